From an optimization exercise on the open Yosys and OpenROAD flow, aimed at small area and a short achievable clock period; shortcuts taken in it are not production practice. Where RTL was checked, it was by simulation tests only, not by an equivalence proof against the original. Order is by start time. A run may have started before the one above it ended, and the first run may already hold edits. Some runs may be left out. An edit can pass the tests and still lose a function that they never use. No functional check of the RTL was part of runs 6 to 8, 14 to 22, 26, 27, 43 and 44. No activity file was given, so power comes from the tool's default toggle rates.

**flow/run.sh**
```bash
#!/bin/bash
# synth_recipe.tcl (not shown) runs the flow's synth.tcl, then flattens the netlist and writes it again
# the make line also repeats each setting of config.mk as NAME=value (left out here)
make -C /OpenROAD-flow-scripts/flow DESIGN_CONFIG=/design/flow/config.mk WORK_HOME=/design/flow/orfs CLKGATE_MAP_FILE= SYNTH_SCRIPT=/design/flow/synth_recipe.tcl finish
```
**flow/design.v**
```verilog
module extractor (
    input [15:0] operand_a,   
    input [15:0] operand_b,   
    output reg [4:0] exp_a,    
    output reg [4:0] exp_b,    
    output reg [10:0] mant_a,   
    output reg [10:0] mant_b,   
    output reg sign_a,         
    output reg sign_b,         
    output reg zero_flag,      
    output reg infinity_flag,  
    output reg NaN_flag        
);
    always @(*) begin
        zero_flag = 1'b0;
        infinity_flag = 1'b0;
        NaN_flag = 1'b0;
        sign_a = operand_a[15];  
        sign_b = operand_b[15];  
        exp_a = operand_a[14:10];  
        exp_b = operand_b[14:10];  
        if (operand_a == 16'b0) begin
            zero_flag = 1'b1;
            mant_a = 11'b0;  
        end else begin
            if (|operand_a[9:0] == 1'b1) begin
                mant_a = {1'b1, operand_a[9:0]};  
            end else begin
                mant_a = {1'b0, operand_a[9:0]};  
            end
        end
        if (operand_b == 16'b0) begin
            zero_flag = 1'b1;
            mant_b = 11'b0;  
        end else begin
            if (|operand_b[9:0] == 1'b1) begin
                mant_b = {1'b1, operand_b[9:0]};  
            end else begin
                mant_b = {1'b0, operand_b[9:0]};  
            end
        end
	zero_flag = ~mant_a[10] & ~mant_b[10];
        if (exp_a == 5'b11111 && operand_a[9:0] == 10'b0) begin
            infinity_flag = 1'b1;  
        end else if (exp_a == 5'b11111 && operand_a[9:0] != 10'b0) begin
            NaN_flag = 1'b1;  
        end
        if (exp_b == 5'b11111 && operand_b[9:0] == 10'b0) begin
            infinity_flag = 1'b1;  
        end else if (exp_b == 5'b11111 && operand_b[9:0] != 10'b0) begin
            NaN_flag = 1'b1;  
        end
    end
endmodule
module alignment_block (
    input sign_m,
    input sign_n,
    input [4:0] exp_m,               
    input [4:0] exp_n,               
    input [10:0] mant_m,             
    input [10:0] mant_n,             
    output reg [13:0] aligned_mantissa,  
    output reg [4:0] big_exponent,   
    output reg [10:0] big_mantissa,   
    output reg final_sign,
    output reg operation_int
);
    wire [5:0] exp_diff;              
    wire [10:0] man_diff;
    wire bigSel;
    assign exp_diff = {1'b0, exp_m[4:0]} + {1'b1, ~exp_n[4:0]} + 1;
    assign man_diff = {1'b0, mant_m[9:0]} + {1'b1, ~mant_n[9:0]} + 1;
    wire expDiffIsZero;
    assign expDiffIsZero = ~|exp_diff;
    wire manDiffIsZero;
    assign manDiffIsZero = ~|man_diff;
    assign bigSel = expDiffIsZero ? man_diff[10] : exp_diff[5];
    wire [3:0] shiftRtAmt = (exp_diff > 11) ? 4'b1011 : exp_diff[3:0];
    wire operation = sign_m ^ sign_n;
    wire signOut = bigSel ? sign_n : sign_m;
    wire [10:0] bigMan = bigSel ? mant_n : mant_m;
    wire [10:0] lilMan = bigSel ? mant_m : mant_n;
    wire [10:0] shiftedMan = lilMan >> shiftRtAmt;
    wire guard = ((shiftRtAmt == 0) || (exp_diff > 11)) ? 1'b0 : lilMan[shiftRtAmt - 1];
    wire round = ((shiftRtAmt <= 1) || (exp_diff > 11)) ? 1'b0 : lilMan[shiftRtAmt - 2];
    reg [10:0] mask;
    always @(*) begin
        casez ({shiftRtAmt, (exp_diff > 11)})
            5'b00000: mask = 11'b00000000000;
            5'b00010: mask = 11'b00000000000;
            5'b00100: mask = 11'b00000000001;
            5'b00110: mask = 11'b00000000011;
            5'b01000: mask = 11'b00000000111;
            5'b01010: mask = 11'b00000001111;
            5'b01100: mask = 11'b00000011111;
            5'b01110: mask = 11'b00000111111;
            5'b10000: mask = 11'b00001111111;
            5'b10010: mask = 11'b00011111111;
            5'b10100: mask = 11'b00111111111;
            5'b10110: mask = 11'b01111111111;
            5'b????1: mask = 11'b11111111111;
            default: mask = 11'b00000000000;
        endcase
    end
    wire sticky = |(lilMan & mask);
    wire [13:0] alignedMan = {shiftedMan, guard, round, sticky};
    assign aligned_mantissa = alignedMan;
    assign big_exponent = exp_m >= exp_n ? exp_m : exp_n;
    assign big_mantissa = bigMan;
    assign final_sign = signOut;
    assign operation_int = operation;
endmodule
module addition_block (
    input [13:0] aligned_mantissa,       
    input [10:0] big_mantissa,            
    input operation_int,
    input final_operation,                 
    output reg [14:0] resultant_mantissa  
);
    reg [14:0] SDm_fa;  
    reg temp_sign;      
    reg operation;
    always @(*) begin
        resultant_mantissa = 0;
        SDm_fa = 0;
	operation = final_operation ^ operation_int;	
        if (operation == 1'b0) begin  
            SDm_fa = {1'b0, aligned_mantissa} + {1'b0, big_mantissa, 3'b0};
        end else begin  
            SDm_fa = {1'b0, big_mantissa, 3'b0} + {1'b0, ~aligned_mantissa} + 1;
	    SDm_fa[14] = 0;
        end
        resultant_mantissa = SDm_fa[14:0];  
    end
endmodule
module normalization_block (
    input [14:0] resultant_mantissa,       
    input [4:0] big_exponent,               
    input final_operation,
    input zero_flag,
    output reg [12:0] normalized_mantissa,  
    output reg [4:0] normalized_exponent     
);
    wire [3:0] leading_zero_count = 0;          
    reg [14:0] shifted_mantissa;            
    reg AS;
    reg SS;
    wire [3:0] normAmt;
    wire [3:0] rawNormAmt;
    wire valid;
    lzd14 lzd(resultant_mantissa[13:0], rawNormAmt, valid);
    assign normAmt = valid ? rawNormAmt : 4'b0;
    always @(*) begin
        normalized_mantissa = resultant_mantissa[12:0];
        normalized_exponent = big_exponent;
	shifted_mantissa = 0;
	if (resultant_mantissa[14] == 1 && final_operation == 0) begin
	    if (zero_flag == 1) begin
            	AS = 1; SS = 0;
            end else begin
                AS = 1; SS = 1;
            end
    	end else begin
            AS = 0; SS = 0;
    	end
        shifted_mantissa = SS ? resultant_mantissa >> 1 : resultant_mantissa;
        normalized_exponent = AS ? big_exponent + 1 : big_exponent;
    if (shifted_mantissa[13] == 1) begin
        normalized_mantissa = shifted_mantissa[12:0];
    end
    else if (shifted_mantissa[13] == 0 && AS == 0 && SS == 0) begin
        if (normAmt < 13 && |resultant_mantissa == 1) begin
            shifted_mantissa = resultant_mantissa << normAmt;
            normalized_mantissa = shifted_mantissa[12:0];
            normalized_exponent = big_exponent + ~normAmt + 1;
        end 
        else if(normAmt == 13) begin
            normalized_exponent = big_exponent + ~normAmt + 1;
            normalized_mantissa = 0;
        end
    end    
    end
endmodule
module lzd14( 
    input [13:0] a,
    output [3:0] position,
    output valid 
);
    wire [2:0] pUpper, pLower;
    wire vUpper, vLower;
    lzd8 lzd8_1( a[13:6], pUpper[2:0], vUpper ); 
    lzd8 lzd8_2( {a[5:0], 2'b0}, pLower[2:0], vLower );  
    assign valid = vUpper | vLower;
    assign position[3] = ~vUpper;
    assign position[2] = vUpper ? pUpper[2] : pLower[2];
    assign position[1] = vUpper ? pUpper[1] : pLower[1];
    assign position[0] = vUpper ? pUpper[0] : pLower[0];
endmodule
 module lzd8( input [7:0] a,
    output [2:0] position,
    output valid );
    wire [1:0] pUpper, pLower;
    wire vUpper, vLower;
    lzd4 lzd4_1( a[7:4], pUpper[1:0], vUpper );
    lzd4 lzd4_2( a[3:0], pLower[1:0], vLower );
    assign valid = vUpper | vLower;
    assign position[2] = ~vUpper;
    assign position[1] = vUpper ? pUpper[1] : pLower[1];
    assign position[0] = vUpper ? pUpper[0] : pLower[0];
 endmodule
 module lzd4( input [3:0] a,
    output [1:0] position,
    output valid );
    wire pUpper, pLower, vUpper, vLower;
    lzd2 lzd2_1( a[3:2], pUpper, vUpper );
    lzd2 lzd2_2( a[1:0], pLower, vLower );
    assign valid = vUpper | vLower;
    assign position[1] = ~vUpper;
    assign position[0] = vUpper ? pUpper : pLower;
 endmodule
 module lzd2( input [1:0] a,
    output position,
    output valid );
    assign valid = a[1] | a[0];
    assign position = ~a[1];
 endmodule
module rounding_block (
    input [12:0] normalized_mantissa,   
    input [4:0] normalized_exponent,    
    input sign,                         
    input infinity_flag,                
    input NaN_flag,                     
    output reg [15:0] result,           
    output reg overflow_flag,           
    output reg underflow_flag           
);
    reg [4:0] final_exponent;           
    reg [9:0] final_mantissa;           
    reg round_bit, guard_bit, sticky_bit;  
    always @(*) begin
        overflow_flag = 1'b0;
        underflow_flag = 1'b0;
        final_exponent = normalized_exponent;
        final_mantissa = normalized_mantissa[12:3];  
        guard_bit = normalized_mantissa[2];
        round_bit = normalized_mantissa[1];
        sticky_bit = normalized_mantissa[0];
        if (guard_bit && (round_bit || sticky_bit || final_mantissa[0])) begin
            final_mantissa = final_mantissa + 1'b1;
        end
        if (final_mantissa == 10'b1000000000) begin
            final_mantissa = 10'b0000000001;   
            final_exponent = final_exponent + 1'b1;  
        end
        if (final_exponent == 5'b11111) begin
            overflow_flag = 1'b1;
            final_mantissa = 10'b0000000000;  
        end
        if (final_exponent == 5'b00000 && final_mantissa == 10'b0000000000) begin
            underflow_flag = 1'b1;
        end
        if (NaN_flag) begin
            final_exponent = 5'b11111;    
            final_mantissa = 10'b1111111111;  
        end
        if (infinity_flag) begin
            final_exponent = 5'b11111;    
            final_mantissa = 10'b0000000000;  
        end
        result = {sign, final_exponent, final_mantissa};
    end
endmodule
module fp_adder_16_bit (
    input clock,
    input reset,
    input in_valid,
    input [15:0] operand_a,
    input [15:0] operand_b,
    input final_operation,
    output reg out_valid,
    output reg [15:0] result,
    output reg overflow_flag,
    output reg underflow_flag,
    output reg zero_flag,
    output reg infinity_flag,
    output reg NaN_flag
);
    wire [4:0] exp_a, exp_b;
    wire [10:0] mant_a, mant_b;
    wire sign_a, sign_b;
    wire [4:0] big_exponent;
    wire [10:0] big_mantissa_int;
    wire [13:0] aligned_mantissa_int;
    wire [14:0] resultant_mantissa_int;
    wire final_sign;
    wire [12:0] normalized_mantissa;
    wire [4:0] normalized_exponent;
    wire op_int;
    wire zero_flag_int;
    wire infinity_flag_int;
    wire NaN_flag_int;
    wire overflow_flag_int;
    wire underflow_flag_int;
    wire [15:0] result_int;
    reg [15:0] reg_operand_a, reg_operand_b;
    reg [4:0] reg_exp_a, reg_exp_b;
    reg [10:0] reg_mant_a, reg_mant_b;
    reg reg_sign_a, reg_sign_b;
    reg [4:0] reg_big_exponent;
    reg [10:0] reg_big_mantissa;
    reg [13:0] reg_aligned_mantissa;
    reg reg_op_int, reg_final_sign;
    reg [14:0] reg_resultant_mantissa;
    reg [12:0] reg_normalized_mantissa;
    reg [4:0] reg_normalized_exponent;
    reg [4:0] valid_pipe;
    reg reg_final_operation, reg_final_operation_1, reg_final_operation_2, reg_final_operation_3;
    reg reg_zero_1, reg_zero_2, reg_zero_3, reg_zero_4;
    reg reg_inf_1, reg_inf_2, reg_inf_3, reg_inf_4;
    reg reg_nan_1, reg_nan_2, reg_nan_3, reg_nan_4;
    reg [4:0] reg_big_exponent_3;
    reg reg_final_sign_3, reg_final_sign_4;
    always @(posedge clock or posedge reset) begin
        if (reset) begin
            reg_operand_a <= 0;
            reg_operand_b <= 0;
            reg_final_operation <= 0;
            valid_pipe[0] <= 0;
        end else begin
            reg_operand_a <= operand_a;
            reg_operand_b <= operand_b;
            reg_final_operation <= final_operation;
            valid_pipe[0] <= in_valid;
        end
    end
    extractor extract (
        .operand_a(reg_operand_a),
        .operand_b(reg_operand_b),
        .exp_a(exp_a),
        .exp_b(exp_b),
        .mant_a(mant_a),
        .mant_b(mant_b),
        .sign_a(sign_a),
        .sign_b(sign_b),
        .zero_flag(zero_flag_int),
        .infinity_flag(infinity_flag_int),
        .NaN_flag(NaN_flag_int)
    );
    always @(posedge clock or posedge reset) begin
        if (reset) begin
            reg_exp_a <= 0;
            reg_exp_b <= 0;
            reg_mant_a <= 0;
            reg_mant_b <= 0;
            reg_sign_a <= 0;
            reg_sign_b <= 0;
            reg_final_operation_1 <= 0;
            reg_zero_1 <= 0;
            reg_inf_1 <= 0;
            reg_nan_1 <= 0;
            valid_pipe[1] <= 0;
        end else begin
            reg_exp_a <= exp_a;
            reg_exp_b <= exp_b;
            reg_mant_a <= mant_a;
            reg_mant_b <= mant_b;
            reg_sign_a <= sign_a;
            reg_sign_b <= sign_b;
            reg_final_operation_1 <= reg_final_operation;
            reg_zero_1 <= zero_flag_int;
            reg_inf_1 <= infinity_flag_int;
            reg_nan_1 <= NaN_flag_int;
            valid_pipe[1] <= valid_pipe[0];
        end
    end
    alignment_block align (
        .sign_m(reg_sign_a),
        .sign_n(reg_sign_b),
        .exp_m(reg_exp_a),
        .exp_n(reg_exp_b),
        .mant_m(reg_mant_a),
        .mant_n(reg_mant_b),
        .aligned_mantissa(aligned_mantissa_int),
        .big_exponent(big_exponent),
        .big_mantissa(big_mantissa_int),
        .final_sign(final_sign),
        .operation_int(op_int)
    );
    always @(posedge clock or posedge reset) begin
        if (reset) begin
            reg_big_exponent <= 0;
            reg_big_mantissa <= 0;
            reg_aligned_mantissa <= 0;
            reg_op_int <= 0;
            reg_final_sign <= 0;
            reg_final_operation_2 <= 0;
            reg_zero_2 <= 0;
            reg_inf_2 <= 0;
            reg_nan_2 <= 0;
            valid_pipe[2] <= 0;
        end else begin
            reg_big_exponent <= big_exponent;
            reg_big_mantissa <= big_mantissa_int;
            reg_aligned_mantissa <= aligned_mantissa_int;
            reg_op_int <= op_int;
            reg_final_sign <= final_sign;
            reg_final_operation_2 <= reg_final_operation_1;
            reg_zero_2 <= reg_zero_1;
            reg_inf_2 <= reg_inf_1;
            reg_nan_2 <= reg_nan_1;
            valid_pipe[2] <= valid_pipe[1];
        end
    end
    addition_block add_sub (
        .aligned_mantissa(reg_aligned_mantissa),
        .big_mantissa(reg_big_mantissa),
        .operation_int(reg_op_int),
        .final_operation(reg_final_operation_2),
        .resultant_mantissa(resultant_mantissa_int)
    );
    always @(posedge clock or posedge reset) begin
        if (reset) begin
            reg_resultant_mantissa <= 0;
            reg_big_exponent_3 <= 0;
            reg_final_sign_3 <= 0;
            reg_final_operation_3 <= 0;
            reg_zero_3 <= 0;
            reg_inf_3 <= 0;
            reg_nan_3 <= 0;
            valid_pipe[3] <= 0;
        end else begin
            reg_resultant_mantissa <= resultant_mantissa_int;
            reg_big_exponent_3 <= reg_big_exponent;
            reg_final_sign_3 <= reg_final_sign;
            reg_final_operation_3 <= reg_final_operation_2;
            reg_zero_3 <= reg_zero_2;
            reg_inf_3 <= reg_inf_2;
            reg_nan_3 <= reg_nan_2;
            valid_pipe[3] <= valid_pipe[2];
        end
    end
    normalization_block normalize (
        .resultant_mantissa(reg_resultant_mantissa),
        .big_exponent(reg_big_exponent_3),
        .final_operation(reg_final_operation_3),
        .zero_flag(reg_zero_3),
        .normalized_mantissa(normalized_mantissa),
        .normalized_exponent(normalized_exponent)
    );
    always @(posedge clock or posedge reset) begin
        if (reset) begin
            reg_normalized_mantissa <= 0;
            reg_normalized_exponent <= 0;
            reg_final_sign_4 <= 0;
            reg_zero_4 <= 0;
            reg_inf_4 <= 0;
            reg_nan_4 <= 0;
            valid_pipe[4] <= 0;
        end else begin
            reg_normalized_mantissa <= normalized_mantissa;
            reg_normalized_exponent <= normalized_exponent;
            reg_final_sign_4 <= reg_final_sign_3;
            reg_zero_4 <= reg_zero_3;
            reg_inf_4 <= reg_inf_3;
            reg_nan_4 <= reg_nan_3;
            valid_pipe[4] <= valid_pipe[3];
        end
    end
    rounding_block round (
        .normalized_mantissa(reg_normalized_mantissa),
        .normalized_exponent(reg_normalized_exponent),
        .sign(reg_final_sign_4),
        .infinity_flag(reg_inf_4),
        .NaN_flag(reg_nan_4),
        .result(result_int),
        .overflow_flag(overflow_flag_int),
        .underflow_flag(underflow_flag_int)
    );
    always @(posedge clock or posedge reset) begin
        if (reset) begin
            result <= 0;
            overflow_flag <= 0;
            underflow_flag <= 0;
            zero_flag <= 0;
            infinity_flag <= 0;
            NaN_flag <= 0;
            out_valid <= 0;
        end else begin
            result <= result_int;
            overflow_flag <= overflow_flag_int;
            underflow_flag <= underflow_flag_int;
            zero_flag <= reg_zero_4;
            infinity_flag <= reg_inf_4;
            NaN_flag <= reg_nan_4;
            out_valid <= valid_pipe[4];
        end
    end
endmodule
```
**flow/constraint.sdc**
```tcl
create_clock -name core_clock -period 3.5 [get_ports {clock}]
set_input_delay 0.7000 -clock core_clock [delete_from_list [all_inputs] [get_ports {clock}]]
set_output_delay 0.7000 -clock core_clock [all_outputs]
set_load 0.01 [all_outputs]
```
**flow/config.mk**
```make
export PLATFORM = sky130hd
export DESIGN_NAME = fp_adder_16_bit
export DESIGN_NICKNAME = fp_adder_16_bit
export VERILOG_FILES = /design/flow/design.v
export SDC_FILE = /design/flow/constraint.sdc
export NUM_CORES = 4
export LEC_CHECK = 0
export CAP_MARGIN = 20
export CORE_MARGIN = 2
export CORE_UTILIZATION = 40
export SLEW_MARGIN = 20
```
==> results of run 1 <==
## final cells by class
type	count	area [µm²]	area share (%)
repair buffers	116	1080	9.76
clock buffers	17	425	3.83
multi-input cells	585	4290	38.6
clock inverters	15	180	1.62
inverters	63	245	2.21
flip-flops and latches	181	4530	40.8
well taps	285	357	3.21
## per-stage QoR
stage | instances | util (%) | total power [mW] | hold WS (ps)
after floorplan | 875 | - | 4.42 | 331
after global placement | 1228 | 46.1 | 5.25 | 332
after detailed placement | 1228 | 46.1 | 5.25 | 335
after CTS | 1260 | 48.8 | 7.23 | 347
after global routing | 1262 | 49.4 | 7.68 | 360
final | 1262 | 49.4 | 7.22 | 346
## worst register-to-register path: stages, from the launching register on
cell,delay (ps)
dfrtp_1,370
inv_2,70
ha_4,120
inv_1,40
fa_2,340
and3_4,160
or3_4,330
a22o_1,300
inv_6,80
a21o_1,150
buf_12,160
mux2i_2,260
mux2i_1,130
mux4_2,470
mux2_2,280
## routing by layer
metal  global-route usage (%)  routed length (µm)  vias up  share of wire, %
met3                     2.56                 624       49               3.1
met4                     8.29                 688        0               3.4
li1                         -                   -     3279                 -
met2                     29.4                9790      164                48
met1                     24.0                9200     3250                45
met5                        0                   0        -                 0
## final timing paths
| path | slack (ps) | startpoint | to | cells past startpoint |
|---|---|---|---|---|
| min reg2reg | 350 | reg_zero_4 | zero_flag | 0 |
| max reg2reg | 130 | reg_exp_a[0] | reg_aligned_mantissa[3] | 14 |
| min in group asynchronous | 710 | reset | valid_pipe[4] | 2 |
| max in group asynchronous | 2070 | reset | reg_operand_b[13] | 3 |
| max | 130 | reg_exp_a[0] | reg_aligned_mantissa[3] | 14 |
| min | 350 | reg_zero_4 | zero_flag | 0 |
## power breakdown
part / switching (mW) / total, mW / leakage [nW] / internal (mW)
registers: 0.401 / 2.85 / 2.18 / 2.45
clock network: 0.920 / 1.95 / 0.297 / 1.03
logic: 1.27 / 2.43 / 2.48 / 1.16
## layout by cell type (no fill, tap or decap), drive strengths merged, types with 12 or more instances in the layout
cell	n
inv	71
a211oi	24
xor2	13
buf	59
mux2i	39
nor2	73
nor3	16
ha	52
and3	12
nand3	13
a21o	12
clkdlybuf4s50	57
clkbuf	17
xnor2	20
o21ai	42
dfrtp	181
nand2	61
nor4	12
a21oi	51
## sequential cells by signal, summed over array words and instances (netlist names), 5 cells and up
signal and cells:
reg_aligned_mantissa 14, reg_big_exponent 5, reg_big_exponent_3 5, reg_big_mantissa 11, reg_exp_a 5, reg_exp_b 5, reg_mant_a 11, reg_mant_b 11
reg_normalized_exponent 5, reg_normalized_mantissa 13, reg_operand_a 16, reg_operand_b 16, reg_resultant_mantissa 15, result 16, valid_pipe 5
## cells by family (layout without fill, tap and decap cells)
group | Yosys count | in the layout | share of synthesized area [%]
fa+ha+maj | 55 | 55 | 7.79
buf+inv | 109 | 211 | 4.89
xor+xnor | 33 | 33 | 3.25
flops | 181 | 181 | 49.6
mux | 49 | 49 | 5.84
compound gates | 215 | 215 | 16.1
simple gates | 233 | 233 | 12.5
## timing repair
item	in CTS	in global routing
resized for setup	0	23
buffers inserted	0	2
setup endpoints to repair	0	8
==> qor.txt, run 1 <==
Worst path top cell family by delay: multiplexers
H-tree Lvls: 4
CP max-delay cell: mux4_2
DR iter-0 viols: 440
Slew headroom: 33.4%
syn nets: 966
Clock transition at path regs: 80 ps
initial antenna violation count: 0
CP arrival: 3690 ps
power per cell area: 650 nW/µm²
pre-CTS setup slack: 24.8 ps
crit end category: flip-flop
Worst Path Buf+Inv: 4
Fin Setup TNS: 0 ps
Nets: 1055
leading area contributor after synthesis: dfrtp_1
Main synth FF type: dfrtp_1
Yosys reg bits: 181
clk buf depth: 2
Post-Syn Instances: 875
Initial Util: 40.6%
Hold Buf Count CTS: 0
Total GRT Usage: 18.0%
Peak VDD IR: 0.336 mV
Data required, critical path: 3830 ps
Clock Skew: 21.2 ps
share of cells above drive strength 1: 14.7%
Via Count: 6742
sequential-to-total area share from yosys stat: 49.6%
Max FO, Critical Path: 12
CTS sink cnt: 181
Max Slew Vio Count: 0
WL/cell: 16.1 µm
aggregate routed wire length: 20300 µm
status: timing/DRC/antenna clean
RSZ-0062 raised after global routing: no
number of synthesized flops with an enable pin: 0
Die Ht: 155 µm
max frequency: 297 MHz
min Tclk post-route: 3370 ps
clock latency on the worst-skew pair: 440 ps
Final HPWL DP: 15300 µm
final setup margin: 135 ps
critical path class: reg -> reg
worst-path cell chain: inv_2 > ha_4 > inv_1 > fa_2 > and3_4 > or3_4 > a22o_1 > inv_6 > a21o_1 > buf_12 > mux2i_2 > mux2i_1 > mux4_2 > mux2_2
TritonCTS clock tree: yes
count of final setup violators: 0
GR Overflow Total: 0
FILL cells: 2032
library cells used by synthesis: 82
placed inst area: 10400 µm²
P_leak: 4.96 nW
pin count of the biggest net entering global routing: 62
diode count: 0
Worst-Margin Slew: 995 ps
Post-synth ARST share: 100%
die area: 24000 µm²
ANT nets after route: 0
Core ar.: 22500 µm²
Site Rows: 55
DRC viols: 0
area delta synth->final: 21.7%
top cells by count, synth: dfrtp_1, nor2_1, nand2_1
min-delay worst type: reg -> reg
Max stage delay on crit path: 470 ps
IO Count: 58
first-pass GRT wire length: 34300 µm
Period Utilization, post-route: 96.2%
CTS root buf: clkbuf_16
Die W: 155 µm
# Max-Cap Violations: 0
DR pass1 iterations: 5
vias in the first global route: 6809
Synth area leaders: dfrtp_1, ha_1, mux2i_1
Mapped Area: 9130 µm²
I/O Buffers: 57
GPL Wtd Cong: 0.946
mean post-synth cell area: 10.4 µm²
Startpoint Class: flip-flop
most numerous cell in the Yosys netlist: dfrtp_1
Yosys Warn Count: 11
fin area: 11100 µm²
via/cell ratio: 5.34
Yosys top cell area share: 49.6%
Num CTS Buffers: 17
final hold vios: 0
==> run 2: changes to the inputs <==
==> flow/design.v (replaced) <==
module fp_adder_16_bit (
    input clock,
    input reset,
    input in_valid,
    input [15:0] operand_a,
    input [15:0] operand_b,
    input final_operation,
    output reg out_valid,
    output reg [15:0] result,
    output reg overflow_flag,
    output reg underflow_flag,
    output reg zero_flag,
    output reg infinity_flag,
    output reg NaN_flag
);
    wire        sa = operand_a[15], sb = operand_b[15];
    wire [4:0]  ea = operand_a[14:10], eb = operand_b[14:10];
    wire [9:0]  fa = operand_a[9:0],  fb = operand_b[9:0];
    wire        ha = |fa, hb = |fb;
    wire [10:0] ma = {ha, fa}, mb = {hb, fb};
    wire ea_max = &ea, eb_max = &eb;
    wire zero_c = ~ha & ~hb;
    wire inf_c  = (ea_max & ~ha) | (eb_max & ~hb);
    wire nan_c  = (ea_max & ha) | (eb_max & hb);
    wire [5:0]  ediff = {1'b0, ea} - {1'b0, eb};      
    wire        e_eq  = (ea == eb);
    wire        f_lt  = (fa < fb);
    wire        bsel  = e_eq ? f_lt : ediff[5];
    wire        sign  = bsel ? sb : sa;
    wire [4:0]  bexp  = ediff[5] ? eb : ea;
    wire [10:0] big   = bsel ? mb : ma;
    wire [10:0] lil   = bsel ? ma : mb;
    wire        flush = ediff[5] | (ediff[4:0] > 5'd11);
    wire [3:0]  sh    = ediff[3:0];
    wire [13:0] lx    = {lil, 3'b000};
    wire [13:0] shx   = lx >> sh;
    wire [13:0] smask = ~(14'h3fff << (sh + 4'd2));    
    wire        stk   = |(lx & smask);
    wire [13:0] al    = flush ? {13'd0, |lil} : {shx[13:1], stk};
    wire        op  = final_operation ^ sa ^ sb;
    wire [14:0] sum = {1'b0, big, 3'b000} + {1'b0, al};
    wire [13:0] dif = {big, 3'b000} - al;
    wire [14:0] R   = op ? {1'b0, dif} : sum;
    wire        as_ = R[14] & ~final_operation;
    reg  [3:0]  lz;
    integer i;
    always @(*) begin
        lz = 4'd0;
        for (i = 0; i <= 13; i = i + 1)
            if (R[i]) lz = 4'd13 - i;
    end
    wire [12:0] nm = as_ ? R[13:1] : (R[12:0] << lz);
    wire [4:0]  ne = as_ ? bexp + 5'd1 : bexp - {1'b0, lz};
    wire        inc = nm[2] & (nm[1] | nm[0] | nm[3]);
    wire [9:0]  mr  = nm[12:3] + {9'd0, inc};
    wire        wr  = (mr == 10'h200);
    wire [4:0]  ex  = wr ? ne + 5'd1 : ne;
    wire [9:0]  mw  = wr ? 10'd1 : mr;
    wire        ovf = &ex;
    wire [9:0]  mo  = ovf ? 10'd0 : mw;
    wire        unf = (ex == 5'd0) & (mo == 10'd0);
    wire [4:0]  xo  = (inf_c | nan_c) ? 5'h1f : ex;
    wire [9:0]  fo  = inf_c ? 10'd0 : nan_c ? 10'h3ff : mo;
    always @(posedge clock) begin
        result         <= {sign, xo, fo};
        overflow_flag  <= ovf;
        underflow_flag <= unf;
        zero_flag      <= zero_c;
        infinity_flag  <= inf_c;
        NaN_flag       <= nan_c;
    end
    always @(posedge clock or posedge reset)
        if (reset) out_valid <= 1'b0;
        else       out_valid <= in_valid;
endmodule
==> qor.txt, run 2 <==
Largest Register: result
ANT nets after route: 0 (unchanged)
share of cells above drive strength 1: 52.8% (+38 points)
area occupied by multi-input gates: 6110 µm² (+43%)
Post-Syn Instances: 800 (-8.6%)
Max Slew Vio Count: 0 (unchanged)
GPL Wtd Cong: 0.983 (+3.8%)
Die W: 125 µm (-19%)
final setup margin: -4790 ps (-4930 ps)
leading area contributor after synthesis: ha_1
via/cell ratio: 5.90 (+10%)
Max FO, Critical Path: 6 (-6)
WL/cell: 19.1 µm (+19%)
critical path class: in -> reg
H-tree Lvls: 1 (-3)
library cells used by synthesis: 110 (+34%)
vias in the first global route: 8296 (+22%)
most common cell after layout, fill and taps aside: buf_4
Core ar.: 14500 µm² (-36%)
first-pass GRT wire length: 42500 µm (+24%)
initial antenna violation count: 0 (unchanged)
Hold Buf Count CTS: 0 (unchanged)
pin count of the biggest net entering global routing: 23 (-63%)
number of synthesized flops with an enable pin: 0 (unchanged)
Inst Count DP: 1336 (+8.8%)
area delta synth->final: 81.4%
Synth area leaders: ha_1, dfxtp_1, nand2_1
Worst-Margin Slew: 733 ps (-262 ps)
TritonCTS clock tree: yes
RSZ-0062 raised after global routing: yes
most numerous cell in the Yosys netlist: nand2_1
Via Count: 8266 (+23%)
IO Count: 58 (unchanged)
Worst Path Buf+Inv: 16 (+12)
DR pass1 iterations: 5 (unchanged)
CTS root buf: clkbuf_16
DR iter-0 viols: 780 (+77%)
min Tclk post-route: 8290 ps (+4930 ps)
Max stage delay on crit path: 450 ps (-20 ps)
mean post-synth cell area: 7.37 µm² (-29%)
I/O Buffers: 57 (unchanged)
final hold vios: 0 (unchanged)
min-delay worst type: in -> async
Startpoint Class: input pin
clk buf depth: 2 (unchanged)
commonest cells after routing, fill and taps aside: buf_4, nand2_1, nor2_1, inv_1, nand3_1
Initial Util: 40.7% (+0.15 points)
Die Ht: 125 µm (-19%)
Worst path depth: 43 (+29)
placed inst area: 9190 µm² (-11%)
CTS sink cnt: 22 (-88%)
Final HPWL DP: 20200 µm (+32%)
SO Viols: negative setup slack
CP arrival: 8420 ps (+4730 ps)
Period Utilization, post-route: 237% (+140 points)
CP max-delay cell: o41ai_2
top cells by count, synth: nand2_1, nor2_1, inv_1
FILL cells: 1078 (-47%)
Mapped Area: 5890 µm² (-35%)
Nets: 1304 (+24%)
aggregate routed wire length: 26800 µm (+32%)
Peak VDD IR: 0.290 mV (-14%)
Largest register FFs: 16
Most common cell on crit path: buf_4
Post-synth ARST share: 4.55% (-95 points)
Fin Setup TNS: -79460 ps (-79460 ps)
Site Rows: 44 (-20%)
pre-CTS setup slack: -5820 ps (-5840 ps)
sequential-to-total area share from yosys stat: 7.56% (-42 points)
Yosys reg bits: 22 (-88%)
P_leak: 4.86 nW (-1.9%)
GR Overflow Total: 0 (unchanged)
diode count: 0 (unchanged)
# Max-Cap Violations: 0 (unchanged)
count of final setup violators: 17 (+17)
fin area: 10700 µm² (-3.7%)
Yosys top cell area share: 9.98% (-40 points)
status: finished with violations
Data required, critical path: 3630 ps (-200 ps)
crit end category: flip-flop
max frequency: 121 MHz (-59%)
Main synth FF type: dfxtp_1
Yosys Warn Count: 1 (-10)
Worst path top cell family by delay: compound AO/OA/AOI/OAI gates
syn nets: 886 (-8.3%)
Seq. cell area: 445 µm² (-90%)
overall power: 5.55 mW (-23%)
power per cell area: 519 nW/µm² (-20%)
DRC viols: 0 (unchanged)
Layout Cells excl Fill: 1401 (+11%)
die area: 15700 µm² (-35%)
Total GRT Usage: 32.3% (+14 points)
Slew headroom: 50.6% (+17 points)
Num CTS Buffers: 3 (-14)
Clock transition at path regs: 60 ps (-20 ps)
## run 2: changes by cell type after synthesis, sizes merged, moves of 12 or more
| cell | delta |
|---|---|
| dfrtp | -180 |
| dfxtp | +21 |
| clkbuf | -15 |
| mux2i | -12 |
| nand2 | +15 |
| nand3 | +25 |
| mux2 | +13 |
## run 2: what timing repair did
action	4_1_cts	5_1_grt
pin swaps	79	21
endpoints found under the setup margin	17	17
resized for setup	242	62
buffers inserted	40	23
gates cloned	2	0
## run 2: metal layers
metal  global-route usage [%]  share of wire, %  vias up
met1                     42.7                43     3934
li1                         -                 -     3868
met5                        0                 0        -
met3                     3.29               6.6       70
met2                     56.4                48      394
met4                     7.91               2.8        0
## run 2: cells by family (layout without fill, tap and decap cells)
family | Yosys count | after routing | synth area share [%]
mux | 55 | 55 | 11.3
buf+inv | 92 | 508 | 6.41
simple gates | 295 | 296 | 25.1
compound gates | 259 | 259 | 34.6
flops | 22 | 22 | 7.56
fa+ha+maj | 50 | 50 | 11.0
xor+xnor | 27 | 27 | 4.01
## run 2: cell type report
| type | instances | share of cell area (%) |
|---|---|---|
| clock buffer | 3 | 0.702 |
| multi-input combinational | 687 | 57.2 |
| tap | 184 | 2.15 |
| clock inverter | 1 | 0.281 |
| inverter | 53 | 2.02 |
| timing repair buffer | 451 | 33.5 |
| sequential | 22 | 4.17 |
## run 2: power by group
part	internal [mW]	switching (mW)	leakage [nW]
logic	2.50	2.35	4.62
clock network	0.227	0.0910	0.0511
registers	0.351	0.0261	0.187
total	3.08	2.46	4.86
## run 2: through the flow
| stage | hold WS (ps) | util [%] |
|---|---|---|
| 2_1_floorplan | 429 | - |
| 3_3_place_gp | 846 | 63.4 |
| 3_5_place_dp | 854 | 63.4 |
| 4_1_cts | 584 | 71.0 |
| 5_1_grt | 591 | 73.8 |
| 6_report | 580 | 73.8 |
## run 2: final timing paths
check	start	to	slack (ps)
hold / removal	reset	out_valid	580
setup / recovery	operand_b[6]	result[11]	-4790
max in group asynchronous	reset	out_valid	2830
min in group core_clock	in_valid	out_valid	880
==> run 3: changes to the inputs <==
==> flow/design.v (replaced) <==
module pipe_stage #(parameter W = 1, parameter EN = 1) (
    input clock,
    input [W-1:0] d,
    output [W-1:0] q
);
    generate if (EN) begin : g_reg
        reg [W-1:0] r;
        always @(posedge clock) r <= d;
        assign q = r;
    end else begin : g_wire
        assign q = d;
    end endgenerate
endmodule
module valid_stage #(parameter EN = 1) (
    input clock,
    input reset,
    input d,
    output q
);
    generate if (EN) begin : g_reg
        reg r;
        always @(posedge clock or posedge reset)
            if (reset) r <= 1'b0;
            else       r <= d;
        assign q = r;
    end else begin : g_wire
        assign q = d;
    end endgenerate
endmodule
module fp_adder_16_bit (
    input clock,
    input reset,
    input in_valid,
    input [15:0] operand_a,
    input [15:0] operand_b,
    input final_operation,
    output reg out_valid,
    output reg [15:0] result,
    output reg overflow_flag,
    output reg underflow_flag,
    output reg zero_flag,
    output reg infinity_flag,
    output reg NaN_flag
);
    localparam S1 = 1;    
    localparam S2 = 1;    
    localparam S3 = 1;    
    localparam S4 = 1;    
    wire        sa = operand_a[15], sb = operand_b[15];
    wire [4:0]  ea = operand_a[14:10], eb = operand_b[14:10];
    wire [9:0]  fa = operand_a[9:0],  fb = operand_b[9:0];
    wire        ha = |fa, hb = |fb;
    wire [10:0] ma = {ha, fa}, mb = {hb, fb};
    wire ea_max = &ea, eb_max = &eb;
    wire zero_c = ~ha & ~hb;
    wire inf_c  = (ea_max & ~ha) | (eb_max & ~hb);
    wire nan_c  = (ea_max & ha) | (eb_max & hb);
    wire [5:0]  ediff = {1'b0, ea} - {1'b0, eb};      
    wire        e_eq  = (ea == eb);
    wire        f_lt  = (fa < fb);
    wire        bsel  = e_eq ? f_lt : ediff[5];
    wire        sign  = bsel ? sb : sa;
    wire [4:0]  bexp  = ediff[5] ? eb : ea;
    wire [10:0] big   = bsel ? mb : ma;
    wire [10:0] lil   = bsel ? ma : mb;
    wire        flush = ediff[5] | (ediff[4:0] > 5'd11);
    wire [3:0]  sh    = ediff[3:0];
    wire        op    = final_operation ^ sa ^ sb;
    wire [10:0] big_1, lil_1;
    wire [4:0]  bexp_1;
    wire [3:0]  sh_1;
    wire        flush_1, sign_1, op_1, fop_1, zero_1, inf_1, nan_1, v_1;
    pipe_stage #(.W(38), .EN(S1)) r1 (clock,
        {big, lil, bexp, sh, flush, sign, op, final_operation, zero_c, inf_c, nan_c},
        {big_1, lil_1, bexp_1, sh_1, flush_1, sign_1, op_1, fop_1, zero_1, inf_1, nan_1});
    valid_stage #(.EN(S1)) rv1 (clock, reset, in_valid, v_1);
    wire [13:0] lx    = {lil_1, 3'b000};
    wire [13:0] shx   = lx >> sh_1;
    wire [13:0] smask = ~(14'h3fff << (sh_1 + 4'd2));    
    wire        stk   = |(lx & smask);
    wire [13:0] al    = flush_1 ? {13'd0, |lil_1} : {shx[13:1], stk};
    wire [10:0] big_2;
    wire [13:0] al_2;
    wire [4:0]  bexp_2;
    wire        sign_2, op_2, fop_2, zero_2, inf_2, nan_2, v_2;
    pipe_stage #(.W(36), .EN(S2)) r2 (clock,
        {big_1, al, bexp_1, sign_1, op_1, fop_1, zero_1, inf_1, nan_1},
        {big_2, al_2, bexp_2, sign_2, op_2, fop_2, zero_2, inf_2, nan_2});
    valid_stage #(.EN(S2)) rv2 (clock, reset, v_1, v_2);
    wire [14:0] s3  = {1'b0, big_2, 3'b000} + {1'b0, al_2 ^ {14{op_2}}} + {14'd0, op_2};
    wire        as_ = s3[14] & ~op_2 & ~fop_2;    
    wire [13:0] R   = s3[13:0];
    wire [13:0] R_3;
    wire [4:0]  bexp_3;
    wire        as_3, sign_3, zero_3, inf_3, nan_3, v_3;
    pipe_stage #(.W(24), .EN(S3)) r3 (clock,
        {R, as_, bexp_2, sign_2, zero_2, inf_2, nan_2},
        {R_3, as_3, bexp_3, sign_3, zero_3, inf_3, nan_3});
    valid_stage #(.EN(S3)) rv3 (clock, reset, v_2, v_3);
    reg  [3:0]  lz;
    integer i;
    always @(*) begin
        lz = 4'd0;
        for (i = 0; i <= 13; i = i + 1)
            if (R_3[i]) lz = 4'd13 - i;
    end
    wire [12:0] nm = as_3 ? R_3[13:1] : (R_3[12:0] << lz);
    wire [4:0]  ne = as_3 ? bexp_3 + 5'd1 : bexp_3 - {1'b0, lz};
    wire [12:0] nm_4;
    wire [4:0]  ne_4;
    wire        sign_4, zero_4, inf_4, nan_4, v_4;
    pipe_stage #(.W(22), .EN(S4)) r4 (clock,
        {nm, ne, sign_3, zero_3, inf_3, nan_3},
        {nm_4, ne_4, sign_4, zero_4, inf_4, nan_4});
    valid_stage #(.EN(S4)) rv4 (clock, reset, v_3, v_4);
    wire        inc = nm_4[2] & (nm_4[1] | nm_4[0] | nm_4[3]);
    wire [9:0]  mr  = nm_4[12:3] + {9'd0, inc};
    wire        wr  = (mr == 10'h200);
    wire [4:0]  ex  = wr ? ne_4 + 5'd1 : ne_4;
    wire [9:0]  mw  = wr ? 10'd1 : mr;
    wire        ovf = &ex;
    wire [9:0]  mo  = ovf ? 10'd0 : mw;
    wire        unf = (ex == 5'd0) & (mo == 10'd0);
    wire [4:0]  xo  = (inf_4 | nan_4) ? 5'h1f : ex;
    wire [9:0]  fo  = inf_4 ? 10'd0 : nan_4 ? 10'h3ff : mo;
    always @(posedge clock) begin
        result         <= {sign_4, xo, fo};
        overflow_flag  <= ovf;
        underflow_flag <= unf;
        zero_flag      <= zero_4;
        infinity_flag  <= inf_4;
        NaN_flag       <= nan_4;
    end
    always @(posedge clock or posedge reset)
        if (reset) out_valid <= 1'b0;
        else       out_valid <= v_4;
endmodule
==> qor.txt, run 3 <==
Mapped Area: 6670 µm² (+13%)
placed inst area: 7420 µm² (-19%)
Num CTS Buffers: 17 (+14)
overall power: 6.85 mW (+24%)
M3 GR Usage: 4.87% (+1.6 points)
Clock transition at path regs: 60 ps (about the same)
Initial Util: 40.5% (-0.20 points)
clock latency on the worst-skew pair: 410 ps
sequential-to-total area share from yosys stat: 44.2% (+37 points)
Worst R2R Start: r3.g_reg.r[20]
hold slack: 325 ps (-255 ps)
# Max-Cap Violations: 0 (unchanged)
Largest register FFs: 38 (+22)
CP arrival: 3350 ps (-5070 ps)
area delta synth->final: 20.4%
Site Rows: 47 (+6.8%)
number of synthesized flops with an enable pin: 0 (unchanged)
Post-Syn Instances: 683 (-15%)
Post-synth ARST share: 3.42% (-1.1 points)
CTS root buf: clkbuf_16
Worst-Margin Slew: 927 ps (+194 ps)
count of final setup violators: 0 (-17)
RSZ-0062 raised after global routing: no
Slew headroom: 38.1% (-12 points)
Yosys top cell area share: 42.3% (+32 points)
met1 Use GR: 20.6% (-22 points)
P_leak: 3.40 nW (-30%)
vias in the first global route: 4920 (-41%)
DR iter-0 viols: 341 (-56%)
leading area contributor after synthesis: dfxtp_1
Critical path origin: r3.g_reg.r[20]
initial antenna violation count: 0 (unchanged)
most common cell after layout, fill and taps aside: dfxtp_1
Regs by FF count: r1.g_reg.r x38, r2.g_reg.r x36, r3.g_reg.r x24
DR pass1 iterations: 5 (unchanged)
Startpoint Class: flip-flop
Fin Setup TNS: 0 ps (+79460 ps)
Die Ht: 133 µm (+6.2%)
DRC viols: 0 (unchanged)
share of cells above drive strength 1: 10.6% (-42 points)
fin area: 8030 µm² (-25%)
Final HPWL DP: 10600 µm (-48%)
grt met2 use: 27.8% (-29 points)
commonest cells after routing, fill and taps aside: dfxtp_1, nor2_1, clkdlybuf4s50_1, a21oi_1, nand2_1
via/cell ratio: 5.18 (-12%)
Period Utilization, post-route: 87.1% (-150 points)
TritonCTS clock tree: yes
grt peak-use layer: met2
Yosys reg bits: 146 (+560%)
post_cts resized: 0 (-100%)
H-tree Lvls: 4 (+3)
Die W: 133 µm (+6.2%)
top cells by count, synth: dfxtp_1, nor2_1, a21oi_1
I/O Buffers: 57 (unchanged)
IO Count: 58 (unchanged)
Peak VDD IR: 0.439 mV (+51%)
CTS sink cnt: 146 (+560%)
Hold Crit Start: r1.g_reg.r[34]
ANT nets after route: 0 (unchanged)
min Tclk post-route: 3050 ps (-5240 ps)
mean post-synth cell area: 9.77 µm² (+33%)
power per cell area: 853 nW/µm² (+64%)
Main synth FF type: dfxtp_1
Largest Register: r1.g_reg.r
Max FO, Critical Path: 10 (+4)
Nets: 810 (-38%)
R2R depth: 10
min-delay worst type: reg -> reg
Total GRT Usage: 16.6% (-16 points)
Max Slew Vio Count: 0 (unchanged)
max frequency: 328 MHz (+170%)
GR Overflow Total: 0 (unchanged)
critical path class: reg -> reg
hold-critical path depth: 0
die area: 17700 µm² (+13%)
Setup Buffers After CTS: 0 (-100%)
library cells used by synthesis: 72 (-35%)
FILL cells: 1554 (+44%)
Yosys Warn Count: 6 (+5)
status: timing/DRC/antenna clean
Clock Skew: 5.19 ps
first-pass GRT wire length: 23900 µm (-44%)
GPL Wtd Cong: 0.871 (-11%)
WL/cell: 14.6 µm (-24%)
pin count of the biggest net entering global routing: 28 (+22%)
diode count: 0 (unchanged)
Hold Buf Count CTS: 0 (unchanged)
final hold vios: 0 (unchanged)
clk buf depth: 2 (unchanged)
crit end category: flip-flop
aggregate routed wire length: 14100 µm (-47%)
Core ar.: 16500 µm² (+14%)
Via Count: 5013 (-39%)
Data required, critical path: 3800 ps (+170 ps)
most numerous cell in the Yosys netlist: dfxtp_1
Synth area leaders: dfxtp_1, ha_1, mux2_2
Post-Route Utilization: 48.8% (-25 points)
syn nets: 758 (-14%)
[run 3: worst max-delay path, cell delays in order, from the launching register on]
cell and delay, ps:
dfxtp_1 560, nor2_1 90, a221oi_1 480, o311ai_2 220
ha_1 300, nor2b_1 160, fa_1 470, a21o_1 190
a21oi_1 170, xor2_1 190, xnor2_1 90
[run 3: final timing paths]
path                             endpoint  slack [ps]
max                         r4.g_reg.r[8]         450
min                        r2.g_reg.r[32]         330
max reg2reg                 r4.g_reg.r[8]         450
min reg2reg                r2.g_reg.r[32]         330
max in group asynchronous       out_valid        2850
min in group asynchronous     rv2.g_reg.r         490
[run 3: final cells by class]
cell class	instances	area [µm²]	share of cell area, %
Clock buffer	18	429	5.35
Clock inverter	14	178	2.21
Inverter	34	128	1.59
Multi-Input combinational cell	473	3440	42.9
Sequential cell	146	2950	36.7
Tap cell	220	275	3.43
Timing Repair Buffer	63	628	7.82
[run 3: kinds of logic (layout without fill, tap and decap cells)]
group / count (synthesis) / in the layout / synth area share [%]
compound gates: 142 / 142 / 14.0
xor+xnor: 51 / 51 / 6.70
fa+ha+maj: 39 / 39 / 7.54
buf+inv: 64 / 129 / 4.24
flops: 146 / 146 / 44.2
mux: 56 / 56 / 9.17
simple gates: 185 / 185 / 14.1
[run 3: power by group]
part / leakage, nW / switching, mW / total [mW] / internal, mW
logic: 1.87 / 1.28 / 2.50 / 1.22
registers: 1.24 / 0.438 / 2.51 / 2.08
clock network: 0.290 / 0.701 / 1.83 / 1.13
[run 3: stage by stage]
step                      worst slack, ps  cells
final                                 452    968
after global routing                  265    968
after CTS                             471    968
after detailed placement              293    936
after global placement                343    936
after floorplan                       397    683
[run 3: routing by layer]
layer	wire length (µm)	vias up	part of all wire, %
li1	-	2519	-
met1	6590	2345	47
met2	6620	131	47
met3	651	18	4.6
met4	257	0	1.8
met5	0	-	0
==> run 4: changes to the inputs <==
--- a/flow/config.mk
+++ b/flow/config.mk
@@ -9,3 +9,4 @@
 export CORE_MARGIN = 2
 export CORE_UTILIZATION = 40
+export SETUP_SLACK_MARGIN = 2.0
 export SLEW_MARGIN = 20
==> qor.txt, run 4 <==
TritonCTS clock tree: yes
area delta synth->final: 47.9%
Post-synth ARST share: 3.42% (unchanged)
library cells used by synthesis: 72 (unchanged)
clock latency on the worst-skew pair: 430 ps (+20 ps)
Mapped Area: 6670 µm² (unchanged)
met2 wire len: 8250 µm (+25%)
Slew headroom: 64.4% (+26 points)
min-delay worst type: reg -> reg
critical path class: reg -> reg
leading area contributor after synthesis: dfxtp_1
via/cell ratio: 5.16 (-0.28%)
H-tree Lvls: 4 (unchanged)
power per cell area: 828 nW/µm² (-2.9%)
Clock Skew: 9.06 ps (+3.87 ps)
Largest Register: r1.g_reg.r
initial antenna violation count: 0 (unchanged)
WL met3: 636 µm (-2.3%)
DRT met1 WL: 6790 µm (+3.0%)
Max Slew Vio Count: 0 (unchanged)
Yosys Warn Count: 6 (unchanged)
GPL Wtd Cong: 0.878 (+0.86%)
Total GRT Usage: 17.8% (+1.1 points)
hold slack: 326 ps (+1.01 ps)
Layout Cells excl Fill: 1048 (+8.3%)
Max FO, Critical Path: 8 (-2)
Site Rows: 47 (unchanged)
IO Count: 58 (unchanged)
top cells by count, synth: dfxtp_1, nor2_1, a21oi_1
vias in the first global route: 5216 (+6.0%)
commonest cells after routing, fill and taps aside: dfxtp_1, buf_4, nor2_1, nand2_1, buf_6
Largest register FFs: 38 (unchanged)
Period Utilization, post-route: 70.0% (-17 points)
first-pass GRT wire length: 25200 µm (+5.5%)
Data required, critical path: 3850 ps (+50 ps)
CTS sink cnt: 146 (unchanged)
Die Ht: 133 µm (unchanged)
min Tclk post-route: 2450 ps (-597 ps)
Synth area leaders: dfxtp_1, ha_1, mux2_2
number of synthesized flops with an enable pin: 0 (unchanged)
RSZ-0062 raised after global routing: yes
count of final setup violators: 0 (unchanged)
Startpoint Class: flip-flop
WL/cell: 15.6 µm (+6.9%)
sequential-to-total area share from yosys stat: 44.2% (unchanged)
Hold Buf Count CTS: 0 (unchanged)
Main synth FF type: dfxtp_1
DR iter-0 viols: 348 (+2.1%)
Initial Util: 40.5% (unchanged)
mean post-synth cell area: 9.77 µm² (unchanged)
Peak VDD IR: 0.444 mV (+1.0%)
pin count of the biggest net entering global routing: 28 (unchanged)
Via Count: 5412 (+8.0%)
# Max-Cap Violations: 0 (unchanged)
Die W: 133 µm (unchanged)
most common cell after layout, fill and taps aside: dfxtp_1
Worst-Margin Slew: 528 ps (-399 ps)
Regs by FF count: r1.g_reg.r x38, r2.g_reg.r x36, r3.g_reg.r x24
final hold vios: 0 (unchanged)
ANT nets after route: 0 (unchanged)
DR pass1 iterations: 5 (unchanged)
I/O Buffers: 57 (unchanged)
status: timing/DRC/antenna clean
GR Overflow Total: 0 (unchanged)
most numerous cell in the Yosys netlist: dfxtp_1
Inst Count DP: 935 (-0.11%)
CP arrival: 2800 ps (-550 ps)
clk buf depth: 2 (unchanged)
Fin Setup TNS: 0 ps (unchanged)
Post-Syn Instances: 683 (unchanged)
Yosys top cell area share: 42.3% (unchanged)
Clock transition at path regs: 60 ps (about the same)
share of cells above drive strength 1: 44.3% (+34 points)
Yosys reg bits: 146 (unchanged)
crit end category: flip-flop
aggregate routed wire length: 16300 µm (+16%)
max frequency: 408 MHz (+24%)
DR top layer: met4
Nets: 890 (+9.9%)
Final HPWL DP: 10600 µm (+0.35%)
diode count: 0 (unchanged)
die area: 17700 µm² (unchanged)
Core ar.: 16500 µm² (unchanged)
Num CTS Buffers: 17 (unchanged)
P_leak: 4.19 nW (+23%)
DRC viols: 0 (unchanged)
syn nets: 758 (unchanged)
CTS root buf: clkbuf_16
-- run 4: cell types whose count changed in the layout (fill, tap and decap cells not counted), moves of 23 or more --
cell,change
dfxtp_1,-27
a21oi_1,-23
mux2_4,+24
buf_4,+47
buf_6,+33
clkdlybuf4s50_1,-52
mux2_2,-24
-- run 4: per-layer routing --
layer  vias up  global-route usage (%)
li1       2687                       -
met1      2533                    21.6
met2       145                    30.1
met3        47                    3.27
met4         0                    9.52
met5         -                       0
-- run 4: path summary, 6_finish.rpt --
check / start / to / slack (ps) / depth (start not counted)
hold / removal: r1.g_reg.r[15] / r2.g_reg.r[10] / 330 / 0
setup / recovery: r3.g_reg.r[10] / r4.g_reg.r[8] / 1050 / 10
setup reg to reg: r3.g_reg.r[10] / r4.g_reg.r[8] / 1050 / 10
min in group asynchronous: reset / rv3.g_reg.r / 480 / 2
max in group asynchronous: reset / out_valid / 2860 / 2
hold reg to reg: r1.g_reg.r[15] / r2.g_reg.r[10] / 330 / 0
-- run 4: cells by family after synthesis --
group                      synth area share, %
buffers and inverters                     4.24
AOI/OAI and AO/OA                         14.0
and+or+nand+nor                           14.1
muxes                                     9.17
adders and majority gates                 7.54
DFF                                       44.2
xor gates and xnor gates                  6.70
-- run 4: layout make-up --
cell class	instances	area, µm²
Tap cell	220	275
Fill cell	1366	6600
Multi-Input combinational cell	473	4430
Sequential cell	146	3010
Inverter	34	171
Timing Repair Buffer	143	1370
Clock inverter	15	176
Clock buffer	17	425
-- run 4: worst max-delay path, stage by stage (launching register included) --
cell and delay [ps]:
dfxtp_2 450, nand2b_4 80, a221oi_4 300, o311ai_4 190, ha_4 280, nor2b_4 130, fa_2 350, a21o_1 180
a21oi_2 120, xor2_1 180, xnor2_1 130
-- run 4: where the power goes --
| part | switching [mW] | total [mW] | internal [mW] |
|---|---|---|---|
| combinational | 1.79 | 3.81 | 2.02 |
| clock | 0.804 | 1.77 | 0.967 |
| sequential | 0.464 | 2.59 | 2.12 |
-- run 4: stage by stage --
| stage | area [µm²] | util [%] | worst slack, ps | power, mW |
|---|---|---|---|---|
| 6_report | 9860 | 59.9 | 1050 | 8.17 |
| 5_1_grt | 9860 | 59.9 | 935 | 8.66 |
| 4_1_cts | 9220 | 56.0 | 1040 | 7.55 |
| 3_5_place_dp | 7820 | 47.5 | 217 | 5.31 |
| 3_3_place_gp | 7820 | 47.5 | 237 | 5.27 |
| 2_1_floorplan | 7170 | - | 922 | 4.69 |
-- run 4: timing repair --
action / 4_1_cts / 5_1_grt
gates cloned: 3 / 1
pin swaps: 50 / 52
setup buffers: 57 / 20
gates resized for setup: 265 / 113
setup endpoints to repair: 115 / 107
==> run 5: changes to the inputs <==
--- a/flow/config.mk
+++ b/flow/config.mk
@@ -9,4 +9,4 @@
 export CORE_MARGIN = 2
 export CORE_UTILIZATION = 40
-export SETUP_SLACK_MARGIN = 2.0
+export SETUP_SLACK_MARGIN = 1.0
 export SLEW_MARGIN = 20
==> qor.txt, run 5 <==
Data required, critical path: 3850 ps (about the same)
min Tclk post-route: 2500 ps (+46.3 ps)
Yosys top cell area share: 42.3% (unchanged)
clock latency on the worst-skew pair: 420 ps (about the same)
Die Ht: 133 µm (unchanged)
IO Count: 58 (unchanged)
syn nets: 758 (unchanged)
Die W: 133 µm (unchanged)
Slew headroom: 33.3% (-31 points)
Nets: 841 (-5.5%)
Max Slew Vio Count: 0 (unchanged)
RSZ-0062 raised after global routing: yes
number of synthesized flops with an enable pin: 0 (unchanged)
Fin Setup TNS: 0 ps (unchanged)
Site Rows: 47 (unchanged)
leading area contributor after synthesis: dfxtp_1
min-delay worst type: reg -> reg
Initial Util: 40.5% (unchanged)
fin area: 8710 µm² (-12%)
Synth area leaders: dfxtp_1, ha_1, mux2_2
Peak VDD IR: 0.443 mV (about the same)
Final HPWL DP: 10900 µm (+3.0%)
Clock transition at path regs: 70 ps (about the same)
Num CTS Buffers: 17 (unchanged)
commonest cells after routing, fill and taps aside: dfxtp_1, nor2_1, a21oi_1, nand2_1, clkdlybuf4s50_1
Total GRT Usage: 17.4% (-0.36 points)
Largest register FFs: 38 (unchanged)
aggregate routed wire length: 15000 µm (-8.4%)
most numerous cell in the Yosys netlist: dfxtp_1
vias in the first global route: 5025 (-3.7%)
DRC viols: 0 (unchanged)
first-pass GRT wire length: 24800 µm (-1.7%)
I/O Buffers: 57 (unchanged)
crit end category: flip-flop
Post-synth ARST share: 3.42% (unchanged)
placed inst area: 7520 µm² (-3.8%)
max frequency: 400 MHz (-1.9%)
Yosys Warn Count: 6 (unchanged)
DR iter-0 viols: 285 (-18%)
critical path class: reg -> reg
Startpoint Class: flip-flop
GPL Wtd Cong: 0.903 (+2.8%)
CTS sink cnt: 146 (unchanged)
Core ar.: 16500 µm² (unchanged)
Period Utilization, post-route: 71.4% (+1.3 points)
GR Overflow Total: 0 (unchanged)
area delta synth->final: 30.7%
Largest Register: r1.g_reg.r
H-tree Lvls: 4 (unchanged)
# Max-Cap Violations: 0 (unchanged)
library cells used by synthesis: 72 (unchanged)
Mapped Area: 6670 µm² (unchanged)
top cells by count, synth: dfxtp_1, nor2_1, a21oi_1
diode count: 0 (unchanged)
initial antenna violation count: 0 (unchanged)
Hold Buf Count CTS: 0 (unchanged)
CTS root buf: clkbuf_16
final hold vios: 0 (unchanged)
Main synth FF type: dfxtp_1
WL/cell: 15.0 µm (-3.9%)
P_leak: 3.73 nW (-11%)
via/cell ratio: 5.14 (-0.52%)
clk buf depth: 2 (unchanged)
die area: 17700 µm² (unchanged)
status: timing/DRC/antenna clean
Yosys reg bits: 146 (unchanged)
Regs by FF count: r1.g_reg.r x38, r2.g_reg.r x36, r3.g_reg.r x24
power per cell area: 845 nW/µm² (+2.1%)
Clock Skew: 7.62 ps (-1.43 ps)
ANT nets after route: 0 (unchanged)
count of final setup violators: 0 (unchanged)
Worst-Margin Slew: 1000 ps (+472 ps)
DR pass1 iterations: 5 (unchanged)
mean post-synth cell area: 9.77 µm² (unchanged)
TritonCTS clock tree: yes
most common cell after layout, fill and taps aside: dfxtp_1
share of cells above drive strength 1: 23.7% (-21 points)
pin count of the biggest net entering global routing: 28 (unchanged)
CP arrival: 2850 ps (+50 ps)
Max FO, Critical Path: 13 (+5)
sequential-to-total area share from yosys stat: 44.2% (unchanged)
Post-Syn Instances: 683 (unchanged)
Via Count: 5132 (-5.2%)
run 5: cell counts after synthesis:
Identical to the previous run, type by type.
run 5: per-layer routing:
metal  GRT usage [%]  routed length (µm)
met1            21.9                6800
met2            29.0                7290
met3            3.54                 468
met4            7.80                 403
met5               0                   0
run 5: worst max-delay path: stages, from the launching register on:
cell,delay [ps]
dfxtp_4,370
nor4_4,320
o31ai_2,120
and2_4,200
clkinv_8,80
ha_4,200
nor2b_4,130
fa_2,380
a21o_1,180
a21oi_2,130
xor2_1,190
xnor2_1,130
run 5: worst paths after layout:
path	startpoint	slack (ps)	to	cells after the start
max in group asynchronous	reset	2880	rv4.g_reg.r	2
min in group asynchronous	reset	460	out_valid	2
hold / removal	r2.g_reg.r[9]	330	r3.g_reg.r[7]	0
hold reg to reg	r2.g_reg.r[9]	330	r3.g_reg.r[7]	0
setup reg to reg	r3.g_reg.r[16]	1000	r4.g_reg.r[8]	11
setup / recovery	r3.g_reg.r[16]	1000	r4.g_reg.r[8]	11
run 5: final cells by class:
class	count	area, µm²
multi-input cells	473	3800
repair buffers	94	901
clock inverters	15	174
clock buffers	17	425
flip-flops and latches	146	3000
inverters	34	143
fillers	1466	7750
well taps	220	275
run 5: stage by stage:
step | power [mW] | setup WS, ps | cells | utilization [%] | hold slack, ps
CTS | 7.19 | 909 | 984 | 51.3 | 328
global placement | 5.13 | 370 | 934 | 45.7 | 310
floorplan | 4.53 | 922 | 683 | - | 310
finish | 7.36 | 1000 | 999 | 52.9 | 328
detailed placement | 5.19 | 312 | 934 | 45.7 | 312
global route | 7.85 | 887 | 999 | 52.9 | 335
run 5: cell families after synthesis:
family	Yosys count	share of synthesized area, %
AO/OA/AOI/OAI	142	14.0
XOR/XNOR	51	6.70
adder cells (fa/ha/maj)	39	7.54
buffers and inverters	64	4.24
flip-flops	146	44.2
multiplexers	56	9.17
AND/OR/NAND/NOR	185	14.1
run 5: repair_timing:
item                       in CTS  in global routing
cloned                          2                  0
pin swaps                      20                 22
gates resized for setup        74                 50
setup endpoints to repair      41                 35
setup buffers                  16                 15
run 5: power by group:
group          switching [mW]  total, mW  internal (mW)
registers               0.481       2.60           2.12
clock network           0.805       1.77          0.968
logic                    1.44       2.99           1.55
total                    2.73       7.36           4.64
==> run 6: changes to the inputs <==
--- a/flow/design.v
+++ b/flow/design.v
@@ -102,24 +102,40 @@
     always @(*) begin
         lz = 4'd0;
-        for (i = 0; i <= 13; i = i + 1)
+        for (i = 0; i < 14; i = i + 1)
             if (R_3[i]) lz = 4'd13 - i;
     end
     wire [12:0] nm = as_3 ? R_3[13:1] : (R_3[12:0] << lz);
-    wire [4:0]  ne = as_3 ? bexp_3 + 5'd1 : bexp_3 - {1'b0, lz};
     wire [12:0] nm_4;
-    wire [4:0]  ne_4;
-    wire        sign_4, zero_4, inf_4, nan_4, v_4;
-    pipe_stage #(.W(22), .EN(S4)) r4 (clock,
-        {nm, ne, sign_3, zero_3, inf_3, nan_3},
-        {nm_4, ne_4, sign_4, zero_4, inf_4, nan_4});
+    wire [3:0]  lz_4;
+    wire [4:0]  bexp_4;
+    wire        as_4, sign_4, zero_4, inf_4, nan_4, v_4;
+    pipe_stage #(.W(27), .EN(S4)) r4 (clock,
+        {nm, lz, bexp_3, as_3, sign_3, zero_3, inf_3, nan_3},
+        {nm_4, lz_4, bexp_4, as_4, sign_4, zero_4, inf_4, nan_4});
     valid_stage #(.EN(S4)) rv4 (clock, reset, v_3, v_4);
+    wire [4:0]  ne0 = as_4 ? bexp_4 + 5'd1 : bexp_4 - {1'b0, lz_4};
+    wire [4:0]  ne1 = ne0 + 5'd1;
+    wire [9:0]  M   = nm_4[12:3];
     wire        inc = nm_4[2] & (nm_4[1] | nm_4[0] | nm_4[3]);
-    wire [9:0]  mr  = nm_4[12:3] + {9'd0, inc};
-    wire        wr  = (mr == 10'h200);
-    wire [4:0]  ex  = wr ? ne_4 + 5'd1 : ne_4;
-    wire [9:0]  mw  = wr ? 10'd1 : mr;
-    wire        ovf = &ex;
-    wire [9:0]  mo  = ovf ? 10'd0 : mw;
-    wire        unf = (ex == 5'd0) & (mo == 10'd0);
+    wire [9:0]  pre;
+    genvar k;
+    generate for (k = 0; k < 10; k = k + 1) begin : g_pre
+        if (k == 0) begin : g0
+            assign pre[k] = 1'b1;
+        end else begin : gk
+            assign pre[k] = &M[k-1:0];
+        end
+    end endgenerate
+    wire [9:0]  mr  = M ^ (pre & {10{inc}});
+    wire        m_all1 = &M;
+    wire        m_zero = ~|M;
+    wire        m_1ff  = (M == 10'h1ff);
+    wire        m_200  = (M == 10'h200);
+    wire        wr  = inc ? m_1ff : m_200;           
+    wire        mrz = inc ? m_all1 : m_zero;         
+    wire        ovf = wr ? (ne0 == 5'd30) : (ne0 == 5'd31);
+    wire        unf = (ne0 == 5'd0) & mrz;
+    wire [4:0]  ex  = wr ? ne1 : ne0;
+    wire [9:0]  mo  = ovf ? 10'd0 : wr ? 10'd1 : mr;
     wire [4:0]  xo  = (inf_4 | nan_4) ? 5'h1f : ex;
     wire [9:0]  fo  = inf_4 ? 10'd0 : nan_4 ? 10'h3ff : mo;
==> qor.txt, run 6 <==
status: timing/DRC/antenna clean
area occupied by multi-input gates: 3750 µm² (-1.3%)
initial antenna violation count: 0 (unchanged)
DRC viols: 0 (unchanged)
worst-path cell chain: clkdlybuf4s50_1 > ha_4 > a21o_1 > a221oi_4 > and2_4 > nor3_4 > buf_12 > buf_16 > mux2_4
Num CTS Buffers: 17 (unchanged)
Mapped Area: 6860 µm² (+2.9%)
CP arrival: 2840 ps (about the same)
Peak VDD IR: 0.350 mV (-21%)
Max Slew Vio Count: 0 (unchanged)
via/cell ratio: 5.31 (+3.3%)
diode count: 0 (unchanged)
clock latency on the worst-skew pair: 420 ps (about the same)
top cells by count, synth: dfxtp_1, nor2_1, inv_1
Period Utilization, post-route: 72.2% (+0.88 points)
Worst-Margin Slew: 661 ps (-339 ps)
Die W: 135 µm (+1.4%)
Initial Util: 41.1% (+0.58 points)
CTS sink cnt: 151 (+3.4%)
Clock transition at path regs: 70 ps (about the same)
RSZ-0062 raised after global routing: yes
Yosys top cell area share: 42.6% (+0.28 points)
syn nets: 763 (+0.66%)
Largest Register: r1.g_reg.r
number of synthesized flops with an enable pin: 0 (unchanged)
clk buf depth: 2 (unchanged)
min Tclk post-route: 2530 ps (+31.0 ps)
crit end category: flip-flop
leading area contributor after synthesis: dfxtp_1
Startpoint Class: input pin
TritonCTS clock tree: yes
count of final setup violators: 0 (unchanged)
aggregate routed wire length: 15600 µm (+4.3%)
# Max-Cap Violations: 0 (unchanged)
CP max-delay cell: clkdlybuf4s50_1
Slew headroom: 55.9% (+23 points)
die area: 18200 µm² (+2.8%)
I/O Buffers: 57 (unchanged)
Nets: 835 (-0.71%)
placed inst area: 7680 µm² (+2.1%)
IO Count: 58 (unchanged)
GPL Wtd Cong: 0.897 (-0.62%)
Max FO, Critical Path: 8 (-5)
Yosys Warn Count: 6 (unchanged)
vias in the first global route: 5239 (+4.3%)
Setup crit end: r1.g_reg.r[21]
final hold vios: 0 (unchanged)
DR iter-0 viols: 361 (+27%)
Via Count: 5264 (+2.6%)
Worst R2R Start: r4.g_reg.r[10]
most common cell after layout, fill and taps aside: dfxtp_1
critical path class: in -> reg
Fin Setup TNS: 0 ps (unchanged)
max frequency: 396 MHz (-1.2%)
Critical path origin: operand_a[12]
area delta synth->final: 25.4%
Data required, critical path: 3810 ps (-40 ps)
Max stage delay on crit path: 570 ps (+190 ps)
Core ar.: 16700 µm² (+1.4%)
H-tree Lvls: 4 (unchanged)
WL/cell: 15.7 µm (+5.0%)
mean post-synth cell area: 9.99 µm² (+2.3%)
Main synth FF type: dfxtp_1
Synth area leaders: dfxtp_1, ha_1, mux2_4
ANT nets after route: 0 (unchanged)
min-delay worst type: reg -> reg
share of cells above drive strength 1: 19.7% (-4.1 points)
DR pass1 iterations: 5 (unchanged)
Die Ht: 135 µm (+1.4%)
Yosys reg bits: 151 (+3.4%)
GR Overflow Total: 0 (unchanged)
library cells used by synthesis: 77 (+6.9%)
commonest cells after routing, fill and taps aside: dfxtp_1, nor2_1, inv_1, nand2_1, clkdlybuf4s50_1
Final HPWL DP: 11400 µm (+4.4%)
power per cell area: 852 nW/µm² (+0.83%)
Post-synth ARST share: 3.31% (-0.11 points)
CTS root buf: clkbuf_16
Site Rows: 47 (unchanged)
Worst R2R Setup Slack: 1070 ps (+70 ps)
Regs by FF count: r1.g_reg.r x38, r2.g_reg.r x36, r4.g_reg.r x27
R2R depth: 8 (-3)
Largest register FFs: 38 (unchanged)
Seq. cell area: 3060 µm² (+2.1%)
Total GRT Usage: 17.9% (+0.44 points)
worst flop-to-flop path endpoint: underflow_flag
first-pass GRT wire length: 25800 µm (+4.2%)
most numerous cell in the Yosys netlist: dfxtp_1
fin area: 8600 µm² (-1.3%)
Post-Syn Instances: 687 (+0.59%)
pin count of the biggest net entering global routing: 19 (-32%)
sequential-to-total area share from yosys stat: 44.4% (+0.23 points)
P_leak: 3.61 nW (-3.0%)
Clock Skew: 10.3 ps (+2.66 ps)
FILL cells: 1511 (+3.1%)
-- run 6: changes by cell type after synthesis, moves of 10 or more --
cell | before | now
mux2_4 | 0 | 18
mux2_2 | 28 | 12
mux2i_1 | 26 | 11
o21ai_0 | 19 | 34
xnor2_1 | 31 | 18
a21oi_1 | 43 | 31
inv_1 | 32 | 44
nand3_1 | 13 | 24
nor2_1 | 58 | 48
-- run 6: worst min-delay path by stage --
stage	start	end	slack, ps	cells past startpoint
after global routing	r2.g_reg.r[7]	r3.g_reg.r[5]	330	0
after CTS	r1.g_reg.r[11]	r2.g_reg.r[6]	330	0
after detailed placement	r2.g_reg.r[6]	r3.g_reg.r[4]	310	0
final	r1.g_reg.r[11]	r2.g_reg.r[6]	320	0
after global placement	r2.g_reg.r[6]	r3.g_reg.r[4]	310	0
after floorplan	r1.g_reg.r[0]	r2.g_reg.r[0]	310	0
-- run 6: cells by family after synthesis --
| family | share of synthesized area, % |
|---|---|
| AOI/OAI and AO/OA | 16.4 |
| xor gates and xnor gates | 6.07 |
| adders and majority gates | 7.51 |
| buffers and inverters | 4.38 |
| DFF | 44.4 |
| muxes | 7.84 |
| and+or+nand+nor | 13.4 |
-- run 6: final cells by class --
cell class | count | share of cell area, %
timing repair buffer | 76 | 8.55
multi-input combinational | 467 | 43.6
sequential | 151 | 35.5
clock inverter | 14 | 1.82
inverter | 46 | 2.04
clock buffer | 18 | 5.24
tap | 220 | 3.20
-- run 6: critical path, delay by kind of cell --
family,cells,cell delay [ps]
adders and majority gates,1,250
buffers and inverters,3,860
AOI/OAI and AO/OA,2,490
and+or+nand+nor,2,240
muxes,1,290
-- run 6: where the power goes --
group          internal (mW)  switching, mW  total, mW  leakage (nW)
Sequential              2.13          0.478       2.61          1.28
Clock                  0.993          0.790       1.78         0.286
Combinational           1.40           1.53       2.94          2.05
-- run 6: per-layer routing --
layer / vias to the layer above / GRT usage [%] / wire length (µm)
met5: - / 0 / 0
li1: 2606 / - / -
met3: 21 / 4.54 / 675
met1: 2476 / 21.1 / 6750
met4: 0 / 6.77 / 260
met2: 161 / 31.2 / 7910
-- run 6: repair_timing --
item / 4_1_cts / 5_1_grt
setup buffers: 7 / 4
hold buffers: 0 / 0
gates resized for setup: 64 / 50
setup endpoints to repair: 37 / 41
cloned: 1 / 1
pin swaps: 13 / 15
-- run 6: per-stage QoR --
stage	hold WS, ps	instances	power, mW	utilization, %	worst slack (ps)
after floorplan	310	687	4.39	-	922
after global placement	311	947	5.19	46.0	221
after detailed placement	312	947	5.20	46.0	143
after CTS	326	987	7.11	50.6	1000
after global routing	329	992	7.80	51.5	898
final	324	992	7.33	51.5	972
==> run 7: changes to the inputs <==
--- a/flow/config.mk
+++ b/flow/config.mk
@@ -9,4 +9,4 @@
 export CORE_MARGIN = 2
 export CORE_UTILIZATION = 40
-export SETUP_SLACK_MARGIN = 1.0
+export SETUP_SLACK_MARGIN = 1.5
 export SLEW_MARGIN = 20
==> qor.txt, run 7 <==
status: timing/DRC/antenna clean
Core ar.: 16700 µm² (unchanged)
min-delay worst type: reg -> reg
FILL cells: 1425 (-5.7%)
Num CTS Buffers: 17 (unchanged)
Total GRT Usage: 18.4% (+0.54 points)
Yosys reg bits: 151 (unchanged)
final hold vios: 0 (unchanged)
area delta synth->final: 39.6%
Nets: 897 (+7.4%)
Initial Util: 41.1% (unchanged)
Largest register FFs: 38 (unchanged)
initial antenna violation count: 0 (unchanged)
CP arrival: 2820 ps (-20 ps)
critical path class: reg -> reg
DRT met1 WL: 7170 µm (+6.1%)
clock latency on the worst-skew pair: 420 ps (about the same)
aggregate routed wire length: 16900 µm (+8.1%)
vias in the first global route: 5419 (+3.4%)
number of synthesized flops with an enable pin: 0 (unchanged)
count of final setup violators: 0 (unchanged)
Hold Buf Count CTS: 0 (unchanged)
Final HPWL DP: 11400 µm (about the same)
final setup margin: 1050 ps (+74.2 ps)
RSZ-0062 raised after global routing: yes
power per cell area: 849 nW/µm² (-0.36%)
area occupied by multi-input gates: 4100 µm² (+9.2%)
Worst R2R Start: r4.g_reg.r[10]
Slew headroom: 50.8% (-5.1 points)
Die Ht: 135 µm (unchanged)
Clock Skew: 11.3 ps (+1.02 ps)
Seq. cell area: 3110 µm² (+1.6%)
Synth area leaders: dfxtp_1, ha_1, mux2_4
diode count: 0 (unchanged)
share of cells above drive strength 1: 34.5% (+15 points)
Worst R2R Setup Slack: 1050 ps (-20 ps)
Post-Syn Instances: 687 (unchanged)
commonest cells after routing, fill and taps aside: dfxtp_1, buf_4, nor2_1, nand2_1, inv_1
Yosys top cell area share: 42.6% (unchanged)
DRC viols: 0 (unchanged)
TritonCTS clock tree: yes
Regs by FF count: r1.g_reg.r x38, r2.g_reg.r x36, r4.g_reg.r x27
first-pass GRT wire length: 26600 µm (+3.3%)
mean post-synth cell area: 9.99 µm² (unchanged)
CTS root buf: clkbuf_16
DR pass1 iterations: 5 (unchanged)
most numerous cell in the Yosys netlist: dfxtp_1
Data required, critical path: 3860 ps (+50 ps)
CTS sink cnt: 151 (unchanged)
Worst-Margin Slew: 737 ps (+76.4 ps)
Max FO, Critical Path: 3 (-5)
clk buf depth: 2 (unchanged)
Die W: 135 µm (unchanged)
library cells used by synthesis: 77 (unchanged)
I/O Buffers: 57 (unchanged)
DR top layer: met4
GPL Wtd Cong: 0.904 (+0.76%)
via/cell ratio: 5.25 (-1.0%)
Clock transition at path regs: 60 ps (about the same)
WL/cell: 16.0 µm (+1.8%)
die area: 18200 µm² (unchanged)
Hold Crit Start: r1.g_reg.r[4]
crit end category: flip-flop
min Tclk post-route: 2450 ps (-74.2 ps)
leading area contributor after synthesis: dfxtp_1
Post-synth ARST share: 3.31% (unchanged)
ANT nets after route: 0 (unchanged)
hold slack: 325 ps (+1.40 ps)
GR Overflow Total: 0 (unchanged)
Site Rows: 47 (unchanged)
top cells by count, synth: dfxtp_1, nor2_1, inv_1
Critical path origin: r4.g_reg.r[10]
sequential-to-total area share from yosys stat: 44.4% (unchanged)
Startpoint Class: flip-flop
Main synth FF type: dfxtp_1
Peak VDD IR: 0.442 mV (+26%)
H-tree Lvls: 4 (unchanged)
most common cell after layout, fill and taps aside: dfxtp_1
Largest Register: r1.g_reg.r
Fin Setup TNS: 0 ps (unchanged)
P_leak: 4.11 nW (+14%)
Mapped Area: 6860 µm² (unchanged)
IO Count: 58 (unchanged)
Period Utilization, post-route: 70.1% (-2.1 points)
pre-CTS setup slack: 168 ps (+25.6 ps)
Yosys Warn Count: 6 (unchanged)
syn nets: 763 (unchanged)
Max Slew Vio Count: 0 (unchanged)
WL met3: 617 µm (-8.6%)
Via Count: 5535 (+5.1%)
max frequency: 407 MHz (+3.0%)
DR iter-0 viols: 361 (unchanged)
# Max-Cap Violations: 0 (unchanged)
pin count of the biggest net entering global routing: 19 (unchanged)
met2 wire len: 8710 µm (+10%)
run 7: changes by cell type in the layout (fill, tap and decap cells not counted), moves of 5 or more:
| cell | before | now |
|---|---|---|
| dlymetal6s2s_1 | 2 | 12 |
| dfxtp_4 | 1 | 13 |
| o21ai_0 | 24 | 14 |
| mux2_4 | 18 | 23 |
| buf_6 | 3 | 14 |
| buf_4 | 13 | 65 |
| inv_1 | 37 | 29 |
| clkdlybuf4s50_1 | 32 | 19 |
| mux2_2 | 12 | 7 |
| nor2_1 | 48 | 40 |
| o21ai_2 | 4 | 11 |
| dfxtp_1 | 140 | 125 |
| nor2_2 | 0 | 5 |
run 7: cells by family after synthesis:
group / after synthesis / synth area share (%)
compound gates: 157 / 16.4
xor+xnor: 46 / 6.07
fa+ha+maj: 40 / 7.51
buf+inv: 70 / 4.38
flops: 151 / 44.4
mux: 42 / 7.84
simple gates: 181 / 13.4
run 7: per-layer routing:
metal  vias up  GRT usage, %
met5         -             0
met4         0          7.93
met2       150          31.9
li1       2743             -
met1      2609          22.0
met3        33          3.94
run 7: cell type report:
cell class                      count  share of cell area, %
Timing Repair Buffer              138                   13.8
Multi-Input combinational cell    467                   42.8
Sequential cell                   151                   32.4
Clock inverter                     14                   1.46
Clock buffer                       18                   4.48
Inverter                           46                   2.14
Tap cell                          220                   2.87
run 7: timing repair:
item | in CTS | in global routing
buffers inserted | 40 | 34
endpoints found under the setup margin | 66 | 77
resized for setup | 153 | 101
gates cloned | 3 | 1
pin swaps | 36 | 36
run 7: path summary, 6_finish.rpt:
path                                   to  depth (start not counted)
setup / recovery           underflow_flag                          9
hold / removal              r2.g_reg.r[4]                          0
setup reg to reg           underflow_flag                          9
hold reg to reg             r2.g_reg.r[4]                          0
max in group asynchronous     rv3.g_reg.r                          2
min in group asynchronous     rv4.g_reg.r                          2
run 7: stage by stage:
| step | power, mW | utilization (%) | std cells | instance area [µm²] |
|---|---|---|---|---|
| CTS | 7.54 | 53.8 | 1019 | 8980 |
| global route | 8.62 | 57.4 | 1054 | 9580 |
| global placement | 5.31 | 46.5 | 944 | 7760 |
| floorplan | 4.52 | - | 687 | 7010 |
| detailed placement | 5.33 | 46.5 | 944 | 7760 |
| finish | 8.13 | 57.4 | 1054 | 9580 |
run 7: power breakdown:
part	internal (mW)	switching, mW
registers	2.18	0.442
logic	1.93	1.89
clock network	0.939	0.759
total	5.05	3.09
run 7: critical path: stages (launching register included):
cell and delay [ps]:
dfxtp_2 330, buf_6 110, or2_4 250, ha_4 160, fa_2 360, a21o_1 180, a21oi_2 140, xnor3_1 270
or4b_4 500, nor2_2 90
==> run 8: changes to the inputs <==
==> flow/flow/run.sh (new file) <==
#!/bin/bash
# Standard ORFS layout, with synthesis mapping the logic through Yosys's own
# ABC script and without full/half-adder extraction. Registers, their names
# and cell types are the same as the standard synthesis gives.
set -euo pipefail
bash standard.sh SYNTH_SCRIPT="$PWD/flow/my_synth.tcl" ADDER_MAP_FILE= finish > "$PWD/flow_make.log" 2>&1
==> flow/flow/my_synth.tcl (new file) <==
proc synth {args} { yosys synth -nofsm -noshare {*}$args }
# technology mapping: Yosys's own ABC script, timing-driven, in place of ORFS's
proc abc {args} {
  set i [lsearch -exact $args -script]
  if {$i >= 0} { set args [lreplace $args $i [expr {$i + 1}]] }
  if {[info exists ::env(MY_ABC_D)]} { lappend args -D $::env(MY_ABC_D) }
  puts "abc override: $args"
  yosys abc {*}$args
}
source $::env(SCRIPTS_DIR)/synth.tcl
# left out here: clear keep_hierarchy, flatten, clean up, hide names made inside functions, write 1_2_yosys.v
==> flow/standard.sh (new file) <==
#!/bin/bash
# synth_recipe.tcl (not shown) runs the flow's synth.tcl, then flattens the netlist and writes it again
# the make line also repeats each setting of config.mk as NAME=value (left out here)
make -C /OpenROAD-flow-scripts/flow DESIGN_CONFIG=/design/flow/config.mk WORK_HOME=/design/flow/orfs CLKGATE_MAP_FILE= SYNTH_SCRIPT=/design/flow/synth_recipe.tcl "${@:-finish}"
--- a/flow/config.mk
+++ b/flow/config.mk
@@ -9,4 +9,4 @@
 export CORE_MARGIN = 2
 export CORE_UTILIZATION = 40
-export SETUP_SLACK_MARGIN = 1.5
+export SETUP_SLACK_MARGIN = 1.0
 export SLEW_MARGIN = 20
removed: flow/run.sh
==> qor.txt, run 8 <==
worst-path cell chain: xor2_2 > maj3_2 > maj3_4 > maj3_4 > maj3_4 > maj3_4 > nand2_4 > a311o_2 > a211o_1 > a31oi_1 > xnor2_1
vias in the first global route: 4603 (-15%)
pre-CTS setup slack: -202 ps (-370 ps)
CP max-delay cell: dfxtp_4
clk buf depth: 2 (unchanged)
Total GRT Usage: 16.5% (-1.9 points)
power per cell area: 893 nW/µm² (+5.2%)
sequential-to-total area share from yosys stat: 50.0% (+5.6 points)
I/O Buffers: 57 (unchanged)
CTS root buf: clkbuf_16
Comb power frac: 41.6% (-5.3 points)
P_leak: 3.42 nW (-17%)
RSZ-0062 raised after global routing: yes
Clock transition at path regs: 60 ps (about the same)
Yosys Warn Count: 6 (unchanged)
commonest cells after routing, fill and taps aside: dfxtp_1, nor2_1, nand2_1, clkdlybuf4s50_1, buf_4
Int Pwr: 4.83 mW (-4.3%)
Core ar.: 15000 µm² (-10%)
number of synthesized flops with an enable pin: 0 (unchanged)
Max FO, Critical Path: 4 (+1)
crit end category: flip-flop
Sequential Power Share: 34.7% (+2.5 points)
Main synth FF type: dfxtp_1
Die W: 127 µm (-5.6%)
IO Count: 58 (unchanged)
area delta synth->final: 36.7%
top cells by count, synth: dfxtp_1, nor2_1, nand2_1
mean post-synth cell area: 9.37 µm² (-6.2%)
Largest Register: r1.g_reg.r
DRC viols: 0 (unchanged)
Regs by FF count: r1.g_reg.r x38, r2.g_reg.r x36, r4.g_reg.r x27
# Max-Cap Violations: 0 (unchanged)
die area: 16200 µm² (-11%)
Net Sw Power: 2.61 mW (-16%)
min-delay worst type: reg -> reg
final setup margin: 485 ps (-561 ps)
ANT nets after route: 0 (unchanged)
Worst-Margin Slew: 776 ps (+39.1 ps)
diode count: 0 (unchanged)
Mapped Area: 6090 µm² (-11%)
max frequency: 332 MHz (-19%)
Period Utilization, post-route: 86.1% (+16 points)
WL/cell: 14.1 µm (-12%)
via/cell ratio: 5.15 (-2.0%)
most common cell after layout, fill and taps aside: dfxtp_1
Post-Syn Instances: 650 (-5.4%)
placed inst area: 7010 µm² (-9.6%)
Post-synth ARST share: 3.31% (unchanged)
share of cells above drive strength 1: 25.9% (-8.6 points)
GR Overflow Total: 0 (unchanged)
TritonCTS clock tree: yes
Worst path top cell family by delay: adder cells
Most common cell on crit path: maj3_4
Worst Path Buf+Inv: 0 (-1)
Site Rows: 45 (-4.3%)
Initial Util: 40.5% (-0.56 points)
Yosys reg bits: 151 (unchanged)
Peak VDD IR: 0.454 mV (+2.9%)
Synth area leaders: dfxtp_1, xnor2_1, mux2i_1
count of final setup violators: 0 (unchanged)
CP arrival: 3320 ps (+500 ps)
most numerous cell in the Yosys netlist: dfxtp_1
aggregate routed wire length: 13500 µm (-20%)
leading area contributor after synthesis: dfxtp_1
CTS sink cnt: 151 (unchanged)
syn nets: 686 (-10%)
min Tclk post-route: 3010 ps (+561 ps)
initial antenna violation count: 0 (unchanged)
Num CTS Buffers: 17 (unchanged)
clock network fraction of design power: 23.7% (+2.8 points)
fin area: 8330 µm² (-13%)
Final HPWL DP: 9310 µm (-18%)
DR iter-0 viols: 309 (-14%)
critical path class: reg -> reg
DR pass1 iterations: 4 (-1)
Via Count: 4937 (-11%)
Slew headroom: 48.2% (-2.6 points)
library cells used by synthesis: 58 (-25%)
first-pass GRT wire length: 21400 µm (-20%)
Die Ht: 127 µm (-5.6%)
Startpoint Class: flip-flop
Clock Skew: 12.0 ps (+0.708 ps)
pin count of the biggest net entering global routing: 19 (unchanged)
Yosys top cell area share: 48.0% (+5.4 points)
clock latency on the worst-skew pair: 420 ps (about the same)
Data required, critical path: 3800 ps (-60 ps)
GPL Wtd Cong: 0.924 (+2.2%)
status: timing/DRC/antenna clean
Sw Share: 35.1% (-2.9 points)
Nets: 794 (-11%)
Max stage delay on crit path: 360 ps (-140 ps)
H-tree Lvls: 4 (unchanged)
hold slack: 326 ps (+1.35 ps)
Max Slew Vio Count: 0 (unchanged)
Largest register FFs: 38 (unchanged)
final hold vios: 0 (unchanged)
## run 8: changes by cell type after synthesis, sizes merged, moves of 16 or more
cell / before / now
inv: 46 / 28
nor2: 48 / 68
ha: 38 / 0
xnor2: 18 / 36
nand2: 34 / 57
mux2i: 11 / 27
mux2: 30 / 12
## run 8: cells by family after synthesis
logic type | after synthesis | synth area share, %
DFF | 151 | 50.0
and+or+nand+nor | 206 | 16.1
xor gates and xnor gates | 57 | 8.19
buffers and inverters | 51 | 3.27
muxes | 39 | 6.65
AOI/OAI and AO/OA | 138 | 14.2
adders and majority gates | 8 | 1.58
## run 8: cell type report
type,count,area [µm²]
clock buffers,18,429
clock inverters,14,153
fillers,1347,6710
inverters,29,109
multi-input cells,448,3280
flip-flops and latches,151,3080
well taps,188,235
repair buffers,111,1040
## run 8: per-layer routing
| metal | wire [µm] | global-route usage [%] |
|---|---|---|
| met4 | 377 | 8.47 |
| met5 | 0 | 0 |
| met3 | 481 | 4.27 |
| met2 | 6840 | 27.7 |
| met1 | 5820 | 19.5 |
## run 8: worst register-to-register path, stage by stage, from the launching register on
cell and delay, ps:
dfxtp_4 360, xor2_2 150, maj3_2 320, maj3_4 350
maj3_4 340, maj3_4 350, maj3_4 360, nand2_4 90
a311o_2 210, a211o_1 150, a31oi_1 90, xnor2_1 130
## run 8: final timing paths
| check | end | depth (start not counted) | from | slack [ps] |
|---|---|---|---|---|
| min in group asynchronous | rv2.g_reg.r | 2 | reset | 470 |
| max | r3.g_reg.r[23] | 11 | r2.g_reg.r[4] | 490 |
| max in group asynchronous | out_valid | 2 | reset | 2860 |
| max reg2reg | r3.g_reg.r[23] | 11 | r2.g_reg.r[4] | 490 |
| min reg2reg | r2.g_reg.r[3] | 0 | r1.g_reg.r[3] | 330 |
| min | r2.g_reg.r[3] | 0 | r1.g_reg.r[3] | 330 |
## run 8: power by group through the flow
stage,registers (mW),logic (mW),clock network [mW]
global route,2.64,3.35,1.90
floorplan,2.46,1.69,0
CTS,2.53,2.49,1.81
finish,2.58,3.09,1.76
global placement,2.55,2.27,0
detailed placement,2.55,2.26,0
## run 8: per-stage QoR
stage	util, %	power (mW)	setup TNS, ps	std cells
6_report	55.4	7.44	0	959
5_1_grt	55.4	7.89	0	959
4_1_cts	52.3	6.83	0	940
3_5_place_dp	46.7	4.81	-3990	888
3_3_place_gp	46.7	4.82	-2420	888
2_1_floorplan	-	4.15	0	650
## run 8: timing repair
action	in CTS	in global routing
resized for setup	54	77
setup buffers	20	19
hold buffers	0	0
setup endpoints to repair	46	56
pin swaps	24	36
==> run 9: changes to the inputs <==
--- a/flow/design.v
+++ b/flow/design.v
@@ -51,5 +51,4 @@
     wire [9:0]  fa = operand_a[9:0],  fb = operand_b[9:0];
     wire        ha = |fa, hb = |fb;
-    wire [10:0] ma = {ha, fa}, mb = {hb, fb};
     wire ea_max = &ea, eb_max = &eb;
     wire zero_c = ~ha & ~hb;
@@ -57,27 +56,31 @@
     wire nan_c  = (ea_max & ha) | (eb_max & hb);
     wire [5:0]  ediff = {1'b0, ea} - {1'b0, eb};      
+    wire        e_lt  = ediff[5];
     wire        e_eq  = (ea == eb);
     wire        f_lt  = (fa < fb);
-    wire        bsel  = e_eq ? f_lt : ediff[5];
-    wire        sign  = bsel ? sb : sa;
-    wire [4:0]  bexp  = ediff[5] ? eb : ea;
-    wire [10:0] big   = bsel ? mb : ma;
-    wire [10:0] lil   = bsel ? ma : mb;
-    wire        flush = ediff[5] | (ediff[4:0] > 5'd11);
+    wire [4:0]  bexp  = e_lt ? eb : ea;
+    wire        flush = e_lt | (ediff[4:0] > 5'd11);
     wire [3:0]  sh    = ediff[3:0];
     wire        op    = final_operation ^ sa ^ sb;
-    wire [10:0] big_1, lil_1;
+    wire [9:0]  fa_1, fb_1;
+    wire        ha_1, hb_1, sa_1, sb_1, e_lt_1, e_eq_1, f_lt_1;
     wire [4:0]  bexp_1;
     wire [3:0]  sh_1;
-    wire        flush_1, sign_1, op_1, fop_1, zero_1, inf_1, nan_1, v_1;
-    pipe_stage #(.W(38), .EN(S1)) r1 (clock,
-        {big, lil, bexp, sh, flush, sign, op, final_operation, zero_c, inf_c, nan_c},
-        {big_1, lil_1, bexp_1, sh_1, flush_1, sign_1, op_1, fop_1, zero_1, inf_1, nan_1});
+    wire        flush_1, op_1, fop_1, zero_1, inf_1, nan_1, v_1;
+    pipe_stage #(.W(42), .EN(S1)) r1 (clock,
+        {fa, fb, ha, hb, sa, sb, e_lt, e_eq, f_lt, bexp, sh, flush, op, final_operation, zero_c, inf_c, nan_c},
+        {fa_1, fb_1, ha_1, hb_1, sa_1, sb_1, e_lt_1, e_eq_1, f_lt_1, bexp_1, sh_1, flush_1, op_1, fop_1, zero_1, inf_1, nan_1});
     valid_stage #(.EN(S1)) rv1 (clock, reset, in_valid, v_1);
-    wire [13:0] lx    = {lil_1, 3'b000};
+    wire [10:0] ma_1  = {ha_1, fa_1}, mb_1 = {hb_1, fb_1};
+    wire        bsel  = e_eq_1 ? f_lt_1 : e_lt_1;
+    wire        sign_1 = bsel ? sb_1 : sa_1;
+    wire [10:0] big_1 = bsel ? mb_1 : ma_1;
+    wire [13:0] lx    = {mb_1, 3'b000};
     wire [13:0] shx   = lx >> sh_1;
     wire [13:0] smask = ~(14'h3fff << (sh_1 + 4'd2));    
     wire        stk   = |(lx & smask);
-    wire [13:0] al    = flush_1 ? {13'd0, |lil_1} : {shx[13:1], stk};
+    wire        fstk  = e_lt_1 ? ha_1 : hb_1;
+    wire [13:0] al    = flush_1 ? {13'd0, fstk} :
+                        (e_eq_1 & f_lt_1) ? {ma_1, 3'b000} : {shx[13:1], stk};
     wire [10:0] big_2;
     wire [13:0] al_2;
==> flow/run.sh (new file) <==
#!/bin/bash
# synth_recipe.tcl (not shown) runs the flow's synth.tcl, then flattens the netlist and writes it again
# the make line also repeats each setting of config.mk as NAME=value (left out here)
make -C /OpenROAD-flow-scripts/flow DESIGN_CONFIG=/design/flow/config.mk WORK_HOME=/design/flow/orfs CLKGATE_MAP_FILE= SYNTH_SCRIPT=/design/flow/synth_recipe.tcl finish
--- a/flow/config.mk
+++ b/flow/config.mk
@@ -9,4 +9,4 @@
 export CORE_MARGIN = 2
 export CORE_UTILIZATION = 40
-export SETUP_SLACK_MARGIN = 1.0
+export SETUP_SLACK_MARGIN = 1.3
 export SLEW_MARGIN = 20
removed: flow/flow/run.sh
removed: flow/flow/my_synth.tcl
removed: flow/standard.sh
==> qor.txt, run 9 <==
Post-Syn Instances: 706 (+8.6%)
min-delay worst type: reg -> reg
share of cells above drive strength 1: 22.3% (-3.6 points)
Total GRT Usage: 18.4% (+1.9 points)
placed inst area: 7730 µm² (+10%)
most numerous cell in the Yosys netlist: dfxtp_1
area delta synth->final: 29.9%
min Tclk post-route: 2380 ps (-630 ps)
Largest register FFs: 42 (+11%)
crit end category: flip-flop
hold-critical path depth: 0 (unchanged)
Largest Register: r1.g_reg.r
Core ar.: 17100 µm² (+14%)
leading area contributor after synthesis: dfxtp_1
syn nets: 782 (+14%)
DR pass1 iterations: 4 (unchanged)
Clock Skew: 7.02 ps (-4.99 ps)
top cells by count, synth: dfxtp_1, nand2_1, nor2_1
Clock transition at path regs: 60 ps (about the same)
vias in the first global route: 5523 (+20%)
first-pass GRT wire length: 26800 µm (+25%)
count of final setup violators: 0 (unchanged)
aggregate routed wire length: 16500 µm (+22%)
Die Ht: 136 µm (+6.4%)
Site Rows: 48 (+6.7%)
Mapped Area: 6930 µm² (+14%)
Slew headroom: 50.7% (+2.5 points)
pin count of the biggest net entering global routing: 19 (unchanged)
Inst Count DP: 972 (+9.5%)
P_leak: 3.71 nW (+8.5%)
Yosys top cell area share: 43.4% (-4.6 points)
WHS Endpoint: r2.g_reg.r[4]
Num CTS Buffers: 17 (unchanged)
Max FO, Critical Path: 3 (-1)
mean post-synth cell area: 9.81 µm² (+4.7%)
RSZ-0062 raised after global routing: yes
pre-CTS setup slack: 615 ps (+816 ps)
Initial Util: 40.5% (-0.057 points)
Post-synth ARST share: 3.23% (-0.085 points)
Startpoint Class: flip-flop
Regs by FF count: r1.g_reg.r x42, r2.g_reg.r x36, r4.g_reg.r x27
I/O Buffers: 57 (unchanged)
CTS root buf: clkbuf_16
Worst R2R Setup Slack: 1120 ps (+630 ps)
Peak VDD IR: 0.361 mV (-21%)
# Max-Cap Violations: 0 (unchanged)
worst flop-to-flop path endpoint: underflow_flag
Data required, critical path: 3860 ps (+60 ps)
Fin Setup TNS: 0 ps (unchanged)
die area: 18400 µm² (+13%)
Nets: 878 (+11%)
critical path class: reg -> reg
Die W: 136 µm (+6.4%)
final setup margin: 1120 ps (+630 ps)
max frequency: 419 MHz (+26%)
via/cell ratio: 5.25 (+2.0%)
Max Slew Vio Count: 0 (unchanged)
status: timing/DRC/antenna clean
GPL Wtd Cong: 0.932 (+0.93%)
Main synth FF type: dfxtp_1
Layout Cells excl Fill: 1040 (+8.4%)
diode count: 0 (unchanged)
CP arrival: 2740 ps (-580 ps)
GR Overflow Total: 0 (unchanged)
IO Count: 58 (unchanged)
Synth area leaders: dfxtp_1, ha_1, mux2_2
Period Utilization, post-route: 68.1% (-18 points)
Via Count: 5459 (+11%)
H-tree Lvls: 4 (unchanged)
WL/cell: 15.9 µm (+12%)
power per cell area: 895 nW/µm² (+0.25%)
library cells used by synthesis: 75 (+29%)
Hold Buf Count CTS: 0 (unchanged)
DRC viols: 0 (unchanged)
R2R depth: 10 (-1)
Worst R2R Start: r4.g_reg.r[10]
overall power: 8.06 mW (+8.4%)
most common cell after layout, fill and taps aside: dfxtp_1
Hold Crit Start: r1.g_reg.r[4]
ANT nets after route: 0 (unchanged)
fin area: 9000 µm² (+8.1%)
final hold vios: 0 (unchanged)
Worst-Margin Slew: 738 ps (-37.6 ps)
number of synthesized flops with an enable pin: 0 (unchanged)
commonest cells after routing, fill and taps aside: dfxtp_1, clkdlybuf4s50_1, nand2_1, nor2_1, inv_1
Final HPWL DP: 11700 µm (+26%)
CTS sink cnt: 155 (+2.6%)
clk buf depth: 2 (unchanged)
initial antenna violation count: 0 (unchanged)
Yosys reg bits: 155 (+2.6%)
sequential-to-total area share from yosys stat: 45.2% (-4.9 points)
clock latency on the worst-skew pair: 420 ps (about the same)
Yosys Warn Count: 6 (unchanged)
DR iter-0 viols: 291 (-5.8%)
TritonCTS clock tree: yes
FILL cells: 1527 (+13%)
==> run 9: through the flow <==
step / hold WS (ps) / utilization [%]
floorplan: 310 / -
global placement: 310 / 45.2
detailed placement: 312 / 45.2
CTS: 325 / 50.6
global route: 331 / 52.6
finish: 327 / 52.6
==> run 9: worst max path at each step <==
stage	startpoint	endpoint	cells past startpoint
detailed placement	operand_b[11]	r1.g_reg.r[11]	9
global placement	operand_b[11]	r1.g_reg.r[13]	9
CTS	r4.g_reg.r[10]	underflow_flag	10
finish	r4.g_reg.r[10]	underflow_flag	10
floorplan	r4.g_reg.r[4]	result[1]	9
global route	r4.g_reg.r[10]	result[5]	12
==> run 9: kinds of logic (layout without fill, tap and decap cells) <==
family | count (synthesis) | count (layout) | synth area share [%]
muxes | 48 | 48 | 7.53
AOI/OAI and AO/OA | 151 | 152 | 15.4
and+or+nand+nor | 200 | 200 | 14.1
DFF | 155 | 155 | 45.2
xor gates and xnor gates | 45 | 45 | 5.89
buffers and inverters | 67 | 175 | 4.48
adders and majority gates | 40 | 40 | 7.44
==> run 9: power breakdown <==
part / total [mW] / switching [mW] / internal [mW]
sequential: 2.63 / 0.444 / 2.19
combinational: 3.63 / 1.80 / 1.83
clock: 1.80 / 0.785 / 1.02
==> run 9: cell type report <==
type	instances	area, µm²	area share [%]
well taps	225	282	3.13
clock inverters	15	171	1.90
clock buffers	17	425	4.73
flip-flops and latches	155	3160	35.1
inverters	47	184	2.04
multi-input cells	485	3880	43.1
repair buffers	96	897	9.97
==> run 9: critical path: stages, from the launching register on <==
cell and delay (ps):
dfxtp_2 360, inv_2 50, ha_4 150, xor2_1 150, nor2_1 60, ha_1 320
a21o_1 200, a21oi_2 130, xnor3_2 290, or4b_4 510, nor2_2 110
==> run 9: what timing repair did <==
| action | 4_1_cts | 5_1_grt |
|---|---|---|
| endpoints found under the setup margin | 37 | 36 |
| cloned | 1 | 0 |
| pin swaps | 15 | 13 |
| setup buffers | 19 | 16 |
| gates resized for setup | 49 | 51 |
==> run 9: metal layers <==
| metal | global-route usage, % | routed length (µm) | vias to the layer above | share of wire [%] |
|---|---|---|---|---|
| met5 | 0 | 0 | - | 0 |
| met4 | 8.51 | 373 | 0 | 2.3 |
| met3 | 3.74 | 620 | 34 | 3.8 |
| met2 | 31.3 | 8270 | 135 | 50 |
| met1 | 22.2 | 7220 | 2569 | 44 |
| li1 | - | - | 2721 | - |
==> run 10: changes to the inputs <==
==> flow/flow/run.sh (new file) <==
#!/bin/bash
# Standard ORFS layout, with synthesis run without full/half-adder cell
# extraction (ADDER_MAP_FILE empty), so ABC maps the arithmetic as plain
# logic. Registers, their names and cell types are the standard synthesis's.
set -euo pipefail
bash standard.sh ADDER_MAP_FILE= finish > "$PWD/flow_make.log" 2>&1
==> flow/standard.sh (new file) <==
#!/bin/bash
# synth_recipe.tcl (not shown) runs the flow's synth.tcl, then flattens the netlist and writes it again
# the make line also repeats each setting of config.mk as NAME=value (left out here)
make -C /OpenROAD-flow-scripts/flow DESIGN_CONFIG=/design/flow/config.mk WORK_HOME=/design/flow/orfs CLKGATE_MAP_FILE= SYNTH_SCRIPT=/design/flow/synth_recipe.tcl "${@:-finish}"
--- a/flow/config.mk
+++ b/flow/config.mk
@@ -9,4 +9,4 @@
 export CORE_MARGIN = 2
 export CORE_UTILIZATION = 40
-export SETUP_SLACK_MARGIN = 1.3
+export SETUP_SLACK_MARGIN = 1.0
 export SLEW_MARGIN = 20
removed: flow/run.sh
==> qor.txt, run 10 <==
DR iter-0 viols: 302 (+3.8%)
Max FO, Critical Path: 2 (-1)
Slew headroom: 47.1% (-3.6 points)
Period Utilization, post-route: 79.7% (+12 points)
Worst-Margin Slew: 792 ps (+53.8 ps)
min Tclk post-route: 2790 ps (+406 ps)
Seq. cell area: 3170 µm² (+0.20%)
Total GRT Usage: 17.9% (-0.47 points)
Hold Crit Start: r2.g_reg.r[9]
most numerous cell in the Yosys netlist: dfxtp_1
TritonCTS clock tree: yes
power per cell area: 805 nW/µm² (-10%)
Mapped Area: 6780 µm² (-2.1%)
initial antenna violation count: 0 (unchanged)
diode count: 0 (unchanged)
syn nets: 767 (-1.9%)
crit end category: flip-flop
CTS sink cnt: 155 (unchanged)
DRC viols: 0 (unchanged)
Inst Count DP: 988 (+1.6%)
Clock transition at path regs: 60 ps (about the same)
H-tree Lvls: 4 (unchanged)
Post-Route Utilization: 52.1% (-0.47 points)
aggregate routed wire length: 15800 µm (-4.2%)
most common cell after layout, fill and taps aside: dfxtp_1
via/cell ratio: 5.39 (+2.7%)
Final HPWL DP: 11200 µm (-4.0%)
Data required, critical path: 3810 ps (-50 ps)
Via Count: 5593 (+2.5%)
die area: 18000 µm² (-2.1%)
Worst R2R Setup Slack: 1060 ps (-60 ps)
Post-Syn Instances: 731 (+3.5%)
Num CTS Buffers: 17 (unchanged)
Largest register FFs: 42 (unchanged)
WL/cell: 15.2 µm (-4.0%)
first-pass GRT wire length: 25900 µm (-3.3%)
mean post-synth cell area: 9.27 µm² (-5.5%)
Site Rows: 47 (-2.1%)
Regs by FF count: r1.g_reg.r x42, r2.g_reg.r x36, r4.g_reg.r x27
Startpoint Class: input pin
GR Overflow Total: 0 (unchanged)
pre-CTS setup slack: -126 ps (-740 ps)
GPL Wtd Cong: 0.846 (-9.2%)
DR pass1 iterations: 5 (+1)
P_leak: 3.36 nW (-9.5%)
FILL cells: 1535 (+0.52%)
final setup margin: 709 ps (-406 ps)
WHS Endpoint: r3.g_reg.r[7]
top cells by count, synth: dfxtp_1, nor2_1, nand2_1
library cells used by synthesis: 57 (-24%)
I/O Buffers: 57 (unchanged)
critical path class: in -> reg
status: timing/DRC/antenna clean
Initial Util: 40.9% (+0.40 points)
Yosys reg bits: 155 (unchanged)
number of synthesized flops with an enable pin: 0 (unchanged)
fin area: 8640 µm² (-4.0%)
Hold Buf Count CTS: 0 (unchanged)
area occupied by multi-input gates: 3670 µm² (-5.3%)
Yosys top cell area share: 44.3% (+0.95 points)
ANT nets after route: 0 (unchanged)
clk buf depth: 2 (unchanged)
Peak VDD IR: 0.412 mV (+14%)
commonest cells after routing, fill and taps aside: dfxtp_1, nand2_1, nor2_1, clkdlybuf4s50_1
area delta synth->final: 27.5%
IO Count: 58 (unchanged)
Largest Register: r1.g_reg.r
hold-critical path depth: 0 (unchanged)
leading area contributor after synthesis: dfxtp_1
pin count of the biggest net entering global routing: 24 (+5)
Die Ht: 134 µm (-1.0%)
RSZ-0062 raised after global routing: yes
Post-synth ARST share: 3.23% (unchanged)
# Max-Cap Violations: 0 (unchanged)
Max Slew Vio Count: 0 (unchanged)
clock latency on the worst-skew pair: 420 ps (about the same)
min-delay worst type: reg -> reg
Layout Cells excl Fill: 1038 (-0.19%)
sequential-to-total area share from yosys stat: 46.2% (+0.99 points)
CTS root buf: clkbuf_16
Main synth FF type: dfxtp_1
share of cells above drive strength 1: 20.8% (-1.5 points)
worst flop-to-flop path endpoint: r3.g_reg.r[23]
count of final setup violators: 0 (unchanged)
Worst R2R Start: r2.g_reg.r[4]
Yosys Warn Count: 6 (unchanged)
Nets: 841 (-4.2%)
Clock Skew: 8.32 ps (+1.30 ps)
max frequency: 358 MHz (-15%)
placed inst area: 7600 µm² (-1.7%)
Die W: 134 µm (-1.0%)
Synth area leaders: dfxtp_1, xnor2_1, mux2i_1
R2R depth: 10 (unchanged)
vias in the first global route: 5408 (-2.1%)
final hold vios: 0 (unchanged)
CP arrival: 3100 ps (+360 ps)
Core ar.: 16600 µm² (-3.1%)
[run 10: cell types whose count changed in the layout (fill, tap and decap cells not counted), sizes merged, moves of 6 or more]
cell / previous run / this run
a211oi: 7 / 13
a21oi: 30 / 47
buf: 39 / 33
ha: 38 / 0
inv: 54 / 41
maj3: 0 / 14
nand3: 23 / 15
o21ai: 29 / 38
o31ai: 3 / 15
xnor2: 18 / 44
xor2: 26 / 17
[run 10: worst max-delay path, stage by stage]
cell     delay (ps)
buf_6            90
nor2b_4         110
maj3_2          280
maj3_2          300
maj3_2          300
maj3_2          290
maj3_2          290
maj3_2          290
maj3_2          290
o22a_1          160
[run 10: how the worst max path moves through the flow]
| stage | start | end | slack [ps] | cells after the start |
|---|---|---|---|---|
| final | operand_b[0] | r1.g_reg.r[15] | 710 | 10 |
| after global routing | operand_b[0] | r1.g_reg.r[15] | 630 | 10 |
| after CTS | operand_b[0] | r1.g_reg.r[15] | 590 | 10 |
| after detailed placement | operand_a[0] | r1.g_reg.r[15] | -130 | 10 |
| after global placement | operand_a[0] | r1.g_reg.r[15] | -90 | 10 |
| after floorplan | operand_b[0] | r1.g_reg.r[15] | 430 | 9 |
[run 10: cells by family (layout without fill, tap and decap cells)]
logic type	count (synthesis)	after routing	share of synthesized area, %
compound gates	183	183	17.6
xor+xnor	61	61	7.88
fa+ha+maj	14	14	2.20
buf+inv	69	156	3.88
flops	155	155	46.2
mux	52	52	8.12
simple gates	197	197	14.2
[run 10: where the power goes]
part	switching, mW	total [mW]	internal [mW]
Combinational	1.26	2.60	1.34
Clock	0.737	1.73	0.997
Sequential	0.449	2.62	2.17
[run 10: metrics by stage]
step                      total power [mW]  setup TNS [ps]  hold WS [ps]
after global placement                4.75           -86.1           310
after CTS                             6.61               0           327
after global routing                  7.42               0           332
final                                 6.96               0           323
after detailed placement              4.78            -126           312
after floorplan                       4.07               0           310
[run 10: cell type report]
cell class / instances / share of cell area [%]
multi-input cells: 507 / 42.5
inverters: 37 / 1.62
clock inverters: 13 / 1.53
well taps: 220 / 3.18
clock buffers: 19 / 5.01
flip-flops and latches: 155 / 36.7
repair buffers: 87 / 9.47
[run 10: layer usage]
layer	part of all wire (%)	track usage [%]	up-vias
met5	0	0	-
met2	51	31.5	150
met3	4.1	4.20	32
met4	1.8	6.78	0
met1	43	21.1	2644
li1	-	-	2767
[run 10: repair_timing]
item | 4_1_cts | 5_1_grt
hold endpoints to repair | 0 | 0
gates resized for setup | 51 | 62
setup endpoints to repair | 23 | 27
pin swaps | 14 | 25
gates cloned | 0 | 1
buffers inserted | 4 | 13
==> run 11: changes to the inputs <==
==> flow/run.sh (new file) <==
#!/bin/bash
# synth_recipe.tcl (not shown) runs the flow's synth.tcl, then flattens the netlist and writes it again
# the make line also repeats each setting of config.mk as NAME=value (left out here)
make -C /OpenROAD-flow-scripts/flow DESIGN_CONFIG=/design/flow/config.mk WORK_HOME=/design/flow/orfs CLKGATE_MAP_FILE= SYNTH_SCRIPT=/design/flow/synth_recipe.tcl finish
removed: flow/flow/run.sh
removed: flow/standard.sh
==> qor.txt, run 11 <==
status: timing/DRC/antenna clean
Max Slew Vio Count: 0 (unchanged)
R2R depth: 11 (+1)
H-tree Lvls: 4 (unchanged)
Nets: 853 (+1.4%)
Net Sw Power: 2.78 mW (+13%)
DR iter-0 viols: 355 (+18%)
Post-Syn Instances: 706 (-3.4%)
IO Count: 58 (unchanged)
DR pass1 iterations: 5 (unchanged)
placed inst area: 7670 µm² (+0.86%)
Inst Count DP: 971 (-1.7%)
Peak VDD IR: 0.588 mV (+43%)
mean post-synth cell area: 9.81 µm² (+5.8%)
via/cell ratio: 5.32 (-1.2%)
Largest register FFs: 42 (unchanged)
CTS sink cnt: 155 (unchanged)
Comb power frac: 40.4% (+3.0 points)
clk buf depth: 2 (unchanged)
Post-synth ARST share: 3.23% (unchanged)
GPL Wtd Cong: 0.929 (+9.8%)
most common cell after layout, fill and taps aside: dfxtp_1
sequential-to-total area share from yosys stat: 45.2% (-0.99 points)
clock network fraction of design power: 24.5% (-0.4 points)
number of synthesized flops with an enable pin: 0 (unchanged)
most numerous cell in the Yosys netlist: dfxtp_1
Main synth FF type: dfxtp_1
RSZ-0062 raised after global routing: yes
Worst R2R Setup Slack: 1060 ps (about the same)
worst-path cell chain: inv_1 > ha_2 > nor2b_4 > fa_2 > a21o_1 > a21oi_2 > xnor3_1 > nand4_1 > buf_6 > o221ai_4 > o21ai_0
Final HPWL DP: 11800 µm (+4.7%)
WHS Endpoint: r2.g_reg.r[0]
area delta synth->final: 22.7%
Startpoint Class: flip-flop
Max stage delay on crit path: 370 ps (+70 ps)
Period Utilization, post-route: 69.8% (-9.9 points)
Slew headroom: 50.0% (+2.8 points)
Worst path top cell family by delay: compound AO/OA/AOI/OAI gates
count of final setup violators: 0 (unchanged)
Clock transition at path regs: 60 ps (about the same)
Site Rows: 48 (+2.1%)
final setup margin: 1060 ps (+348 ps)
Clock Skew: 10.0 ps (+1.69 ps)
die area: 18400 µm² (+2.1%)
Die W: 136 µm (+1.1%)
top cells by count, synth: dfxtp_1, nand2_1, nor2_1
Yosys top cell area share: 43.4% (-0.95 points)
aggregate routed wire length: 16100 µm (+1.8%)
ANT nets after route: 0 (unchanged)
pin count of the biggest net entering global routing: 19 (-21%)
pre-CTS setup slack: 492 ps (+618 ps)
Layout Cells excl Fill: 1015 (-2.2%)
initial antenna violation count: 0 (unchanged)
hold slack: 323 ps (-0.364 ps)
overall power: 7.48 mW (+7.6%)
GR Overflow Total: 0 (unchanged)
final hold vios: 0 (unchanged)
Synth area leaders: dfxtp_1, ha_1, mux2_2
worst flop-to-flop path endpoint: result[7]
Die Ht: 136 µm (+1.1%)
first-pass GRT wire length: 26000 µm (+0.21%)
Worst-Margin Slew: 750 ps (-42.6 ps)
DRC viols: 0 (unchanged)
WL/cell: 15.8 µm (+4.1%)
CTS root buf: clkbuf_16
Yosys Warn Count: 6 (unchanged)
# Max-Cap Violations: 0 (unchanged)
Total GRT Usage: 17.9% (+0.051 points)
Post-Route Utilization: 49.6% (-2.5 points)
min-delay worst type: reg -> reg
syn nets: 782 (+2.0%)
power per cell area: 881 nW/µm² (+9.4%)
CP max-delay cell: fa_2
CP arrival: 2730 ps (-370 ps)
Num CTS Buffers: 17 (unchanged)
critical path class: reg -> reg
I/O Buffers: 57 (unchanged)
clock latency on the worst-skew pair: 420 ps (about the same)
TritonCTS clock tree: yes
Max FO, Critical Path: 4 (+2)
Int Pwr: 4.71 mW (+4.5%)
share of cells above drive strength 1: 12.7% (-8.1 points)
Data required, critical path: 3790 ps (-20 ps)
P_leak: 3.54 nW (+5.6%)
Hold Crit Start: r1.g_reg.r[0]
Mapped Area: 6930 µm² (+2.2%)
Regs by FF count: r1.g_reg.r x42, r2.g_reg.r x36, r4.g_reg.r x27
Via Count: 5404 (-3.4%)
diode count: 0 (unchanged)
Worst R2R Start: r4.g_reg.r[10]
max frequency: 409 MHz (+14%)
leading area contributor after synthesis: dfxtp_1
fin area: 8500 µm² (-1.7%)
Yosys reg bits: 155 (unchanged)
Worst Path Buf+Inv: 2 (+1)
crit end category: flip-flop
Core ar.: 17100 µm² (+3.2%)
min Tclk post-route: 2440 ps (-348 ps)
library cells used by synthesis: 75 (+32%)
Initial Util: 40.5% (-0.40 points)
Fin Setup TNS: 0 ps (unchanged)
hold-critical path depth: 0 (unchanged)
Largest Register: r1.g_reg.r
vias in the first global route: 5282 (-2.3%)
Sw Share: 37.1% (+1.9 points)
commonest cells after routing, fill and taps aside: dfxtp_1, clkdlybuf4s50_1, nand2_1, nor2_1, inv_1
Sequential Power Share: 35.0% (-2.6 points)
[run 11: worst max path at each step]
stage / from / end / slack [ps] / depth (start not counted)
2_1_floorplan: r4.g_reg.r[10] / underflow_flag / 1040 / 9
3_5_place_dp: operand_b[11] / r1.g_reg.r[10] / 490 / 9
4_1_cts: r4.g_reg.r[10] / result[6] / 990 / 12
6_report: r4.g_reg.r[10] / result[7] / 1060 / 11
3_3_place_gp: operand_b[11] / r1.g_reg.r[11] / 700 / 9
5_1_grt: r4.g_reg.r[10] / result[7] / 930 / 11
[run 11: worst reg2reg max path: stages, from the launching register on]
cell,delay [ps]
dfxtp_2,350
inv_1,50
ha_2,270
nor2b_4,140
fa_2,370
a21o_1,200
a21oi_2,120
xnor3_1,200
nand4_1,130
buf_6,160
o221ai_4,230
o21ai_0,120
[run 11: area by class of cell]
cell class | count | area, µm²
timing repair buffer | 71 | 679
sequential | 155 | 3140
clock inverter | 15 | 180
inverter | 47 | 180
clock buffer | 17 | 425
tap | 225 | 282
fill | 1583 | 8620
multi-input combinational | 485 | 3610
[run 11: kinds of logic (layout without fill, tap and decap cells)]
group                      Yosys count  after routing  synth area share, %
muxes                               48             48                 7.53
and+or+nand+nor                    200            200                 14.1
AOI/OAI and AO/OA                  151            152                 15.4
adders and majority gates           40             40                 7.44
buffers and inverters               67            150                 4.48
DFF                                155            155                 45.2
xor gates and xnor gates            45             45                 5.89
[run 11: power groups by stage]
stage | sequential [mW] | combinational (mW) | clock [mW]
6_report | 2.62 | 3.03 | 1.84
5_1_grt | 2.68 | 3.31 | 1.95
4_1_cts | 2.61 | 2.83 | 1.88
3_5_place_dp | 2.64 | 2.64 | 0
3_3_place_gp | 2.64 | 2.61 | 0
2_1_floorplan | 2.45 | 2.08 | 0
[run 11: what timing repair did]
| action | 4_1_cts | 5_1_grt |
|---|---|---|
| endpoints found under the setup margin | 21 | 26 |
| pin swaps | 5 | 19 |
| cloned | 1 | 0 |
| setup buffers | 7 | 4 |
| hold buffers | 0 | 0 |
| resized for setup | 11 | 28 |
[run 11: metal layers]
metal / vias up / share of wire [%] / global-route usage, %
met2: 168 / 50 / 31.5
li1: 2669 / - / -
met4: 0 / 2.5 / 8.10
met3: 37 / 4.5 / 4.49
met1: 2530 / 43 / 20.5
met5: - / 0 / 0
==> run 12: changes to the inputs <==
--- a/flow/config.mk
+++ b/flow/config.mk
@@ -8,5 +8,5 @@
 export CAP_MARGIN = 20
 export CORE_MARGIN = 2
-export CORE_UTILIZATION = 40
+export CORE_UTILIZATION = 60
 export SETUP_SLACK_MARGIN = 1.0
 export SLEW_MARGIN = 20
==> qor.txt, run 12 <==
library cells used by synthesis: 75 (unchanged)
Core ar.: 11300 µm² (-34%)
WHS Endpoint: r2.g_reg.r[9]
I/O Buffers: 57 (unchanged)
Total GRT Usage: 26.4% (+8.5 points)
Layout Cells excl Fill: 939 (-7.5%)
CP max-delay cell: fa_2
Critical path origin: r4.g_reg.r[10]
Worst path top cell family by delay: compound AO/OA/AOI/OAI gates
share of cells above drive strength 1: 13.8% (+1.2 points)
main combinational cell family by area after synthesis: compound AO/OA/AOI/OAI gates
leading area contributor after synthesis: dfxtp_1
final setup margin: 1010 ps (-47.0 ps)
Die Ht: 111 µm (-18%)
number of synthesized flops with an enable pin: 0 (unchanged)
power per cell area: 897 nW/µm² (+1.8%)
vias in the first global route: 5515 (+4.4%)
min-delay worst type: reg -> reg
GPL Wtd Cong: 0.965 (+3.9%)
via/cell ratio: 5.88 (+10%)
sequential-to-total area share from yosys stat: 45.2% (unchanged)
Max Slew Vio Count: 0 (unchanged)
worst-path cell chain: or2_4 > ha_4 > fa_2 > a21o_1 > a21oi_2 > xnor3_1 > nand4_1 > buf_6 > o221ai_4 > o21ai_1
Clock transition at path regs: 60 ps (about the same)
post-synthesis xor/xnor area fraction: 5.89% (unchanged)
Mapped Area: 6930 µm² (unchanged)
Inst Count DP: 889 (-8.4%)
WL/cell: 17.4 µm (+10%)
compound-gate portion of the synthesized area: 15.4% (unchanged)
hold-critical path depth: 0 (unchanged)
syn nets: 782 (unchanged)
Via Count: 5519 (+2.1%)
IO Count: 58 (unchanged)
Hold Crit Start: r1.g_reg.r[13]
Clock Skew: 8.83 ps (-1.18 ps)
post-synthesis adder-cell area fraction: 7.44% (unchanged)
post-synthesis simple-gate area fraction: 14.1% (unchanged)
DR pass1 iterations: 5 (unchanged)
Startpoint Class: flip-flop
die area: 12400 µm² (-32%)
Num CTS Buffers: 17 (unchanged)
mean post-synth cell area: 9.81 µm² (unchanged)
first-pass GRT wire length: 26100 µm (+0.61%)
Post-Syn Instances: 706 (unchanged)
critical path class: reg -> reg
DRC viols: 0 (unchanged)
pre-CTS setup slack: 576 ps (+84.1 ps)
fin area: 8420 µm² (-0.91%)
R2R depth: 10 (-1)
Slew headroom: 47.8% (-2.1 points)
Worst Path Buf+Inv: 1 (-1)
Max stage delay on crit path: 390 ps (+20 ps)
count of final setup violators: 0 (unchanged)
Worst path depth: 10 (-1)
RSZ-0062 raised after global routing: yes
most common cell after layout, fill and taps aside: dfxtp_1
max frequency: 402 MHz (-1.9%)
Main synth FF type: dfxtp_1
Period Utilization, post-route: 71.1% (+1.3 points)
Regs by FF count: r1.g_reg.r x42, r2.g_reg.r x36, r4.g_reg.r x27
FILL cells: 779 (-51%)
CTS sink cnt: 155 (unchanged)
commonest cells after routing, fill and taps aside: dfxtp_1, clkdlybuf4s50_1, nand2_1, nor2_1, inv_1
diode count: 0 (unchanged)
initial antenna violation count: 0 (unchanged)
Post-synth ARST share: 3.23% (unchanged)
overall power: 7.55 mW (+0.86%)
top cells by count, synth: dfxtp_1, nand2_1, nor2_1
Synth area leaders: dfxtp_1, ha_1, mux2_2
CTS root buf: clkbuf_16
CP arrival: 2790 ps (+60 ps)
Yosys reg bits: 155 (unchanged)
Final HPWL DP: 11600 µm (-1.3%)
crit end category: flip-flop
ANT nets after route: 0 (unchanged)
P_leak: 3.55 nW (+0.14%)
Data required, critical path: 3800 ps (about the same)
most numerous cell in the Yosys netlist: dfxtp_1
Fin Setup TNS: 0 ps (unchanged)
DR iter-0 viols: 391 (+10%)
Yosys top cell area share: 43.4% (unchanged)
clock latency on the worst-skew pair: 430 ps (about the same)
area delta synth->final: 21.6%
Worst R2R Start: r4.g_reg.r[10]
# Max-Cap Violations: 0 (unchanged)
placed inst area: 7570 µm² (-1.3%)
Largest Register: r1.g_reg.r
Peak VDD IR: 0.668 mV (+14%)
Max FO, Critical Path: 5 (+1)
mux contribution to synthesized area: 7.53% (unchanged)
Worst-Margin Slew: 776 ps (+26.8 ps)
clk buf depth: 2 (unchanged)
status: timing/DRC/antenna clean
Site Rows: 39 (-19%)
Worst R2R Setup Slack: 1010 ps (-50 ps)
Yosys Warn Count: 6 (unchanged)
Hold Buf Count CTS: 0 (unchanged)
worst flop-to-flop path endpoint: result[2]
final hold vios: 0 (unchanged)
min Tclk post-route: 2490 ps (+47.0 ps)
H-tree Lvls: 4 (unchanged)
Nets: 859 (+0.70%)
aggregate routed wire length: 16400 µm (+1.8%)
GR Overflow Total: 0 (unchanged)
TritonCTS clock tree: yes
Die W: 111 µm (-18%)
pin count of the biggest net entering global routing: 19 (unchanged)
Largest register FFs: 42 (unchanged)
Initial Util: 61.2% (+21 points)
-- run 12: metrics by stage --
stage	util [%]	hold slack (ps)
3_5_place_dp	66.8	312
6_report	74.4	324
2_1_floorplan	-	310
3_3_place_gp	66.8	310
4_1_cts	72.6	325
5_1_grt	74.4	329
-- run 12: worst max-delay path by stage --
stage	end
3_5_place_dp	r1.g_reg.r[11]
3_3_place_gp	r1.g_reg.r[13]
6_report	result[2]
4_1_cts	result[7]
2_1_floorplan	underflow_flag
5_1_grt	result[2]
-- run 12: cell type report --
type / instances / area (µm²) / share of cell area, %
multi-input cells: 485 / 3640 / 43.2
flip-flops and latches: 155 / 3140 / 37.3
repair buffers: 77 / 724 / 8.60
clock buffers: 18 / 429 / 5.10
inverters: 47 / 180 / 2.14
well taps: 143 / 179 / 2.12
clock inverters: 14 / 130 / 1.55
-- run 12: logic make-up after synthesis --
kind of cell	Yosys count
fa+ha+maj	40
compound gates	151
simple gates	200
buf+inv	67
flops	155
xor+xnor	45
mux	48
-- run 12: routing by layer --
layer / global-route usage, % / wire, µm / up-vias
met3: 5.72 / 659 / 59
met2: 47.2 / 8440 / 183
met5: 0 / 0 / -
li1: - / - / 2694
met4: 13.7 / 704 / 0
met1: 29.6 / 6570 / 2583
-- run 12: report_power, final --
part	internal, mW	switching [mW]
clock network	0.934	0.767
logic	1.57	1.67
registers	2.16	0.448
-- run 12: worst register-to-register path, stage by stage (launching register included) --
cell and delay [ps]:
dfxtp_2 330, or2_4 260, ha_4 170, fa_2 390
a21o_1 190, a21oi_2 130, xnor3_1 200, nand4_1 180
buf_6 190, o221ai_4 230, o21ai_1 100
-- run 12: timing repair --
| item | CTS | global route |
|---|---|---|
| cloned | 1 | 0 |
| setup endpoints to repair | 18 | 27 |
| resized for setup | 15 | 29 |
| buffers inserted | 4 | 13 |
| pin swaps | 4 | 18 |
==> run 13: changes to the inputs <==
--- a/flow/config.mk
+++ b/flow/config.mk
@@ -8,5 +8,7 @@
 export CAP_MARGIN = 20
 export CORE_MARGIN = 2
-export CORE_UTILIZATION = 60
+export CORE_UTILIZATION = 40
+export CTS_BUF_LIST = sky130_fd_sc_hd__clkbuf_8
+export CTS_CLUSTER_SIZE = 40
 export SETUP_SLACK_MARGIN = 1.0
 export SLEW_MARGIN = 20
==> qor.txt, run 13 <==
status: timing/DRC/antenna clean
FILL cells: 1599 (+110%)
DRC viols: 0 (unchanged)
aggregate routed wire length: 16100 µm (-1.7%)
Sw Share: 38.7% (+0.50 points)
Startpoint Class: flip-flop
die area: 18400 µm² (+48%)
WHS Endpoint: r2.g_reg.r[0]
IO Count: 58 (unchanged)
clock network fraction of design power: 19.2% (-3.3 points)
Die Ht: 136 µm (+22%)
Worst-Margin Slew: 746 ps (-29.9 ps)
Via Count: 5380 (-2.5%)
Net Sw Power: 2.73 mW (-5.5%)
RSZ-0062 raised after global routing: yes
Fin Setup TNS: 0 ps (unchanged)
Clock Skew: 12.2 ps (+3.39 ps)
initial antenna violation count: 0 (unchanged)
critical path class: reg -> reg
Num CTS Buffers: 17 (unchanged)
most common cell after layout, fill and taps aside: dfxtp_1
worst-path cell chain: nor2_1 > o311ai_0 > nand2_1 > clkinvlp_4 > or4_1 > nand3_1 > o221ai_1
Sequential Power Share: 37.3% (+2.7 points)
share of cells above drive strength 1: 13.0% (-0.81 points)
Yosys Warn Count: 6 (unchanged)
power per cell area: 846 nW/µm² (-5.7%)
Die W: 136 µm (+22%)
pin count of the biggest net entering global routing: 19 (unchanged)
Regs by FF count: r1.g_reg.r x42, r2.g_reg.r x36, r4.g_reg.r x27
clock latency on the worst-skew pair: 450 ps (+20 ps)
crit end category: flip-flop
library cells used by synthesis: 75 (unchanged)
first-pass GRT wire length: 25900 µm (-0.82%)
CP max-delay cell: or4_1
number of synthesized flops with an enable pin: 0 (unchanged)
Largest Register: r1.g_reg.r
Data required, critical path: 3810 ps (about the same)
clk buf depth: 2 (unchanged)
Max stage delay on crit path: 600 ps (+210 ps)
Slew headroom: 50.2% (+2.3 points)
Clock transition at path regs: 90 ps (+30 ps)
Worst R2R Start: r3.g_reg.r[21]
Final HPWL DP: 11800 µm (+1.3%)
Synth area leaders: dfxtp_1, ha_1, mux2_2
Yosys top cell area share: 43.4% (unchanged)
commonest cells after routing, fill and taps aside: dfxtp_1, clkdlybuf4s50_1, nand2_1, nor2_1, inv_1
leading area contributor after synthesis: dfxtp_1
DR pass1 iterations: 5 (unchanged)
ANT nets after route: 0 (unchanged)
mean post-synth cell area: 9.81 µm² (unchanged)
Hold Crit Start: r1.g_reg.r[0]
Post-synth ARST share: 3.23% (unchanged)
Max FO, Critical Path: 13 (+8)
CTS root buf: clkbuf_8
hold-critical path depth: 0 (unchanged)
syn nets: 782 (unchanged)
Core ar.: 17100 µm² (+51%)
sequential-to-total area share from yosys stat: 45.2% (unchanged)
H-tree Lvls: 4 (unchanged)
min-delay worst type: reg -> reg
max frequency: 410 MHz (+2.1%)
Worst path depth: 7 (-3)
area delta synth->final: 20.3%
WL/cell: 15.8 µm (-9.3%)
GPL Wtd Cong: 0.929 (-3.7%)
min Tclk post-route: 2440 ps (-50.0 ps)
TritonCTS clock tree: yes
Worst Path Buf+Inv: 1 (unchanged)
I/O Buffers: 57 (unchanged)
Mapped Area: 6930 µm² (unchanged)
Post-Syn Instances: 706 (unchanged)
Comb power frac: 43.5% (+0.6 points)
CP arrival: 2750 ps (-40 ps)
diode count: 0 (unchanged)
count of final setup violators: 0 (unchanged)
top cells by count, synth: dfxtp_1, nand2_1, nor2_1
Initial Util: 40.5% (-21 points)
Max Slew Vio Count: 0 (unchanged)
Largest register FFs: 42 (unchanged)
pre-CTS setup slack: 492 ps (-84.1 ps)
via/cell ratio: 5.29 (-10%)
CTS sink cnt: 155 (unchanged)
GR Overflow Total: 0 (unchanged)
Inst Count DP: 971 (+9.2%)
Period Utilization, post-route: 69.7% (-1.4 points)
worst flop-to-flop path endpoint: r4.g_reg.r[20]
Yosys reg bits: 155 (unchanged)
vias in the first global route: 5274 (-4.4%)
R2R depth: 7 (-3)
Site Rows: 48 (+23%)
# Max-Cap Violations: 0 (unchanged)
Total GRT Usage: 17.9% (-8.5 points)
Worst path top cell family by delay: simple AND/OR/NAND/NOR gates
Layout Cells excl Fill: 1017 (+8.3%)
Peak VDD IR: 0.391 mV (-42%)
Nets: 855 (-0.47%)
final hold vios: 0 (unchanged)
P_leak: 3.46 nW (-2.4%)
Main synth FF type: dfxtp_1
Int Pwr: 4.32 mW (-7.4%)
final setup margin: 1060 ps (+50.0 ps)
most numerous cell in the Yosys netlist: dfxtp_1
Worst R2R Setup Slack: 1060 ps (+50 ps)
DR iter-0 viols: 300 (-23%)
[run 13: cell counts after synthesis]
Identical to the previous run, type by type.
[run 13: area by class of cell]
class                      count  area [µm²]  share of cell area [%]
timing repair buffer          73         694                    8.34
inverter                      47         180                    2.16
clock buffer                  17         234                    2.81
tap                          225         282                    3.38
sequential                   155        3140                    37.7
multi-input combinational    485        3620                    43.5
clock inverter                15         180                    2.16
[run 13: power groups by stage]
stage               logic (mW)  clock network, mW  registers (mW)
floorplan                 2.08                  0            2.45
global placement          2.61                  0            2.64
detailed placement        2.64                  0            2.64
CTS                       2.83               1.40            2.61
global route              3.36               1.47            2.68
finish                    3.06               1.36            2.63
[run 13: worst reg2reg max path: stages, from the launching register on]
cell and delay, ps:
dfxtp_1 480, nor2_1 210, o311ai_0 250, nand2_1 210, clkinvlp_4 270, or4_1 600
nand3_1 140, o221ai_1 160
[run 13: timing repair]
| action | in CTS | in global routing |
|---|---|---|
| setup endpoints to repair | 21 | 27 |
| gates resized for setup | 13 | 22 |
| pin swaps | 5 | 11 |
| endpoints found under the hold margin | 0 | 0 |
| gates cloned | 0 | 1 |
| buffers inserted | 7 | 6 |
| hold buffers | 0 | 0 |
[run 13: how the worst max path moves through the flow]
stage                         startpoint              to
after floorplan           r4.g_reg.r[10]  underflow_flag
after global placement     operand_b[11]  r1.g_reg.r[11]
after detailed placement   operand_b[11]  r1.g_reg.r[10]
after CTS                 r4.g_reg.r[10]       result[8]
after global routing      r4.g_reg.r[10]       result[9]
final                     r3.g_reg.r[21]  r4.g_reg.r[20]
[run 13: per-layer routing]
| layer | GRT usage, % | share of wire, % | up-vias |
|---|---|---|---|
| met5 | 0 | 0 | - |
| met4 | 7.00 | 2.2 | 0 |
| met3 | 4.75 | 4.1 | 34 |
| met2 | 31.8 | 51 | 162 |
| met1 | 20.4 | 43 | 2503 |
| li1 | - | - | 2681 |
[run 13: cells by family (layout without fill, tap and decap cells)]
kind of cell	after synthesis	after routing	synth area share, %
buf+inv	67	152	4.48
xor+xnor	45	45	5.89
fa+ha+maj	40	40	7.44
simple gates	200	200	14.1
mux	48	48	7.53
compound gates	151	152	15.4
flops	155	155	45.2
[run 13: through the flow]
stage               hold slack, ps  area (µm²)  power, mW  util (%)
floorplan                      310        6930       4.53         -
global placement               310        7670       5.25      44.8
detailed placement             312        7670       5.28      44.8
CTS                            330        8190       6.84      47.8
global route                   336        8330       7.51      48.7
finish                         327        8330       7.05      48.7
==> run 14: changes to the inputs <==
--- a/flow/design.v
+++ b/flow/design.v
@@ -52,5 +52,4 @@
     wire        ha = |fa, hb = |fb;
     wire ea_max = &ea, eb_max = &eb;
-    wire zero_c = ~ha & ~hb;
     wire inf_c  = (ea_max & ~ha) | (eb_max & ~hb);
     wire nan_c  = (ea_max & ha) | (eb_max & hb);
@@ -62,15 +61,16 @@
     wire        flush = e_lt | (ediff[4:0] > 5'd11);
     wire [3:0]  sh    = ediff[3:0];
-    wire        op    = final_operation ^ sa ^ sb;
     wire [9:0]  fa_1, fb_1;
     wire        ha_1, hb_1, sa_1, sb_1, e_lt_1, e_eq_1, f_lt_1;
     wire [4:0]  bexp_1;
     wire [3:0]  sh_1;
-    wire        flush_1, op_1, fop_1, zero_1, inf_1, nan_1, v_1;
-    pipe_stage #(.W(42), .EN(S1)) r1 (clock,
-        {fa, fb, ha, hb, sa, sb, e_lt, e_eq, f_lt, bexp, sh, flush, op, final_operation, zero_c, inf_c, nan_c},
-        {fa_1, fb_1, ha_1, hb_1, sa_1, sb_1, e_lt_1, e_eq_1, f_lt_1, bexp_1, sh_1, flush_1, op_1, fop_1, zero_1, inf_1, nan_1});
+    wire        flush_1, fop_1, inf_1, nan_1, v_1;
+    pipe_stage #(.W(40), .EN(S1)) r1 (clock,
+        {fa, fb, ha, hb, sa, sb, e_lt, e_eq, f_lt, bexp, sh, flush, final_operation, inf_c, nan_c},
+        {fa_1, fb_1, ha_1, hb_1, sa_1, sb_1, e_lt_1, e_eq_1, f_lt_1, bexp_1, sh_1, flush_1, fop_1, inf_1, nan_1});
     valid_stage #(.EN(S1)) rv1 (clock, reset, in_valid, v_1);
     wire [10:0] ma_1  = {ha_1, fa_1}, mb_1 = {hb_1, fb_1};
+    wire        op_1   = fop_1 ^ sa_1 ^ sb_1;
+    wire        zero_1 = ~ha_1 & ~hb_1;
     wire        bsel  = e_eq_1 ? f_lt_1 : e_lt_1;
     wire        sign_1 = bsel ? sb_1 : sa_1;
@@ -109,13 +109,12 @@
     end
     wire [12:0] nm = as_3 ? R_3[13:1] : (R_3[12:0] << lz);
+    wire [4:0]  ne  = as_3 ? bexp_3 + 5'd1 : bexp_3 - {1'b0, lz};
     wire [12:0] nm_4;
-    wire [3:0]  lz_4;
-    wire [4:0]  bexp_4;
-    wire        as_4, sign_4, zero_4, inf_4, nan_4, v_4;
-    pipe_stage #(.W(27), .EN(S4)) r4 (clock,
-        {nm, lz, bexp_3, as_3, sign_3, zero_3, inf_3, nan_3},
-        {nm_4, lz_4, bexp_4, as_4, sign_4, zero_4, inf_4, nan_4});
+    wire [4:0]  ne0;
+    wire        sign_4, zero_4, inf_4, nan_4, v_4;
+    pipe_stage #(.W(22), .EN(S4)) r4 (clock,
+        {nm, ne, sign_3, zero_3, inf_3, nan_3},
+        {nm_4, ne0, sign_4, zero_4, inf_4, nan_4});
     valid_stage #(.EN(S4)) rv4 (clock, reset, v_3, v_4);
-    wire [4:0]  ne0 = as_4 ? bexp_4 + 5'd1 : bexp_4 - {1'b0, lz_4};
     wire [4:0]  ne1 = ne0 + 5'd1;
     wire [9:0]  M   = nm_4[12:3];
==> qor.txt, run 14 <==
status: timing/DRC/antenna clean
power per cell area: 841 nW/µm² (-0.57%)
grt met2 use: 28.5% (-3.3 points)
worst flop-to-flop path endpoint: r4.g_reg.r[8]
Core ar.: 15900 µm² (-6.9%)
DRC viols: 0 (unchanged)
most numerous cell in the Yosys netlist: dfxtp_1
Via Count: 4991 (-7.2%)
Worst R2R Setup Slack: 930 ps (-130 ps)
P_leak: 3.34 nW (-3.5%)
die area: 17400 µm² (-5.3%)
Yosys Warn Count: 6 (unchanged)
sequential-to-total area share from yosys stat: 45.6% (+0.47 points)
Hold Buf Count CTS: 0 (unchanged)
Largest register FFs: 40 (-4.8%)
top cells by count, synth: dfxtp_1, nor2_1, a21oi_1, ha_1, inv_1
clock latency on the worst-skew pair: 450 ps (about the same)
number of synthesized flops with an enable pin: 0 (unchanged)
Clock transition at path regs: 80 ps (about the same)
FILL cells: 1453 (-9.1%)
share of cells above drive strength 1: 15.4% (+2.4 points)
min-delay worst type: reg -> reg
area occupied by multi-input gates: 3390 µm² (-6.3%)
R2R depth: 11 (+4)
compound-gate portion of the synthesized area: 15.4% (-0.029 points)
hold-critical path depth: 0 (unchanged)
M3 GR Usage: 4.08% (-0.68 points)
Synth area leaders: dfxtp_1, ha_1, mux2i_1
GPL Wtd Cong: 0.919 (-1.1%)
final hold vios: 0 (unchanged)
mux contribution to synthesized area: 8.73% (+1.2 points)
syn nets: 734 (-6.1%)
Largest Register: r1.g_reg.r
grt peak-use layer: met2
DR iter-0 viols: 210 (-30%)
ANT nets after route: 0 (unchanged)
Post-synth ARST share: 3.38% (+0.15 points)
critical path class: reg -> reg
library cells used by synthesis: 69 (-8.0%)
Seq. cell area: 3010 µm² (-4.1%)
Num CTS Buffers: 17 (unchanged)
final setup margin: 932 ps (-128 ps)
max frequency: 389 MHz (-5.0%)
Yosys reg bits: 148 (-4.5%)
Max FO, Critical Path: 7 (-6)
Nets: 809 (-5.4%)
pre-CTS setup slack: 688 ps (+195 ps)
placed inst area: 7370 µm² (-3.9%)
I/O Buffers: 57 (unchanged)
fin area: 7980 µm² (-4.2%)
post-synthesis simple-gate area fraction: 12.3% (-1.8 points)
IO Count: 58 (unchanged)
leading area contributor after synthesis: dfxtp_1
most common cell after layout, fill and taps aside: dfxtp_1
Worst R2R Start: r3.g_reg.r[21]
# Max-Cap Violations: 0 (unchanged)
Post-Route Utilization: 50.0% (+1.4 points)
area delta synth->final: 21.8%
initial antenna violation count: 0 (unchanged)
Yosys top cell area share: 43.7% (+0.36 points)
Die Ht: 132 µm (-2.7%)
Fin Setup TNS: 0 ps (unchanged)
aggregate routed wire length: 13900 µm (-13%)
Startpoint Class: flip-flop
clk buf depth: 2 (unchanged)
DR pass1 iterations: 5 (unchanged)
Total GRT Usage: 16.7% (-1.2 points)
first-pass GRT wire length: 23500 µm (-9.2%)
Main synth FF type: dfxtp_1
CTS root buf: clkbuf_8
GR Overflow Total: 0 (unchanged)
Data required, critical path: 3890 ps (+80 ps)
Regs by FF count: r1.g_reg.r x40, r2.g_reg.r x36, r3.g_reg.r x24
Clock Skew: 13.2 ps (+1.01 ps)
CP arrival: 2950 ps (+200 ps)
Peak VDD IR: 0.310 mV (-21%)
H-tree Lvls: 4 (unchanged)
TritonCTS clock tree: yes
count of final setup violators: 0 (unchanged)
Post-Syn Instances: 658 (-6.8%)
diode count: 0 (unchanged)
WHS Endpoint: r4.g_reg.r[1]
Hold Crit Start: r3.g_reg.r[1]
via/cell ratio: 5.19 (-1.9%)
WL/cell: 14.5 µm (-8.4%)
met1 Use GR: 19.2% (-1.2 points)
Initial Util: 41.1% (+0.61 points)
Worst-Margin Slew: 734 ps (-12.7 ps)
CTS sink cnt: 148 (-4.5%)
commonest cells after routing, fill and taps aside: dfxtp_1, clkdlybuf4s50_1, nor2_1, ha_1
min Tclk post-route: 2570 ps (+128 ps)
crit end category: flip-flop
overall power: 6.71 mW (-4.8%)
Slew headroom: 50.9% (+0.73 points)
mean post-synth cell area: 9.95 µm² (+1.4%)
RSZ-0062 raised after global routing: yes
post-synthesis xor/xnor area fraction: 6.42% (+0.53 points)
Die W: 132 µm (-2.7%)
main combinational cell family by area after synthesis: compound AO/OA/AOI/OAI gates
vias in the first global route: 4980 (-5.6%)
post-synthesis adder-cell area fraction: 7.87% (+0.43 points)
Mapped Area: 6550 µm² (-5.5%)
Final HPWL DP: 10500 µm (-11%)
pin count of the biggest net entering global routing: 24 (+5)
Max Slew Vio Count: 0 (unchanged)
Period Utilization, post-route: 73.4% (+3.7 points)
Site Rows: 46 (-4.2%)
run 14: stage by stage:
step | cells | hold WS, ps
final | 962 | 324
after global placement | 918 | 310
after global routing | 962 | 335
after detailed placement | 918 | 312
after CTS | 950 | 328
after floorplan | 658 | 310
run 14: logic make-up after synthesis:
| group | count (synthesis) |
|---|---|
| flops | 148 |
| fa+ha+maj | 40 |
| compound gates | 146 |
| mux | 54 |
| buf+inv | 60 |
| simple gates | 162 |
| xor+xnor | 48 |
run 14: critical path, cell delays in order, from the launching register on:
cell and delay (ps):
dfxtp_2 370, nor2b_1 170, nor3_2 270, a21boi_4 260, inv_1 70, ha_2 250, nor2b_4 130, fa_2 370
a21o_1 200, a21oi_2 160, xnor2_2 130, xnor2_1 130
run 14: power by group:
group,internal (mW),switching [mW],total (mW)
registers,2.11,0.409,2.51
logic,1.43,1.38,2.81
clock network,0.730,0.655,1.38
run 14: layout make-up:
cell class                 count  share of cell area [%]
tap                          216                    3.39
timing repair buffer          77                    9.13
clock inverter                14                    2.18
multi-input combinational    450                    42.5
inverter                      39                    1.90
sequential                   148                    37.8
clock buffer                  18                    3.11
run 14: worst max path at each step:
stage	start	end	slack, ps	cells after the start
after floorplan	r3.g_reg.r[14]	r4.g_reg.r[8]	810	14
after global placement	operand_b[12]	r1.g_reg.r[10]	720	8
after detailed placement	operand_b[12]	r1.g_reg.r[11]	690	8
after CTS	r3.g_reg.r[22]	r4.g_reg.r[8]	790	13
after global routing	r3.g_reg.r[11]	r4.g_reg.r[8]	800	14
final	r3.g_reg.r[21]	r4.g_reg.r[8]	930	11
run 14: routing by layer:
layer / up-vias / part of all wire [%]
met5: - / 0
met4: 0 / 2.8
met3: 33 / 4.2
met2: 157 / 51
met1: 2310 / 42
li1: 2491 / -
run 14: repair_timing:
action,in CTS,in global routing
setup buffers,0,12
endpoints found under the setup margin,5,6
pin swaps,1,14
resized for setup,7,24
==> run 15: changes to the inputs <==
--- a/flow/design.v
+++ b/flow/design.v
@@ -47,4 +47,5 @@
     localparam S3 = 1;    
     localparam S4 = 1;    
+    localparam S5 = 1;    
     wire        sa = operand_a[15], sb = operand_b[15];
     wire [4:0]  ea = operand_a[14:10], eb = operand_b[14:10];
@@ -101,21 +102,24 @@
         {R_3, as_3, bexp_3, sign_3, zero_3, inf_3, nan_3});
     valid_stage #(.EN(S3)) rv3 (clock, reset, v_2, v_3);
-    reg  [3:0]  lz;
+    wire [14:0] T = {as_3, R_3};
+    reg  [3:0]  s;
     integer i;
     always @(*) begin
-        lz = 4'd0;
+        s = 4'd1;
         for (i = 0; i < 14; i = i + 1)
-            if (R_3[i]) lz = 4'd13 - i;
+            if (R_3[i]) s = 4'd14 - i;
+        if (as_3) s = 4'd0;
     end
-    wire [12:0] nm = as_3 ? R_3[13:1] : (R_3[12:0] << lz);
-    wire [4:0]  ne  = as_3 ? bexp_3 + 5'd1 : bexp_3 - {1'b0, lz};
+    wire [14:0] tsh = T << s;
+    wire [12:0] nm  = tsh[13:1];
     wire [12:0] nm_4;
-    wire [4:0]  ne0;
+    wire [3:0]  s_4;
+    wire [4:0]  bexp_4;
     wire        sign_4, zero_4, inf_4, nan_4, v_4;
-    pipe_stage #(.W(22), .EN(S4)) r4 (clock,
-        {nm, ne, sign_3, zero_3, inf_3, nan_3},
-        {nm_4, ne0, sign_4, zero_4, inf_4, nan_4});
+    pipe_stage #(.W(26), .EN(S4)) r4 (clock,
+        {nm, s, bexp_3, sign_3, zero_3, inf_3, nan_3},
+        {nm_4, s_4, bexp_4, sign_4, zero_4, inf_4, nan_4});
     valid_stage #(.EN(S4)) rv4 (clock, reset, v_3, v_4);
-    wire [4:0]  ne1 = ne0 + 5'd1;
+    wire [4:0]  ne  = bexp_4 + 5'd1 - {1'b0, s_4};
     wire [9:0]  M   = nm_4[12:3];
     wire        inc = nm_4[2] & (nm_4[1] | nm_4[0] | nm_4[3]);
@@ -136,20 +140,28 @@
     wire        wr  = inc ? m_1ff : m_200;           
     wire        mrz = inc ? m_all1 : m_zero;         
-    wire        ovf = wr ? (ne0 == 5'd30) : (ne0 == 5'd31);
-    wire        unf = (ne0 == 5'd0) & mrz;
-    wire [4:0]  ex  = wr ? ne1 : ne0;
-    wire [9:0]  mo  = ovf ? 10'd0 : wr ? 10'd1 : mr;
-    wire [4:0]  xo  = (inf_4 | nan_4) ? 5'h1f : ex;
-    wire [9:0]  fo  = inf_4 ? 10'd0 : nan_4 ? 10'h3ff : mo;
+    wire [9:0]  mr_5;
+    wire [4:0]  ne0;
+    wire        wr_5, mrz_5, sign_5, zero_5, inf_5, nan_5, v_5;
+    pipe_stage #(.W(21), .EN(S5)) r5 (clock,
+        {mr, wr, mrz, ne, sign_4, zero_4, inf_4, nan_4},
+        {mr_5, wr_5, mrz_5, ne0, sign_5, zero_5, inf_5, nan_5});
+    valid_stage #(.EN(S5)) rv5 (clock, reset, v_4, v_5);
+    wire [4:0]  ne1 = ne0 + 5'd1;
+    wire        ovf = wr_5 ? (ne0 == 5'd30) : (ne0 == 5'd31);
+    wire        unf = (ne0 == 5'd0) & mrz_5;
+    wire [4:0]  ex  = wr_5 ? ne1 : ne0;
+    wire [9:0]  mo  = ovf ? 10'd0 : wr_5 ? 10'd1 : mr_5;
+    wire [4:0]  xo  = (inf_5 | nan_5) ? 5'h1f : ex;
+    wire [9:0]  fo  = inf_5 ? 10'd0 : nan_5 ? 10'h3ff : mo;
     always @(posedge clock) begin
-        result         <= {sign_4, xo, fo};
+        result         <= {sign_5, xo, fo};
         overflow_flag  <= ovf;
         underflow_flag <= unf;
-        zero_flag      <= zero_4;
-        infinity_flag  <= inf_4;
-        NaN_flag       <= nan_4;
+        zero_flag      <= zero_5;
+        infinity_flag  <= inf_5;
+        NaN_flag       <= nan_5;
     end
     always @(posedge clock or posedge reset)
         if (reset) out_valid <= 1'b0;
-        else       out_valid <= v_4;
+        else       out_valid <= v_5;
 endmodule
--- a/flow/config.mk
+++ b/flow/config.mk
@@ -11,4 +11,4 @@
 export CTS_BUF_LIST = sky130_fd_sc_hd__clkbuf_8
 export CTS_CLUSTER_SIZE = 40
-export SETUP_SLACK_MARGIN = 1.0
+export SETUP_SLACK_MARGIN = 1.3
 export SLEW_MARGIN = 20
==> qor.txt, run 15 <==
GPL Wtd Cong: 0.930 (+1.2%)
Worst Path Buf+Inv: 1 (unchanged)
main combinational cell family by area after synthesis: compound AO/OA/AOI/OAI gates
commonest cells after routing, fill and taps aside: dfxtp_1, clkdlybuf4s50_1, nor2_1, inv_1, nand2_1
# Max-Cap Violations: 0 (unchanged)
CTS root buf: clkbuf_8
final hold vios: 0 (unchanged)
Period Utilization, post-route: 65.5% (-7.9 points)
grt met2 use: 27.6% (-0.86 points)
power per cell area: 793 nW/µm² (-5.6%)
P_leak: 3.61 nW (+8.1%)
vias in the first global route: 5221 (+4.8%)
Worst-Margin Slew: 676 ps (-57.7 ps)
Clock transition at path regs: 80 ps (about the same)
Fin Setup TNS: 0 ps (unchanged)
Data required, critical path: 3890 ps (about the same)
Final HPWL DP: 11200 µm (+6.8%)
sequential-to-total area share from yosys stat: 48.9% (+3.3 points)
Regs by FF count: r1.g_reg.r x40, r2.g_reg.r x36, r4.g_reg.r x26
Yosys reg bits: 174 (+18%)
Core ar.: 17800 µm² (+12%)
first-pass GRT wire length: 24400 µm (+3.6%)
share of cells above drive strength 1: 15.6% (+0.17 points)
FILL cells: 1631 (+12%)
Worst R2R Setup Slack: 1210 ps (+270 ps)
CP arrival: 2680 ps (-270 ps)
count of final setup violators: 0 (unchanged)
DR pass1 iterations: 4 (-1)
IO Count: 58 (unchanged)
met1 Use GR: 17.5% (-1.7 points)
max frequency: 436 MHz (+12%)
pin count of the biggest net entering global routing: 20 (-17%)
ANT nets after route: 0 (unchanged)
Post-Route Utilization: 48.8% (-1.2 points)
Initial Util: 40.4% (-0.65 points)
Critical path origin: r2.g_reg.r[4]
GR Overflow Total: 0 (unchanged)
compound-gate portion of the synthesized area: 14.6% (-0.81 points)
most common cell after layout, fill and taps aside: dfxtp_1
crit end category: flip-flop
via/cell ratio: 5.16 (-0.52%)
Startpoint Class: flip-flop
Post-synth ARST share: 3.45% (+0.070 points)
TritonCTS clock tree: yes
Max stage delay on crit path: 430 ps (+60 ps)
syn nets: 796 (+8.4%)
mean post-synth cell area: 10.0 µm² (+0.43%)
Synth area leaders: dfxtp_1, ha_1, mux2_2
overall power: 6.89 mW (+2.6%)
diode count: 0 (unchanged)
Peak VDD IR: 0.339 mV (+9.5%)
Largest Register: r1.g_reg.r
die area: 19100 µm² (+9.4%)
initial antenna violation count: 0 (unchanged)
Largest register FFs: 40 (unchanged)
post-synthesis simple-gate area fraction: 12.6% (+0.30 points)
status: timing/DRC/antenna clean
R2R depth: 8 (-3)
critical path class: reg -> reg
Via Count: 5321 (+6.6%)
Hold Crit Start: r3.g_reg.r[8]
leading area contributor after synthesis: dfxtp_1
Worst R2R Start: r2.g_reg.r[4]
DRC viols: 0 (unchanged)
clock latency on the worst-skew pair: 460 ps (about the same)
Max FO, Critical Path: 5 (-2)
CTS sink cnt: 174 (+18%)
post-synthesis xor/xnor area fraction: 5.48% (-0.94 points)
Post-Syn Instances: 719 (+9.3%)
Worst path top cell family by delay: simple AND/OR/NAND/NOR gates
Die Ht: 138 µm (+4.6%)
top cells by count, synth: dfxtp_1, nor2_1, inv_1
area delta synth->final: 20.8%
worst flop-to-flop path endpoint: r3.g_reg.r[23]
M3 GR Usage: 3.57% (-0.51 points)
I/O Buffers: 57 (unchanged)
hold-critical path depth: 0 (unchanged)
mux contribution to synthesized area: 6.95% (-1.8 points)
Hold Buf Count CTS: 0 (unchanged)
RSZ-0062 raised after global routing: yes
WHS Endpoint: r4.g_reg.r[8]
Clock Skew: 14.8 ps (+1.53 ps)
hold slack: 331 ps (+6.72 ps)
Nets: 866 (+7.0%)
DR iter-0 viols: 280 (+33%)
Mapped Area: 7190 µm² (+9.7%)
Yosys top cell area share: 46.8% (+3.1 points)
clk buf depth: 2 (unchanged)
Site Rows: 49 (+6.5%)
min-delay worst type: reg -> reg
grt peak-use layer: met2
CP max-delay cell: or4_1
worst-path cell chain: buf_4 > xor2_1 > ha_2 > or3_4 > a211oi_4 > o31ai_4 > or4_1 > nand3_1
most numerous cell in the Yosys netlist: dfxtp_1
Yosys Warn Count: 7 (+1)
aggregate routed wire length: 15200 µm (+9.0%)
Num CTS Buffers: 17 (unchanged)
H-tree Lvls: 4 (unchanged)
Slew headroom: 54.5% (+3.6 points)
post-synthesis adder-cell area fraction: 7.35% (-0.52 points)
min Tclk post-route: 2290 ps (-275 ps)
Total GRT Usage: 15.6% (-1.1 points)
number of synthesized flops with an enable pin: 0 (unchanged)
library cells used by synthesis: 70 (+1.4%)
Main synth FF type: dfxtp_1
Max Slew Vio Count: 0 (unchanged)
Die W: 138 µm (+4.6%)
WL/cell: 14.7 µm (+1.7%)
[run 15: cell count changes in the layout (fill, tap and decap cells not counted), moves of 4 or more]
cell / change
dfxtp_1: +23
inv_1: +17
mux2i_1: -14
a22o_1: -10
a211oi_1: -8
nand2_1: +8
nor2_1: +8
a22oi_1: +6
dfxtp_2: +5
a21oi_1: -4
o2111ai_1: +4
o21ai_1: -4
xor2_1: -4
[run 15: stage by stage]
| step | area [µm²] | std cells | setup WS, ps |
|---|---|---|---|
| final | 8680 | 1031 | 1210 |
| after floorplan | 7200 | 719 | 1250 |
| after detailed placement | 7980 | 985 | 647 |
| after CTS | 8410 | 1019 | 1230 |
| after global placement | 7980 | 985 | 697 |
| after global routing | 8680 | 1031 | 1140 |
[run 15: worst max-delay path by stage]
stage                                 to  slack, ps  cells past startpoint
after global placement    r1.g_reg.r[11]        700                      8
after global routing      r3.g_reg.r[23]       1140                      9
after detailed placement  r1.g_reg.r[12]        650                      8
after floorplan           r3.g_reg.r[23]       1250                      9
final                     r3.g_reg.r[23]       1210                      8
after CTS                 r3.g_reg.r[23]       1230                      8
[run 15: where the power goes]
group	internal (mW)	total (mW)	switching (mW)
combinational	1.33	2.68	1.35
sequential	2.48	2.93	0.451
clock	0.531	1.28	0.748
[run 15: logic make-up after synthesis]
kind of cell    Yosys count
simple gates            186
flops                   174
compound gates          151
buf+inv                  78
xor+xnor                 45
mux                      44
fa+ha+maj                41
[run 15: worst reg2reg max path: stages (launching register included)]
cell and delay [ps]:
dfxtp_4 360, buf_4 160, xor2_1 160, ha_2 180
or3_4 410, a211oi_4 300, o31ai_4 120, or4_1 430
nand3_1 100
[run 15: per-layer routing]
metal	part of all wire (%)	up-vias
li1	-	2683
met1	42	2485
met2	50	113
met3	3.6	40
met4	3.7	0
met5	0	-
[run 15: area by class of cell]
type / count / area, µm² / share of cell area [%]
tap: 229 / 287 / 3.30
inverter: 54 / 203 / 2.34
clock inverter: 14 / 126 / 1.46
sequential: 174 / 3530 / 40.7
clock buffer: 18 / 248 / 2.85
multi-input combinational: 467 / 3550 / 40.9
timing repair buffer: 75 / 734 / 8.46
[run 15: timing repair]
| action | in CTS | in global routing |
|---|---|---|
| setup endpoints to repair | 17 | 20 |
| setup buffers | 2 | 12 |
| cloned | 0 | 0 |
| pin swaps | 0 | 9 |
| resized for setup | 11 | 42 |
==> run 16: changes to the inputs <==
--- a/flow/design.v
+++ b/flow/design.v
@@ -84,15 +84,19 @@
     wire [13:0] al    = flush_1 ? {13'd0, fstk} :
                         (e_eq_1 & f_lt_1) ? {ma_1, 3'b000} : {shx[13:1], stk};
-    wire [10:0] big_2;
-    wire [13:0] al_2;
+    wire [13:0] ax    = al ^ {14{op_1}};
+    wire [2:0]  r_lo  = op_1 ? (3'd0 - al[2:0]) : al[2:0];
+    wire        c3    = op_1 & ~|al[2:0];
+    wire        keep  = ~op_1 & ~fop_1;              
+    wire [10:0] big_2, axh_2;
+    wire [2:0]  r_lo_2;
     wire [4:0]  bexp_2;
-    wire        sign_2, op_2, fop_2, zero_2, inf_2, nan_2, v_2;
+    wire        c3_2, keep_2, sign_2, zero_2, inf_2, nan_2, v_2;
     pipe_stage #(.W(36), .EN(S2)) r2 (clock,
-        {big_1, al, bexp_1, sign_1, op_1, fop_1, zero_1, inf_1, nan_1},
-        {big_2, al_2, bexp_2, sign_2, op_2, fop_2, zero_2, inf_2, nan_2});
+        {big_1, ax[13:3], r_lo, c3, keep, bexp_1, sign_1, zero_1, inf_1, nan_1},
+        {big_2, axh_2, r_lo_2, c3_2, keep_2, bexp_2, sign_2, zero_2, inf_2, nan_2});
     valid_stage #(.EN(S2)) rv2 (clock, reset, v_1, v_2);
-    wire [14:0] s3  = {1'b0, big_2, 3'b000} + {1'b0, al_2 ^ {14{op_2}}} + {14'd0, op_2};
-    wire        as_ = s3[14] & ~op_2 & ~fop_2;    
-    wire [13:0] R   = s3[13:0];
+    wire [11:0] hi  = {1'b0, big_2} + {1'b0, axh_2} + {11'd0, c3_2};
+    wire        as_ = hi[11] & keep_2;
+    wire [13:0] R   = {hi[10:0], r_lo_2};
     wire [13:0] R_3;
     wire [4:0]  bexp_3;
@@ -111,14 +115,15 @@
         if (as_3) s = 4'd0;
     end
-    wire [14:0] tsh = T << s;
-    wire [12:0] nm  = tsh[13:1];
-    wire [12:0] nm_4;
+    wire [14:0] tsh = T << {s[3:2], 2'b00};          
+    wire [13:0] tsh_4;
     wire [3:0]  s_4;
     wire [4:0]  bexp_4;
     wire        sign_4, zero_4, inf_4, nan_4, v_4;
-    pipe_stage #(.W(26), .EN(S4)) r4 (clock,
-        {nm, s, bexp_3, sign_3, zero_3, inf_3, nan_3},
-        {nm_4, s_4, bexp_4, sign_4, zero_4, inf_4, nan_4});
+    pipe_stage #(.W(27), .EN(S4)) r4 (clock,
+        {tsh[13:0], s, bexp_3, sign_3, zero_3, inf_3, nan_3},
+        {tsh_4, s_4, bexp_4, sign_4, zero_4, inf_4, nan_4});
     valid_stage #(.EN(S4)) rv4 (clock, reset, v_3, v_4);
+    wire [13:0] fsh = tsh_4 << s_4[1:0];
+    wire [12:0] nm_4 = fsh[13:1];
     wire [4:0]  ne  = bexp_4 + 5'd1 - {1'b0, s_4};
     wire [9:0]  M   = nm_4[12:3];
==> qor.txt, run 16 <==
IO Count: 58 (unchanged)
max frequency: 451 MHz (+3.3%)
CP arrival: 2510 ps (-170 ps)
DRC viols: 0 (unchanged)
H-tree Lvls: 4 (unchanged)
Fin Setup TNS: 0 ps (unchanged)
I/O Buffers: 57 (unchanged)
Seq. cell area: 3550 µm² (+0.42%)
clk buf depth: 2 (unchanged)
Startpoint Class: flip-flop
GR Overflow Total: 0 (unchanged)
most common cell after layout, fill and taps aside: dfxtp_1
crit end category: flip-flop
Regs by FF count: r1.g_reg.r x40, r2.g_reg.r x36, r4.g_reg.r x27
Final HPWL DP: 10400 µm (-7.4%)
Initial Util: 40.6% (+0.13 points)
DR pass1 iterations: 4 (unchanged)
Period Utilization, post-route: 63.4% (-2.1 points)
top cells by count, synth: dfxtp_1, inv_1, nor2_1
commonest cells after routing, fill and taps aside: dfxtp_1, clkdlybuf4s50_1, inv_1, nor2_1, nand2_1
Yosys Warn Count: 7 (unchanged)
RSZ-0062 raised after global routing: yes
Layout Cells excl Fill: 969 (-6.0%)
syn nets: 740 (-7.0%)
diode count: 0 (unchanged)
FILL cells: 1546 (-5.2%)
Post-synth ARST share: 3.43% (-0.020 points)
pin count of the biggest net entering global routing: 21 (+5.0%)
Mapped Area: 6940 µm² (-3.4%)
Peak VDD IR: 0.329 mV (-3.0%)
Nets: 811 (-6.4%)
CTS sink cnt: 175 (+0.57%)
sequential-to-total area share from yosys stat: 50.9% (+2.0 points)
min-delay worst type: reg -> reg
area occupied by multi-input gates: 3250 µm² (-8.5%)
WL/cell: 14.1 µm (-4.1%)
share of cells above drive strength 1: 15.1% (-0.53 points)
Die W: 136 µm (-1.7%)
library cells used by synthesis: 65 (-7.1%)
Largest register FFs: 40 (unchanged)
Max FO, Critical Path: 13 (+8)
Total GRT Usage: 15.8% (+0.16 points)
ANT nets after route: 0 (unchanged)
Synth area leaders: dfxtp_1, ha_1, xnor2_1
area delta synth->final: 20.7% (about the same)
Yosys top cell area share: 48.7% (+1.9 points)
Worst-Margin Slew: 1150 ps (+474 ps)
critical path class: reg -> reg
most numerous cell in the Yosys netlist: dfxtp_1
Post-Syn Instances: 661 (-8.1%)
via/cell ratio: 4.95 (-4.0%)
Data required, critical path: 3790 ps (-100 ps)
vias in the first global route: 4992 (-4.4%)
TritonCTS clock tree: yes
DR iter-0 viols: 112 (-60%)
Yosys reg bits: 175 (+0.57%)
count of final setup violators: 0 (unchanged)
die area: 18400 µm² (-3.3%)
GPL Wtd Cong: 0.950 (+2.2%)
status: timing/DRC/antenna clean
Num CTS Buffers: 17 (unchanged)
number of synthesized flops with an enable pin: 0 (unchanged)
Core ar.: 17100 µm² (-3.7%)
Max Slew Vio Count: 0 (unchanged)
power per cell area: 771 nW/µm² (-2.8%)
min Tclk post-route: 2220 ps (-73.5 ps)
# Max-Cap Violations: 0 (unchanged)
Via Count: 4801 (-9.8%)
Largest Register: r1.g_reg.r
P_leak: 3.48 nW (-3.7%)
Die Ht: 136 µm (-1.7%)
Slew headroom: 23.1% (-31 points)
Inst Count DP: 930 (-5.6%)
final hold vios: 0 (unchanged)
aggregate routed wire length: 13700 µm (-9.9%)
first-pass GRT wire length: 23000 µm (-5.8%)
Clock transition at path regs: 100 ps (+20 ps)
clock latency on the worst-skew pair: 440 ps (-20 ps)
leading area contributor after synthesis: dfxtp_1
Main synth FF type: dfxtp_1
Site Rows: 48 (-2.0%)
Clock Skew: 13.5 ps (-1.23 ps)
initial antenna violation count: 0 (unchanged)
mean post-synth cell area: 10.5 µm² (+5.1%)
CTS root buf: clkbuf_8
run 16: changes by cell type after synthesis, sizes merged, moves of 5 or more:
cell    before  now
o221ai       5    0
mux2i       18   31
xor2        21    9
nand3       17    9
a21oi       33   40
o22ai        9    4
nor2        55   44
clkbuf      20    8
a21o        11    2
xnor2       24   30
run 16: what timing repair did:
action,4_1_cts,5_1_grt
hold buffers,0,0
gates cloned,0,0
endpoints found under the setup margin,17,20
pin swaps,6,16
gates resized for setup,27,30
buffers inserted,6,2
run 16: stage by stage:
| stage | hold slack (ps) | total power [mW] | setup slack (ps) | util, % | cell area (µm²) |
|---|---|---|---|---|---|
| 4_1_cts | 329 | 6.46 | 1220 | 48.3 | 8260 |
| 3_3_place_gp | 311 | 4.91 | 719 | 45.1 | 7720 |
| 5_1_grt | 332 | 6.91 | 1140 | 48.9 | 8380 |
| 6_report | 325 | 6.46 | 1280 | 48.9 | 8380 |
| 3_5_place_dp | 312 | 4.97 | 543 | 45.1 | 7720 |
| 2_1_floorplan | 310 | 4.36 | 1330 | - | 6940 |
run 16: metal layers:
metal | track usage (%) | wire [µm] | vias up
li1 | - | - | 2426
met1 | 17.9 | 5980 | 2260
met2 | 27.8 | 6990 | 95
met3 | 3.78 | 413 | 20
met4 | 7.75 | 298 | 0
met5 | 0 | 0 | -
run 16: cell type report:
| type | instances | area share [%] |
|---|---|---|
| Sequential cell | 175 | 42.4 |
| Multi-Input combinational cell | 411 | 38.7 |
| Timing Repair Buffer | 68 | 7.90 |
| Tap cell | 225 | 3.36 |
| Clock buffer | 17 | 2.79 |
| Inverter | 59 | 2.67 |
| Clock inverter | 14 | 2.17 |
run 16: cell families after synthesis:
group / after synthesis / share of synthesized area [%]
flip-flops: 175 / 50.9
AND/OR/NAND/NOR: 151 / 10.7
AO/OA/AOI/OAI: 122 / 11.2
buffers and inverters: 75 / 4.58
multiplexers: 56 / 9.53
adder cells (fa/ha/maj): 43 / 8.18
XOR/XNOR: 39 / 4.92
run 16: worst max-delay path, cell delays in order (launching register included):
cell and delay, ps:
dfxtp_4 470, mux4_2 560, mux2i_2 280, nand2_1 90, nand3b_1 130, ha_2 180
ha_1 230, nand2_2 60, o21ai_2 60
run 16: power by group:
part	total [mW]	leakage, nW	internal, mW	switching, mW
clock	1.43	0.211	0.717	0.711
sequential	2.90	1.49	2.50	0.395
combinational	2.13	1.78	1.08	1.06
total	6.46	3.48	4.29	2.16
run 16: path summary, 6_finish.rpt:
path / end / slack, ps / startpoint / cells after the start
max reg2reg: r2.g_reg.r[13] / 1280 / r1.g_reg.r[4] / 8
max in group asynchronous: rv5.g_reg.r / 2860 / reset / 2
min reg2reg: r2.g_reg.r[6] / 320 / r1.g_reg.r[10] / 0
min in group asynchronous: rv2.g_reg.r / 460 / reset / 2
max: r2.g_reg.r[13] / 1280 / r1.g_reg.r[4] / 8
min: r2.g_reg.r[6] / 320 / r1.g_reg.r[10] / 0
==> run 17: changes to the inputs <==
--- a/flow/design.v
+++ b/flow/design.v
@@ -84,19 +84,15 @@
     wire [13:0] al    = flush_1 ? {13'd0, fstk} :
                         (e_eq_1 & f_lt_1) ? {ma_1, 3'b000} : {shx[13:1], stk};
-    wire [13:0] ax    = al ^ {14{op_1}};
-    wire [2:0]  r_lo  = op_1 ? (3'd0 - al[2:0]) : al[2:0];
-    wire        c3    = op_1 & ~|al[2:0];
-    wire        keep  = ~op_1 & ~fop_1;              
-    wire [10:0] big_2, axh_2;
-    wire [2:0]  r_lo_2;
+    wire [10:0] big_2;
+    wire [13:0] al_2;
     wire [4:0]  bexp_2;
-    wire        c3_2, keep_2, sign_2, zero_2, inf_2, nan_2, v_2;
+    wire        sign_2, op_2, fop_2, zero_2, inf_2, nan_2, v_2;
     pipe_stage #(.W(36), .EN(S2)) r2 (clock,
-        {big_1, ax[13:3], r_lo, c3, keep, bexp_1, sign_1, zero_1, inf_1, nan_1},
-        {big_2, axh_2, r_lo_2, c3_2, keep_2, bexp_2, sign_2, zero_2, inf_2, nan_2});
+        {big_1, al, bexp_1, sign_1, op_1, fop_1, zero_1, inf_1, nan_1},
+        {big_2, al_2, bexp_2, sign_2, op_2, fop_2, zero_2, inf_2, nan_2});
     valid_stage #(.EN(S2)) rv2 (clock, reset, v_1, v_2);
-    wire [11:0] hi  = {1'b0, big_2} + {1'b0, axh_2} + {11'd0, c3_2};
-    wire        as_ = hi[11] & keep_2;
-    wire [13:0] R   = {hi[10:0], r_lo_2};
+    wire [14:0] s3  = {1'b0, big_2, 3'b000} + {1'b0, al_2 ^ {14{op_2}}} + {14'd0, op_2};
+    wire        as_ = s3[14] & ~op_2 & ~fop_2;    
+    wire [13:0] R   = s3[13:0];
     wire [13:0] R_3;
     wire [4:0]  bexp_3;
@@ -115,15 +111,14 @@
         if (as_3) s = 4'd0;
     end
-    wire [14:0] tsh = T << {s[3:2], 2'b00};          
-    wire [13:0] tsh_4;
+    wire [14:0] tsh = T << s;
+    wire [12:0] nm  = tsh[13:1];
+    wire [12:0] nm_4;
     wire [3:0]  s_4;
     wire [4:0]  bexp_4;
     wire        sign_4, zero_4, inf_4, nan_4, v_4;
-    pipe_stage #(.W(27), .EN(S4)) r4 (clock,
-        {tsh[13:0], s, bexp_3, sign_3, zero_3, inf_3, nan_3},
-        {tsh_4, s_4, bexp_4, sign_4, zero_4, inf_4, nan_4});
+    pipe_stage #(.W(26), .EN(S4)) r4 (clock,
+        {nm, s, bexp_3, sign_3, zero_3, inf_3, nan_3},
+        {nm_4, s_4, bexp_4, sign_4, zero_4, inf_4, nan_4});
     valid_stage #(.EN(S4)) rv4 (clock, reset, v_3, v_4);
-    wire [13:0] fsh = tsh_4 << s_4[1:0];
-    wire [12:0] nm_4 = fsh[13:1];
     wire [4:0]  ne  = bexp_4 + 5'd1 - {1'b0, s_4};
     wire [9:0]  M   = nm_4[12:3];
--- a/flow/config.mk
+++ b/flow/config.mk
@@ -11,4 +11,4 @@
 export CTS_BUF_LIST = sky130_fd_sc_hd__clkbuf_8
 export CTS_CLUSTER_SIZE = 40
-export SETUP_SLACK_MARGIN = 1.3
+export SETUP_SLACK_MARGIN = 1.5
 export SLEW_MARGIN = 20
==> qor.txt, run 17 <==
H-tree Lvls: 4 (unchanged)
Worst path top cell family by delay: simple AND/OR/NAND/NOR gates
WL/cell: 14.8 µm (+5.0%)
Max FO, Critical Path: 9 (-4)
most common cell after layout, fill and taps aside: dfxtp_1
Main synth FF type: dfxtp_1
Largest Register: r1.g_reg.r
CP arrival: 2510 ps (about the same)
Synth area leaders: dfxtp_1, ha_1, mux2_2
Worst Path Buf+Inv: 0 (unchanged)
final hold vios: 0 (unchanged)
Yosys Warn Count: 7 (unchanged)
via/cell ratio: 5.16 (+4.1%)
share of cells above drive strength 1: 17.0% (+1.9 points)
I/O Buffers: 57 (unchanged)
ANT nets after route: 0 (unchanged)
Fin Setup TNS: 0 ps (unchanged)
Initial Util: 40.4% (-0.13 points)
Comb power frac: 37.9% (+4.9 points)
clock latency on the worst-skew pair: 450 ps (about the same)
top cells by count, synth: dfxtp_1, nor2_1, inv_1
aggregate routed wire length: 15300 µm (+12%)
min Tclk post-route: 2140 ps (-81.2 ps)
most numerous cell in the Yosys netlist: dfxtp_1
DR iter-0 viols: 334 (+200%)
Most common cell on crit path: nand3_1
CTS sink cnt: 174 (-0.57%)
worst-path cell chain: xor2_1 > ha_1 > nand3_1 > nand2_1 > a211oi_2 > o31ai_2 > or4_1 > nand3_1
worst flop-to-flop path endpoint: r3.g_reg.r[23]
WL met3: 481 µm (+16%)
P_leak: 3.71 nW (+6.7%)
Post-synth ARST share: 3.45% (+0.020 points)
Post-Route Utilization: 49.1% (+0.18 points)
Die Ht: 138 µm (+1.7%)
Layout Cells excl Fill: 1030 (+6.3%)
Regs by FF count: r1.g_reg.r x40, r2.g_reg.r x36, r4.g_reg.r x26
Sequential Power Share: 41.8% (-3.0 points)
sequential-to-total area share from yosys stat: 48.9% (-2.0 points)
Yosys reg bits: 174 (-0.57%)
clock network fraction of design power: 20.3% (-1.8 points)
diode count: 0 (unchanged)
Post-Syn Instances: 719 (+8.8%)
Largest register FFs: 40 (unchanged)
Site Rows: 49 (+2.1%)
Mapped Area: 7190 µm² (+3.5%)
number of synthesized flops with an enable pin: 0 (unchanged)
min-delay worst type: reg -> reg
mean post-synth cell area: 10.0 µm² (-4.8%)
Period Utilization, post-route: 61.1% (-2.3 points)
Int Pwr: 4.49 mW (+4.6%)
Sw Share: 36.0% (+2.5 points)
Total GRT Usage: 16.0% (+0.22 points)
R2R depth: 8 (unchanged)
pre-CTS setup slack: 717 ps (+173 ps)
WHS Endpoint: r4.g_reg.r[7]
DRC viols: 0 (unchanged)
TritonCTS clock tree: yes
Worst path depth: 8 (unchanged)
Max stage delay on crit path: 410 ps (-150 ps)
Startpoint Class: flip-flop
leading area contributor after synthesis: dfxtp_1
Slew headroom: 62.7% (+40 points)
DRT met1 WL: 6400 µm (+7.0%)
Core ar.: 17800 µm² (+3.9%)
# Max-Cap Violations: 0 (unchanged)
hold-critical path depth: 0 (unchanged)
vias in the first global route: 5285 (+5.9%)
Clock transition at path regs: 90 ps (about the same)
area delta synth->final: 21.5%
Net Sw Power: 2.52 mW (+17%)
IO Count: 58 (unchanged)
RSZ-0062 raised after global routing: yes
CTS root buf: clkbuf_8
final setup margin: 1360 ps (+81.2 ps)
DR pass1 iterations: 5 (+1)
DR top layer: met4
Worst R2R Setup Slack: 1360 ps (+80 ps)
critical path class: reg -> reg
library cells used by synthesis: 70 (+7.7%)
Hold Crit Start: r3.g_reg.r[7]
overall power: 7.01 mW (+8.6%)
power per cell area: 803 nW/µm² (+4.2%)
initial antenna violation count: 0 (unchanged)
Peak VDD IR: 0.352 mV (+7.1%)
die area: 19100 µm² (+3.4%)
crit end category: flip-flop
Max Slew Vio Count: 0 (unchanged)
pin count of the biggest net entering global routing: 20 (-4.8%)
clk buf depth: 2 (unchanged)
Clock Skew: 14.1 ps (+0.517 ps)
count of final setup violators: 0 (unchanged)
Num CTS Buffers: 17 (unchanged)
GPL Wtd Cong: 0.886 (-6.8%)
Data required, critical path: 3870 ps (+80 ps)
Yosys top cell area share: 46.8% (-1.9 points)
Via Count: 5315 (+11%)
syn nets: 796 (+7.6%)
status: timing/DRC/antenna clean
first-pass GRT wire length: 24800 µm (+8.2%)
Worst R2R Start: r2.g_reg.r[4]
Nets: 866 (+6.8%)
Die W: 138 µm (+1.7%)
met2 wire len: 7900 µm (+13%)
max frequency: 468 MHz (+3.8%)
Worst-Margin Slew: 554 ps (-596 ps)
Inst Count DP: 985 (+5.9%)
GR Overflow Total: 0 (unchanged)
commonest cells after routing, fill and taps aside: dfxtp_1, nor2_1, inv_1, nand2_1, ha_1
CP max-delay cell: or4_1
Final HPWL DP: 11200 µm (+7.6%)
## run 17: cell type report
cell class	count	area [µm²]
Fill cell	1687	9050
Sequential cell	174	3550
Clock inverter	13	164
Timing Repair Buffer	74	694
Clock buffer	18	248
Tap cell	229	287
Inverter	54	206
Multi-Input combinational cell	468	3580
## run 17: how the worst max path moves through the flow
stage,startpoint,to
after floorplan,r2.g_reg.r[4],r3.g_reg.r[23]
after global placement,operand_b[11],r1.g_reg.r[9]
after detailed placement,operand_b[11],r1.g_reg.r[11]
after CTS,r2.g_reg.r[4],r3.g_reg.r[23]
after global routing,r2.g_reg.r[4],r3.g_reg.r[23]
final,r2.g_reg.r[4],r3.g_reg.r[23]
## run 17: kinds of logic (layout without fill, tap and decap cells)
group / count (synthesis) / in the layout / share of synthesized area (%)
AOI/OAI and AO/OA: 151 / 152 / 14.6
xor gates and xnor gates: 45 / 45 / 5.48
adders and majority gates: 41 / 41 / 7.35
buffers and inverters: 78 / 159 / 4.20
DFF: 174 / 174 / 48.9
muxes: 44 / 44 / 6.95
and+or+nand+nor: 186 / 186 / 12.6
## run 17: routing by layer
layer	track usage, %	vias up
met5	0	-
met4	8.59	0
met3	3.91	32
met2	28.8	120
met1	17.4	2488
li1	-	2675
## run 17: what timing repair did
action	4_1_cts	5_1_grt
buffers inserted	11	2
pin swaps	9	6
endpoints found under the setup margin	51	24
cloned	1	0
hold buffers	0	0
resized for setup	71	23
## run 17: metrics by stage
step	hold WS, ps	instance area (µm²)
finish	323	8730
global route	335	8730
CTS	324	8650
detailed placement	312	8010
global placement	310	8010
floorplan	310	7240
## run 17: worst reg2reg max path: cells and delay by family (launching register included)
family                   cells  cell delay [ps]
AND/OR/NAND/NOR              4              740
flip-flops                   1              390
AO/OA/AOI/OAI                2              420
XOR/XNOR                     1              170
adder cells (fa/ha/maj)      1              360
## run 17: power by group through the flow
stage	registers, mW	clock network, mW	logic, mW
after global routing	3.00	1.56	2.89
final	2.93	1.42	2.66
after detailed placement	2.94	0	2.33
after floorplan	2.77	0	1.80
after global placement	2.94	0	2.30
after CTS	2.91	1.47	2.56
==> run 18: changes to the inputs <==
--- a/flow/design.v
+++ b/flow/design.v
@@ -84,15 +84,19 @@
     wire [13:0] al    = flush_1 ? {13'd0, fstk} :
                         (e_eq_1 & f_lt_1) ? {ma_1, 3'b000} : {shx[13:1], stk};
-    wire [10:0] big_2;
-    wire [13:0] al_2;
+    wire [13:0] ax    = al ^ {14{op_1}};
+    wire [2:0]  r_lo  = op_1 ? (3'd0 - al[2:0]) : al[2:0];
+    wire        c3    = op_1 & ~|al[2:0];
+    wire        keep  = ~op_1 & ~fop_1;              
+    wire [10:0] big_2, axh_2;
+    wire [2:0]  r_lo_2;
     wire [4:0]  bexp_2;
-    wire        sign_2, op_2, fop_2, zero_2, inf_2, nan_2, v_2;
+    wire        c3_2, keep_2, sign_2, zero_2, inf_2, nan_2, v_2;
     pipe_stage #(.W(36), .EN(S2)) r2 (clock,
-        {big_1, al, bexp_1, sign_1, op_1, fop_1, zero_1, inf_1, nan_1},
-        {big_2, al_2, bexp_2, sign_2, op_2, fop_2, zero_2, inf_2, nan_2});
+        {big_1, ax[13:3], r_lo, c3, keep, bexp_1, sign_1, zero_1, inf_1, nan_1},
+        {big_2, axh_2, r_lo_2, c3_2, keep_2, bexp_2, sign_2, zero_2, inf_2, nan_2});
     valid_stage #(.EN(S2)) rv2 (clock, reset, v_1, v_2);
-    wire [14:0] s3  = {1'b0, big_2, 3'b000} + {1'b0, al_2 ^ {14{op_2}}} + {14'd0, op_2};
-    wire        as_ = s3[14] & ~op_2 & ~fop_2;    
-    wire [13:0] R   = s3[13:0];
+    wire [11:0] hi  = {1'b0, big_2} + {1'b0, axh_2} + {11'd0, c3_2};
+    wire        as_ = hi[11] & keep_2;
+    wire [13:0] R   = {hi[10:0], r_lo_2};
     wire [13:0] R_3;
     wire [4:0]  bexp_3;
@@ -111,14 +115,15 @@
         if (as_3) s = 4'd0;
     end
-    wire [14:0] tsh = T << s;
-    wire [12:0] nm  = tsh[13:1];
-    wire [12:0] nm_4;
+    wire [14:0] tsh = T << {s[3:2], 2'b00};          
+    wire [13:0] tsh_4;
     wire [3:0]  s_4;
     wire [4:0]  bexp_4;
     wire        sign_4, zero_4, inf_4, nan_4, v_4;
-    pipe_stage #(.W(26), .EN(S4)) r4 (clock,
-        {nm, s, bexp_3, sign_3, zero_3, inf_3, nan_3},
-        {nm_4, s_4, bexp_4, sign_4, zero_4, inf_4, nan_4});
+    pipe_stage #(.W(27), .EN(S4)) r4 (clock,
+        {tsh[13:0], s, bexp_3, sign_3, zero_3, inf_3, nan_3},
+        {tsh_4, s_4, bexp_4, sign_4, zero_4, inf_4, nan_4});
     valid_stage #(.EN(S4)) rv4 (clock, reset, v_3, v_4);
+    wire [13:0] fsh = tsh_4 << s_4[1:0];
+    wire [12:0] nm_4 = fsh[13:1];
     wire [4:0]  ne  = bexp_4 + 5'd1 - {1'b0, s_4};
     wire [9:0]  M   = nm_4[12:3];
==> qor.txt, run 18 <==
Main synth FF type: dfxtp_1
leading area contributor after synthesis: dfxtp_1
DRC viols: 0 (unchanged)
WL/cell: 14.4 µm (-3.1%)
IO Count: 58 (unchanged)
Regs by FF count: r1.g_reg.r x40, r2.g_reg.r x36, r4.g_reg.r x27
crit end category: flip-flop
min Tclk post-route: 2160 ps (+21.0 ps)
I/O Buffers: 57 (unchanged)
clock latency on the worst-skew pair: 460 ps (about the same)
Largest register FFs: 40 (unchanged)
Peak VDD IR: 0.306 mV (-13%)
vias in the first global route: 4816 (-8.9%)
aggregate routed wire length: 14100 µm (-7.9%)
DR iter-0 viols: 177 (-47%)
share of cells above drive strength 1: 18.4% (+1.5 points)
top cells by count, synth: dfxtp_1, inv_1, nor2_1
CP arrival: 2540 ps (+30 ps)
GPL Wtd Cong: 0.984 (+11%)
Max Slew Vio Count: 0 (unchanged)
CTS sink cnt: 175 (+0.57%)
Slew headroom: 48.6% (-14 points)
post-synthesis simple-gate area fraction: 10.7% (-1.9 points)
area occupied by multi-input gates: 3370 µm² (-6.0%)
Die W: 136 µm (-1.7%)
Yosys top cell area share: 48.7% (+1.9 points)
TritonCTS clock tree: yes
die area: 18400 µm² (-3.3%)
mean post-synth cell area: 10.5 µm² (+5.1%)
pin count of the biggest net entering global routing: 21 (+5.0%)
Via Count: 4835 (-9.0%)
most numerous cell in the Yosys netlist: dfxtp_1
Mapped Area: 6940 µm² (-3.4%)
Fin Setup TNS: 0 ps (unchanged)
power per cell area: 771 nW/µm² (-4.0%)
CTS root buf: clkbuf_8
# Max-Cap Violations: 0 (unchanged)
status: timing/DRC/antenna clean
post-synthesis adder-cell area fraction: 8.18% (+0.84 points)
Startpoint Class: flip-flop
P_leak: 3.64 nW (-2.0%)
main combinational cell family by area after synthesis: compound AO/OA/AOI/OAI gates
critical path class: reg -> reg
post-synthesis xor/xnor area fraction: 4.92% (-0.56 points)
initial antenna violation count: 0 (unchanged)
Clock Skew: 17.0 ps (+2.91 ps)
area delta synth->final: 23.8%
Num CTS Buffers: 17 (unchanged)
FILL cells: 1543 (-8.5%)
Data required, critical path: 3880 ps (about the same)
H-tree Lvls: 4 (unchanged)
Clock transition at path regs: 90 ps (about the same)
ANT nets after route: 0 (unchanged)
diode count: 0 (unchanged)
Site Rows: 48 (-2.0%)
mux contribution to synthesized area: 9.53% (+2.6 points)
Yosys Warn Count: 7 (unchanged)
Total GRT Usage: 15.8% (-0.23 points)
Initial Util: 40.6% (+0.13 points)
Period Utilization, post-route: 61.7% (+0.60 points)
count of final setup violators: 0 (unchanged)
clk buf depth: 2 (unchanged)
syn nets: 740 (-7.0%)
most common cell after layout, fill and taps aside: dfxtp_1
number of synthesized flops with an enable pin: 0 (unchanged)
Worst-Margin Slew: 769 ps (+215 ps)
Synth area leaders: dfxtp_1, ha_1, xnor2_1
DR pass1 iterations: 4 (-1)
GR Overflow Total: 0 (unchanged)
Nets: 820 (-5.3%)
Hold Buf Count CTS: 0 (unchanged)
commonest cells after routing, fill and taps aside: dfxtp_1, inv_1, nor2_1, nand2_1, a21oi_1
Core ar.: 17100 µm² (-3.7%)
Max FO, Critical Path: 2 (-7)
Post-Route Utilization: 50.2% (+1.1 points)
Largest Register: r1.g_reg.r
final hold vios: 0 (unchanged)
worst-path cell chain: inv_2 > fa_2 > inv_2 > fa_2 > a21oi_4 > o21ai_4 > a2111oi_4 > o31ai_2 > a21oi_1 > xnor2_1
Yosys reg bits: 175 (+0.57%)
Post-Syn Instances: 661 (-8.1%)
sequential-to-total area share from yosys stat: 50.9% (+2.0 points)
CP max-delay cell: a2111oi_4
max frequency: 463 MHz (-0.97%)
first-pass GRT wire length: 22500 µm (-9.5%)
Seq. cell area: 3560 µm² (+0.14%)
RSZ-0062 raised after global routing: yes
Post-synth ARST share: 3.43% (-0.020 points)
Final HPWL DP: 10300 µm (-8.1%)
library cells used by synthesis: 65 (-7.1%)
Die Ht: 136 µm (-1.7%)
via/cell ratio: 4.94 (-4.3%)
Max stage delay on crit path: 430 ps (+20 ps)
min-delay worst type: reg -> reg
compound-gate portion of the synthesized area: 11.2% (-3.3 points)
[run 18: cell count changes after synthesis, moves of 4 or more]
cell / before / now
xor2_1: 21 / 9
o22ai_1: 9 / 4
a21o_1: 11 / 2
nor4_1: 11 / 7
a211o_1: 4 / 0
o221ai_1: 4 / 0
nor3_1: 14 / 10
a21oi_1: 33 / 38
xnor2_1: 24 / 30
nor2_1: 55 / 43
nand3_1: 17 / 9
clkbuf_1: 20 / 8
mux2i_1: 18 / 26
[run 18: repair_timing]
| action | 4_1_cts | 5_1_grt |
|---|---|---|
| setup endpoints to repair | 54 | 24 |
| hold endpoints to repair | 0 | 0 |
| gates cloned | 0 | 0 |
| gates resized for setup | 66 | 31 |
| setup buffers | 15 | 3 |
| pin swaps | 17 | 20 |
[run 18: final timing paths]
check                                    start  depth (start not counted)             end  slack (ps)
worst max-delay path            r2.g_reg.r[25]                         10  r3.g_reg.r[23]        1340
worst max register to register  r2.g_reg.r[25]                         10  r3.g_reg.r[23]        1340
max in group asynchronous                reset                          2     rv1.g_reg.r        2870
worst min-delay path            r2.g_reg.r[12]                          0  r3.g_reg.r[11]         330
worst min register to register  r2.g_reg.r[12]                          0  r3.g_reg.r[11]         330
min in group asynchronous                reset                          2     rv3.g_reg.r         450
[run 18: per-layer routing]
metal | track usage (%) | routed length (µm) | up-vias
met4 | 8.68 | 417 | 0
li1 | - | - | 2444
met1 | 18.2 | 6160 | 2256
met2 | 26.8 | 7040 | 105
met5 | 0 | 0 | -
met3 | 3.97 | 454 | 30
[run 18: cell type report]
cell class	instances	area share, %
Tap cell	225	3.27
Clock inverter	15	2.53
Inverter	59	2.81
Timing Repair Buffer	77	8.12
Sequential cell	175	41.4
Multi-Input combinational cell	411	39.2
Clock buffer	17	2.72
[run 18: power breakdown]
| group | total (mW) | internal (mW) | switching (mW) |
|---|---|---|---|
| Clock | 1.54 | 0.803 | 0.742 |
| Sequential | 2.89 | 2.50 | 0.388 |
| Combinational | 2.19 | 1.08 | 1.11 |
[run 18: logic make-up (layout without fill, tap and decap cells)]
logic type | Yosys count | count (layout)
compound gates | 122 | 122
buf+inv | 75 | 168
mux | 56 | 56
xor+xnor | 39 | 39
simple gates | 151 | 151
fa+ha+maj | 43 | 43
flops | 175 | 175
[run 18: critical path: cells and delay by family (launching register included)]
kind | cells | cell delay [ps]
DFF | 1 | 330
xor gates and xnor gates | 1 | 130
adders and majority gates | 2 | 550
AOI/OAI and AO/OA | 5 | 1000
buffers and inverters | 2 | 100
[run 18: through the flow]
stage | cells | worst slack, ps | area, µm² | hold slack (ps) | power (mW)
final | 979 | 1340 | 8600 | 326 | 6.63
after global routing | 979 | 1190 | 8600 | 331 | 7.06
after CTS | 976 | 1330 | 8430 | 326 | 6.58
after detailed placement | 929 | 588 | 7780 | 312 | 4.99
after global placement | 929 | 645 | 7780 | 310 | 4.94
after floorplan | 661 | 1480 | 7030 | 310 | 4.40
==> run 19: changes to the inputs <==
--- a/flow/config.mk
+++ b/flow/config.mk
@@ -11,4 +11,4 @@
 export CTS_BUF_LIST = sky130_fd_sc_hd__clkbuf_8
 export CTS_CLUSTER_SIZE = 40
-export SETUP_SLACK_MARGIN = 1.5
+export SETUP_SLACK_MARGIN = 1.7
 export SLEW_MARGIN = 20
==> qor.txt, run 19 <==
Slew headroom: 63.2% (+15 points)
area delta synth->final: 27.2%
aggregate routed wire length: 14300 µm (+1.8%)
status: timing/DRC/antenna clean
mean post-synth cell area: 10.5 µm² (unchanged)
Die Ht: 136 µm (unchanged)
Layout Cells excl Fill: 990 (+1.1%)
Max Slew Vio Count: 0 (unchanged)
Core ar.: 17100 µm² (unchanged)
Yosys reg bits: 175 (unchanged)
Data required, critical path: 3830 ps (-50 ps)
share of cells above drive strength 1: 24.2% (+5.7 points)
Post-Route Utilization: 51.6% (+1.4 points)
leading area contributor after synthesis: dfxtp_1
GR Overflow Total: 0 (unchanged)
Clock Skew: 15.6 ps (-1.36 ps)
Via Count: 4879 (+0.91%)
Largest register FFs: 40 (unchanged)
DR pass1 iterations: 6 (+2)
# Max-Cap Violations: 0 (unchanged)
critical path class: reg -> reg
final hold vios: 0 (unchanged)
Post-synth ARST share: 3.43% (unchanged)
Yosys Warn Count: 7 (unchanged)
I/O Buffers: 57 (unchanged)
Die W: 136 µm (unchanged)
FILL cells: 1526 (-1.1%)
first-pass GRT wire length: 23300 µm (+3.8%)
Mapped Area: 6940 µm² (unchanged)
IO Count: 58 (unchanged)
Period Utilization, post-route: 61.6% (-0.12 points)
Site Rows: 48 (unchanged)
clock latency on the worst-skew pair: 450 ps (about the same)
diode count: 0 (unchanged)
Num CTS Buffers: 17 (unchanged)
WL/cell: 14.5 µm (+0.63%)
Final HPWL DP: 10400 µm (+0.91%)
Clock transition at path regs: 100 ps (about the same)
Peak VDD IR: 0.326 mV (+6.6%)
number of synthesized flops with an enable pin: 0 (unchanged)
pin count of the biggest net entering global routing: 20 (-4.8%)
most common cell after layout, fill and taps aside: dfxtp_1
GPL Wtd Cong: 0.949 (-3.6%)
die area: 18400 µm² (unchanged)
RSZ-0062 raised after global routing: yes
Initial Util: 40.6% (unchanged)
final setup margin: 1340 ps (+4.08 ps)
power per cell area: 767 nW/µm² (-0.45%)
count of final setup violators: 0 (unchanged)
H-tree Lvls: 4 (unchanged)
Hold Buf Count CTS: 0 (unchanged)
initial antenna violation count: 0 (unchanged)
vias in the first global route: 4904 (+1.8%)
TritonCTS clock tree: yes
Max FO, Critical Path: 2 (unchanged)
min Tclk post-route: 2160 ps (-4.08 ps)
syn nets: 740 (unchanged)
ANT nets after route: 0 (unchanged)
Worst-Margin Slew: 549 ps (-220 ps)
CTS sink cnt: 175 (unchanged)
Seq. cell area: 3550 µm² (about the same)
Inst Count DP: 929 (unchanged)
sequential-to-total area share from yosys stat: 50.9% (unchanged)
Yosys top cell area share: 48.7% (unchanged)
Nets: 831 (+1.3%)
CP arrival: 2490 ps (-50 ps)
area occupied by multi-input gates: 3530 µm² (+4.8%)
Total GRT Usage: 16.1% (+0.35 points)
Largest Register: r1.g_reg.r
Post-Syn Instances: 661 (unchanged)
via/cell ratio: 4.93 (-0.21%)
P_leak: 3.67 nW (+0.66%)
Worst R2R Setup Slack: 1340 ps (about the same)
crit end category: flip-flop
Regs by FF count: r1.g_reg.r x40, r2.g_reg.r x36, r4.g_reg.r x27
DR iter-0 viols: 135 (-24%)
CTS root buf: clkbuf_8
min-delay worst type: reg -> reg
most numerous cell in the Yosys netlist: dfxtp_1
Max stage delay on crit path: 370 ps (-60 ps)
Main synth FF type: dfxtp_1
top cells by count, synth: dfxtp_1, inv_1, nor2_1
DRC viols: 0 (unchanged)
CP max-delay cell: fa_2
commonest cells after routing, fill and taps aside: dfxtp_1, inv_1, nor2_1, nand2_1, a21oi_1
library cells used by synthesis: 65 (unchanged)
clk buf depth: 2 (unchanged)
worst-path cell chain: inv_2 > fa_2 > inv_2 > fa_2 > a21oi_4 > o21ai_2 > a2111oi_4 > o31ai_1 > a21oi_1 > xnor2_1
Startpoint Class: flip-flop
pre-CTS setup slack: 584 ps (-3.74 ps)
Fin Setup TNS: 0 ps (unchanged)
Synth area leaders: dfxtp_1, ha_1, xnor2_1
max frequency: 464 MHz (+0.19%)
## run 19: cell counts after synthesis
No cell type changed its count.
## run 19: where the power goes
part           leakage (nW)  switching, mW  internal, mW
clock                 0.211          0.802         0.615
sequential             1.49          0.411          2.51
combinational          1.97           1.20          1.24
## run 19: cell families after synthesis
| group | synth area share [%] |
|---|---|
| and+or+nand+nor | 10.7 |
| buffers and inverters | 4.58 |
| adders and majority gates | 8.18 |
| AOI/OAI and AO/OA | 11.2 |
| xor gates and xnor gates | 4.92 |
| muxes | 9.53 |
| DFF | 50.9 |
## run 19: cell type report
cell class              count  area share [%]
clock buffers              17            2.65
multi-input cells         411            40.0
clock inverters            15            2.20
well taps                 225            3.19
repair buffers             88            8.80
inverters                  59            2.93
flip-flops and latches    175            40.3
## run 19: worst paths after layout
path / from / end / depth (start not counted)
setup / recovery: r2.g_reg.r[25] / r3.g_reg.r[23] / 10
hold / removal: r2.g_reg.r[6] / r3.g_reg.r[6] / 0
setup reg to reg: r2.g_reg.r[25] / r3.g_reg.r[23] / 10
hold reg to reg: r2.g_reg.r[6] / r3.g_reg.r[6] / 0
max in group asynchronous: reset / rv5.g_reg.r / 2
min in group asynchronous: reset / rv4.g_reg.r / 2
## run 19: metal layers
layer | track usage, % | share of wire (%) | vias up
li1 | - | - | 2475
met1 | 18.5 | 43 | 2275
met2 | 28.8 | 52 | 104
met3 | 4.04 | 3.2 | 25
met4 | 6.19 | 2.1 | 0
met5 | 0 | 0 | -
## run 19: critical path, delay by kind of cell (launching register included)
family	cells	cell delay [ps]
AO/OA/AOI/OAI	5	850
adder cells (fa/ha/maj)	2	610
flip-flops	1	330
XOR/XNOR	1	150
buffers and inverters	2	110
## run 19: stage by stage
stage	area, µm²	total power [mW]	hold WS [ps]
final	8830	6.77	327
after detailed placement	7870	5.01	312
after floorplan	7120	4.41	310
after CTS	8500	6.54	329
after global routing	8830	7.23	339
after global placement	7870	4.96	310
## run 19: timing repair
action	CTS	global route
gates resized for setup	81	79
setup buffers	13	16
pin swaps	19	26
cloned	0	0
endpoints found under the setup margin	65	55
==> run 20: changes to the inputs <==
--- a/flow/design.v
+++ b/flow/design.v
@@ -145,28 +145,30 @@
     wire        wr  = inc ? m_1ff : m_200;           
     wire        mrz = inc ? m_all1 : m_zero;         
+    wire [4:0]  ne1 = bexp_4 + 5'd2 - {1'b0, s_4};
+    wire        ovf = wr ? (ne == 5'd30) : (ne == 5'd31);
+    wire        unf = (ne == 5'd0) & mrz;
+    wire [4:0]  ex  = wr ? ne1 : ne;
+    wire        special = inf_4 | nan_4;
+    wire        f_ones  = nan_4 & ~inf_4;               
+    wire        sel_mr  = ~special & ~ovf & ~wr;        
+    wire        f_one   = ~special & ~ovf & wr;         
     wire [9:0]  mr_5;
-    wire [4:0]  ne0;
-    wire        wr_5, mrz_5, sign_5, zero_5, inf_5, nan_5, v_5;
-    pipe_stage #(.W(21), .EN(S5)) r5 (clock,
-        {mr, wr, mrz, ne, sign_4, zero_4, inf_4, nan_4},
-        {mr_5, wr_5, mrz_5, ne0, sign_5, zero_5, inf_5, nan_5});
+    wire [4:0]  ex_5;
+    wire        special_5, f_ones_5, sel_mr_5, f_one_5;
+    wire        ovf_5, unf_5, sign_5, zero_5, inf_5, nan_5, v_5;
+    pipe_stage #(.W(25), .EN(S5)) r5 (clock,
+        {mr, ex, special, f_ones, sel_mr, f_one, ovf, unf, sign_4, zero_4, inf_4, nan_4},
+        {mr_5, ex_5, special_5, f_ones_5, sel_mr_5, f_one_5, ovf_5, unf_5, sign_5, zero_5, inf_5, nan_5});
     valid_stage #(.EN(S5)) rv5 (clock, reset, v_4, v_5);
-    wire [4:0]  ne1 = ne0 + 5'd1;
-    wire        ovf = wr_5 ? (ne0 == 5'd30) : (ne0 == 5'd31);
-    wire        unf = (ne0 == 5'd0) & mrz_5;
-    wire [4:0]  ex  = wr_5 ? ne1 : ne0;
-    wire [9:0]  mo  = ovf ? 10'd0 : wr_5 ? 10'd1 : mr_5;
-    wire [4:0]  xo  = (inf_5 | nan_5) ? 5'h1f : ex;
-    wire [9:0]  fo  = inf_5 ? 10'd0 : nan_5 ? 10'h3ff : mo;
-    always @(posedge clock) begin
-        result         <= {sign_5, xo, fo};
-        overflow_flag  <= ovf;
-        underflow_flag <= unf;
-        zero_flag      <= zero_5;
-        infinity_flag  <= inf_5;
-        NaN_flag       <= nan_5;
+    wire [9:0]  fo = {10{f_ones_5}} | ({10{sel_mr_5}} & mr_5) | {9'd0, f_one_5};
+    wire [4:0]  xo = ex_5 | {5{special_5}};
+    always @(*) begin
+        result         = {sign_5, xo, fo};
+        overflow_flag  = ovf_5;
+        underflow_flag = unf_5;
+        zero_flag      = zero_5;
+        infinity_flag  = inf_5;
+        NaN_flag       = nan_5;
+        out_valid      = v_5;
     end
-    always @(posedge clock or posedge reset)
-        if (reset) out_valid <= 1'b0;
-        else       out_valid <= v_5;
 endmodule
--- a/flow/config.mk
+++ b/flow/config.mk
@@ -11,4 +11,4 @@
 export CTS_BUF_LIST = sky130_fd_sc_hd__clkbuf_8
 export CTS_CLUSTER_SIZE = 40
-export SETUP_SLACK_MARGIN = 1.7
+export SETUP_SLACK_MARGIN = 1.3
 export SLEW_MARGIN = 20
==> qor.txt, run 20 <==
status: timing/DRC/antenna clean
number of synthesized flops with an enable pin: 0 (unchanged)
FILL cells: 1438 (-5.8%)
CTS root buf: clkbuf_8
vias in the first global route: 4769 (-2.8%)
count of final setup violators: 0 (unchanged)
CP max-delay cell: or4_4
Peak VDD IR: 0.297 mV (-8.7%)
area delta synth->final: 26.2%
Largest register FFs: 40 (unchanged)
most common cell after layout, fill and taps aside: dfxtp_1
die area: 17300 µm² (-5.9%)
GR Overflow Total: 0 (unchanged)
Data required, critical path: 3830 ps (about the same)
TritonCTS clock tree: yes
final hold vios: 0 (unchanged)
max frequency: 388 MHz (-16%)
Slew headroom: 46.2% (-17 points)
# Max-Cap Violations: 0 (unchanged)
leading area contributor after synthesis: dfxtp_1
Worst R2R Setup Slack: 920 ps (-420 ps)
first-pass GRT wire length: 22800 µm (-2.3%)
syn nets: 711 (-3.9%)
Worst R2R Start: r4.g_reg.r[9]
Main synth FF type: dfxtp_1
Max stage delay on crit path: 550 ps (+180 ps)
diode count: 0 (unchanged)
DR iter-0 viols: 196 (+45%)
Final HPWL DP: 10100 µm (-3.0%)
mean post-synth cell area: 10.3 µm² (-1.6%)
Die W: 132 µm (-3.0%)
Core ar.: 15900 µm² (-7.2%)
library cells used by synthesis: 54 (-17%)
ANT nets after route: 0 (unchanged)
Die Ht: 132 µm (-3.0%)
via/cell ratio: 4.91 (-0.31%)
power per cell area: 796 nW/µm² (+3.7%)
IO Count: 58 (unchanged)
Worst-Margin Slew: 805 ps (+256 ps)
Yosys top cell area share: 46.7% (-2.1 points)
Max FO, Critical Path: 6 (+4)
WL/cell: 14.3 µm (-0.78%)
worst-path cell chain: mux4_2 > or4_4 > or3_4 > o21ai_4 > a2111oi_2 > a211o_1 > xor2_1
sequential-to-total area share from yosys stat: 48.6% (-2.3 points)
worst flop-to-flop path endpoint: r5.g_reg.r[14]
CTS sink cnt: 157 (-10%)
RSZ-0062 raised after global routing: yes
R2R depth: 7 (-3)
clk buf depth: 2 (unchanged)
clock latency on the worst-skew pair: 440 ps (about the same)
share of cells above drive strength 1: 20.8% (-3.4 points)
Mapped Area: 6520 µm² (-6.1%)
min Tclk post-route: 2580 ps (+425 ps)
pin count of the biggest net entering global routing: 18 (-10%)
GPL Wtd Cong: 0.907 (-4.4%)
crit end category: flip-flop
Post-Route Utilization: 51.8% (+0.22 points)
Initial Util: 41.0% (+0.48 points)
Yosys Warn Count: 7 (unchanged)
initial antenna violation count: 0 (unchanged)
most numerous cell in the Yosys netlist: dfxtp_1
Hold Crit Start: r3.g_reg.r[7]
Nets: 804 (-3.2%)
critical path class: reg -> reg
aggregate routed wire length: 13700 µm (-4.5%)
Post-Syn Instances: 631 (-4.5%)
Synth area leaders: dfxtp_1, ha_1, mux2_2
hold-critical path depth: 0 (unchanged)
top cells by count, synth: dfxtp_1, inv_1, a21oi_1, ha_1
CP arrival: 2910 ps (+420 ps)
I/O Buffers: 57 (unchanged)
min-delay worst type: reg -> reg
Largest Register: r1.g_reg.r
H-tree Lvls: 4 (unchanged)
Yosys reg bits: 157 (-10%)
Hold Buf Count CTS: 0 (unchanged)
DR pass1 iterations: 4 (-2)
Clock transition at path regs: 80 ps (-20 ps)
Site Rows: 46 (-4.2%)
Clock Skew: 10.5 ps (-5.11 ps)
commonest cells after routing, fill and taps aside: dfxtp_1, clkdlybuf4s50_1, inv_1, a21oi_1
DRC viols: 0 (unchanged)
Via Count: 4682 (-4.0%)
Num CTS Buffers: 17 (unchanged)
Startpoint Class: flip-flop
Regs by FF count: r1.g_reg.r x40, r2.g_reg.r x36, r4.g_reg.r x27
WHS Endpoint: r4.g_reg.r[7]
Fin Setup TNS: 0 ps (unchanged)
Total GRT Usage: 16.3% (+0.21 points)
Max Slew Vio Count: 0 (unchanged)
P_leak: 3.53 nW (-3.6%)
Period Utilization, post-route: 73.7% (+12 points)
Post-synth ARST share: 3.18% (-0.24 points)
[run 20: how the worst max path moves through the flow]
| stage | start | to | depth (start not counted) | slack, ps |
|---|---|---|---|---|
| floorplan | r4.g_reg.r[10] | r5.g_reg.r[14] | 8 | 880 |
| global placement | r4.g_reg.r[9] | r5.g_reg.r[14] | 7 | 610 |
| detailed placement | r4.g_reg.r[10] | r5.g_reg.r[14] | 7 | 550 |
| CTS | r4.g_reg.r[9] | r5.g_reg.r[14] | 7 | 910 |
| global route | r4.g_reg.r[9] | r5.g_reg.r[14] | 10 | 830 |
| finish | r4.g_reg.r[9] | r5.g_reg.r[14] | 7 | 920 |
[run 20: final cells by class]
class / count / area [µm²] / area share (%)
clock inverters: 11 / 131 / 1.60
multi-input cells: 401 / 3290 / 40.0
repair buffers: 92 / 845 / 10.3
clock buffers: 21 / 289 / 3.51
inverters: 55 / 206 / 2.51
well taps: 216 / 270 / 3.28
flip-flops and latches: 157 / 3190 / 38.8
[run 20: kinds of logic after synthesis]
family | after synthesis | share of synthesized area, %
flops | 157 | 48.6
buf+inv | 73 | 4.32
xor+xnor | 39 | 5.24
simple gates | 143 | 11.0
mux | 48 | 9.33
fa+ha+maj | 44 | 9.02
compound gates | 127 | 12.5
[run 20: routing by layer]
metal  wire length [µm]  part of all wire, %  track usage [%]
met1               5690                   42             18.1
met2               7220                   53             29.6
met3                457                  3.3             4.63
met4                303                  2.2             6.16
met5                  0                    0                0
[run 20: timing repair]
action / CTS / global route
setup endpoints to repair: 33 / 31
buffers inserted: 22 / 8
resized for setup: 54 / 24
pin swaps: 24 / 17
[run 20: power breakdown]
group          internal [mW]  switching, mW
registers               2.22          0.293
logic                   1.41           1.24
clock network          0.720          0.665
[run 20: critical path, delay by kind of cell (launching register included)]
family	cells	cell delay, ps
AO/OA/AOI/OAI	3	490
AND/OR/NAND/NOR	2	910
flip-flops	1	400
multiplexers	1	530
XOR/XNOR	1	150
[run 20: metrics by stage]
step | hold WS (ps) | power [mW] | std cells | area, µm² | worst slack, ps
after global placement | 312 | 4.71 | 891 | 7360 | 614
after CTS | 332 | 6.37 | 945 | 8070 | 909
after floorplan | 310 | 4.13 | 631 | 6570 | 878
final | 327 | 6.55 | 953 | 8230 | 920
after global routing | 339 | 7.00 | 953 | 8230 | 833
after detailed placement | 312 | 4.78 | 891 | 7360 | 553
==> run 21: changes to the inputs <==
--- a/flow/config.mk
+++ b/flow/config.mk
@@ -11,4 +11,4 @@
 export CTS_BUF_LIST = sky130_fd_sc_hd__clkbuf_8
 export CTS_CLUSTER_SIZE = 40
-export SETUP_SLACK_MARGIN = 1.3
+export SETUP_SLACK_MARGIN = 1.5
 export SLEW_MARGIN = 20
==> qor.txt, run 21 <==
I/O Buffers: 57 (unchanged)
max frequency: 386 MHz (-0.45%)
count of final setup violators: 0 (unchanged)
area occupied by multi-input gates: 3420 µm² (+3.7%)
CP max-delay cell: or4_1
GR Overflow Total: 0 (unchanged)
Slew headroom: 46.2% (about the same)
R2R depth: 6 (-1)
Max stage delay on crit path: 540 ps (about the same)
min-delay worst type: reg -> reg
Largest register FFs: 40 (unchanged)
DR pass1 iterations: 4 (unchanged)
DR iter-0 viols: 184 (-6.1%)
library cells used by synthesis: 54 (unchanged)
Worst R2R Setup Slack: 910 ps (about the same)
FILL cells: 1451 (+0.90%)
via/cell ratio: 4.97 (+1.2%)
Period Utilization, post-route: 74.0% (+0.33 points)
Setup crit end: r5.g_reg.r[11]
Final HPWL DP: 10100 µm (-0.12%)
mean post-synth cell area: 10.3 µm² (unchanged)
most numerous cell in the Yosys netlist: dfxtp_1
initial antenna violation count: 0 (unchanged)
number of synthesized flops with an enable pin: 0 (unchanged)
die area: 17300 µm² (unchanged)
Yosys Warn Count: 7 (unchanged)
Worst path depth: 6 (-1)
Post-synth ARST share: 3.18% (unchanged)
P_leak: 3.68 nW (+4.2%)
Worst path top cell family by delay: simple AND/OR/NAND/NOR gates
most common cell after layout, fill and taps aside: dfxtp_1
CP arrival: 2920 ps (about the same)
Seq. cell area: 3200 µm² (+0.24%)
vias in the first global route: 4880 (+2.3%)
Mapped Area: 6520 µm² (unchanged)
Post-Route Utilization: 52.7% (+0.87 points)
Core ar.: 15900 µm² (unchanged)
Site Rows: 46 (unchanged)
pre-CTS setup slack: 568 ps (+15.0 ps)
ANT nets after route: 0 (unchanged)
Clock Skew: 10.4 ps (-0.0665 ps)
worst flop-to-flop path endpoint: r5.g_reg.r[11]
top cells by count, synth: dfxtp_1, inv_1, a21oi_1, ha_1
final setup margin: 909 ps (-11.6 ps)
clk buf depth: 2 (unchanged)
diode count: 0 (unchanged)
TritonCTS clock tree: yes
H-tree Lvls: 4 (unchanged)
Synth area leaders: dfxtp_1, ha_1, mux2_2
critical path class: reg -> reg
Peak VDD IR: 0.306 mV (+2.9%)
Regs by FF count: r1.g_reg.r x40, r2.g_reg.r x36, r4.g_reg.r x27
clock latency on the worst-skew pair: 440 ps (about the same)
first-pass GRT wire length: 23000 µm (+1.0%)
Largest Register: r1.g_reg.r
status: timing/DRC/antenna clean
Startpoint Class: flip-flop
Worst R2R Start: r4.g_reg.r[9]
Worst Path Buf+Inv: 1 (+1)
crit end category: flip-flop
Max FO, Critical Path: 6 (unchanged)
Data required, critical path: 3830 ps (about the same)
Post-Syn Instances: 631 (unchanged)
IO Count: 58 (unchanged)
Critical path origin: r4.g_reg.r[9]
Worst-Margin Slew: 805 ps (+0.0401 ps)
Num CTS Buffers: 17 (unchanged)
pin count of the biggest net entering global routing: 18 (unchanged)
Yosys top cell area share: 46.7% (unchanged)
min Tclk post-route: 2590 ps (+11.6 ps)
area delta synth->final: 28.3%
GPL Wtd Cong: 0.876 (-3.4%)
leading area contributor after synthesis: dfxtp_1
Max Slew Vio Count: 0 (unchanged)
Fin Setup TNS: 0 ps (unchanged)
CTS sink cnt: 157 (unchanged)
CTS root buf: clkbuf_8
Clock transition at path regs: 80 ps (about the same)
aggregate routed wire length: 14100 µm (+3.0%)
# Max-Cap Violations: 0 (unchanged)
RSZ-0062 raised after global routing: yes
Via Count: 4778 (+2.1%)
Die Ht: 132 µm (unchanged)
Main synth FF type: dfxtp_1
Die W: 132 µm (unchanged)
Initial Util: 41.0% (unchanged)
DRC viols: 0 (unchanged)
final hold vios: 0 (unchanged)
Nets: 812 (+1.0%)
worst-path cell chain: mux4_2 > or4_1 > or3_4 > o21ai_4 > buf_4 > mux2_4
WL/cell: 14.7 µm (+2.1%)
Total GRT Usage: 16.6% (+0.25 points)
sequential-to-total area share from yosys stat: 48.6% (unchanged)
Yosys reg bits: 157 (unchanged)
share of cells above drive strength 1: 25.9% (+5.1 points)
power per cell area: 792 nW/µm² (-0.46%)
syn nets: 711 (unchanged)
commonest cells after routing, fill and taps aside: dfxtp_1, inv_1, buf_4, a21oi_1, nor2_1
## run 21: worst register-to-register path, stage by stage, from the launching register on
cell and delay [ps]:
dfxtp_4 400, mux4_2 530, or4_1 540, or3_4 370
o21ai_4 200, buf_4 160, mux2_4 290
## run 21: what timing repair did
item | 4_1_cts | 5_1_grt
hold buffers | 0 | 0
cloned | 0 | 1
setup buffers | 29 | 10
endpoints found under the setup margin | 54 | 40
pin swaps | 28 | 28
gates resized for setup | 131 | 46
## run 21: area by class of cell
| cell class | instances | area share (%) |
|---|---|---|
| clock buffer | 20 | 3.29 |
| clock inverter | 12 | 1.60 |
| inverter | 55 | 2.56 |
| multi-input combinational | 402 | 40.8 |
| sequential | 157 | 38.2 |
| tap | 216 | 3.23 |
| timing repair buffer | 99 | 10.2 |
## run 21: worst min-delay path by stage
stage                     endpoint  slack [ps]      startpoint  cells after the start
floorplan            r2.g_reg.r[0]         310   r1.g_reg.r[0]                      0
global placement     r5.g_reg.r[3]         310   r4.g_reg.r[3]                      0
detailed placement   r3.g_reg.r[7]         310   r2.g_reg.r[7]                      0
CTS                  r3.g_reg.r[2]         330   r2.g_reg.r[2]                      0
global route         r4.g_reg.r[0]         340   r3.g_reg.r[0]                      0
finish              r3.g_reg.r[10]         330  r2.g_reg.r[11]                      0
## run 21: kinds of logic after synthesis
logic type	count (synthesis)	synth area share, %
AOI/OAI and AO/OA	127	12.5
adders and majority gates	44	9.02
and+or+nand+nor	143	11.0
DFF	157	48.6
muxes	48	9.33
buffers and inverters	73	4.32
xor gates and xnor gates	39	5.24
## run 21: report_power, final
| group | switching [mW] | internal, mW | leakage [nW] | total [mW] |
|---|---|---|---|---|
| clock | 0.657 | 0.698 | 0.212 | 1.36 |
| sequential | 0.293 | 2.22 | 1.33 | 2.51 |
| combinational | 1.35 | 1.41 | 2.14 | 2.76 |
| total | 2.30 | 4.33 | 3.68 | 6.63 |
## run 21: per-stage QoR
| stage | total power, mW | instances | area (µm²) | hold slack (ps) |
|---|---|---|---|---|
| floorplan | 4.15 | 631 | 6600 | 310 |
| global placement | 4.72 | 889 | 7370 | 312 |
| detailed placement | 4.79 | 889 | 7370 | 312 |
| CTS | 6.41 | 950 | 8110 | 329 |
| global route | 7.06 | 961 | 8370 | 337 |
| finish | 6.63 | 961 | 8370 | 330 |
## run 21: metal layers
layer | wire length [µm] | GRT usage, % | vias to the layer above
li1 | - | - | 2384
met1 | 5660 | 17.6 | 2267
met2 | 7460 | 30.3 | 94
met3 | 479 | 4.51 | 33
met4 | 484 | 7.97 | 0
met5 | 0 | 0 | -
==> run 22: changes to the inputs <==
--- a/flow/design.v
+++ b/flow/design.v
@@ -84,19 +84,53 @@
     wire [13:0] al    = flush_1 ? {13'd0, fstk} :
                         (e_eq_1 & f_lt_1) ? {ma_1, 3'b000} : {shx[13:1], stk};
+    wire [13:0] zmask = ~(14'h3fff << (sh_1 + 4'd3));    
+    wire        z3    = flush_1 ? ~fstk : (e_eq_1 & f_lt_1) ? 1'b1 : ~|(lx & zmask);
+    wire        c3    = op_1 & z3;
     wire [13:0] ax    = al ^ {14{op_1}};
-    wire [2:0]  r_lo  = op_1 ? (3'd0 - al[2:0]) : al[2:0];
-    wire        c3    = op_1 & ~|al[2:0];
     wire        keep  = ~op_1 & ~fop_1;              
     wire [10:0] big_2, axh_2;
-    wire [2:0]  r_lo_2;
+    wire [2:0]  al_lo_2;
     wire [4:0]  bexp_2;
-    wire        c3_2, keep_2, sign_2, zero_2, inf_2, nan_2, v_2;
-    pipe_stage #(.W(36), .EN(S2)) r2 (clock,
-        {big_1, ax[13:3], r_lo, c3, keep, bexp_1, sign_1, zero_1, inf_1, nan_1},
-        {big_2, axh_2, r_lo_2, c3_2, keep_2, bexp_2, sign_2, zero_2, inf_2, nan_2});
+    wire        c3_2, op_2, keep_2, sign_2, zero_2, inf_2, nan_2, v_2;
+    pipe_stage #(.W(37), .EN(S2)) r2 (clock,
+        {big_1, ax[13:3], al[2:0], c3, op_1, keep, bexp_1, sign_1, zero_1, inf_1, nan_1},
+        {big_2, axh_2, al_lo_2, c3_2, op_2, keep_2, bexp_2, sign_2, zero_2, inf_2, nan_2});
     valid_stage #(.EN(S2)) rv2 (clock, reset, v_1, v_2);
-    wire [11:0] hi  = {1'b0, big_2} + {1'b0, axh_2} + {11'd0, c3_2};
-    wire        as_ = hi[11] & keep_2;
-    wire [13:0] R   = {hi[10:0], r_lo_2};
+    wire [11:0] g0 = {big_2 & axh_2, c3_2};
+    wire [11:0] p0 = {big_2 ^ axh_2, 1'b0};
+    wire [11:0] g1, p1, g2, p2, g3, p3, g4;
+    genvar j;
+    generate for (j = 0; j < 12; j = j + 1) begin : g_ks
+        if (j >= 1) begin : l1
+            assign g1[j] = g0[j] | (p0[j] & g0[j-1]);
+            assign p1[j] = p0[j] & p0[j-1];
+        end else begin : n1
+            assign g1[j] = g0[j];
+            assign p1[j] = p0[j];
+        end
+        if (j >= 2) begin : l2
+            assign g2[j] = g1[j] | (p1[j] & g1[j-2]);
+            assign p2[j] = p1[j] & p1[j-2];
+        end else begin : n2
+            assign g2[j] = g1[j];
+            assign p2[j] = p1[j];
+        end
+        if (j >= 4) begin : l3
+            assign g3[j] = g2[j] | (p2[j] & g2[j-4]);
+            assign p3[j] = p2[j] & p2[j-4];
+        end else begin : n3
+            assign g3[j] = g2[j];
+            assign p3[j] = p2[j];
+        end
+        if (j >= 8) begin : l4
+            assign g4[j] = g3[j] | (p3[j] & g3[j-8]);
+        end else begin : n4
+            assign g4[j] = g3[j];
+        end
+    end endgenerate
+    wire [11:0] hi   = {g4[11], p0[11:1] ^ g4[10:0]};
+    wire [2:0]  r_lo = op_2 ? (3'd0 - al_lo_2) : al_lo_2;
+    wire        as_  = hi[11] & keep_2;
+    wire [13:0] R    = {hi[10:0], r_lo};
     wire [13:0] R_3;
     wire [4:0]  bexp_3;
@@ -115,5 +149,5 @@
         if (as_3) s = 4'd0;
     end
-    wire [14:0] tsh = T << {s[3:2], 2'b00};          
+    wire [14:0] tsh = T << s;                        
     wire [13:0] tsh_4;
     wire [3:0]  s_4;
@@ -124,6 +158,5 @@
         {tsh_4, s_4, bexp_4, sign_4, zero_4, inf_4, nan_4});
     valid_stage #(.EN(S4)) rv4 (clock, reset, v_3, v_4);
-    wire [13:0] fsh = tsh_4 << s_4[1:0];
-    wire [12:0] nm_4 = fsh[13:1];
+    wire [12:0] nm_4 = tsh_4[13:1];
     wire [4:0]  ne  = bexp_4 + 5'd1 - {1'b0, s_4};
     wire [9:0]  M   = nm_4[12:3];
==> qor.txt, run 22 <==
status: timing/DRC/antenna clean
Clock transition at path regs: 90 ps (about the same)
vias in the first global route: 5564 (+14%)
DR iter-0 viols: 319 (+73%)
Critical path origin: r3.g_reg.r[12]
Sw Share: 36.8% (+2.1 points)
# Max-Cap Violations: 0 (unchanged)
leading area contributor after synthesis: dfxtp_1
P_leak: 3.84 nW (+4.3%)
clock latency on the worst-skew pair: 450 ps (about the same)
commonest cells after routing, fill and taps aside: dfxtp_1, inv_1, nor2_1, buf_4, nand2_1
post-synthesis xor/xnor area fraction: 5.01% (-0.23 points)
post-synthesis adder-cell area fraction: 9.02% (about the same)
count of final setup violators: 0 (unchanged)
Startpoint Class: flip-flop
Mapped Area: 6990 µm² (+7.3%)
Num CTS Buffers: 17 (unchanged)
Site Rows: 48 (+4.3%)
Synth area leaders: dfxtp_1, ha_1, xnor2_1
diode count: 0 (unchanged)
Main synth FF type: dfxtp_1
final setup margin: 1380 ps (+468 ps)
pin count of the biggest net entering global routing: 22 (+4)
Worst R2R Setup Slack: 1380 ps (+470 ps)
TritonCTS clock tree: yes
FILL cells: 1555 (+7.2%)
Via Count: 5532 (+16%)
critical path class: reg -> reg
Post-Syn Instances: 707 (+12%)
worst flop-to-flop path endpoint: r4.g_reg.r[21]
Max stage delay on crit path: 470 ps (-70 ps)
CP arrival: 2470 ps (-450 ps)
main combinational cell family by area after synthesis: compound AO/OA/AOI/OAI gates
Total GRT Usage: 18.2% (+1.6 points)
Regs by FF count: r1.g_reg.r x40, r2.g_reg.r x37, r4.g_reg.r x26
Yosys reg bits: 157 (unchanged)
GR Overflow Total: 0 (unchanged)
crit end category: flip-flop
final hold vios: 0 (unchanged)
worst-path cell chain: nor2_1 > a221oi_4 > buf_4 > o211ai_1 > o21ai_1 > mux4_2 > a31o_1
Comb power frac: 45.0% (+3.4 points)
I/O Buffers: 57 (unchanged)
Slew headroom: 52.4% (+6.3 points)
area occupied by multi-input gates: 3840 µm² (+12%)
Worst R2R Start: r3.g_reg.r[12]
pre-CTS setup slack: 528 ps (-40.0 ps)
IO Count: 58 (unchanged)
CP max-delay cell: mux4_2
die area: 18600 µm² (+7.0%)
Clock Skew: 15.8 ps (+5.33 ps)
Post-synth ARST share: 3.18% (unchanged)
Data required, critical path: 3850 ps (+20 ps)
Initial Util: 40.7% (-0.33 points)
first-pass GRT wire length: 26600 µm (+15%)
Fin Setup TNS: 0 ps (unchanged)
max frequency: 471 MHz (+22%)
R2R depth: 7 (+1)
sequential-to-total area share from yosys stat: 45.3% (-3.3 points)
library cells used by synthesis: 67 (+24%)
Largest register FFs: 40 (unchanged)
Largest Register: r1.g_reg.r
Net Sw Power: 2.67 mW (+16%)
compound-gate portion of the synthesized area: 15.3% (+2.8 points)
mean post-synth cell area: 9.89 µm² (-4.3%)
top cells by count, synth: dfxtp_1, inv_1, ha_1
mux contribution to synthesized area: 8.09% (-1.2 points)
Nets: 895 (+10%)
Yosys Warn Count: 7 (unchanged)
Setup crit end: r4.g_reg.r[21]
hold slack: 328 ps (-1.79 ps)
clock network fraction of design power: 18.5% (-2.0 points)
most common cell after layout, fill and taps aside: dfxtp_1
Hold Buf Count CTS: 0 (unchanged)
clk buf depth: 2 (unchanged)
number of synthesized flops with an enable pin: 0 (unchanged)
Die Ht: 136 µm (+3.5%)
Max FO, Critical Path: 6 (unchanged)
fin area: 8890 µm² (+6.3%)
power per cell area: 817 nW/µm² (+3.1%)
Worst-Margin Slew: 711 ps (-93.8 ps)
Post-Route Utilization: 51.8% (-0.89 points)
ANT nets after route: 0 (unchanged)
Period Utilization, post-route: 60.7% (-13 points)
post-synthesis simple-gate area fraction: 12.3% (+1.3 points)
placed inst area: 7800 µm² (+5.9%)
most numerous cell in the Yosys netlist: dfxtp_1
DR pass1 iterations: 4 (unchanged)
RSZ-0062 raised after global routing: yes
Sequential Power Share: 36.5% (-1.5 points)
min Tclk post-route: 2120 ps (-468 ps)
min-delay worst type: reg -> reg
Yosys top cell area share: 43.5% (-3.2 points)
via/cell ratio: 5.28 (+6.2%)
WL/cell: 15.8 µm (+7.7%)
Max Slew Vio Count: 0 (unchanged)
Int Pwr: 4.59 mW (+6.1%)
GPL Wtd Cong: 0.896 (+2.4%)
initial antenna violation count: 0 (unchanged)
share of cells above drive strength 1: 26.6% (+0.70 points)
Core ar.: 17200 µm² (+8.1%)
CTS root buf: clkbuf_8
DRC viols: 0 (unchanged)
CTS sink cnt: 157 (unchanged)
area delta synth->final: 27.2%
Final HPWL DP: 11600 µm (+15%)
aggregate routed wire length: 16500 µm (+17%)
H-tree Lvls: 4 (unchanged)
syn nets: 791 (+11%)
Die W: 136 µm (+3.5%)
Seq. cell area: 3230 µm² (+1.1%)
Peak VDD IR: 0.286 mV (-6.7%)
[run 22: worst max-delay path, delay by kind of cell (launching register included)]
family                 cells  cell delay [ps]
buffers and inverters      1              170
DFF                        1              380
and+or+nand+nor            1              250
AOI/OAI and AO/OA          4              750
muxes                      1              470
[run 22: cell type report]
type	instances	area share, %
multi-input cells	466	43.2
flip-flops and latches	157	36.4
repair buffers	105	9.84
well taps	225	3.17
inverters	64	2.93
clock buffers	18	2.79
clock inverters	13	1.72
[run 22: metrics by stage]
step | total power [mW] | cells
3_5_place_dp | 5.13 | 970
5_1_grt | 7.70 | 1048
6_report | 7.26 | 1048
3_3_place_gp | 5.07 | 970
2_1_floorplan | 4.46 | 707
4_1_cts | 6.91 | 1039
[run 22: power groups by stage]
stage	sequential (mW)	combinational [mW]	clock, mW
final	2.65	3.27	1.34
after global routing	2.70	3.55	1.45
after CTS	2.59	2.95	1.37
after detailed placement	2.61	2.51	0
after global placement	2.60	2.47	0
after floorplan	2.43	2.02	0
[run 22: layer usage]
layer  share of wire [%]  global-route usage (%)
met4                 3.4                    8.91
met5                   0                       0
met3                 3.5                    3.36
met2                  52                    33.1
met1                  41                    20.3
[run 22: cells by family (layout without fill, tap and decap cells)]
family / after synthesis / count (layout)
muxes: 52 / 52
DFF: 157 / 157
and+or+nand+nor: 174 / 174
xor gates and xnor gates: 40 / 40
buffers and inverters: 84 / 200
adders and majority gates: 48 / 48
AOI/OAI and AO/OA: 152 / 152
[run 22: how the worst min path moves through the flow]
stage                             start             to  slack [ps]  cells after the start
final                     r3.g_reg.r[4]  r4.g_reg.r[4]         330                      0
after global routing      r3.g_reg.r[3]  r4.g_reg.r[3]         330                      0
after CTS                 r2.g_reg.r[3]  r3.g_reg.r[3]         330                      0
after detailed placement  r2.g_reg.r[3]  r3.g_reg.r[3]         310                      0
after global placement    r4.g_reg.r[3]  r5.g_reg.r[3]         310                      0
after floorplan           r1.g_reg.r[0]  r2.g_reg.r[0]         310                      0
[run 22: repair_timing]
item	4_1_cts	5_1_grt
pin swaps	16	13
resized for setup	117	72
setup endpoints to repair	54	34
buffers inserted	38	9
==> run 23: changes to the inputs <==
--- a/flow/design.v
+++ b/flow/design.v
@@ -149,5 +149,5 @@
         if (as_3) s = 4'd0;
     end
-    wire [14:0] tsh = T << s;                        
+    wire [14:0] tsh = T << {s[3:2], 2'b00};          
     wire [13:0] tsh_4;
     wire [3:0]  s_4;
@@ -158,5 +158,6 @@
         {tsh_4, s_4, bexp_4, sign_4, zero_4, inf_4, nan_4});
     valid_stage #(.EN(S4)) rv4 (clock, reset, v_3, v_4);
-    wire [12:0] nm_4 = tsh_4[13:1];
+    wire [13:0] fsh = tsh_4 << s_4[1:0];
+    wire [12:0] nm_4 = fsh[13:1];
     wire [4:0]  ne  = bexp_4 + 5'd1 - {1'b0, s_4};
     wire [9:0]  M   = nm_4[12:3];
@@ -178,30 +179,28 @@
     wire        wr  = inc ? m_1ff : m_200;           
     wire        mrz = inc ? m_all1 : m_zero;         
-    wire [4:0]  ne1 = bexp_4 + 5'd2 - {1'b0, s_4};
-    wire        ovf = wr ? (ne == 5'd30) : (ne == 5'd31);
-    wire        unf = (ne == 5'd0) & mrz;
-    wire [4:0]  ex  = wr ? ne1 : ne;
-    wire        special = inf_4 | nan_4;
-    wire        f_ones  = nan_4 & ~inf_4;               
-    wire        sel_mr  = ~special & ~ovf & ~wr;        
-    wire        f_one   = ~special & ~ovf & wr;         
     wire [9:0]  mr_5;
-    wire [4:0]  ex_5;
-    wire        special_5, f_ones_5, sel_mr_5, f_one_5;
-    wire        ovf_5, unf_5, sign_5, zero_5, inf_5, nan_5, v_5;
-    pipe_stage #(.W(25), .EN(S5)) r5 (clock,
-        {mr, ex, special, f_ones, sel_mr, f_one, ovf, unf, sign_4, zero_4, inf_4, nan_4},
-        {mr_5, ex_5, special_5, f_ones_5, sel_mr_5, f_one_5, ovf_5, unf_5, sign_5, zero_5, inf_5, nan_5});
+    wire [4:0]  ne0;
+    wire        wr_5, mrz_5, sign_5, zero_5, inf_5, nan_5, v_5;
+    pipe_stage #(.W(21), .EN(S5)) r5 (clock,
+        {mr, wr, mrz, ne, sign_4, zero_4, inf_4, nan_4},
+        {mr_5, wr_5, mrz_5, ne0, sign_5, zero_5, inf_5, nan_5});
     valid_stage #(.EN(S5)) rv5 (clock, reset, v_4, v_5);
-    wire [9:0]  fo = {10{f_ones_5}} | ({10{sel_mr_5}} & mr_5) | {9'd0, f_one_5};
-    wire [4:0]  xo = ex_5 | {5{special_5}};
-    always @(*) begin
-        result         = {sign_5, xo, fo};
-        overflow_flag  = ovf_5;
-        underflow_flag = unf_5;
-        zero_flag      = zero_5;
-        infinity_flag  = inf_5;
-        NaN_flag       = nan_5;
-        out_valid      = v_5;
+    wire [4:0]  ne1 = ne0 + 5'd1;
+    wire        ovf = wr_5 ? (ne0 == 5'd30) : (ne0 == 5'd31);
+    wire        unf = (ne0 == 5'd0) & mrz_5;
+    wire [4:0]  ex  = wr_5 ? ne1 : ne0;
+    wire [9:0]  mo  = ovf ? 10'd0 : wr_5 ? 10'd1 : mr_5;
+    wire [4:0]  xo  = (inf_5 | nan_5) ? 5'h1f : ex;
+    wire [9:0]  fo  = inf_5 ? 10'd0 : nan_5 ? 10'h3ff : mo;
+    always @(posedge clock) begin
+        result         <= {sign_5, xo, fo};
+        overflow_flag  <= ovf;
+        underflow_flag <= unf;
+        zero_flag      <= zero_5;
+        infinity_flag  <= inf_5;
+        NaN_flag       <= nan_5;
     end
+    always @(posedge clock or posedge reset)
+        if (reset) out_valid <= 1'b0;
+        else       out_valid <= v_5;
 endmodule
==> qor.txt, run 23 <==
Num CTS Buffers: 17 (unchanged)
area delta synth->final: 21.5%
Hold Buf Count CTS: 0 (unchanged)
I/O Buffers: 57 (unchanged)
Worst path depth: 6 (-1)
Yosys reg bits: 176 (+12%)
IO Count: 58 (unchanged)
count of final setup violators: 0 (unchanged)
library cells used by synthesis: 70 (+4.5%)
Yosys top cell area share: 46.9% (+3.4 points)
Worst path top cell family by delay: multiplexers
worst flop-to-flop path endpoint: r5.g_reg.r[9]
pin count of the biggest net entering global routing: 25 (+14%)
share of cells above drive strength 1: 15.6% (-11 points)
DR iter-0 viols: 178 (-44%)
Worst Path Buf+Inv: 0 (-1)
Critical path origin: r4.g_reg.r[9]
status: timing/DRC/antenna clean
leading area contributor after synthesis: dfxtp_1
Yosys Warn Count: 7 (unchanged)
hold slack: 328 ps (-0.0280 ps)
mean post-synth cell area: 10.5 µm² (+6.7%)
CP max-delay cell: mux4_1
CP arrival: 2290 ps (-180 ps)
Setup crit end: r5.g_reg.r[9]
Via Count: 5109 (-7.6%)
most common cell after layout, fill and taps aside: dfxtp_1
top cells by count, synth: dfxtp_1, nor2_1, inv_1
Clock transition at path regs: 90 ps (about the same)
H-tree Lvls: 4 (unchanged)
fin area: 8820 µm² (-0.86%)
Final HPWL DP: 10800 µm (-6.4%)
sequential-to-total area share from yosys stat: 49.0% (+3.7 points)
Die W: 139 µm (+1.8%)
max frequency: 514 MHz (+9.1%)
worst-path cell chain: mux4_1 > a21boi_2 > and2_1 > nand4_1 > nor2_1 > a22o_1
vias in the first global route: 4864 (-13%)
Startpoint Class: flip-flop
# Max-Cap Violations: 0 (unchanged)
ANT nets after route: 0 (unchanged)
Largest Register: r1.g_reg.r
Slew headroom: 38.1% (-14 points)
Die Ht: 139 µm (+1.8%)
TritonCTS clock tree: yes
CTS sink cnt: 176 (+12%)
P_leak: 3.77 nW (-1.8%)
min Tclk post-route: 1950 ps (-177 ps)
Clock Skew: 17.9 ps (+2.14 ps)
Initial Util: 40.5% (-0.17 points)
initial antenna violation count: 0 (unchanged)
Data required, critical path: 3840 ps (about the same)
overall power: 6.70 mW (-7.7%)
Site Rows: 49 (+2.1%)
Core ar.: 17900 µm² (+4.2%)
Synth area leaders: dfxtp_1, ha_1, mux2_2
GR Overflow Total: 0 (unchanged)
Largest register FFs: 40 (unchanged)
placed inst area: 8100 µm² (+3.8%)
Post-Route Utilization: 49.2% (-2.5 points)
Fin Setup TNS: 0 ps (unchanged)
commonest cells after routing, fill and taps aside: dfxtp_1, nor2_1, inv_1, a21oi_1, ha_1
critical path class: reg -> reg
Nets: 847 (-5.4%)
via/cell ratio: 5.08 (-3.7%)
DRC viols: 0 (unchanged)
Max stage delay on crit path: 570 ps (+100 ps)
crit end category: flip-flop
Total GRT Usage: 14.9% (-3.2 points)
Post-Syn Instances: 688 (-2.7%)
Regs by FF count: r1.g_reg.r x40, r2.g_reg.r x37, r4.g_reg.r x27
GPL Wtd Cong: 0.907 (+1.2%)
Period Utilization, post-route: 55.6% (-5.0 points)
Worst R2R Start: r4.g_reg.r[9]
number of synthesized flops with an enable pin: 0 (unchanged)
Mapped Area: 7260 µm² (+3.8%)
clk buf depth: 2 (unchanged)
Peak VDD IR: 0.329 mV (+15%)
Max FO, Critical Path: 14 (+8)
CTS root buf: clkbuf_8
syn nets: 772 (-2.4%)
Max Slew Vio Count: 0 (unchanged)
Post-synth ARST share: 3.41% (+0.22 points)
die area: 19200 µm² (+3.7%)
aggregate routed wire length: 14700 µm (-11%)
most numerous cell in the Yosys netlist: dfxtp_1
min-delay worst type: reg -> reg
WL/cell: 14.7 µm (-7.1%)
Worst R2R Setup Slack: 1550 ps (+180 ps)
first-pass GRT wire length: 23400 µm (-12%)
power per cell area: 760 nW/µm² (-6.9%)
Worst-Margin Slew: 921 ps (+210 ps)
RSZ-0062 raised after global routing: yes
R2R depth: 6 (-1)
final hold vios: 0 (unchanged)
FILL cells: 1665 (+7.1%)
clock latency on the worst-skew pair: 450 ps (about the same)
Main synth FF type: dfxtp_1
diode count: 0 (unchanged)
DR pass1 iterations: 5 (+1)
[run 23: cell count changes in the layout (fill, tap and decap cells not counted), moves of 10 or more]
cell / change
dfxtp_4: -10
buf_4: -31
nor2_1: +18
dlygate4sd2_1: +21
buf_2: -11
dfxtp_2: -11
dfxtp_1: +39
a21oi_1: +11
[run 23: worst min-delay path by stage]
stage                             start             to  cells past startpoint
after floorplan           r1.g_reg.r[0]  r2.g_reg.r[0]                      0
after global placement    r4.g_reg.r[3]  r5.g_reg.r[3]                      0
after detailed placement  r2.g_reg.r[3]  r3.g_reg.r[3]                      0
after CTS                 r3.g_reg.r[1]  r4.g_reg.r[1]                      0
after global routing      r2.g_reg.r[0]  r3.g_reg.r[0]                      0
final                     r3.g_reg.r[1]  r4.g_reg.r[1]                      0
[run 23: layout make-up]
cell class | count | area, µm² | area share (%)
inverter | 64 | 274 | 3.11
multi-input combinational | 432 | 3550 | 40.3
timing repair buffer | 72 | 696 | 7.89
sequential | 176 | 3570 | 40.5
tap | 229 | 287 | 3.25
clock inverter | 15 | 206 | 2.34
clock buffer | 17 | 234 | 2.65
[run 23: through the flow]
step           std cells  worst slack (ps)
5_1_grt             1005              1450
6_report            1005              1550
3_5_place_dp         962               487
3_3_place_gp         962               595
4_1_cts              999              1500
2_1_floorplan        688              1470
[run 23: cell families after synthesis]
kind of cell	after synthesis	synth area share (%)
DFF	176	49.0
and+or+nand+nor	153	10.1
AOI/OAI and AO/OA	135	12.6
buffers and inverters	80	4.71
muxes	57	10.4
adders and majority gates	48	8.59
xor gates and xnor gates	39	4.71
[run 23: power breakdown]
part,internal (mW),switching [mW]
Sequential,2.51,0.394
Clock,0.791,0.732
Combinational,1.15,1.12
[run 23: timing repair]
item	in CTS	in global routing
pin swaps	5	8
setup buffers	5	5
gates resized for setup	50	26
endpoints found under the setup margin	48	15
gates cloned	0	1
[run 23: layer usage]
metal  global-route usage [%]  part of all wire (%)
met5                        0                     0
met2                     27.4                    52
met1                     17.0                    43
met3                     3.25                   3.1
met4                     5.79                   2.0
==> run 24: changes to the inputs <==
--- a/flow/config.mk
+++ b/flow/config.mk
@@ -11,4 +11,4 @@
 export CTS_BUF_LIST = sky130_fd_sc_hd__clkbuf_8
 export CTS_CLUSTER_SIZE = 40
-export SETUP_SLACK_MARGIN = 1.5
+export SETUP_SLACK_MARGIN = 1.8
 export SLEW_MARGIN = 20
==> qor.txt, run 24 <==
Core ar.: 17900 µm² (unchanged)
power per cell area: 753 nW/µm² (-0.98%)
commonest cells after routing, fill and taps aside: dfxtp_1, buf_4, nor2_1, inv_1, nand2_1
hold-critical path depth: 0 (unchanged)
Final HPWL DP: 11100 µm (+2.2%)
CTS root buf: clkbuf_8
Inst Count DP: 962 (unchanged)
mux contribution to synthesized area: 10.4% (unchanged)
Clock transition at path regs: 90 ps (about the same)
DRC viols: 0 (unchanged)
diode count: 0 (unchanged)
pin count of the biggest net entering global routing: 19 (-24%)
initial antenna violation count: 0 (unchanged)
Regs by FF count: r1.g_reg.r x40, r2.g_reg.r x37, r4.g_reg.r x27
GPL Wtd Cong: 0.908 (+0.12%)
GR Overflow Total: 0 (unchanged)
Post-synth ARST share: 3.41% (unchanged)
IO Count: 58 (unchanged)
WHS Endpoint: r3.g_reg.r[3]
Yosys Warn Count: 7 (unchanged)
ANT nets after route: 0 (unchanged)
R2R depth: 7 (+1)
overall power: 7.31 mW (+9.0%)
CP arrival: 2220 ps (-70 ps)
Worst-Margin Slew: 721 ps (-201 ps)
clk buf depth: 2 (unchanged)
Startpoint Class: flip-flop
min-delay worst type: reg -> reg
post-synthesis xor/xnor area fraction: 4.71% (unchanged)
Die Ht: 139 µm (unchanged)
RSZ-0062 raised after global routing: yes
Worst R2R Setup Slack: 1650 ps (+90 ps)
max frequency: 539 MHz (+5.0%)
Worst path depth: 7 (+1)
Largest register FFs: 40 (unchanged)
Main synth FF type: dfxtp_1
WL/cell: 15.4 µm (+5.1%)
grt met2 use: 29.5% (+2.1 points)
worst-path cell chain: ha_4 > a21o_1 > a221oi_4 > nor2_1 > a31o_2 > o41ai_4 > xnor2_1
CTS sink cnt: 176 (unchanged)
count of final setup violators: 0 (unchanged)
post-synthesis adder-cell area fraction: 8.59% (unchanged)
via/cell ratio: 5.18 (+1.9%)
Max FO, Critical Path: 3 (-11)
Yosys reg bits: 176 (unchanged)
clock latency on the worst-skew pair: 450 ps (about the same)
Clock Skew: 16.8 ps (-1.13 ps)
library cells used by synthesis: 70 (unchanged)
most numerous cell in the Yosys netlist: dfxtp_1
Data required, critical path: 3870 ps (+30 ps)
syn nets: 772 (unchanged)
Nets: 902 (+6.5%)
Site Rows: 49 (unchanged)
Worst R2R Start: r2.g_reg.r[20]
Post-Route Utilization: 54.2% (+5.0 points)
grt peak-use layer: met2
top cells by count, synth: dfxtp_1, nor2_1, inv_1
I/O Buffers: 57 (unchanged)
M3 GR Usage: 3.76% (+0.52 points)
P_leak: 4.07 nW (+8.0%)
first-pass GRT wire length: 25800 µm (+10%)
Largest Register: r1.g_reg.r
mean post-synth cell area: 10.5 µm² (unchanged)
final hold vios: 0 (unchanged)
Peak VDD IR: 0.394 mV (+20%)
Max Slew Vio Count: 0 (unchanged)
sequential-to-total area share from yosys stat: 49.0% (unchanged)
Layout Cells excl Fill: 1060 (+5.5%)
DR pass1 iterations: 7 (+2)
main combinational cell family by area after synthesis: compound AO/OA/AOI/OAI gates
aggregate routed wire length: 16300 µm (+11%)
most common cell after layout, fill and taps aside: dfxtp_1
post-synthesis simple-gate area fraction: 10.1% (unchanged)
die area: 19200 µm² (unchanged)
vias in the first global route: 5405 (+11%)
min Tclk post-route: 1850 ps (-92.9 ps)
met1 Use GR: 18.8% (+1.8 points)
Max stage delay on crit path: 340 ps (-230 ps)
Mapped Area: 7260 µm² (unchanged)
fin area: 9710 µm² (+10%)
Period Utilization, post-route: 53.0% (-2.7 points)
Synth area leaders: dfxtp_1, ha_1, mux2_2
CP max-delay cell: dfxtp_2
Num CTS Buffers: 17 (unchanged)
Post-Syn Instances: 688 (unchanged)
H-tree Lvls: 4 (unchanged)
Worst Path Buf+Inv: 0 (unchanged)
leading area contributor after synthesis: dfxtp_1
Total GRT Usage: 16.4% (+1.4 points)
Die W: 139 µm (unchanged)
Fin Setup TNS: 0 ps (unchanged)
status: timing/DRC/antenna clean
# Max-Cap Violations: 0 (unchanged)
Hold Buf Count CTS: 0 (unchanged)
Yosys top cell area share: 46.9% (unchanged)
Worst path top cell family by delay: compound AO/OA/AOI/OAI gates
Hold Crit Start: r2.g_reg.r[3]
DR iter-0 viols: 176 (-1.1%)
placed inst area: 8250 µm² (+1.9%)
share of cells above drive strength 1: 36.7% (+21 points)
TritonCTS clock tree: yes
crit end category: flip-flop
worst flop-to-flop path endpoint: r3.g_reg.r[23]
Initial Util: 40.5% (unchanged)
compound-gate portion of the synthesized area: 12.6% (unchanged)
critical path class: reg -> reg
Slew headroom: 51.4% (+13 points)
number of synthesized flops with an enable pin: 0 (unchanged)
Via Count: 5490 (+7.5%)
Critical path origin: r2.g_reg.r[20]
area delta synth->final: 33.8%
[run 24: cell counts after synthesis]
No cell type changed its count.
[run 24: layout make-up]
cell class / count / area (µm²)
clock inverter: 14 / 143
fill: 1553 / 8190
timing repair buffer: 127 / 1060
inverter: 64 / 315
multi-input combinational: 432 / 4070
clock buffer: 18 / 248
sequential: 176 / 3590
tap: 229 / 287
[run 24: worst reg2reg max path: stages, from the launching register on]
cell	delay, ps
dfxtp_2	340
ha_4	240
a21o_1	190
a221oi_4	330
nor2_1	70
a31o_2	250
o41ai_4	220
xnor2_1	150
[run 24: metrics by stage]
| stage | hold WS, ps | worst slack [ps] |
|---|---|---|
| floorplan | 310 | 1480 |
| global placement | 310 | 630 |
| detailed placement | 312 | 547 |
| CTS | 322 | 1550 |
| global route | 330 | 1480 |
| finish | 321 | 1650 |
[run 24: repair_timing]
action                     4_1_cts  5_1_grt
gates cloned                     0        1
setup endpoints to repair       73       57
buffers inserted                35       30
pin swaps                       42       55
resized for setup              221       91
[run 24: worst max path at each step]
stage / to / slack (ps)
6_report: r3.g_reg.r[23] / 1650
5_1_grt: r2.g_reg.r[12] / 1480
4_1_cts: r3.g_reg.r[23] / 1550
3_5_place_dp: r1.g_reg.r[8] / 550
3_3_place_gp: r1.g_reg.r[8] / 630
2_1_floorplan: r1.g_reg.r[10] / 1480
[run 24: cells by family after synthesis]
group / Yosys count
flops: 176
simple gates: 153
compound gates: 135
buf+inv: 80
mux: 57
fa+ha+maj: 48
xor+xnor: 39
[run 24: power breakdown]
group          leakage, nW  switching (mW)  internal, mW
registers             1.50           0.414          2.52
logic                 2.38            1.45          1.60
clock network        0.197           0.774         0.547
[run 24: routing by layer]
metal  share of wire [%]  vias up
li1                    -     2664
met1                  41     2656
met2                  53      134
met3                 3.8       36
met4                 2.7        0
met5                   0        -
==> run 25: changes to the inputs <==
--- a/flow/config.mk
+++ b/flow/config.mk
@@ -10,5 +10,6 @@
 export CORE_UTILIZATION = 40
 export CTS_BUF_LIST = sky130_fd_sc_hd__clkbuf_8
+export CTS_CLUSTER_DIAMETER = 150
 export CTS_CLUSTER_SIZE = 40
-export SETUP_SLACK_MARGIN = 1.8
+export SETUP_SLACK_MARGIN = 1.5
 export SLEW_MARGIN = 20
==> qor.txt, run 25 <==
I/O Buffers: 57 (unchanged)
mean post-synth cell area: 10.5 µm² (unchanged)
Post-Route Utilization: 49.2% (-5.0 points)
ANT nets after route: 0 (unchanged)
Max FO, Critical Path: 14 (+11)
share of cells above drive strength 1: 15.6% (-21 points)
count of final setup violators: 0 (unchanged)
FILL cells: 1665 (+7.2%)
top cells by count, synth: dfxtp_1, nor2_1, inv_1
first-pass GRT wire length: 23400 µm (-9.3%)
clock latency on the worst-skew pair: 450 ps (about the same)
Clock Skew: 17.9 ps (+1.13 ps)
Die W: 139 µm (unchanged)
Largest Register: r1.g_reg.r
GR Overflow Total: 0 (unchanged)
P_leak: 3.77 nW (-7.4%)
Nets: 847 (-6.1%)
min-delay worst type: reg -> reg
WL/cell: 14.7 µm (-4.9%)
Yosys top cell area share: 46.9% (unchanged)
final setup margin: 1550 ps (-92.9 ps)
Sequential Power Share: 43.4% (+3.2 points)
hold slack: 328 ps (+7.60 ps)
Main synth FF type: dfxtp_1
Startpoint Class: flip-flop
Fin Setup TNS: 0 ps (unchanged)
pre-CTS setup slack: 487 ps (-59.6 ps)
TritonCTS clock tree: yes
Regs by FF count: r1.g_reg.r x40, r2.g_reg.r x37, r4.g_reg.r x27
crit end category: flip-flop
pin count of the biggest net entering global routing: 25 (+6)
Largest register FFs: 40 (unchanged)
commonest cells after routing, fill and taps aside: dfxtp_1, nor2_1, inv_1, a21oi_1, ha_1
Data required, critical path: 3840 ps (-30 ps)
Worst Path Buf+Inv: 0 (unchanged)
DR iter-0 viols: 178 (+1.1%)
clk buf depth: 2 (unchanged)
Worst R2R Start: r4.g_reg.r[9]
status: timing/DRC/antenna clean
syn nets: 772 (unchanged)
Yosys reg bits: 176 (unchanged)
critical path class: reg -> reg
sequential-to-total area share from yosys stat: 49.0% (unchanged)
DR pass1 iterations: 5 (-2)
R2R depth: 6 (-1)
CTS root buf: clkbuf_8
Worst path top cell family by delay: multiplexers
main combinational cell family by area after synthesis: compound AO/OA/AOI/OAI gates
via/cell ratio: 5.08 (-1.8%)
Num CTS Buffers: 17 (unchanged)
Slew headroom: 38.1% (-13 points)
clock network fraction of design power: 22.7% (+4.6 points)
Hold Buf Count CTS: 0 (unchanged)
initial antenna violation count: 0 (unchanged)
Synth area leaders: dfxtp_1, ha_1, mux2_2
H-tree Lvls: 4 (unchanged)
Via Count: 5109 (-6.9%)
Period Utilization, post-route: 55.6% (+2.7 points)
area delta synth->final: 21.5%
Peak VDD IR: 0.329 mV (-17%)
Clock transition at path regs: 90 ps (about the same)
Initial Util: 40.5% (unchanged)
Core ar.: 17900 µm² (unchanged)
min Tclk post-route: 1950 ps (+92.9 ps)
Post-Syn Instances: 688 (unchanged)
Comb power frac: 33.9% (-7.8 points)
overall power: 6.70 mW (-8.3%)
Sw Share: 33.5% (-2.6 points)
Hold Crit Start: r3.g_reg.r[1]
leading area contributor after synthesis: dfxtp_1
WHS Endpoint: r4.g_reg.r[1]
Max Slew Vio Count: 0 (unchanged)
post-synthesis adder-cell area fraction: 8.59% (unchanged)
# Max-Cap Violations: 0 (unchanged)
Die Ht: 139 µm (unchanged)
Max stage delay on crit path: 570 ps (+230 ps)
worst-path cell chain: mux4_1 > a21boi_2 > and2_1 > nand4_1 > nor2_1 > a22o_1
Net Sw Power: 2.25 mW (-15%)
DRC viols: 0 (unchanged)
Post-synth ARST share: 3.41% (unchanged)
IO Count: 58 (unchanged)
Worst-Margin Slew: 921 ps (+201 ps)
CTS sink cnt: 176 (unchanged)
most common cell after layout, fill and taps aside: dfxtp_1
CP max-delay cell: mux4_1
Worst R2R Setup Slack: 1550 ps (-90 ps)
vias in the first global route: 4864 (-10%)
Yosys Warn Count: 7 (unchanged)
most numerous cell in the Yosys netlist: dfxtp_1
mux contribution to synthesized area: 10.4% (unchanged)
die area: 19200 µm² (unchanged)
power per cell area: 760 nW/µm² (+0.99%)
Final HPWL DP: 10800 µm (-2.2%)
post-synthesis simple-gate area fraction: 10.1% (unchanged)
worst flop-to-flop path endpoint: r5.g_reg.r[9]
max frequency: 514 MHz (-4.8%)
CP arrival: 2290 ps (+70 ps)
post-synthesis xor/xnor area fraction: 4.71% (unchanged)
GPL Wtd Cong: 0.907 (-0.12%)
library cells used by synthesis: 70 (unchanged)
RSZ-0062 raised after global routing: yes
compound-gate portion of the synthesized area: 12.6% (unchanged)
hold-critical path depth: 0 (unchanged)
Int Pwr: 4.46 mW (-4.5%)
Total GRT Usage: 14.9% (-1.4 points)
final hold vios: 0 (unchanged)
diode count: 0 (unchanged)
number of synthesized flops with an enable pin: 0 (unchanged)
aggregate routed wire length: 14700 µm (-9.8%)
Site Rows: 49 (unchanged)
Mapped Area: 7260 µm² (unchanged)
[run 25: cell counts after synthesis]
Identical to the previous run, type by type.
[run 25: logic make-up after synthesis]
kind of cell / count (synthesis)
AO/OA/AOI/OAI: 135
AND/OR/NAND/NOR: 153
adder cells (fa/ha/maj): 48
flip-flops: 176
multiplexers: 57
buffers and inverters: 80
XOR/XNOR: 39
[run 25: worst max-delay path by stage]
stage,start,end,slack [ps],depth (start not counted)
after floorplan,operand_b[11],r1.g_reg.r[12],1470,9
after global placement,operand_b[11],r1.g_reg.r[12],590,9
after detailed placement,operand_b[11],r1.g_reg.r[12],490,9
after CTS,operand_b[13],r1.g_reg.r[12],1500,7
after global routing,r1.g_reg.r[4],r2.g_reg.r[11],1450,8
final,r4.g_reg.r[9],r5.g_reg.r[9],1550,6
[run 25: power by group through the flow]
stage / Combinational (mW) / Sequential, mW / Clock (mW)
after floorplan: 1.69 / 2.84 / 0
after global placement: 2.16 / 2.95 / 0
after detailed placement: 2.19 / 2.96 / 0
after CTS: 2.17 / 2.92 / 1.56
after global routing: 2.52 / 2.98 / 1.64
final: 2.27 / 2.91 / 1.52
[run 25: worst register-to-register path, stage by stage (launching register included)]
cell and delay, ps:
dfxtp_4 480, mux4_1 580, a21boi_2 180, and2_1 170
nand4_1 150, nor2_1 90, a22o_1 200
[run 25: area by class of cell]
cell class | count | area (µm²) | area share (%)
clock buffers | 17 | 234 | 2.65
clock inverters | 15 | 206 | 2.34
inverters | 64 | 274 | 3.11
multi-input cells | 432 | 3550 | 40.3
flip-flops and latches | 176 | 3570 | 40.5
well taps | 229 | 287 | 3.25
repair buffers | 72 | 696 | 7.89
[run 25: through the flow]
stage,instance area (µm²),cells
detailed placement,8100,962
finish,8820,1005
floorplan,7320,688
global placement,8100,962
global route,8820,1005
CTS,8600,999
[run 25: layer usage]
metal  part of all wire (%)  global-route usage (%)  vias up  wire length (µm)
li1                       -                       -     2554                 -
met1                     43                    17.0     2426              6300
met2                     52                    27.4      105              7670
met3                    3.1                    3.25       24               463
met4                    2.0                    5.79        0               301
met5                      0                       0        -                 0
[run 25: timing repair]
item                                    in CTS  in global routing
pin swaps                                    5                  8
endpoints found under the setup margin      48                 15
resized for setup                           50                 26
endpoints found under the hold margin        0                  0
gates cloned                                 0                  1
buffers inserted                             5                  5
==> run 26: changes to the inputs <==
--- a/flow/design.v
+++ b/flow/design.v
@@ -27,4 +27,28 @@
         assign q = d;
     end endgenerate
+endmodule
+module ks_carry #(parameter N = 8) (
+    input  [N-1:0] g,
+    input  [N-1:0] p,
+    output [N-1:0] co
+);
+    localparam L = $clog2(N);
+    wire [N-1:0] gl [0:L];
+    wire [N-1:0] pl [0:L];
+    assign gl[0] = g;
+    assign pl[0] = p;
+    genvar l, i;
+    generate for (l = 0; l < L; l = l + 1) begin : g_lvl
+        for (i = 0; i < N; i = i + 1) begin : g_bit
+            if (i >= (1 << l)) begin : g_op
+                assign gl[l+1][i] = gl[l][i] | (pl[l][i] & gl[l][i-(1<<l)]);
+                assign pl[l+1][i] = pl[l][i] & pl[l][i-(1<<l)];
+            end else begin : g_pass
+                assign gl[l+1][i] = gl[l][i];
+                assign pl[l+1][i] = pl[l][i];
+            end
+        end
+    end endgenerate
+    assign co = gl[L];
 endmodule
 module fp_adder_16_bit (
@@ -55,8 +79,13 @@
     wire inf_c  = (ea_max & ~ha) | (eb_max & ~hb);
     wire nan_c  = (ea_max & ha) | (eb_max & hb);
-    wire [5:0]  ediff = {1'b0, ea} - {1'b0, eb};      
-    wire        e_lt  = ediff[5];
-    wire        e_eq  = (ea == eb);
-    wire        f_lt  = (fa < fb);
+    wire [5:0]  ec;
+    ks_carry #(.N(6)) kse (.g({ea & ~eb, 1'b1}), .p({~(ea ^ eb), 1'b0}), .co(ec));
+    wire [4:0]  ed    = ~(ea ^ eb) ^ ec[4:0];
+    wire        e_lt  = ~ec[5];                       
+    wire        e_eq  = &(~(ea ^ eb));
+    wire [10:0] fc;
+    ks_carry #(.N(11)) ksf (.g({fa & ~fb, 1'b1}), .p({~(fa ^ fb), 1'b0}), .co(fc));
+    wire        f_lt  = ~fc[10];                      
+    wire [5:0]  ediff = {e_lt, ed};
     wire [4:0]  bexp  = e_lt ? eb : ea;
     wire        flush = e_lt | (ediff[4:0] > 5'd11);
@@ -79,10 +108,16 @@
     wire [13:0] lx    = {mb_1, 3'b000};
     wire [13:0] shx   = lx >> sh_1;
-    wire [13:0] smask = ~(14'h3fff << (sh_1 + 4'd2));    
+    reg  [13:0] smask, zmask;
+    integer m;
+    always @(*) begin
+        for (m = 0; m < 14; m = m + 1) begin
+            smask[m] = (m < sh_1 + 2);
+            zmask[m] = (m < sh_1 + 3);
+        end
+    end
     wire        stk   = |(lx & smask);
     wire        fstk  = e_lt_1 ? ha_1 : hb_1;
     wire [13:0] al    = flush_1 ? {13'd0, fstk} :
                         (e_eq_1 & f_lt_1) ? {ma_1, 3'b000} : {shx[13:1], stk};
-    wire [13:0] zmask = ~(14'h3fff << (sh_1 + 4'd3));    
     wire        z3    = flush_1 ? ~fstk : (e_eq_1 & f_lt_1) ? 1'b1 : ~|(lx & zmask);
     wire        c3    = op_1 & z3;
@@ -149,5 +184,5 @@
         if (as_3) s = 4'd0;
     end
-    wire [14:0] tsh = T << {s[3:2], 2'b00};          
+    wire [14:0] tsh = T << {s[3:1], 1'b0};           
     wire [13:0] tsh_4;
     wire [3:0]  s_4;
@@ -158,5 +193,5 @@
         {tsh_4, s_4, bexp_4, sign_4, zero_4, inf_4, nan_4});
     valid_stage #(.EN(S4)) rv4 (clock, reset, v_3, v_4);
-    wire [13:0] fsh = tsh_4 << s_4[1:0];
+    wire [13:0] fsh = tsh_4 << s_4[0];
     wire [12:0] nm_4 = fsh[13:1];
     wire [4:0]  ne  = bexp_4 + 5'd1 - {1'b0, s_4};
--- a/flow/config.mk
+++ b/flow/config.mk
@@ -10,5 +10,4 @@
 export CORE_UTILIZATION = 40
 export CTS_BUF_LIST = sky130_fd_sc_hd__clkbuf_8
-export CTS_CLUSTER_DIAMETER = 150
 export CTS_CLUSTER_SIZE = 40
 export SETUP_SLACK_MARGIN = 1.5
==> qor.txt, run 26 <==
top cells by count, synth: dfxtp_1, inv_1, nor2_1
Largest register FFs: 40 (unchanged)
final hold vios: 0 (unchanged)
P_leak: 3.77 nW (about the same)
sequential-to-total area share from yosys stat: 48.1% (-0.83 points)
Final HPWL DP: 11500 µm (+6.1%)
I/O Buffers: 57 (unchanged)
WL/cell: 15.4 µm (+4.8%)
Startpoint Class: flip-flop
mux contribution to synthesized area: 8.27% (-2.2 points)
first-pass GRT wire length: 26000 µm (+11%)
RSZ-0062 raised after global routing: yes
Data required, critical path: 3890 ps (+50 ps)
clock latency on the worst-skew pair: 460 ps (about the same)
# Max-Cap Violations: 0 (unchanged)
Synth area leaders: dfxtp_1, ha_1, mux2_2
Clock transition at path regs: 100 ps (about the same)
Yosys top cell area share: 46.1% (-0.79 points)
library cells used by synthesis: 70 (unchanged)
max frequency: 501 MHz (-2.5%)
CTS sink cnt: 176 (unchanged)
WHS Endpoint: r5.g_reg.r[1]
most common cell after layout, fill and taps aside: dfxtp_1
area delta synth->final: 20.0%
Post-Syn Instances: 731 (+6.3%)
most numerous cell in the Yosys netlist: dfxtp_1
clk buf depth: 2 (unchanged)
overall power: 6.64 mW (-0.89%)
Regs by FF count: r1.g_reg.r x40, r2.g_reg.r x37, r4.g_reg.r x27
Max Slew Vio Count: 0 (unchanged)
aggregate routed wire length: 16000 µm (+8.4%)
DRC viols: 0 (unchanged)
Max FO, Critical Path: 9 (-5)
FILL cells: 1663 (-0.12%)
post-synthesis adder-cell area fraction: 8.00% (-0.59 points)
hold-critical path depth: 0 (unchanged)
initial antenna violation count: 0 (unchanged)
TritonCTS clock tree: yes
number of synthesized flops with an enable pin: 0 (unchanged)
Site Rows: 49 (unchanged)
Total GRT Usage: 16.5% (+1.5 points)
main combinational cell family by area after synthesis: compound AO/OA/AOI/OAI gates
crit end category: flip-flop
Die W: 140 µm (+0.83%)
Worst R2R Setup Slack: 1500 ps (-50 ps)
worst flop-to-flop path endpoint: r2.g_reg.r[11]
share of cells above drive strength 1: 16.3% (+0.70 points)
via/cell ratio: 5.33 (+4.8%)
Largest Register: r1.g_reg.r
Post-synth ARST share: 3.41% (unchanged)
diode count: 0 (unchanged)
power per cell area: 750 nW/µm² (-1.4%)
min Tclk post-route: 2000 ps (+49.5 ps)
GR Overflow Total: 0 (unchanged)
Slew headroom: 53.8% (+16 points)
ANT nets after route: 0 (unchanged)
Clock Skew: 14.3 ps (-3.58 ps)
min-delay worst type: reg -> reg
Mapped Area: 7380 µm² (+1.7%)
GPL Wtd Cong: 0.933 (+2.9%)
Nets: 879 (+3.8%)
Period Utilization, post-route: 57.0% (+1.4 points)
count of final setup violators: 0 (unchanged)
Main synth FF type: dfxtp_1
Hold Crit Start: r4.g_reg.r[1]
Fin Setup TNS: 0 ps (unchanged)
commonest cells after routing, fill and taps aside: dfxtp_1, inv_1, nor2_1, nand2_1, a21oi_1
vias in the first global route: 5437 (+12%)
die area: 19600 µm² (+1.7%)
leading area contributor after synthesis: dfxtp_1
critical path class: reg -> reg
CP max-delay cell: dfxtp_2
worst-path cell chain: buf_12 > clkinv_4 > ha_4 > inv_1 > a221o_1 > a21o_1 > a22oi_1 > o2111ai_1 > a21oi_1
Num CTS Buffers: 17 (unchanged)
compound-gate portion of the synthesized area: 14.6% (+2.1 points)
pin count of the biggest net entering global routing: 32 (+28%)
Worst R2R Start: r1.g_reg.r[5]
Via Count: 5536 (+8.4%)
IO Count: 58 (unchanged)
Yosys Warn Count: 9 (+2)
DR iter-0 viols: 437 (+150%)
Die Ht: 140 µm (+0.83%)
R2R depth: 9 (+3)
Core ar.: 18000 µm² (+0.68%)
mean post-synth cell area: 10.1 µm² (-4.3%)
DR pass1 iterations: 5 (unchanged)
post-synthesis simple-gate area fraction: 11.5% (+1.5 points)
CTS root buf: clkbuf_8
Max stage delay on crit path: 350 ps (-220 ps)
CP arrival: 2390 ps (+100 ps)
status: timing/DRC/antenna clean
post-synthesis xor/xnor area fraction: 4.51% (-0.20 points)
Worst-Margin Slew: 693 ps (-229 ps)
H-tree Lvls: 4 (unchanged)
Hold Buf Count CTS: 0 (unchanged)
Peak VDD IR: 0.351 mV (+6.9%)
Initial Util: 41.0% (+0.42 points)
syn nets: 813 (+5.3%)
Yosys reg bits: 176 (unchanged)
run 26: changes by cell type after synthesis, sizes merged, moves of 6 or more:
cell    change
nor2        -7
clkbuf     +11
nand2      +15
o211ai      +7
mux2        -6
a31oi       +6
run 26: per-layer routing:
metal | GRT usage [%] | vias up | part of all wire (%)
met3 | 4.34 | 42 | 5.2
li1 | - | 2709 | -
met1 | 19.8 | 2614 | 44
met4 | 8.89 | 0 | 3.4
met5 | 0 | - | 0
met2 | 27.0 | 171 | 48
run 26: cell families (layout without fill, tap and decap cells):
logic type / Yosys count / in the layout
muxes: 48 / 48
buffers and inverters: 87 / 166
and+or+nand+nor: 177 / 177
xor gates and xnor gates: 38 / 38
AOI/OAI and AO/OA: 159 / 159
adders and majority gates: 46 / 46
DFF: 176 / 176
run 26: worst max path at each step:
stage | from | endpoint | slack [ps] | cells past startpoint
floorplan | operand_b[11] | r1.g_reg.r[10] | 1440 | 9
global placement | operand_b[11] | r1.g_reg.r[11] | 800 | 9
detailed placement | operand_b[11] | r1.g_reg.r[10] | 750 | 9
CTS | r1.g_reg.r[5] | r2.g_reg.r[11] | 1480 | 9
global route | r1.g_reg.r[5] | r2.g_reg.r[12] | 1420 | 8
finish | r1.g_reg.r[5] | r2.g_reg.r[11] | 1500 | 9
run 26: what timing repair did:
action / 4_1_cts / 5_1_grt
setup buffers: 8 / 6
pin swaps: 3 / 14
resized for setup: 54 / 40
setup endpoints to repair: 58 / 21
run 26: metrics by stage:
stage                     utilization, %  instances  hold slack [ps]  instance area (µm²)  worst slack [ps]
after floorplan                        -        731              310                 7410              1440
after global placement              45.2        993              310                 8140               801
after detailed placement            45.2        993              312                 8140               748
after CTS                           48.1       1033              326                 8660              1480
after global routing                49.1       1039              336                 8860              1420
final                               49.1       1039              323                 8860              1500
run 26: layout make-up:
type,instances,area [µm²],area share (%)
Multi-Input combinational cell,468,3660,41.3
Inverter,61,241,2.73
Clock buffer,18,248,2.80
Timing Repair Buffer,73,687,7.76
Clock inverter,14,149,1.68
Sequential cell,176,3580,40.5
Tap cell,229,287,3.23
run 26: where the power goes:
group          switching (mW)  internal (mW)  total [mW]
registers               0.457           2.53        2.99
clock network           0.761          0.609        1.37
logic                    1.16           1.12        2.28
run 26: worst max-delay path: cells and delay by family, from the launching register on:
family,cells,cell delay (ps)
AO/OA/AOI/OAI,5,1050
flip-flops,1,350
adder cells (fa/ha/maj),1,290
buffers and inverters,3,250
==> run 27: changes to the inputs <==
--- a/flow/design.v
+++ b/flow/design.v
@@ -184,5 +184,5 @@
         if (as_3) s = 4'd0;
     end
-    wire [14:0] tsh = T << {s[3:1], 1'b0};           
+    wire [14:0] tsh = T << {s[3:2], 2'b00};          
     wire [13:0] tsh_4;
     wire [3:0]  s_4;
@@ -193,5 +193,5 @@
         {tsh_4, s_4, bexp_4, sign_4, zero_4, inf_4, nan_4});
     valid_stage #(.EN(S4)) rv4 (clock, reset, v_3, v_4);
-    wire [13:0] fsh = tsh_4 << s_4[0];
+    wire [13:0] fsh = tsh_4 << s_4[1:0];
     wire [12:0] nm_4 = fsh[13:1];
     wire [4:0]  ne  = bexp_4 + 5'd1 - {1'b0, s_4};
==> qor.txt, run 27 <==
Max FO, Critical Path: 5 (-4)
crit end category: flip-flop
Post-synth ARST share: 3.41% (unchanged)
overall power: 6.66 mW (+0.27%)
number of synthesized flops with an enable pin: 0 (unchanged)
Site Rows: 49 (unchanged)
Main synth FF type: dfxtp_1
Post-Syn Instances: 722 (-1.2%)
Worst R2R Start: r1.g_reg.r[5]
Slew headroom: 40.7% (-13 points)
share of cells above drive strength 1: 15.3% (-0.95 points)
mean post-synth cell area: 10.2 µm² (+1.1%)
die area: 19500 µm² (-0.15%)
sequential-to-total area share from yosys stat: 48.2% (+0.074 points)
Clock transition at path regs: 90 ps (about the same)
Initial Util: 40.9% (-0.062 points)
clock latency on the worst-skew pair: 440 ps (-20 ps)
Sequential Power Share: 44.0% (-1.0 points)
DRC viols: 0 (unchanged)
clock network fraction of design power: 20.9% (+0.3 points)
Worst-Margin Slew: 888 ps (+196 ps)
GPL Wtd Cong: 0.860 (-7.8%)
first-pass GRT wire length: 25000 µm (-3.9%)
Core ar.: 18000 µm² (unchanged)
Critical path origin: operand_a[11]
DR pass1 iterations: 4 (-1)
Regs by FF count: r1.g_reg.r x40, r2.g_reg.r x37, r4.g_reg.r x27
Clock Skew: 13.0 ps (-1.29 ps)
Synth area leaders: dfxtp_1, ha_1, mux2_2
FILL cells: 1699 (+2.2%)
pin count of the biggest net entering global routing: 26 (-19%)
status: timing/DRC/antenna clean
Period Utilization, post-route: 58.0% (+0.95 points)
Fin Setup TNS: 0 ps (unchanged)
critical path class: in -> reg
commonest cells after routing, fill and taps aside: dfxtp_1, inv_1, nor2_1, a21oi_1, nand2_1
area occupied by multi-input gates: 3600 µm² (-1.6%)
library cells used by synthesis: 62 (-11%)
syn nets: 804 (-1.1%)
leading area contributor after synthesis: dfxtp_1
Sw Share: 34.2% (-1.6 points)
compound-gate portion of the synthesized area: 12.5% (-2.2 points)
fin area: 8810 µm² (-0.51%)
placed inst area: 8160 µm² (+0.15%)
area delta synth->final: 19.6%
Nets: 878 (-0.11%)
most numerous cell in the Yosys netlist: dfxtp_1
initial antenna violation count: 0 (unchanged)
Startpoint Class: input pin
min Tclk post-route: 2030 ps (+33.3 ps)
Hold Crit Start: r3.g_reg.r[7]
main combinational cell family by area after synthesis: compound AO/OA/AOI/OAI gates
final hold vios: 0 (unchanged)
I/O Buffers: 57 (unchanged)
via/cell ratio: 5.16 (-3.1%)
GR Overflow Total: 0 (unchanged)
P_leak: 3.78 nW (+0.20%)
Yosys top cell area share: 46.2% (+0.070 points)
# Max-Cap Violations: 0 (unchanged)
clk buf depth: 2 (unchanged)
vias in the first global route: 5284 (-2.8%)
CP max-delay cell: dlygate4sd2_1
CP arrival: 2350 ps (-40 ps)
Comb power frac: 35.1% (+0.7 points)
Largest register FFs: 40 (unchanged)
Total GRT Usage: 15.8% (-0.68 points)
Die W: 140 µm (about the same)
ANT nets after route: 0 (unchanged)
worst-path cell chain: dlygate4sd2_1 > ha_4 > nor2b_1 > o21ai_1 > nand2_1 > a21o_1 > a21o_4 > mux2_2
post-synthesis simple-gate area fraction: 11.2% (-0.34 points)
Yosys Warn Count: 9 (unchanged)
Die Ht: 140 µm (about the same)
Max Slew Vio Count: 0 (unchanged)
CTS sink cnt: 176 (unchanged)
aggregate routed wire length: 15400 µm (-3.3%)
power per cell area: 756 nW/µm² (+0.78%)
mux contribution to synthesized area: 10.4% (+2.1 points)
post-synthesis xor/xnor area fraction: 4.87% (+0.36 points)
count of final setup violators: 0 (unchanged)
top cells by count, synth: dfxtp_1, inv_1, nor2_1
Yosys reg bits: 176 (unchanged)
Seq. cell area: 3570 µm² (-0.35%)
Num CTS Buffers: 17 (unchanged)
min-delay worst type: reg -> reg
post-synthesis adder-cell area fraction: 8.01% (+0.012 points)
Peak VDD IR: 0.391 mV (+11%)
IO Count: 58 (unchanged)
H-tree Lvls: 4 (unchanged)
Net Sw Power: 2.28 mW (-4.3%)
TritonCTS clock tree: yes
CTS root buf: clkbuf_8
Via Count: 5358 (-3.2%)
Mapped Area: 7370 µm² (-0.15%)
WL/cell: 14.9 µm (-3.2%)
Max stage delay on crit path: 290 ps (-60 ps)
DR iter-0 viols: 206 (-53%)
RSZ-0062 raised after global routing: yes
Largest Register: r1.g_reg.r
Final HPWL DP: 11200 µm (-2.5%)
Data required, critical path: 3820 ps (-70 ps)
max frequency: 493 MHz (-1.6%)
most common cell after layout, fill and taps aside: dfxtp_1
Int Pwr: 4.38 mW (+2.8%)
-- run 27: cell count changes after synthesis, sizes merged, moves of 4 or more --
cell,before,now
nand2b,9,3
mux2,21,26
nor2b,4,9
xnor2,27,32
mux4,8,12
nand2,46,42
-- run 27: kinds of logic (layout without fill, tap and decap cells) --
group / count (synthesis) / count (layout)
simple gates: 170 / 170
buf+inv: 86 / 172
xor+xnor: 41 / 41
fa+ha+maj: 46 / 46
compound gates: 145 / 145
flops: 176 / 176
other cells: 0 / 1
mux: 58 / 58
-- run 27: worst max-delay path, delay by kind of cell --
family | cells | cell delay [ps]
adder cells (fa/ha/maj) | 1 | 270
buffers and inverters | 1 | 290
AND/OR/NAND/NOR | 2 | 220
AO/OA/AOI/OAI | 3 | 590
multiplexers | 1 | 270
-- run 27: through the flow --
| step | util, % | instances | hold slack [ps] | setup WS [ps] |
|---|---|---|---|---|
| 3_3_place_gp | 45.2 | 987 | 311 | 796 |
| 5_1_grt | 48.9 | 1037 | 336 | 1390 |
| 3_5_place_dp | 45.2 | 987 | 312 | 754 |
| 4_1_cts | 47.8 | 1023 | 330 | 1460 |
| 2_1_floorplan | - | 722 | 310 | 1440 |
| 6_report | 48.9 | 1038 | 326 | 1470 |
-- run 27: layout make-up --
cell class	instances	area share [%]
sequential	176	40.5
inverter	61	2.71
clock inverter	14	1.87
timing repair buffer	80	8.08
tap	229	3.25
antenna	1	0.0284
multi-input combinational	460	40.9
clock buffer	17	2.66
-- run 27: final timing paths --
check                            endpoint  slack [ps]  cells past startpoint
setup / recovery           r1.g_reg.r[10]        1470                      8
min in group asynchronous       out_valid         460                      2
max in group asynchronous     rv2.g_reg.r        2860                      2
hold reg to reg             r4.g_reg.r[7]         330                      0
setup reg to reg           r2.g_reg.r[12]        1500                      8
hold / removal              r4.g_reg.r[7]         330                      0
-- run 27: power groups by stage --
stage | clock [mW] | combinational, mW | sequential, mW
floorplan | 0 | 1.67 | 2.83
global placement | 0 | 2.10 | 2.99
detailed placement | 0 | 2.15 | 3.01
CTS | 1.45 | 2.12 | 2.97
global route | 1.53 | 2.61 | 2.99
finish | 1.39 | 2.34 | 2.93
-- run 27: what timing repair did --
action	CTS	global route
buffers inserted	5	14
endpoints found under the hold margin	0	0
resized for setup	44	22
endpoints found under the setup margin	55	12
pin swaps	8	12
hold buffers	0	0
-- run 27: metal layers --
metal  global-route usage, %  wire length (µm)  vias to the layer above
met1                    17.8              6520                     2538
met2                    28.2              8100                      120
met3                    4.37               617                       16
li1                        -                 -                     2684
met4                    6.21               212                        0
met5                       0                 0                        -
==> run 28: changes to the inputs <==
==> flow/design.v: back to that of run 23 <==
--- a/flow/config.mk
+++ b/flow/config.mk
@@ -13,2 +13,3 @@
 export SETUP_SLACK_MARGIN = 1.5
 export SLEW_MARGIN = 20
+export TNS_END_PERCENT = 0
==> qor.txt, run 28 <==
Main synth FF type: dfxtp_1
Inst Count DP: 963 (-2.4%)
pin count of the biggest net entering global routing: 25 (-3.8%)
TritonCTS clock tree: yes
most common cell after layout, fill and taps aside: dfxtp_1
most numerous cell in the Yosys netlist: dfxtp_1
Fin Setup TNS: 0 ps (unchanged)
diode count: 0 (-1)
syn nets: 772 (-4.0%)
WL/cell: 14.4 µm (-3.0%)
top cells by count, synth: dfxtp_1, nor2_1, inv_1
leading area contributor after synthesis: dfxtp_1
count of final setup violators: 0 (unchanged)
Largest Register: r1.g_reg.r
# Max-Cap Violations: 0 (unchanged)
Via Count: 5015 (-6.4%)
Layout Cells excl Fill: 999 (-3.8%)
crit end category: flip-flop
Max Slew Vio Count: 0 (unchanged)
min Tclk post-route: 2090 ps (+57.0 ps)
final hold vios: 0 (unchanged)
DR iter-0 viols: 296 (+44%)
Data required, critical path: 3890 ps (+70 ps)
Worst-Margin Slew: 725 ps (-163 ps)
Total GRT Usage: 15.1% (-0.67 points)
CP arrival: 2480 ps (+130 ps)
Core ar.: 17900 µm² (-0.68%)
P_leak: 3.66 nW (-3.3%)
H-tree Lvls: 4 (unchanged)
via/cell ratio: 5.02 (-2.7%)
initial antenna violation count: 0 (unchanged)
clk buf depth: 2 (unchanged)
hold slack: 328 ps (+1.75 ps)
CTS root buf: clkbuf_8
number of synthesized flops with an enable pin: 0 (unchanged)
Die Ht: 139 µm (-0.75%)
critical path class: in -> reg
R2R depth: 7 (-1)
Startpoint Class: input pin
I/O Buffers: 57 (unchanged)
Synth area leaders: dfxtp_1, ha_1, mux2_2
power per cell area: 750 nW/µm² (-0.81%)
share of cells above drive strength 1: 14.0% (-1.3 points)
IO Count: 58 (unchanged)
GR Overflow Total: 0 (unchanged)
mean post-synth cell area: 10.5 µm² (+3.3%)
final setup margin: 1410 ps (-57.0 ps)
Regs by FF count: r1.g_reg.r x40, r2.g_reg.r x37, r4.g_reg.r x27
hold-critical path depth: 0 (unchanged)
Post-synth ARST share: 3.41% (unchanged)
max frequency: 479 MHz (-2.7%)
vias in the first global route: 4975 (-5.8%)
commonest cells after routing, fill and taps aside: dfxtp_1, nor2_1, inv_1, clkdlybuf4s50_1, ha_1
Clock transition at path regs: 100 ps (about the same)
aggregate routed wire length: 14400 µm (-6.7%)
Post-Syn Instances: 688 (-4.7%)
FILL cells: 1645 (-3.2%)
CTS sink cnt: 176 (unchanged)
clock latency on the worst-skew pair: 450 ps (about the same)
min-delay worst type: reg -> reg
Largest register FFs: 40 (unchanged)
Yosys Warn Count: 7 (-2)
GPL Wtd Cong: 0.946 (+10%)
Die W: 139 µm (-0.75%)
Initial Util: 40.5% (-0.36 points)
RSZ-0062 raised after global routing: yes
Hold Buf Count CTS: 0 (unchanged)
die area: 19200 µm² (-1.5%)
Clock Skew: 12.2 ps (-0.827 ps)
pre-CTS setup slack: 646 ps (-108 ps)
Yosys top cell area share: 46.9% (+0.72 points)
Mapped Area: 7260 µm² (-1.5%)
Nets: 841 (-4.2%)
Slew headroom: 51.5% (+11 points)
area delta synth->final: 19.7%
DR pass1 iterations: 5 (+1)
DRC viols: 0 (unchanged)
Site Rows: 49 (unchanged)
Yosys reg bits: 176 (unchanged)
Num CTS Buffers: 17 (unchanged)
first-pass GRT wire length: 23700 µm (-5.2%)
Final HPWL DP: 10800 µm (-3.3%)
Period Utilization, post-route: 59.6% (+1.6 points)
overall power: 6.51 mW (-2.2%)
sequential-to-total area share from yosys stat: 49.0% (+0.76 points)
Max FO, Critical Path: 3 (-2)
status: timing/DRC/antenna clean
ANT nets after route: 0 (unchanged)
library cells used by synthesis: 70 (+13%)
Peak VDD IR: 0.366 mV (-6.5%)
run 28: per-layer routing:
| layer | GRT usage [%] | up-vias | part of all wire [%] |
|---|---|---|---|
| met5 | 0 | - | 0 |
| met2 | 27.0 | 111 | 52 |
| li1 | - | 2544 | - |
| met3 | 3.31 | 32 | 3.1 |
| met1 | 17.3 | 2328 | 43 |
| met4 | 6.96 | 0 | 2.7 |
run 28: layout make-up:
type	count	area, µm²	share of cell area, %
sequential	176	3570	41.1
multi-input combinational	432	3490	40.1
timing repair buffer	66	686	7.89
tap	229	287	3.30
inverter	64	264	3.04
clock buffer	18	248	2.85
clock inverter	14	150	1.73
run 28: per-stage QoR:
| stage | cell area (µm²) | util, % |
|---|---|---|
| after global placement | 8090 | 45.2 |
| after CTS | 8540 | 47.7 |
| after detailed placement | 8090 | 45.2 |
| after floorplan | 7300 | - |
| final | 8690 | 48.5 |
| after global routing | 8690 | 48.5 |
run 28: cells by family after synthesis:
group / after synthesis / synth area share, %
buf+inv: 80 / 4.71
mux: 57 / 10.4
flops: 176 / 49.0
compound gates: 135 / 12.6
xor+xnor: 39 / 4.71
fa+ha+maj: 48 / 8.59
simple gates: 153 / 10.1
run 28: path summary, 6_finish.rpt:
check / to / slack (ps) / startpoint
min in group asynchronous: rv1.g_reg.r / 440 / reset
hold / removal: r4.g_reg.r[2] / 330 / r3.g_reg.r[2]
max in group asynchronous: rv3.g_reg.r / 2870 / reset
hold reg to reg: r4.g_reg.r[2] / 330 / r3.g_reg.r[2]
setup / recovery: r1.g_reg.r[13] / 1410 / operand_a[4]
setup reg to reg: r2.g_reg.r[12] / 1460 / r1.g_reg.r[5]
run 28: power by group:
group / internal (mW) / total (mW) / leakage (nW) / switching [mW]
Clock: 0.549 / 1.33 / 0.188 / 0.786
Combinational: 1.17 / 2.25 / 1.97 / 1.07
Sequential: 2.51 / 2.93 / 1.49 / 0.416
Total: 4.24 / 6.51 / 3.66 / 2.27
run 28: worst max-delay path: stages:
cell and delay (ps):
clkdlybuf4s50_1 570, ha_4 240, a21o_1 190, a2111oi_4 280
o21ai_1 120, a31o_2 240, a21oi_1 130
run 28: repair_timing:
action / in CTS / in global routing
resized for setup: 12 / 29
pin swaps: 0 / 4
endpoints found under the setup margin: 47 / 41
gates cloned: 0 / 1
buffers inserted: 2 / 1
==> run 29: changes to the inputs <==
--- a/flow/config.mk
+++ b/flow/config.mk
@@ -13,3 +13,3 @@
 export SETUP_SLACK_MARGIN = 1.5
 export SLEW_MARGIN = 20
-export TNS_END_PERCENT = 0
+export TNS_END_PERCENT = 20
==> qor.txt, run 29 <==
status: timing/DRC/antenna clean
crit end category: output port
Worst-Margin Slew: 726 ps (+1.03 ps)
clk buf depth: 2 (unchanged)
Core ar.: 17900 µm² (unchanged)
Site Rows: 49 (unchanged)
pre-CTS setup slack: 646 ps (unchanged)
Worst R2R Setup Slack: 1480 ps (+20 ps)
DR iter-0 viols: 249 (-16%)
Hold Crit Start: r3.g_reg.r[2]
grt met2 use: 27.4% (+0.39 points)
number of synthesized flops with an enable pin: 0 (unchanged)
Clock transition at path regs: 100 ps (about the same)
Initial Util: 40.5% (unchanged)
Clock Skew: 14.6 ps (+2.44 ps)
DRC viols: 0 (unchanged)
final setup margin: 1470 ps (+53.7 ps)
Yosys top cell area share: 46.9% (unchanged)
# Max-Cap Violations: 0 (unchanged)
initial antenna violation count: 0 (unchanged)
diode count: 0 (unchanged)
WL/cell: 14.7 µm (+2.1%)
GR Overflow Total: 0 (unchanged)
DR pass1 iterations: 5 (unchanged)
Yosys reg bits: 176 (unchanged)
pin count of the biggest net entering global routing: 25 (unchanged)
Mapped Area: 7260 µm² (unchanged)
library cells used by synthesis: 70 (unchanged)
Total GRT Usage: 15.3% (+0.19 points)
Via Count: 5047 (+0.64%)
min Tclk post-route: 2030 ps (-53.7 ps)
Largest Register: r1.g_reg.r
RSZ-0062 raised after global routing: yes
aggregate routed wire length: 14800 µm (+2.3%)
critical path class: reg -> out
most common cell after layout, fill and taps aside: dfxtp_1
syn nets: 772 (unchanged)
first-pass GRT wire length: 23900 µm (+1.1%)
most numerous cell in the Yosys netlist: dfxtp_1
final hold vios: 0 (unchanged)
Worst path depth: 1 (-6)
mean post-synth cell area: 10.5 µm² (unchanged)
CP arrival: 1330 ps (-1150 ps)
Startpoint Class: flip-flop
Worst R2R Start: r1.g_reg.r[5]
Max FO, Critical Path: 1 (-2)
Synth area leaders: dfxtp_1, ha_1, mux2_2
leading area contributor after synthesis: dfxtp_1
met1 Use GR: 17.4% (+0.11 points)
sequential-to-total area share from yosys stat: 49.0% (unchanged)
P_leak: 3.68 nW (+0.75%)
ANT nets after route: 0 (unchanged)
worst flop-to-flop path endpoint: r2.g_reg.r[12]
IO Count: 58 (unchanged)
CTS sink cnt: 176 (unchanged)
via/cell ratio: 5.04 (+0.44%)
min-delay worst type: reg -> reg
M3 GR Usage: 3.45% (+0.14 points)
Final HPWL DP: 10800 µm (unchanged)
hold slack: 328 ps (+0.821 ps)
Max stage delay on crit path: 540 ps (-30 ps)
Num CTS Buffers: 17 (unchanged)
Data required, critical path: 2800 ps (-1090 ps)
CP max-delay cell: clkdlybuf4s50_1
power per cell area: 750 nW/µm² (about the same)
Setup crit end: underflow_flag
Max Slew Vio Count: 0 (unchanged)
FILL cells: 1648 (+0.18%)
clock latency on the worst-skew pair: 450 ps (about the same)
count of final setup violators: 0 (unchanged)
Nets: 843 (+0.24%)
max frequency: 492 MHz (+2.6%)
Regs by FF count: r1.g_reg.r x40, r2.g_reg.r x37, r4.g_reg.r x27
Period Utilization, post-route: 58.1% (-1.5 points)
H-tree Lvls: 4 (unchanged)
Post-Syn Instances: 688 (unchanged)
area delta synth->final: 20.1%
Slew headroom: 51.4% (-0.069 points)
Largest register FFs: 40 (unchanged)
R2R depth: 8 (+1)
Worst Path Buf+Inv: 1 (unchanged)
I/O Buffers: 57 (unchanged)
CTS root buf: clkbuf_8
GPL Wtd Cong: 0.946 (unchanged)
TritonCTS clock tree: yes
Main synth FF type: dfxtp_1
Critical path origin: underflow_flag
grt peak-use layer: met2
Peak VDD IR: 0.366 mV (about the same)
top cells by count, synth: dfxtp_1, nor2_1, inv_1
Post-synth ARST share: 3.41% (unchanged)
commonest cells after routing, fill and taps aside: dfxtp_1, nor2_1, inv_1, clkdlybuf4s50_1, a21oi_1
share of cells above drive strength 1: 14.6% (+0.61 points)
Die W: 139 µm (unchanged)
Die Ht: 139 µm (unchanged)
vias in the first global route: 5035 (+1.2%)
Hold Buf Count CTS: 0 (unchanged)
Worst path top cell family by delay: buffers and inverters
Fin Setup TNS: 0 ps (unchanged)
worst-path cell chain: clkdlybuf4s50_1
die area: 19200 µm² (unchanged)
Seq. cell area: 3570 µm² (unchanged)
Yosys Warn Count: 7 (unchanged)
area occupied by multi-input gates: 3510 µm² (+0.57%)
==> run 29: cell counts after synthesis <==
Identical to the previous run, type by type.
==> run 29: kinds of logic after synthesis <==
kind of cell | Yosys count | share of synthesized area, %
compound gates | 135 | 12.6
fa+ha+maj | 48 | 8.59
flops | 176 | 49.0
simple gates | 153 | 10.1
xor+xnor | 39 | 4.71
buf+inv | 80 | 4.71
mux | 57 | 10.4
==> run 29: how the worst min path moves through the flow <==
stage,end,cells after the start
2_1_floorplan,r2.g_reg.r[0],0
3_3_place_gp,r4.g_reg.r[3],0
3_5_place_dp,r3.g_reg.r[1],0
4_1_cts,r4.g_reg.r[2],0
5_1_grt,r3.g_reg.r[5],0
6_report,r4.g_reg.r[2],0
==> run 29: layer usage <==
metal / up-vias / part of all wire (%)
met5: - / 0
met4: 0 / 2.6
met3: 32 / 3.4
met2: 113 / 52
met1: 2357 / 42
li1: 2545 / -
==> run 29: final cells by class <==
type	count	share of cell area [%]
clock buffers	18	2.84
clock inverters	14	1.72
inverters	64	3.00
multi-input cells	432	40.2
flip-flops and latches	176	40.9
well taps	229	3.29
repair buffers	68	8.04
==> run 29: worst reg2reg max path: cells and delay by family (launching register included) <==
family	cells	cell delay (ps)
AO/OA/AOI/OAI	4	970
adder cells (fa/ha/maj)	1	280
buffers and inverters	2	220
flip-flops	1	390
AND/OR/NAND/NOR	1	60
==> run 29: where the power goes <==
part           internal [mW]  total [mW]  leakage [nW]  switching, mW
Clock                  0.549        1.34         0.188          0.788
Sequential              2.51        2.91          1.49          0.400
Combinational           1.19        2.29          2.00           1.10
==> run 29: what timing repair did <==
action	4_1_cts	5_1_grt
cloned	1	0
resized for setup	26	19
buffers inserted	4	1
pin swaps	4	6
setup endpoints to repair	47	40
==> run 29: stage by stage <==
step / util, % / area, µm² / std cells / total power [mW]
2_1_floorplan: - / 7300 / 688 / 4.53
3_3_place_gp: 45.2 / 8090 / 963 / 5.11
3_5_place_dp: 45.2 / 8090 / 963 / 5.16
4_1_cts: 48.2 / 8630 / 1000 / 6.55
5_1_grt: 48.7 / 8720 / 1001 / 6.98
6_report: 48.7 / 8720 / 1001 / 6.53
==> run 30: changes to the inputs <==
--- a/flow/config.mk
+++ b/flow/config.mk
@@ -8,8 +8,7 @@
 export CAP_MARGIN = 20
 export CORE_MARGIN = 2
-export CORE_UTILIZATION = 40
+export CORE_UTILIZATION = 50
 export CTS_BUF_LIST = sky130_fd_sc_hd__clkbuf_8
 export CTS_CLUSTER_SIZE = 40
 export SETUP_SLACK_MARGIN = 1.5
 export SLEW_MARGIN = 20
-export TNS_END_PERCENT = 20
==> qor.txt, run 30 <==
status: timing/DRC/antenna clean
Post-Route Utilization: 61.0% (+12 points)
min-delay worst type: reg -> reg
CP arrival: 2310 ps (+980 ps)
DR iter-0 viols: 238 (-4.4%)
Total GRT Usage: 19.4% (+4.1 points)
share of cells above drive strength 1: 16.2% (+1.6 points)
IO Count: 58 (unchanged)
aggregate routed wire length: 15100 µm (+2.5%)
syn nets: 772 (unchanged)
pre-CTS setup slack: 538 ps (-109 ps)
Post-Syn Instances: 688 (unchanged)
Largest register FFs: 40 (unchanged)
Inst Count DP: 917 (-4.8%)
Via Count: 5138 (+1.8%)
most numerous cell in the Yosys netlist: dfxtp_1
Initial Util: 50.5% (+10 points)
CTS sink cnt: 176 (unchanged)
Nets: 854 (+1.3%)
Post-synth ARST share: 3.41% (unchanged)
Synth area leaders: dfxtp_1, ha_1, mux2_2
Startpoint Class: flip-flop
initial antenna violation count: 0 (unchanged)
number of synthesized flops with an enable pin: 0 (unchanged)
CTS root buf: clkbuf_8
Layout Cells excl Fill: 967 (-3.4%)
Largest Register: r1.g_reg.r
GR Overflow Total: 0 (unchanged)
H-tree Lvls: 4 (unchanged)
Die Ht: 124 µm (-10%)
Worst-Margin Slew: 850 ps (+123 ps)
ANT nets after route: 0 (unchanged)
Hold Buf Count CTS: 0 (unchanged)
Yosys top cell area share: 46.9% (unchanged)
vias in the first global route: 5095 (+1.2%)
crit end category: flip-flop
count of final setup violators: 0 (unchanged)
area delta synth->final: 20.9%
Yosys Warn Count: 7 (unchanged)
RSZ-0062 raised after global routing: yes
mean post-synth cell area: 10.5 µm² (unchanged)
via/cell ratio: 5.31 (+5.4%)
I/O Buffers: 57 (unchanged)
clk buf depth: 2 (unchanged)
placed inst area: 8050 µm² (-0.59%)
Core ar.: 14400 µm² (-20%)
Fin Setup TNS: 0 ps (unchanged)
# Max-Cap Violations: 0 (unchanged)
FILL cells: 1242 (-25%)
Yosys reg bits: 176 (unchanged)
top cells by count, synth: dfxtp_1, nor2_1, inv_1
M3 GR Usage: 4.12% (+0.67 points)
diode count: 0 (unchanged)
die area: 15500 µm² (-19%)
commonest cells after routing, fill and taps aside: dfxtp_1, nor2_1, inv_1, ha_1, a21oi_1
P_leak: 3.79 nW (+3.0%)
fin area: 8770 µm² (+0.60%)
Final HPWL DP: 11200 µm (+3.1%)
Die W: 124 µm (-10%)
Max FO, Critical Path: 7 (+6)
Num CTS Buffers: 17 (unchanged)
WL/cell: 15.6 µm (+6.1%)
GPL Wtd Cong: 0.871 (-7.9%)
final hold vios: 0 (unchanged)
Slew headroom: 43.0% (-8.4 points)
clock latency on the worst-skew pair: 450 ps (about the same)
first-pass GRT wire length: 24300 µm (+1.7%)
met1 Use GR: 21.5% (+4.1 points)
most common cell after layout, fill and taps aside: dfxtp_1
DR pass1 iterations: 4 (-1)
TritonCTS clock tree: yes
Site Rows: 44 (-10%)
grt met2 use: 36.2% (+8.8 points)
Clock transition at path regs: 90 ps (about the same)
Mapped Area: 7260 µm² (unchanged)
power per cell area: 750 nW/µm² (about the same)
critical path class: reg -> reg
max frequency: 507 MHz (+3.0%)
final setup margin: 1530 ps (+58.8 ps)
Peak VDD IR: 0.239 mV (-35%)
Clock Skew: 11.3 ps (-3.36 ps)
Regs by FF count: r1.g_reg.r x40, r2.g_reg.r x37, r4.g_reg.r x27
leading area contributor after synthesis: dfxtp_1
library cells used by synthesis: 70 (unchanged)
pin count of the biggest net entering global routing: 25 (unchanged)
min Tclk post-route: 1970 ps (-58.8 ps)
grt peak-use layer: met2
DRC viols: 0 (unchanged)
Data required, critical path: 3830 ps (+1030 ps)
Max Slew Vio Count: 0 (unchanged)
Main synth FF type: dfxtp_1
Period Utilization, post-route: 56.4% (-1.7 points)
sequential-to-total area share from yosys stat: 49.0% (unchanged)
==> run 30: cell counts after synthesis <==
Identical to the previous run, type by type.
==> run 30: repair_timing <==
action,in CTS,in global routing
setup endpoints to repair,48,14
endpoints found under the hold margin,0,0
setup buffers,6,11
pin swaps,4,11
gates resized for setup,49,33
cloned,0,1
==> run 30: layout make-up <==
class	count	area, µm²	area share (%)
sequential	176	3570	40.7
multi-input combinational	432	3560	40.5
timing repair buffer	79	771	8.79
inverter	64	279	3.18
clock buffer	19	262	2.98
tap	184	230	2.62
clock inverter	13	105	1.20
==> run 30: worst paths after layout <==
check	startpoint	to	slack [ps]	cells past startpoint
min reg2reg	r2.g_reg.r[4]	r3.g_reg.r[4]	330	0
min	r2.g_reg.r[4]	r3.g_reg.r[4]	330	0
min in group asynchronous	reset	rv4.g_reg.r	460	2
max reg2reg	r1.g_reg.r[5]	r2.g_reg.r[12]	1530	8
max in group asynchronous	reset	rv3.g_reg.r	2840	2
max	r1.g_reg.r[5]	r2.g_reg.r[12]	1530	8
==> run 30: where the power goes <==
part | total (mW) | switching [mW] | internal [mW]
Clock | 1.25 | 0.711 | 0.542
Combinational | 2.41 | 1.18 | 1.22
Sequential | 2.92 | 0.402 | 2.51
==> run 30: cell families after synthesis <==
kind of cell	share of synthesized area, %
AND/OR/NAND/NOR	10.1
adder cells (fa/ha/maj)	8.59
AO/OA/AOI/OAI	12.6
XOR/XNOR	4.71
flip-flops	49.0
buffers and inverters	4.71
multiplexers	10.4
==> run 30: per-stage QoR <==
| step | total power [mW] | hold WS (ps) |
|---|---|---|
| finish | 6.58 | 331 |
| CTS | 6.43 | 332 |
| floorplan | 4.53 | 310 |
| detailed placement | 5.19 | 312 |
| global placement | 5.14 | 310 |
| global route | 7.01 | 337 |
==> run 30: routing by layer <==
layer  vias to the layer above  share of wire [%]
met5                         -                  0
met4                         0                1.8
met3                        23                3.3
met2                       103                 54
met1                      2440                 41
li1                       2572                  -
==> run 30: worst max-delay path: stages (launching register included) <==
cell and delay (ps):
dfxtp_4 370, buf_12 110, inv_8 40, ha_4 260, nand2_2 50, a222oi_1 300
o2111ai_1 160, a221o_1 380, a22o_1 190
==> run 31: changes to the inputs <==
--- a/flow/design.v
+++ b/flow/design.v
@@ -79,11 +79,17 @@
     wire [13:0] lx    = {mb_1, 3'b000};
     wire [13:0] shx   = lx >> sh_1;
-    wire [13:0] smask = ~(14'h3fff << (sh_1 + 4'd2));    
-    wire        stk   = |(lx & smask);
+    wire [10:0] por;
+    genvar q;
+    generate for (q = 0; q < 11; q = q + 1) begin : g_por
+        assign por[q] = |mb_1[q:0];
+    end endgenerate
+    wire [15:0] stk_sel = {3'b000, por, 2'b00};     
+    wire [15:0] nz_sel  = {4'b0000, por, 1'b0};     
+    wire        stk   = stk_sel[sh_1];
+    wire        nz_lo = nz_sel[sh_1];
     wire        fstk  = e_lt_1 ? ha_1 : hb_1;
     wire [13:0] al    = flush_1 ? {13'd0, fstk} :
                         (e_eq_1 & f_lt_1) ? {ma_1, 3'b000} : {shx[13:1], stk};
-    wire [13:0] zmask = ~(14'h3fff << (sh_1 + 4'd3));    
-    wire        z3    = flush_1 ? ~fstk : (e_eq_1 & f_lt_1) ? 1'b1 : ~|(lx & zmask);
+    wire        z3    = flush_1 ? ~fstk : (e_eq_1 & f_lt_1) ? 1'b1 : ~nz_lo;
     wire        c3    = op_1 & z3;
     wire [13:0] ax    = al ^ {14{op_1}};
--- a/flow/config.mk
+++ b/flow/config.mk
@@ -8,7 +8,7 @@
 export CAP_MARGIN = 20
 export CORE_MARGIN = 2
-export CORE_UTILIZATION = 50
+export CORE_UTILIZATION = 40
 export CTS_BUF_LIST = sky130_fd_sc_hd__clkbuf_8
 export CTS_CLUSTER_SIZE = 40
-export SETUP_SLACK_MARGIN = 1.5
+export SETUP_SLACK_MARGIN = 1.6
 export SLEW_MARGIN = 20
==> qor.txt, run 31 <==
status: timing/DRC/antenna clean
Critical path origin: r1.g_reg.r[23]
CP arrival: 2380 ps (+70 ps)
grt peak-use layer: met2
CTS sink cnt: 176 (unchanged)
Slew headroom: 57.7% (+15 points)
Yosys Warn Count: 7 (unchanged)
GPL Wtd Cong: 0.915 (+5.0%)
library cells used by synthesis: 63 (-10%)
Fin Setup TNS: 0 ps (unchanged)
area delta synth->final: 24.1%
number of synthesized flops with an enable pin: 0 (unchanged)
pin count of the biggest net entering global routing: 23 (-8.0%)
WL/cell: 15.0 µm (-4.2%)
clk buf depth: 2 (unchanged)
sequential-to-total area share from yosys stat: 49.9% (+0.94 points)
min-delay worst type: reg -> reg
first-pass GRT wire length: 25600 µm (+5.4%)
Peak VDD IR: 0.452 mV (+89%)
Clock transition at path regs: 90 ps (about the same)
syn nets: 779 (+0.91%)
Final HPWL DP: 11200 µm (+0.19%)
GR Overflow Total: 0 (unchanged)
clock latency on the worst-skew pair: 440 ps (about the same)
TritonCTS clock tree: yes
pre-CTS setup slack: 584 ps (+46.7 ps)
Hold Buf Count CTS: 0 (unchanged)
ANT nets after route: 0 (unchanged)
Yosys reg bits: 176 (unchanged)
final setup margin: 1500 ps (-29.7 ps)
via/cell ratio: 5.10 (-4.1%)
Max FO, Critical Path: 3 (-4)
DR pass1 iterations: 4 (unchanged)
Total GRT Usage: 17.2% (-2.2 points)
RSZ-0062 raised after global routing: yes
initial antenna violation count: 0 (unchanged)
final hold vios: 0 (unchanged)
Startpoint Class: flip-flop
Period Utilization, post-route: 57.2% (+0.85 points)
power per cell area: 771 nW/µm² (+2.8%)
FILL cells: 1581 (+27%)
top cells by count, synth: dfxtp_1, nor2_1, inv_1
Clock Skew: 14.3 ps (+3.01 ps)
Worst-Margin Slew: 630 ps (-219 ps)
Sw Share: 36.1% (+1.1 points)
Inst Count DP: 969 (+5.7%)
aggregate routed wire length: 15400 µm (+1.9%)
area occupied by multi-input gates: 3530 µm² (-0.70%)
IO Count: 58 (unchanged)
P_leak: 3.81 nW (+0.41%)
vias in the first global route: 5393 (+5.8%)
Largest Register: r1.g_reg.r
Die W: 137 µm (+10%)
CTS root buf: clkbuf_8
critical path class: reg -> reg
Sequential Power Share: 43.1% (-1.2 points)
clock network fraction of design power: 20.3% (+1.2 points)
Main synth FF type: dfxtp_1
DR iter-0 viols: 214 (-10%)
Num CTS Buffers: 17 (unchanged)
Net Sw Power: 2.46 mW (+6.9%)
Layout Cells excl Fill: 1029 (+6.4%)
Max Slew Vio Count: 0 (unchanged)
Yosys top cell area share: 47.8% (+0.90 points)
Initial Util: 41.0% (-9.5 points)
most numerous cell in the Yosys netlist: dfxtp_1
commonest cells after routing, fill and taps aside: dfxtp_1, nor2_1, inv_1, a21oi_1, nand2_1
count of final setup violators: 0 (unchanged)
diode count: 0 (unchanged)
Via Count: 5245 (+2.1%)
I/O Buffers: 57 (unchanged)
met1 Use GR: 19.6% (-1.9 points)
Post-Syn Instances: 704 (+2.3%)
CP max-delay cell: or4_4
H-tree Lvls: 4 (unchanged)
mean post-synth cell area: 10.1 µm² (-4.1%)
Site Rows: 48 (+9.1%)
max frequency: 499 MHz (-1.5%)
share of cells above drive strength 1: 19.9% (+3.7 points)
M3 GR Usage: 3.64% (-0.48 points)
DRC viols: 0 (unchanged)
min Tclk post-route: 2000 ps (+29.7 ps)
Max stage delay on crit path: 530 ps (+150 ps)
most common cell after layout, fill and taps aside: dfxtp_1
Seq. cell area: 3590 µm² (+0.49%)
Core ar.: 17400 µm² (+21%)
# Max-Cap Violations: 0 (unchanged)
Hold Crit Start: r4.g_reg.r[2]
Worst R2R Start: r1.g_reg.r[23]
Most common cell on crit path: or4_4
crit end category: flip-flop
grt met2 use: 31.2% (-5.0 points)
Comb power frac: 36.6% (about the same)
die area: 18900 µm² (+22%)
Int Pwr: 4.36 mW (+1.8%)
Regs by FF count: r1.g_reg.r x40, r2.g_reg.r x37, r4.g_reg.r x27
Mapped Area: 7120 µm² (-1.9%)
Die Ht: 137 µm (+10%)
Post-synth ARST share: 3.41% (unchanged)
leading area contributor after synthesis: dfxtp_1
Data required, critical path: 3880 ps (+50 ps)
Nets: 866 (+1.4%)
Largest register FFs: 40 (unchanged)
Synth area leaders: dfxtp_1, ha_1, mux2i_1
worst-path cell chain: or4_4 > or4_4 > buf_4 > o311ai_4 > and4_1
==> run 31: what timing repair did <==
| action | in CTS | in global routing |
|---|---|---|
| gates resized for setup | 69 | 45 |
| endpoints found under the setup margin | 56 | 26 |
| endpoints found under the hold margin | 0 | 0 |
| setup buffers | 18 | 10 |
| pin swaps | 16 | 6 |
==> run 31: worst paths after layout <==
| check | slack (ps) | endpoint | cells after the start |
|---|---|---|---|
| worst max-delay path | 1500 | r2.g_reg.r[11] | 5 |
| worst min-delay path | 330 | r5.g_reg.r[2] | 0 |
| worst max register to register | 1500 | r2.g_reg.r[11] | 5 |
| worst min register to register | 330 | r5.g_reg.r[2] | 0 |
| max in group asynchronous | 2860 | out_valid | 2 |
| min in group asynchronous | 460 | rv1.g_reg.r | 2 |
==> run 31: critical path: cells and delay by family, from the launching register on <==
family                 cells  cell delay (ps)
and+or+nand+nor            3             1200
buffers and inverters      1              160
DFF                        1              360
AOI/OAI and AO/OA          1              230
==> run 31: power groups by stage <==
stage,Combinational [mW],Clock [mW],Sequential [mW]
after detailed placement,2.08,0,2.98
after global routing,2.75,1.52,3.00
after CTS,2.26,1.43,2.90
after floorplan,1.59,0,2.82
final,2.50,1.38,2.94
after global placement,2.03,0,2.96
==> run 31: routing by layer <==
layer / up-vias / part of all wire (%)
li1: 2634 / -
met1: 2477 / 43
met2: 116 / 52
met3: 18 / 3.2
met4: 0 / 1.8
met5: - / 0
==> run 31: metrics by stage <==
stage / hold slack, ps / cell area [µm²] / utilization (%) / total power [mW]
after floorplan: 310 / 7190 / - / 4.41
after detailed placement: 312 / 7960 / 45.9 / 5.07
after CTS: 331 / 8600 / 49.5 / 6.59
after global routing: 339 / 8840 / 50.9 / 7.27
final: 330 / 8840 / 50.9 / 6.81
after global placement: 310 / 7960 / 45.9 / 4.99
==> run 31: cell families (layout without fill, tap and decap cells) <==
logic type | after synthesis | in the layout | share of synthesized area, %
buf+inv | 77 | 177 | 4.45
simple gates | 164 | 164 | 11.2
mux | 58 | 58 | 9.00
flops | 176 | 176 | 49.9
compound gates | 154 | 154 | 13.8
xor+xnor | 36 | 36 | 4.43
fa+ha+maj | 39 | 39 | 7.17
==> run 31: final cells by class <==
type	instances	area share, %
inverter	57	2.69
sequential	176	40.6
clock inverter	15	1.93
tap	225	3.19
timing repair buffer	88	9.02
multi-input combinational	451	40.0
clock buffer	17	2.65
==> run 32: changes to the inputs <==
--- a/flow/config.mk
+++ b/flow/config.mk
@@ -10,5 +10,6 @@
 export CORE_UTILIZATION = 40
 export CTS_BUF_LIST = sky130_fd_sc_hd__clkbuf_8
-export CTS_CLUSTER_SIZE = 40
-export SETUP_SLACK_MARGIN = 1.6
+export CTS_CLUSTER_DIAMETER = 500
+export CTS_CLUSTER_SIZE = 100
+export SETUP_SLACK_MARGIN = 1.5
 export SLEW_MARGIN = 20
==> qor.txt, run 32 <==
Regs by FF count: r1.g_reg.r x40, r2.g_reg.r x37, r4.g_reg.r x27
crit end category: flip-flop
Main synth FF type: dfxtp_1
Worst-Margin Slew: 626 ps (-3.94 ps)
fin area: 8630 µm² (-2.3%)
vias in the first global route: 5063 (-6.1%)
Synth area leaders: dfxtp_1, ha_1, mux2i_1
Initial Util: 41.0% (unchanged)
pin count of the biggest net entering global routing: 23 (unchanged)
Startpoint Class: flip-flop
aggregate routed wire length: 14600 µm (-5.4%)
Largest Register: r1.g_reg.r
M3 GR Usage: 3.35% (-0.29 points)
H-tree Lvls: 4 (unchanged)
critical path class: reg -> reg
via/cell ratio: 4.99 (-2.1%)
RSZ-0062 raised after global routing: yes
power per cell area: 748 nW/µm² (-3.0%)
die area: 18900 µm² (unchanged)
library cells used by synthesis: 63 (unchanged)
clk buf depth: 2 (unchanged)
Max FO, Critical Path: 3 (unchanged)
Slew headroom: 57.9% (+0.29 points)
Yosys reg bits: 176 (unchanged)
CP arrival: 2320 ps (-60 ps)
number of synthesized flops with an enable pin: 0 (unchanged)
Period Utilization, post-route: 56.9% (-0.35 points)
Clock transition at path regs: 90 ps (about the same)
commonest cells after routing, fill and taps aside: dfxtp_1, nor2_1, inv_1, a21oi_1, nand2_1
leading area contributor after synthesis: dfxtp_1
I/O Buffers: 57 (unchanged)
most common cell after layout, fill and taps aside: dfxtp_1
final setup margin: 1510 ps (+12.2 ps)
Die W: 137 µm (unchanged)
CTS sink cnt: 176 (unchanged)
Nets: 856 (-1.2%)
Final HPWL DP: 10800 µm (-3.5%)
# Max-Cap Violations: 0 (unchanged)
GR Overflow Total: 0 (unchanged)
Data required, critical path: 3830 ps (-50 ps)
syn nets: 779 (unchanged)
grt peak-use layer: met2
WL/cell: 14.3 µm (-4.5%)
DR iter-0 viols: 163 (-24%)
Post-synth ARST share: 3.41% (unchanged)
pre-CTS setup slack: 541 ps (-43.3 ps)
GPL Wtd Cong: 0.901 (-1.6%)
status: timing/DRC/antenna clean
first-pass GRT wire length: 23800 µm (-7.1%)
count of final setup violators: 0 (unchanged)
area delta synth->final: 21.3%
most numerous cell in the Yosys netlist: dfxtp_1
Largest register FFs: 40 (unchanged)
CTS root buf: clkbuf_8
Max Slew Vio Count: 0 (unchanged)
min-delay worst type: reg -> reg
max frequency: 502 MHz (+0.61%)
Yosys Warn Count: 7 (unchanged)
Via Count: 5085 (-3.1%)
top cells by count, synth: dfxtp_1, nor2_1, inv_1
Peak VDD IR: 0.323 mV (-28%)
IO Count: 58 (unchanged)
ANT nets after route: 0 (unchanged)
TritonCTS clock tree: yes
final hold vios: 0 (unchanged)
Clock Skew: 16.2 ps (+1.88 ps)
Hold Buf Count CTS: 0 (unchanged)
share of cells above drive strength 1: 16.0% (-3.9 points)
Fin Setup TNS: 0 ps (unchanged)
Num CTS Buffers: 17 (unchanged)
P_leak: 3.72 nW (-2.3%)
DR pass1 iterations: 7 (+3)
met1 Use GR: 18.4% (-1.2 points)
diode count: 0 (unchanged)
DRC viols: 0 (unchanged)
Mapped Area: 7120 µm² (unchanged)
Core ar.: 17400 µm² (unchanged)
sequential-to-total area share from yosys stat: 49.9% (unchanged)
placed inst area: 7940 µm² (-0.25%)
FILL cells: 1574 (-0.44%)
overall power: 6.46 mW (-5.2%)
hold slack: 332 ps (+2.73 ps)
min Tclk post-route: 1990 ps (-12.2 ps)
grt met2 use: 29.4% (-1.9 points)
mean post-synth cell area: 10.1 µm² (unchanged)
Yosys top cell area share: 47.8% (unchanged)
Site Rows: 48 (unchanged)
clock latency on the worst-skew pair: 450 ps (about the same)
Post-Syn Instances: 704 (unchanged)
Die Ht: 137 µm (unchanged)
initial antenna violation count: 0 (unchanged)
Total GRT Usage: 16.1% (-1.1 points)
run 32: cell count changes in the layout (fill, tap and decap cells not counted), moves of 4 or more:
cell             delta
buf_4               -9
clkdlybuf4s50_1     +6
mux2i_2             -7
dfxtp_1             +4
dfxtp_2             -4
mux2i_1             +9
run 32: cells by family after synthesis:
| group | Yosys count | share of synthesized area (%) |
|---|---|---|
| AOI/OAI and AO/OA | 154 | 13.8 |
| xor gates and xnor gates | 36 | 4.43 |
| adders and majority gates | 39 | 7.17 |
| buffers and inverters | 77 | 4.45 |
| DFF | 176 | 49.9 |
| muxes | 58 | 9.00 |
| and+or+nand+nor | 164 | 11.2 |
run 32: path summary, 6_finish.rpt:
kind | cells after the start | from | slack, ps | endpoint
max | 6 | r1.g_reg.r[23] | 1510 | r2.g_reg.r[12]
min | 0 | r4.g_reg.r[1] | 330 | r5.g_reg.r[1]
max reg2reg | 6 | r1.g_reg.r[23] | 1510 | r2.g_reg.r[12]
min reg2reg | 0 | r4.g_reg.r[1] | 330 | r5.g_reg.r[1]
max in group asynchronous | 2 | reset | 2880 | out_valid
min in group asynchronous | 2 | reset | 450 | rv2.g_reg.r
run 32: critical path: stages (launching register included):
cell and delay, ps:
dfxtp_4 350, or4_4 530, or4_4 460, o311ai_4 230, nand3_1 130, o21ai_2 100
o21ai_1 80
run 32: final cells by class:
class | count | area, µm² | share of cell area [%]
Clock inverter | 15 | 166 | 1.93
Clock buffer | 17 | 234 | 2.71
Timing Repair Buffer | 78 | 698 | 8.09
Inverter | 57 | 239 | 2.77
Tap cell | 225 | 282 | 3.26
Sequential cell | 176 | 3580 | 41.5
Multi-Input combinational cell | 451 | 3430 | 39.8
run 32: what timing repair did:
action	CTS	global route
setup endpoints to repair	54	17
gates resized for setup	53	24
pin swaps	7	11
buffers inserted	8	10
run 32: per-layer routing:
layer	share of wire, %	wire (µm)
met5	0	0
met3	2.6	385
met4	1.5	218
met1	44	6370
met2	52	7600
run 32: power breakdown:
group / total [mW] / internal, mW / switching [mW]
clock network: 1.34 / 0.540 / 0.800
registers: 2.91 / 2.51 / 0.399
logic: 2.20 / 1.06 / 1.14
total: 6.46 / 4.11 / 2.34
run 32: per-stage QoR:
step	utilization, %	instances
floorplan	-	704
global placement	45.8	969
detailed placement	45.8	969
CTS	48.7	1009
global route	49.7	1019
finish	49.7	1019
==> run 33: changes to the inputs <==
--- a/flow/config.mk
+++ b/flow/config.mk
@@ -9,7 +9,7 @@
 export CORE_MARGIN = 2
 export CORE_UTILIZATION = 40
-export CTS_BUF_LIST = sky130_fd_sc_hd__clkbuf_8
-export CTS_CLUSTER_DIAMETER = 500
-export CTS_CLUSTER_SIZE = 100
+export CTS_BUF_LIST = sky130_fd_sc_hd__clkbuf_16
+export CTS_CLUSTER_DIAMETER = 300
+export CTS_CLUSTER_SIZE = 80
 export SETUP_SLACK_MARGIN = 1.5
 export SLEW_MARGIN = 20
==> qor.txt, run 33 <==
Fin Setup TNS: 0 ps (unchanged)
top cells by count, synth: dfxtp_1, nor2_1, inv_1
RSZ-0062 raised after global routing: yes
DR iter-0 viols: 172 (+5.5%)
pre-CTS setup slack: 541 ps (unchanged)
aggregate routed wire length: 14700 µm (+0.75%)
Max Slew Vio Count: 0 (unchanged)
leading area contributor after synthesis: dfxtp_1
Final HPWL DP: 10800 µm (unchanged)
Die Ht: 137 µm (unchanged)
CTS sink cnt: 176 (unchanged)
Die W: 137 µm (unchanged)
Initial Util: 41.0% (unchanged)
Post-Route Utilization: 51.1% (+1.4 points)
R2R depth: 6 (unchanged)
Startpoint Class: flip-flop
share of cells above drive strength 1: 15.7% (-0.28 points)
die area: 18900 µm² (unchanged)
Synth area leaders: dfxtp_1, ha_1, mux2i_1
critical path class: reg -> reg
Period Utilization, post-route: 57.5% (+0.59 points)
initial antenna violation count: 0 (unchanged)
DR pass1 iterations: 4 (-3)
worst-path cell chain: or4_4 > or4_4 > o311ai_4 > nand3_1 > o21ai_2 > o21ai_1
hold-critical path depth: 0 (unchanged)
syn nets: 779 (unchanged)
Max stage delay on crit path: 530 ps (about the same)
overall power: 7.01 mW (+8.5%)
clock latency on the worst-skew pair: 430 ps (-20 ps)
DRT met1 WL: 6320 µm (-0.68%)
Largest register FFs: 40 (unchanged)
TritonCTS clock tree: yes
library cells used by synthesis: 63 (unchanged)
ANT nets after route: 0 (unchanged)
final hold vios: 0 (unchanged)
Slew headroom: 57.3% (-0.66 points)
Clock transition at path regs: 70 ps (-20 ps)
most numerous cell in the Yosys netlist: dfxtp_1
Worst path top cell family by delay: simple AND/OR/NAND/NOR gates
min-delay worst type: reg -> reg
Mapped Area: 7120 µm² (unchanged)
diode count: 0 (unchanged)
Peak VDD IR: 0.396 mV (+22%)
count of final setup violators: 0 (unchanged)
GR Overflow Total: 0 (unchanged)
WL/cell: 14.5 µm (+1.2%)
Yosys Warn Count: 7 (unchanged)
Clock Skew: 12.4 ps (-3.80 ps)
Total GRT Usage: 16.3% (+0.20 points)
Nets: 851 (-0.58%)
Post-Syn Instances: 704 (unchanged)
met2 wire len: 7610 µm (about the same)
pin count of the biggest net entering global routing: 23 (unchanged)
mean post-synth cell area: 10.1 µm² (unchanged)
min Tclk post-route: 2010 ps (+20.6 ps)
area delta synth->final: 24.6%
WL met3: 434 µm (+13%)
GPL Wtd Cong: 0.901 (unchanged)
commonest cells after routing, fill and taps aside: dfxtp_1, nor2_1, inv_1, a21oi_1, nand2_1
DR top layer: met4
Largest Register: r1.g_reg.r
Yosys top cell area share: 47.8% (unchanged)
IO Count: 58 (unchanged)
clk buf depth: 2 (unchanged)
sequential-to-total area share from yosys stat: 49.9% (unchanged)
I/O Buffers: 57 (unchanged)
via/cell ratio: 5.04 (+0.97%)
Most common cell on crit path: or4_4
Worst-Margin Slew: 636 ps (+9.88 ps)
Site Rows: 48 (unchanged)
Post-synth ARST share: 3.41% (unchanged)
number of synthesized flops with an enable pin: 0 (unchanged)
crit end category: flip-flop
vias in the first global route: 5096 (+0.65%)
first-pass GRT wire length: 24000 µm (+0.73%)
Core ar.: 17400 µm² (unchanged)
power per cell area: 790 nW/µm² (+5.6%)
Main synth FF type: dfxtp_1
status: timing/DRC/antenna clean
P_leak: 3.98 nW (+7.1%)
Regs by FF count: r1.g_reg.r x40, r2.g_reg.r x37, r4.g_reg.r x27
CP max-delay cell: or4_4
Data required, critical path: 3810 ps (-20 ps)
# Max-Cap Violations: 0 (unchanged)
max frequency: 497 MHz (-1.0%)
Worst path depth: 6 (unchanged)
final setup margin: 1490 ps (-20.6 ps)
Max FO, Critical Path: 6 (+3)
CTS root buf: clkbuf_16
H-tree Lvls: 4 (unchanged)
DRC viols: 0 (unchanged)
Yosys reg bits: 176 (unchanged)
Via Count: 5109 (+0.47%)
Worst Path Buf+Inv: 0 (unchanged)
most common cell after layout, fill and taps aside: dfxtp_1
CP arrival: 2320 ps (about the same)
Num CTS Buffers: 17 (unchanged)
run 33: changes by cell type in the layout (fill, tap and decap cells not counted), sizes merged:
cell,change
clkbuf,-3
clkdlybuf4s50,-2
inv,+1
dlymetal6s2s,+21
clkinv,-1
buf,-2
dlygate4sd2,-19
run 33: kinds of logic (layout without fill, tap and decap cells):
family	Yosys count	count (layout)	share of synthesized area (%)
adder cells (fa/ha/maj)	39	39	7.17
XOR/XNOR	36	36	4.43
flip-flops	176	176	49.9
AO/OA/AOI/OAI	154	154	13.8
multiplexers	58	58	9.00
buffers and inverters	77	162	4.45
AND/OR/NAND/NOR	164	164	11.2
run 33: metal layers:
| layer | track usage, % | up-vias |
|---|---|---|
| li1 | - | 2604 |
| met1 | 18.6 | 2385 |
| met2 | 29.4 | 97 |
| met3 | 2.98 | 23 |
| met4 | 7.39 | 0 |
| met5 | 0 | - |
run 33: repair_timing:
item,4_1_cts,5_1_grt
endpoints found under the setup margin,33,37
hold buffers,0,0
buffers inserted,7,6
gates resized for setup,36,48
pin swaps,7,10
run 33: metrics by stage:
step	area (µm²)	std cells	hold slack [ps]
2_1_floorplan	7170	704	310
3_3_place_gp	7940	969	310
3_5_place_dp	7940	969	312
4_1_cts	8670	1008	328
5_1_grt	8870	1014	329
6_report	8870	1014	327
run 33: path summary, 6_finish.rpt:
path / from / end / slack [ps]
max: r1.g_reg.r[23] / r2.g_reg.r[12] / 1490
min reg2reg: r4.g_reg.r[1] / r5.g_reg.r[1] / 330
max in group asynchronous: reset / out_valid / 2850
min in group asynchronous: reset / rv2.g_reg.r / 470
min: r4.g_reg.r[1] / r5.g_reg.r[1] / 330
max reg2reg: r1.g_reg.r[23] / r2.g_reg.r[12] / 1490
run 33: power by group:
| group | switching [mW] | leakage, nW | internal (mW) |
|---|---|---|---|
| clock | 0.860 | 0.287 | 0.958 |
| combinational | 1.15 | 2.20 | 1.12 |
| sequential | 0.407 | 1.49 | 2.51 |
| total | 2.42 | 3.98 | 4.59 |
run 33: worst register-to-register path, delay by kind of cell, from the launching register on:
family,cells,cell delay [ps]
simple gates,3,1130
compound gates,3,410
flops,1,370
run 33: layout make-up:
type                            count  area, µm²
Sequential cell                   176       3580
Inverter                           57        234
Timing Repair Buffer               73        737
Fill cell                        1538       8480
Clock buffer                       17        425
Clock inverter                     15        166
Multi-Input combinational cell    451       3450
Tap cell                          225        282
==> run 34: changes to the inputs <==
--- a/flow/config.mk
+++ b/flow/config.mk
@@ -9,7 +9,7 @@
 export CORE_MARGIN = 2
 export CORE_UTILIZATION = 40
-export CTS_BUF_LIST = sky130_fd_sc_hd__clkbuf_16
-export CTS_CLUSTER_DIAMETER = 300
-export CTS_CLUSTER_SIZE = 80
+export CTS_BUF_LIST = sky130_fd_sc_hd__clkbuf_8
+export CTS_CLUSTER_SIZE = 40
+export PLACE_DENSITY = 0.45
 export SETUP_SLACK_MARGIN = 1.5
 export SLEW_MARGIN = 20
==> qor.txt, run 34 <==
status: timing/DRC/antenna clean
Max Slew Vio Count: 0 (unchanged)
compound-gate portion of the synthesized area: 13.8% (unchanged)
placed inst area: 7970 µm² (+0.28%)
IO Count: 58 (unchanged)
FILL cells: 1636 (+6.4%)
worst-path cell chain: buf_4 > mux2i_4 > mux2i_2 > nand2_2 > nor3_4 > mux2_2 > a21oi_1
RSZ-0062 raised after global routing: yes
Regs by FF count: r1.g_reg.r x40, r2.g_reg.r x37, r4.g_reg.r x27
leading area contributor after synthesis: dfxtp_1
Seq. cell area: 3590 µm² (+0.24%)
share of cells above drive strength 1: 19.1% (+3.4 points)
number of synthesized flops with an enable pin: 0 (unchanged)
final hold vios: 0 (unchanged)
area occupied by multi-input gates: 3510 µm² (+1.6%)
# Max-Cap Violations: 0 (unchanged)
clock latency on the worst-skew pair: 450 ps (+20 ps)
DR iter-0 viols: 234 (+36%)
Die W: 137 µm (unchanged)
first-pass GRT wire length: 24700 µm (+3.1%)
Clock transition at path regs: 100 ps (+30 ps)
Inst Count DP: 972 (+0.31%)
Slew headroom: 58.0% (+0.69 points)
pre-CTS setup slack: 590 ps (+48.5 ps)
final setup margin: 1480 ps (-12.6 ps)
H-tree Lvls: 4 (unchanged)
diode count: 0 (unchanged)
min-delay worst type: reg -> reg
sequential-to-total area share from yosys stat: 49.9% (unchanged)
critical path class: reg -> reg
fin area: 8860 µm² (-0.21%)
Nets: 868 (+2.0%)
Period Utilization, post-route: 57.8% (+0.36 points)
count of final setup violators: 0 (unchanged)
aggregate routed wire length: 15400 µm (+4.6%)
Max stage delay on crit path: 400 ps (-130 ps)
Startpoint Class: flip-flop
GR Overflow Total: 0 (unchanged)
Mapped Area: 7120 µm² (unchanged)
Core ar.: 17400 µm² (unchanged)
power per cell area: 785 nW/µm² (-0.54%)
Data required, critical path: 3880 ps (+70 ps)
Site Rows: 48 (unchanged)
Largest register FFs: 40 (unchanged)
GPL Wtd Cong: 0.894 (-0.78%)
post-synthesis simple-gate area fraction: 11.2% (unchanged)
most numerous cell in the Yosys netlist: dfxtp_1
Fin Setup TNS: 0 ps (unchanged)
library cells used by synthesis: 63 (unchanged)
via/cell ratio: 4.99 (-0.94%)
crit end category: flip-flop
I/O Buffers: 57 (unchanged)
clk buf depth: 2 (unchanged)
initial antenna violation count: 0 (unchanged)
Final HPWL DP: 11600 µm (+7.8%)
pin count of the biggest net entering global routing: 23 (unchanged)
Post-Syn Instances: 704 (unchanged)
CP max-delay cell: dfxtp_4
Die Ht: 137 µm (unchanged)
CP arrival: 2400 ps (+80 ps)
M3 GR Usage: 4.45% (+1.5 points)
WL/cell: 14.9 µm (+2.8%)
area delta synth->final: 24.4%
DRC viols: 0 (unchanged)
grt peak-use layer: met2
syn nets: 779 (unchanged)
Main synth FF type: dfxtp_1
Via Count: 5146 (+0.72%)
Initial Util: 41.0% (unchanged)
Total GRT Usage: 16.9% (+0.62 points)
vias in the first global route: 5138 (+0.82%)
most common cell after layout, fill and taps aside: dfxtp_1
max frequency: 494 MHz (-0.62%)
Num CTS Buffers: 17 (unchanged)
Max FO, Critical Path: 7 (+1)
Peak VDD IR: 0.422 mV (+6.6%)
Layout Cells excl Fill: 1031 (+1.7%)
Largest Register: r1.g_reg.r
mux contribution to synthesized area: 9.00% (unchanged)
Yosys top cell area share: 47.8% (unchanged)
post-synthesis adder-cell area fraction: 7.17% (unchanged)
P_leak: 3.84 nW (-3.6%)
ANT nets after route: 0 (unchanged)
Hold Buf Count CTS: 0 (unchanged)
top cells by count, synth: dfxtp_1, nor2_1, inv_1
CTS sink cnt: 176 (unchanged)
Worst-Margin Slew: 626 ps (-10.6 ps)
Yosys Warn Count: 7 (unchanged)
Clock Skew: 13.8 ps (+1.41 ps)
main combinational cell family by area after synthesis: compound AO/OA/AOI/OAI gates
TritonCTS clock tree: yes
die area: 18900 µm² (unchanged)
min Tclk post-route: 2020 ps (+12.6 ps)
mean post-synth cell area: 10.1 µm² (unchanged)
DR pass1 iterations: 4 (unchanged)
post-synthesis xor/xnor area fraction: 4.43% (unchanged)
Post-synth ARST share: 3.41% (unchanged)
met1 Use GR: 21.5% (+2.9 points)
commonest cells after routing, fill and taps aside: dfxtp_1, nor2_1, inv_1, a21oi_1, nand2_1
Synth area leaders: dfxtp_1, ha_1, mux2i_1
grt met2 use: 27.4% (-2.0 points)
Yosys reg bits: 176 (unchanged)
CTS root buf: clkbuf_8
==> run 34: cell counts after synthesis <==
No cell type changed its count.
==> run 34: cell type report <==
cell class	instances	area share (%)
inverter	57	2.74
sequential	176	40.5
timing repair buffer	90	9.14
clock buffer	17	2.64
clock inverter	15	2.18
multi-input combinational	451	39.6
tap	225	3.18
==> run 34: routing by layer <==
metal / vias up / routed length, µm
li1: 2630 / -
met2: 95 / 7200
met4: 0 / 346
met1: 2396 / 7250
met3: 25 / 552
met5: - / 0
==> run 34: logic make-up after synthesis <==
logic type | after synthesis
AOI/OAI and AO/OA | 154
muxes | 58
DFF | 176
xor gates and xnor gates | 36
and+or+nand+nor | 164
buffers and inverters | 77
adders and majority gates | 39
==> run 34: through the flow <==
step | utilization, % | total power, mW | hold slack [ps]
finish | 51.0 | 6.95 | 330
global route | 51.0 | 7.44 | 337
CTS | 49.0 | 6.57 | 331
detailed placement | 45.9 | 5.10 | 312
global placement | 45.9 | 5.07 | 311
floorplan | - | 4.40 | 310
==> run 34: timing repair <==
action / in CTS / in global routing
pin swaps: 10 / 13
gates resized for setup: 50 / 54
hold endpoints to repair: 0 / 0
setup buffers: 8 / 19
endpoints found under the setup margin: 55 / 19
==> run 34: path summary, 6_finish.rpt <==
path	startpoint	to	slack, ps	depth (start not counted)
max	r4.g_reg.r[10]	r5.g_reg.r[16]	1480	7
min	r3.g_reg.r[7]	r4.g_reg.r[7]	330	0
max reg2reg	r4.g_reg.r[10]	r5.g_reg.r[16]	1480	7
min reg2reg	r3.g_reg.r[7]	r4.g_reg.r[7]	330	0
max in group asynchronous	reset	rv2.g_reg.r	2880	2
min in group asynchronous	reset	rv5.g_reg.r	440	2
==> run 34: worst max-delay path, delay by kind of cell, from the launching register on <==
family          cells  cell delay, ps
compound gates      1             130
flops               1             400
mux                 3             850
buf+inv             1             170
simple gates        2             410
==> run 34: report_power, final <==
part / switching (mW) / internal (mW) / leakage (nW)
Combinational: 1.28 / 1.27 / 2.12
Clock: 0.775 / 0.674 / 0.221
Sequential: 0.431 / 2.52 / 1.49
Total: 2.49 / 4.47 / 3.84
==> run 35: changes to the inputs <==
--- a/flow/config.mk
+++ b/flow/config.mk
@@ -11,5 +11,5 @@
 export CTS_BUF_LIST = sky130_fd_sc_hd__clkbuf_8
 export CTS_CLUSTER_SIZE = 40
-export PLACE_DENSITY = 0.45
+export PLACE_DENSITY = 0.8
 export SETUP_SLACK_MARGIN = 1.5
 export SLEW_MARGIN = 20
==> qor.txt, run 35 <==
Max Slew Vio Count: 0 (unchanged)
I/O Buffers: 57 (unchanged)
Nets: 850 (-2.1%)
post-synthesis xor/xnor area fraction: 4.43% (unchanged)
Total GRT Usage: 14.7% (-2.2 points)
CP arrival: 2410 ps (about the same)
post-synthesis adder-cell area fraction: 7.17% (unchanged)
DR pass1 iterations: 4 (unchanged)
Worst-Margin Slew: 611 ps (-15.0 ps)
final hold vios: 0 (unchanged)
Main synth FF type: dfxtp_1
Num CTS Buffers: 17 (unchanged)
status: timing/DRC/antenna clean
clk buf depth: 2 (unchanged)
sequential-to-total area share from yosys stat: 49.9% (unchanged)
Hold Buf Count CTS: 0 (unchanged)
library cells used by synthesis: 63 (unchanged)
Startpoint Class: flip-flop
Synth area leaders: dfxtp_1, ha_1, mux2i_1
GR Overflow Total: 0 (unchanged)
aggregate routed wire length: 13300 µm (-14%)
met2 wire len: 6970 µm (-3.3%)
Site Rows: 48 (unchanged)
max frequency: 492 MHz (-0.40%)
crit end category: flip-flop
first-pass GRT wire length: 21800 µm (-12%)
number of synthesized flops with an enable pin: 0 (unchanged)
Yosys Warn Count: 7 (unchanged)
TritonCTS clock tree: yes
H-tree Lvls: 4 (unchanged)
Post-synth ARST share: 3.41% (unchanged)
Post-Syn Instances: 704 (unchanged)
power per cell area: 747 nW/µm² (-4.8%)
min-delay worst type: reg -> reg
syn nets: 779 (unchanged)
P_leak: 3.68 nW (-4.0%)
CTS sink cnt: 176 (unchanged)
leading area contributor after synthesis: dfxtp_1
Mapped Area: 7120 µm² (unchanged)
Die Ht: 137 µm (unchanged)
Clock Skew: 9.61 ps (-4.16 ps)
Yosys top cell area share: 47.8% (unchanged)
most common cell after layout, fill and taps aside: dfxtp_1
pin count of the biggest net entering global routing: 23 (unchanged)
vias in the first global route: 4837 (-5.9%)
WL met3: 588 µm (+6.5%)
DR iter-0 viols: 245 (+4.7%)
Core ar.: 17400 µm² (unchanged)
main combinational cell family by area after synthesis: compound AO/OA/AOI/OAI gates
min Tclk post-route: 2030 ps (+8.05 ps)
critical path class: reg -> reg
Initial Util: 41.0% (unchanged)
Regs by FF count: r1.g_reg.r x40, r2.g_reg.r x37, r4.g_reg.r x27
area delta synth->final: 19.6%
DRT met1 WL: 5600 µm (-23%)
Largest register FFs: 40 (unchanged)
mean post-synth cell area: 10.1 µm² (unchanged)
compound-gate portion of the synthesized area: 13.8% (unchanged)
die area: 18900 µm² (unchanged)
GPL Wtd Cong: 0.930 (+4.1%)
most numerous cell in the Yosys netlist: dfxtp_1
clock latency on the worst-skew pair: 460 ps (about the same)
post-synthesis simple-gate area fraction: 11.2% (unchanged)
Via Count: 5073 (-1.4%)
count of final setup violators: 0 (unchanged)
mux contribution to synthesized area: 9.00% (unchanged)
DR top layer: met4
Final HPWL DP: 9650 µm (-17%)
Period Utilization, post-route: 58.1% (+0.23 points)
commonest cells after routing, fill and taps aside: dfxtp_1, nor2_1, inv_1, a21oi_1, nand2_1
CTS root buf: clkbuf_8
Largest Register: r1.g_reg.r
RSZ-0062 raised after global routing: yes
top cells by count, synth: dfxtp_1, nor2_1, inv_1
Yosys reg bits: 176 (unchanged)
ANT nets after route: 0 (unchanged)
FILL cells: 1549 (-5.3%)
Clock transition at path regs: 90 ps (about the same)
DRC viols: 0 (unchanged)
Peak VDD IR: 0.496 mV (+18%)
WL/cell: 13.1 µm (-12%)
Max FO, Critical Path: 12 (+5)
# Max-Cap Violations: 0 (unchanged)
via/cell ratio: 5.01 (+0.33%)
initial antenna violation count: 0 (unchanged)
Slew headroom: 59.0% (+1.0 points)
Fin Setup TNS: 0 ps (unchanged)
hold slack: 329 ps (-0.921 ps)
Data required, critical path: 3880 ps (about the same)
diode count: 0 (unchanged)
IO Count: 58 (unchanged)
Die W: 137 µm (unchanged)
share of cells above drive strength 1: 15.1% (-4.0 points)
[run 35: cell count changes in the layout (fill, tap and decap cells not counted), moves of 4 or more]
cell     previous run  this run
mux2i_4             5         0
mux2i_1            20        24
dfxtp_1           154       160
dfxtp_2            11         6
inv_6               3         7
buf_4              31        15
[run 35: through the flow]
stage / power [mW] / area [µm²] / utilization (%) / cells / worst slack (ps)
final: 6.36 / 8520 / 49.1 / 1013 / 1470
after floorplan: 4.40 / 7170 / - / 704 / 1480
after global placement: 4.90 / 7940 / 45.8 / 969 / 628
after detailed placement: 4.97 / 7940 / 45.8 / 969 / 603
after global routing: 6.81 / 8520 / 49.1 / 1013 / 1410
after CTS: 6.30 / 8420 / 48.5 / 1009 / 1510
[run 35: report_power, final]
group | total [mW] | switching [mW] | leakage [nW] | internal, mW
combinational | 2.15 | 1.09 | 1.99 | 1.06
sequential | 2.91 | 0.398 | 1.49 | 2.51
clock | 1.31 | 0.780 | 0.197 | 0.527
[run 35: area by class of cell]
type / count / area [µm²] / share of cell area, %
clock buffer: 17 / 234 / 2.75
clock inverter: 15 / 139 / 1.63
inverter: 57 / 231 / 2.72
multi-input combinational: 451 / 3400 / 39.9
sequential: 176 / 3580 / 42.0
tap: 225 / 282 / 3.31
timing repair buffer: 72 / 658 / 7.73
[run 35: critical path, stage by stage (launching register included)]
cell      delay, ps
dfxtp_4         470
buf_4           230
mux2_2          370
nor2_1          120
a21oi_1         120
or3_1           400
a221oi_2        230
[run 35: repair_timing]
item	4_1_cts	5_1_grt
pin swaps	10	7
setup endpoints to repair	53	16
setup buffers	8	4
gates resized for setup	50	20
[run 35: per-layer routing]
| metal | GRT usage (%) | up-vias |
|---|---|---|
| met5 | 0 | - |
| met4 | 6.64 | 0 |
| met3 | 4.01 | 10 |
| met2 | 26.4 | 109 |
| met1 | 16.2 | 2354 |
| li1 | - | 2600 |
[run 35: logic make-up after synthesis]
family	Yosys count
adders and majority gates	39
AOI/OAI and AO/OA	154
muxes	58
buffers and inverters	77
and+or+nand+nor	164
DFF	176
xor gates and xnor gates	36
[run 35: path summary, 6_finish.rpt]
kind / slack, ps / start / depth (start not counted) / end
worst max-delay path: 1470 / r4.g_reg.r[10] / 6 / r5.g_reg.r[10]
worst min-delay path: 330 / r4.g_reg.r[0] / 0 / r5.g_reg.r[0]
worst max register to register: 1470 / r4.g_reg.r[10] / 6 / r5.g_reg.r[10]
worst min register to register: 330 / r4.g_reg.r[0] / 0 / r5.g_reg.r[0]
max in group asynchronous: 2880 / reset / 2 / rv1.g_reg.r
min in group asynchronous: 440 / reset / 2 / rv4.g_reg.r
==> run 36: changes to the inputs <==
--- a/flow/design.v
+++ b/flow/design.v
@@ -79,17 +79,11 @@
     wire [13:0] lx    = {mb_1, 3'b000};
     wire [13:0] shx   = lx >> sh_1;
-    wire [10:0] por;
-    genvar q;
-    generate for (q = 0; q < 11; q = q + 1) begin : g_por
-        assign por[q] = |mb_1[q:0];
-    end endgenerate
-    wire [15:0] stk_sel = {3'b000, por, 2'b00};     
-    wire [15:0] nz_sel  = {4'b0000, por, 1'b0};     
-    wire        stk   = stk_sel[sh_1];
-    wire        nz_lo = nz_sel[sh_1];
+    wire [13:0] smask = ~(14'h3fff << (sh_1 + 4'd2));    
+    wire        stk   = |(lx & smask);
     wire        fstk  = e_lt_1 ? ha_1 : hb_1;
     wire [13:0] al    = flush_1 ? {13'd0, fstk} :
                         (e_eq_1 & f_lt_1) ? {ma_1, 3'b000} : {shx[13:1], stk};
-    wire        z3    = flush_1 ? ~fstk : (e_eq_1 & f_lt_1) ? 1'b1 : ~nz_lo;
+    wire [13:0] zmask = ~(14'h3fff << (sh_1 + 4'd3));    
+    wire        z3    = flush_1 ? ~fstk : (e_eq_1 & f_lt_1) ? 1'b1 : ~|(lx & zmask);
     wire        c3    = op_1 & z3;
     wire [13:0] ax    = al ^ {14{op_1}};
--- a/flow/config.mk
+++ b/flow/config.mk
@@ -11,5 +11,4 @@
 export CTS_BUF_LIST = sky130_fd_sc_hd__clkbuf_8
 export CTS_CLUSTER_SIZE = 40
-export PLACE_DENSITY = 0.8
-export SETUP_SLACK_MARGIN = 1.5
+export SETUP_SLACK_MARGIN = 1.6
 export SLEW_MARGIN = 20
==> qor.txt, run 36 <==
CP arrival: 2290 ps (-120 ps)
Die W: 139 µm (+0.93%)
Startpoint Class: flip-flop
critical path class: reg -> reg
top cells by count, synth: dfxtp_1, nor2_1, inv_1
IO Count: 58 (unchanged)
most common cell after layout, fill and taps aside: dfxtp_1
first-pass GRT wire length: 24200 µm (+11%)
Peak VDD IR: 0.376 mV (-24%)
final setup margin: 1580 ps (+112 ps)
max frequency: 521 MHz (+5.9%)
status: timing/DRC/antenna clean
die area: 19200 µm² (+1.9%)
Largest register FFs: 40 (unchanged)
ANT nets after route: 0 (unchanged)
Clock transition at path regs: 100 ps (about the same)
Final HPWL DP: 10700 µm (+11%)
Nets: 849 (-0.12%)
via/cell ratio: 5.06 (+1.0%)
Hold Buf Count CTS: 0 (unchanged)
final hold vios: 0 (unchanged)
worst-path cell chain: ha_4 > a21o_1 > a221oi_2 > nor2_1 > a31o_2 > o41ai_2 > xnor2_1
DR iter-0 viols: 242 (-1.2%)
sequential-to-total area share from yosys stat: 49.0% (-0.94 points)
Total GRT Usage: 15.3% (+0.60 points)
crit end category: flip-flop
Die Ht: 139 µm (+0.93%)
library cells used by synthesis: 70 (+11%)
vias in the first global route: 5038 (+4.2%)
Data required, critical path: 3870 ps (about the same)
Post-Syn Instances: 688 (-2.3%)
share of cells above drive strength 1: 19.3% (+4.2 points)
I/O Buffers: 57 (unchanged)
GPL Wtd Cong: 0.895 (-3.8%)
Yosys top cell area share: 46.9% (-0.90 points)
Slew headroom: 50.2% (-8.8 points)
H-tree Lvls: 4 (unchanged)
Worst path top cell family by delay: compound AO/OA/AOI/OAI gates
CP max-delay cell: dfxtp_2
# Max-Cap Violations: 0 (unchanged)
Clock Skew: 15.1 ps (+5.46 ps)
Largest Register: r1.g_reg.r
initial antenna violation count: 0 (unchanged)
Num CTS Buffers: 17 (unchanged)
clk buf depth: 2 (unchanged)
CTS root buf: clkbuf_8
Yosys reg bits: 176 (unchanged)
Max FO, Critical Path: 3 (-9)
Max stage delay on crit path: 340 ps (-130 ps)
Max Slew Vio Count: 0 (unchanged)
TritonCTS clock tree: yes
min-delay worst type: reg -> reg
power per cell area: 750 nW/µm² (+0.40%)
pin count of the biggest net entering global routing: 25 (+8.7%)
commonest cells after routing, fill and taps aside: dfxtp_1, nor2_1, inv_1, a21oi_1, ha_1
Core ar.: 17900 µm² (+3.1%)
WL/cell: 14.7 µm (+12%)
number of synthesized flops with an enable pin: 0 (unchanged)
most numerous cell in the Yosys netlist: dfxtp_1
Worst R2R Setup Slack: 1580 ps (+110 ps)
GR Overflow Total: 0 (unchanged)
count of final setup violators: 0 (unchanged)
DRC viols: 0 (unchanged)
Mapped Area: 7260 µm² (+1.9%)
P_leak: 3.73 nW (+1.4%)
Worst Path Buf+Inv: 0 (-1)
mean post-synth cell area: 10.5 µm² (+4.3%)
Main synth FF type: dfxtp_1
Synth area leaders: dfxtp_1, ha_1, mux2_2
Yosys Warn Count: 7 (unchanged)
Worst-Margin Slew: 745 ps (+134 ps)
syn nets: 772 (-0.90%)
leading area contributor after synthesis: dfxtp_1
pre-CTS setup slack: 574 ps (-28.6 ps)
clock latency on the worst-skew pair: 460 ps (about the same)
Fin Setup TNS: 0 ps (unchanged)
Regs by FF count: r1.g_reg.r x40, r2.g_reg.r x37, r4.g_reg.r x27
CTS sink cnt: 176 (unchanged)
aggregate routed wire length: 14800 µm (+11%)
Site Rows: 49 (+2.1%)
diode count: 0 (unchanged)
DR pass1 iterations: 4 (unchanged)
Via Count: 5095 (+0.43%)
min Tclk post-route: 1920 ps (-112 ps)
Initial Util: 40.5% (-0.49 points)
Post-synth ARST share: 3.41% (unchanged)
RSZ-0062 raised after global routing: yes
area delta synth->final: 22.0%
Period Utilization, post-route: 54.9% (-3.2 points)
==> run 36: layer usage <==
metal / vias up / GRT usage (%) / part of all wire [%]
met3: 18 / 3.45 / 3.0
met4: 0 / 6.38 / 2.1
met5: - / 0 / 0
met2: 93 / 27.4 / 52
li1: 2557 / - / -
met1: 2427 / 17.7 / 43
==> run 36: worst paths after layout <==
path / start / to / cells past startpoint
max: r2.g_reg.r[20] / r3.g_reg.r[23] / 7
min: r4.g_reg.r[1] / r5.g_reg.r[1] / 0
max reg2reg: r2.g_reg.r[20] / r3.g_reg.r[23] / 7
min reg2reg: r4.g_reg.r[1] / r5.g_reg.r[1] / 0
max in group asynchronous: reset / rv3.g_reg.r / 2
min in group asynchronous: reset / rv5.g_reg.r / 2
==> run 36: what timing repair did <==
item	in CTS	in global routing
pin swaps	6	19
buffers inserted	7	7
resized for setup	60	41
setup endpoints to repair	49	27
==> run 36: through the flow <==
step | hold slack [ps] | cell area, µm² | utilization [%] | power [mW] | instances
5_1_grt | 341 | 8850 | 49.5 | 7.10 | 1007
2_1_floorplan | 310 | 7350 | - | 4.54 | 688
4_1_cts | 332 | 8630 | 48.2 | 6.52 | 1000
3_5_place_dp | 312 | 8120 | 45.4 | 5.18 | 961
6_report | 326 | 8850 | 49.5 | 6.64 | 1007
3_3_place_gp | 310 | 8120 | 45.4 | 5.11 | 961
==> run 36: kinds of logic after synthesis <==
kind of cell	count (synthesis)	synth area share [%]
flip-flops	176	49.0
AND/OR/NAND/NOR	153	10.1
AO/OA/AOI/OAI	135	12.6
buffers and inverters	80	4.71
multiplexers	57	10.4
adder cells (fa/ha/maj)	48	8.59
XOR/XNOR	39	4.71
==> run 36: cell type report <==
cell class              count  area [µm²]
clock inverters            15         151
inverters                  64         268
multi-input cells         432        3650
repair buffers             74         684
well taps                 229         287
clock buffers              17         234
flip-flops and latches    176        3580
fillers                  1624        9050
==> run 36: power by group <==
part / internal, mW / total, mW / switching [mW]
registers: 2.52 / 2.92 / 0.399
logic: 1.21 / 2.41 / 1.20
clock network: 0.529 / 1.32 / 0.790
total: 4.26 / 6.64 / 2.39
==> run 37: changes to the inputs <==
--- a/flow/design.v
+++ b/flow/design.v
@@ -79,11 +79,17 @@
     wire [13:0] lx    = {mb_1, 3'b000};
     wire [13:0] shx   = lx >> sh_1;
-    wire [13:0] smask = ~(14'h3fff << (sh_1 + 4'd2));    
-    wire        stk   = |(lx & smask);
+    wire [10:0] por;
+    genvar q;
+    generate for (q = 0; q < 11; q = q + 1) begin : g_por
+        assign por[q] = |mb_1[q:0];
+    end endgenerate
+    wire [15:0] stk_sel = {3'b000, por, 2'b00};     
+    wire [15:0] nz_sel  = {4'b0000, por, 1'b0};     
+    wire        stk   = stk_sel[sh_1];
+    wire        nz_lo = nz_sel[sh_1];
     wire        fstk  = e_lt_1 ? ha_1 : hb_1;
     wire [13:0] al    = flush_1 ? {13'd0, fstk} :
                         (e_eq_1 & f_lt_1) ? {ma_1, 3'b000} : {shx[13:1], stk};
-    wire [13:0] zmask = ~(14'h3fff << (sh_1 + 4'd3));    
-    wire        z3    = flush_1 ? ~fstk : (e_eq_1 & f_lt_1) ? 1'b1 : ~|(lx & zmask);
+    wire        z3    = flush_1 ? ~fstk : (e_eq_1 & f_lt_1) ? 1'b1 : ~nz_lo;
     wire        c3    = op_1 & z3;
     wire [13:0] ax    = al ^ {14{op_1}};
--- a/flow/config.mk
+++ b/flow/config.mk
@@ -11,4 +11,4 @@
 export CTS_BUF_LIST = sky130_fd_sc_hd__clkbuf_8
 export CTS_CLUSTER_SIZE = 40
-export SETUP_SLACK_MARGIN = 1.6
+export SETUP_SLACK_MARGIN = 1.5
 export SLEW_MARGIN = 20
==> qor.txt, run 37 <==
most common cell after layout, fill and taps aside: dfxtp_1
Largest Register: r1.g_reg.r
Main synth FF type: dfxtp_1
die area: 18900 µm² (-1.8%)
crit end category: flip-flop
DRC viols: 0 (unchanged)
Yosys Warn Count: 7 (unchanged)
Worst-Margin Slew: 626 ps (-118 ps)
Regs by FF count: r1.g_reg.r x40, r2.g_reg.r x37, r4.g_reg.r x27
diode count: 0 (unchanged)
vias in the first global route: 5063 (+0.50%)
Total GRT Usage: 16.1% (+0.73 points)
min-delay worst type: reg -> reg
final hold vios: 0 (unchanged)
Post-synth ARST share: 3.41% (unchanged)
Synth area leaders: dfxtp_1, ha_1, mux2i_1
GR Overflow Total: 0 (unchanged)
Core ar.: 17400 µm² (-3.0%)
first-pass GRT wire length: 23800 µm (-1.4%)
Max Slew Vio Count: 0 (unchanged)
I/O Buffers: 57 (unchanged)
leading area contributor after synthesis: dfxtp_1
top cells by count, synth: dfxtp_1, nor2_1, inv_1
sequential-to-total area share from yosys stat: 49.9% (+0.94 points)
Startpoint Class: flip-flop
most numerous cell in the Yosys netlist: dfxtp_1
pin count of the biggest net entering global routing: 23 (-8.0%)
Num CTS Buffers: 17 (unchanged)
Clock Skew: 16.2 ps (+1.10 ps)
overall power: 6.46 mW (-2.8%)
clk buf depth: 2 (unchanged)
Period Utilization, post-route: 56.9% (+2.0 points)
Clock transition at path regs: 90 ps (about the same)
count of final setup violators: 0 (unchanged)
clock latency on the worst-skew pair: 450 ps (about the same)
power per cell area: 748 nW/µm² (-0.35%)
placed inst area: 7940 µm² (-2.2%)
IO Count: 58 (unchanged)
Site Rows: 48 (-2.0%)
CP arrival: 2320 ps (+30 ps)
Nets: 856 (+0.82%)
Die Ht: 137 µm (-0.92%)
Seq. cell area: 3580 µm² (about the same)
share of cells above drive strength 1: 16.0% (-3.3 points)
Post-Syn Instances: 704 (+2.3%)
CTS sink cnt: 176 (unchanged)
commonest cells after routing, fill and taps aside: dfxtp_1, nor2_1, inv_1, a21oi_1, nand2_1
aggregate routed wire length: 14600 µm (-1.5%)
Via Count: 5085 (-0.20%)
fin area: 8630 µm² (-2.5%)
Yosys reg bits: 176 (unchanged)
status: timing/DRC/antenna clean
Peak VDD IR: 0.323 mV (-14%)
# Max-Cap Violations: 0 (unchanged)
area delta synth->final: 21.3%
Die W: 137 µm (-0.92%)
DR iter-0 viols: 163 (-33%)
GPL Wtd Cong: 0.901 (+0.63%)
DR pass1 iterations: 7 (+3)
ANT nets after route: 0 (unchanged)
Data required, critical path: 3830 ps (-40 ps)
RSZ-0062 raised after global routing: yes
P_leak: 3.72 nW (-0.37%)
Initial Util: 41.0% (+0.49 points)
Max FO, Critical Path: 3 (unchanged)
via/cell ratio: 4.99 (-1.4%)
Fin Setup TNS: 0 ps (unchanged)
number of synthesized flops with an enable pin: 0 (unchanged)
syn nets: 779 (+0.91%)
critical path class: reg -> reg
WL/cell: 14.3 µm (-2.6%)
Final HPWL DP: 10800 µm (+0.79%)
min Tclk post-route: 1990 ps (+71.3 ps)
Mapped Area: 7120 µm² (-1.9%)
Yosys top cell area share: 47.8% (+0.90 points)
mean post-synth cell area: 10.1 µm² (-4.1%)
CTS root buf: clkbuf_8
Largest register FFs: 40 (unchanged)
TritonCTS clock tree: yes
max frequency: 502 MHz (-3.6%)
library cells used by synthesis: 63 (-10%)
initial antenna violation count: 0 (unchanged)
Hold Buf Count CTS: 0 (unchanged)
Slew headroom: 57.9% (+7.8 points)
FILL cells: 1574 (-3.1%)
H-tree Lvls: 4 (unchanged)
area occupied by multi-input gates: 3430 µm² (-5.9%)
[run 37: changes by cell type after synthesis, moves of 4 or more]
cell      previous run  this run
inv_1               59        55
nand2_1             31        39
ha_1                45        36
o21ai_0             27        31
mux2i_1             18        30
mux4_2               7         2
a21o_1               9        13
a21oi_1             38        46
clkbuf_1             8        14
[run 37: logic make-up after synthesis]
logic type	synth area share, %
AO/OA/AOI/OAI	13.8
XOR/XNOR	4.43
adder cells (fa/ha/maj)	7.17
buffers and inverters	4.45
flip-flops	49.9
multiplexers	9.00
AND/OR/NAND/NOR	11.2
[run 37: final timing paths]
| check | slack, ps | startpoint | cells after the start | to |
|---|---|---|---|---|
| worst max-delay path | 1510 | r1.g_reg.r[23] | 6 | r2.g_reg.r[12] |
| min in group asynchronous | 450 | reset | 2 | rv2.g_reg.r |
| max in group asynchronous | 2880 | reset | 2 | out_valid |
| worst min-delay path | 330 | r4.g_reg.r[1] | 0 | r5.g_reg.r[1] |
| worst max register to register | 1510 | r1.g_reg.r[23] | 6 | r2.g_reg.r[12] |
| worst min register to register | 330 | r4.g_reg.r[1] | 0 | r5.g_reg.r[1] |
[run 37: layer usage]
metal	global-route usage, %	part of all wire, %	up-vias
li1	-	-	2614
met1	18.4	44	2358
met2	29.4	52	99
met3	3.35	2.6	14
met4	5.67	1.5	0
met5	0	0	-
[run 37: area by class of cell]
| type | count | area share (%) |
|---|---|---|
| flip-flops and latches | 176 | 41.5 |
| well taps | 225 | 3.26 |
| clock inverters | 15 | 1.93 |
| clock buffers | 17 | 2.71 |
| repair buffers | 78 | 8.09 |
| multi-input cells | 451 | 39.8 |
| inverters | 57 | 2.77 |
[run 37: report_power, final]
part / total [mW] / leakage (nW) / switching, mW / internal (mW)
Clock: 1.34 / 0.200 / 0.800 / 0.540
Combinational: 2.20 / 2.03 / 1.14 / 1.06
Sequential: 2.91 / 1.49 / 0.399 / 2.51
[run 37: critical path, cell delays in order, from the launching register on]
cell and delay (ps):
dfxtp_4 350, or4_4 530, or4_4 460, o311ai_4 230, nand3_1 130, o21ai_2 100, o21ai_1 80
[run 37: repair_timing]
action,4_1_cts,5_1_grt
cloned,0,0
setup buffers,8,10
gates resized for setup,53,24
setup endpoints to repair,54,17
hold endpoints to repair,0,0
pin swaps,7,11
[run 37: per-stage QoR]
stage,setup slack (ps),util (%),hold WS [ps],std cells
floorplan,1480,-,310,704
global placement,620,45.8,310,969
detailed placement,541,45.8,312,969
CTS,1440,48.7,334,1009
global route,1460,49.7,336,1019
finish,1510,49.7,332,1019
==> run 38: changes to the inputs <==
--- a/flow/design.v
+++ b/flow/design.v
@@ -79,17 +79,11 @@
     wire [13:0] lx    = {mb_1, 3'b000};
     wire [13:0] shx   = lx >> sh_1;
-    wire [10:0] por;
-    genvar q;
-    generate for (q = 0; q < 11; q = q + 1) begin : g_por
-        assign por[q] = |mb_1[q:0];
-    end endgenerate
-    wire [15:0] stk_sel = {3'b000, por, 2'b00};     
-    wire [15:0] nz_sel  = {4'b0000, por, 1'b0};     
-    wire        stk   = stk_sel[sh_1];
-    wire        nz_lo = nz_sel[sh_1];
+    wire [13:0] smask = ~(14'h3fff << (sh_1 + 4'd2));    
+    wire        stk   = |(lx & smask);
     wire        fstk  = e_lt_1 ? ha_1 : hb_1;
     wire [13:0] al    = flush_1 ? {13'd0, fstk} :
                         (e_eq_1 & f_lt_1) ? {ma_1, 3'b000} : {shx[13:1], stk};
-    wire        z3    = flush_1 ? ~fstk : (e_eq_1 & f_lt_1) ? 1'b1 : ~nz_lo;
+    wire [13:0] zmask = ~(14'h3fff << (sh_1 + 4'd3));    
+    wire        z3    = flush_1 ? ~fstk : (e_eq_1 & f_lt_1) ? 1'b1 : ~|(lx & zmask);
     wire        c3    = op_1 & z3;
     wire [13:0] ax    = al ^ {14{op_1}};
--- a/flow/config.mk
+++ b/flow/config.mk
@@ -6,4 +6,5 @@
 export NUM_CORES = 4
 export LEC_CHECK = 0
+export ABC_AREA = 1
 export CAP_MARGIN = 20
 export CORE_MARGIN = 2
@@ -11,4 +12,4 @@
 export CTS_BUF_LIST = sky130_fd_sc_hd__clkbuf_8
 export CTS_CLUSTER_SIZE = 40
-export SETUP_SLACK_MARGIN = 1.5
+export SETUP_SLACK_MARGIN = 1.6
 export SLEW_MARGIN = 20
==> qor.txt, run 38 <==
status: timing/DRC/antenna clean
Yosys reg bits: 176 (unchanged)
M3 GR Usage: 3.49% (+0.14 points)
Inst Count DP: 1130 (+17%)
DR iter-0 viols: 342 (+110%)
count of final setup violators: 0 (unchanged)
sequential-to-total area share from yosys stat: 48.9% (-1.0 points)
WHS Endpoint: r4.g_reg.r[2]
CP arrival: 2220 ps (-100 ps)
syn nets: 946 (+21%)
TritonCTS clock tree: yes
Clock Skew: 18.6 ps (+2.47 ps)
P_leak: 4.09 nW (+9.9%)
worst-path cell chain: clkdlybuf4s50_1 > ha_2 > or4_4 > nand3_4 > inv_2 > nor2_1 > nand2_1
GPL Wtd Cong: 0.915 (+1.6%)
library cells used by synthesis: 46 (-27%)
min-delay worst type: reg -> reg
diode count: 0 (unchanged)
Yosys top cell area share: 46.8% (-0.95 points)
clk buf depth: 2 (unchanged)
most numerous cell in the Yosys netlist: dfxtp_1
Main synth FF type: dfxtp_1
Data required, critical path: 3860 ps (+30 ps)
fin area: 8650 µm² (+0.17%)
CTS root buf: clkbuf_8
CTS sink cnt: 176 (unchanged)
Slew headroom: 65.4% (+7.4 points)
Post-Syn Instances: 862 (+22%)
Total GRT Usage: 15.4% (-0.67 points)
Startpoint Class: input pin
die area: 19300 µm² (+2.0%)
Sw Share: 38.5% (+2.3 points)
placed inst area: 8100 µm² (+2.0%)
Worst-Margin Slew: 514 ps (-113 ps)
Comb power frac: 36.1% (+2.0 points)
Net Sw Power: 2.54 mW (+8.5%)
hold slack: 321 ps (-11.1 ps)
# Max-Cap Violations: 0 (unchanged)
Worst R2R Setup Slack: 1730 ps (+220 ps)
max frequency: 539 MHz (+7.4%)
worst flop-to-flop path endpoint: r2.g_reg.r[12]
pre-CTS setup slack: 753 ps (+211 ps)
Nets: 1018 (+19%)
Core ar.: 17900 µm² (+3.1%)
Max stage delay on crit path: 570 ps (+40 ps)
met1 Use GR: 18.5% (+0.040 points)
DR pass1 iterations: 5 (-2)
R2R depth: 9 (+3)
clock latency on the worst-skew pair: 460 ps (about the same)
Worst R2R Start: r1.g_reg.r[5]
final setup margin: 1650 ps (+137 ps)
leading area contributor after synthesis: dfxtp_1
pin count of the biggest net entering global routing: 26 (+13%)
grt met2 use: 26.9% (-2.5 points)
Die W: 139 µm (+0.99%)
RSZ-0062 raised after global routing: yes
Post-synth ARST share: 3.41% (unchanged)
crit end category: flip-flop
Post-Route Utilization: 48.3% (-1.4 points)
IO Count: 58 (unchanged)
I/O Buffers: 57 (unchanged)
critical path class: in -> reg
Max FO, Critical Path: 6 (+3)
vias in the first global route: 5176 (+2.2%)
mean post-synth cell area: 8.43 µm² (-17%)
DRC viols: 0 (unchanged)
Largest register FFs: 40 (unchanged)
Peak VDD IR: 0.424 mV (+31%)
Largest Register: r1.g_reg.r
clock network fraction of design power: 21.1% (+0.3 points)
area delta synth->final: 19.0%
overall power: 6.59 mW (+2.2%)
via/cell ratio: 4.76 (-4.5%)
grt peak-use layer: met2
Layout Cells excl Fill: 1176 (+15%)
Max Slew Vio Count: 0 (unchanged)
final hold vios: 0 (unchanged)
Period Utilization, post-route: 53.0% (-3.9 points)
ANT nets after route: 0 (unchanged)
Int Pwr: 4.05 mW (-1.5%)
commonest cells after routing, fill and taps aside: dfxtp_1, nand2_1, inv_1, o21ai_0, a21oi_1
top cells by count, synth: dfxtp_1, nand2_1, inv_1
Regs by FF count: r1.g_reg.r x40, r2.g_reg.r x37, r4.g_reg.r x27
Sequential Power Share: 42.7% (-2.4 points)
Yosys Warn Count: 7 (unchanged)
number of synthesized flops with an enable pin: 0 (unchanged)
Final HPWL DP: 11100 µm (+2.5%)
hold-critical path depth: 0 (unchanged)
H-tree Lvls: 4 (unchanged)
CP max-delay cell: or4_4
initial antenna violation count: 0 (unchanged)
power per cell area: 762 nW/µm² (+2.0%)
min Tclk post-route: 1850 ps (-137 ps)
Die Ht: 139 µm (+0.99%)
Mapped Area: 7270 µm² (+2.0%)
Hold Buf Count CTS: 0 (unchanged)
GR Overflow Total: 0 (unchanged)
Synth area leaders: dfxtp_1, nand2_1, ha_1
Num CTS Buffers: 17 (unchanged)
share of cells above drive strength 1: 11.0% (-5.0 points)
most common cell after layout, fill and taps aside: dfxtp_1
WL/cell: 12.7 µm (-12%)
Site Rows: 49 (+2.1%)
Clock transition at path regs: 100 ps (about the same)
aggregate routed wire length: 14900 µm (+2.1%)
Fin Setup TNS: 0 ps (unchanged)
Hold Crit Start: r3.g_reg.r[2]
Initial Util: 40.6% (-0.44 points)
Via Count: 5602 (+10%)
first-pass GRT wire length: 24300 µm (+1.9%)
==> run 38: changes by cell type after synthesis, moves of 8 or more <==
cell / delta
inv_1: +74
nand2_1: +126
o21ai_0: +28
mux2_2: -24
nor2b_1: -8
mux2i_1: -30
xnor2_1: -20
a22oi_1: -9
ha_1: +9
a21o_1: -11
nand3_1: +23
nor2_1: -16
xor2_1: +22
==> run 38: cell families (layout without fill, tap and decap cells) <==
kind of cell / count (synthesis) / after routing / share of synthesized area, %
AO/OA/AOI/OAI: 163 / 163 / 12.9
XOR/XNOR: 38 / 38 / 4.58
adder cells (fa/ha/maj): 48 / 48 / 8.58
buffers and inverters: 156 / 239 / 8.49
flip-flops: 176 / 176 / 48.9
multiplexers: 1 / 1 / 0.155
AND/OR/NAND/NOR: 280 / 282 / 16.4
==> run 38: final cells by class <==
| cell class | count | area [µm²] |
|---|---|---|
| repair buffers | 71 | 631 |
| fillers | 1780 | 9250 |
| well taps | 229 | 287 |
| inverters | 136 | 538 |
| clock inverters | 15 | 183 |
| flip-flops and latches | 176 | 3570 |
| clock buffers | 17 | 234 |
| multi-input cells | 532 | 3210 |
==> run 38: worst max path at each step <==
stage,from,cells past startpoint,slack (ps),to
global route,r1.g_reg.r[5],11,1540,r2.g_reg.r[11]
detailed placement,operand_b[14],9,750,r1.g_reg.r[3]
global placement,operand_b[14],9,760,r1.g_reg.r[3]
finish,operand_b[10],7,1650,r1.g_reg.r[3]
floorplan,operand_b[14],7,1580,r1.g_reg.r[10]
CTS,r1.g_reg.r[4],11,1560,r2.g_reg.r[11]
==> run 38: critical path, delay by kind of cell <==
kind	cells	cell delay [ps]
adder cells (fa/ha/maj)	1	210
AND/OR/NAND/NOR	4	820
buffers and inverters	2	480
==> run 38: metal layers <==
metal	vias to the layer above	routed length (µm)
li1	2940	-
met1	2505	6640
met2	131	7320
met3	26	568
met4	0	348
met5	-	0
==> run 38: power groups by stage <==
stage | clock network, mW | registers [mW] | logic, mW
final | 1.39 | 2.82 | 2.38
after global routing | 1.52 | 2.88 | 2.73
after CTS | 1.44 | 2.85 | 2.26
after detailed placement | 0 | 2.90 | 2.30
after global placement | 0 | 2.90 | 2.29
after floorplan | 0 | 2.80 | 1.75
==> run 38: repair_timing <==
item,CTS,global route
resized for setup,50,16
buffers inserted,3,9
gates cloned,1,1
endpoints found under the setup margin,51,13
pin swaps,3,2
==> run 39: changes to the inputs <==
--- a/flow/design.v
+++ b/flow/design.v
@@ -79,11 +79,17 @@
     wire [13:0] lx    = {mb_1, 3'b000};
     wire [13:0] shx   = lx >> sh_1;
-    wire [13:0] smask = ~(14'h3fff << (sh_1 + 4'd2));    
-    wire        stk   = |(lx & smask);
+    wire [10:0] por;
+    genvar q;
+    generate for (q = 0; q < 11; q = q + 1) begin : g_por
+        assign por[q] = |mb_1[q:0];
+    end endgenerate
+    wire [15:0] stk_sel = {3'b000, por, 2'b00};     
+    wire [15:0] nz_sel  = {4'b0000, por, 1'b0};     
+    wire        stk   = stk_sel[sh_1];
+    wire        nz_lo = nz_sel[sh_1];
     wire        fstk  = e_lt_1 ? ha_1 : hb_1;
     wire [13:0] al    = flush_1 ? {13'd0, fstk} :
                         (e_eq_1 & f_lt_1) ? {ma_1, 3'b000} : {shx[13:1], stk};
-    wire [13:0] zmask = ~(14'h3fff << (sh_1 + 4'd3));    
-    wire        z3    = flush_1 ? ~fstk : (e_eq_1 & f_lt_1) ? 1'b1 : ~|(lx & zmask);
+    wire        z3    = flush_1 ? ~fstk : (e_eq_1 & f_lt_1) ? 1'b1 : ~nz_lo;
     wire        c3    = op_1 & z3;
     wire [13:0] ax    = al ^ {14{op_1}};
==> qor.txt, run 39 <==
worst-path cell chain: dlygate4sd2_1
mux contribution to synthesized area: 0.295% (+0.14 points)
clock latency on the worst-skew pair: 460 ps (about the same)
Initial Util: 40.4% (-0.21 points)
Regs by FF count: r1.g_reg.r x40, r2.g_reg.r x37, r4.g_reg.r x27
main combinational cell family by area after synthesis: simple AND/OR/NAND/NOR gates
Site Rows: 49 (unchanged)
Critical path origin: out_valid
DRC viols: 0 (unchanged)
area occupied by multi-input gates: 3220 µm² (+0.27%)
Worst-Margin Slew: 554 ps (+40.2 ps)
Clock Skew: 17.9 ps (-0.776 ps)
Main synth FF type: dfxtp_1
placed inst area: 8040 µm² (-0.73%)
critical path class: reg -> out
fin area: 8590 µm² (-0.71%)
pre-CTS setup slack: 795 ps (+41.9 ps)
overall power: 6.58 mW (-0.16%)
Clock transition at path regs: 100 ps (about the same)
CTS sink cnt: 176 (unchanged)
Hold Crit Start: r3.g_reg.r[6]
Period Utilization, post-route: 52.1% (-0.92 points)
clk buf depth: 2 (unchanged)
post-synthesis simple-gate area fraction: 18.1% (+1.7 points)
CTS root buf: clkbuf_8
max frequency: 549 MHz (+1.8%)
initial antenna violation count: 0 (unchanged)
CP max-delay cell: dfrtp_1
Largest register FFs: 40 (unchanged)
Max stage delay on crit path: 380 ps (-190 ps)
post-synthesis adder-cell area fraction: 7.09% (-1.5 points)
diode count: 0 (unchanged)
Max FO, Critical Path: 1 (-5)
Final HPWL DP: 11200 µm (+0.80%)
Slew headroom: 62.7% (-2.7 points)
share of cells above drive strength 1: 11.0% (-0.026 points)
most common cell after layout, fill and taps aside: dfxtp_1
Mapped Area: 7200 µm² (-0.86%)
leading area contributor after synthesis: dfxtp_1
Die Ht: 138 µm (-0.42%)
CP arrival: 1120 ps (-1100 ps)
Post-synth ARST share: 3.41% (unchanged)
Worst R2R Start: r2.g_reg.r[26]
Worst Path Buf+Inv: 1 (-1)
Core ar.: 17800 µm² (-0.34%)
Total GRT Usage: 15.6% (+0.25 points)
final setup margin: 1680 ps (+32.3 ps)
Startpoint Class: flip-flop
final hold vios: 0 (unchanged)
sequential-to-total area share from yosys stat: 49.3% (+0.42 points)
Largest Register: r1.g_reg.r
power per cell area: 767 nW/µm² (+0.56%)
Inst Count DP: 1121 (-0.80%)
RSZ-0062 raised after global routing: yes
top cells by count, synth: dfxtp_1, nand2_1, inv_1
Yosys Warn Count: 7 (unchanged)
compound-gate portion of the synthesized area: 12.7% (-0.18 points)
Max Slew Vio Count: 0 (unchanged)
Post-Syn Instances: 853 (-1.0%)
GR Overflow Total: 0 (unchanged)
Die W: 138 µm (-0.42%)
TritonCTS clock tree: yes
Via Count: 5506 (-1.7%)
via/cell ratio: 4.75 (-0.36%)
mean post-synth cell area: 8.44 µm² (+0.18%)
Worst path top cell family by delay: flip-flops
most numerous cell in the Yosys netlist: dfxtp_1
Yosys top cell area share: 47.2% (+0.41 points)
FILL cells: 1716 (-3.6%)
crit end category: output port
commonest cells after routing, fill and taps aside: dfxtp_1, nand2_1, inv_1, a21oi_1, o21ai_0
Nets: 993 (-2.5%)
Layout Cells excl Fill: 1160 (-1.4%)
GPL Wtd Cong: 0.878 (-4.1%)
DR pass1 iterations: 5 (unchanged)
min Tclk post-route: 1820 ps (-32.3 ps)
die area: 19100 µm² (-0.83%)
DR iter-0 viols: 231 (-32%)
Peak VDD IR: 0.384 mV (-9.3%)
P_leak: 4.01 nW (-1.9%)
area delta synth->final: 19.2%
Seq. cell area: 3570 µm² (about the same)
# Max-Cap Violations: 0 (unchanged)
Yosys reg bits: 176 (unchanged)
vias in the first global route: 5345 (+3.3%)
ANT nets after route: 0 (unchanged)
Fin Setup TNS: 0 ps (unchanged)
Num CTS Buffers: 17 (unchanged)
status: timing/DRC/antenna clean
number of synthesized flops with an enable pin: 0 (unchanged)
count of final setup violators: 0 (unchanged)
syn nets: 928 (-1.9%)
pin count of the biggest net entering global routing: 26 (unchanged)
Synth area leaders: dfxtp_1, nand2_1, ha_1
aggregate routed wire length: 14400 µm (-2.9%)
Data required, critical path: 2800 ps (-1060 ps)
library cells used by synthesis: 55 (+20%)
first-pass GRT wire length: 24400 µm (+0.68%)
min-delay worst type: reg -> reg
WL/cell: 12.5 µm (-1.6%)
Hold Buf Count CTS: 0 (unchanged)
I/O Buffers: 57 (unchanged)
H-tree Lvls: 4 (unchanged)
post-synthesis xor/xnor area fraction: 4.48% (-0.099 points)
IO Count: 58 (unchanged)
-- run 39: changes by cell type after synthesis, sizes merged, moves of 4 or more --
cell / before / now
a21oi: 47 / 51
nand3: 32 / 36
o21ai: 77 / 71
inv: 134 / 123
ha: 45 / 36
-- run 39: logic make-up after synthesis --
kind of cell | count (synthesis)
AO/OA/AOI/OAI | 161
XOR/XNOR | 36
adder cells (fa/ha/maj) | 39
buffers and inverters | 145
flip-flops | 176
multiplexers | 2
AND/OR/NAND/NOR | 294
-- run 39: power breakdown --
group	leakage, nW	switching [mW]	total [mW]	internal, mW
Combinational	2.31	1.40	2.33	0.933
Sequential	1.49	0.298	2.83	2.54
Clock	0.212	0.803	1.41	0.612
Total	4.01	2.50	6.58	4.08
-- run 39: layout make-up --
class                      count  area share, %
inverter                     124           5.71
clock inverter                15           2.16
sequential                   176           41.5
clock buffer                  17           2.72
multi-input combinational    533           37.5
timing repair buffer          66           7.07
tap                          229           3.34
-- run 39: layer usage --
layer | global-route usage, % | wire length (µm)
met5 | 0 | 0
met4 | 6.71 | 407
met3 | 3.39 | 453
met2 | 27.5 | 7250
met1 | 18.4 | 6330
-- run 39: stage by stage --
step,util [%],hold WS (ps)
final,48.1,328
after global routing,48.1,335
after CTS,47.5,329
after detailed placement,45.1,312
after global placement,45.1,310
after floorplan,-,310
-- run 39: path summary, 6_finish.rpt --
path                       cells past startpoint  slack, ps             end
setup / recovery                               1       1680       out_valid
hold / removal                                 0        330   r4.g_reg.r[6]
setup reg to reg                               7       1740  r3.g_reg.r[22]
hold reg to reg                                0        330   r4.g_reg.r[6]
max in group asynchronous                      2       2880       out_valid
min in group asynchronous                      2        440     rv5.g_reg.r
-- run 39: repair_timing --
item | CTS | global route
buffers inserted | 0 | 6
endpoints found under the setup margin | 51 | 26
cloned | 1 | 0
pin swaps | 5 | 3
endpoints found under the hold margin | 0 | 0
resized for setup | 45 | 26
==> run 40: changes to the inputs <==
--- a/flow/config.mk
+++ b/flow/config.mk
@@ -12,4 +12,4 @@
 export CTS_BUF_LIST = sky130_fd_sc_hd__clkbuf_8
 export CTS_CLUSTER_SIZE = 40
-export SETUP_SLACK_MARGIN = 1.6
+export SETUP_SLACK_MARGIN = 2.0
 export SLEW_MARGIN = 20
==> qor.txt, run 40 <==
status: timing/DRC/antenna clean
syn nets: 928 (unchanged)
Worst path top cell family by delay: simple AND/OR/NAND/NOR gates
crit end category: flip-flop
vias in the first global route: 5884 (+10%)
library cells used by synthesis: 55 (unchanged)
clock latency on the worst-skew pair: 460 ps (about the same)
final setup margin: 1830 ps (+152 ps)
CP max-delay cell: dfxtp_4
H-tree Lvls: 4 (unchanged)
pre-CTS setup slack: 753 ps (-41.4 ps)
area occupied by multi-input gates: 4040 µm² (+25%)
clk buf depth: 2 (unchanged)
leading area contributor after synthesis: dfxtp_1
Period Utilization, post-route: 47.7% (-4.3 points)
Site Rows: 49 (unchanged)
Peak VDD IR: 0.474 mV (+24%)
Post-Syn Instances: 853 (unchanged)
CTS root buf: clkbuf_8
Max stage delay on crit path: 430 ps (+50 ps)
min Tclk post-route: 1670 ps (-152 ps)
RSZ-0062 raised after global routing: yes
Nets: 1058 (+6.5%)
Hold Crit Start: r3.g_reg.r[6]
Post-Route Utilization: 56.0% (+7.8 points)
area delta synth->final: 38.6%
power per cell area: 777 nW/µm² (+1.4%)
worst flop-to-flop path endpoint: r5.g_reg.r[10]
mux contribution to synthesized area: 0.295% (unchanged)
Largest Register: r1.g_reg.r
Regs by FF count: r1.g_reg.r x40, r2.g_reg.r x37, r4.g_reg.r x27
Seq. cell area: 3620 µm² (+1.5%)
Data required, critical path: 3900 ps (+1100 ps)
min-delay worst type: reg -> reg
max frequency: 599 MHz (+9.1%)
worst-path cell chain: buf_8 > o21ai_1 > or2_1 > nand2_2 > nor3b_2 > nand2_1 > nand2_1 > nand3_2 > nor2_1
ANT nets after route: 0 (unchanged)
CTS sink cnt: 176 (unchanged)
WHS Endpoint: r4.g_reg.r[6]
main combinational cell family by area after synthesis: simple AND/OR/NAND/NOR gates
P_leak: 4.45 nW (+11%)
count of final setup violators: 0 (unchanged)
Startpoint Class: flip-flop
Yosys Warn Count: 7 (unchanged)
Die Ht: 138 µm (unchanged)
Yosys top cell area share: 47.2% (unchanged)
Largest register FFs: 40 (unchanged)
commonest cells after routing, fill and taps aside: dfxtp_1, nand2_1, inv_1, buf_4, a21oi_1
Max Slew Vio Count: 0 (unchanged)
Max FO, Critical Path: 6 (+5)
diode count: 0 (unchanged)
share of cells above drive strength 1: 38.3% (+27 points)
I/O Buffers: 57 (unchanged)
critical path class: reg -> reg
Yosys reg bits: 176 (unchanged)
die area: 19100 µm² (unchanged)
Post-synth ARST share: 3.41% (unchanged)
Hold Buf Count CTS: 0 (unchanged)
most common cell after layout, fill and taps aside: dfxtp_1
Worst Path Buf+Inv: 1 (unchanged)
WL/cell: 14.0 µm (+12%)
post-synthesis xor/xnor area fraction: 4.48% (unchanged)
post-synthesis simple-gate area fraction: 18.1% (unchanged)
final hold vios: 0 (unchanged)
Most common cell on crit path: nand2_1
DRC viols: 0 (unchanged)
number of synthesized flops with an enable pin: 0 (unchanged)
mean post-synth cell area: 8.44 µm² (unchanged)
Slew headroom: 60.6% (-2.0 points)
Initial Util: 40.4% (unchanged)
Synth area leaders: dfxtp_1, nand2_1, ha_1
TritonCTS clock tree: yes
via/cell ratio: 4.91 (+3.5%)
Worst R2R Start: r4.g_reg.r[9]
CP arrival: 2070 ps (+950 ps)
Clock Skew: 13.1 ps (-4.75 ps)
sequential-to-total area share from yosys stat: 49.3% (unchanged)
first-pass GRT wire length: 27000 µm (+11%)
Worst R2R Setup Slack: 1830 ps (+90 ps)
GPL Wtd Cong: 0.914 (+4.2%)
Via Count: 6016 (+9.3%)
Mapped Area: 7200 µm² (unchanged)
Main synth FF type: dfxtp_1
hold-critical path depth: 0 (unchanged)
most numerous cell in the Yosys netlist: dfxtp_1
R2R depth: 9 (+2)
top cells by count, synth: dfxtp_1, nand2_1, inv_1
aggregate routed wire length: 17200 µm (+19%)
Clock transition at path regs: 100 ps (about the same)
DR pass1 iterations: 9 (+4)
FILL cells: 1557 (-9.3%)
GR Overflow Total: 0 (unchanged)
Final HPWL DP: 11100 µm (-0.23%)
Worst-Margin Slew: 590 ps (+35.5 ps)
DR iter-0 viols: 431 (+87%)
pin count of the biggest net entering global routing: 24 (-7.7%)
initial antenna violation count: 0 (unchanged)
IO Count: 58 (unchanged)
compound-gate portion of the synthesized area: 12.7% (unchanged)
Core ar.: 17800 µm² (unchanged)
Die W: 138 µm (unchanged)
post-synthesis adder-cell area fraction: 7.09% (unchanged)
# Max-Cap Violations: 0 (unchanged)
Total GRT Usage: 17.2% (+1.5 points)
Num CTS Buffers: 17 (unchanged)
Fin Setup TNS: 0 ps (unchanged)
==> run 40: cell type report <==
type	count	share of cell area, %
inverters	124	5.38
multi-input cells	534	40.4
repair inverters	1	0.0752
well taps	229	2.87
clock buffers	17	2.34
repair buffers	129	11.2
clock inverters	15	1.47
flip-flops and latches	176	36.2
==> run 40: per-layer routing <==
| metal | share of wire (%) | wire length, µm | GRT usage (%) |
|---|---|---|---|
| met1 | 41 | 7020 | 19.6 |
| met4 | 2.7 | 471 | 7.30 |
| met5 | 0 | 0 | 0 |
| met3 | 3.4 | 580 | 3.78 |
| met2 | 53 | 9080 | 30.9 |
==> run 40: worst max-delay path by stage <==
stage	start	to	slack [ps]	depth (start not counted)
after detailed placement	operand_b[13]	r1.g_reg.r[11]	750	8
after CTS	out_valid	out_valid	1810	1
after floorplan	operand_b[13]	r1.g_reg.r[10]	1540	7
after global routing	r4.g_reg.r[9]	r5.g_reg.r[10]	1730	12
after global placement	operand_b[13]	r1.g_reg.r[9]	800	7
final	r4.g_reg.r[9]	r5.g_reg.r[10]	1830	9
==> run 40: stage by stage <==
stage               hold WS [ps]  cell area [µm²]  std cells  power [mW]
finish                       332             9980       1225        7.76
global route                 331             9980       1225        8.32
CTS                          330             9210       1200        7.27
detailed placement           312             8150       1120        5.32
global placement             310             8150       1120        5.30
floorplan                    310             7390        853        4.65
==> run 40: kinds of logic (layout without fill, tap and decap cells) <==
logic type | count (synthesis) | count (layout)
XOR/XNOR | 36 | 36
buffers and inverters | 145 | 286
AND/OR/NAND/NOR | 294 | 296
adder cells (fa/ha/maj) | 39 | 39
multiplexers | 2 | 2
AO/OA/AOI/OAI | 161 | 161
flip-flops | 176 | 176
==> run 40: report_power, final <==
part / switching, mW / leakage, nW / internal (mW) / total [mW]
clock network: 0.791 / 0.191 / 0.529 / 1.32
logic: 1.92 / 2.76 / 1.58 / 3.50
registers: 0.380 / 1.50 / 2.56 / 2.94
==> run 40: what timing repair did <==
action | CTS | global route
setup buffers | 44 | 25
pin swaps | 53 | 73
resized for setup | 280 | 187
cloned | 4 | 0
setup endpoints to repair | 95 | 90
==> run 41: changes to the inputs <==
--- a/flow/config.mk
+++ b/flow/config.mk
@@ -12,4 +12,4 @@
 export CTS_BUF_LIST = sky130_fd_sc_hd__clkbuf_8
 export CTS_CLUSTER_SIZE = 40
-export SETUP_SLACK_MARGIN = 2.0
+export SETUP_SLACK_MARGIN = 1.8
 export SLEW_MARGIN = 20
==> qor.txt, run 41 <==
status: timing/DRC/antenna clean
Mapped Area: 7200 µm² (unchanged)
Via Count: 5746 (-4.5%)
Post-Syn Instances: 853 (unchanged)
Final HPWL DP: 11000 µm (-1.3%)
commonest cells after routing, fill and taps aside: nand2_1, dfxtp_1, inv_1, a21oi_1, nor2_1
Fin Setup TNS: 0 ps (unchanged)
Clock Skew: 18.4 ps (+5.33 ps)
Net Sw Power: 2.78 mW (-10%)
Largest register FFs: 40 (unchanged)
Yosys top cell area share: 47.2% (unchanged)
hold-critical path depth: 0 (unchanged)
min-delay worst type: reg -> reg
Die W: 138 µm (unchanged)
critical path class: reg -> reg
Synth area leaders: dfxtp_1, nand2_1, ha_1
Sw Share: 39.3% (-0.54 points)
syn nets: 928 (unchanged)
DR pass1 iterations: 5 (-4)
mux contribution to synthesized area: 0.295% (unchanged)
top cells by count, synth: dfxtp_1, nand2_1, inv_1
IO Count: 58 (unchanged)
power per cell area: 789 nW/µm² (+1.5%)
DRC viols: 0 (unchanged)
mean post-synth cell area: 8.44 µm² (unchanged)
pre-CTS setup slack: 804 ps (+50.8 ps)
clock latency on the worst-skew pair: 460 ps (about the same)
diode count: 0 (unchanged)
Total GRT Usage: 15.7% (-1.5 points)
initial antenna violation count: 0 (unchanged)
RSZ-0062 raised after global routing: yes
fin area: 8960 µm² (-10%)
WL/cell: 13.0 µm (-7.4%)
main combinational cell family by area after synthesis: simple AND/OR/NAND/NOR gates
Sequential Power Share: 40.3% (+2.4 points)
max frequency: 595 MHz (-0.59%)
TritonCTS clock tree: yes
compound-gate portion of the synthesized area: 12.7% (unchanged)
post-synthesis simple-gate area fraction: 18.1% (unchanged)
share of cells above drive strength 1: 21.2% (-17 points)
# Max-Cap Violations: 0 (unchanged)
CTS sink cnt: 176 (unchanged)
Core ar.: 17800 µm² (unchanged)
Int Pwr: 4.29 mW (-8.0%)
Yosys Warn Count: 7 (unchanged)
CTS root buf: clkbuf_8
Peak VDD IR: 0.499 mV (+5.3%)
DR iter-0 viols: 249 (-42%)
area delta synth->final: 24.5%
Inst Count DP: 1120 (unchanged)
Layout Cells excl Fill: 1188 (-3.0%)
clock network fraction of design power: 19.0% (+2.0 points)
number of synthesized flops with an enable pin: 0 (unchanged)
Clock transition at path regs: 110 ps (about the same)
min Tclk post-route: 1680 ps (+9.95 ps)
GPL Wtd Cong: 0.885 (-3.2%)
Hold Buf Count CTS: 0 (unchanged)
count of final setup violators: 0 (unchanged)
Worst-Margin Slew: 504 ps (-86.0 ps)
hold slack: 320 ps (-11.8 ps)
Largest Register: r1.g_reg.r
Num CTS Buffers: 17 (unchanged)
Post-synth ARST share: 3.41% (unchanged)
vias in the first global route: 5356 (-9.0%)
FILL cells: 1695 (+8.9%)
Comb power frac: 40.7% (-4.4 points)
ANT nets after route: 0 (unchanged)
crit end category: flip-flop
P_leak: 4.17 nW (-6.3%)
post-synthesis xor/xnor area fraction: 4.48% (unchanged)
first-pass GRT wire length: 24500 µm (-9.2%)
Startpoint Class: flip-flop
final setup margin: 1820 ps (-9.95 ps)
leading area contributor after synthesis: dfxtp_1
Initial Util: 40.4% (unchanged)
sequential-to-total area share from yosys stat: 49.3% (unchanged)
clk buf depth: 2 (unchanged)
Die Ht: 138 µm (unchanged)
most numerous cell in the Yosys netlist: dfxtp_1
placed inst area: 8040 µm² (-1.4%)
Max FO, Critical Path: 5 (-1)
Yosys reg bits: 176 (unchanged)
Site Rows: 49 (unchanged)
Max stage delay on crit path: 370 ps (-60 ps)
CP max-delay cell: dfxtp_4
CP arrival: 2040 ps (-30 ps)
final hold vios: 0 (unchanged)
I/O Buffers: 57 (unchanged)
post-synthesis adder-cell area fraction: 7.09% (unchanged)
library cells used by synthesis: 55 (unchanged)
Max Slew Vio Count: 0 (unchanged)
worst-path cell chain: buf_4 > nand2_1 > o21ai_4 > nand2_2 > a21oi_2 > nor2_2 > nand2_2 > inv_4 > buf_12 > nand2_4 > nor2_8 > xor2_2
Slew headroom: 66.4% (+5.7 points)
Main synth FF type: dfxtp_1
Regs by FF count: r1.g_reg.r x40, r2.g_reg.r x37, r4.g_reg.r x27
via/cell ratio: 4.84 (-1.5%)
Nets: 1021 (-3.5%)
Period Utilization, post-route: 48.0% (+0.28 points)
aggregate routed wire length: 15400 µm (-10%)
Most common cell on crit path: nand2_2
R2R depth: 12 (+3)
die area: 19100 µm² (unchanged)
GR Overflow Total: 0 (unchanged)
Data required, critical path: 3860 ps (-40 ps)
pin count of the biggest net entering global routing: 24 (unchanged)
H-tree Lvls: 4 (unchanged)
[run 41: cell counts after synthesis]
Identical to the previous run, type by type.
[run 41: path summary, 6_finish.rpt]
path | slack (ps) | to | from
setup / recovery | 1820 | r5.g_reg.r[19] | r4.g_reg.r[9]
hold / removal | 320 | r4.g_reg.r[6] | r3.g_reg.r[6]
setup reg to reg | 1820 | r5.g_reg.r[19] | r4.g_reg.r[9]
hold reg to reg | 320 | r4.g_reg.r[6] | r3.g_reg.r[6]
max in group asynchronous | 2880 | out_valid | reset
min in group asynchronous | 440 | rv4.g_reg.r | reset
[run 41: metal layers]
| metal | wire, µm | global-route usage (%) | up-vias |
|---|---|---|---|
| met1 | 6420 | 18.3 | 2607 |
| met2 | 8020 | 27.9 | 144 |
| met5 | 0 | 0 | - |
| met4 | 328 | 6.07 | 0 |
| met3 | 640 | 3.84 | 23 |
| li1 | - | - | 2972 |
[run 41: stage by stage]
stage | utilization (%) | power [mW]
6_report | 50.2 | 7.07
2_1_floorplan | - | 4.59
5_1_grt | 50.2 | 7.64
4_1_cts | 47.7 | 6.62
3_3_place_gp | 45.0 | 5.23
3_5_place_dp | 45.0 | 5.25
[run 41: power groups by stage]
| stage | logic, mW | registers [mW] | clock network, mW |
|---|---|---|---|
| 3_5_place_dp | 2.34 | 2.91 | 0 |
| 6_report | 2.88 | 2.85 | 1.34 |
| 4_1_cts | 2.37 | 2.85 | 1.39 |
| 5_1_grt | 3.25 | 2.91 | 1.49 |
| 2_1_floorplan | 1.79 | 2.80 | 0 |
| 3_3_place_gp | 2.33 | 2.90 | 0 |
[run 41: repair_timing]
item                       4_1_cts  5_1_grt
setup buffers                   10       23
setup endpoints to repair       77       49
pin swaps                       11       29
cloned                           2        1
resized for setup              145       86
[run 41: worst max-delay path, delay by kind of cell (launching register included)]
| kind | cells | cell delay (ps) |
|---|---|---|
| XOR/XNOR | 1 | 160 |
| flip-flops | 1 | 370 |
| buffers and inverters | 3 | 340 |
| AO/OA/AOI/OAI | 2 | 210 |
| AND/OR/NAND/NOR | 6 | 520 |
[run 41: layout make-up]
type                       instances  area, µm²  share of cell area (%)
timing repair inverter             1       5.00                  0.0558
clock buffer                      17        234                    2.61
sequential                       176       3580                    39.9
multi-input combinational        534       3470                    38.7
clock inverter                    15        163                    1.81
timing repair buffer              92        733                    8.18
tap                              229        287                    3.20
inverter                         124        498                    5.55
[run 41: logic make-up (layout without fill, tap and decap cells)]
logic type                 after synthesis  in the layout
DFF                                    176            176
buffers and inverters                  145            249
xor gates and xnor gates                36             36
and+or+nand+nor                        294            296
adders and majority gates               39             39
AOI/OAI and AO/OA                      161            161
muxes                                    2              2
==> run 42: changes to the inputs <==
--- a/flow/config.mk
+++ b/flow/config.mk
@@ -12,4 +12,4 @@
 export CTS_BUF_LIST = sky130_fd_sc_hd__clkbuf_8
 export CTS_CLUSTER_SIZE = 40
-export SETUP_SLACK_MARGIN = 1.8
+export SETUP_SLACK_MARGIN = 1.7
 export SLEW_MARGIN = 20
==> qor.txt, run 42 <==
status: timing/DRC/antenna clean
RSZ-0062 raised after global routing: yes
Core ar.: 17800 µm² (unchanged)
area delta synth->final: 20.9%
Initial Util: 40.4% (unchanged)
Startpoint Class: flip-flop
count of final setup violators: 0 (unchanged)
IO Count: 58 (unchanged)
top cells by count, synth: dfxtp_1, nand2_1, inv_1
Nets: 999 (-2.2%)
CP arrival: 2130 ps (+90 ps)
Yosys reg bits: 176 (unchanged)
clk buf depth: 2 (unchanged)
WL/cell: 12.9 µm (-0.76%)
Main synth FF type: dfxtp_1
Largest Register: r1.g_reg.r
Yosys Warn Count: 7 (unchanged)
Regs by FF count: r1.g_reg.r x40, r2.g_reg.r x37, r4.g_reg.r x27
Hold Crit Start: r3.g_reg.r[6]
most numerous cell in the Yosys netlist: dfxtp_1
Fin Setup TNS: 0 ps (unchanged)
final setup margin: 1720 ps (-99.8 ps)
GPL Wtd Cong: 0.888 (+0.29%)
min Tclk post-route: 1780 ps (+99.8 ps)
Via Count: 5568 (-3.1%)
library cells used by synthesis: 55 (unchanged)
Slew headroom: 65.3% (-1.1 points)
Hold Buf Count CTS: 0 (unchanged)
Max Slew Vio Count: 0 (unchanged)
initial antenna violation count: 0 (unchanged)
Yosys top cell area share: 47.2% (unchanged)
CTS root buf: clkbuf_8
power per cell area: 774 nW/µm² (-1.8%)
Site Rows: 49 (unchanged)
min-delay worst type: reg -> reg
commonest cells after routing, fill and taps aside: dfxtp_1, nand2_1, inv_1, a21oi_1, nor2_1
DR iter-0 viols: 328 (+32%)
placed inst area: 8040 µm² (about the same)
Data required, critical path: 3850 ps (about the same)
ANT nets after route: 0 (unchanged)
Final HPWL DP: 11200 µm (+2.5%)
mean post-synth cell area: 8.44 µm² (unchanged)
diode count: 0 (unchanged)
P_leak: 4.04 nW (-3.1%)
Max FO, Critical Path: 15 (+10)
pin count of the biggest net entering global routing: 26 (+8.3%)
GR Overflow Total: 0 (unchanged)
Post-Syn Instances: 853 (unchanged)
syn nets: 928 (unchanged)
Mapped Area: 7200 µm² (unchanged)
max frequency: 562 MHz (-5.6%)
first-pass GRT wire length: 24400 µm (-0.76%)
Die Ht: 138 µm (unchanged)
fin area: 8710 µm² (-2.9%)
Total GRT Usage: 15.7% (+0.050 points)
Worst-Margin Slew: 519 ps (+15.0 ps)
sequential-to-total area share from yosys stat: 49.3% (unchanged)
Clock transition at path regs: 90 ps (-20 ps)
share of cells above drive strength 1: 12.3% (-8.9 points)
DRC viols: 0 (unchanged)
crit end category: flip-flop
clock latency on the worst-skew pair: 470 ps (about the same)
# Max-Cap Violations: 0 (unchanged)
Post-synth ARST share: 3.41% (unchanged)
Peak VDD IR: 0.329 mV (-34%)
pre-CTS setup slack: 767 ps (-36.6 ps)
vias in the first global route: 5301 (-1.0%)
via/cell ratio: 4.78 (-1.3%)
Clock Skew: 16.3 ps (-2.16 ps)
aggregate routed wire length: 15000 µm (-2.6%)
Largest register FFs: 40 (unchanged)
Num CTS Buffers: 17 (unchanged)
Period Utilization, post-route: 50.9% (+2.9 points)
Worst R2R Start: r1.g_reg.r[5]
die area: 19100 µm² (unchanged)
number of synthesized flops with an enable pin: 0 (unchanged)
Synth area leaders: dfxtp_1, nand2_1, ha_1
TritonCTS clock tree: yes
critical path class: reg -> reg
leading area contributor after synthesis: dfxtp_1
I/O Buffers: 57 (unchanged)
final hold vios: 0 (unchanged)
Die W: 138 µm (unchanged)
Critical path origin: r1.g_reg.r[5]
CTS sink cnt: 176 (unchanged)
DR pass1 iterations: 7 (+2)
H-tree Lvls: 4 (unchanged)
run 42: cell counts after synthesis:
Identical to the previous run, type by type.
run 42: logic make-up (layout without fill, tap and decap cells):
| kind of cell | Yosys count | after routing | share of synthesized area, % |
|---|---|---|---|
| AO/OA/AOI/OAI | 161 | 161 | 12.7 |
| XOR/XNOR | 36 | 36 | 4.48 |
| adder cells (fa/ha/maj) | 39 | 39 | 7.09 |
| buffers and inverters | 145 | 227 | 7.96 |
| flip-flops | 176 | 176 | 49.3 |
| multiplexers | 2 | 2 | 0.295 |
| AND/OR/NAND/NOR | 294 | 296 | 18.1 |
run 42: layer usage:
metal	wire length (µm)	up-vias	global-route usage, %
li1	-	2913	-
met1	6420	2507	18.1
met2	7670	120	27.9
met3	506	28	3.67
met4	414	0	6.93
met5	0	-	0
run 42: path summary, 6_finish.rpt:
kind                             endpoint  slack, ps  cells after the start
setup / recovery           r2.g_reg.r[15]       1720                      6
hold / removal              r4.g_reg.r[6]        330                      0
setup reg to reg           r2.g_reg.r[15]       1720                      6
hold reg to reg             r4.g_reg.r[6]        330                      0
max in group asynchronous     rv3.g_reg.r       2890                      2
min in group asynchronous       out_valid        430                      2
run 42: through the flow:
stage | hold slack [ps] | util [%] | cells | total power, mW
after global routing | 331 | 48.8 | 1166 | 7.29
after floorplan | 310 | - | 853 | 4.59
final | 326 | 48.8 | 1166 | 6.74
after global placement | 310 | 45.1 | 1121 | 5.23
after detailed placement | 312 | 45.1 | 1121 | 5.26
after CTS | 330 | 47.6 | 1158 | 6.63
run 42: worst max-delay path: stages (launching register included):
cell,delay [ps]
dfxtp_4,450
clkinvlp_4,210
o21ai_0,280
nor2_1,60
o21ai_0,310
o21ai_0,180
xor2_1,170
run 42: final cells by class:
class                   count  area (µm²)
clock inverters            15         170
repair buffers             71         671
flip-flops and latches    176        3570
clock buffers              17         234
well taps                 229         287
multi-input cells         534        3280
fillers                  1717        9140
inverters                 124         490
run 42: power breakdown:
group	internal [mW]	total (mW)	switching, mW
combinational	1.01	2.50	1.49
clock	0.599	1.39	0.792
sequential	2.54	2.85	0.309
total	4.15	6.74	2.59
run 42: what timing repair did:
item | CTS | global route
cloned | 1 | 1
resized for setup | 51 | 54
pin swaps | 4 | 13
setup endpoints to repair | 61 | 62
setup buffers | 4 | 7
==> run 43: changes to the inputs <==
--- a/flow/design.v
+++ b/flow/design.v
@@ -147,12 +147,28 @@
     valid_stage #(.EN(S3)) rv3 (clock, reset, v_2, v_3);
     wire [14:0] T = {as_3, R_3};
-    reg  [3:0]  s;
-    integer i;
-    always @(*) begin
-        s = 4'd1;
-        for (i = 0; i < 14; i = i + 1)
-            if (R_3[i]) s = 4'd14 - i;
-        if (as_3) s = 4'd0;
+    wire [15:0] X = {T, 1'b0};
+    wire [7:0]  v1, c1;
+    wire [3:0]  v2;
+    wire [7:0]  c2;
+    wire [1:0]  v3;
+    wire [5:0]  c3z;
+    genvar u;
+    generate for (u = 0; u < 8; u = u + 1) begin : g_l1
+        assign v1[u] = X[2*u+1] | X[2*u];
+        assign c1[u] = ~X[2*u+1];
     end
+    for (u = 0; u < 4; u = u + 1) begin : g_l2
+        assign v2[u] = v1[2*u+1] | v1[2*u];
+        assign c2[2*u+1] = ~v1[2*u+1];
+        assign c2[2*u]   = v1[2*u+1] ? c1[2*u+1] : c1[2*u];
+    end
+    for (u = 0; u < 2; u = u + 1) begin : g_l3
+        assign v3[u] = v2[2*u+1] | v2[2*u];
+        assign c3z[3*u+2]   = ~v2[2*u+1];
+        assign c3z[3*u+1:3*u] = v2[2*u+1] ? c2[4*u+3:4*u+2] : c2[4*u+1:4*u];
+    end endgenerate
+    wire        vz = v3[1] | v3[0];
+    wire [3:0]  lz = {~v3[1], v3[1] ? c3z[5:3] : c3z[2:0]};
+    wire [3:0]  s  = vz ? lz : 4'd1;                  
     wire [14:0] tsh = T << {s[3:2], 2'b00};          
     wire [13:0] tsh_4;
--- a/flow/config.mk
+++ b/flow/config.mk
@@ -12,4 +12,4 @@
 export CTS_BUF_LIST = sky130_fd_sc_hd__clkbuf_8
 export CTS_CLUSTER_SIZE = 40
-export SETUP_SLACK_MARGIN = 1.7
+export SETUP_SLACK_MARGIN = 1.8
 export SLEW_MARGIN = 20
==> qor.txt, run 43 <==
status: timing/DRC/antenna clean
first-pass GRT wire length: 26500 µm (+8.6%)
Largest Register: r1.g_reg.r
FILL cells: 1799 (+4.8%)
WL/cell: 12.6 µm (-2.2%)
DR pass1 iterations: 7 (unchanged)
Hold Crit Start: r5.g_reg.r[3]
mean post-synth cell area: 7.98 µm² (-5.5%)
Largest register FFs: 40 (unchanged)
GPL Wtd Cong: 0.890 (+0.24%)
clk buf depth: 2 (unchanged)
ANT nets after route: 0 (unchanged)
min Tclk post-route: 1670 ps (-108 ps)
diode count: 0 (unchanged)
Data required, critical path: 3890 ps (+40 ps)
Clock transition at path regs: 100 ps (about the same)
most numerous cell in the Yosys netlist: nand2_1
TritonCTS clock tree: yes
Final HPWL DP: 11700 µm (+3.6%)
R2R depth: 8 (+2)
via/cell ratio: 4.88 (+2.2%)
Post-Syn Instances: 928 (+8.8%)
crit end category: flip-flop
WHS Endpoint: result[15]
critical path class: in -> reg
Main synth FF type: dfxtp_1
pre-CTS setup slack: 947 ps (+180 ps)
Inst Count DP: 1198 (+6.9%)
share of cells above drive strength 1: 16.6% (+4.3 points)
leading area contributor after synthesis: dfxtp_1
DRC viols: 0 (unchanged)
I/O Buffers: 57 (unchanged)
Yosys Warn Count: 7 (unchanged)
aggregate routed wire length: 15900 µm (+5.6%)
IO Count: 58 (unchanged)
Max Slew Vio Count: 0 (unchanged)
number of synthesized flops with an enable pin: 0 (unchanged)
Post-synth ARST share: 3.41% (unchanged)
Site Rows: 49 (unchanged)
# Max-Cap Violations: 0 (unchanged)
clock latency on the worst-skew pair: 470 ps (about the same)
Peak VDD IR: 0.288 mV (-12%)
final setup margin: 1830 ps (+108 ps)
DR iter-0 viols: 386 (+18%)
initial antenna violation count: 0 (unchanged)
H-tree Lvls: 4 (unchanged)
P_leak: 4.31 nW (+6.8%)
pin count of the biggest net entering global routing: 22 (-15%)
Core ar.: 18100 µm² (+1.4%)
Layout Cells excl Fill: 1259 (+8.0%)
Die Ht: 140 µm (+1.4%)
Post-Route Utilization: 49.9% (+1.1 points)
sequential-to-total area share from yosys stat: 48.0% (-1.4 points)
syn nets: 1003 (+8.1%)
Regs by FF count: r1.g_reg.r x40, r2.g_reg.r x37, r4.g_reg.r x27
hold-critical path depth: 0 (unchanged)
Mapped Area: 7410 µm² (+2.8%)
Initial Util: 41.0% (+0.58 points)
die area: 19600 µm² (+2.7%)
Worst R2R Start: r4.g_reg.r[9]
worst flop-to-flop path endpoint: r5.g_reg.r[6]
Nets: 1092 (+9.3%)
Clock Skew: 23.4 ps (+7.10 ps)
Die W: 140 µm (+1.4%)
Synth area leaders: dfxtp_1, nand2_1, ha_1
top cells by count, synth: nand2_1, dfxtp_1, inv_1
CTS root buf: clkbuf_8
Worst R2R Setup Slack: 1840 ps (+120 ps)
Fin Setup TNS: 0 ps (unchanged)
overall power: 7.12 mW (+5.7%)
Slew headroom: 67.8% (+2.5 points)
power per cell area: 789 nW/µm² (+1.8%)
Max FO, Critical Path: 5 (-10)
vias in the first global route: 5692 (+7.4%)
CTS sink cnt: 176 (unchanged)
CP arrival: 2070 ps (-60 ps)
most common cell after layout, fill and taps aside: nand2_1
Yosys top cell area share: 45.9% (-1.3 points)
Total GRT Usage: 16.6% (+0.90 points)
min-delay worst type: reg -> reg
GR Overflow Total: 0 (unchanged)
library cells used by synthesis: 48 (-13%)
Worst-Margin Slew: 481 ps (-37.9 ps)
Period Utilization, post-route: 47.8% (-3.1 points)
RSZ-0062 raised after global routing: yes
area delta synth->final: 21.9%
count of final setup violators: 0 (unchanged)
Yosys reg bits: 176 (unchanged)
Startpoint Class: input pin
final hold vios: 0 (unchanged)
max frequency: 598 MHz (+6.5%)
commonest cells after routing, fill and taps aside: nand2_1, dfxtp_1, inv_1, nand3_1, nor2_1
Via Count: 6142 (+10%)
Num CTS Buffers: 17 (unchanged)
==> run 43: worst max-delay path by stage <==
stage / from / end / slack, ps / cells after the start
2_1_floorplan: operand_b[12] / r1.g_reg.r[3] / 1760 / 10
3_3_place_gp: operand_b[12] / r1.g_reg.r[3] / 960 / 11
3_5_place_dp: operand_b[12] / r1.g_reg.r[3] / 950 / 11
4_1_cts: r4.g_reg.r[9] / r5.g_reg.r[10] / 1780 / 11
5_1_grt: r4.g_reg.r[9] / r5.g_reg.r[10] / 1740 / 13
6_report: operand_b[14] / r1.g_reg.r[8] / 1830 / 7
==> run 43: where the power goes <==
| part | total [mW] | switching [mW] | internal [mW] |
|---|---|---|---|
| sequential | 2.82 | 0.294 | 2.53 |
| combinational | 2.87 | 1.68 | 1.19 |
| clock | 1.43 | 0.817 | 0.612 |
| total | 7.12 | 2.79 | 4.34 |
==> run 43: layer usage <==
layer,track usage (%),part of all wire [%],vias up
li1,-,-,3175
met1,20.4,45,2776
met2,28.8,49,162
met3,3.76,4.1,29
met4,6.22,1.9,0
met5,0,0,-
==> run 43: logic make-up after synthesis <==
group	count (synthesis)	synth area share [%]
AOI/OAI and AO/OA	121	9.07
DFF	176	48.0
xor gates and xnor gates	26	3.18
and+or+nand+nor	426	24.8
adders and majority gates	39	6.89
buffers and inverters	136	7.47
muxes	4	0.608
==> run 43: final cells by class <==
| class | count | area [µm²] | share of cell area, % |
|---|---|---|---|
| clock buffer | 17 | 234 | 2.59 |
| clock inverter | 15 | 195 | 2.16 |
| inverter | 117 | 465 | 5.15 |
| multi-input combinational | 617 | 3530 | 39.1 |
| sequential | 176 | 3570 | 39.6 |
| tap | 229 | 287 | 3.17 |
| timing repair buffer | 87 | 738 | 8.17 |
| timing repair inverter | 1 | 5.00 | 0.0554 |
==> run 43: worst max-delay path, stage by stage <==
cell and delay, ps:
clkdlybuf4s50_1 510, inv_1 70, ha_1 350, a21o_4 250, inv_2 70, nand2_1 50, o21ai_0 70
==> run 43: per-stage QoR <==
stage               cell area, µm²  hold WS (ps)
floorplan                     7450           310
global placement              8220           310
detailed placement            8220           312
CTS                           8760           332
global route                  9030           341
finish                        9030           331
==> run 43: repair_timing <==
item / in CTS / in global routing
pin swaps: 8 / 14
setup endpoints to repair: 59 / 36
gates resized for setup: 120 / 50
hold buffers: 0 / 0
buffers inserted: 15 / 10
cloned: 2 / 2
==> run 44: changes to the inputs <==
==> flow/design.v: back to that of run 26 <==
==> qor.txt, run 44 <==
status: timing/DRC/antenna clean
Slew headroom: 61.5% (-6.4 points)
die area: 19700 µm² (+0.41%)
Main synth FF type: dfxtp_1
ANT nets after route: 0 (unchanged)
Via Count: 5845 (-4.8%)
area delta synth->final: 22.0% (about the same)
# Max-Cap Violations: 0 (unchanged)
power per cell area: 744 nW/µm² (-5.6%)
Clock Skew: 18.7 ps (-4.67 ps)
Data required, critical path: 3880 ps (about the same)
min-delay worst type: reg -> reg
Die W: 140 µm (+0.20%)
Yosys Warn Count: 9 (+2)
leading area contributor after synthesis: dfxtp_1
mean post-synth cell area: 8.33 µm² (+4.4%)
Hold Buf Count CTS: 0 (unchanged)
pin count of the biggest net entering global routing: 24 (+9.1%)
DR iter-0 viols: 359 (-7.0%)
Post-Route Utilization: 50.2% (+0.22 points)
Fin Setup TNS: 0 ps (unchanged)
share of cells above drive strength 1: 18.0% (+1.4 points)
DR pass1 iterations: 5 (-2)
Core ar.: 18100 µm² (unchanged)
RSZ-0062 raised after global routing: yes
syn nets: 975 (-2.8%)
post-synthesis simple-gate area fraction: 19.5% (-5.3 points)
Seq. cell area: 3570 µm² (-0.14%)
clock latency on the worst-skew pair: 460 ps (about the same)
clk buf depth: 2 (unchanged)
max frequency: 581 MHz (-2.9%)
area occupied by multi-input gates: 3570 µm² (+0.99%)
CTS root buf: clkbuf_8
Yosys top cell area share: 45.8% (-0.19 points)
critical path class: reg -> reg
DRC viols: 0 (unchanged)
via/cell ratio: 4.75 (-2.7%)
crit end category: flip-flop
GR Overflow Total: 0 (unchanged)
Worst-Margin Slew: 573 ps (+92.7 ps)
Die Ht: 140 µm (+0.20%)
mux contribution to synthesized area: 0.471% (-0.14 points)
CP arrival: 2100 ps (+30 ps)
Regs by FF count: r1.g_reg.r x40, r2.g_reg.r x37, r4.g_reg.r x27
Num CTS Buffers: 17 (unchanged)
number of synthesized flops with an enable pin: 0 (unchanged)
H-tree Lvls: 4 (unchanged)
min Tclk post-route: 1720 ps (+49.8 ps)
Initial Util: 41.1% (+0.17 points)
Max Slew Vio Count: 0 (unchanged)
compound-gate portion of the synthesized area: 11.6% (+2.5 points)
Period Utilization, post-route: 49.2% (+1.4 points)
Post-synth ARST share: 3.41% (unchanged)
CTS sink cnt: 176 (unchanged)
count of final setup violators: 0 (unchanged)
library cells used by synthesis: 52 (+8.3%)
most common cell after layout, fill and taps aside: nand2_1
Total GRT Usage: 15.6% (-1.0 points)
Peak VDD IR: 0.283 mV (-1.7%)
Largest register FFs: 40 (unchanged)
placed inst area: 8260 µm² (+0.49%)
I/O Buffers: 57 (unchanged)
fin area: 9070 µm² (+0.44%)
Nets: 1071 (-1.9%)
initial antenna violation count: 0 (unchanged)
Largest Register: r1.g_reg.r
WL/cell: 12.4 µm (-1.7%)
Yosys reg bits: 176 (unchanged)
Max FO, Critical Path: 7 (+2)
Synth area leaders: dfxtp_1, nand2_1, ha_1
top cells by count, synth: nand2_1, dfxtp_1, inv_1
final hold vios: 0 (unchanged)
Final HPWL DP: 11400 µm (-2.5%)
diode count: 0 (unchanged)
P_leak: 4.29 nW (-0.50%)
main combinational cell family by area after synthesis: simple AND/OR/NAND/NOR gates
IO Count: 58 (unchanged)
commonest cells after routing, fill and taps aside: nand2_1, dfxtp_1, inv_1, o21ai_0, nand3_1
post-synthesis xor/xnor area fraction: 4.59% (+1.4 points)
FILL cells: 1734 (-3.6%)
GPL Wtd Cong: 0.882 (-0.88%)
Site Rows: 49 (unchanged)
post-synthesis adder-cell area fraction: 7.94% (+1.0 points)
aggregate routed wire length: 15200 µm (-3.8%)
TritonCTS clock tree: yes
vias in the first global route: 5427 (-4.7%)
Clock transition at path regs: 90 ps (about the same)
sequential-to-total area share from yosys stat: 47.8% (-0.20 points)
Post-Syn Instances: 893 (-3.8%)
Mapped Area: 7440 µm² (+0.42%)
first-pass GRT wire length: 25000 µm (-5.6%)
Startpoint Class: flip-flop
most numerous cell in the Yosys netlist: nand2_1
==> run 44: changes by cell type after synthesis, moves of 5 or more <==
cell     change
ha_1         +8
o21ai_0     +11
xor2_1      +15
nand2_1     -34
inv_1       +13
o21ai_1      +5
nor2_1      -21
nand3_1     -42
==> run 44: layer usage <==
layer | global-route usage [%] | part of all wire, % | vias up | wire length [µm]
li1 | - | - | 3085 | -
met1 | 19.8 | 45 | 2601 | 6930
met2 | 26.0 | 49 | 132 | 7400
met3 | 3.35 | 3.9 | 27 | 594
met4 | 6.43 | 2.1 | 0 | 318
met5 | 0 | 0 | - | 0
==> run 44: critical path, stage by stage (launching register included) <==
cell        delay, ps
dfxtp_2           340
buf_6             130
clkinvlp_4        170
ha_4              220
xnor2_2           160
o21ai_1           160
nand2_1            80
nand2_1            50
nand4_1           180
a21oi_2           180
==> run 44: cell families after synthesis <==
kind of cell             count (synthesis)
flip-flops                             176
AND/OR/NAND/NOR                        330
AO/OA/AOI/OAI                          151
buffers and inverters                  148
XOR/XNOR                                39
multiplexers                             3
adder cells (fa/ha/maj)                 46
==> run 44: through the flow <==
step                      power [mW]  hold slack [ps]  worst slack, ps  cells
after floorplan                 4.59              310             1730    893
after global placement          5.20              310             1030   1166
after detailed placement        5.20              312             1000   1166
after CTS                       6.59              333             1800   1213
after global routing            7.29              334             1660   1231
final                           6.75              332             1780   1231
==> run 44: area by class of cell <==
type | instances | area share [%]
timing repair buffer | 94 | 8.10
sequential | 176 | 39.3
multi-input combinational | 569 | 39.3
tap | 229 | 3.16
clock inverter | 14 | 1.68
clock buffer | 18 | 2.73
inverter | 131 | 5.65
==> run 44: report_power, final <==
part / switching [mW] / internal, mW / leakage, nW
logic: 1.52 / 1.06 / 2.60
clock network: 0.755 / 0.607 / 0.196
registers: 0.279 / 2.52 / 1.49
total: 2.56 / 4.19 / 4.29
==> run 44: worst paths after layout <==
| path | slack [ps] | cells after the start | end | startpoint |
|---|---|---|---|---|
| min in group asynchronous | 450 | 2 | rv3.g_reg.r | reset |
| hold / removal | 330 | 0 | r3.g_reg.r[7] | r2.g_reg.r[7] |
| max in group asynchronous | 2870 | 2 | rv1.g_reg.r | reset |
| setup / recovery | 1780 | 9 | r2.g_reg.r[11] | r1.g_reg.r[4] |
| setup reg to reg | 1780 | 9 | r2.g_reg.r[11] | r1.g_reg.r[4] |
| hold reg to reg | 330 | 0 | r3.g_reg.r[7] | r2.g_reg.r[7] |
==> run 44: timing repair <==
item	4_1_cts	5_1_grt
endpoints found under the hold margin	0	0
buffers inserted	14	17
gates resized for setup	119	64
pin swaps	7	9
setup endpoints to repair	67	50
cloned	1	1
==> run 45: changes to the inputs <==
==> flow/design.v: back to that of run 23 <==
==> qor.txt, run 45 <==
fin area: 9030 µm² (-0.43%)
CTS sink cnt: 176 (unchanged)
Fin Setup TNS: 0 ps (unchanged)
critical path class: in -> reg
ANT nets after route: 0 (unchanged)
Data required, critical path: 3830 ps (-50 ps)
Yosys top cell area share: 46.8% (+1.1 points)
aggregate routed wire length: 15300 µm (+0.24%)
commonest cells after routing, fill and taps aside: dfxtp_1, nand2_1, inv_1, a21oi_1, nor2_1
Die Ht: 139 µm (-1.1%)
Nets: 1035 (-3.4%)
Clock Skew: 17.7 ps (-1.02 ps)
top cells by count, synth: dfxtp_1, nand2_1, inv_1
Mapped Area: 7270 µm² (-2.3%)
Worst Path Buf+Inv: 2 (unchanged)
IO Count: 58 (unchanged)
worst flop-to-flop path endpoint: r5.g_reg.r[10]
first-pass GRT wire length: 24600 µm (-1.4%)
CTS root buf: clkbuf_8
Site Rows: 49 (unchanged)
number of synthesized flops with an enable pin: 0 (unchanged)
max frequency: 573 MHz (-1.3%)
diode count: 0 (unchanged)
Num CTS Buffers: 17 (unchanged)
I/O Buffers: 57 (unchanged)
leading area contributor after synthesis: dfxtp_1
clk buf depth: 2 (unchanged)
crit end category: flip-flop
mean post-synth cell area: 8.43 µm² (+1.2%)
count of final setup violators: 0 (unchanged)
P_leak: 4.25 nW (-1.0%)
R2R depth: 11 (+2)
most common cell after layout, fill and taps aside: dfxtp_1
via/cell ratio: 4.78 (+0.68%)
GPL Wtd Cong: 0.895 (+1.5%)
Clock transition at path regs: 100 ps (about the same)
Max Slew Vio Count: 0 (unchanged)
Final HPWL DP: 11000 µm (-3.6%)
most numerous cell in the Yosys netlist: dfxtp_1
RSZ-0062 raised after global routing: yes
final hold vios: 0 (unchanged)
Largest Register: r1.g_reg.r
Post-Syn Instances: 862 (-3.5%)
Worst R2R Start: r4.g_reg.r[9]
GR Overflow Total: 0 (unchanged)
min-delay worst type: reg -> reg
Period Utilization, post-route: 49.8% (+0.62 points)
Yosys Warn Count: 7 (-2)
initial antenna violation count: 0 (unchanged)
Die W: 139 µm (-1.1%)
DRC viols: 0 (unchanged)
Total GRT Usage: 15.8% (+0.11 points)
Slew headroom: 66.6% (+5.1 points)
Worst R2R Setup Slack: 1840 ps (+60 ps)
library cells used by synthesis: 46 (-12%)
Peak VDD IR: 0.362 mV (+28%)
WL/cell: 12.8 µm (+3.4%)
Worst-Margin Slew: 500 ps (-72.9 ps)
sequential-to-total area share from yosys stat: 48.9% (+1.1 points)
Yosys reg bits: 176 (unchanged)
Core ar.: 17900 µm² (-1.0%)
Initial Util: 40.6% (-0.54 points)
worst-path cell chain: clkdlybuf4s50_1 > ha_4 > inv_1 > o31ai_2 > nand2_1 > o311ai_0 > a31oi_1
Max FO, Critical Path: 3 (-4)
clock latency on the worst-skew pair: 460 ps (about the same)
vias in the first global route: 5273 (-2.8%)
# Max-Cap Violations: 0 (unchanged)
Critical path origin: operand_a[5]
Synth area leaders: dfxtp_1, nand2_1, ha_1
Regs by FF count: r1.g_reg.r x40, r2.g_reg.r x37, r4.g_reg.r x27
Worst path top cell family by delay: buffers and inverters
DR pass1 iterations: 4 (-1)
placed inst area: 8120 µm² (-1.7%)
FILL cells: 1756 (+1.3%)
TritonCTS clock tree: yes
min Tclk post-route: 1740 ps (+21.9 ps)
status: timing/DRC/antenna clean
area delta synth->final: 24.3%
share of cells above drive strength 1: 21.0% (+3.0 points)
Setup crit end: r1.g_reg.r[13]
power per cell area: 772 nW/µm² (+3.8%)
CP max-delay cell: clkdlybuf4s50_1
Post-synth ARST share: 3.41% (unchanged)
hold slack: 330 ps (-1.42 ps)
Largest register FFs: 40 (unchanged)
Worst path depth: 7 (-2)
Max stage delay on crit path: 510 ps (+170 ps)
syn nets: 946 (-3.0%)
Startpoint Class: input pin
die area: 19300 µm² (-2.3%)
CP arrival: 2080 ps (-20 ps)
Hold Buf Count CTS: 0 (unchanged)
DR iter-0 viols: 377 (+5.0%)
pin count of the biggest net entering global routing: 24 (unchanged)
Main synth FF type: dfxtp_1
Via Count: 5703 (-2.4%)
H-tree Lvls: 4 (unchanged)
==> run 45: cell types whose count changed in the layout (fill, tap and decap cells not counted), moves of 6 or more <==
cell,change
o21ai_1,+7
nand4_1,-9
nand3_1,-11
o21ai_0,-6
clkdlybuf4s50_1,-8
o21ai_2,+6
nand2_1,-33
buf_4,-7
==> run 45: cells by family after synthesis <==
family / count (synthesis) / share of synthesized area (%)
flip-flops: 176 / 48.9
buffers and inverters: 156 / 8.49
AND/OR/NAND/NOR: 280 / 16.4
multiplexers: 1 / 0.155
XOR/XNOR: 38 / 4.58
AO/OA/AOI/OAI: 163 / 12.9
adder cells (fa/ha/maj): 48 / 8.58
==> run 45: final cells by class <==
| type | count | area (µm²) | share of cell area (%) |
|---|---|---|---|
| Tap cell | 229 | 287 | 3.17 |
| Clock buffer | 17 | 234 | 2.59 |
| Timing Repair inverter | 1 | 5.00 | 0.0554 |
| Clock inverter | 15 | 168 | 1.86 |
| Timing Repair Buffer | 88 | 726 | 8.03 |
| Sequential cell | 176 | 3580 | 39.6 |
| Inverter | 136 | 541 | 5.98 |
| Multi-Input combinational cell | 531 | 3500 | 38.7 |
==> run 45: where the power goes <==
group          total [mW]  internal, mW  switching (mW)
clock network        1.35         0.537           0.810
registers            2.86          2.54           0.323
logic                2.76          1.20            1.57
total                6.98          4.27            2.70
==> run 45: per-layer routing <==
metal  part of all wire, %  GRT usage [%]
met1                    44           18.9
met2                    50           27.4
met3                   3.7           3.83
met4                   1.9           5.95
met5                     0              0
==> run 45: worst min path at each step <==
stage / start / to / slack, ps / cells past startpoint
CTS: r4.g_reg.r[2] / r5.g_reg.r[2] / 330 / 0
global placement: r3.g_reg.r[3] / r4.g_reg.r[3] / 310 / 0
floorplan: r1.g_reg.r[0] / r2.g_reg.r[0] / 310 / 0
detailed placement: r3.g_reg.r[2] / r4.g_reg.r[2] / 310 / 0
global route: r4.g_reg.r[0] / r5.g_reg.r[0] / 340 / 0
finish: r4.g_reg.r[1] / r5.g_reg.r[1] / 330 / 0
==> run 45: metrics by stage <==
stage / worst slack, ps / power (mW) / std cells / utilization, %
after global placement: 759 / 5.19 / 1130 / 45.3
final: 1760 / 6.98 / 1193 / 50.5
after floorplan: 1580 / 4.57 / 862 / -
after CTS: 1760 / 6.66 / 1180 / 48.4
after detailed placement: 729 / 5.20 / 1130 / 45.3
after global routing: 1730 / 7.54 / 1193 / 50.5
==> run 45: worst register-to-register path, delay by kind of cell (launching register included) <==
family | cells | cell delay [ps]
AOI/OAI and AO/OA | 2 | 200
adders and majority gates | 1 | 200
buffers and inverters | 2 | 250
DFF | 1 | 450
and+or+nand+nor | 6 | 520
==> run 45: what timing repair did <==
action / in CTS / in global routing
gates cloned: 1 / 2
resized for setup: 155 / 89
setup endpoints to repair: 77 / 49
pin swaps: 12 / 35
setup buffers: 17 / 11
==> run 46: changes to the inputs <==
--- a/flow/design.v
+++ b/flow/design.v
@@ -79,11 +79,17 @@
     wire [13:0] lx    = {mb_1, 3'b000};
     wire [13:0] shx   = lx >> sh_1;
-    wire [13:0] smask = ~(14'h3fff << (sh_1 + 4'd2));    
-    wire        stk   = |(lx & smask);
+    wire [10:0] por;
+    genvar q;
+    generate for (q = 0; q < 11; q = q + 1) begin : g_por
+        assign por[q] = |mb_1[q:0];
+    end endgenerate
+    wire [15:0] stk_sel = {3'b000, por, 2'b00};     
+    wire [15:0] nz_sel  = {4'b0000, por, 1'b0};     
+    wire        stk   = stk_sel[sh_1];
+    wire        nz_lo = nz_sel[sh_1];
     wire        fstk  = e_lt_1 ? ha_1 : hb_1;
     wire [13:0] al    = flush_1 ? {13'd0, fstk} :
                         (e_eq_1 & f_lt_1) ? {ma_1, 3'b000} : {shx[13:1], stk};
-    wire [13:0] zmask = ~(14'h3fff << (sh_1 + 4'd3));    
-    wire        z3    = flush_1 ? ~fstk : (e_eq_1 & f_lt_1) ? 1'b1 : ~|(lx & zmask);
+    wire        z3    = flush_1 ? ~fstk : (e_eq_1 & f_lt_1) ? 1'b1 : ~nz_lo;
     wire        c3    = op_1 & z3;
     wire [13:0] ax    = al ^ {14{op_1}};
--- a/flow/config.mk
+++ b/flow/config.mk
@@ -12,4 +12,4 @@
 export CTS_BUF_LIST = sky130_fd_sc_hd__clkbuf_8
 export CTS_CLUSTER_SIZE = 40
-export SETUP_SLACK_MARGIN = 1.8
+export SETUP_SLACK_MARGIN = 1.9
 export SLEW_MARGIN = 20
==> qor.txt, run 46 <==
commonest cells after routing, fill and taps aside: nand2_1, dfxtp_1, inv_1, buf_4, a21oi_1
I/O Buffers: 57 (unchanged)
first-pass GRT wire length: 25200 µm (+2.5%)
final hold vios: 0 (unchanged)
most numerous cell in the Yosys netlist: dfxtp_1
Int Pwr: 4.37 mW (+2.3%)
GR Overflow Total: 0 (unchanged)
Net Sw Power: 2.84 mW (+5.1%)
GPL Wtd Cong: 0.889 (-0.69%)
Period Utilization, post-route: 47.5% (-2.4 points)
Yosys top cell area share: 47.2% (+0.41 points)
H-tree Lvls: 4 (unchanged)
Inst Count DP: 1120 (-0.88%)
DRC viols: 0 (unchanged)
ANT nets after route: 0 (unchanged)
CP max-delay cell: dfrtp_1
Num CTS Buffers: 17 (unchanged)
library cells used by synthesis: 55 (+20%)
power per cell area: 783 nW/µm² (+1.4%)
Clock Skew: 17.9 ps (+0.204 ps)
Max FO, Critical Path: 1 (-2)
IO Count: 58 (unchanged)
status: timing/DRC/antenna clean
Total GRT Usage: 16.2% (+0.41 points)
Comb power frac: 41.2% (+1.6 points)
leading area contributor after synthesis: dfxtp_1
Worst R2R Setup Slack: 1870 ps (+30 ps)
Slew headroom: 60.3% (-6.3 points)
Layout Cells excl Fill: 1197 (+0.34%)
Clock transition at path regs: 100 ps (about the same)
Post-Route Utilization: 51.6% (+1.1 points)
pre-CTS setup slack: 793 ps (+64.2 ps)
WHS Endpoint: r5.g_reg.r[2]
max frequency: 602 MHz (+5.0%)
WL/cell: 13.1 µm (+2.3%)
Largest register FFs: 40 (unchanged)
Worst path top cell family by delay: flip-flops
Main synth FF type: dfxtp_1
syn nets: 928 (-1.9%)
Worst R2R Start: r4.g_reg.r[9]
RSZ-0062 raised after global routing: yes
via/cell ratio: 4.80 (+0.45%)
Die W: 138 µm (-0.42%)
R2R depth: 10 (-1)
min-delay worst type: reg -> reg
mean post-synth cell area: 8.44 µm² (+0.18%)
Hold Crit Start: r4.g_reg.r[2]
# Max-Cap Violations: 0 (unchanged)
Die Ht: 138 µm (-0.42%)
Sequential Power Share: 40.0% (-1.1 points)
Initial Util: 40.4% (-0.21 points)
aggregate routed wire length: 15700 µm (+2.6%)
die area: 19100 µm² (-0.83%)
hold slack: 329 ps (-1.63 ps)
Synth area leaders: dfxtp_1, nand2_1, ha_1
Startpoint Class: flip-flop
Nets: 1030 (-0.48%)
Yosys Warn Count: 7 (unchanged)
CTS sink cnt: 176 (unchanged)
Worst Path Buf+Inv: 1 (-1)
clock network fraction of design power: 18.8% (-0.5 points)
diode count: 0 (unchanged)
Hold Buf Count CTS: 0 (unchanged)
hold-critical path depth: 0 (unchanged)
Mapped Area: 7200 µm² (-0.86%)
initial antenna violation count: 0 (unchanged)
crit end category: output port
pin count of the biggest net entering global routing: 20 (-17%)
Post-Syn Instances: 853 (-1.0%)
vias in the first global route: 5438 (+3.1%)
Worst-Margin Slew: 595 ps (+94.3 ps)
Yosys reg bits: 176 (unchanged)
CTS root buf: clkbuf_8
worst-path cell chain: buf_2
Fin Setup TNS: 0 ps (unchanged)
Critical path origin: out_valid
Max stage delay on crit path: 370 ps (-140 ps)
count of final setup violators: 0 (unchanged)
Peak VDD IR: 0.449 mV (+24%)
Regs by FF count: r1.g_reg.r x40, r2.g_reg.r x37, r4.g_reg.r x27
final setup margin: 1840 ps (+82.4 ps)
Max Slew Vio Count: 0 (unchanged)
worst flop-to-flop path endpoint: r5.g_reg.r[9]
clk buf depth: 2 (unchanged)
Sw Share: 39.4% (+0.65 points)
TritonCTS clock tree: yes
Core ar.: 17800 µm² (-0.34%)
clock latency on the worst-skew pair: 460 ps (about the same)
top cells by count, synth: dfxtp_1, nand2_1, inv_1
most common cell after layout, fill and taps aside: nand2_1
Post-synth ARST share: 3.41% (unchanged)
FILL cells: 1685 (-4.0%)
Largest Register: r1.g_reg.r
min Tclk post-route: 1660 ps (-82.4 ps)
critical path class: reg -> out
Via Count: 5748 (+0.79%)
Site Rows: 49 (unchanged)
DR pass1 iterations: 5 (+1)
DR iter-0 viols: 260 (-31%)
area delta synth->final: 27.8%
Data required, critical path: 2800 ps (-1030 ps)
number of synthesized flops with an enable pin: 0 (unchanged)
CP arrival: 960 ps (-1120 ps)
share of cells above drive strength 1: 24.8% (+3.8 points)
Final HPWL DP: 11100 µm (+1.4%)
P_leak: 4.22 nW (-0.65%)
sequential-to-total area share from yosys stat: 49.3% (+0.42 points)
run 46: changes by cell type in the layout (fill, tap and decap cells not counted), sizes merged, moves of 4 or more:
cell,previous run,this run
o21ai,77,71
inv,139,126
dlygate4sd2,3,8
buf,55,71
nand3,32,37
ha,45,36
a21oi,47,51
run 46: cell families (layout without fill, tap and decap cells):
family                   after synthesis  after routing  synth area share [%]
AND/OR/NAND/NOR                      294            296                  18.1
flip-flops                           176            176                  49.3
AO/OA/AOI/OAI                        161            161                  12.7
buffers and inverters                145            258                  7.96
adder cells (fa/ha/maj)               39             39                  7.09
XOR/XNOR                              36             36                  4.48
multiplexers                           2              2                 0.295
run 46: cell type report:
type	instances	area [µm²]	area share, %
Sequential cell	176	3590	39.0
Inverter	124	499	5.42
Timing Repair Buffer	101	818	8.89
Clock inverter	15	169	1.84
Timing Repair inverter	1	5.00	0.0544
Tap cell	229	287	3.11
Multi-Input combinational cell	534	3600	39.1
Clock buffer	17	234	2.54
run 46: metal layers:
| metal | share of wire [%] | global-route usage [%] | up-vias |
|---|---|---|---|
| met1 | 42 | 18.7 | 2634 |
| met5 | 0 | 0 | - |
| met2 | 52 | 28.6 | 105 |
| met3 | 3.2 | 3.60 | 23 |
| met4 | 2.6 | 7.25 | 0 |
| li1 | - | - | 2986 |
run 46: what timing repair did:
item,CTS,global route
pin swaps,28,36
resized for setup,194,99
endpoints found under the setup margin,88,82
cloned,2,2
setup buffers,25,16
run 46: worst max path at each step:
stage,end,slack [ps],depth (start not counted)
floorplan,r1.g_reg.r[10],1540,7
global placement,r1.g_reg.r[9],810,7
detailed placement,r1.g_reg.r[11],790,7
CTS,out_valid,1800,1
global route,r5.g_reg.r[10],1760,12
finish,out_valid,1840,1
run 46: per-stage QoR:
| stage | total power [mW] | area [µm²] |
|---|---|---|
| 6_report | 7.21 | 9200 |
| 3_3_place_gp | 5.27 | 8070 |
| 4_1_cts | 6.86 | 8750 |
| 2_1_floorplan | 4.63 | 7310 |
| 3_5_place_dp | 5.29 | 8070 |
| 5_1_grt | 7.73 | 9200 |
run 46: power groups by stage:
stage               Combinational, mW  Clock, mW  Sequential, mW
floorplan                        1.82          0            2.81
global route                     3.31       1.48            2.94
detailed placement               2.38          0            2.91
CTS                              2.60       1.40            2.86
finish                           2.97       1.36            2.88
global placement                 2.37          0            2.91

-- re-timing with driven ports --
The results above use ideal ports. As a check the final layouts listed here were re-extracted and re-timed, cells and wires unchanged.
Step 1 assumes that a clkbuf_16 drives the clock port and a buf_2 every other input.
Step 2 times the ports against the registers' clock, not the clock port: input delays grow and output delays shrink by t, the midpoint of the rising clock arrivals with the driver on.
Three values: ideal ports, drivers, drivers and shift; two values: the first two.
run | shift t [ns] | setup WS [ns] | hold slack, ns | cell pins on the clock port's net
run 1 | 0.472 | 0.135 / 0.135 / 0.135 | 0.346 / 0.346 / 0.346 | 1
run 2 | 0.283 | -4.792 / -4.795 / -5.078 | 0.580 / 0.576 / 0.859 | 1
run 3 | 0.453 | 0.452 / 0.452 / 0.275 | 0.325 / 0.325 / 0.325 | 1
run 4 | 0.464 | 1.049 / 1.049 / 0.690 | 0.326 / 0.326 / 0.326 | 1
run 5 | 0.460 | 1.003 / 1.003 / 0.593 | 0.328 / 0.328 / 0.328 | 1
run 6 | 0.462 | 0.972 / 0.982 / 0.521 | 0.324 / 0.324 / 0.324 | 1
run 7 | 0.455 | 1.046 / 1.046 / 0.592 | 0.325 / 0.325 / 0.325 | 1
run 8 | 0.458 | 0.485 / 0.485 / 0.110 | 0.326 / 0.326 / 0.326 | 1
run 9 | 0.459 | 1.115 / 1.115 / 0.908 | 0.327 / 0.327 / 0.327 | 1
run 10 | 0.461 | 0.709 / 0.721 / 0.260 | 0.323 / 0.323 / 0.323 | 1
run 11 | 0.455 | 1.057 / 1.057 / 0.706 | 0.323 / 0.323 / 0.323 | 1
run 12 | 0.462 | 1.010 / 1.010 / 0.590 | 0.324 / 0.324 / 0.324 | 1
run 13 | 0.474 | 1.060 / 1.060 / 0.680 | 0.327 / 0.327 / 0.327 | 1
run 14 | 0.488 | 0.932 / 0.932 / 0.668 | 0.324 / 0.324 / 0.324 | 1
run 15 | 0.491 | 1.207 / 1.207 / 0.848 | 0.331 / 0.331 / 0.331 | 1
run 16 | 0.478 | 1.280 / 1.280 / 0.899 | 0.325 / 0.325 / 0.325 | 1
run 17 | 0.478 | 1.362 / 1.362 / 1.058 | 0.323 / 0.323 / 0.323 | 1
run 18 | 0.484 | 1.341 / 1.341 / 1.033 | 0.326 / 0.326 / 0.326 | 1
run 19 | 0.485 | 1.345 / 1.345 / 1.226 | 0.327 / 0.327 / 0.327 | 1
run 20 | 0.475 | 0.920 / 0.920 / 0.904 | 0.327 / 0.327 / 0.327 | 1
run 21 | 0.474 | 0.909 / 0.909 / 0.909 | 0.330 / 0.330 / 0.330 | 1
run 22 | 0.476 | 1.377 / 1.377 / 1.044 | 0.328 / 0.328 / 0.328 | 1
run 23 | 0.484 | 1.553 / 1.553 / 1.076 | 0.328 / 0.328 / 0.328 | 1
run 24 | 0.479 | 1.646 / 1.646 / 1.319 | 0.321 / 0.321 / 0.321 | 1
run 25 | 0.484 | 1.553 / 1.553 / 1.076 | 0.328 / 0.328 / 0.328 | 1
run 26 | 0.491 | 1.504 / 1.504 / 1.067 | 0.323 / 0.323 / 0.323 | 1
run 27 | 0.468 | 1.471 / 1.491 / 1.023 | 0.326 / 0.326 / 0.326 | 1
run 28 | 0.483 | 1.414 / 1.427 / 0.944 | 0.328 / 0.328 / 0.328 | 1
run 29 | 0.484 | 1.467 / 1.430 / 1.015 | 0.328 / 0.328 / 0.328 | 1
run 30 | 0.475 | 1.526 / 1.526 / 1.079 | 0.331 / 0.331 / 0.331 | 1
run 31 | 0.476 | 1.497 / 1.497 / 1.158 | 0.330 / 0.330 / 0.330 | 1
run 32 | 0.475 | 1.509 / 1.509 / 1.064 | 0.332 / 0.332 / 0.332 | 1
run 33 | 0.463 | 1.488 / 1.488 / 1.108 | 0.327 / 0.327 / 0.327 | 1
run 34 | 0.481 | 1.476 / 1.476 / 1.050 | 0.330 / 0.330 / 0.330 | 1
run 35 | 0.495 | 1.468 / 1.468 / 1.029 | 0.329 / 0.329 / 0.329 | 1
run 36 | 0.486 | 1.580 / 1.580 / 1.134 | 0.326 / 0.326 / 0.326 | 1
run 37 | 0.475 | 1.509 / 1.509 / 1.064 | 0.332 / 0.332 / 0.332 | 1
run 38 | 0.488 | 1.645 / 1.649 / 1.161 | 0.321 / 0.321 / 0.321 | 1
run 39 | 0.488 | 1.678 / 1.641 / 1.208 | 0.328 / 0.328 / 0.328 | 1
run 40 | 0.487 | 1.829 / 1.803 / 1.401 | 0.332 / 0.332 / 0.332 | 1
run 41 | 0.486 | 1.819 / 1.805 / 1.348 | 0.320 / 0.320 / 0.320 | 1
run 42 | 0.502 | 1.720 / 1.712 / 1.257 | 0.326 / 0.326 / 0.326 | 1
run 43 | 0.492 | 1.828 / 1.800 / 1.344 | 0.331 / 0.331 / 0.331 | 1
run 44 | 0.490 | 1.778 / 1.778 / 1.349 | 0.332 / 0.332 / 0.332 | 1
run 45 | 0.489 | 1.756 / 1.774 / 1.285 | 0.330 / 0.330 / 0.330 | 1
run 46 | 0.486 | 1.839 / 1.801 / 1.398 | 0.329 / 0.329 / 0.329 | 1
